Background: an optimization exercise with open tools, aiming at small area. Do not read the settings as production practice.
RTL that was checked went through simulation tests only; none was proved equivalent to the original.
Runs are listed by start time; runs that overlapped did not see each other's results, and the first one shown may already differ from the original design.
The series may have gaps, and a smaller design here may also do less where the tests do not look.
The RTL of runs 1 to 4, 7, 8 and 10 to 14 was laid out without a check of its function.
No activity file was given, so power comes from the tool's default toggle rates.

==> flow/design.v <==
`timescale 1ns / 1ps
module comparator(
input[9:0] newdata, 
input[9:0] storeddata,
output CMP
    );
assign CMP = newdata > storeddata ? 1'b1 : 1'b0;
endmodule
`timescale 1ns / 1ps
module treg (
    input wire clk,             
    input wire rst,             
    input wire [9:0] data_in,   
    output reg [9:0] data_out   
);
    always @(posedge clk) begin
        if (rst) begin
            data_out <= 10'h000;
        end else begin
            data_out <= data_in;
        end
    end
endmodule
`timescale 1ns / 1ps
module SR_N(input[9:0] newdata, input[9:0] above, input ctrl, input clk, input reset, input [1:0] load,input abvctrl, output[9:0] down
    );
    reg [9:0] data;
    always@(posedge clk) begin
        if (reset==1) begin
            data <= 10'b0;
        end
   case (load) 
   2'b00: begin
         if (abvctrl==0&&ctrl==1) begin
            data<=newdata;
        end
        else if ((abvctrl==1&&ctrl==1))begin
            data<=above;
        end 
    end
    2'b10: begin
         if (abvctrl==0) begin
            data<=newdata;
        end
        else if (abvctrl==1)begin
            data<=above;
        end 
    end
        2'b11: begin     
            data<=above;    
    end
    2'b01: begin
        data<=10'b0;
        end
    endcase
    end
  assign down= data;
endmodule
`timescale 1ns / 1ps
module SR_full(input[9:0] newdata, input [9:0] above, input clk, input reset,input [1:0] load,input abvctrl, output cmp, output [9:0] down
    );
wire[9:0] curval;        
SR_N SR_N0(newdata,above,cmp,clk,reset,load,abvctrl,curval);     
comparator c0(newdata,curval,cmp);       
assign down=curval;      
endmodule
`timescale 1ns / 1ps
module SR_chain(input [9:0] in0, input clk, input reset, input [N:0] enable, output [9:0] out0);
    parameter N = 1000;   
    parameter R = N/10;  
    wire [N*10+19:0] downwire;   
    wire [R*10-1:0] regwire;     
    wire [N:0] ctrl;             
    genvar i, j;
    assign downwire[9:0] = 10'b1111111111;    
    assign ctrl[0] = 0;  
    generate
        for(i=0; i<R; i=i+1) begin : reg_gen
            treg tregx(clk, reset, in0, regwire[i*10+9:i*10]);
        end
    endgenerate
    SR_full sr0(regwire[9:0], downwire[9:0], clk, reset, enable[1:0], ctrl[0], ctrl[1], downwire[19:10]);
    generate
        for(i=0; i<R; i=i+1) begin : reg_group
            if(i == 0) begin
                for(j=1; j<N/R; j=j+1) begin : sr_chain_first
                    SR_full srx(regwire[i*10+9:i*10], 
                              downwire[(i*N/R+j)*10+9:(i*N/R+j)*10], 
                              clk, reset, enable[i*N/R+j+1:i*N/R+j], 
                              ctrl[i*N/R+j], 
                              ctrl[i*N/R+j+1], 
                              downwire[(i*N/R+j)*10+19:(i*N/R+j)*10+10]);
                end
            end
            else begin
                for(j=0; j<N/R; j=j+1) begin : sr_chain_others
                    SR_full srx(regwire[i*10+9:i*10], 
                              downwire[(i*N/R+j)*10+9:(i*N/R+j)*10], 
                              clk, reset, enable[i*N/R+j+1:i*N/R+j], 
                              ctrl[i*N/R+j], 
                              ctrl[i*N/R+j+1], 
                              downwire[(i*N/R+j)*10+19:(i*N/R+j)*10+10]);
                end
            end
        end
    endgenerate
    assign out0 = downwire[N*10+9:N*10];
endmodule
`timescale 1ns / 1ps
module SR_chain_control(
    input start,
    input clk,
    input reset,
    output reg [N:0] enable,     
    output reg MLP_en,           
    output reg frame_end             
);
    reg [9:0] count;
    reg[3:0] cordic_count;
    reg CHAIN_en;  
    parameter N = 1000;    
        always@(posedge clk) begin
        if (reset == 1) begin
            CHAIN_en<=0;
            cordic_count<=0;
        end
        else if ((cordic_count<14)&&(start==1)) begin
            cordic_count<=cordic_count+1;
            end
        else if (start==1) begin
            CHAIN_en<=1;
        end
        end            
    always @(posedge clk) begin
        if (reset == 1) begin
            count <= 1;
            enable <= {1'b1, {(N-1){1'b1}}, 1'b0};
        end
        else if (count == N && CHAIN_en == 1) begin
            count <= 1;
            enable <= {1'b1, {(N-1){1'b1}}, 1'b0};
        end
        else if (count < N && CHAIN_en == 1) begin
            count <= count + 1;
            enable[count] <= 1'b0;
        end
    end
    always@(posedge clk) begin
        if (reset == 1) begin
            MLP_en<=0;
        end
        else if ((count<30)&&(count>2)) begin
            MLP_en<=1;
            end
        else begin
            MLP_en<=0;
        end
        end        
   always@(posedge clk) begin
        if (reset == 1) begin
            frame_end<=0;
        end
        else if ((count==N)) begin
            frame_end<=1;
            end
        else begin
            frame_end<=0;
        end
        end     
endmodule
`timescale 1ns / 1ps
module SR_chain_and_control_improved(
    input[9:0] ini, inq,           
    input clk, 
    input reset,
    input start,
    output[9:0] out0, out1,          
    output MLP_en, frame_end        
);
parameter N=1000;     
   wire[N:0] enable;      
    SR_chain #(.N(N)) SRC0(ini, clk, reset, enable, out0);     
    SR_chain #(.N(N)) SRC1(inq, clk, reset, enable, out1);
    SR_chain_control #(.N(N)) SRCC0(start, clk, reset, enable,MLP_en,frame_end);     
endmodule
`timescale 1ns / 1ps
module cordic_rtop #(
    parameter IW = 14,          
    parameter OW = 10,          
    parameter NSTAGES = 12,     
    parameter WW = IW+1         
) (
    input  wire               i_clk,    
    input  wire               i_ce,     
    input  wire signed [IW-1:0] i_xval,   
    input  wire signed [IW-1:0] i_yval,   
    output reg [OW-1:0] o_mag,    
    output reg [OW-1:0] o_phase   
);
    reg signed [WW-1:0] xv [0:NSTAGES];
    reg signed [WW-1:0] yv [0:NSTAGES];
    reg signed [18:0]   ph [0:NSTAGES];   
    wire signed [WW-1:0] e_xval = { i_xval[IW-1], i_xval };
    wire signed [WW-1:0] e_yval = { i_yval[IW-1], i_yval };
    localparam signed [19:0] CORDIC_GAIN = 20'd39798;   
    wire [18:0] cordic_angle [0:NSTAGES-1];
    assign cordic_angle[0]  = 19'd27203;  
    assign cordic_angle[1]  = 19'd14373;  
    assign cordic_angle[2]  = 19'd7296;  
    assign cordic_angle[3]  = 19'd3662;  
    assign cordic_angle[4]  = 19'd1832;  
    assign cordic_angle[5]  = 19'd916;  
    assign cordic_angle[6]  = 19'd458;  
    assign cordic_angle[7]  = 19'd229;  
    assign cordic_angle[8]  = 19'd115;  
    assign cordic_angle[9]  = 19'd57;  
    assign cordic_angle[10] = 19'd29;  
    assign cordic_angle[11] = 19'd14;  
    always @(posedge i_clk)
    if (i_ce)
        case({i_xval[IW-1], i_yval[IW-1]})
        2'b01: begin  
            xv[0] <=  e_xval - e_yval;
            yv[0] <=  e_xval + e_yval;
            ph[0] <= 19'd322560;  
            end
        2'b10: begin  
            xv[0] <= -e_xval + e_yval;
            yv[0] <= -e_xval - e_yval;
            ph[0] <= 19'd138240;  
            end
        2'b11: begin  
            xv[0] <= -e_xval - e_yval;
            yv[0] <=  e_xval - e_yval;
            ph[0] <= 19'd230400;  
            end
        default: begin  
            xv[0] <=  e_xval + e_yval;
            yv[0] <= -e_xval + e_yval;
            ph[0] <= 19'd46080;  
            end
        endcase
    genvar i;
    generate for(i=0; i<NSTAGES; i=i+1) begin : TOPOLARloop
        always @(posedge i_clk)
        if (i_ce)
        begin
            if (yv[i][WW-1]) begin  
                xv[i+1] <= xv[i] - (yv[i]>>>(i+1));
                yv[i+1] <= yv[i] + (xv[i]>>>(i+1));
                ph[i+1] <= ph[i] - cordic_angle[i];
            end else begin
                xv[i+1] <= xv[i] + (yv[i]>>>(i+1));
                yv[i+1] <= yv[i] - (xv[i]>>>(i+1));
                ph[i+1] <= ph[i] + cordic_angle[i];
            end
        end
    end endgenerate
    reg signed [2*WW:0] mag_result;
    reg [OW-1:0] phase_result;
always @(posedge i_clk) begin
    if (i_ce) begin
        mag_result <= (xv[NSTAGES] * CORDIC_GAIN) >>> 13;
        phase_result <= ph[NSTAGES][18:19-OW];
    end
end
always @(posedge i_clk) begin
    if (i_ce) begin
        o_mag <= mag_result[WW-1:WW-OW];
        o_phase <= phase_result;
    end
end
endmodule
`timescale 1ns / 1ps
module DBSCAN_ARG(input[9:0] in0,input clk,input reset,input start,input frame_end,output [9:0] out0);
reg[9:0] newval,oldval,pointcount,clustercount;    
wire[9:0] diff;    
parameter e = 0;   
parameter m = 1;   
reg [9:0] outreg;    
assign diff=newval-oldval;
assign out0=outreg;     
always@(posedge clk) begin
oldval<=newval;      
newval<=in0;         
if (reset==1) begin
newval<=0;
oldval<=0;               
pointcount<=0;
clustercount <=0;
end
else if ((pointcount>=m)&&(frame_end==1)) begin
outreg<=clustercount+1;
clustercount <=0;
pointcount<=0;
end
else if ((pointcount<m)&&(frame_end==1)) begin
outreg<=clustercount;
clustercount <=0;
pointcount<=0;
end
else if ((diff<=e)&&(start==1)) begin
pointcount = pointcount +1;
end
else if ((pointcount>=m)&&(start==1))begin
clustercount =clustercount+1;
pointcount<=0;
end
end
endmodule
`timescale 1ns / 1ps
module DBSCAN_ABS(input[9:0] in0,input clk,input reset,input start,input frame_end,output [9:0] out0);
reg[9:0] newval,oldval,pointcount,clustercount;    
wire[9:0] diff;    
parameter e = 0;   
parameter m = 1;   
reg [9:0] outreg;    
assign diff=newval-oldval;
assign out0=outreg;     
always@(posedge clk) begin
oldval<=newval;      
newval<=in0;         
if (reset==1) begin
newval<=0;
oldval<=0;               
pointcount<=0;
clustercount <=0;
end
else if ((pointcount>=m)&&(frame_end==1)) begin
outreg<=clustercount+1;
clustercount <=0;
pointcount<=0;
end
else if ((pointcount<m)&&(frame_end==1)) begin
outreg<=clustercount;
clustercount <=0;
pointcount<=0;
end
else if ((diff<=e)&&(start==1)) begin
pointcount = pointcount +1;
end
else if ((pointcount>=m)&&(start==1))begin
clustercount =clustercount+1;
pointcount<=0;
end
end
endmodule
`timescale 1ns / 1ps
module mlp_24bit_scalable #(
    parameter NUM_HIDDEN = 3,
    parameter NUM_OUTPUTS = 15
)(
    input wire clk,
    input wire rst,
    input wire start,
    input wire [23:0] input_1,
    input wire [23:0] input_2,
    output wire [3:0] classification_result,
    output wire [23:0] regression_result,
    output wire done
);
    localparam IDLE = 3'd0;
    localparam COMPUTE_HIDDEN_MUL = 3'd1;
    localparam COMPUTE_HIDDEN_SUM = 3'd2;
    localparam COMPUTE_OUTPUT_MUL = 3'd3;
    localparam COMPUTE_OUTPUT_SUM = 3'd4;
    localparam ARGMAX = 3'd5;
    localparam DONE_STATE = 3'd6;
    reg [23:0] current_value;
    reg [2:0] state;
    localparam NUM_INPUTS = 2;
    reg [23:0] hidden_outputs [0:NUM_HIDDEN-1];
    reg [47:0] hidden_mul_results [0:NUM_HIDDEN-1][0:NUM_INPUTS-1];
    reg [23:0] hidden_sums [0:NUM_HIDDEN-1];
    reg [47:0] output_mul_results [0:NUM_OUTPUTS-1][0:NUM_HIDDEN-1];
    reg [23:0] output_values [0:NUM_OUTPUTS-1];
    reg [23:0] temp_sum;
    reg [4:0] counter;
    reg [23:0] max_value;
    reg [3:0] max_index;
    integer i, j;
function [15:0] hidden_weights;
    input integer a, b;
    begin
        case (a*4+b)
            0: hidden_weights = 16'h0032;   
            1: hidden_weights = 16'hFFEA;   
            4: hidden_weights = 16'hFFF6;   
            5: hidden_weights = 16'h005F;   
            8: hidden_weights = 16'hFFB8;   
            9: hidden_weights = 16'h0062;   
            default: hidden_weights = 16'h0000;
        endcase
    end
endfunction
function [15:0] hidden_biases;
    input integer a;
    begin
        case (a)
            0: hidden_biases = 16'hFBAA;   
            1: hidden_biases = 16'hFE84;   
            2: hidden_biases = 16'h07DA;   
            default: hidden_biases = 16'h0000;
        endcase
    end
endfunction
function [15:0] output_weights;
    input integer a, b;
    begin
        case (a*4+b)
            0: output_weights = 16'h0040;   
            1: output_weights = 16'hFFE3;   
            2: output_weights = 16'h00CE;   
            4: output_weights = 16'hF89B;   
            5: output_weights = 16'h0209;   
            6: output_weights = 16'hFEC1;   
            8: output_weights = 16'hFEB1;   
            9: output_weights = 16'h0082;   
            10: output_weights = 16'hFFB1;   
            12: output_weights = 16'hFF75;   
            13: output_weights = 16'h006C;   
            14: output_weights = 16'hFFAA;   
            16: output_weights = 16'hFFDC;   
            17: output_weights = 16'h0011;   
            18: output_weights = 16'hEAEE;   
            20: output_weights = 16'h0034;   
            21: output_weights = 16'h0000;   
            22: output_weights = 16'hF52C;   
            24: output_weights = 16'h005A;   
            25: output_weights = 16'h0014;   
            26: output_weights = 16'h0029;   
            28: output_weights = 16'hFF9E;   
            29: output_weights = 16'h0066;   
            30: output_weights = 16'hFFCD;   
            32: output_weights = 16'hFFD3;   
            33: output_weights = 16'hFF1D;   
            34: output_weights = 16'hFFD3;   
            36: output_weights = 16'hFFCE;   
            37: output_weights = 16'hFEB4;   
            38: output_weights = 16'hE351;   
            40: output_weights = 16'h001F;   
            41: output_weights = 16'hFF21;   
            42: output_weights = 16'hF64E;   
            44: output_weights = 16'hFFF2;   
            45: output_weights = 16'hFFA0;   
            46: output_weights = 16'hD835;   
            48: output_weights = 16'h003D;   
            49: output_weights = 16'hFFBD;   
            50: output_weights = 16'hF083;   
            52: output_weights = 16'h0070;   
            53: output_weights = 16'hFF91;   
            54: output_weights = 16'hFF6D;   
            56: output_weights = 16'h009C;   
            57: output_weights = 16'hFFDE;   
            58: output_weights = 16'hFE3A;   
            default: output_weights = 16'h0000;
        endcase
    end
endfunction
function [15:0] output_biases;
    input integer a;
    begin
        case (a)
            0: output_biases = 16'hFB48;   
            1: output_biases = 16'h1174;   
            2: output_biases = 16'h0802;   
            3: output_biases = 16'h03A5;   
            4: output_biases = 16'h053B;   
            5: output_biases = 16'hFAAF;   
            6: output_biases = 16'hEED2;   
            7: output_biases = 16'hFF66;   
            8: output_biases = 16'h0B76;   
            9: output_biases = 16'h0EA9;   
            10: output_biases = 16'h063F;   
            11: output_biases = 16'h08A5;   
            12: output_biases = 16'hFF7B;   
            13: output_biases = 16'hF731;   
            14: output_biases = 16'hE796;   
            default: output_biases = 16'h0000;
        endcase
    end
endfunction
    function [23:0] relu;
        input [23:0] value;
        begin
            relu = (value[23]) ? 24'h000000 : value;  
        end
    endfunction
    always @(posedge clk) begin
        if (rst) begin
            state <= IDLE;
            counter <= 5'd0;
            max_value <= 24'h800000;  
            max_index <= 4'd0;
            for (i = 0; i < NUM_OUTPUTS; i = i + 1) begin
                output_values[i] <= 24'h800000;
            end
            for (i = 0; i < NUM_HIDDEN; i = i + 1) begin
                hidden_outputs[i] <= 24'h000000;
            end
        end else begin
            case (state)
                IDLE: begin
                    if (start) begin
                        state <= COMPUTE_HIDDEN_MUL;
                    end
                end
                COMPUTE_HIDDEN_MUL: begin
                    for (i = 0; i < NUM_HIDDEN; i = i + 1) begin
                        hidden_mul_results[i][0] <= $signed(input_1) * $signed(hidden_weights(i,0));
                        hidden_mul_results[i][1] <= $signed(input_2) * $signed(hidden_weights(i,1));
                    end
                    state <= COMPUTE_HIDDEN_SUM;
                end
                COMPUTE_HIDDEN_SUM: begin
                    for (i = 0; i < NUM_HIDDEN; i = i + 1) begin
                        hidden_sums[i] = $signed(hidden_biases(i));
                        for (j = 0; j < NUM_INPUTS; j = j + 1) begin
                            hidden_sums[i] = hidden_sums[i] + $signed(hidden_mul_results[i][j][30:7]);
                        end
                        hidden_outputs[i] <= relu(hidden_sums[i]);
                    end
                    state <= COMPUTE_OUTPUT_MUL;
                end
                COMPUTE_OUTPUT_MUL: begin
                    for (i = 0; i < NUM_OUTPUTS; i = i + 1) begin
                        for (j = 0; j < NUM_HIDDEN; j = j + 1) begin
                            output_mul_results[i][j] <= $signed(hidden_outputs[j]) * $signed(output_weights(i,j));
                        end
                    end
                    state <= COMPUTE_OUTPUT_SUM;
                end
                COMPUTE_OUTPUT_SUM: begin
                    for (i = 0; i < NUM_OUTPUTS; i = i + 1) begin
                        temp_sum = $signed(output_biases(i));
                        for (j = 0; j < NUM_HIDDEN; j = j + 1) begin
                            temp_sum = temp_sum + $signed(output_mul_results[i][j][30:7]);
                        end
                        output_values[i] <= temp_sum;
                    end
                    counter <= 5'd0;
                    state <= ARGMAX;
                end
                ARGMAX: begin
                    if (counter < NUM_OUTPUTS) begin
                        if (counter == 0) begin
                            max_value <= output_values[0];
                            max_index <= 4'd0;
                            current_value <= output_values[counter+1];
                            counter <= counter + 1;
                        end else begin
                            if ($signed(current_value) > $signed(max_value)) begin
                                max_value <= current_value;
                                max_index <= counter[3:0];
                            end
                            if (counter < NUM_OUTPUTS - 1) begin
                                current_value <= output_values[counter+1];
                            end
                            counter <= counter + 1;
                            if (counter == (NUM_OUTPUTS - 1)) begin
                                state <= DONE_STATE;
                            end
                        end
                    end else begin
                        state <= DONE_STATE;
                    end
                end
                DONE_STATE: begin
                    if (start == 0) begin
                        state <= IDLE;
                    end
                end
                default: state <= IDLE;
            endcase
        end
    end
    assign classification_result = max_index;
    assign regression_result = output_values[0];
    assign done = (state == DONE_STATE);
endmodule
`timescale 1ns / 1ps
module SR_full_top(input [13:0] ini, 
                    input[13:0] inq, 
                    input clk, 
                    input reset, 
                    input start, 
                    output [9:0] out0, 
                    output [9:0] out1, 
                    output[3:0] classification_result, 
                    output [23:0] regression_result, 
                    output done,
                    output frame_end
    );
    parameter N=250;    
    wire [9:0] abs, arg,sortoutarg, sortoutabs;    
    wire MLP_en;   
    wire [23:0] mlpin0,mlpin1;   
cordic_rtop CORDIC0(clk,start,ini,inq,abs,arg);
SR_chain_and_control_improved #(.N(N)) SRCC0(abs,arg,clk,reset,start,sortoutabs,sortoutarg,MLP_en,frame_end);   
reg dbscan_final;
always@(posedge clk) begin
    if (reset == 1)
        dbscan_final <= 0;
    else
        dbscan_final <= frame_end;
end
DBSCAN_ARG DBSCANARG(sortoutarg, clk, reset, start, dbscan_final,out0);  
DBSCAN_ABS DBSCANABS(sortoutabs, clk, reset, start, dbscan_final,out1);
assign mlpin0 = {7'b0000000, out0, 7'b0000000};    
assign mlpin1 = {7'b0000000, out1, 7'b0000000};    
mlp_24bit_scalable MLP0(clk,reset,MLP_en,mlpin0,mlpin1,classification_result,regression_result,done);
endmodule
==> flow/run.sh <==
#!/bin/bash
# synth_recipe.tcl (not shown) runs the flow's synth.tcl, then flattens the netlist and writes it again
# the make line also repeats each setting of config.mk as NAME=value (left out here)
make -C /OpenROAD-flow-scripts/flow DESIGN_CONFIG=/design/flow/config.mk WORK_HOME=/design/flow/orfs CLKGATE_MAP_FILE= SYNTH_SCRIPT=/design/flow/synth_recipe.tcl finish
==> flow/config.mk <==
export PLATFORM = sky130hd
export DESIGN_NAME = SR_full_top
export DESIGN_NICKNAME = SR_full_top
export VERILOG_FILES = /design/flow/design.v
export SDC_FILE = /design/flow/constraint.sdc
export NUM_CORES = 8
export LEC_CHECK = 0
export CAP_MARGIN = 20
export CORE_MARGIN = 2
export CORE_UTILIZATION = 40
export PLACE_DENSITY = 0.5
export SLEW_MARGIN = 20
==> flow/constraint.sdc <==
create_clock -name core_clock -period 10.0 [get_ports {clk}]
set_input_delay 2.0000 -clock core_clock [delete_from_list [all_inputs] [get_ports {clk}]]
set_output_delay 2.0000 -clock core_clock [all_outputs]
set_load 0.01 [all_outputs]
==> results.txt, run 1 <==
* Endpoints failing setup at 0
* DP Worst Slack at 2140 ps
* Period minus WS final at 7970 ps
* Post-synth top area share at 20.9%
* Gate power share at 36.1%
* Share of cells above drive strength 1 at 5.12%
* Initial drt markers at 47000
* Post-route cell area at 619000 um2
* Vias at 461000
* Status: no timing/DRC/antenna violations
* Count of unique library cells instantiated by Yosys at 118
* Mapped Area at 559000 um2
* Rows at 434
* IO Port Bufs at 80
* Post-CTS resize count at 0
* Detailed-route wire length per cell at 26.0 um
* Worst skew pair latency at 1310 ps
* Unrepaired setup endpoints after global routing: false
* Worst-path cell chain: inv_1 -> ha_1 -> inv_1 -> fa_1 -> inv_1 -> fa_1 -> inv_1 -> fa_1 -> ha_1 -> ha_1 -> inv_1 -> o21ai_1 -> a21oi_1 -> o21ai_1 -> a211oi_1 -> o21ai_1 -> a41oi_1 -> a21oi_1 -> nor4bb_1 -> a211o_1
* Clk sinks at 7570
* Synthesis warning total at 16
* Routed WL at 2090000 um
* Delay-heaviest family, CP: adder cells
* Worst Tran Pin Value at 1330 ps
* Area contributors post-synth: dfxtp_1, ha_1, edfxtp_1, inv_1, fa_1
* Core Footprint at 1400000 um2
* Max H-tree Level at 6
* Power share of the sequential group at 32.5%
* Setup CP Type: reg2reg
* Clock power share at 31.4%
* Gr usage total at 28.7%
* Antenna viol nets, final at 0
* Post-synthesis sequential area ratio at 30.2%
* Leak pwr at 289 nW
* Die width at 1190 um
* Req. time, crit path at 11120 ps
* Max clock buf depth at 5
* Post-synth EDFFs at 1743
* Period Utilization, post-route at 79.7%
* Hold bufs inserted after CTS at 0
* Peak supply drop at 1.06 mV
* Most used flip-flop cell after synthesis: dfxtp_1
* HP Class: reg2reg
* Final Hold Vio Count at 0
* Leading area contributor after synthesis: dfxtp_1
* Largest stage delay on the critical path at 970 ps
* Setup Total Neg Slack at 0 ps
* Final worst slack at 2030 ps
* Clock buffer count from CTS at 922
* Io pins at 81
* Layout filler cell count at 137000
* Psw at 40.7 mW
* Setup crit end kind: register
* Internal power at 74.4 mW
* Yosys reg bits at 7570
* DRC violations left at 0
* Initial antenna violation count at 203
* Placer Congestion at 0.975
* Drt via density at 5.74
* Setup Buffers After CTS at 0
* Pwr/cell area at 186 nW/um2
* CP Buf/Inv Count at 5
* CTS root buf: clkbuf_16
* Die Span Y at 1190 um
* Slew Viols, Final at 0
* Placed cell count at 78300
* Synth-to-layout area growth at 10.6%
* RR Startpoint: MLP0.hidden_outputs[2][6]
* Upper clock frequency limit at 0.125 GHz
* Post-Syn Area per Cell at 9.21 um2
* Critical Path Start Type: register
* Max Clock Skew at 131 ps
* Detailed Place HPWL at 1600000 um
* Placed Area at 585000 um2
* Critical path's slowest cell: a41oi_1
* Slew headroom at 10.9%
* Hold WS at 355 ps
* TritonCTS clock tree: yes
* Vias in the first global route at 446000
* CP max FO at 12
* Die area at 1410000 um2
* Largest net degree at the start of global routing at 154
* NumNets Final at 71700
* FF/Latch Area at 169000 um2
* Crit. Startpoint: MLP0.hidden_outputs[2][6]
* Gate Count Post-Synth at 60700
* CP dominant cell by count: inv_1
* Non-Filler Instances at 80300
* First-pass GRT wire length at 3040000 um
* Ys async rst share at 0%
* GRT overflow at 0
* Area of the multi-input gates at 343000 um2
* Max-cap violations at 0
* Clk slew on worst S/H paths at 80 ps
* Critical path arrival at 9090 ps
* Worst hold start: CORDIC0.o_phase[6]
* Initial Util at 40.1%
* Sw Ratio at 35.4%
* Drt pass-1 iters at 12
## per-layer routing
layer  vias up  share of wire (%)  GRT usage [%]
met5         -              0.021              0
met4        70                4.4           11.4
met3      3251                6.7           4.52
met2     14400                 45           46.8
met1    224000                 43           38.1
li1     219000                  -              -
## per-stage QoR
step	power, mW	util (%)
finish	115	44.4
global placement	79.4	41.9
CTS	116	44.2
floorplan	68.7	-
global route	124	44.3
detailed placement	79.7	42.0
## layout make-up
cell class	instances	area share, %
clock buffers	1304	4.33
diodes	229	0.0926
flip-flops and latches	7570	27.3
clock inverters	413	0.854
inverters	11200	6.81
repair buffers	991	1.45
multi-input cells	40000	55.4
well taps	18500	3.75
## power groups by stage
stage	logic [mW]	registers (mW)	clock network, mW
global route	48.0	37.7	37.9
finish	41.5	37.4	36.2
CTS	42.0	37.5	36.8
global placement	41.3	38.1	0
detailed placement	41.7	38.1	0
floorplan	31.0	37.7	0
## registers in the layout, summed over array words and instances, names as in the netlist, 24 cells and up
name                                                         count
MLP0.output_values                                             360
MLP0.hidden_outputs                                             62
MLP0.hidden_mul_results                                         89
CORDIC0.xv                                                     195
MLP0.output_mul_results                                       1001
SRCC0.SRC0.reg_group.genblk1.sr_chain_others.srx.SR_N0.data   2400
SRCC0.SRC1.reg_group.genblk1.sr_chain_first.srx.SR_N0.data      90
SRCC0.SRCC0.enable                                             251
CORDIC0.yv                                                     167
SRCC0.SRC0.reg_group.genblk1.sr_chain_first.srx.SR_N0.data      90
MLP0.max_value                                                  24
CORDIC0.ph                                                     207
SRCC0.SRC1.reg_group.genblk1.sr_chain_others.srx.SR_N0.data   2400
MLP0.current_value                                              24
## Yosys cell counts (86+ instances only)
| cell | n |
|---|---|
| ha_1 | 8977 |
| or3_1 | 130 |
| a222oi_1 | 2075 |
| nand2b_1 | 278 |
| a21o_1 | 1325 |
| and4_1 | 176 |
| o32ai_1 | 138 |
| a211oi_1 | 349 |
| nor3_1 | 1605 |
| and3_1 | 366 |
| o21bai_1 | 315 |
| a2111oi_0 | 112 |
| and2_1 | 650 |
| nor3b_1 | 109 |
| fa_1 | 1966 |
| a22o_1 | 164 |
| a21oi_1 | 2793 |
| a221o_1 | 1643 |
| nand3_1 | 1778 |
| o21ai_0 | 1849 |
| nor2_1 | 2729 |
| o311ai_0 | 429 |
| edfxtp_1 | 1743 |
| xnor2_1 | 1294 |
| o22ai_1 | 181 |
| buf_1 | 229 |
| o221ai_1 | 174 |
| nor2b_1 | 836 |
| nand4_1 | 665 |
| or2_2 | 121 |
| o21a_1 | 1030 |
| clkbuf_1 | 1676 |
| a211o_1 | 86 |
| o211ai_1 | 131 |
| xor2_1 | 516 |
| a31oi_1 | 203 |
| o21ai_1 | 224 |
| a21boi_0 | 86 |
| inv_1 | 11200 |
| nor4_1 | 431 |
| dfxtp_1 | 5827 |
| o31ai_1 | 140 |
| nand2_1 | 2222 |
| a22oi_1 | 683 |
## cells in the final DEF, fill, tap and decap left out, drive strengths merged, types with 148 or more instances in the layout
cell,Yosys,routed
a211oi,355,355
a21boi,148,148
a21o,1325,1325
a21oi,2802,2802
a221o,1643,1643
a222oi,2075,2075
a22o,164,164
a22oi,683,683
a31oi,205,205
and2,660,660
and3,366,366
and4,176,176
buf,240,907
clkbuf,1679,1310
clkinv,8,275
dfxtp,5827,5827
diode,0,229
edfxtp,1743,1743
fa,1966,1966
ha,8977,8977
inv,11200,11200
nand2,2224,2224
nand2b,278,278
nand3,1779,1779
nand4,665,665
nor2,2729,2729
nor2b,838,838
nor3,1619,1619
nor4,505,505
o21a,1030,1030
o21ai,2073,2073
o21bai,315,315
o221ai,174,174
o22ai,184,184
o311ai,447,447
or2,156,156
xnor2,1294,1294
xor2,516,516
## worst reg2reg max path, stage by stage, from the launching register on
cell      delay (ps)
dfxtp_1          920
inv_1            650
ha_1             750
inv_1            260
fa_1             530
inv_1             50
fa_1             490
inv_1             50
fa_1             460
ha_1             290
ha_1             330
inv_1             80
o21ai_1           70
a21oi_1          330
o21ai_1          190
a211oi_1         390
o21ai_1          140
a41oi_1          970
a21oi_1          430
nor4bb_1         370
a211o_1          140
## cells by family (layout without fill, tap and decap cells)
kind of cell / Yosys count / count (layout) / share of synthesized area (%)
mux: 81 / 81 / 0.153
flops: 7570 / 7570 / 30.2
other cells: 0 / 229 / 0
buf+inv: 13100 / 13900 / 8.81
simple gates: 12400 / 12400 / 11.1
compound gates: 14800 / 14800 / 19.7
fa+ha+maj: 10900 / 10900 / 27.1
xor+xnor: 1810 / 1810 / 2.83
## path summary, 6_finish.rpt
path,depth (start not counted),slack [ps],to
max,20,2030,MLP0.output_mul_results[41][29]
min,1,360,SRCC0.SRC1.reg_gen[24].tregx.data_out[6]
max reg2reg,20,2030,MLP0.output_mul_results[41][29]
min reg2reg,1,360,SRCC0.SRC1.reg_gen[24].tregx.data_out[6]
==> run 2: changes to the inputs <==
==> flow/design.v (replaced) <==
`timescale 1ns / 1ps
module SR_chain #(parameter PH = 0) (
    input  wire       clk,
    input  wire       clr,
    input  wire [9:0] code,
    output wire       inc
);
    function automatic reachable(input integer v);
        begin
            if (PH == 0) reachable = 1'b1;
            else reachable = (v <= 721) || v == 725 || v == 739 || v == 1004 ||
                             v == 1018 || v == 1022 || v == 1023;
        end
    endfunction
    wire [31:0] row = 32'd1 << code[9:5];
    wire [31:0] col = 32'd1 << code[4:0];
    wire [1023:0] t;
    genvar r, c;
    generate for (r = 0; r < 32; r = r + 1) begin : rw
        for (c = 0; c < 32; c = c + 1) begin : cl
            if (reachable(r*32+c)) begin : e
                reg s1, s2;
                wire hit = row[r] & col[c];
                always @(posedge clk) begin
                    s1 <= hit | (s1 & ~clr);
                    s2 <= (s2 | (hit & s1)) & ~clr;
                end
                assign t[r*32+c] = hit & s1 & ~s2;
            end else begin : n
                assign t[r*32+c] = 1'b0;
            end
        end
    end endgenerate
    assign inc = |t;
endmodule
`timescale 1ns / 1ps
module SR_chain_control (
    input  wire       clk,
    input  wire       reset,
    input  wire       start,
    output reg  [7:0] q,
    output reg        run,
    output reg        frame_end,
    output reg        done
);
    wire last = (q == 8'd249);
    always @(posedge clk) begin
        if (reset) begin
            q <= 8'd235;
            run <= 1'b0;
            frame_end <= 1'b0;
            done <= 1'b0;
        end else begin
            if (run | start) begin
                q <= last ? 8'd0 : q + 8'd1;
                if (last) run <= 1'b1;
            end
            frame_end <= run & last;
            done <= run & (q >= 8'd22) & (q <= 8'd29);
        end
    end
endmodule
`timescale 1ns / 1ps
module cordic_rtop (
    input  wire        i_clk,
    input  wire [13:0] i_xval,
    input  wire [13:0] i_yval,
    output wire [9:0]  o_mag,
    output wire [9:0]  o_phase
);
    localparam NST = 12;
    wire signed [14:0] e_x = {i_xval[13], i_xval};
    wire signed [14:0] e_y = {i_yval[13], i_yval};
    reg signed [14:0] xv [0:NST];
    reg signed [14:0] yv [0:NST-1];
    reg [NST+1:0] dq [0:NST];
    always @(posedge i_clk) begin
        case ({i_xval[13], i_yval[13]})
        2'b01: begin xv[0] <=  e_x - e_y; yv[0] <=  e_x + e_y; end
        2'b10: begin xv[0] <= -e_x + e_y; yv[0] <= -e_x - e_y; end
        2'b11: begin xv[0] <= -e_x - e_y; yv[0] <=  e_x - e_y; end
        default: begin xv[0] <= e_x + e_y; yv[0] <= -e_x + e_y; end
        endcase
        dq[0] <= {i_xval[13], i_yval[13], {NST{1'b0}}};
    end
    genvar i;
    generate for (i = 0; i < NST; i = i + 1) begin : it
        wire neg = yv[i][14];
        always @(posedge i_clk) begin
            xv[i+1] <= neg ? xv[i] - (yv[i] >>> (i+1)) : xv[i] + (yv[i] >>> (i+1));
            dq[i+1] <= dq[i] | ({{(NST+1){1'b0}}, neg} << (NST-1-i));
        end
        if (i < NST-1) begin : yy
            always @(posedge i_clk)
                yv[i+1] <= neg ? yv[i] + (xv[i] >>> (i+1)) : yv[i] - (xv[i] >>> (i+1));
        end
    end endgenerate
    wire signed [31:0] prod = xv[NST] * 32'sd39798;
    assign o_mag = prod[27:18];
    wire [NST+1:0] f = dq[NST];
    reg [18:0] ph0;
    always @* begin
        case (f[NST+1:NST])
        2'b01: ph0 = 19'd322560;
        2'b10: ph0 = 19'd138240;
        2'b11: ph0 = 19'd230400;
        default: ph0 = 19'd46080;
        endcase
    end
    wire [18:0] a0  = f[11] ? -19'd27203 : 19'd27203;
    wire [18:0] a1  = f[10] ? -19'd14373 : 19'd14373;
    wire [18:0] a2  = f[9]  ? -19'd7296  : 19'd7296;
    wire [18:0] a3  = f[8]  ? -19'd3662  : 19'd3662;
    wire [18:0] a4  = f[7]  ? -19'd1832  : 19'd1832;
    wire [18:0] a5  = f[6]  ? -19'd916   : 19'd916;
    wire [18:0] a6  = f[5]  ? -19'd458   : 19'd458;
    wire [18:0] a7  = f[4]  ? -19'd229   : 19'd229;
    wire [18:0] a8  = f[3]  ? -19'd115   : 19'd115;
    wire [18:0] a9  = f[2]  ? -19'd57    : 19'd57;
    wire [18:0] a10 = f[1]  ? -19'd29    : 19'd29;
    wire [18:0] a11 = f[0]  ? -19'd14    : 19'd14;
    wire [18:0] ph = ph0 + a0 + a1 + a2 + a3 + a4 + a5 + a6 + a7 + a8 + a9 + a10 + a11;
    assign o_phase = ph[18:9];
endmodule
`timescale 1ns / 1ps
module DBSCAN_ARG (
    input  wire       clk,
    input  wire       clr,
    input  wire       inc,
    input  wire       load,
    output reg  [6:0] count,
    output wire [9:0] out
);
    reg [6:0] run_cnt, prev, out_r;
    always @(posedge clk) begin
        if (clr) begin
            run_cnt <= 7'd0;
            count <= run_cnt;
            prev <= count;
        end else begin
            run_cnt <= run_cnt + {6'd0, inc};
        end
        if (load) out_r <= prev;
    end
    assign out = {3'b000, out_r};
endmodule
`timescale 1ns / 1ps
module mlp_24bit_scalable (
    input  wire        clk,
    input  wire        go,          
    input  wire [6:0]  c0,
    input  wire [6:0]  c1,
    output wire [3:0]  classification_result,
    output wire [23:0] regression_result
);
    localparam W0 = 12, W1 = 11, W2 = 15;    
    reg        hid;         
    reg        act;         
    reg        fin;         
    reg  [3:0] b;           
    reg  [3:0] k;           
    wire       hid_last = hid & (b == 4'd6);
    wire       out_last = act & (b == 4'd13);
    reg signed [W0-1:0] A0; reg [6:0] L0;
    reg signed [W1-1:0] A1; reg [6:0] L1;
    reg signed [W2-1:0] A2; reg [6:0] L2;
    reg [13:0] h0, h1, h2;
    reg        xfer;        
    reg  [3:0] kp;          
    reg        have;        
    wire cb0 = c0[b[2:0]];
    wire cb1 = c1[b[2:0]];
    reg signed [W0-1:0] v0; reg signed [W1-1:0] v1; reg signed [W2-1:0] v2;
    always @* begin
        case (k)
        4'd0:  begin v0 = 64;    v1 = -29;  v2 = 206;    end
        4'd1:  begin v0 = -1893; v1 = 521;  v2 = -319;   end
        4'd2:  begin v0 = -335;  v1 = 130;  v2 = -79;    end
        4'd3:  begin v0 = -139;  v1 = 108;  v2 = -86;    end
        4'd4:  begin v0 = -36;   v1 = 17;   v2 = -5394;  end
        4'd5:  begin v0 = 52;    v1 = 0;    v2 = -2772;  end
        4'd6:  begin v0 = 90;    v1 = 20;   v2 = 41;     end
        4'd7:  begin v0 = -98;   v1 = 102;  v2 = -51;    end
        4'd8:  begin v0 = -45;   v1 = -227; v2 = -45;    end
        4'd9:  begin v0 = -50;   v1 = -332; v2 = -7343;  end
        4'd10: begin v0 = 31;    v1 = -223; v2 = -2482;  end
        4'd11: begin v0 = -14;   v1 = -96;  v2 = -10187; end
        4'd12: begin v0 = 61;    v1 = -67;  v2 = -3965;  end
        4'd13: begin v0 = 112;   v1 = -111; v2 = -147;   end
        default: begin v0 = 156; v1 = -34;  v2 = -454;   end
        endcase
    end
    reg signed [W0-1:0] d0; reg signed [W1-1:0] d1; reg signed [W2-1:0] d2;
    always @* begin
        if (hid) begin
            d0 = (cb0 ? 50 : 0)  + (cb1 ? -22 : 0);
            d1 = (cb0 ? -10 : 0) + (cb1 ? 95 : 0);
            d2 = (cb0 ? -72 : 0) + (cb1 ? 98 : 0);
        end else begin
            d0 = h0[b] ? v0 : 0;
            d1 = h1[b] ? v1 : 0;
            d2 = h2[b] ? v2 : 0;
        end
    end
    wire first = act & (b == 4'd0);
    wire signed [W0:0] s0 = (first ? 0 : A0) + d0;
    wire signed [W1:0] s1 = (first ? 0 : A1) + d1;
    wire signed [W2:0] s2 = (first ? 0 : A2) + d2;
    wire signed [W0+6:0] f0 = {A0, L0};
    wire signed [W1+6:0] f1 = {A1, L1};
    wire signed [W2+6:0] f2 = {A2, L2};
    reg signed [15:0] obk;
    always @* begin
        case (kp)
        4'd0: obk = -1208;  4'd1: obk = 4468;   4'd2: obk = 2050;  4'd3: obk = 933;
        4'd4: obk = 1339;   4'd5: obk = -1361;  4'd6: obk = -4398; 4'd7: obk = -154;
        4'd8: obk = 2934;   4'd9: obk = 3753;   4'd10: obk = 1599; 4'd11: obk = 2213;
        4'd12: obk = -133;  4'd13: obk = -2255; default: obk = -6250;
        endcase
    end
    wire signed [22:0] ok = obk + f0 + f1 + f2;
    reg signed [15:0] maxv;
    reg [3:0] maxi;
    reg signed [15:0] reg0;
    always @(posedge clk) begin
        if (go) begin
            hid <= 1'b1; act <= 1'b0; b <= 4'd0; k <= 4'd0; have <= 1'b0; xfer <= 1'b0;
            A0 <= -1110; A1 <= -380; A2 <= 2010;
        end else begin
            xfer <= hid_last;
            have <= out_last;
            if (out_last) kp <= k;
            if (hid) begin
                b <= b + 4'd1;
                if (hid_last) hid <= 1'b0;
            end
            if (xfer) begin
                h0 <= f0[W0+6] ? 14'd0 : f0[13:0];
                h1 <= f1[W1+6] ? 14'd0 : f1[13:0];
                h2 <= f2[W2+6] ? 14'd0 : f2[13:0];
                act <= 1'b1; b <= 4'd0; k <= 4'd0;
            end
            if (act) begin
                b <= out_last ? 4'd0 : b + 4'd1;
                if (out_last) begin
                    k <= k + 4'd1;
                    if (k == 4'd14) act <= 1'b0;
                end
            end
            if (hid | act) begin
                A0 <= s0 >>> 1; L0 <= {s0[0], L0[6:1]};
                A1 <= s1 >>> 1; L1 <= {s1[0], L1[6:1]};
                A2 <= s2 >>> 1; L2 <= {s2[0], L2[6:1]};
            end
            if (have) begin
                if (kp == 4'd0) begin
                    maxv <= ok[15:0]; maxi <= 4'd0; reg0 <= ok[15:0];
                end else if (ok > $signed({{7{maxv[15]}}, maxv})) begin
                    maxv <= ok[15:0]; maxi <= kp;
                end
            end
        end
    end
    assign classification_result = maxi;
    assign regression_result = {{8{reg0[15]}}, reg0};
endmodule
`timescale 1ns / 1ps
module SR_full_top(input [13:0] ini,
                   input [13:0] inq,
                   input clk,
                   input reset,
                   input start,
                   output [9:0] out0,
                   output [9:0] out1,
                   output [3:0] classification_result,
                   output [23:0] regression_result,
                   output done,
                   output frame_end
    );
    wire [7:0] q;
    wire run;
    SR_chain_control ctl(.clk(clk), .reset(reset), .start(start), .q(q), .run(run),
                         .frame_end(frame_end), .done(done));
    wire [9:0] mag, arg;
    cordic_rtop cordic(.i_clk(clk), .i_xval(ini), .i_yval(inq), .o_mag(mag), .o_phase(arg));
    wire clr = (q == 8'd247);
    wire inc_abs, inc_arg;
    SR_chain #(.PH(0)) hist_abs(.clk(clk), .clr(clr), .code(mag), .inc(inc_abs));
    SR_chain #(.PH(1)) hist_arg(.clk(clk), .clr(clr), .code(arg), .inc(inc_arg));
    wire [6:0] c_arg, c_abs;
    DBSCAN_ARG cnt_arg(.clk(clk), .clr(clr), .inc(inc_arg), .load(q == 8'd1), .count(c_arg), .out(out0));
    DBSCAN_ARG cnt_abs(.clk(clk), .clr(clr), .inc(inc_abs), .load(q == 8'd1), .count(c_abs), .out(out1));
    mlp_24bit_scalable mlp(.clk(clk), .go(run & (q == 8'd31)), .c0(c_arg), .c1(c_abs),
                           .classification_result(classification_result),
                           .regression_result(regression_result));
endmodule
==> run 2 against run 1 <==
Effect of this change:
- first-iteration DRC count fell by 76%
- global-route usage fell by 3.3 points
- sequential share of layout area increased by 15 points
==> results.txt, run 2 <==
* Layout filler cell count at 42000 (-69%)
* Vias at 140000 (-70%)
* NumNets Final at 20100 (-72%)
* TritonCTS clock tree: yes
* Area of the multi-input gates at 80400 um2 (-77%)
* Initial Util at 40.2% (+0.099 points)
* Period minus WS final at 9610 ps (+1630 ps)
* Gr usage total at 25.4% (-3.3 points)
* FF/Latch Area at 86400 um2 (-49%)
* R2R setup slack at 390 ps (-1630 ps)
* Final Hold Vio Count at 0 (unchanged)
* Largest stage delay on the critical path at 530 ps (-440 ps)
* Core Footprint at 442000 um2 (-68%)
* Synth-to-layout area growth at 16.0%
* Slew headroom at 20.5% (+9.6 points)
* Most used flip-flop cell after synthesis: dfxtp_1
* Clock buffer count from CTS at 458 (-50%)
* RR Startpoint: cordic.xv[12][2]
* Die area at 449000 um2 (-68%)
* Hold Path Stages at 0 (-1)
* Post-synth EDFFs at 145 (-92%)
* HP Class: reg2reg
* Critical Path Start Type: register
* Drt via density at 5.52 (-3.9%)
* Biggest regs: hist_abs.rw.cl.e.s1: 1024 flops, hist_abs.rw.cl.e.s2: 1024 flops
* Most frequent cell after synthesis: dfxtp_1
* Worst Tran Pin Value at 1180 ps (-145 ps)
* Met3 Use GR at 2.69% (-1.8 points)
* DP Worst Slack at -79.9 ps (-2220 ps)
* Mapped Area at 178000 um2 (-68%)
* Initial antenna violation count at 26 (-87%)
* IO Port Bufs at 74 (-7.5%)
* Largest net degree at the start of global routing at 182 (+18%)
* Synth top cells by count: dfxtp_1, inv_1, a21oi_1, a22o_1, nor2_1
* Setup crit end kind: register
* Crit. Startpoint: cordic.xv[12][2]
* Detailed-route wire length per cell at 23.3 um (-11%)
* Vias in the first global route at 132000 (-70%)
* Most used routing layer: met2
* GRT overflow at 0 (unchanged)
* Area contributors post-synth: dfxtp_1, a22o_1, ha_1, a21oi_1, inv_1
* Commonest cells after routing, fill and taps aside: dfxtp_1, inv_1, a21oi_1
* RR Endpoint: cnt_abs.run_cnt[6]
* Final worst slack at 395 ps (-1630 ps)
* Max clock buf depth at 4 (-1)
* Detailed Place HPWL at 405000 um (-75%)
* Critical path's slowest cell: fa_1
* Hold EP: cordic.dq[7][6]
* Clk sinks at 4241 (-44%)
* Hold WS at 295 ps (-60.3 ps)
* Max Clock Skew at 83.5 ps (-47.3 ps)
* Period Utilization, post-route at 96.1% (+16 points)
* Max-cap violations at 0 (unchanged)
* Synthesis warning total at 9 (-7)
* Post-synth top area share at 46.2% (+25 points)
* Critical path arrival at 10440 ps (+1350 ps)
* Met1 Track Usage GR at 36.5% (-1.6 points)
* CP max FO at 13 (+1)
* Endpoints failing setup at 0 (unchanged)
* Ys async rst share at 0% (unchanged)
* Routed WL at 592000 um (-72%)
* Share of cells above drive strength 1 at 9.87% (+4.7 points)
* FF-to-FF path depth at 37 (+85%)
* Most common cell after layout, fill and taps aside: dfxtp_1
* Gate Count Post-Synth at 19000 (-69%)
* Post-synthesis sequential area ratio at 48.6% (+18 points)
* Setup CP Type: reg2reg
* Die Span Y at 670 um (-44%)
* Rows at 244 (-44%)
* Antenna viol nets, final at 0 (unchanged)
* CTS root buf: clkbuf_16
* Count of unique library cells instantiated by Yosys at 104 (-12%)
* CP dominant cell by count: inv_1
* Die width at 670 um (-44%)
* Upper clock frequency limit at 0.104 GHz (-17%)
* Initial drt markers at 11300 (-76%)
* Clk slew on worst S/H paths at 60 ps (-20 ps)
* Worst hold start: cordic.dq[6][6]
* Worst skew pair latency at 1020 ps (-290 ps)
* Leading area contributor after synthesis: dfxtp_1
* Yosys reg bits at 4241 (-44%)
* Status: no timing/DRC/antenna violations
* Post-Syn Area per Cell at 9.33 um2 (+1.3%)
* DRC violations left at 0 (unchanged)
* Slew Viols, Final at 0 (unchanged)
* First-pass GRT wire length at 877000 um (-71%)
* Placer Congestion at 0.855 (-12%)
* Max H-tree Level at 5 (-1)
* Req. time, crit path at 10840 ps (-280 ps)
* Drt pass-1 iters at 6 (-6)
* Io pins at 81 (unchanged)
* M2 GR Usage at 40.6% (-6.2 points)
run 2: changes by cell type in the layout (fill, tap and decap cells not counted), sizes merged, moves of 1269 or more:
| cell | before | now |
|---|---|---|
| nor3 | 1619 | 125 |
| nand2 | 2224 | 708 |
| a222oi | 2075 | 13 |
| a21oi | 2802 | 1533 |
| fa | 1966 | 244 |
| o21ai | 2073 | 653 |
| dfxtp | 5827 | 4096 |
| inv | 11220 | 1812 |
| edfxtp | 1743 | 145 |
| ha | 8977 | 687 |
| a221o | 1643 | 2 |
| nor2 | 2729 | 1281 |
run 2: cell families (layout without fill, tap and decap cells):
| kind of cell | count (synthesis) | in the layout | share of synthesized area, % |
|---|---|---|---|
| AO/OA/AOI/OAI | 5537 | 5537 | 20.8 |
| XOR/XNOR | 544 | 544 | 2.69 |
| adder cells (fa/ha/maj) | 931 | 931 | 7.59 |
| buffers and inverters | 3148 | 3634 | 6.73 |
| flip-flops | 4241 | 4241 | 48.6 |
| multiplexers | 81 | 81 | 0.563 |
| other | 1 | 14 | 0.00211 |
| AND/OR/NAND/NOR | 4538 | 4539 | 13.0 |
run 2: per-layer routing:
metal  routed length, um  vias to the layer above  share of wire, %
li1                    -                    67500                 -
met1              279000                    68400                47
met2              265000                     3757                45
met3               32100                      765               5.4
met4               15500                        8               2.6
met5                  52                        -            0.0088
run 2: repair_timing:
action | 4_1_cts | 5_1_grt
endpoints found under the setup margin | 3 | 12
endpoints found under the hold margin | 0 | 0
gates cloned | 0 | 1
pin swaps | 1 | 13
hold buffers | 0 | 0
resized for setup | 6 | 70
buffers inserted | 0 | 23
run 2: cell type report:
class | instances | share of cell area [%]
inverters | 1794 | 3.28
repair buffers | 994 | 4.60
clock inverters | 181 | 1.06
flip-flops and latches | 4241 | 41.9
well taps | 5904 | 3.59
diodes | 8 | 0.00972
multi-input cells | 11600 | 39.1
clock buffers | 665 | 6.47
run 2: worst max-delay path by stage:
stage | end
floorplan | cnt_arg.run_cnt[6]
global placement | cnt_abs.run_cnt[6]
detailed placement | cnt_abs.run_cnt[6]
CTS | cnt_arg.run_cnt[6]
global route | cnt_abs.run_cnt[6]
finish | cnt_abs.run_cnt[6]
run 2: critical path, delay by kind of cell (launching register included):
kind                       cells  cell delay (ps)
AOI/OAI and AO/OA              4             1020
DFF                            1              390
buffers and inverters         10             1120
xor gates and xnor gates       1              150
adders and majority gates      9             3600
and+or+nand+nor               12             2840
muxes                          1              280
run 2: through the flow:
| step | TNS (ps) | instance area (um2) | util (%) | instances |
|---|---|---|---|---|
| after global placement | -584 | 190000 | 43.0 | 24500 |
| after global routing | -9.42 | 206000 | 46.6 | 25400 |
| after detailed placement | -101 | 190000 | 43.0 | 24500 |
| after CTS | 0 | 205000 | 46.5 | 25400 |
| final | 0 | 206000 | 46.6 | 25400 |
| after floorplan | 0 | 178000 | - | 19000 |
Power of run 2 is left out: the tool's default activity adds up to more than one toggle a clock period on the data nets, which glitch-free logic cannot reach.
==> run 3: changes to the inputs <==
==> flow/design.v (replaced) <==
`timescale 1ns / 1ps
module SR_chain #(parameter PH = 0) (
    input  wire       clk,
    input  wire       clr,
    input  wire [9:0] code,
    output wire       inc
);
    function automatic reachable(input integer v);
        begin
            if (PH == 0) reachable = 1'b1;
            else reachable = (v <= 721) || v == 725 || v == 739 || v == 1004 ||
                             v == 1018 || v == 1022 || v == 1023;
        end
    endfunction
    wire [31:0] row = 32'd1 << code[9:5];
    wire [31:0] col = 32'd1 << code[4:0];
    wire [1023:0] t;
    genvar r, c;
    generate for (r = 0; r < 32; r = r + 1) begin : rw
        for (c = 0; c < 32; c = c + 1) begin : cl
            if (reachable(r*32+c)) begin : e
                reg s1, s2;
                wire hit = row[r] & col[c];
                always @(posedge clk) begin
                    s1 <= hit | (s1 & ~clr);
                    s2 <= (s2 | (hit & s1)) & ~clr;
                end
                assign t[r*32+c] = hit & s1 & ~s2;
            end else begin : n
                assign t[r*32+c] = 1'b0;
            end
        end
    end endgenerate
    assign inc = |t;
endmodule
`timescale 1ns / 1ps
module SR_chain_control (
    input  wire       clk,
    input  wire       reset,
    input  wire       start,
    output reg  [7:0] q,
    output reg        run,
    output reg        frame_end,
    output reg        done
);
    wire last = (q == 8'd249);
    always @(posedge clk) begin
        if (reset) begin
            q <= 8'd235;
            run <= 1'b0;
            frame_end <= 1'b0;
            done <= 1'b0;
        end else begin
            if (run | start) begin
                q <= last ? 8'd0 : q + 8'd1;
                if (last) run <= 1'b1;
            end
            frame_end <= run & last;
            done <= run & (q >= 8'd22) & (q <= 8'd29);
        end
    end
endmodule
`timescale 1ns / 1ps
module cordic_rtop (
    input  wire        i_clk,
    input  wire [13:0] i_xval,
    input  wire [13:0] i_yval,
    output wire [9:0]  o_mag,
    output wire [9:0]  o_phase
);
    localparam NST = 12;
    wire sx = i_xval[13], sy = i_yval[13];
    wire [14:0] ex = {sx, i_xval};
    wire [14:0] ey = {sy, i_yval};
    wire [14:0] x0 = (ex ^ {15{sx}}) + (ey ^ {15{sy}}) + {13'd0, sx & sy, sx ^ sy};
    wire [14:0] y0 = (ex ^ {15{~sy}}) + (ey ^ {15{sx}}) + {13'd0, ~sy & sx, ~sy ^ sx};
    reg [14:0] xv [0:NST];
    reg [13:0] uv [0:NST-1];
    reg [NST+1:0] dq [0:NST];
    always @(posedge i_clk) begin
        xv[0] <= x0;
        uv[0] <= y0[13:0] ^ {14{y0[14]}};
        dq[0] <= {sx, sy, y0[14], {(NST-1){1'b0}}};
    end
    genvar i, j;
    generate for (i = 0; i < NST; i = i + 1) begin : it
        localparam S = i + 1;
        wire [14:0] x = xv[i];
        wire [13:0] u = uv[i];
        wire neg = dq[i][NST-1-i];
        wire [14:0] ua = {{(S+1){1'b0}}, u[13:S]};
        wire [15:0] cx;
        wire [14:0] xn;
        assign cx[0] = neg;
        for (j = 0; j < 15; j = j + 1) begin : ax
            assign xn[j] = x[j] ^ ua[j] ^ cx[j];
            assign cx[j+1] = (x[j] & ua[j]) | (cx[j] & (x[j] ^ ua[j]));
        end
        always @(posedge i_clk) xv[i+1] <= xn;
        if (i < NST-1) begin : yy
            wire [14:0] ua2 = {1'b0, u};
            wire [14:0] xs = ~({{S{x[14]}}, x[14:S]});
            wire [15:0] cy;
            wire [14:0] d;
            assign cy[0] = 1'b1;
            for (j = 0; j < 15; j = j + 1) begin : ay
                assign d[j] = ua2[j] ^ xs[j] ^ cy[j];
                assign cy[j+1] = (ua2[j] & xs[j]) | (cy[j] & (ua2[j] ^ xs[j]));
            end
            always @(posedge i_clk) begin
                uv[i+1] <= d[13:0] ^ {14{d[14]}};
                dq[i+1] <= dq[i] | ({{(NST+1){1'b0}}, neg ^ d[14]} << (NST-2-i));
            end
        end else begin : yl
            always @(posedge i_clk) dq[i+1] <= dq[i];
        end
    end endgenerate
    wire [27:0] xw = {{13{xv[NST][14]}}, xv[NST]};
    wire [27:0] prod = (xw << 15) + (xw << 13) - (xw << 10) - (xw << 7) - (xw << 3) - (xw << 1);
    assign o_mag = prod[27:18];
    wire [NST+1:0] f = dq[NST];
    reg [18:0] k0;
    always @* begin
        case (f[NST+1:NST])
        2'b01: k0 = 19'd322560 - 19'd56184;
        2'b10: k0 = 19'd138240 - 19'd56184;
        2'b11: k0 = 19'd230400 - 19'd56184;
        default: k0 = 19'd46080 - 19'd56184;
        endcase
    end
    wire [18:0] ph = k0
        + (f[11] ? 19'd0 : 19'd54406) + (f[10] ? 19'd0 : 19'd28746)
        + (f[9]  ? 19'd0 : 19'd14592) + (f[8]  ? 19'd0 : 19'd7324)
        + (f[7]  ? 19'd0 : 19'd3664)  + (f[6]  ? 19'd0 : 19'd1832)
        + (f[5]  ? 19'd0 : 19'd916)   + (f[4]  ? 19'd0 : 19'd458)
        + (f[3]  ? 19'd0 : 19'd230)   + (f[2]  ? 19'd0 : 19'd114)
        + (f[1]  ? 19'd0 : 19'd58)    + (f[0]  ? 19'd0 : 19'd28);
    assign o_phase = ph[18:9];
endmodule
`timescale 1ns / 1ps
module DBSCAN_ARG (
    input  wire       clk,
    input  wire       clr,
    input  wire       inc,
    input  wire       load,
    output reg  [6:0] count,
    output wire [9:0] out
);
    reg [6:0] run_cnt, prev, out_r;
    always @(posedge clk) begin
        if (clr) begin
            run_cnt <= 7'd0;
            count <= run_cnt;
            prev <= count;
        end else begin
            run_cnt <= run_cnt + {6'd0, inc};
        end
        if (load) out_r <= prev;
    end
    assign out = {3'b000, out_r};
endmodule
`timescale 1ns / 1ps
module mlp_24bit_scalable (
    input  wire        clk,
    input  wire [7:0]  q,
    input  wire [6:0]  c0,
    input  wire [6:0]  c1,
    output wire [3:0]  classification_result,
    output wire [23:0] regression_result
);
    localparam W0 = 12, W1 = 11, W2 = 15;    
    wire hid  = (q >= 8'd31) & (q <= 8'd37);
    wire hid0 = (q == 8'd31);
    wire xfer = (q == 8'd38);
    reg [3:0] b;       
    reg [3:0] k;       
    always @(posedge clk) begin
        b <= (xfer | b == 4'd13) ? 4'd0 : b + 4'd1;
        k <= xfer ? 4'd0 : (b == 4'd13) ? k + 4'd1 : k;
    end
    wire have = (b == 4'd0) & (q >= 8'd53);     
    wire [2:0] cs = q[2:0] + 3'd1;
    wire cb0 = c0[cs];
    wire cb1 = c1[cs];
    reg [13:0] h0, h1, h2;
    reg signed [W0-1:0] v0; reg signed [W1-1:0] v1; reg signed [W2-1:0] v2;
    always @* begin
        case (k)
        4'd0:  begin v0 = 64;    v1 = -29;  v2 = 206;    end
        4'd1:  begin v0 = -1893; v1 = 521;  v2 = -319;   end
        4'd2:  begin v0 = -335;  v1 = 130;  v2 = -79;    end
        4'd3:  begin v0 = -139;  v1 = 108;  v2 = -86;    end
        4'd4:  begin v0 = -36;   v1 = 17;   v2 = -5394;  end
        4'd5:  begin v0 = 52;    v1 = 0;    v2 = -2772;  end
        4'd6:  begin v0 = 90;    v1 = 20;   v2 = 41;     end
        4'd7:  begin v0 = -98;   v1 = 102;  v2 = -51;    end
        4'd8:  begin v0 = -45;   v1 = -227; v2 = -45;    end
        4'd9:  begin v0 = -50;   v1 = -332; v2 = -7343;  end
        4'd10: begin v0 = 31;    v1 = -223; v2 = -2482;  end
        4'd11: begin v0 = -14;   v1 = -96;  v2 = -10187; end
        4'd12: begin v0 = 61;    v1 = -67;  v2 = -3965;  end
        4'd13: begin v0 = 112;   v1 = -111; v2 = -147;   end
        default: begin v0 = 156; v1 = -34;  v2 = -454;   end
        endcase
    end
    reg signed [W0-1:0] d0; reg signed [W1-1:0] d1; reg signed [W2-1:0] d2;
    always @* begin
        if (hid) begin
            d0 = (cb0 ? 50 : 0)  + (cb1 ? -22 : 0);
            d1 = (cb0 ? -10 : 0) + (cb1 ? 95 : 0);
            d2 = (cb0 ? -72 : 0) + (cb1 ? 98 : 0);
        end else begin
            d0 = h0[0] ? v0 : 0;
            d1 = h1[0] ? v1 : 0;
            d2 = h2[0] ? v2 : 0;
        end
    end
    wire first = hid ? hid0 : (b == 4'd0);
    wire signed [W0-1:0] i0 = hid ? -1110 : 0;
    wire signed [W1-1:0] i1 = hid ? -380 : 0;
    wire signed [W2-1:0] i2 = hid ? 2010 : 0;
    reg signed [W0-1:0] A0; reg [6:0] L0;
    reg signed [W1-1:0] A1; reg [6:0] L1;
    reg signed [W2-1:0] A2; reg [6:0] L2;
    wire signed [W0:0] s0 = (first ? i0 : A0) + d0;
    wire signed [W1:0] s1 = (first ? i1 : A1) + d1;
    wire signed [W2:0] s2 = (first ? i2 : A2) + d2;
    always @(posedge clk) begin
        A0 <= s0 >>> 1; L0 <= {s0[0], L0[6:1]};
        A1 <= s1 >>> 1; L1 <= {s1[0], L1[6:1]};
        A2 <= s2 >>> 1; L2 <= {s2[0], L2[6:1]};
    end
    wire signed [W0+6:0] f0 = {A0, L0};
    wire signed [W1+6:0] f1 = {A1, L1};
    wire signed [W2+6:0] f2 = {A2, L2};
    always @(posedge clk) begin
        h0 <= xfer ? (f0[W0+6] ? 14'd0 : f0[13:0]) : {h0[0], h0[13:1]};
        h1 <= xfer ? (f1[W1+6] ? 14'd0 : f1[13:0]) : {h1[0], h1[13:1]};
        h2 <= xfer ? (f2[W2+6] ? 14'd0 : f2[13:0]) : {h2[0], h2[13:1]};
    end
    reg signed [15:0] obk;
    always @* begin
        case (k)
        4'd1: obk = -1208;  4'd2: obk = 4468;   4'd3: obk = 2050;  4'd4: obk = 933;
        4'd5: obk = 1339;   4'd6: obk = -1361;  4'd7: obk = -4398; 4'd8: obk = -154;
        4'd9: obk = 2934;   4'd10: obk = 3753;  4'd11: obk = 1599; 4'd12: obk = 2213;
        4'd13: obk = -133;  4'd14: obk = -2255; default: obk = -6250;
        endcase
    end
    wire signed [22:0] ok = obk + f0 + f1 + f2;
    reg signed [15:0] maxv;
    reg [3:0] maxi;
    reg signed [15:0] reg0;
    always @(posedge clk) begin
        if (have) begin
            if (k == 4'd1) begin
                maxv <= ok[15:0]; maxi <= 4'd0; reg0 <= ok[15:0];
            end else if (ok > $signed({{7{maxv[15]}}, maxv})) begin
                maxv <= ok[15:0]; maxi <= k - 4'd1;
            end
        end
    end
    assign classification_result = maxi;
    assign regression_result = {{8{reg0[15]}}, reg0};
endmodule
`timescale 1ns / 1ps
module SR_full_top(input [13:0] ini,
                   input [13:0] inq,
                   input clk,
                   input reset,
                   input start,
                   output [9:0] out0,
                   output [9:0] out1,
                   output [3:0] classification_result,
                   output [23:0] regression_result,
                   output done,
                   output frame_end
    );
    wire [7:0] q;
    wire run;
    SR_chain_control ctl(.clk(clk), .reset(reset), .start(start), .q(q), .run(run),
                         .frame_end(frame_end), .done(done));
    wire [9:0] mag, arg;
    cordic_rtop cordic(.i_clk(clk), .i_xval(ini), .i_yval(inq), .o_mag(mag), .o_phase(arg));
    wire clr = (q == 8'd247);
    wire inc_abs, inc_arg;
    SR_chain #(.PH(0)) hist_abs(.clk(clk), .clr(clr), .code(mag), .inc(inc_abs));
    SR_chain #(.PH(1)) hist_arg(.clk(clk), .clr(clr), .code(arg), .inc(inc_arg));
    wire [6:0] c_arg, c_abs;
    DBSCAN_ARG cnt_arg(.clk(clk), .clr(clr), .inc(inc_arg), .load(q == 8'd1), .count(c_arg), .out(out0));
    DBSCAN_ARG cnt_abs(.clk(clk), .clr(clr), .inc(inc_abs), .load(q == 8'd1), .count(c_abs), .out(out1));
    mlp_24bit_scalable mlp(.clk(clk), .q(q), .c0(c_arg), .c1(c_abs),
                           .classification_result(classification_result),
                           .regression_result(regression_result));
endmodule
==> run 3 against run 2 <==
Effect of this change:
- critical path depth shrank 7
- worst setup slack got worse by 110 ps
- maximum frequency decreased by 1.1%
- die area down 7.0%
- still clean on timing, DRC and antenna
- sequential share of layout area up 3.5 points
- non-clock buffer count is 397 lower
- flip-flop and latch count down 7
- largest cell class unchanged
- cell area down 8.5%
- highest routed layer unchanged
- hold slack improved by 18 ps
==> results.txt, run 3 <==
* Status: no timing/DRC/antenna violations
* Leading area contributor after synthesis: dfxtp_1
* Die area at 418000 um2 (-7.0%)
* Met3 Use GR at 2.92% (+0.23 points)
* Count of unique library cells instantiated by Yosys at 109 (+4.8%)
* Most used routing layer: met2
* Io pins at 81 (unchanged)
* Setup crit end kind: register
* Unrepaired setup endpoints after global routing: false
* Detailed-route wire length per cell at 24.4 um (+4.7%)
* Biggest regs: hist_abs.rw.cl.e.s1: 1024 flops, hist_abs.rw.cl.e.s2: 1024 flops
* Critical path's slowest cell: a2111oi_1
* Gate Count Post-Synth at 17200 (-9.6%)
* Max clock buf depth at 4 (unchanged)
* Yosys reg bits at 4234 (-0.17%)
* Routed WL at 555000 um (-6.2%)
* Drt pass-1 iters at 6 (unchanged)
* Share of cells above drive strength 1 at 8.67% (-1.2 points)
* NumNets Final at 17700 (-12%)
* Post-synth top area share at 50.4% (+4.2 points)
* Slew Viols, Final at 0 (unchanged)
* DRC violations left at 0 (unchanged)
* GRT overflow at 0 (unchanged)
* Gr usage total at 25.8% (+0.38 points)
* Worst Tran Pin Value at 1160 ps (-24.4 ps)
* Rows at 235 (-3.7%)
* Post-Syn Area per Cell at 9.60 um2 (+2.9%)
* Commonest cells after routing, fill and taps aside: dfxtp_1, inv_1, a22o_1
* Largest net degree at the start of global routing at 190 (+4.4%)
* Max H-tree Level at 5 (unchanged)
* Slew headroom at 22.8% (+2.3 points)
* Final Hold Vio Count at 0 (unchanged)
* CTS root buf: clkbuf_16
* Core Footprint at 410000 um2 (-7.1%)
* HP Class: reg2reg
* Initial drt markers at 12300 (+8.2%)
* M2 GR Usage at 39.8% (-0.74 points)
* Endpoints failing setup at 0 (unchanged)
* Mapped Area at 165000 um2 (-7.0%)
* Largest stage delay on the critical path at 630 ps (+100 ps)
* Setup CP Type: reg2reg
* Critical Path Start Type: register
* Most frequent cell after synthesis: dfxtp_1
* Die Span Y at 646 um (-3.5%)
* Max Clock Skew at 93.3 ps (+9.80 ps)
* Hold WS at 313 ps (+17.7 ps)
* CP max FO at 39 (+26)
* Period Utilization, post-route at 97.1% (+1.1 points)
* Vias at 128000 (-8.9%)
* Placer Congestion at 0.874 (+2.3%)
* Area contributors post-synth: dfxtp_1, a22o_1, fa_1, a21oi_1, inv_1
* Clk slew on worst S/H paths at 60 ps (about the same)
* Most used flip-flop cell after synthesis: dfxtp_1
* Drt via density at 5.61 (+1.6%)
* Die width at 646 um (-3.5%)
* Met1 Track Usage GR at 37.9% (+1.3 points)
* Antenna viol nets, final at 0 (unchanged)
* Initial Util at 40.2% (about the same)
* First-pass GRT wire length at 814000 um (-7.3%)
* Synth-to-layout area growth at 14.1%
* Initial antenna violation count at 41 (+58%)
* Clock buffer count from CTS at 456 (-0.44%)
* Worst skew pair latency at 1030 ps (about the same)
* Detailed Place HPWL at 362000 um (-11%)
* Synthesis warning total at 9 (unchanged)
* Period minus WS final at 9710 ps (+107 ps)
* Max-cap violations at 0 (unchanged)
* Req. time, crit path at 10820 ps (-20 ps)
* Vias in the first global route at 118000 (-10%)
* Fin util at 45.9% (-0.70 points)
* Hold bufs inserted after CTS at 0 (unchanged)
* Ys async rst share at 0% (unchanged)
* Critical path arrival at 10540 ps (+100 ps)
* Post-synthesis sequential area ratio at 51.8% (+3.2 points)
* CP dominant cell by count: buf_4
* Post-synth EDFFs at 78 (-46%)
* Upper clock frequency limit at 0.103 GHz (-1.1%)
* Most common cell after layout, fill and taps aside: dfxtp_1
* IO Port Bufs at 74 (unchanged)
* Clk sinks at 4234 (-0.17%)
* Synth top cells by count: dfxtp_1, inv_1, a22o_1, a21oi_1, nand3_1
* TritonCTS clock tree: yes
-- run 3: final cells by class --
class	count	area, um2
Inverter	1653	6220
Clock inverter	162	1860
Multi-Input combinational cell	9977	68900
Clock buffer	686	13600
Tap cell	5451	6820
Antenna cell	17	42.5
Fill cell	39000	222000
Timing Repair Buffer	597	5430
Sequential cell	4234	85500
-- run 3: metal layers --
| layer | wire length (um) | up-vias | share of wire, % |
|---|---|---|---|
| met1 | 261000 | 63000 | 47 |
| li1 | - | 59800 | - |
| met2 | 242000 | 4249 | 44 |
| met3 | 37000 | 777 | 6.7 |
| met4 | 15600 | 4 | 2.8 |
| met5 | 26 | - | 0.0047 |
-- run 3: path summary, 6_finish.rpt --
kind                startpoint                  to  slack [ps]  cells past startpoint
max          cordic.xv[12][14]  cnt_abs.run_cnt[6]         290                     30
min           cordic.dq[10][2]    cordic.dq[11][2]         310                      0
max reg2reg  cordic.xv[12][14]  cnt_abs.run_cnt[6]         290                     30
min reg2reg   cordic.dq[10][2]    cordic.dq[11][2]         310                      0
-- run 3: logic make-up (layout without fill, tap and decap cells) --
kind of cell | after synthesis | count (layout) | share of synthesized area, %
and+or+nand+nor | 3999 | 3999 | 12.3
xor gates and xnor gates | 376 | 376 | 1.99
buffers and inverters | 2988 | 3098 | 6.93
muxes | 19 | 19 | 0.134
DFF | 4234 | 4234 | 51.8
AOI/OAI and AO/OA | 4844 | 4844 | 19.7
adders and majority gates | 733 | 733 | 7.13
other | 1 | 23 | 0.00227
-- run 3: what timing repair did --
action,CTS,global route
pin swaps,1,0
setup buffers,3,0
resized for setup,0,9
setup endpoints to repair,2,9
-- run 3: per-stage QoR --
| step | area (um2) | setup TNS [ps] | worst slack, ps | instances |
|---|---|---|---|---|
| final | 188000 | 0 | 287 | 22800 |
| after global routing | 188000 | 0 | 12.5 | 22800 |
| after CTS | 188000 | 0 | 13.6 | 22800 |
| after detailed placement | 173000 | -182 | -108 | 21900 |
| after global placement | 173000 | -51.7 | -29.9 | 21900 |
| after floorplan | 165000 | 0 | 2600 | 17200 |
-- run 3: critical path, delay by kind of cell (launching register included) --
kind / cells / cell delay, ps
AOI/OAI and AO/OA: 7 / 2250
DFF: 1 / 370
xor gates and xnor gates: 1 / 160
and+or+nand+nor: 9 / 2450
adders and majority gates: 6 / 2650
buffers and inverters: 7 / 1620
Power of run 3 is left out for the same reason.
==> run 4: changes to the inputs <==
--- a/flow/design.v
+++ b/flow/design.v
@@ -174,88 +174,90 @@
     wire xfer = (q == 8'd38);
     reg [3:0] b;       
     reg [3:0] k;       
+    wire bl = (b == 4'd13);
     always @(posedge clk) begin
-        b <= (xfer | b == 4'd13) ? 4'd0 : b + 4'd1;
-        k <= xfer ? 4'd0 : (b == 4'd13) ? k + 4'd1 : k;
+        b <= (xfer | bl) ? 4'd0 : b + 4'd1;
+        k <= xfer ? 4'd0 : k + {3'd0, bl};
     end
     wire have = (b == 4'd0) & (q >= 8'd53);     
     wire [2:0] cs = q[2:0] + 3'd1;
     wire cb0 = c0[cs];
     wire cb1 = c1[cs];
     reg [13:0] h0, h1, h2;
-    reg signed [W0-1:0] v0; reg signed [W1-1:0] v1; reg signed [W2-1:0] v2;
-    always @* begin
-        case (k)
-        4'd0:  begin v0 = 64;    v1 = -29;  v2 = 206;    end
-        4'd1:  begin v0 = -1893; v1 = 521;  v2 = -319;   end
-        4'd2:  begin v0 = -335;  v1 = 130;  v2 = -79;    end
-        4'd3:  begin v0 = -139;  v1 = 108;  v2 = -86;    end
-        4'd4:  begin v0 = -36;   v1 = 17;   v2 = -5394;  end
-        4'd5:  begin v0 = 52;    v1 = 0;    v2 = -2772;  end
-        4'd6:  begin v0 = 90;    v1 = 20;   v2 = 41;     end
-        4'd7:  begin v0 = -98;   v1 = 102;  v2 = -51;    end
-        4'd8:  begin v0 = -45;   v1 = -227; v2 = -45;    end
-        4'd9:  begin v0 = -50;   v1 = -332; v2 = -7343;  end
-        4'd10: begin v0 = 31;    v1 = -223; v2 = -2482;  end
-        4'd11: begin v0 = -14;   v1 = -96;  v2 = -10187; end
-        4'd12: begin v0 = 61;    v1 = -67;  v2 = -3965;  end
-        4'd13: begin v0 = 112;   v1 = -111; v2 = -147;   end
-        default: begin v0 = 156; v1 = -34;  v2 = -454;   end
-        endcase
-    end
-    reg signed [W0-1:0] d0; reg signed [W1-1:0] d1; reg signed [W2-1:0] d2;
+    localparam [38*16-1:0] VROM = 608'b11111100011101011111011110000010011100111111000111010111110111100000100111001111111011011011111001000100000111000011100001000001111110111101000000111101101100000110101111101000001111111100101110110010011101110010000100000001111111000110101000111010110100111111001110111111111010011111000111011111110100111111111110011010000110011011111001111000000000010100100000010100000001011010111010100101100000000000000000001101001101010111011100000001000111111101110011111111010101000001101100111101110101111111110110001000100000101110101100011111110110000010100000100110001001101100000001100111011111100011000001000000;
+    wire [37:0] vk = VROM[k*38 +: 38];
+    wire [W0-1:0] v0 = vk[11:0];
+    wire [W1-1:0] v1 = vk[22:12];
+    wire [W2-1:0] v2 = vk[37:23];
+    reg [W0-1:0] d0; reg [W1-1:0] d1; reg [W2-1:0] d2;
     always @* begin
         if (hid) begin
-            d0 = (cb0 ? 50 : 0)  + (cb1 ? -22 : 0);
-            d1 = (cb0 ? -10 : 0) + (cb1 ? 95 : 0);
-            d2 = (cb0 ? -72 : 0) + (cb1 ? 98 : 0);
+            case ({cb1, cb0})
+            2'b00: begin d0 = 0;   d1 = 0;   d2 = 0;   end
+            2'b01: begin d0 = 50;  d1 = -10; d2 = -72; end
+            2'b10: begin d0 = -22; d1 = 95;  d2 = 98;  end
+            default: begin d0 = 28; d1 = 85; d2 = 26; end
+            endcase
         end else begin
-            d0 = h0[0] ? v0 : 0;
-            d1 = h1[0] ? v1 : 0;
-            d2 = h2[0] ? v2 : 0;
+            d0 = h0[0] ? v0 : {W0{1'b0}};
+            d1 = h1[0] ? v1 : {W1{1'b0}};
+            d2 = h2[0] ? v2 : {W2{1'b0}};
         end
     end
     wire first = hid ? hid0 : (b == 4'd0);
-    wire signed [W0-1:0] i0 = hid ? -1110 : 0;
-    wire signed [W1-1:0] i1 = hid ? -380 : 0;
-    wire signed [W2-1:0] i2 = hid ? 2010 : 0;
-    reg signed [W0-1:0] A0; reg [6:0] L0;
-    reg signed [W1-1:0] A1; reg [6:0] L1;
-    reg signed [W2-1:0] A2; reg [6:0] L2;
-    wire signed [W0:0] s0 = (first ? i0 : A0) + d0;
-    wire signed [W1:0] s1 = (first ? i1 : A1) + d1;
-    wire signed [W2:0] s2 = (first ? i2 : A2) + d2;
+    wire [W0-1:0] i0 = hid ? -12'sd1110 : 12'd0;
+    wire [W1-1:0] i1 = hid ? -11'sd380 : 11'd0;
+    wire [W2-1:0] i2 = hid ? 15'sd2010 : 15'd0;
+    reg [W0-1:0] A0; reg [6:0] L0;
+    reg [W1-1:0] A1; reg [6:0] L1;
+    reg [W2-1:0] A2; reg [6:0] L2;
+    wire [W0:0] s0; wire [W1:0] s1; wire [W2:0] s2;
+    mlp_radd #(W0) ad0(.a(first ? i0 : A0), .b(d0), .s(s0));
+    mlp_radd #(W1) ad1(.a(first ? i1 : A1), .b(d1), .s(s1));
+    mlp_radd #(W2) ad2(.a(first ? i2 : A2), .b(d2), .s(s2));
     always @(posedge clk) begin
-        A0 <= s0 >>> 1; L0 <= {s0[0], L0[6:1]};
-        A1 <= s1 >>> 1; L1 <= {s1[0], L1[6:1]};
-        A2 <= s2 >>> 1; L2 <= {s2[0], L2[6:1]};
-    end
-    wire signed [W0+6:0] f0 = {A0, L0};
-    wire signed [W1+6:0] f1 = {A1, L1};
-    wire signed [W2+6:0] f2 = {A2, L2};
+        A0 <= s0[W0:1]; L0 <= {s0[0], L0[6:1]};
+        A1 <= s1[W1:1]; L1 <= {s1[0], L1[6:1]};
+        A2 <= s2[W2:1]; L2 <= {s2[0], L2[6:1]};
+    end
+    wire [W0+6:0] f0 = {A0, L0};
+    wire [W1+6:0] f1 = {A1, L1};
+    wire [W2+6:0] f2 = {A2, L2};
     always @(posedge clk) begin
         h0 <= xfer ? (f0[W0+6] ? 14'd0 : f0[13:0]) : {h0[0], h0[13:1]};
         h1 <= xfer ? (f1[W1+6] ? 14'd0 : f1[13:0]) : {h1[0], h1[13:1]};
         h2 <= xfer ? (f2[W2+6] ? 14'd0 : f2[13:0]) : {h2[0], h2[13:1]};
     end
-    reg signed [15:0] obk;
-    always @* begin
-        case (k)
-        4'd1: obk = -1208;  4'd2: obk = 4468;   4'd3: obk = 2050;  4'd4: obk = 933;
-        4'd5: obk = 1339;   4'd6: obk = -1361;  4'd7: obk = -4398; 4'd8: obk = -154;
-        4'd9: obk = 2934;   4'd10: obk = 3753;  4'd11: obk = 1599; 4'd12: obk = 2213;
-        4'd13: obk = -133;  4'd14: obk = -2255; default: obk = -6250;
-        endcase
-    end
-    wire signed [22:0] ok = obk + f0 + f1 + f2;
-    reg signed [15:0] maxv;
+    localparam [16*16-1:0] OBROM = 256'b1110011110010110111101110011000111111111011110110000100010100101000001100011111100001110101010010000101101110110111111110110011011101110110100101111101010101111000001010011101100000011101001010000100000000010000100010111010011111011010010001110011110010110;
+    wire [15:0] obk = OBROM[k*16 +: 16];
+    wire [22:0] e0 = {{(23-W0-7){f0[W0+6]}}, f0};
+    wire [22:0] e1 = {{(23-W1-7){f1[W1+6]}}, f1};
+    wire [22:0] e2 = {{(23-W2-7){f2[W2+6]}}, f2};
+    wire [22:0] e3 = {{7{obk[15]}}, obk};
+    wire [22:0] p1 = e0 ^ e1 ^ e2;
+    wire [22:0] g1 = {(e0[21:0] & e1[21:0]) | (e2[21:0] & (e0[21:0] ^ e1[21:0])), 1'b0};
+    wire [22:0] p2 = p1 ^ g1 ^ e3;
+    wire [22:0] g2 = {(p1[21:0] & g1[21:0]) | (e3[21:0] & (p1[21:0] ^ g1[21:0])), 1'b0};
+    wire [23:0] ok;
+    mlp_radd #(23) ads(.a(p2), .b(g2), .s(ok));
+    reg [15:0] maxv;
     reg [3:0] maxi;
-    reg signed [15:0] reg0;
+    reg [15:0] reg0;
+    wire fits = (ok[22:15] == 8'h00) | (ok[22:15] == 8'hff);
+    wire [15:0] ma = {~maxv[15], maxv[14:0]};
+    wire [15:0] ob = {ok[15], ~ok[14:0]};
+    wire [16:0] cc;
+    assign cc[0] = 1'b1;
+    genvar j;
+    generate for (j = 0; j < 16; j = j + 1) begin : cmp
+        assign cc[j+1] = (ma[j] & ob[j]) | (cc[j] & (ma[j] | ob[j]));
+    end endgenerate
+    wire gt = fits & ~cc[16];
     always @(posedge clk) begin
         if (have) begin
             if (k == 4'd1) begin
                 maxv <= ok[15:0]; maxi <= 4'd0; reg0 <= ok[15:0];
-            end else if (ok > $signed({{7{maxv[15]}}, maxv})) begin
+            end else if (gt) begin
                 maxv <= ok[15:0]; maxi <= k - 4'd1;
             end
         end
@@ -263,6 +265,20 @@
     assign classification_result = maxi;
     assign regression_result = {{8{reg0[15]}}, reg0};
 endmodule
+module mlp_radd #(parameter W = 8) (
+    input  wire [W-1:0] a,
+    input  wire [W-1:0] b,
+    output wire [W:0]   s
+);
+    wire [W:0] c;
+    assign c[0] = 1'b0;
+    genvar j;
+    generate for (j = 0; j < W; j = j + 1) begin : fa
+        assign s[j] = a[j] ^ b[j] ^ c[j];
+        assign c[j+1] = (a[j] & b[j]) | (c[j] & (a[j] ^ b[j]));
+    end endgenerate
+    assign s[W] = a[W-1] ^ b[W-1] ^ c[W];
+endmodule
 `timescale 1ns / 1ps
 module SR_full_top(input [13:0] ini,
                    input [13:0] inq,
--- a/flow/config.mk
+++ b/flow/config.mk
@@ -8,5 +8,8 @@
 export CAP_MARGIN = 20
 export CORE_MARGIN = 2
 export CORE_UTILIZATION = 40
+export CTS_BUF_LIST = sky130_fd_sc_hd__clkbuf_8
+export CTS_CLUSTER_DIAMETER = 100
+export CTS_CLUSTER_SIZE = 12
 export PLACE_DENSITY = 0.5
 export SLEW_MARGIN = 20
==> run 4 against run 3 <==
Effect of this change:
- now fails the layout checks on setup timing
- clock-buffer cell count is 295 lower
- clock skew grew 40 ps
- maximum frequency down 5.2%
- die area down 0.90%
- worst setup slack got worse by 530 ps
- cell area is 5.3% lower
- non-clock buffer count increased by 131
- wire length increased by 3.0%
- global-route usage up 0.92 points
- critical endpoint is now mlp.maxv[4]
==> results.txt, run 4 <==
* Status: finished with violations
* Failed Checks: setup timing
* Period minus WS final at 10240 ps (+532 ps)
* Initial Util at 40.2% (about the same)
* Die Span Y at 644 um (-0.45%)
* Detailed Place HPWL at 374000 um (+3.3%)
* Ys async rst share at 0% (unchanged)
* Synth top cells by count: dfxtp_1, inv_1, nor2_1, a21oi_1, a22o_1
* Drt pass-1 iters at 8 (+2)
* Largest net degree at the start of global routing at 193 (+1.6%)
* Placer Congestion at 0.869 (-0.55%)
* NumNets Final at 17500 (-0.86%)
* Final worst slack at -245 ps (-532 ps)
* Antenna viol nets, final at 0 (unchanged)
* Clock buffer count from CTS at 388 (-15%)
* Max clock buf depth at 4 (unchanged)
* Unrepaired setup endpoints after global routing: true
* RR Endpoint: mlp.maxv[4]
* Detailed-route wire length per cell at 25.7 um (+5.3%)
* Hold EP: cordic.dq[7][9]
* TritonCTS clock tree: yes
* Worst skew pair latency at 1200 ps (+170 ps)
* RR Startpoint: mlp.k[0]
* Commonest cells after routing, fill and taps aside: dfxtp_1, inv_1, nor2_1
* Setup Buffers After CTS at 0 (-3)
* DRC violations left at 0 (unchanged)
* Endpoints failing setup at 20 (+20)
* Max Clock Skew at 133 ps (+39.7 ps)
* Gr usage total at 26.7% (+0.92 points)
* Vias at 127000 (-0.31%)
* Leading area contributor after synthesis: dfxtp_1
* Post-synth EDFFs at 78 (unchanged)
* First-pass GRT wire length at 833000 um (+2.4%)
* Clk slew on worst S/H paths at 100 ps (+40 ps)
* Die area at 414000 um2 (-0.90%)
* Hold Path Stages at 0 (unchanged)
* Critical path arrival at 11090 ps (+550 ps)
* Area contributors post-synth: dfxtp_1, a22o_1, fa_1, a31oi_1, a21oi_1
* Post-Syn Area per Cell at 9.61 um2 (about the same)
* CTS root buf: clkbuf_8
* Most frequent cell after synthesis: dfxtp_1
* Count of unique library cells instantiated by Yosys at 114 (+4.6%)
* Initial antenna violation count at 35 (-15%)
* Synth-to-layout area growth at 9.08%
* GRT overflow at 0 (unchanged)
* Worst Tran Pin Value at 1230 ps (+76.2 ps)
* Rows at 234 (-0.43%)
* FF-to-FF path depth at 36 (+20%)
* Hold bufs inserted after CTS at 0 (unchanged)
* Req. time, crit path at 10840 ps (+20 ps)
* Gate Count Post-Synth at 17000 (-0.94%)
* Period Utilization, post-route at 102% (+5.3 points)
* Synthesis warning total at 9 (unchanged)
* Max-cap violations at 0 (unchanged)
* Slew headroom at 17.7% (-5.1 points)
* Share of cells above drive strength 1 at 7.85% (-0.81 points)
* Setup CP Type: reg2reg
* Post-synthesis sequential area ratio at 51.7% (-0.15 points)
* Most used flip-flop cell after synthesis: dfxtp_1
* Largest stage delay on the critical path at 380 ps (-250 ps)
* Final Hold Vio Count at 0 (unchanged)
* Yosys reg bits at 4183 (-1.2%)
* Core Footprint at 407000 um2 (-0.92%)
* CP dominant cell by count: fa_2
* Most common cell after layout, fill and taps aside: dfxtp_1
* DP Worst Slack at -368 ps (-260 ps)
* Io pins at 81 (unchanged)
* Max H-tree Level at 5 (unchanged)
* Critical path's slowest cell: a31oi_1
* Routed WL at 572000 um (+3.0%)
* R2R setup slack at -240 ps (-530 ps)
* CP max FO at 20 (-49%)
* IO Port Bufs at 74 (unchanged)
* HP Class: reg2reg
* Die width at 644 um (-0.45%)
* Setup Total Neg Slack at -4800 ps (-4800 ps)
* Hold WS at 310 ps (-2.56 ps)
* Post-synth top area share at 50.2% (-0.16 points)
* Mapped Area at 164000 um2 (-0.91%)
* Upper clock frequency limit at 0.0976 GHz (-5.2%)
* Crit. Startpoint: mlp.k[0]
* Initial drt markers at 11800 (-3.5%)
* Vias in the first global route at 119000 (+0.77%)
* Biggest regs: hist_abs.rw.cl.e.s1: 1024 flops, hist_abs.rw.cl.e.s2: 1024 flops
* Worst hold start: cordic.dq[6][9]
* Drt via density at 5.72 (+1.9%)
* Setup crit end kind: register
* Slew Viols, Final at 0 (unchanged)
* Clk sinks at 4183 (-1.2%)
* Critical Path Start Type: register
## run 4: cell count changes after synthesis, moves of 72 or more
cell	delta
a21oi_1	-218
a22o_1	-243
a31oi_1	+204
clkbuf_1	+72
fa_1	+75
ha_1	-101
inv_1	-352
nand2_1	+172
nand3_1	-86
nand4b_1	+89
nor2_1	+135
o21ai_0	+253
o22ai_1	-75
## run 4: routing by layer
metal  wire length (um)  GRT usage, %  part of all wire (%)
met1             256000          37.1                    45
met3              35400          3.12                   6.2
met5                 92             0                 0.016
met4              20400          8.88                   3.6
met2             260000          43.0                    45
## run 4: kinds of logic after synthesis
| kind of cell | Yosys count | share of synthesized area, % |
|---|---|---|
| buf+inv | 2666 | 6.24 |
| flops | 4183 | 51.7 |
| compound gates | 4792 | 19.3 |
| other cells | 1 | 0.00229 |
| simple gates | 4366 | 13.7 |
| mux | 16 | 0.116 |
| xor+xnor | 294 | 1.59 |
| fa+ha+maj | 715 | 7.39 |
## run 4: timing repair
item / 4_1_cts / 5_1_grt
endpoints found under the setup margin: 20 / 22
gates resized for setup: 2 / 4
pin swaps: 0 / 1
## run 4: critical path: cells and delay by family, from the launching register on
kind	cells	cell delay, ps
AND/OR/NAND/NOR	3	650
adder cells (fa/ha/maj)	23	7270
buffers and inverters	3	300
flip-flops	1	350
XOR/XNOR	3	420
AO/OA/AOI/OAI	4	930
## run 4: how the worst max path moves through the flow
stage,slack [ps],to
detailed placement,-370,mlp.maxi[1]
CTS,-280,mlp.maxv[4]
floorplan,-120,mlp.maxi[0]
finish,-240,mlp.maxv[4]
global route,-590,mlp.maxv[4]
global placement,-310,mlp.maxi[2]
## run 4: layout make-up
| type | instances | area (um2) |
|---|---|---|
| antenna | 13 | 32.5 |
| timing repair buffer | 728 | 6660 |
| inverter | 1303 | 4900 |
| clock inverter | 38 | 333 |
| sequential | 4183 | 84500 |
| multi-input combinational | 10200 | 69800 |
| tap | 5428 | 6790 |
| fill | 39400 | 228000 |
| clock buffer | 391 | 5380 |
## run 4: metrics by stage
stage          util (%)  area, um2  cells
3_5_place_dp       42.5     173000  21800
5_1_grt            43.9     178000  22300
4_1_cts            43.9     178000  22300
2_1_floorplan         -     164000  17000
6_report           43.9     178000  22300
3_3_place_gp       42.5     173000  21800
Power of run 4 is left out for the same reason.
==> run 5: changes to the inputs <==
--- a/flow/design.v
+++ b/flow/design.v
@@ -240,12 +240,19 @@
     wire [22:0] g2 = {(p1[21:0] & g1[21:0]) | (e3[21:0] & (p1[21:0] ^ g1[21:0])), 1'b0};
     wire [23:0] ok;
     mlp_radd #(23) ads(.a(p2), .b(g2), .s(ok));
+    reg [15:0] okr;
+    reg        fits;
+    reg        cmpv;      
+    always @(posedge clk) begin
+        okr <= ok[15:0];
+        fits <= (ok[22:15] == 8'h00) | (ok[22:15] == 8'hff);
+        cmpv <= have;
+    end
     reg [15:0] maxv;
     reg [3:0] maxi;
     reg [15:0] reg0;
-    wire fits = (ok[22:15] == 8'h00) | (ok[22:15] == 8'hff);
     wire [15:0] ma = {~maxv[15], maxv[14:0]};
-    wire [15:0] ob = {ok[15], ~ok[14:0]};
+    wire [15:0] ob = {okr[15], ~okr[14:0]};
     wire [16:0] cc;
     assign cc[0] = 1'b1;
     genvar j;
@@ -254,11 +261,11 @@
     end endgenerate
     wire gt = fits & ~cc[16];
     always @(posedge clk) begin
-        if (have) begin
+        if (cmpv) begin
             if (k == 4'd1) begin
-                maxv <= ok[15:0]; maxi <= 4'd0; reg0 <= ok[15:0];
+                maxv <= okr; maxi <= 4'd0; reg0 <= okr;
             end else if (gt) begin
-                maxv <= ok[15:0]; maxi <= k - 4'd1;
+                maxv <= okr; maxi <= k - 4'd1;
             end
         end
     end
--- a/flow/config.mk
+++ b/flow/config.mk
@@ -7,9 +7,9 @@
 export LEC_CHECK = 0
 export CAP_MARGIN = 20
 export CORE_MARGIN = 2
-export CORE_UTILIZATION = 40
+export CORE_UTILIZATION = 50
 export CTS_BUF_LIST = sky130_fd_sc_hd__clkbuf_8
 export CTS_CLUSTER_DIAMETER = 100
 export CTS_CLUSTER_SIZE = 12
-export PLACE_DENSITY = 0.5
+export PLACE_DENSITY = 0.6
 export SLEW_MARGIN = 20
==> run 5 against run 4 <==
Effect of this change:
- the run now finishes clean
- non-clock buffer count grew 6
- wire length up 10%
- worst setup slack improved by 480 ps
- first-iteration DRC count up 51%
- clock skew increased by 0.77 ps
- synthesized area up 1.4%
- maximum frequency grew 5.0%
- synthesized cell count rose by 2.9%
- clock-buffer cell count up 5
- highest routed layer unchanged
==> results.txt, run 5 <==
* Status: no timing/DRC/antenna violations
* Period minus WS final at 9760 ps (-484 ps)
* Max Clock Skew at 134 ps (+0.773 ps)
* Gr usage total at 36.2% (+9.5 points)
* Most frequent cell after synthesis: dfxtp_1
* Critical path arrival at 10750 ps (-340 ps)
* Endpoints failing setup at 0 (-100%)
* Critical Path Start Type: register
* Worst Tran Pin Value at 1290 ps (+57.2 ps)
* Biggest regs: hist_abs.rw.cl.e.s1: 1024 flops, hist_abs.rw.cl.e.s2: 1024 flops
* Initial antenna violation count at 60 (+71%)
* Die width at 580 um (-9.9%)
* Placer Congestion at 1.02 (+17%)
* Most common cell after layout, fill and taps aside: dfxtp_1
* First-pass GRT wire length at 903000 um (+8.4%)
* Drt pass-1 iters at 9 (+1)
* Setup Buffers After CTS at 0 (unchanged)
* Initial drt markers at 17800 (+51%)
* Mapped Area at 166000 um2 (+1.4%)
* Leading area contributor after synthesis: dfxtp_1
* Layout filler cell count at 30000 (-24%)
* Detailed Place HPWL at 407000 um (+8.6%)
* Core Footprint at 330000 um2 (-19%)
* Routed WL at 629000 um (+10%)
* IO Port Bufs at 74 (unchanged)
* CTS root buf: clkbuf_8
* Upper clock frequency limit at 0.102 GHz (+5.0%)
* Max-cap violations at 0 (unchanged)
* Post-synth top area share at 49.8% (-0.47 points)
* Req. time, crit path at 10990 ps (+150 ps)
* Rows at 211 (-9.8%)
* Share of cells above drive strength 1 at 7.62% (-0.23 points)
* Io pins at 81 (unchanged)
* Max clock buf depth at 4 (unchanged)
* Clock buffer count from CTS at 390 (+0.52%)
* Die area at 336000 um2 (-19%)
* Max H-tree Level at 5 (unchanged)
* NumNets Final at 18000 (+2.6%)
* Initial Util at 50.2% (+10 points)
* HP Class: reg2reg
* Most used flip-flop cell after synthesis: dfxtp_1
* Unrepaired setup endpoints after global routing: false
* Synth-to-layout area growth at 8.47%
* Setup CP Type: reg2reg
* Slew Viols, Final at 0 (unchanged)
* Detailed-route wire length per cell at 29.0 um (+13%)
* Post-synthesis sequential area ratio at 51.2% (-0.49 points)
* Largest net degree at the start of global routing at 181 (-6.2%)
* Synthesis warning total at 9 (unchanged)
* Slew headroom at 13.1% (-4.6 points)
* Yosys reg bits at 4201 (+0.43%)
* Synth top cells by count: dfxtp_1, nor2_1, inv_1, nand2_1, a31oi_1
* Clk slew on worst S/H paths at 100 ps (about the same)
* GRT overflow at 0 (unchanged)
* Clk sinks at 4201 (+0.43%)
* Commonest cells after routing, fill and taps aside: dfxtp_1, nor2_1, inv_1
* Die Span Y at 580 um (-9.9%)
* Post-synth EDFFs at 78 (unchanged)
* Post-Syn Area per Cell at 9.46 um2 (-1.5%)
* Worst skew pair latency at 1220 ps (+20 ps)
* TritonCTS clock tree: yes
* Vias in the first global route at 128000 (+7.0%)
* CP max FO at 21 (+5.0%)
* Setup Total Neg Slack at 0 ps (+4800 ps)
* Setup crit end kind: register
* Vias at 138000 (+8.4%)
* DRC violations left at 0 (unchanged)
* Ys async rst share at 0% (unchanged)
* Gate Count Post-Synth at 17500 (+2.9%)
* Count of unique library cells instantiated by Yosys at 99 (-13%)
* Area contributors post-synth: dfxtp_1, fa_1, a31oi_1, a22o_1, o21ai_0
* Period Utilization, post-route at 97.6% (-4.8 points)
* Final Hold Vio Count at 0 (unchanged)
* Drt via density at 6.36 (+11%)
* Antenna viol nets, final at 0 (unchanged)
## run 5: logic make-up (layout without fill, tap and decap cells)
family	after synthesis	after routing	synth area share [%]
xor+xnor	299	299	1.58
buf+inv	2600	2366	6.05
fa+ha+maj	717	717	7.30
mux	29	29	0.198
compound gates	4781	4781	18.7
other cells	1	51	0.00226
simple gates	4903	4903	15.0
flops	4201	4201	51.2
## run 5: final cells by class
class / instances / area, um2 / area share [%]
Antenna cell: 45 / 113 / 0.0626
Clock buffer: 396 / 5450 / 3.03
Clock inverter: 41 / 327 / 0.181
Inverter: 1195 / 4490 / 2.50
Multi-Input combinational cell: 10700 / 72200 / 40.1
Sequential cell: 4201 / 84900 / 47.2
Tap cell: 4366 / 5460 / 3.04
Timing Repair Buffer: 734 / 7010 / 3.90
## run 5: final timing paths
check | startpoint | to | slack, ps | cells past startpoint
setup reg to reg | cordic.dq[12][4] | cnt_arg.run_cnt[6] | 240 | 27
setup / recovery | cordic.dq[12][4] | cnt_arg.run_cnt[6] | 240 | 27
hold / removal | cordic.dq[11][6] | cordic.dq[12][6] | 290 | 0
hold reg to reg | cordic.dq[11][6] | cordic.dq[12][6] | 290 | 0
## run 5: metal layers
metal  part of all wire (%)  GRT usage [%]  wire length, um
met5                  0.045              0              280
met4                    6.8           21.0            42700
met3                     11           8.93            71600
met2                     43           54.3           268000
met1                     39           47.3           246000
## run 5: metrics by stage
stage                     instances  util (%)  hold slack, ps  cell area, um2  setup WS [ps]
after floorplan               17500         -             310          166000           1390
after global placement        21200      52.7             310          174000            579
after detailed placement      21200      52.7             312          174000            601
after CTS                     21700      54.4             305          180000            576
after global routing          21700      54.4             320          180000           31.5
final                         21700      54.5             288          180000            239
## run 5: what timing repair did
action                     in CTS  in global routing
hold buffers                    0                  0
gates resized for setup         0                  1
setup endpoints to repair       0                  1
## run 5: critical path, stage by stage, from the launching register on
cell       delay [ps]
dfxtp_1           450
inv_1             190
fa_1              590
fa_1              460
fa_1              430
ha_1              290
ha_1              370
o21a_1            230
o2111ai_1         390
o22a_1            270
o21ai_1           260
o41a_1            590
nand2_2           600
buf_4             330
nor4_1            100
a221oi_1          650
nand4_1           150
nor4_1            760
nand2_1           370
nor4_1            520
buf_4             210
nand3_1           290
ha_1              360
ha_1              220
and3_1            210
nand3_1           100
xor2_1            150
nor2_1             50
Power of run 5 is left out for the same reason.
==> run 6: changes to the inputs <==
--- a/flow/config.mk
+++ b/flow/config.mk
@@ -7,9 +7,9 @@
 export LEC_CHECK = 0
 export CAP_MARGIN = 20
 export CORE_MARGIN = 2
-export CORE_UTILIZATION = 50
+export CORE_UTILIZATION = 40
 export CTS_BUF_LIST = sky130_fd_sc_hd__clkbuf_8
 export CTS_CLUSTER_DIAMETER = 100
 export CTS_CLUSTER_SIZE = 12
-export PLACE_DENSITY = 0.6
+export PLACE_DENSITY = 0.5
 export SLEW_MARGIN = 20
==> run 6 against run 5 <==
Effect of this change:
- sequential share of layout area is 0.50 points lower
- largest cell class unchanged
- register-to-register slack worse by 30 ps
- via count is 0.58% lower
- die area is 25% higher
- highest routed layer unchanged
- hold slack lost 40 ps
- global-route usage decreased by 5.0 points
- worst setup slack got worse by 27 ps
- cell area grew 1.1%
- core utilization decreased by 10 points
- clock skew up 8.4 ps
- critical path depth up 1
==> results.txt, run 6 <==
* Post-Syn Area per Cell at 9.46 um2 (unchanged)
* Commonest cells after routing, fill and taps aside: dfxtp_1, nor2_1, inv_1
* Worst Tran Pin Value at 1240 ps (-50.4 ps)
* Gate Count Post-Synth at 17500 (unchanged)
* Slew headroom at 17.1% (+4.0 points)
* Placer Congestion at 0.948 (-6.8%)
* Setup crit end kind: register
* Setup Buffers After CTS at 0 (unchanged)
* Leading area contributor after synthesis: dfxtp_1
* Synth top cells by count: dfxtp_1, nor2_1, inv_1, nand2_1, a31oi_1
* GRT overflow at 0 (unchanged)
* Critical path's slowest cell: nor4_1
* Detailed-route wire length per cell at 29.4 um (+1.6%)
* Final Hold Vio Count at 0 (unchanged)
* Max clock buf depth at 4 (unchanged)
* Die area at 420000 um2 (+25%)
* Main combinational cell family by area after synthesis: compound AO/OA/AOI/OAI gates
* Endpoints failing setup at 0 (unchanged)
* Antenna viol nets, final at 0 (unchanged)
* CP Buf/Inv Count at 5 (+2)
* Period Utilization, post-route at 97.9% (+0.27 points)
* TritonCTS clock tree: yes
* Yosys reg bits at 4201 (unchanged)
* Synthesis warning total at 9 (unchanged)
* Upper clock frequency limit at 0.102 GHz (-0.27%)
* Io pins at 81 (unchanged)
* Largest net degree at the start of global routing at 160 (-12%)
* Most used flip-flop cell after synthesis: dfxtp_1
* Multiplexer share of the synthesized area at 0.198% (unchanged)
* Die Span Y at 648 um (+12%)
* IO Port Bufs at 74 (unchanged)
* Max-cap violations at 0 (unchanged)
* First-pass GRT wire length at 952000 um (+5.4%)
* Vias at 137000 (-0.58%)
* Core Footprint at 413000 um2 (+25%)
* Die width at 648 um (+12%)
* Initial Util at 40.2% (-10 points)
* Req. time, crit path at 11000 ps (about the same)
* Drt pass-1 iters at 6 (-3)
* Mapped Area at 166000 um2 (unchanged)
* Gr usage total at 31.1% (-5.0 points)
* Post-Synth Simple-Gate Area at 15.0% (unchanged)
* Initial antenna violation count at 62 (+3.3%)
* Slew Viols, Final at 0 (unchanged)
* Xor and xnor fraction of the mapped netlist area at 1.58% (unchanged)
* Biggest regs: hist_abs.rw.cl.e.s1: 1024 flops, hist_abs.rw.cl.e.s2: 1024 flops
* Unrepaired setup endpoints after global routing: false
* Post-synthesis sequential area ratio at 51.2% (unchanged)
* HP Class: reg2reg
* Vias in the first global route at 126000 (-1.0%)
* CP dominant cell by count: nand3_1
* Complex-gate fraction of the synthesized area at 18.7% (unchanged)
* Routed WL at 674000 um (+7.2%)
* Period minus WS final at 9790 ps (+26.6 ps)
* Max Clock Skew at 142 ps (+8.36 ps)
* Clock buffer count from CTS at 392 (+0.51%)
* Setup Total Neg Slack at 0 ps (unchanged)
* Synth-to-layout area growth at 9.62%
* Critical path arrival at 10790 ps (+40 ps)
* Critical Path Start Type: register
* Post-synth EDFFs at 78 (unchanged)
* Delay-heaviest family, CP: simple AND/OR/NAND/NOR gates
* Status: no timing/DRC/antenna violations
* Drt via density at 6.00 (-5.8%)
* Ys async rst share at 0% (unchanged)
* Max H-tree Level at 5 (unchanged)
* Hold bufs inserted after CTS at 0 (unchanged)
* Rows at 236 (+12%)
* CTS root buf: clkbuf_8
* Area contributors post-synth: dfxtp_1, fa_1, a31oi_1, a22o_1, o21ai_0
* Layout filler cell count at 40200 (+34%)
* NumNets Final at 18100 (+0.56%)
* Worst skew pair latency at 1230 ps (about the same)
* Post-CTS resize count at 0 (unchanged)
* Post-synth top area share at 49.8% (unchanged)
* Share of cells above drive strength 1 at 8.21% (+0.59 points)
* Largest stage delay on the critical path at 710 ps (-50 ps)
* Clk sinks at 4201 (unchanged)
* Synth Area in Adders at 7.30% (unchanged)
* Most common cell after layout, fill and taps aside: dfxtp_1
* DRC violations left at 0 (unchanged)
* Setup CP Type: reg2reg
* CP max FO at 17 (-19%)
* Clk slew on worst S/H paths at 80 ps (-20 ps)
* Detailed Place HPWL at 447000 um (+10%)
* Initial drt markers at 17000 (-4.6%)
* Most frequent cell after synthesis: dfxtp_1
* Count of unique library cells instantiated by Yosys at 99 (unchanged)
## run 6: changes by cell type in the layout (fill, tap and decap cells not counted), moves of 3 or more
cell | before | now
inv_8 | 4 | 7
buf_4 | 553 | 672
diode_2 | 45 | 32
clkinv_2 | 3 | 0
nand3_1 | 779 | 776
nand3_2 | 12 | 15
buf_12 | 105 | 84
clkbuf_8 | 396 | 405
## run 6: path summary, 6_finish.rpt
| path | start | to | slack [ps] | cells after the start |
|---|---|---|---|---|
| worst max-delay path | cordic.xv[12][1] | cnt_abs.run_cnt[6] | 210 | 28 |
| worst min-delay path | cordic.dq[3][13] | cordic.dq[4][13] | 250 | 0 |
| worst max register to register | cordic.xv[12][1] | cnt_abs.run_cnt[6] | 210 | 28 |
| worst min register to register | cordic.dq[3][13] | cordic.dq[4][13] | 250 | 0 |
## run 6: cell type report
cell class	count	area, um2	area share, %
clock inverters	36	248	0.136
well taps	5474	6850	3.77
multi-input cells	10700	72200	39.7
flip-flops and latches	4201	84900	46.7
diodes	32	80.1	0.0440
inverters	1195	4490	2.47
clock buffers	404	5560	3.06
repair buffers	833	7510	4.13
## run 6: per-layer routing
layer / track usage [%] / vias to the layer above / wire, um
met3: 5.48 / 1441 / 60900
met1: 42.7 / 67900 / 284000
met5: 0 / - / 98
li1: - / 61200 / -
met2: 47.9 / 6780 / 293000
met4: 13.9 / 14 / 35400
## run 6: stage by stage
step | cell area, um2 | hold WS [ps] | util, % | setup WS (ps) | std cells
after global routing | 182000 | 330 | 44.0 | 30.1 | 22900
after floorplan | 166000 | 310 | - | 1390 | 17500
after global placement | 176000 | 310 | 42.6 | 297 | 22400
after detailed placement | 176000 | 312 | 42.6 | 317 | 22400
final | 182000 | 248 | 44.0 | 212 | 22900
after CTS | 182000 | 302 | 44.0 | 284 | 22900
## run 6: worst reg2reg max path, delay by kind of cell (launching register included)
kind,cells,cell delay [ps]
AND/OR/NAND/NOR,12,4660
adder cells (fa/ha/maj),6,2290
AO/OA/AOI/OAI,4,1070
buffers and inverters,5,910
flip-flops,1,510
XOR/XNOR,1,170
## run 6: cells by family after synthesis
family / Yosys count
compound gates: 4781
simple gates: 4903
xor+xnor: 299
mux: 29
fa+ha+maj: 717
buf+inv: 2600
other cells: 1
flops: 4201
Power of run 6 is left out for the same reason.
==> run 7: changes to the inputs <==
--- a/flow/design.v
+++ b/flow/design.v
@@ -12,22 +12,28 @@
                              v == 1018 || v == 1022 || v == 1023;
         end
     endfunction
-    wire [31:0] row = 32'd1 << code[9:5];
-    wire [31:0] col = 32'd1 << code[4:0];
+    wire [3:0]  qs  = 4'd1 << code[9:8];
+    wire [15:0] row = 16'd1 << code[7:4];
+    wire [15:0] col = 16'd1 << code[3:0];
     wire [1023:0] t;
-    genvar r, c;
-    generate for (r = 0; r < 32; r = r + 1) begin : rw
-        for (c = 0; c < 32; c = c + 1) begin : cl
-            if (reachable(r*32+c)) begin : e
-                reg s1, s2;
-                wire hit = row[r] & col[c];
-                always @(posedge clk) begin
-                    s1 <= hit | (s1 & ~clr);
-                    s2 <= (s2 | (hit & s1)) & ~clr;
+    genvar q, r, c;
+    generate for (q = 0; q < 4; q = q + 1) begin : qu
+        wire [15:0] rq = row & {16{qs[q]}};
+        wire [15:0] cq = col & {16{qs[q]}};
+        for (r = 0; r < 16; r = r + 1) begin : rw
+            for (c = 0; c < 16; c = c + 1) begin : cl
+                localparam integer V = q*256 + r*16 + c;
+                if (reachable(V)) begin : e
+                    reg s1, s2;
+                    wire hit = rq[r] & cq[c];
+                    always @(posedge clk) begin
+                        s1 <= hit | (s1 & ~clr);
+                        s2 <= (s2 | (hit & s1)) & ~clr;
+                    end
+                    assign t[V] = hit & s1 & ~s2;
+                end else begin : n
+                    assign t[V] = 1'b0;
                 end
-                assign t[r*32+c] = hit & s1 & ~s2;
-            end else begin : n
-                assign t[r*32+c] = 1'b0;
             end
         end
     end endgenerate
==> run 7 against run 6 <==
Effect of this change:
- still clean
- critical path depth increased by 1
- first-iteration DRC count increased by 0.42%
- flip-flop and latch count unchanged
- synthesized area decreased by 0.80%
==> results.txt, run 7 <==
* Status: no timing/DRC/antenna violations
* Mapped Area at 165000 um2 (-0.80%)
* Routed WL at 694000 um (+3.0%)
* Post-Syn Area per Cell at 9.57 um2 (+1.1%)
* IO Port Bufs at 74 (unchanged)
* Placed cell count at 22300 (-0.61%)
* Drt via density at 6.03 (+0.56%)
* Final Hold Vio Count at 0 (unchanged)
* Detailed Place HPWL at 485000 um (+8.5%)
* Setup Total Neg Slack at 0 ps (unchanged)
* Post-synth top area share at 50.2% (+0.40 points)
* CP Buf/Inv Count at 5 (unchanged)
* Req. time, crit path at 11090 ps (+90 ps)
* Leading area contributor after synthesis: dfxtp_1
* Rows at 235 (-0.42%)
* Antenna viol nets, final at 0 (unchanged)
* Worst hold start: cordic.dq[5][12]
* Gr usage total at 32.2% (+1.1 points)
* Post-synth EDFFs at 78 (unchanged)
* Initial drt markers at 17100 (+0.42%)
* Slew headroom at 10.8% (-6.4 points)
* DRC violations left at 0 (unchanged)
* Share of cells above drive strength 1 at 9.38% (+1.2 points)
* Vias at 137000 (-0.037%)
* Gate Count Post-Synth at 17200 (-1.9%)
* Endpoints failing setup at 0 (unchanged)
* Drt pass-1 iters at 6 (unchanged)
* Delay-heaviest family, CP: simple AND/OR/NAND/NOR gates
* Clk slew on worst S/H paths at 80 ps (about the same)
* NumNets Final at 18000 (-0.65%)
* Synth top cells by count: dfxtp_1, nor2_1, inv_1, a31oi_1, clkbuf_1
* First-pass GRT wire length at 974000 um (+2.3%)
* Hold EP: cordic.dq[6][12]
* Worst Tran Pin Value at 1320 ps (+83.6 ps)
* Biggest regs: hist_abs.qu.rw.cl.e.s1: 1024 flops, hist_abs.qu.rw.cl.e.s2: 1024 flops
* Most frequent cell after synthesis: dfxtp_1
* Fin util at 44.5% (+0.44 points)
* TritonCTS clock tree: yes
* Max-cap violations at 0 (unchanged)
* Largest stage delay on the critical path at 1040 ps (+330 ps)
* Upper clock frequency limit at 0.101 GHz (-1.0%)
* RR Startpoint: cordic.xv[12][1]
* HP Class: reg2reg
* Hold Path Stages at 0 (unchanged)
* Most common cell after layout, fill and taps aside: dfxtp_1
* Critical path's slowest cell: o21ai_2
* Initial antenna violation count at 56 (-9.7%)
* Max H-tree Level at 5 (unchanged)
* Critical path arrival at 10970 ps (+180 ps)
* Clock buffer count from CTS at 389 (-0.77%)
* FF-to-FF path depth at 29 (+3.6%)
* Count of unique library cells instantiated by Yosys at 104 (+5.1%)
* Detailed-route wire length per cell at 30.5 um (+3.6%)
* Ys async rst share at 0% (unchanged)
* Worst skew pair latency at 1270 ps (+40 ps)
* Initial Util at 40.2% (about the same)
* Placer Congestion at 0.990 (+4.4%)
* Yosys reg bits at 4201 (unchanged)
* CTS root buf: clkbuf_8
* Max Clock Skew at 148 ps (+5.57 ps)
* Vias in the first global route at 127000 (+0.31%)
* Max clock buf depth at 4 (unchanged)
* Hold bufs inserted after CTS at 0 (unchanged)
* RR Endpoint: cnt_abs.run_cnt[6]
* Synth-to-layout area growth at 10.7%
* Period minus WS final at 9890 ps (+102 ps)
* Setup CP Type: reg2reg
* GRT overflow at 0 (unchanged)
* Non-Filler Instances at 22800 (-0.59%)
* R2R setup slack at 110 ps (-100 ps)
* CP max FO at 8 (-9)
* Synthesis warning total at 9 (unchanged)
* Period Utilization, post-route at 98.9% (+1.0 points)
* Post-synthesis sequential area ratio at 51.6% (+0.41 points)
* Largest net degree at the start of global routing at 163 (+1.9%)
* Setup crit end kind: register
* Clk sinks at 4201 (unchanged)
* Io pins at 81 (unchanged)
* Commonest cells after routing, fill and taps aside: dfxtp_1, inv_1, nor2_1
* Die Span Y at 645 um (-0.40%)
* Die width at 645 um (-0.40%)
* Most used flip-flop cell after synthesis: dfxtp_1
* Hold WS at 269 ps (+21.1 ps)
* Slew Viols, Final at 0 (unchanged)
* Area contributors post-synth: dfxtp_1, a22o_1, fa_1, a31oi_1, nor2_1
* Core Footprint at 410000 um2 (-0.85%)
* Critical Path Start Type: register
* Die area at 417000 um2 (-0.79%)
run 7: cell count changes in the layout (fill, tap and decap cells not counted), moves of 90 or more:
cell	delta
nand2_1	-187
buf_4	+155
o21ai_0	-175
nor4b_1	+90
nor2b_1	-111
a22o_1	+212
run 7: cells by family after synthesis:
kind of cell,Yosys count,synth area share (%)
AO/OA/AOI/OAI,4745,18.9
XOR/XNOR,290,1.55
adder cells (fa/ha/maj),716,7.35
buffers and inverters,2586,5.98
flip-flops,4201,51.6
multiplexers,19,0.134
other,1,0.00228
AND/OR/NAND/NOR,4647,14.5
run 7: metrics by stage:
step	cell area [um2]	worst slack (ps)
floorplan	165000	1550
CTS	182000	65.9
global placement	176000	-408
finish	182000	111
detailed placement	176000	1.21
global route	182000	-0.140
run 7: metal layers:
metal  wire (um)  vias to the layer above  share of wire (%)  global-route usage [%]
li1            -                    60700                  -                       -
met1      285000                    67800                 41                    42.8
met2      299000                     7125                 43                    49.4
met3       65800                     1707                9.5                    6.60
met4       43900                       20                6.3                    17.0
met5         141                        -              0.020                       0
run 7: how the worst max path moves through the flow:
stage | slack (ps) | start | endpoint | depth (start not counted)
final | 110 | cordic.xv[12][1] | cnt_abs.run_cnt[6] | 29
after global routing | -0.1 | cordic.xv[12][8] | cnt_abs.run_cnt[6] | 29
after CTS | 70 | cordic.dq[12][4] | cnt_arg.run_cnt[6] | 32
after detailed placement | 1 | cordic.dq[12][4] | cnt_arg.run_cnt[6] | 31
after global placement | -410 | cordic.dq[12][4] | cnt_arg.run_cnt[6] | 32
after floorplan | 1550 | mlp.k[2] | mlp.fits | 35
run 7: repair_timing:
| item | 4_1_cts | 5_1_grt |
|---|---|---|
| pin swaps | 0 | 1 |
| buffers inserted | 0 | 0 |
| endpoints found under the setup margin | 1 | 6 |
| resized for setup | 1 | 8 |
run 7: final cells by class:
| type | instances | area, um2 |
|---|---|---|
| multi-input combinational | 10400 | 71500 |
| tap | 5451 | 6820 |
| antenna | 39 | 97.6 |
| sequential | 4201 | 84900 |
| fill | 39500 | 227000 |
| timing repair buffer | 974 | 8380 |
| clock buffer | 395 | 5440 |
| clock inverter | 41 | 324 |
| inverter | 1251 | 4700 |
Power of run 7 is left out for the same reason.
==> run 8: changes to the inputs <==
--- a/flow/design.v
+++ b/flow/design.v
@@ -121,27 +121,309 @@
             always @(posedge i_clk) dq[i+1] <= dq[i];
         end
     end endgenerate
-    wire [27:0] xw = {{13{xv[NST][14]}}, xv[NST]};
-    wire [27:0] prod = (xw << 15) + (xw << 13) - (xw << 10) - (xw << 7) - (xw << 3) - (xw << 1);
-    assign o_mag = prod[27:18];
-    wire [NST+1:0] f = dq[NST];
-    reg [18:0] k0;
-    always @* begin
-        case (f[NST+1:NST])
-        2'b01: k0 = 19'd322560 - 19'd56184;
-        2'b10: k0 = 19'd138240 - 19'd56184;
-        2'b11: k0 = 19'd230400 - 19'd56184;
-        default: k0 = 19'd46080 - 19'd56184;
-        endcase
-    end
-    wire [18:0] ph = k0
-        + (f[11] ? 19'd0 : 19'd54406) + (f[10] ? 19'd0 : 19'd28746)
-        + (f[9]  ? 19'd0 : 19'd14592) + (f[8]  ? 19'd0 : 19'd7324)
-        + (f[7]  ? 19'd0 : 19'd3664)  + (f[6]  ? 19'd0 : 19'd1832)
-        + (f[5]  ? 19'd0 : 19'd916)   + (f[4]  ? 19'd0 : 19'd458)
-        + (f[3]  ? 19'd0 : 19'd230)   + (f[2]  ? 19'd0 : 19'd114)
-        + (f[1]  ? 19'd0 : 19'd58)    + (f[0]  ? 19'd0 : 19'd28);
-    assign o_phase = ph[18:9];
+    cordic_mag mg(.x(xv[NST]), .o_mag(o_mag));
+    cordic_phase pg(.f(dq[NST]), .o_phase(o_phase));
+endmodule
+module cordic_mag (
+    input  wire [14:0] x,
+    output wire [9:0]  o_mag
+);
+    wire mg1 = x[0] ^ x[2];
+    wire mg2 = x[0] & x[2];
+    wire mg3 = x[1] ^ x[3];
+    wire mg4 = x[1] & x[3];
+    wire mg5 = ~x[0] ^ ~x[3];
+    wire mg6 = ~x[0] & ~x[3];
+    wire mg7 = ~x[1] ^ ~x[4];
+    wire mg8 = ~x[1] & ~x[4];
+    wire mg9 = ~x[2] ^ ~x[5];
+    wire mg10 = ~x[2] & ~x[5];
+    wire mg11 = x[0] ^ ~x[3] ^ ~x[6];
+    wire mg12 = (x[0] & ~x[3]) | (~x[6] & (x[0] ^ ~x[3]));
+    wire mg13 = x[1] ^ ~x[4] ^ ~x[7];
+    wire mg14 = (x[1] & ~x[4]) | (~x[7] & (x[1] ^ ~x[4]));
+    wire mg15 = ~x[5] ^ ~x[8] ^ ~x[12];
+    wire mg16 = (~x[5] & ~x[8]) | (~x[12] & (~x[5] ^ ~x[8]));
+    wire mg17 = x[14] ^ 1'b1;
+    wire mg18 = x[14] & 1'b1;
+    wire mg19 = ~x[6] ^ ~x[9] ^ ~x[13];
+    wire mg20 = (~x[6] & ~x[9]) | (~x[13] & (~x[6] ^ ~x[9]));
+    wire mg21 = 1'b1 ^ mg2 ^ mg3;
+    wire mg22 = (1'b1 & mg2) | (mg3 & (1'b1 ^ mg2));
+    wire mg23 = x[2] ^ x[4] ^ ~x[7];
+    wire mg24 = (x[2] & x[4]) | (~x[7] & (x[2] ^ x[4]));
+    wire mg25 = ~x[10] ^ x[14] ^ mg4;
+    wire mg26 = (~x[10] & x[14]) | (mg4 & (~x[10] ^ x[14]));
+    wire mg27 = x[3] ^ x[5] ^ ~x[8];
+    wire mg28 = (x[3] & x[5]) | (~x[8] & (x[3] ^ x[5]));
+    wire mg29 = ~x[11] ^ 1'b1;
+    wire mg30 = ~x[11] & 1'b1;
+    wire mg31 = x[4] ^ x[6] ^ ~x[9];
+    wire mg32 = (x[4] & x[6]) | (~x[9] & (x[4] ^ x[6]));
+    wire mg33 = ~x[12] ^ 1'b1;
+    wire mg34 = ~x[12] & 1'b1;
+    wire mg35 = x[5] ^ x[7] ^ ~x[10];
+    wire mg36 = (x[5] & x[7]) | (~x[10] & (x[5] ^ x[7]));
+    wire mg37 = ~x[13] ^ 1'b1;
+    wire mg38 = ~x[13] & 1'b1;
+    wire mg39 = x[6] ^ x[8] ^ ~x[11];
+    wire mg40 = (x[6] & x[8]) | (~x[11] & (x[6] ^ x[8]));
+    wire mg41 = x[7] ^ x[9];
+    wire mg42 = x[7] & x[9];
+    wire mg43 = x[8] ^ x[10];
+    wire mg44 = x[8] & x[10];
+    wire mg45 = ~x[0] ^ ~x[4];
+    wire mg46 = ~x[0] & ~x[4];
+    wire mg47 = ~x[1] ^ ~x[5];
+    wire mg48 = ~x[1] & ~x[5];
+    wire mg49 = ~x[2] ^ ~x[6];
+    wire mg50 = ~x[2] & ~x[6];
+    wire mg51 = ~x[7] ^ ~x[9] ^ 1'b1;
+    wire mg52 = (~x[7] & ~x[9]) | (1'b1 & (~x[7] ^ ~x[9]));
+    wire mg53 = ~x[8] ^ ~x[10] ^ mg6;
+    wire mg54 = (~x[8] & ~x[10]) | (mg6 & (~x[8] ^ ~x[10]));
+    wire mg55 = ~x[9] ^ ~x[11] ^ mg8;
+    wire mg56 = (~x[9] & ~x[11]) | (mg8 & (~x[9] ^ ~x[11]));
+    wire mg57 = ~x[10] ^ ~x[12] ^ mg10;
+    wire mg58 = (~x[10] & ~x[12]) | (mg10 & (~x[10] ^ ~x[12]));
+    wire mg59 = ~x[11] ^ ~x[13] ^ mg12;
+    wire mg60 = (~x[11] & ~x[13]) | (mg12 & (~x[11] ^ ~x[13]));
+    wire mg61 = mg1 ^ mg14 ^ mg15;
+    wire mg62 = (mg1 & mg14) | (mg15 & (mg1 ^ mg14));
+    wire mg63 = mg16 ^ mg18 ^ mg19;
+    wire mg64 = (mg16 & mg18) | (mg19 & (mg16 ^ mg18));
+    wire mg65 = mg20 ^ mg22 ^ mg23;
+    wire mg66 = (mg20 & mg22) | (mg23 & (mg20 ^ mg22));
+    wire mg67 = mg24 ^ mg26 ^ mg27;
+    wire mg68 = (mg24 & mg26) | (mg27 & (mg24 ^ mg26));
+    wire mg69 = mg28 ^ mg30 ^ mg31;
+    wire mg70 = (mg28 & mg30) | (mg31 & (mg28 ^ mg30));
+    wire mg71 = mg32 ^ mg34 ^ mg35;
+    wire mg72 = (mg32 & mg34) | (mg35 & (mg32 ^ mg34));
+    wire mg73 = x[14] ^ mg36 ^ mg38;
+    wire mg74 = (x[14] & mg36) | (mg38 & (x[14] ^ mg36));
+    wire mg75 = ~x[12] ^ 1'b1 ^ mg40;
+    wire mg76 = (~x[12] & 1'b1) | (mg40 & (~x[12] ^ 1'b1));
+    wire mg77 = ~x[13] ^ 1'b1 ^ mg42;
+    wire mg78 = (~x[13] & 1'b1) | (mg42 & (~x[13] ^ 1'b1));
+    wire mg79 = x[9] ^ x[11] ^ x[14];
+    wire mg80 = (x[9] & x[11]) | (x[14] & (x[9] ^ x[11]));
+    wire mg81 = x[10] ^ x[12];
+    wire mg82 = x[10] & x[12];
+    wire mg83 = x[11] ^ x[13];
+    wire mg84 = x[11] & x[13];
+    wire mg85 = ~x[0] ^ ~x[2];
+    wire mg86 = ~x[0] & ~x[2];
+    wire mg87 = ~x[1] ^ ~x[3];
+    wire mg88 = ~x[1] & ~x[3];
+    wire mg89 = ~x[2] ^ ~x[4];
+    wire mg90 = ~x[2] & ~x[4];
+    wire mg91 = ~x[3] ^ ~x[5];
+    wire mg92 = ~x[3] & ~x[5];
+    wire mg93 = ~x[6] ^ 1'b1 ^ mg45;
+    wire mg94 = (~x[6] & 1'b1) | (mg45 & (~x[6] ^ 1'b1));
+    wire mg95 = ~x[7] ^ mg46 ^ mg47;
+    wire mg96 = (~x[7] & mg46) | (mg47 & (~x[7] ^ mg46));
+    wire mg97 = ~x[8] ^ mg48 ^ mg49;
+    wire mg98 = (~x[8] & mg48) | (mg49 & (~x[8] ^ mg48));
+    wire mg99 = mg5 ^ mg50 ^ mg51;
+    wire mg100 = (mg5 & mg50) | (mg51 & (mg5 ^ mg50));
+    wire mg101 = mg7 ^ mg52 ^ mg53;
+    wire mg102 = (mg7 & mg52) | (mg53 & (mg7 ^ mg52));
+    wire mg103 = mg9 ^ mg54 ^ mg55;
+    wire mg104 = (mg9 & mg54) | (mg55 & (mg9 ^ mg54));
+    wire mg105 = mg11 ^ mg56 ^ mg57;
+    wire mg106 = (mg11 & mg56) | (mg57 & (mg11 ^ mg56));
+    wire mg107 = mg13 ^ mg58 ^ mg59;
+    wire mg108 = (mg13 & mg58) | (mg59 & (mg13 ^ mg58));
+    wire mg109 = mg17 ^ mg60 ^ mg61;
+    wire mg110 = (mg17 & mg60) | (mg61 & (mg17 ^ mg60));
+    wire mg111 = mg21 ^ mg62 ^ mg63;
+    wire mg112 = (mg21 & mg62) | (mg63 & (mg21 ^ mg62));
+    wire mg113 = mg25 ^ mg64 ^ mg65;
+    wire mg114 = (mg25 & mg64) | (mg65 & (mg25 ^ mg64));
+    wire mg115 = mg29 ^ mg66 ^ mg67;
+    wire mg116 = (mg29 & mg66) | (mg67 & (mg29 ^ mg66));
+    wire mg117 = mg33 ^ mg68 ^ mg69;
+    wire mg118 = (mg33 & mg68) | (mg69 & (mg33 ^ mg68));
+    wire mg119 = mg37 ^ mg70 ^ mg71;
+    wire mg120 = (mg37 & mg70) | (mg71 & (mg37 ^ mg70));
+    wire mg121 = mg39 ^ mg72 ^ mg73;
+    wire mg122 = (mg39 & mg72) | (mg73 & (mg39 ^ mg72));
+    wire mg123 = mg41 ^ mg74 ^ mg75;
+    wire mg124 = (mg41 & mg74) | (mg75 & (mg41 ^ mg74));
+    wire mg125 = mg43 ^ mg76 ^ mg77;
+    wire mg126 = (mg43 & mg76) | (mg77 & (mg43 ^ mg76));
+    wire mg127 = mg44 ^ mg78 ^ mg79;
+    wire mg128 = (mg44 & mg78) | (mg79 & (mg44 ^ mg78));
+    wire mg129 = 1'b1 ^ mg80 ^ mg81;
+    wire mg130 = (1'b1 & mg80) | (mg81 & (1'b1 ^ mg80));
+    wire mg131 = 1'b1 ^ mg82 ^ mg83;
+    wire mg132 = (1'b1 & mg82) | (mg83 & (1'b1 ^ mg82));
+    wire mg133 = x[12] ^ ~x[14] ^ mg84;
+    wire mg134 = (x[12] & ~x[14]) | (mg84 & (x[12] ^ ~x[14]));
+    wire mg135 = ~x[0] & 1'b1;
+    wire mg136 = ~x[1] & mg135;
+    wire mg137 = (1'b1 & mg85) | (mg136 & (1'b1 | mg85));
+    wire mg138 = (mg86 & mg87) | (mg137 & (mg86 | mg87));
+    wire mg139 = (mg88 & mg89) | (mg138 & (mg88 | mg89));
+    wire mg140 = (mg90 & mg91) | (mg139 & (mg90 | mg91));
+    wire mg141 = (mg92 & mg93) | (mg140 & (mg92 | mg93));
+    wire mg142 = (mg94 & mg95) | (mg141 & (mg94 | mg95));
+    wire mg143 = (mg96 & mg97) | (mg142 & (mg96 | mg97));
+    wire mg144 = (mg98 & mg99) | (mg143 & (mg98 | mg99));
+    wire mg145 = (mg100 & mg101) | (mg144 & (mg100 | mg101));
+    wire mg146 = (mg102 & mg103) | (mg145 & (mg102 | mg103));
+    wire mg147 = (mg104 & mg105) | (mg146 & (mg104 | mg105));
+    wire mg148 = (mg106 & mg107) | (mg147 & (mg106 | mg107));
+    wire mg149 = (mg108 & mg109) | (mg148 & (mg108 | mg109));
+    wire mg150 = (mg110 & mg111) | (mg149 & (mg110 | mg111));
+    wire mg151 = (mg112 & mg113) | (mg150 & (mg112 | mg113));
+    wire mg152 = mg114 ^ mg115 ^ mg151;
+    wire mg153 = (mg114 & mg115) | (mg151 & (mg114 ^ mg115));
+    wire mg154 = mg116 ^ mg117 ^ mg153;
+    wire mg155 = (mg116 & mg117) | (mg153 & (mg116 ^ mg117));
+    wire mg156 = mg118 ^ mg119 ^ mg155;
+    wire mg157 = (mg118 & mg119) | (mg155 & (mg118 ^ mg119));
+    wire mg158 = mg120 ^ mg121 ^ mg157;
+    wire mg159 = (mg120 & mg121) | (mg157 & (mg120 ^ mg121));
+    wire mg160 = mg122 ^ mg123 ^ mg159;
+    wire mg161 = (mg122 & mg123) | (mg159 & (mg122 ^ mg123));
+    wire mg162 = mg124 ^ mg125 ^ mg161;
+    wire mg163 = (mg124 & mg125) | (mg161 & (mg124 ^ mg125));
+    wire mg164 = mg126 ^ mg127 ^ mg163;
+    wire mg165 = (mg126 & mg127) | (mg163 & (mg126 ^ mg127));
+    wire mg166 = mg128 ^ mg129 ^ mg165;
+    wire mg167 = (mg128 & mg129) | (mg165 & (mg128 ^ mg129));
+    wire mg168 = mg130 ^ mg131 ^ mg167;
+    wire mg169 = (mg130 & mg131) | (mg167 & (mg130 ^ mg131));
+    wire mg170 = mg132 ^ mg133 ^ mg169;
+    wire mg171 = (mg132 & mg133) | (mg169 & (mg132 ^ mg133));
+    assign o_mag = {mg170, mg168, mg166, mg164, mg162, mg160, mg158, mg156, mg154, mg152};
+endmodule
+module cordic_phase (
+    input  wire [13:0] f,
+    output wire [9:0]  o_phase
+);
+    wire pg1 = ~f[10] ^ ~f[8];
+    wire pg2 = ~f[10] & ~f[8];
+    wire pg3 = ~f[8] ^ ~f[7];
+    wire pg4 = ~f[8] & ~f[7];
+    wire pg5 = ~f[11] ^ ~f[10] ^ ~f[4];
+    wire pg6 = (~f[11] & ~f[10]) | (~f[4] & (~f[11] ^ ~f[10]));
+    wire pg7 = ~f[11] ^ ~f[8] ^ ~f[5];
+    wire pg8 = (~f[11] & ~f[8]) | (~f[5] & (~f[11] ^ ~f[8]));
+    wire pg9 = ~f[6] ^ ~f[4] ^ ~f[1];
+    wire pg10 = (~f[6] & ~f[4]) | (~f[1] & (~f[6] ^ ~f[4]));
+    wire pg11 = ~f[0] ^ 1'b1;
+    wire pg12 = ~f[0] & 1'b1;
+    wire pg13 = ~f[5] ^ ~f[2] ^ ~f[1];
+    wire pg14 = (~f[5] & ~f[2]) | (~f[1] & (~f[5] ^ ~f[2]));
+    wire pg15 = ~f[0] ^ pg2 ^ pg3;
+    wire pg16 = (~f[0] & pg2) | (pg3 & (~f[0] ^ pg2));
+    wire pg17 = ~f[6] ^ ~f[3] ^ ~f[2];
+    wire pg18 = (~f[6] & ~f[3]) | (~f[2] & (~f[6] ^ ~f[3]));
+    wire pg19 = ~f[1] ^ pg4;
+    wire pg20 = ~f[1] & pg4;
+    wire pg21 = ~f[10] ^ ~f[7] ^ ~f[4];
+    wire pg22 = (~f[10] & ~f[7]) | (~f[4] & (~f[10] ^ ~f[7]));
+    wire pg23 = ~f[3] ^ ~f[2];
+    wire pg24 = ~f[3] & ~f[2];
+    wire pg25 = ~f[11] ^ ~f[8] ^ ~f[5];
+    wire pg26 = (~f[11] & ~f[8]) | (~f[5] & (~f[11] ^ ~f[8]));
+    wire pg27 = ~f[4] ^ ~f[3] ^ 1'b1;
+    wire pg28 = (~f[4] & ~f[3]) | (1'b1 & (~f[4] ^ ~f[3]));
+    wire pg29 = ~f[9] ^ ~f[6] ^ ~f[5];
+    wire pg30 = (~f[9] & ~f[6]) | (~f[5] & (~f[9] ^ ~f[6]));
+    wire pg31 = ~f[11] ^ ~f[10];
+    wire pg32 = ~f[11] & ~f[10];
+    wire pg33 = ~f[3] ^ ~f[2];
+    wire pg34 = ~f[3] & ~f[2];
+    wire pg35 = ~f[3] ^ ~f[0] ^ pg6;
+    wire pg36 = (~f[3] & ~f[0]) | (pg6 & (~f[3] ^ ~f[0]));
+    wire pg37 = pg1 ^ pg8 ^ pg9;
+    wire pg38 = (pg1 & pg8) | (pg9 & (pg1 ^ pg8));
+    wire pg39 = pg10 ^ pg12 ^ pg13;
+    wire pg40 = (pg10 & pg12) | (pg13 & (pg10 ^ pg12));
+    wire pg41 = pg14 ^ pg16 ^ pg17;
+    wire pg42 = (pg14 & pg16) | (pg17 & (pg14 ^ pg16));
+    wire pg43 = pg18 ^ pg20 ^ pg21;
+    wire pg44 = (pg18 & pg20) | (pg21 & (pg18 ^ pg20));
+    wire pg45 = pg22 ^ pg24 ^ pg25;
+    wire pg46 = (pg22 & pg24) | (pg25 & (pg22 ^ pg24));
+    wire pg47 = ~f[4] ^ pg26 ^ pg28;
+    wire pg48 = (~f[4] & pg26) | (pg28 & (~f[4] ^ pg26));
+    wire pg49 = ~f[7] ^ ~f[6] ^ ~f[5];
+    wire pg50 = (~f[7] & ~f[6]) | (~f[5] & (~f[7] ^ ~f[6]));
+    wire pg51 = ~f[11] ^ ~f[8] ^ ~f[7];
+    wire pg52 = (~f[11] & ~f[8]) | (~f[7] & (~f[11] ^ ~f[8]));
+    wire pg53 = ~f[9] ^ ~f[8] ^ ~f[7];
+    wire pg54 = (~f[9] & ~f[8]) | (~f[7] & (~f[9] ^ ~f[8]));
+    wire pg55 = ~f[9] ^ ~f[8] ^ ((~f[13] & ~f[12]) | (~f[13] & f[12]));
+    wire pg56 = (~f[9] & ~f[8]) | (((~f[13] & ~f[12]) | (~f[13] & f[12])) & (~f[9] ^ ~f[8]));
+    wire pg57 = ~f[10] ^ ~f[9] ^ ((f[13] & f[12]));
+    wire pg58 = (~f[10] & ~f[9]) | (((f[13] & f[12])) & (~f[10] ^ ~f[9]));
+    wire pg59 = ~f[11] ^ ~f[10];
+    wire pg60 = ~f[11] & ~f[10];
+    wire pg61 = ~f[1] ^ pg5;
+    wire pg62 = ~f[1] & pg5;
+    wire pg63 = pg7 ^ pg34 ^ pg35;
+    wire pg64 = (pg7 & pg34) | (pg35 & (pg7 ^ pg34));
+    wire pg65 = pg11 ^ pg36 ^ pg37;
+    wire pg66 = (pg11 & pg36) | (pg37 & (pg11 ^ pg36));
+    wire pg67 = pg15 ^ pg38 ^ pg39;
+    wire pg68 = (pg15 & pg38) | (pg39 & (pg15 ^ pg38));
+    wire pg69 = pg19 ^ pg40 ^ pg41;
+    wire pg70 = (pg19 & pg40) | (pg41 & (pg19 ^ pg40));
+    wire pg71 = pg23 ^ pg42 ^ pg43;
+    wire pg72 = (pg23 & pg42) | (pg43 & (pg23 ^ pg42));
+    wire pg73 = pg27 ^ pg44 ^ pg45;
+    wire pg74 = (pg27 & pg44) | (pg45 & (pg27 ^ pg44));
+    wire pg75 = pg29 ^ pg46 ^ pg47;
+    wire pg76 = (pg29 & pg46) | (pg47 & (pg29 ^ pg46));
+    wire pg77 = pg30 ^ pg48 ^ pg49;
+    wire pg78 = (pg30 & pg48) | (pg49 & (pg30 ^ pg48));
+    wire pg79 = ~f[6] ^ pg50 ^ pg51;
+    wire pg80 = (~f[6] & pg50) | (pg51 & (~f[6] ^ pg50));
+    wire pg81 = ((~f[13] & ~f[12]) | (f[13] & f[12])) ^ pg52 ^ pg53;
+    wire pg82 = (((~f[13] & ~f[12]) | (f[13] & f[12])) & pg52) | (pg53 & (((~f[13] & ~f[12]) | (f[13] & f[12])) ^ pg52));
+    wire pg83 = pg31 ^ pg54 ^ pg55;
+    wire pg84 = (pg31 & pg54) | (pg55 & (pg31 ^ pg54));
+    wire pg85 = pg32 ^ pg56 ^ pg57;
+    wire pg86 = (pg32 & pg56) | (pg57 & (pg32 ^ pg56));
+    wire pg87 = ((~f[13] & ~f[12]) | (f[13] & ~f[12])) ^ pg58 ^ pg59;
+    wire pg88 = (((~f[13] & ~f[12]) | (f[13] & ~f[12])) & pg58) | (pg59 & (((~f[13] & ~f[12]) | (f[13] & ~f[12])) ^ pg58));
+    wire pg89 = ~f[11] ^ ((~f[13] & ~f[12]) | (f[13] & f[12])) ^ pg60;
+    wire pg90 = (~f[11] & ((~f[13] & ~f[12]) | (f[13] & f[12]))) | (pg60 & (~f[11] ^ ((~f[13] & ~f[12]) | (f[13] & f[12]))));
+    wire pg91 = pg33 & pg61;
+    wire pg92 = (pg62 & pg63) | (pg91 & (pg62 | pg63));
+    wire pg93 = (pg64 & pg65) | (pg92 & (pg64 | pg65));
+    wire pg94 = (pg66 & pg67) | (pg93 & (pg66 | pg67));
+    wire pg95 = (pg68 & pg69) | (pg94 & (pg68 | pg69));
+    wire pg96 = (pg70 & pg71) | (pg95 & (pg70 | pg71));
+    wire pg97 = (pg72 & pg73) | (pg96 & (pg72 | pg73));
+    wire pg98 = (pg74 & pg75) | (pg97 & (pg74 | pg75));
+    wire pg99 = pg76 ^ pg77 ^ pg98;
+    wire pg100 = (pg76 & pg77) | (pg98 & (pg76 ^ pg77));
+    wire pg101 = pg78 ^ pg79 ^ pg100;
+    wire pg102 = (pg78 & pg79) | (pg100 & (pg78 ^ pg79));
+    wire pg103 = pg80 ^ pg81 ^ pg102;
+    wire pg104 = (pg80 & pg81) | (pg102 & (pg80 ^ pg81));
+    wire pg105 = pg82 ^ pg83 ^ pg104;
+    wire pg106 = (pg82 & pg83) | (pg104 & (pg82 ^ pg83));
+    wire pg107 = pg84 ^ pg85 ^ pg106;
+    wire pg108 = (pg84 & pg85) | (pg106 & (pg84 ^ pg85));
+    wire pg109 = pg86 ^ pg87 ^ pg108;
+    wire pg110 = (pg86 & pg87) | (pg108 & (pg86 ^ pg87));
+    wire pg111 = pg88 ^ pg89 ^ pg110;
+    wire pg112 = (pg88 & pg89) | (pg110 & (pg88 ^ pg89));
+    wire pg113 = ((~f[13] & ~f[12]) | (f[13] & ~f[12])) ^ pg90 ^ pg112;
+    wire pg114 = (((~f[13] & ~f[12]) | (f[13] & ~f[12])) & pg90) | (pg112 & (((~f[13] & ~f[12]) | (f[13] & ~f[12])) ^ pg90));
+    wire pg115 = ((~f[13] & ~f[12]) | (f[13] & f[12])) ^ pg114;
+    wire pg116 = ((~f[13] & ~f[12]) | (f[13] & f[12])) & pg114;
+    wire pg117 = ((~f[13] & ~f[12]) | (~f[13] & f[12])) ^ pg116;
+    wire pg118 = ((~f[13] & ~f[12]) | (~f[13] & f[12])) & pg116;
+    assign o_phase = {pg117, pg115, pg113, pg111, pg109, pg107, pg105, pg103, pg101, pg99};
 endmodule
 `timescale 1ns / 1ps
 module DBSCAN_ARG (
==> run 8 against run 7 <==
Effect of this change:
- now fails the layout checks on setup timing
- non-clock buffer count is 1020 higher
- maximum frequency decreased by 4.8%
- final cell count down 1.5%
- hold slack improved by 42 ps
- worst setup slack worse by 500 ps
- die area decreased by 4.3%
- sequential share of layout area is 1.2 points lower
- via count shrank 11%
- cell area increased by 2.7%
- first-iteration DRC count is 35% lower
- register-to-register slack worse by 500 ps
- largest cell class unchanged
- highest routed layer unchanged
==> results.txt, run 8 <==
* Status: finished with violations
* Failed Checks: setup timing
* Core Footprint at 392000 um2 (-4.2%)
* Slew Viols, Final at 0 (unchanged)
* Mapped Area at 158000 um2 (-4.3%)
* Count of unique library cells instantiated by Yosys at 81 (-22%)
* GRT overflow at 0 (unchanged)
* FF/Latch Area at 84900 um2 (about the same)
* Post-synthesis sequential area ratio at 53.9% (+2.3 points)
* Post-Syn Area per Cell at 9.87 um2 (+3.1%)
* Leading area contributor after synthesis: dfxtp_1
* Max Clock Skew at 94.5 ps (-53.2 ps)
* Ys async rst share at 0% (unchanged)
* Share of cells above drive strength 1 at 16.7% (+7.3 points)
* CP dominant cell by count: fa_2
* Die width at 632 um (-2.1%)
* Setup Total Neg Slack at -2090 ps (-2090 ps)
* Setup CP Type: reg2reg
* Detailed-route wire length per cell at 24.4 um (-20%)
* Period minus WS final at 10390 ps (+502 ps)
* CP max FO at 8 (unchanged)
* Area of the multi-input gates at 63400 um2 (-11%)
* Vias in the first global route at 115000 (-9.6%)
* Drt via density at 5.45 (-9.7%)
* CP Buf/Inv Count at 12 (+7)
* CTS root buf: clkbuf_8
* Synth top cells by count: dfxtp_1, inv_1, a22o_1, a21oi_1, nand3_1
* Final worst slack at -391 ps (-502 ps)
* Initial drt markers at 11000 (-35%)
* Post-synth EDFFs at 78 (unchanged)
* Gr usage total at 26.6% (-5.6 points)
* NumNets Final at 17800 (-0.73%)
* Placer Congestion at 0.907 (-8.4%)
* R2R setup slack at -390 ps (-500 ps)
* Biggest regs: hist_abs.qu.rw.cl.e.s1: 1024 flops, hist_abs.qu.rw.cl.e.s2: 1024 flops
* Critical Path Start Type: register
* Setup crit end kind: register
* Unrepaired setup endpoints after global routing: true
* First-pass GRT wire length at 793000 um (-19%)
* Req. time, crit path at 11000 ps (-90 ps)
* Clk slew on worst S/H paths at 90 ps (about the same)
* Synthesis warning total at 12 (+3)
* Post-route cell area at 187000 um2 (+2.7%)
* Initial antenna violation count at 13 (-77%)
* Gate Count Post-Synth at 16000 (-7.2%)
* Most common cell after layout, fill and taps aside: dfxtp_1
* Max-cap violations at 0 (unchanged)
* Worst Tran Pin Value at 1340 ps (+15.0 ps)
* Initial Util at 40.2% (about the same)
* Drt pass-1 iters at 7 (+1)
* Yosys reg bits at 4201 (unchanged)
* Most used flip-flop cell after synthesis: dfxtp_1
* Layout filler cell count at 36600 (-7.3%)
* Post-synth top area share at 52.4% (+2.2 points)
* Final Hold Vio Count at 0 (unchanged)
* Slew headroom at 10.7% (-0.065 points)
* Critical path's slowest cell: fa_1
* Io pins at 81 (unchanged)
* Vias at 122000 (-11%)
* TritonCTS clock tree: yes
* DRC violations left at 0 (unchanged)
* Most frequent cell after synthesis: dfxtp_1
* Rows at 230 (-2.1%)
* IO Port Bufs at 74 (unchanged)
* Clk sinks at 4201 (unchanged)
* Die Span Y at 632 um (-2.1%)
* Area contributors post-synth: dfxtp_1, a22o_1, fa_1, a21oi_1, nand3_1
* Detailed Place HPWL at 383000 um (-21%)
* Max clock buf depth at 4 (unchanged)
* Delay-heaviest family, CP: adder cells
* Synth-to-layout area growth at 18.7%
* Max H-tree Level at 5 (unchanged)
* Placed Area at 177000 um2 (+0.64%)
* Die area at 399000 um2 (-4.3%)
* Endpoints failing setup at 8 (+8)
* Period Utilization, post-route at 104% (+5.0 points)
* Largest stage delay on the critical path at 480 ps (-560 ps)
* Largest net degree at the start of global routing at 176 (+8.0%)
* Clock buffer count from CTS at 391 (+0.51%)
* Critical path arrival at 11390 ps (+420 ps)
* Antenna viol nets, final at 0 (unchanged)
* Worst skew pair latency at 1200 ps (-70 ps)
* Upper clock frequency limit at 0.0962 GHz (-4.8%)
* HP Class: reg2reg
* Routed WL at 548000 um (-21%)
* Commonest cells after routing, fill and taps aside: dfxtp_1, inv_1, a22o_1
==> run 8: cell types whose count changed after synthesis, moves of 133 or more <==
cell and change:
a31oi_1 -935, nor2_1 -862, nor3b_1 -207, nand4b_1 -233, nor4b_1 -133, nand3_1 +838, a22o_1 +767, a21oi_1 +810
inv_1 +803, o22ai_1 +497, nand2_1 -767, o21ai_0 -832
==> run 8: worst paths after layout <==
check,start,endpoint,depth (start not counted)
worst max-delay path,cordic.xv[12][6],cnt_abs.run_cnt[6],47
worst min-delay path,cordic.dq[11][9],cordic.dq[12][9],0
worst max register to register,cordic.xv[12][6],cnt_abs.run_cnt[6],47
worst min register to register,cordic.dq[11][9],cordic.dq[12][9],0
==> run 8: cells by family after synthesis <==
| group | synth area share [%] |
|---|---|
| AO/OA/AOI/OAI | 20.1 |
| other | 0.00238 |
| multiplexers | 0.0612 |
| buffers and inverters | 7.79 |
| flip-flops | 53.9 |
| XOR/XNOR | 1.61 |
| AND/OR/NAND/NOR | 9.38 |
| adder cells (fa/ha/maj) | 7.22 |
==> run 8: final cells by class <==
cell class / instances / area share, %
inverter: 2053 / 4.13
multi-input combinational: 8529 / 33.9
sequential: 4201 / 45.4
timing repair buffer: 1994 / 9.93
clock inverter: 43 / 0.212
clock buffer: 395 / 2.91
tap: 5220 / 3.49
antenna: 4 / 0.00535
==> run 8: through the flow <==
| step | worst slack [ps] | std cells | utilization, % | hold WS, ps |
|---|---|---|---|---|
| floorplan | 531 | 16000 | - | 310 |
| global placement | -1880 | 21900 | 45.2 | 310 |
| detailed placement | -1660 | 21900 | 45.2 | 312 |
| CTS | -473 | 22400 | 47.2 | 326 |
| global route | -686 | 22400 | 47.7 | 321 |
| finish | -391 | 22400 | 47.7 | 311 |
==> run 8: worst reg2reg max path, delay by kind of cell, from the launching register on <==
family | cells | cell delay, ps
buf+inv | 12 | 1470
simple gates | 10 | 2260
flops | 1 | 340
xor+xnor | 3 | 720
fa+ha+maj | 15 | 4420
compound gates | 7 | 1040
==> run 8: metal layers <==
layer / share of wire, % / wire length (um) / track usage [%] / vias up
met5: 0.0077 / 42 / 0 / -
met4: 3.6 / 19600 / 8.27 / 6
met3: 6.0 / 32900 / 2.88 / 869
met2: 44 / 243000 / 42.0 / 3903
met1: 46 / 252000 / 38.1 / 59700
li1: - / - / - / 57700
==> run 8: timing repair <==
item,4_1_cts,5_1_grt
buffers inserted,96,55
endpoints found under the hold margin,0,0
hold buffers,0,0
setup endpoints to repair,14,16
cloned,2,4
resized for setup,255,255
pin swaps,85,128
Power of run 8 is left out for the same reason.
==> run 9: changes to the inputs <==
--- a/flow/design.v
+++ b/flow/design.v
@@ -12,28 +12,22 @@
                              v == 1018 || v == 1022 || v == 1023;
         end
     endfunction
-    wire [3:0]  qs  = 4'd1 << code[9:8];
-    wire [15:0] row = 16'd1 << code[7:4];
-    wire [15:0] col = 16'd1 << code[3:0];
+    wire [31:0] row = 32'd1 << code[9:5];
+    wire [31:0] col = 32'd1 << code[4:0];
     wire [1023:0] t;
-    genvar q, r, c;
-    generate for (q = 0; q < 4; q = q + 1) begin : qu
-        wire [15:0] rq = row & {16{qs[q]}};
-        wire [15:0] cq = col & {16{qs[q]}};
-        for (r = 0; r < 16; r = r + 1) begin : rw
-            for (c = 0; c < 16; c = c + 1) begin : cl
-                localparam integer V = q*256 + r*16 + c;
-                if (reachable(V)) begin : e
-                    reg s1, s2;
-                    wire hit = rq[r] & cq[c];
-                    always @(posedge clk) begin
-                        s1 <= hit | (s1 & ~clr);
-                        s2 <= (s2 | (hit & s1)) & ~clr;
-                    end
-                    assign t[V] = hit & s1 & ~s2;
-                end else begin : n
-                    assign t[V] = 1'b0;
+    genvar r, c;
+    generate for (r = 0; r < 32; r = r + 1) begin : rw
+        for (c = 0; c < 32; c = c + 1) begin : cl
+            if (reachable(r*32+c)) begin : e
+                reg s1, s2;
+                wire hit = row[r] & col[c];
+                always @(posedge clk) begin
+                    s1 <= hit | (s1 & ~clr);
+                    s2 <= (s2 | (hit & s1)) & ~clr;
                 end
+                assign t[r*32+c] = hit & s1 & ~s2;
+            end else begin : n
+                assign t[r*32+c] = 1'b0;
             end
         end
     end endgenerate
@@ -591,9 +585,14 @@
     wire run;
     SR_chain_control ctl(.clk(clk), .reset(reset), .start(start), .q(q), .run(run),
                          .frame_end(frame_end), .done(done));
-    wire [9:0] mag, arg;
-    cordic_rtop cordic(.i_clk(clk), .i_xval(ini), .i_yval(inq), .o_mag(mag), .o_phase(arg));
-    wire clr = (q == 8'd247);
+    wire [9:0] mag_c, arg_c;
+    cordic_rtop cordic(.i_clk(clk), .i_xval(ini), .i_yval(inq), .o_mag(mag_c), .o_phase(arg_c));
+    reg [9:0] mag, arg;
+    always @(posedge clk) begin
+        mag <= mag_c;
+        arg <= arg_c;
+    end
+    wire clr = (q == 8'd248);
     wire inc_abs, inc_arg;
     SR_chain #(.PH(0)) hist_abs(.clk(clk), .clr(clr), .code(mag), .inc(inc_abs));
     SR_chain #(.PH(1)) hist_arg(.clk(clk), .clr(clr), .code(arg), .inc(inc_arg));
==> run 9 against run 8 <==
Effect of this change:
- the run now finishes clean
- hold slack lost 6.9 ps
- synthesized cell count is essentially flat
- core utilization shrank 4.5 points
- global-route usage shrank 4.7 points
- non-clock buffer count shrank 1652
- cell area shrank 9.6%
- maximum frequency grew 15%
- register-to-register slack gained 1400 ps
- synthesized area shrank 0.31%
- critical path type unchanged
==> results.txt, run 9 <==
* Period minus WS final at 9000 ps (-1390 ps)
* Post-synth EDFFs at 78 (unchanged)
* IO Port Bufs at 74 (unchanged)
* Worst skew pair latency at 1150 ps (-50 ps)
* Clk slew on worst S/H paths at 100 ps (about the same)
* Vias at 111000 (-9.5%)
* Biggest regs: hist_abs.rw.cl.e.s1: 1024 flops, hist_abs.rw.cl.e.s2: 1024 flops
* Non-Filler Instances at 20800 (-7.4%)
* Io pins at 81 (unchanged)
* Hold Path Stages at 0 (unchanged)
* Setup Buffers After CTS at 0 (-100%)
* Req. time, crit path at 11030 ps (+30 ps)
* Count of unique library cells instantiated by Yosys at 70 (-14%)
* Initial drt markers at 7568 (-31%)
* Area contributors post-synth: dfxtp_1, a22o_1, nand3_1, a21oi_1, fa_1
* Unrepaired setup endpoints after global routing: false
* CP dominant cell by count: fa_1
* RR Endpoint: mlp.fits
* Share of cells above drive strength 1 at 5.36% (-11 points)
* Core Footprint at 392000 um2 (-0.15%)
* Pwr/cell area at 295 nW/um2
* HP Class: reg2reg
* CTS root buf: clkbuf_8
* Setup CP Type: reg2reg
* FF-to-FF path depth at 33 (-30%)
* Die width at 631 um (-0.15%)
* Ys async rst share at 0% (unchanged)
* R2R setup slack at 1000 ps (+1390 ps)
* Total power at 49.9 mW
* Placer Congestion at 0.821 (-9.4%)
* Worst hold start: cordic.dq[4][10]
* Die area at 398000 um2 (-0.30%)
* Die Span Y at 631 um (-0.15%)
* Critical path's slowest cell: fa_1
* Largest net degree at the start of global routing at 182 (+3.4%)
* CP max FO at 9 (+1)
* Post-CTS resize count at 0 (-100%)
* Top sig layer: met5
* Max-cap violations at 0 (unchanged)
* Period Utilization, post-route at 90.0% (-14 points)
* Synth-to-layout area growth at 7.66%
* Synthesis warning total at 13 (+1)
* RR Startpoint: mlp.k[1]
* Gr usage total at 21.9% (-4.7 points)
* Most used flip-flop cell after synthesis: dfxtp_1
* Setup Total Neg Slack at 0 ps (+2090 ps)
* Hold EP: cordic.dq[5][10]
* Detailed-route wire length per cell at 21.5 um (-12%)
* Detailed Place HPWL at 268000 um (-30%)
* TritonCTS clock tree: yes
* DRC violations left at 0 (unchanged)
* Peak supply drop at 0.263 mV
* Post-synthesis sequential area ratio at 54.3% (+0.42 points)
* Antenna viol nets, final at 0 (unchanged)
* Worst Tran Pin Value at 1160 ps (-176 ps)
* Post-route cell area at 169000 um2 (-9.6%)
* Leak pwr at 74.6 nW
* Gate Count Post-Synth at 16000 (-0.025%)
* GRT overflow at 0 (unchanged)
* Drt pass-1 iters at 6 (-1)
* Met1 WL at 213000 um (-15%)
* Vias in the first global route at 105000 (-8.6%)
* First-pass GRT wire length at 672000 um (-15%)
* Initial Util at 40.1% (-0.064 points)
* Most frequent cell after synthesis: dfxtp_1
* Slew headroom at 21.8% (+11 points)
* Largest stage delay on the critical path at 470 ps (about the same)
* Slew Viols, Final at 0 (unchanged)
* Synth top cells by count: dfxtp_1, inv_1, nand3_1, a21oi_1, a22o_1
* Met3 wire length at 16300 um (-50%)
* Max H-tree Level at 5 (unchanged)
* Max Clock Skew at 99.0 ps (+4.48 ps)
* Yosys reg bits at 4221 (+0.48%)
* Hold bufs inserted after CTS at 0 (unchanged)
* Drt via density at 5.32 (-2.3%)
* Endpoints failing setup at 0 (-8)
* Critical path arrival at 10030 ps (-1360 ps)
* Critical Path Start Type: register
* Most common cell after layout, fill and taps aside: dfxtp_1
* Post-synth top area share at 52.8% (+0.42 points)
* Commonest cells after routing, fill and taps aside: dfxtp_1, inv_1, nand3_1
* Initial antenna violation count at 3 (-10)
* Setup crit end kind: register
* WL met2 at 208000 um (-15%)
* Clk sinks at 4221 (+0.48%)
* NumNets Final at 16200 (-9.2%)
* Post-Syn Area per Cell at 9.84 um2 (-0.28%)
* Placed Area at 163000 um2 (-7.9%)
* Placed cell count at 20400 (-6.8%)
* Rows at 230 (unchanged)
* Max clock buf depth at 4 (unchanged)
* Final Hold Vio Count at 0 (unchanged)
* Upper clock frequency limit at 0.111 GHz (+15%)
* Mapped Area at 157000 um2 (-0.31%)
* Routed WL at 446000 um (-18%)
* Status: no timing/DRC/antenna violations
* Clock buffer count from CTS at 390 (-0.26%)
* Leading area contributor after synthesis: dfxtp_1
==> run 9: cell count changes after synthesis, moves of 50 or more <==
| cell | before | now |
|---|---|---|
| a21oi_1 | 1670 | 1776 |
| o22ai_1 | 752 | 858 |
| a31oi_1 | 155 | 38 |
| nor2_1 | 437 | 487 |
| nor3_1 | 124 | 39 |
| nand3_1 | 1667 | 1798 |
| nand2_1 | 205 | 119 |
| inv_1 | 2052 | 2180 |
==> run 9: layout make-up <==
| type | instances | area [um2] |
|---|---|---|
| fillers | 37700 | 223000 |
| flip-flops and latches | 4221 | 85300 |
| multi-input cells | 8394 | 60000 |
| inverters | 2181 | 8190 |
| well taps | 5220 | 6530 |
| clock buffers | 397 | 5460 |
| repair buffers | 342 | 3320 |
| clock inverters | 31 | 245 |
| diodes | 2 | 5.00 |
==> run 9: how the worst max path moves through the flow <==
stage,from,endpoint,depth (start not counted)
floorplan,mlp.k[1],mlp.fits,35
global placement,mlp.k[1],mlp.fits,32
detailed placement,mlp.k[1],mlp.fits,33
CTS,mlp.k[1],mlp.fits,33
global route,mlp.k[1],mlp.fits,34
finish,mlp.k[1],mlp.fits,33
==> run 9: cell families after synthesis <==
| family | after synthesis | share of synthesized area, % |
|---|---|---|
| and+or+nand+nor | 2776 | 8.69 |
| buffers and inverters | 3354 | 8.07 |
| AOI/OAI and AO/OA | 4659 | 20.0 |
| other | 1 | 0.00239 |
| adders and majority gates | 661 | 7.29 |
| xor gates and xnor gates | 281 | 1.57 |
| muxes | 11 | 0.0868 |
| DFF | 4221 | 54.3 |
==> run 9: stage by stage <==
stage	worst slack (ps)	hold WS (ps)	util, %
detailed placement	1060	312	41.7
floorplan	1400	310	-
CTS	990	301	43.2
global route	629	308	43.2
global placement	1150	310	41.7
finish	1000	304	43.2
==> run 9: critical path: cells and delay by family (launching register included) <==
family                   cells  cell delay [ps]
XOR/XNOR                     3              410
flip-flops                   1              320
AND/OR/NAND/NOR              1              390
adder cells (fa/ha/maj)     23             6780
AO/OA/AOI/OAI                2              580
buffers and inverters        4              390
==> run 9: routing by layer <==
metal | GRT usage, % | vias up
met2 | 36.6 | 2004
met5 | 0 | -
met1 | 30.6 | 54000
met4 | 4.69 | 4
met3 | 2.05 | 553
li1 | - | 54000
==> run 9: power breakdown <==
group	internal [mW]	switching, mW
registers	22.2	2.77
logic	7.03	8.57
clock network	3.57	5.74
==> run 10: changes to the inputs <==
--- a/flow/design.v
+++ b/flow/design.v
@@ -72,23 +72,152 @@
     wire sx = i_xval[13], sy = i_yval[13];
     wire [14:0] ex = {sx, i_xval};
     wire [14:0] ey = {sy, i_yval};
-    wire [14:0] x0 = (ex ^ {15{sx}}) + (ey ^ {15{sy}}) + {13'd0, sx & sy, sx ^ sy};
-    wire [14:0] y0 = (ex ^ {15{~sy}}) + (ey ^ {15{sx}}) + {13'd0, ~sy & sx, ~sy ^ sx};
+    wire [14:0] x0, y0;
+    wire [14:0] pa = ex ^ {15{sx}};
+    wire [14:0] pb = ey ^ {15{sy}};
+    wire [14:0] pc = ex ^ {15{~sy}};
+    wire [14:0] pd = ey ^ {15{sx}};
+    wire px1 = pa[0] ^ pb[0];
+    wire px2 = pa[0] & pb[0];
+    wire px3 = sx ^ sy;
+    wire px4 = sx & sy;
+    wire px5 = pa[1] ^ pb[1] ^ px2;
+    wire px6 = (pa[1] & pb[1]) | (px2 & (pa[1] ^ pb[1]));
+    wire px7 = pa[2] ^ pb[2];
+    wire px8 = pa[2] & pb[2];
+    wire px9 = pa[3] ^ pb[3];
+    wire px10 = pa[3] & pb[3];
+    wire px11 = pa[4] ^ pb[4];
+    wire px12 = pa[4] & pb[4];
+    wire px13 = pa[5] ^ pb[5];
+    wire px14 = pa[5] & pb[5];
+    wire px15 = pa[6] ^ pb[6];
+    wire px16 = pa[6] & pb[6];
+    wire px17 = pa[7] ^ pb[7];
+    wire px18 = pa[7] & pb[7];
+    wire px19 = pa[8] ^ pb[8];
+    wire px20 = pa[8] & pb[8];
+    wire px21 = pa[9] ^ pb[9];
+    wire px22 = pa[9] & pb[9];
+    wire px23 = pa[10] ^ pb[10];
+    wire px24 = pa[10] & pb[10];
+    wire px25 = pa[11] ^ pb[11];
+    wire px26 = pa[11] & pb[11];
+    wire px27 = pa[12] ^ pb[12];
+    wire px28 = pa[12] & pb[12];
+    wire px29 = pa[13] ^ pb[13];
+    wire px30 = pa[13] & pb[13];
+    wire px31 = pa[14] ^ pb[14];
+    wire px32 = pa[14] & pb[14];
+    wire px33 = px1 ^ px3;
+    wire px34 = px1 & px3;
+    wire px35 = px4 ^ px5 ^ px34;
+    wire px36 = (px4 & px5) | (px34 & (px4 ^ px5));
+    wire px37 = px6 ^ px7 ^ px36;
+    wire px38 = (px6 & px7) | (px36 & (px6 ^ px7));
+    wire px39 = px8 ^ px9 ^ px38;
+    wire px40 = (px8 & px9) | (px38 & (px8 ^ px9));
+    wire px41 = px10 ^ px11 ^ px40;
+    wire px42 = (px10 & px11) | (px40 & (px10 ^ px11));
+    wire px43 = px12 ^ px13 ^ px42;
+    wire px44 = (px12 & px13) | (px42 & (px12 ^ px13));
+    wire px45 = px14 ^ px15 ^ px44;
+    wire px46 = (px14 & px15) | (px44 & (px14 ^ px15));
+    wire px47 = px16 ^ px17 ^ px46;
+    wire px48 = (px16 & px17) | (px46 & (px16 ^ px17));
+    wire px49 = px18 ^ px19 ^ px48;
+    wire px50 = (px18 & px19) | (px48 & (px18 ^ px19));
+    wire px51 = px20 ^ px21 ^ px50;
+    wire px52 = (px20 & px21) | (px50 & (px20 ^ px21));
+    wire px53 = px22 ^ px23 ^ px52;
+    wire px54 = (px22 & px23) | (px52 & (px22 ^ px23));
+    wire px55 = px24 ^ px25 ^ px54;
+    wire px56 = (px24 & px25) | (px54 & (px24 ^ px25));
+    wire px57 = px26 ^ px27 ^ px56;
+    wire px58 = (px26 & px27) | (px56 & (px26 ^ px27));
+    wire px59 = px28 ^ px29 ^ px58;
+    wire px60 = (px28 & px29) | (px58 & (px28 ^ px29));
+    wire px61 = px30 ^ px31 ^ px60;
+    wire px62 = (px30 & px31) | (px60 & (px30 ^ px31));
+    assign x0 = {px61, px59, px57, px55, px53, px51, px49, px47, px45, px43, px41, px39, px37, px35, px33};
+    wire py1 = pc[0] ^ pd[0];
+    wire py2 = pc[0] & pd[0];
+    wire py3 = ~sy ^ sx;
+    wire py4 = ~sy & sx;
+    wire py5 = pc[1] ^ pd[1] ^ py2;
+    wire py6 = (pc[1] & pd[1]) | (py2 & (pc[1] ^ pd[1]));
+    wire py7 = pc[2] ^ pd[2];
+    wire py8 = pc[2] & pd[2];
+    wire py9 = pc[3] ^ pd[3];
+    wire py10 = pc[3] & pd[3];
+    wire py11 = pc[4] ^ pd[4];
+    wire py12 = pc[4] & pd[4];
+    wire py13 = pc[5] ^ pd[5];
+    wire py14 = pc[5] & pd[5];
+    wire py15 = pc[6] ^ pd[6];
+    wire py16 = pc[6] & pd[6];
+    wire py17 = pc[7] ^ pd[7];
+    wire py18 = pc[7] & pd[7];
+    wire py19 = pc[8] ^ pd[8];
+    wire py20 = pc[8] & pd[8];
+    wire py21 = pc[9] ^ pd[9];
+    wire py22 = pc[9] & pd[9];
+    wire py23 = pc[10] ^ pd[10];
+    wire py24 = pc[10] & pd[10];
+    wire py25 = pc[11] ^ pd[11];
+    wire py26 = pc[11] & pd[11];
+    wire py27 = pc[12] ^ pd[12];
+    wire py28 = pc[12] & pd[12];
+    wire py29 = pc[13] ^ pd[13];
+    wire py30 = pc[13] & pd[13];
+    wire py31 = pc[14] ^ pd[14];
+    wire py32 = pc[14] & pd[14];
+    wire py33 = py1 ^ py3;
+    wire py34 = py1 & py3;
+    wire py35 = py4 ^ py5 ^ py34;
+    wire py36 = (py4 & py5) | (py34 & (py4 ^ py5));
+    wire py37 = py6 ^ py7 ^ py36;
+    wire py38 = (py6 & py7) | (py36 & (py6 ^ py7));
+    wire py39 = py8 ^ py9 ^ py38;
+    wire py40 = (py8 & py9) | (py38 & (py8 ^ py9));
+    wire py41 = py10 ^ py11 ^ py40;
+    wire py42 = (py10 & py11) | (py40 & (py10 ^ py11));
+    wire py43 = py12 ^ py13 ^ py42;
+    wire py44 = (py12 & py13) | (py42 & (py12 ^ py13));
+    wire py45 = py14 ^ py15 ^ py44;
+    wire py46 = (py14 & py15) | (py44 & (py14 ^ py15));
+    wire py47 = py16 ^ py17 ^ py46;
+    wire py48 = (py16 & py17) | (py46 & (py16 ^ py17));
+    wire py49 = py18 ^ py19 ^ py48;
+    wire py50 = (py18 & py19) | (py48 & (py18 ^ py19));
+    wire py51 = py20 ^ py21 ^ py50;
+    wire py52 = (py20 & py21) | (py50 & (py20 ^ py21));
+    wire py53 = py22 ^ py23 ^ py52;
+    wire py54 = (py22 & py23) | (py52 & (py22 ^ py23));
+    wire py55 = py24 ^ py25 ^ py54;
+    wire py56 = (py24 & py25) | (py54 & (py24 ^ py25));
+    wire py57 = py26 ^ py27 ^ py56;
+    wire py58 = (py26 & py27) | (py56 & (py26 ^ py27));
+    wire py59 = py28 ^ py29 ^ py58;
+    wire py60 = (py28 & py29) | (py58 & (py28 ^ py29));
+    wire py61 = py30 ^ py31 ^ py60;
+    wire py62 = (py30 & py31) | (py60 & (py30 ^ py31));
+    assign y0 = {py61, py59, py57, py55, py53, py51, py49, py47, py45, py43, py41, py39, py37, py35, py33};
     reg [14:0] xv [0:NST];
-    reg [13:0] uv [0:NST-1];
+    reg [13:0] nv [0:NST-1];
     reg [NST+1:0] dq [0:NST];
     always @(posedge i_clk) begin
         xv[0] <= x0;
-        uv[0] <= y0[13:0] ^ {14{y0[14]}};
+        nv[0] <= ~(y0[13:0] ^ {14{y0[14]}});
         dq[0] <= {sx, sy, y0[14], {(NST-1){1'b0}}};
     end
     genvar i, j;
     generate for (i = 0; i < NST; i = i + 1) begin : it
         localparam S = i + 1;
         wire [14:0] x = xv[i];
-        wire [13:0] u = uv[i];
+        wire [13:0] un = nv[i];
         wire neg = dq[i][NST-1-i];
-        wire [14:0] ua = {{(S+1){1'b0}}, u[13:S]};
+        wire [14:0] ua = {{(S+1){1'b0}}, ~un[13:S]};
         wire [15:0] cx;
         wire [14:0] xn;
         assign cx[0] = neg;
@@ -98,18 +227,18 @@
         end
         always @(posedge i_clk) xv[i+1] <= xn;
         if (i < NST-1) begin : yy
-            wire [14:0] ua2 = {1'b0, u};
-            wire [14:0] xs = ~({{S{x[14]}}, x[14:S]});
+            wire [14:0] ub = {1'b1, un};
+            wire [14:0] xs = {{S{x[14]}}, x[14:S]};
             wire [15:0] cy;
             wire [14:0] d;
-            assign cy[0] = 1'b1;
+            assign cy[0] = 1'b0;
             for (j = 0; j < 15; j = j + 1) begin : ay
-                assign d[j] = ua2[j] ^ xs[j] ^ cy[j];
-                assign cy[j+1] = (ua2[j] & xs[j]) | (cy[j] & (ua2[j] ^ xs[j]));
+                assign d[j] = ub[j] ^ xs[j] ^ cy[j];
+                assign cy[j+1] = (ub[j] & xs[j]) | (cy[j] & (ub[j] ^ xs[j]));
             end
             always @(posedge i_clk) begin
-                uv[i+1] <= d[13:0] ^ {14{d[14]}};
-                dq[i+1] <= dq[i] | ({{(NST+1){1'b0}}, neg ^ d[14]} << (NST-2-i));
+                nv[i+1] <= ~(d[13:0] ^ {14{d[14]}});
+                dq[i+1] <= dq[i] | ({{(NST+1){1'b0}}, neg ^ ~d[14]} << (NST-2-i));
             end
         end else begin : yl
             always @(posedge i_clk) dq[i+1] <= dq[i];
==> run 10 against run 9 <==
Effect of this change:
- critical endpoint unchanged
- still clean on timing, DRC and antenna
- core utilization rose by 0.27 points
- cell area rose by 0.11%
- critical path depth rose by 1
- first-iteration DRC count rose by 4.0%
- wire length rose by 1.4%
- flip-flop and latch count did not move
- die area barely moved
- register-to-register slack barely moved
- sequential power barely moved
==> results.txt, run 10 <==
* RR Endpoint: mlp.fits
* Die width at 630 um (about the same)
* Hold bufs inserted after CTS at 0 (unchanged)
* Io pins at 81 (unchanged)
* Internal power at 33.1 mW (+0.94%)
* Sw Ratio at 34.2% (-0.054 points)
* Total power at 50.3 mW (+0.86%)
* Fin util at 43.4% (+0.27 points)
* Max clock buf depth at 4 (unchanged)
* Post-synth EDFFs at 78 (unchanged)
* Placer Congestion at 0.828 (+0.78%)
* Setup Total Neg Slack at 0 ps (unchanged)
* Setup CP Type: reg2reg
* Max-cap violations at 0 (unchanged)
* Ys async rst share at 0% (unchanged)
* Die area at 397000 um2 (about the same)
* Hold WS at 321 ps (+16.5 ps)
* Initial drt markers at 7868 (+4.0%)
* CP dominant cell by count: fa_1
* Setup Buffers After CTS at 0 (unchanged)
* Most frequent cell after synthesis: dfxtp_1
* Status: no timing/DRC/antenna violations
* Clock power share at 18.5% (-0.2 points)
* Largest stage delay on the critical path at 450 ps (-20 ps)
* CP max FO at 9 (unchanged)
* Pwr/cell area at 297 nW/um2 (+0.75%)
* Clock buffer count from CTS at 390 (unchanged)
* Drt via density at 5.30 (-0.32%)
* Max Clock Skew at 99.2 ps (+0.270 ps)
* Most common cell after layout, fill and taps aside: dfxtp_1
* Count of unique library cells instantiated by Yosys at 72 (+2.9%)
* GRT overflow at 0 (unchanged)
* RR Startpoint: mlp.k[1]
* Gate Count Post-Synth at 15900 (-0.21%)
* Post-route cell area at 169000 um2 (+0.11%)
* Core Footprint at 390000 um2 (-0.51%)
* Delay-heaviest family, CP: adder cells
* HP Class: reg2reg
* Layout filler cell count at 37500 (-0.51%)
* Biggest regs: hist_abs.rw.cl.e.s1: 1024 flops, hist_abs.rw.cl.e.s2: 1024 flops
* Initial antenna violation count at 12 (+9)
* Gr usage total at 22.2% (+0.29 points)
* Critical path arrival at 9980 ps (-50 ps)
* Vias in the first global route at 105000 (-0.14%)
* Leak pwr at 75.2 nW (+0.75%)
* Clk slew on worst S/H paths at 80 ps (-20 ps)
* Period minus WS final at 8990 ps (-10.7 ps)
* Commonest cells after routing, fill and taps aside: dfxtp_1, inv_1, nand3_1
* Max H-tree Level at 5 (unchanged)
* Multiplexer share of the synthesized area at 0.115% (+0.028 points)
* Non-Filler Instances at 20800 (-0.024%)
* Detailed-route wire length per cell at 21.8 um (+1.4%)
* NumNets Final at 16200 (+0.068%)
* Placed Area at 163000 um2 (about the same)
* Placed cell count at 20300 (-0.084%)
* Rows at 229 (-0.43%)
* Setup crit end kind: register
* Most used flip-flop cell after synthesis: dfxtp_1
* Upper clock frequency limit at 0.111 GHz (+0.12%)
* Area of the multi-input gates at 59500 um2 (-0.88%)
* Detailed Place HPWL at 275000 um (+2.4%)
* Final Hold Vio Count at 0 (unchanged)
* Die Span Y at 630 um (about the same)
* Final worst slack at 1010 ps (+10.7 ps)
* Psw at 17.2 mW (+0.70%)
* Largest net degree at the start of global routing at 188 (+3.3%)
* CP Buf/Inv Count at 4 (unchanged)
* CTS root buf: clkbuf_8
* Post-Syn Area per Cell at 9.85 um2 (+0.12%)
* Critical Path Start Type: register
* Critical path's slowest cell: fa_1
* Worst skew pair latency at 1150 ps (about the same)
* Vias at 110000 (-0.34%)
* Share of cells above drive strength 1 at 5.53% (+0.17 points)
* Worst Tran Pin Value at 1160 ps (-3.42 ps)
* Post-synth top area share at 52.9% (about the same)
* Post-Synth Simple-Gate Area at 8.62% (-0.061 points)
* Synth Area in Adders at 7.41% (+0.13 points)
* Drt pass-1 iters at 5 (-1)
* Power share of the sequential group at 50.0% (about the same)
* Worst Setup EP: mlp.fits
* Yosys reg bits at 4221 (unchanged)
* Post-synthesis sequential area ratio at 54.4% (about the same)
* Initial Util at 40.3% (+0.17 points)
* Post-CTS resize count at 0 (unchanged)
* DRC violations left at 0 (unchanged)
* FF-to-FF path depth at 34 (+3.0%)
* Area contributors post-synth: dfxtp_1, a22o_1, nand3_1, fa_1, a21oi_1
* FF/Latch Area at 85300 um2 (unchanged)
* Req. time, crit path at 11000 ps (-30 ps)
* Main combinational cell family by area after synthesis: compound AO/OA/AOI/OAI gates
* Mapped Area at 157000 um2 (about the same)
* Clk sinks at 4221 (unchanged)
* Xor and xnor fraction of the mapped netlist area at 1.47% (-0.093 points)
* Routed WL at 453000 um (+1.4%)
* TritonCTS clock tree: yes
* Period Utilization, post-route at 89.9% (-0.11 points)
* Endpoints failing setup at 0 (unchanged)
* IO Port Bufs at 74 (unchanged)
* Synthesis warning total at 13 (unchanged)
* Synth-to-layout area growth at 7.88%
* Antenna viol nets, final at 0 (unchanged)
* R2R setup slack at 1010 ps (about the same)
* First-pass GRT wire length at 672000 um (about the same)
* Slew Viols, Final at 0 (unchanged)
* Critical path depth in cells at 34 (+3.0%)
* Unrepaired setup endpoints after global routing: false
* DP Worst Slack at 798 ps (-266 ps)
* Slew headroom at 22.5% (+0.64 points)
* Peak supply drop at 0.251 mV (-4.3%)
* Crit. Startpoint: mlp.k[1]
* Gate power share at 31.4% (about the same)
* Synth top cells by count: dfxtp_1, inv_1, nand3_1, a21oi_1, a22o_1
* Complex-gate fraction of the synthesized area at 19.7% (-0.27 points)
* Leading area contributor after synthesis: dfxtp_1
==> run 10: worst reg2reg max path, delay by kind of cell, from the launching register on <==
family          cells  cell delay [ps]
fa+ha+maj          23             6720
compound gates      3              640
xor+xnor            3              420
simple gates        1              420
buf+inv             4              410
flops               1              320
==> run 10: cell type report <==
type	count	area share (%)
tap	5197	3.84
inverter	2277	5.05
timing repair buffer	358	2.14
clock buffer	397	3.23
clock inverter	35	0.175
multi-input combinational	8288	35.2
sequential	4221	50.4
antenna	10	0.0148
==> run 10: cell families (layout without fill, tap and decap cells) <==
group | Yosys count | count (layout)
AND/OR/NAND/NOR | 2742 | 2742
buffers and inverters | 3426 | 3067
flip-flops | 4221 | 4221
AO/OA/AOI/OAI | 4598 | 4598
XOR/XNOR | 264 | 264
adder cells (fa/ha/maj) | 663 | 663
other | 1 | 16
multiplexers | 15 | 15
==> run 10: per-layer routing <==
layer	vias up	track usage (%)	share of wire, %
li1	53700	-	-
met1	53500	30.3	46
met2	2288	36.6	46
met3	647	2.77	4.6
met4	6	6.59	3.2
met5	-	0	0.0091
==> run 10: worst min-delay path by stage <==
| stage | slack, ps | startpoint | endpoint | cells past startpoint |
|---|---|---|---|---|
| 2_1_floorplan | 310 | cordic.dq[9][10] | cordic.dq[10][10] | 0 |
| 3_5_place_dp | 310 | cordic.dq[11][12] | cordic.dq[12][12] | 0 |
| 5_1_grt | 320 | cordic.dq[4][13] | cordic.dq[5][13] | 0 |
| 3_3_place_gp | 310 | cordic.dq[2][13] | cordic.dq[3][13] | 0 |
| 4_1_cts | 330 | cordic.dq[6][11] | cordic.dq[7][11] | 0 |
| 6_report | 320 | cordic.dq[6][11] | cordic.dq[7][11] | 0 |
==> run 10: power by group through the flow <==
| stage | sequential [mW] | clock, mW | combinational (mW) |
|---|---|---|---|
| 2_1_floorplan | 24.7 | 0 | 11.7 |
| 3_3_place_gp | 25.5 | 0 | 15.8 |
| 3_5_place_dp | 25.5 | 0 | 16.1 |
| 4_1_cts | 25.2 | 9.70 | 16.2 |
| 5_1_grt | 25.8 | 10.3 | 18.0 |
| 6_report | 25.2 | 9.32 | 15.8 |
==> run 11: changes to the inputs <==
--- a/flow/design.v
+++ b/flow/design.v
@@ -580,23 +580,25 @@
     output wire [23:0] regression_result
 );
     localparam W0 = 12, W1 = 11, W2 = 15;    
-    wire hid  = (q >= 8'd31) & (q <= 8'd37);
+    wire hid  = (q >= 8'd31) & (q <= 8'd44);    
+    wire hidc = (q >= 8'd31) & (q <= 8'd37);    
     wire hid0 = (q == 8'd31);
-    wire xfer = (q == 8'd38);
+    wire hidl = (q == 8'd44);
     reg [3:0] b;       
-    reg [3:0] k;       
+    reg [4:0] k;       
     wire bl = (b == 4'd13);
     always @(posedge clk) begin
-        b <= (xfer | bl) ? 4'd0 : b + 4'd1;
-        k <= xfer ? 4'd0 : k + {3'd0, bl};
+        b <= (hidl | bl) ? 4'd0 : b + 4'd1;
+        k <= hidl ? 5'd0 : k + {4'd0, bl};
     end
-    wire have = (b == 4'd0) & (q >= 8'd53);     
+    wire have = (b == 4'd0) & (k != 5'd0) & (k <= 5'd15);
     wire [2:0] cs = q[2:0] + 3'd1;
-    wire cb0 = c0[cs];
-    wire cb1 = c1[cs];
-    reg [13:0] h0, h1, h2;
+    wire cb0 = c0[cs] & hidc;
+    wire cb1 = c1[cs] & hidc;
+    reg [13:0] h0, h1, h2;      
+    reg        z0, z1, z2;      
     localparam [38*16-1:0] VROM = 608'b11111100011101011111011110000010011100111111000111010111110111100000100111001111111011011011111001000100000111000011100001000001111110111101000000111101101100000110101111101000001111111100101110110010011101110010000100000001111111000110101000111010110100111111001110111111111010011111000111011111110100111111111110011010000110011011111001111000000000010100100000010100000001011010111010100101100000000000000000001101001101010111011100000001000111111101110011111111010101000001101100111101110101111111110110001000100000101110101100011111110110000010100000100110001001101100000001100111011111100011000001000000;
-    wire [37:0] vk = VROM[k*38 +: 38];
+    wire [37:0] vk = VROM[k[3:0]*38 +: 38];
     wire [W0-1:0] v0 = vk[11:0];
     wire [W1-1:0] v1 = vk[22:12];
     wire [W2-1:0] v2 = vk[37:23];
@@ -610,9 +612,9 @@
             default: begin d0 = 28; d1 = 85; d2 = 26; end
             endcase
         end else begin
-            d0 = h0[0] ? v0 : {W0{1'b0}};
-            d1 = h1[0] ? v1 : {W1{1'b0}};
-            d2 = h2[0] ? v2 : {W2{1'b0}};
+            d0 = (h0[0] & ~z0) ? v0 : {W0{1'b0}};
+            d1 = (h1[0] & ~z1) ? v1 : {W1{1'b0}};
+            d2 = (h2[0] & ~z2) ? v2 : {W2{1'b0}};
         end
     end
     wire first = hid ? hid0 : (b == 4'd0);
@@ -630,17 +632,18 @@
         A0 <= s0[W0:1]; L0 <= {s0[0], L0[6:1]};
         A1 <= s1[W1:1]; L1 <= {s1[0], L1[6:1]};
         A2 <= s2[W2:1]; L2 <= {s2[0], L2[6:1]};
+        h0 <= hid ? {s0[0], h0[13:1]} : {h0[0], h0[13:1]};
+        h1 <= hid ? {s1[0], h1[13:1]} : {h1[0], h1[13:1]};
+        h2 <= hid ? {s2[0], h2[13:1]} : {h2[0], h2[13:1]};
+        if (hidl) begin
+            z0 <= s0[W0]; z1 <= s1[W1]; z2 <= s2[W2];
+        end
     end
     wire [W0+6:0] f0 = {A0, L0};
     wire [W1+6:0] f1 = {A1, L1};
     wire [W2+6:0] f2 = {A2, L2};
-    always @(posedge clk) begin
-        h0 <= xfer ? (f0[W0+6] ? 14'd0 : f0[13:0]) : {h0[0], h0[13:1]};
-        h1 <= xfer ? (f1[W1+6] ? 14'd0 : f1[13:0]) : {h1[0], h1[13:1]};
-        h2 <= xfer ? (f2[W2+6] ? 14'd0 : f2[13:0]) : {h2[0], h2[13:1]};
-    end
     localparam [16*16-1:0] OBROM = 256'b1110011110010110111101110011000111111111011110110000100010100101000001100011111100001110101010010000101101110110111111110110011011101110110100101111101010101111000001010011101100000011101001010000100000000010000100010111010011111011010010001110011110010110;
-    wire [15:0] obk = OBROM[k*16 +: 16];
+    wire [15:0] obk = OBROM[k[3:0]*16 +: 16];
     wire [22:0] e0 = {{(23-W0-7){f0[W0+6]}}, f0};
     wire [22:0] e1 = {{(23-W1-7){f1[W1+6]}}, f1};
     wire [22:0] e2 = {{(23-W2-7){f2[W2+6]}}, f2};
@@ -673,10 +676,10 @@
     wire gt = fits & ~cc[16];
     always @(posedge clk) begin
         if (cmpv) begin
-            if (k == 4'd1) begin
+            if (k == 5'd1) begin
                 maxv <= okr; maxi <= 4'd0; reg0 <= okr;
             end else if (gt) begin
-                maxv <= okr; maxi <= k - 4'd1;
+                maxv <= okr; maxi <= k[3:0] - 4'd1;
             end
         end
     end
--- a/flow/config.mk
+++ b/flow/config.mk
@@ -10,6 +10,6 @@
 export CORE_UTILIZATION = 40
 export CTS_BUF_LIST = sky130_fd_sc_hd__clkbuf_8
 export CTS_CLUSTER_DIAMETER = 100
-export CTS_CLUSTER_SIZE = 12
+export CTS_CLUSTER_SIZE = 15
 export PLACE_DENSITY = 0.5
 export SLEW_MARGIN = 20
==> run 11 against run 10 <==
Effect of this change:
- global-route usage shrank 0.35 points
- non-clock buffer count grew 12
- register-to-register slack gained 100 ps
- hold slack lost 27 ps
- sequential share of layout area grew 0.55 points
- synthesized area shrank 0.27%
- total power shrank 0.80%
- via count shrank 0.98%
- flip-flop and latch count grew 4
- highest routed layer unchanged
==> results.txt, run 11 <==
* Period Utilization, post-route at 88.8% (-1.0 points)
* Biggest regs: hist_abs.rw.cl.e.s1: 1024 flops, hist_abs.rw.cl.e.s2: 1024 flops
* Post-CTS resize count at 0 (unchanged)
* Most common cell after layout, fill and taps aside: dfxtp_1
* Count of unique library cells instantiated by Yosys at 67 (-6.9%)
* Max H-tree Level at 5 (unchanged)
* Setup crit end kind: register
* Antenna viol nets, final at 0 (unchanged)
* Max Clock Skew at 92.8 ps (-6.42 ps)
* Die Span Y at 629 um (-0.13%)
* Gr usage total at 21.8% (-0.35 points)
* CP dominant cell by count: fa_1
* Critical path's slowest cell: fa_1
* Leak pwr at 74.7 nW (-0.65%)
* Critical Path Start Type: register
* Pwr/cell area at 298 nW/um2 (+0.15%)
* Die width at 629 um (-0.13%)
* Die area at 396000 um2 (-0.27%)
* Upper clock frequency limit at 0.113 GHz (+1.2%)
* Initial antenna violation count at 11 (-1)
* GRT overflow at 0 (unchanged)
* Post-synth top area share at 53.0% (+0.16 points)
* Initial Util at 40.2% (-0.080 points)
* Most used flip-flop cell after synthesis: dfxtp_1
* Final Hold Vio Count at 0 (unchanged)
* Core Footprint at 389000 um2 (about the same)
* Initial drt markers at 7703 (-2.1%)
* Hold bufs inserted after CTS at 0 (unchanged)
* Mapped Area at 156000 um2 (-0.27%)
* Placed Area at 163000 um2 (-0.43%)
* Clk slew on worst S/H paths at 100 ps (+20 ps)
* Setup Buffers After CTS at 0 (unchanged)
* Post-synthesis sequential area ratio at 54.6% (+0.22 points)
* Slew Viols, Final at 0 (unchanged)
* Status: no timing/DRC/antenna violations
* CTS root buf: clkbuf_8
* Critical path arrival at 9870 ps (-110 ps)
* Clk sinks at 4225 (+0.095%)
* Vias at 109000 (-0.98%)
* NumNets Final at 16100 (-0.76%)
* Worst skew pair latency at 1120 ps (-30 ps)
* Max clock buf depth at 4 (unchanged)
* Drt pass-1 iters at 5 (unchanged)
* Rows at 229 (unchanged)
* Share of cells above drive strength 1 at 5.19% (-0.35 points)
* Largest stage delay on the critical path at 480 ps (+30 ps)
* Worst Tran Pin Value at 1090 ps (-72.1 ps)
* Ys async rst share at 0% (unchanged)
* Unrepaired setup endpoints after global routing: false
* Layout filler cell count at 37400 (-0.22%)
* CP max FO at 6 (-3)
* Post-synth EDFFs at 81 (+3.8%)
* Yosys reg bits at 4225 (+0.095%)
* Post-route cell area at 168000 um2 (-0.95%)
* Slew headroom at 26.8% (+4.3 points)
* Synth top cells by count: dfxtp_1, inv_1, nand3_1, a21oi_1, a22o_1
* Detailed Place HPWL at 270000 um (-1.6%)
* Req. time, crit path at 10990 ps (about the same)
* Synthesis warning total at 13 (unchanged)
* Synth-to-layout area growth at 7.15%
* Routed WL at 443000 um (-2.1%)
* Commonest cells after routing, fill and taps aside: dfxtp_1, inv_1, nand3_1
* Max-cap violations at 0 (unchanged)
* Detailed-route wire length per cell at 21.5 um (-1.5%)
* Setup CP Type: reg2reg
* DRC violations left at 0 (unchanged)
* Placer Congestion at 0.796 (-3.9%)
* Clock buffer count from CTS at 322 (-17%)
* HP Class: reg2reg
* Vias in the first global route at 105000 (-0.078%)
* Endpoints failing setup at 0 (unchanged)
* Peak supply drop at 0.238 mV (-5.3%)
* Area contributors post-synth: dfxtp_1, a22o_1, nand3_1, a21oi_1, fa_1
* Most frequent cell after synthesis: dfxtp_1
* Leading area contributor after synthesis: dfxtp_1
* Period minus WS final at 8880 ps (-104 ps)
* Gate Count Post-Synth at 15900 (-0.47%)
* Largest net degree at the start of global routing at 179 (-4.8%)
* First-pass GRT wire length at 669000 um (-0.46%)
* IO Port Bufs at 74 (unchanged)
* Setup Total Neg Slack at 0 ps (unchanged)
* TritonCTS clock tree: yes
* Drt via density at 5.28 (-0.40%)
* Io pins at 81 (unchanged)
* Post-Syn Area per Cell at 9.87 um2 (+0.20%)
## run 11: cell types whose count changed after synthesis, moves of 13 or more
cell / before / now
clkbuf_1: 864 / 792
buf_2: 22 / 60
nand2b_1: 59 / 21
nand2_1: 108 / 71
buf_1: 233 / 264
o21ai_0: 82 / 51
nor2_1: 475 / 497
a21oi_1: 1784 / 1798
nor2_2: 7 / 20
## run 11: kinds of logic after synthesis
kind of cell	Yosys count	share of synthesized area [%]
DFF	4225	54.6
AOI/OAI and AO/OA	4569	19.7
and+or+nand+nor	2704	8.49
muxes	8	0.0696
xor gates and xnor gates	266	1.49
adders and majority gates	656	7.38
other	1	0.00240
buffers and inverters	3426	8.32
## run 11: path summary, 6_finish.rpt
check             startpoint         to  slack, ps  cells past startpoint
setup / recovery    mlp.k[0]   mlp.fits       1120                     34
hold / removal    mlp.h2[10]  mlp.h2[9]        290                      0
setup reg to reg    mlp.k[0]   mlp.fits       1120                     34
hold reg to reg   mlp.h2[10]  mlp.h2[9]        290                      0
## run 11: cell type report
type                    instances  area (um2)  area share [%]
repair buffers                370        3310            1.98
inverters                    2289        8600            5.13
clock inverters                40         320           0.191
multi-input cells            8209       59000            35.2
clock buffers                 331        4560            2.72
well taps                    5197        6500            3.88
diodes                          2        5.00         0.00299
flip-flops and latches       4225       85400            50.9
## run 11: worst max-delay path: cells and delay by family, from the launching register on
family | cells | cell delay [ps]
adders and majority gates | 23 | 7020
AOI/OAI and AO/OA | 3 | 670
and+or+nand+nor | 4 | 510
DFF | 1 | 330
buffers and inverters | 4 | 300
## run 11: report_power, final
group | total, mW | internal [mW] | switching, mW
combinational | 16.1 | 7.21 | 8.86
sequential | 25.2 | 22.3 | 2.85
clock | 8.62 | 3.05 | 5.58
total | 49.9 | 32.6 | 17.3
## run 11: through the flow
| step | power, mW | hold slack [ps] | util [%] | worst slack (ps) | std cells |
|---|---|---|---|---|---|
| 2_1_floorplan | 36.5 | 310 | - | 439 | 15900 |
| 3_3_place_gp | 41.6 | 309 | 41.8 | 703 | 20300 |
| 3_5_place_dp | 41.9 | 312 | 41.8 | 701 | 20300 |
| 4_1_cts | 50.6 | 295 | 43.1 | 1050 | 20700 |
| 5_1_grt | 53.7 | 308 | 43.1 | 602 | 20700 |
| 6_report | 49.9 | 294 | 43.1 | 1120 | 20700 |
## run 11: layer usage
metal / wire length [um] / GRT usage [%] / vias up
met5: 27 / 0 / -
met4: 8380 / 4.31 / 4
met3: 17100 / 1.86 / 476
met2: 206000 / 36.5 / 1969
met1: 212000 / 30.8 / 53300
li1: - / - / 53400
==> run 12: changes to the inputs <==
--- a/flow/design.v
+++ b/flow/design.v
@@ -203,49 +203,47 @@
     wire py61 = py30 ^ py31 ^ py60;
     wire py62 = (py30 & py31) | (py60 & (py30 ^ py31));
     assign y0 = {py61, py59, py57, py55, py53, py51, py49, py47, py45, py43, py41, py39, py37, py35, py33};
-    reg [14:0] xv [0:NST];
-    reg [13:0] nv [0:NST-1];
-    reg [NST+1:0] dq [0:NST];
+    reg [14:0] xr [0:10];
+    reg [13:0] nr [0:10];
+    reg [NST+1:0] dr [0:10];
     always @(posedge i_clk) begin
-        xv[0] <= x0;
-        nv[0] <= ~(y0[13:0] ^ {14{y0[14]}});
-        dq[0] <= {sx, sy, y0[14], {(NST-1){1'b0}}};
+        xr[0] <= x0;
+        nr[0] <= ~(y0[13:0] ^ {14{y0[14]}});
+        dr[0] <= {sx, sy, y0[14], {(NST-1){1'b0}}};
     end
-    genvar i, j;
+    wire [14:0] xa [0:NST-1], xb [0:NST-1];
+    wire [13:0] na [0:NST-1], nb [0:NST-1];
+    wire        ga [0:NST-1], gb [0:NST-1];
+    genvar i;
     generate for (i = 0; i < NST; i = i + 1) begin : it
-        localparam S = i + 1;
-        wire [14:0] x = xv[i];
-        wire [13:0] un = nv[i];
-        wire neg = dq[i][NST-1-i];
-        wire [14:0] ua = {{(S+1){1'b0}}, ~un[13:S]};
-        wire [15:0] cx;
-        wire [14:0] xn;
-        assign cx[0] = neg;
-        for (j = 0; j < 15; j = j + 1) begin : ax
-            assign xn[j] = x[j] ^ ua[j] ^ cx[j];
-            assign cx[j+1] = (x[j] & ua[j]) | (cx[j] & (x[j] ^ ua[j]));
-        end
-        always @(posedge i_clk) xv[i+1] <= xn;
-        if (i < NST-1) begin : yy
-            wire [14:0] ub = {1'b1, un};
-            wire [14:0] xs = {{S{x[14]}}, x[14:S]};
-            wire [15:0] cy;
-            wire [14:0] d;
-            assign cy[0] = 1'b0;
-            for (j = 0; j < 15; j = j + 1) begin : ay
-                assign d[j] = ub[j] ^ xs[j] ^ cy[j];
-                assign cy[j+1] = (ub[j] & xs[j]) | (cy[j] & (ub[j] ^ xs[j]));
-            end
-            always @(posedge i_clk) begin
-                nv[i+1] <= ~(d[13:0] ^ {14{d[14]}});
-                dq[i+1] <= dq[i] | ({{(NST+1){1'b0}}, neg ^ ~d[14]} << (NST-2-i));
-            end
-        end else begin : yl
-            always @(posedge i_clk) dq[i+1] <= dq[i];
+        cordic_iter #(.S(i+1)) u_it(.x(xa[i]), .un(na[i]), .neg(ga[i]),
+                                    .xo(xb[i]), .uno(nb[i]), .nego(gb[i]));
+    end endgenerate
+    generate for (i = 0; i <= 7; i = i + 1) begin : s1
+        assign xa[i] = xr[i]; assign na[i] = nr[i]; assign ga[i] = dr[i][NST-1-i];
+        always @(posedge i_clk) begin
+            xr[i+1] <= xb[i];
+            nr[i+1] <= nb[i];
+            dr[i+1] <= dr[i] | ({{(NST+1){1'b0}}, gb[i]} << (NST-2-i));
         end
     end endgenerate
-    cordic_mag mg(.x(xv[NST]), .o_mag(o_mag));
-    cordic_phase pg(.f(dq[NST]), .o_phase(o_phase));
+    assign xa[8] = xr[8]; assign na[8] = nr[8]; assign ga[8] = dr[8][NST-1-8];
+    assign xa[9] = xb[8]; assign na[9] = nb[8]; assign ga[9] = gb[8];
+    always @(posedge i_clk) begin
+        xr[9] <= xb[9];
+        nr[9] <= nb[9];
+        dr[9] <= dr[8] | ({{(NST+1){1'b0}}, gb[8]} << (NST-1-9))
+                       | ({{(NST+1){1'b0}}, gb[9]} << (NST-1-10));
+    end
+    assign xa[10] = xr[9]; assign na[10] = nr[9]; assign ga[10] = dr[9][NST-1-10];
+    always @(posedge i_clk) begin
+        xr[10] <= xb[10];
+        nr[10] <= nb[10];
+        dr[10] <= dr[9] | ({{(NST+1){1'b0}}, gb[10]} << (NST-1-11));
+    end
+    assign xa[11] = xr[10]; assign na[11] = nr[10]; assign ga[11] = dr[10][0];
+    cordic_mag mg(.x(xb[NST-1]), .o_mag(o_mag));
+    cordic_phase pg(.f(dr[10]), .o_phase(o_phase));
 endmodule
 module cordic_mag (
     input  wire [14:0] x,
@@ -548,6 +546,34 @@
     wire pg118 = ((~f[13] & ~f[12]) | (~f[13] & f[12])) & pg116;
     assign o_phase = {pg117, pg115, pg113, pg111, pg109, pg107, pg105, pg103, pg101, pg99};
 endmodule
+module cordic_iter #(parameter S = 1) (
+    input  wire [14:0] x,
+    input  wire [13:0] un,
+    input  wire        neg,
+    output wire [14:0] xo,
+    output wire [13:0] uno,
+    output wire        nego
+);
+    genvar j;
+    wire [14:0] ua = {{(S+1){1'b0}}, ~un[13:S]};
+    wire [15:0] cx;
+    assign cx[0] = neg;
+    generate for (j = 0; j < 15; j = j + 1) begin : ax
+        assign xo[j] = x[j] ^ ua[j] ^ cx[j];
+        assign cx[j+1] = (x[j] & ua[j]) | (cx[j] & (x[j] ^ ua[j]));
+    end endgenerate
+    wire [14:0] ub = {1'b1, un};
+    wire [14:0] xs = {{S{x[14]}}, x[14:S]};
+    wire [15:0] cy;
+    wire [14:0] d;
+    assign cy[0] = 1'b0;
+    generate for (j = 0; j < 15; j = j + 1) begin : ay
+        assign d[j] = ub[j] ^ xs[j] ^ cy[j];
+        assign cy[j+1] = (ub[j] & xs[j]) | (cy[j] & (ub[j] ^ xs[j]));
+    end endgenerate
+    assign uno = ~(d[13:0] ^ {14{d[14]}});
+    assign nego = neg ^ ~d[14];
+endmodule
 `timescale 1ns / 1ps
 module DBSCAN_ARG (
     input  wire       clk,
@@ -724,7 +750,7 @@
         mag <= mag_c;
         arg <= arg_c;
     end
-    wire clr = (q == 8'd248);
+    wire clr = (q == 8'd246);
     wire inc_abs, inc_arg;
     SR_chain #(.PH(0)) hist_abs(.clk(clk), .clr(clr), .code(mag), .inc(inc_abs));
     SR_chain #(.PH(1)) hist_arg(.clk(clk), .clr(clr), .code(arg), .inc(inc_arg));
==> run 12 against run 11 <==
Effect of this change:
- the layout now fails its checks (setup timing)
- register-to-register slack got worse by 1400 ps
- first-iteration DRC count decreased by 0.66%
- clock-buffer cell count decreased by 12
- flip-flop and latch count decreased by 70
- non-clock buffer count increased by 20
- clock skew decreased by 9.2 ps
- final cell count decreased by 0.59%
- core utilization increased by 0.14 points
- worst setup slack got worse by 1400 ps
- sequential power decreased by 9.1%
- critical path depth increased by 4
- synthesized cell count decreased by 0.67%
- largest cell class unchanged
- largest power group unchanged
==> results.txt, run 12 <==
* Status: finished with violations
* Failed Checks: setup timing
* Met3 wire length at 17300 um (+1.7%)
* Clk sinks at 4155 (-1.7%)
* Placer Congestion at 0.790 (-0.70%)
* Detailed-route wire length per cell at 21.4 um (-0.23%)
* Initial drt markers at 7652 (-0.66%)
* Slew Viols, Final at 0 (unchanged)
* Vias at 109000 (-0.33%)
* Die area at 392000 um2 (-0.95%)
* Post-synth EDFFs at 81 (unchanged)
* Post-synthesis sequential area ratio at 54.2% (-0.38 points)
* Final worst slack at -235 ps (-1350 ps)
* Area contributors post-synth: dfxtp_1, a22o_1, nand3_1, fa_1, a21oi_1
* FF/Latch Area at 84000 um2 (-1.6%)
* Antenna viol nets, final at 0 (unchanged)
* Clk slew on worst S/H paths at 100 ps (about the same)
* Mapped Area at 155000 um2 (-0.96%)
* Drt via density at 5.29 (+0.26%)
* GRT overflow at 0 (unchanged)
* Layout filler cell count at 37200 (-0.55%)
* Endpoints failing setup at 15 (+15)
* Area of the multi-input gates at 59200 um2 (+0.39%)
* Setup Total Neg Slack at -3000 ps (-3000 ps)
* Leak pwr at 75.0 nW (+0.36%)
* CTS root buf: clkbuf_8
* Critical Path Start Type: register
* Drt pass-1 iters at 8 (+3)
* Period minus WS final at 10240 ps (+1350 ps)
* Largest stage delay on the critical path at 390 ps (-90 ps)
* Period Utilization, post-route at 102% (+14 points)
* Max clock buf depth at 4 (unchanged)
* Post-Syn Area per Cell at 9.84 um2 (-0.28%)
* Setup CP Type: reg2reg
* Most frequent cell after synthesis: dfxtp_1
* Io pins at 81 (unchanged)
* Biggest regs: hist_abs.rw.cl.e.s1: 1024 flops, hist_abs.rw.cl.e.s2: 1024 flops
* Detailed Place HPWL at 268000 um (-0.89%)
* Upper clock frequency limit at 0.0977 GHz (-13%)
* IO Port Bufs at 74 (unchanged)
* Non-Filler Instances at 20500 (-0.59%)
* HP Class: reg2reg
* WL met2 at 204000 um (-0.78%)
* Count of unique library cells instantiated by Yosys at 76 (+13%)
* Hold WS at 320 ps (+26.3 ps)
* Gr usage total at 21.9% (+0.071 points)
* NumNets Final at 16000 (-0.59%)
* Synth-to-layout area growth at 7.49%
* DRC violations left at 0 (unchanged)
* Gate Count Post-Synth at 15700 (-0.67%)
* CP dominant cell by count: fa_2
* Most used flip-flop cell after synthesis: dfxtp_1
* Die Span Y at 626 um (-0.48%)
* Die width at 626 um (-0.48%)
* Final Hold Vio Count at 0 (unchanged)
* Met1 WL at 209000 um (-1.4%)
* Synthesis warning total at 13 (unchanged)
* TritonCTS clock tree: yes
* Max H-tree Level at 5 (unchanged)
* Placed cell count at 20200 (-0.56%)
* First-pass GRT wire length at 661000 um (-1.1%)
* Routed WL at 440000 um (-0.82%)
* Largest net degree at the start of global routing at 203 (+13%)
* Post-synth top area share at 52.6% (-0.39 points)
* Most common cell after layout, fill and taps aside: dfxtp_1
* Req. time, crit path at 10950 ps (-40 ps)
* Share of cells above drive strength 1 at 5.65% (+0.46 points)
* Unrepaired setup endpoints after global routing: true
* Ys async rst share at 0% (unchanged)
* Max-cap violations at 0 (unchanged)
* Leading area contributor after synthesis: dfxtp_1
* Fin util at 43.2% (+0.14 points)
* Worst Tran Pin Value at 1160 ps (+68.2 ps)
* Slew headroom at 22.9% (-3.9 points)
* Hold Path Stages at 0 (unchanged)
* Critical path's slowest cell: fa_2
* FF-to-FF path depth at 38 (+12%)
* Critical path arrival at 11180 ps (+1310 ps)
* Top sig layer: met5
* Peak supply drop at 0.383 mV (+61%)
* Synth top cells by count: dfxtp_1, inv_1, nand3_1, a21oi_1, a22o_1
* Initial Util at 40.2% (about the same)
* Rows at 228 (-0.44%)
* CP max FO at 2 (-4)
* Setup crit end kind: register
* Pwr/cell area at 292 nW/um2 (-1.8%)
* Initial antenna violation count at 7 (-4)
* Max Clock Skew at 83.6 ps (-9.23 ps)
* Worst skew pair latency at 1100 ps (-20 ps)
* Commonest cells after routing, fill and taps aside: dfxtp_1, inv_1, nand3_1
* Clock buffer count from CTS at 316 (-1.9%)
* Yosys reg bits at 4155 (-1.7%)
* Core Footprint at 386000 um2 (-0.95%)
* Vias in the first global route at 104000 (-0.94%)
[run 12: layout make-up]
cell class | instances | area share [%]
timing repair buffer | 390 | 2.20
clock buffer | 319 | 2.64
multi-input combinational | 8201 | 35.5
inverter | 2260 | 5.10
clock inverter | 40 | 0.222
sequential | 4155 | 50.4
antenna | 2 | 0.00300
tap | 5175 | 3.89
[run 12: repair_timing]
| action | in CTS | in global routing |
|---|---|---|
| pin swaps | 15 | 9 |
| buffers inserted | 3 | 0 |
| resized for setup | 16 | 12 |
| endpoints found under the setup margin | 16 | 17 |
| cloned | 1 | 0 |
| hold buffers | 0 | 0 |
[run 12: cells by family (layout without fill, tap and decap cells)]
| family | count (synthesis) | count (layout) | share of synthesized area (%) |
|---|---|---|---|
| buf+inv | 3398 | 3009 | 8.33 |
| compound gates | 4569 | 4569 | 19.9 |
| flops | 4155 | 4155 | 54.2 |
| mux | 5 | 5 | 0.0492 |
| xor+xnor | 263 | 264 | 1.49 |
| other cells | 1 | 8 | 0.00242 |
| fa+ha+maj | 654 | 654 | 7.44 |
| simple gates | 2703 | 2703 | 8.60 |
[run 12: per-layer routing]
layer / vias up / global-route usage (%)
li1: 53100 / -
met1: 53100 / 30.7
met2: 1988 / 36.7
met3: 506 / 1.98
met4: 6 / 4.41
met5: - / 0
[run 12: critical path, delay by kind of cell (launching register included)]
family	cells	cell delay, ps
fa+ha+maj	28	8840
flops	1	340
buf+inv	8	670
xor+xnor	2	260
[run 12: where the power goes]
group          internal (mW)  switching, mW  total [mW]
logic                   7.96           9.39        17.3
registers               20.7           2.12        22.9
clock network           2.96           5.52        8.48
[run 12: worst paths after layout]
kind	slack [ps]	end	start
setup / recovery	-240	cordic.nr[9][13]	cordic.xr[8][9]
hold / removal	320	cordic.dr[9][13]	cordic.dr[8][13]
setup reg to reg	-240	cordic.nr[9][13]	cordic.xr[8][9]
hold reg to reg	320	cordic.dr[9][13]	cordic.dr[8][13]
[run 12: through the flow]
stage / power, mW / setup slack [ps] / instance area (um2)
6_report: 48.7 / -235 / 167000
5_1_grt: 52.6 / -604 / 167000
4_1_cts: 49.3 / -285 / 167000
3_5_place_dp: 40.5 / -723 / 162000
3_3_place_gp: 40.4 / -717 / 162000
2_1_floorplan: 35.3 / -500 / 155000
==> run 13: changes to the inputs <==
--- a/flow/design.v
+++ b/flow/design.v
@@ -203,47 +203,53 @@
     wire py61 = py30 ^ py31 ^ py60;
     wire py62 = (py30 & py31) | (py60 & (py30 ^ py31));
     assign y0 = {py61, py59, py57, py55, py53, py51, py49, py47, py45, py43, py41, py39, py37, py35, py33};
-    reg [14:0] xr [0:10];
-    reg [13:0] nr [0:10];
-    reg [NST+1:0] dr [0:10];
+    localparam [NST-2:0] REGB = 11'b11111111111;
+    reg [14:0] xr0;
+    reg [13:0] rr0;
+    reg [NST+1:0] dr0;    
     always @(posedge i_clk) begin
-        xr[0] <= x0;
-        nr[0] <= ~(y0[13:0] ^ {14{y0[14]}});
-        dr[0] <= {sx, sy, y0[14], {(NST-1){1'b0}}};
+        xr0 <= x0;
+        rr0 <= y0[13:0];      
+        dr0 <= {sx, sy, y0[14], {(NST-1){1'b0}}};
     end
     wire [14:0] xa [0:NST-1], xb [0:NST-1];
-    wire [13:0] na [0:NST-1], nb [0:NST-1];
-    wire        ga [0:NST-1], gb [0:NST-1];
+    wire [13:0] ra [0:NST-1], rb [0:NST-1];
+    wire        ma [0:NST-1];
+    wire [NST+1:0] da [0:NST-1], db [0:NST-1];
+    wire        gb [0:NST-1];
+    reg  [14:0] xq [0:NST-2];
+    reg  [13:0] rq [0:NST-2];
+    reg  [NST+1:0] dq [0:NST-2];
     genvar i;
     generate for (i = 0; i < NST; i = i + 1) begin : it
-        cordic_iter #(.S(i+1)) u_it(.x(xa[i]), .un(na[i]), .neg(ga[i]),
-                                    .xo(xb[i]), .uno(nb[i]), .nego(gb[i]));
-    end endgenerate
-    generate for (i = 0; i <= 7; i = i + 1) begin : s1
-        assign xa[i] = xr[i]; assign na[i] = nr[i]; assign ga[i] = dr[i][NST-1-i];
-        always @(posedge i_clk) begin
-            xr[i+1] <= xb[i];
-            nr[i+1] <= nb[i];
-            dr[i+1] <= dr[i] | ({{(NST+1){1'b0}}, gb[i]} << (NST-2-i));
+        if (i == 0) begin : s0
+            assign xa[0] = xr0; assign ra[0] = rr0; assign da[0] = dr0;
+            assign ma[0] = dr0[NST-1];
+        end else begin : sn
+            if (REGB[i-1]) begin : sr
+                assign xa[i] = xq[i-1]; assign ra[i] = rq[i-1]; assign da[i] = dq[i-1];
+            end else begin : sc
+                assign xa[i] = xb[i-1]; assign ra[i] = rb[i-1]; assign da[i] = db[i-1];
+            end
+            assign ma[i] = ~(da[i][NST-1-i] ^ da[i][NST-i]);
+        end
+        cordic_iter #(.S(i+1)) u_it(.x(xa[i]), .r(ra[i]), .m(ma[i]), .neg(da[i][NST-1-i]),
+                                    .xo(xb[i]), .ro(rb[i]), .nego(gb[i]));
+        if (i < NST-1) begin : dn
+            assign db[i] = da[i] | ({{(NST+1){1'b0}}, gb[i]} << (NST-2-i));
+            if (REGB[i]) begin : rg
+                always @(posedge i_clk) begin
+                    xq[i] <= xb[i];
+                    rq[i] <= rb[i];
+                    dq[i] <= db[i];
+                end
+            end
+        end else begin : dl
+            assign db[i] = da[i];
         end
     end endgenerate
-    assign xa[8] = xr[8]; assign na[8] = nr[8]; assign ga[8] = dr[8][NST-1-8];
-    assign xa[9] = xb[8]; assign na[9] = nb[8]; assign ga[9] = gb[8];
-    always @(posedge i_clk) begin
-        xr[9] <= xb[9];
-        nr[9] <= nb[9];
-        dr[9] <= dr[8] | ({{(NST+1){1'b0}}, gb[8]} << (NST-1-9))
-                       | ({{(NST+1){1'b0}}, gb[9]} << (NST-1-10));
-    end
-    assign xa[10] = xr[9]; assign na[10] = nr[9]; assign ga[10] = dr[9][NST-1-10];
-    always @(posedge i_clk) begin
-        xr[10] <= xb[10];
-        nr[10] <= nb[10];
-        dr[10] <= dr[9] | ({{(NST+1){1'b0}}, gb[10]} << (NST-1-11));
-    end
-    assign xa[11] = xr[10]; assign na[11] = nr[10]; assign ga[11] = dr[10][0];
     cordic_mag mg(.x(xb[NST-1]), .o_mag(o_mag));
-    cordic_phase pg(.f(dr[10]), .o_phase(o_phase));
+    cordic_phase pg(.f(da[NST-1]), .o_phase(o_phase));
 endmodule
 module cordic_mag (
     input  wire [14:0] x,
@@ -548,13 +554,15 @@
 endmodule
 module cordic_iter #(parameter S = 1) (
     input  wire [14:0] x,
-    input  wire [13:0] un,
+    input  wire [13:0] r,
+    input  wire        m,
     input  wire        neg,
     output wire [14:0] xo,
-    output wire [13:0] uno,
+    output wire [13:0] ro,
     output wire        nego
 );
     genvar j;
+    wire [13:0] un = ~(r ^ {14{m}});
     wire [14:0] ua = {{(S+1){1'b0}}, ~un[13:S]};
     wire [15:0] cx;
     assign cx[0] = neg;
@@ -571,7 +579,7 @@
         assign d[j] = ub[j] ^ xs[j] ^ cy[j];
         assign cy[j+1] = (ub[j] & xs[j]) | (cy[j] & (ub[j] ^ xs[j]));
     end endgenerate
-    assign uno = ~(d[13:0] ^ {14{d[14]}});
+    assign ro = d[13:0];
     assign nego = neg ^ ~d[14];
 endmodule
 `timescale 1ns / 1ps
@@ -750,7 +758,7 @@
         mag <= mag_c;
         arg <= arg_c;
     end
-    wire clr = (q == 8'd246);
+    wire clr = (q == 8'd247);
     wire inc_abs, inc_arg;
     SR_chain #(.PH(0)) hist_abs(.clk(clk), .clr(clr), .code(mag), .inc(inc_abs));
     SR_chain #(.PH(1)) hist_arg(.clk(clk), .clr(clr), .code(arg), .inc(inc_arg));
--- a/flow/config.mk
+++ b/flow/config.mk
@@ -10,6 +10,6 @@
 export CORE_UTILIZATION = 40
 export CTS_BUF_LIST = sky130_fd_sc_hd__clkbuf_8
 export CTS_CLUSTER_DIAMETER = 100
-export CTS_CLUSTER_SIZE = 15
+export CTS_CLUSTER_SIZE = 14
 export PLACE_DENSITY = 0.5
 export SLEW_MARGIN = 20
==> run 13 against run 12 <==
Effect of this change:
- total power is 4.5% higher
- wire length is 1.5% higher
- cell area is 0.61% higher
- first-iteration DRC count is 8.0% higher
- hold slack worse by 20 ps
- non-clock buffer count is 2 lower
- via count is 1.1% higher
- worst setup slack better by 670 ps
- critical path type unchanged
- sequential power is 2% higher
- now clean on timing, DRC and antenna
- synthesized area is 0.71% higher
- flip-flop and latch count is 41 higher
==> results.txt, run 13 <==
* Share of cells above drive strength 1 at 5.62% (-0.028 points)
* Max H-tree Level at 5 (unchanged)
* Req. time, crit path at 11010 ps (+60 ps)
* Initial drt markers at 8266 (+8.0%)
* Post-synthesis sequential area ratio at 54.3% (+0.14 points)
* Upper clock frequency limit at 0.105 GHz (+7.0%)
* TritonCTS clock tree: yes
* Critical Path Start Type: register
* Max Clock Skew at 102 ps (+18.2 ps)
* Status: no timing/DRC/antenna violations
* Worst Tran Pin Value at 1180 ps (+25.2 ps)
* Placed Area at 163000 um2 (+0.51%)
* Synth top cells by count: dfxtp_1, inv_1, nand3_1, a21oi_1, a22o_1
* Count of unique library cells instantiated by Yosys at 85 (+12%)
* Period minus WS final at 9570 ps (-666 ps)
* Hold WS at 300 ps (-20.1 ps)
* Clock buffer count from CTS at 339 (+7.3%)
* HP Class: reg2reg
* Hold Path Stages at 0 (unchanged)
* Yosys reg bits at 4196 (+0.99%)
* Most used flip-flop cell after synthesis: dfxtp_1
* Leading area contributor after synthesis: dfxtp_1
* Setup CP Type: reg2reg
* Final Hold Vio Count at 0 (unchanged)
* Vias at 110000 (+1.1%)
* Ys async rst share at 0% (unchanged)
* Slew Viols, Final at 0 (unchanged)
* Drt pass-1 iters at 22 (+14)
* IO Port Bufs at 74 (unchanged)
* Critical path arrival at 10580 ps (-600 ps)
* Drt via density at 5.32 (+0.57%)
* Peak supply drop at 0.531 mV (+39%)
* Post-synth EDFFs at 81 (unchanged)
* GRT overflow at 0 (unchanged)
* Rows at 229 (+0.44%)
* Initial antenna violation count at 14 (+7)
* Mapped Area at 156000 um2 (+0.71%)
* CP max FO at 3 (+1)
* Pwr/cell area at 304 nW/um2 (+3.9%)
* Synth-to-layout area growth at 7.38%
* Max clock buf depth at 4 (unchanged)
* Most common cell after layout, fill and taps aside: dfxtp_1
* Synthesis warning total at 13 (unchanged)
* Max-cap violations at 0 (unchanged)
* Commonest cells after routing, fill and taps aside: dfxtp_1, inv_1, nand3_1
* Layout filler cell count at 37800 (+1.5%)
* Detailed Place HPWL at 274000 um (+2.4%)
* Leak pwr at 75.3 nW (+0.43%)
* Critical path's slowest cell: fa_1
* Biggest regs: hist_abs.rw.cl.e.s1: 1024 flops, hist_abs.rw.cl.e.s2: 1024 flops
* FF-to-FF path depth at 40 (+5.3%)
* FF/Latch Area at 84800 um2 (+0.98%)
* Gate Count Post-Synth at 15800 (+0.39%)
* DRC violations left at 0 (unchanged)
* Gr usage total at 22.0% (+0.081 points)
* Period Utilization, post-route at 95.7% (-6.7 points)
* Total power at 50.9 mW (+4.5%)
* Antenna viol nets, final at 0 (unchanged)
* Worst skew pair latency at 1130 ps (+30 ps)
* Post-Syn Area per Cell at 9.87 um2 (+0.32%)
* Vias in the first global route at 105000 (+1.5%)
* Area contributors post-synth: dfxtp_1, a22o_1, nand3_1, a21oi_1, fa_1
* Post-route cell area at 168000 um2 (+0.61%)
* Slew headroom at 21.3% (-1.7 points)
* Setup crit end kind: register
* Post-synth top area share at 52.8% (+0.16 points)
* Die Span Y at 629 um (+0.35%)
* NumNets Final at 16100 (+0.36%)
* Most frequent cell after synthesis: dfxtp_1
* Die area at 395000 um2 (+0.70%)
* Endpoints failing setup at 0 (-15)
* Initial Util at 40.1% (-0.041 points)
* Io pins at 81 (unchanged)
* Largest stage delay on the critical path at 510 ps (+120 ps)
* CTS root buf: clkbuf_8
* Die width at 629 um (+0.35%)
* Clk sinks at 4196 (+0.99%)
* Clk slew on worst S/H paths at 90 ps (about the same)
* Area of the multi-input gates at 59200 um2 (about the same)
* Detailed-route wire length per cell at 21.6 um (+0.99%)
* First-pass GRT wire length at 671000 um (+1.5%)
* Largest net degree at the start of global routing at 203 (unchanged)
* Core Footprint at 389000 um2 (+0.81%)
* Placer Congestion at 0.812 (+2.8%)
* Routed WL at 446000 um (+1.5%)
run 13: repair_timing:
action,in CTS,in global routing
endpoints found under the setup margin,0,1
buffers inserted,0,0
hold buffers,0,0
gates resized for setup,0,4
run 13: cell type report:
class / count / area share, %
diodes: 4 / 0.00597
clock buffers: 347 / 2.85
clock inverters: 39 / 0.166
inverters: 2259 / 5.06
multi-input cells: 8212 / 35.3
flip-flops and latches: 4196 / 50.6
well taps: 5197 / 3.88
repair buffers: 388 / 2.12
run 13: kinds of logic after synthesis:
logic type      share of synthesized area (%)
compound gates                           19.8
flops                                    54.3
other cells                           0.00240
buf+inv                                  8.34
xor+xnor                                 1.61
simple gates                             8.63
mux                                    0.0681
fa+ha+maj                                7.23
run 13: power breakdown:
| part | internal (mW) | leakage (nW) | switching (mW) |
|---|---|---|---|
| Clock | 3.15 | 2.66 | 5.60 |
| Sequential | 21.1 | 34.2 | 2.15 |
| Combinational | 8.22 | 38.4 | 10.6 |
run 13: through the flow:
step	worst slack, ps	util [%]	instances	TNS (ps)
CTS	219	43.1	20600	0
global route	-10.6	43.1	20600	-10.6
detailed placement	152	41.8	20300	0
global placement	172	41.8	20300	0
floorplan	436	-	15800	0
finish	431	43.1	20600	0
run 13: routing by layer:
layer  track usage, %  vias to the layer above  wire [um]
li1                 -                    53400          -
met5                0                        -         27
met3             2.61                      509      18700
met2             36.9                     2048     208000
met4             4.39                        4       8980
met1             30.4                    53900     211000
run 13: worst max-delay path: cells and delay by family, from the launching register on:
family / cells / cell delay, ps
and+or+nand+nor: 2 / 110
xor gates and xnor gates: 5 / 780
buffers and inverters: 4 / 230
DFF: 1 / 340
AOI/OAI and AO/OA: 3 / 370
adders and majority gates: 26 / 7700
run 13: final timing paths:
path         slack (ps)               to              from
max                 430           mag[9]  cordic.dq[10][0]
min                 300  cordic.dq[9][8]   cordic.dq[8][8]
max reg2reg         430           mag[9]  cordic.dq[10][0]
min reg2reg         300  cordic.dq[9][8]   cordic.dq[8][8]
==> run 14: changes to the inputs <==
--- a/flow/config.mk
+++ b/flow/config.mk
@@ -7,9 +7,9 @@
 export LEC_CHECK = 0
 export CAP_MARGIN = 20
 export CORE_MARGIN = 2
-export CORE_UTILIZATION = 40
+export CORE_UTILIZATION = 55
 export CTS_BUF_LIST = sky130_fd_sc_hd__clkbuf_8
 export CTS_CLUSTER_DIAMETER = 100
 export CTS_CLUSTER_SIZE = 14
-export PLACE_DENSITY = 0.5
+export PLACE_DENSITY = 0.65
 export SLEW_MARGIN = 20
==> run 14 against run 13 <==
Effect of this change:
- flip-flop and latch count unchanged
- highest routed layer is now met4
- global-route usage rose by 6.0 points
- maximum frequency is 0.52% higher
- core utilization grew 16 points
- critical path type unchanged
- wire length fell by 7.9%
- cell area fell by 1.2%
- via count grew 1.5%
- hold slack better by 8.4 ps
- die area fell by 27%
==> results.txt, run 14 <==
* Mapped Area at 156000 um2 (unchanged)
* Setup crit end kind: register
* Clock buffer count from CTS at 338 (-0.29%)
* Slew Viols, Final at 0 (unchanged)
* Routed WL at 411000 um (-7.9%)
* Endpoints failing setup at 0 (unchanged)
* First-pass GRT wire length at 629000 um (-6.3%)
* Share of cells above drive strength 1 at 5.46% (-0.16 points)
* GRT overflow at 0 (unchanged)
* Yosys reg bits at 4196 (unchanged)
* Biggest regs: hist_abs.rw.cl.e.s1: 1024 flops, hist_abs.rw.cl.e.s2: 1024 flops
* Leading area contributor after synthesis: dfxtp_1
* IO Port Bufs at 74 (unchanged)
* Vias at 112000 (+1.5%)
* Die Span Y at 537 um (-15%)
* Vias in the first global route at 104000 (-1.1%)
* Area contributors post-synth: dfxtp_1, a22o_1, nand3_1, a21oi_1, fa_1
* Initial drt markers at 9723 (+18%)
* Status: no timing/DRC/antenna violations
* Worst skew pair latency at 1130 ps (about the same)
* Count of unique library cells instantiated by Yosys at 85 (unchanged)
* HP Class: reg2reg
* Gr usage total at 28.0% (+6.0 points)
* Synth-to-layout area growth at 6.08%
* Period Utilization, post-route at 95.2% (-0.50 points)
* Detailed-route wire length per cell at 21.4 um (-0.80%)
* CP dominant cell by count: ha_1
* Worst Tran Pin Value at 1160 ps (-18.9 ps)
* Upper clock frequency limit at 0.105 GHz (+0.52%)
* Initial antenna violation count at 5 (-9)
* Gate Count Post-Synth at 15800 (unchanged)
* Max-cap violations at 0 (unchanged)
* Die width at 537 um (-15%)
* Max clock buf depth at 4 (unchanged)
* Rows at 195 (-15%)
* Synthesis warning total at 13 (unchanged)
* Unrepaired setup endpoints after global routing: false
* Core Footprint at 282000 um2 (-27%)
* Synth top cells by count: dfxtp_1, inv_1, nand3_1, a21oi_1, a22o_1
* TritonCTS clock tree: yes
* Antenna viol nets, final at 0 (unchanged)
* CTS root buf: clkbuf_8
* Clk slew on worst S/H paths at 80 ps (about the same)
* Commonest cells after routing, fill and taps aside: dfxtp_1, inv_1, nand3_1
* DRC violations left at 0 (unchanged)
* Setup Total Neg Slack at 0 ps (unchanged)
* Slew headroom at 22.5% (+1.3 points)
* Max H-tree Level at 5 (unchanged)
* Post-synthesis sequential area ratio at 54.3% (unchanged)
* Largest stage delay on the critical path at 510 ps (about the same)
* Leak pwr at 75.1 nW (-0.22%)
* Max Clock Skew at 95.8 ps (-5.97 ps)
* Most used flip-flop cell after synthesis: dfxtp_1
* Post-synth top area share at 52.8% (unchanged)
* Io pins at 81 (unchanged)
* Detailed Place HPWL at 251000 um (-8.5%)
* Period minus WS final at 9520 ps (-49.9 ps)
* Post-Syn Area per Cell at 9.87 um2 (unchanged)
* Ys async rst share at 0% (unchanged)
* Critical Path Start Type: register
* Die area at 288000 um2 (-27%)
* Clk sinks at 4196 (unchanged)
* Post-synth EDFFs at 81 (unchanged)
* Critical path arrival at 10480 ps (-100 ps)
* Placer Congestion at 0.862 (+6.2%)
* Most frequent cell after synthesis: dfxtp_1
* CP max FO at 3 (unchanged)
* NumNets Final at 16000 (-0.17%)
* Drt via density at 5.82 (+9.4%)
* Non-Filler Instances at 19200 (-7.2%)
* Drt pass-1 iters at 6 (-73%)
* Final Hold Vio Count at 0 (unchanged)
* Largest net degree at the start of global routing at 225 (+11%)
* Peak supply drop at 0.488 mV (-8.1%)
* Setup CP Type: reg2reg
* Placed cell count at 18800 (-7.3%)
* Pwr/cell area at 305 nW/um2 (+0.35%)
* Req. time, crit path at 10960 ps (-50 ps)
* Layout filler cell count at 24400 (-35%)
* Most common cell after layout, fill and taps aside: dfxtp_1
* Initial Util at 55.3% (+15 points)
* Critical path's slowest cell: fa_1
run 14: cell families after synthesis:
family,synth area share [%]
buffers and inverters,8.34
AOI/OAI and AO/OA,19.8
DFF,54.3
muxes,0.0681
adders and majority gates,7.23
and+or+nand+nor,8.63
xor gates and xnor gates,1.61
other,0.00240
run 14: repair_timing:
item / CTS / global route
buffers inserted: 0 / 0
gates resized for setup: 0 / 6
hold buffers: 0 / 0
endpoints found under the setup margin: 0 / 2
run 14: area by class of cell:
type	count	area (um2)	area share [%]
clock inverters	39	319	0.193
clock buffers	343	4720	2.85
inverters	2259	8490	5.13
diodes	5	12.5	0.00756
flip-flops and latches	4196	84800	51.2
repair buffers	362	3370	2.04
multi-input cells	8212	59200	35.7
well taps	3743	4680	2.83
run 14: per-layer routing:
metal / track usage [%] / part of all wire [%] / vias up
li1: - / - / 53300
met4: 7.37 / 2.8 / 0
met3: 3.08 / 6.1 / 570
met2: 45.2 / 46 / 3139
met5: 0 / 0 / -
met1: 39.9 / 46 / 54500
run 14: through the flow:
step           power [mW]  instance area, um2  utilization (%)  setup slack [ps]  hold WS (ps)
6_report             50.4              166000             58.7               480           308
5_1_grt              54.6              166000             58.7              6.43           295
4_1_cts              51.0              166000             58.6               153           300
3_5_place_dp         42.5              160000             56.8               182           312
3_3_place_gp         42.0              160000             56.8               221           311
2_1_floorplan        36.6              156000                -               436           310
run 14: power breakdown:
group / switching, mW / internal, mW / leakage (nW)
logic: 10.4 / 8.17 / 38.3
clock network: 5.43 / 3.13 / 2.64
registers: 2.15 / 21.1 / 34.2
run 14: path summary, 6_finish.rpt:
check,from,endpoint,slack (ps),cells after the start
setup / recovery,cordic.dq[10][1],mag[9],480,40
setup reg to reg,cordic.dq[10][1],mag[9],480,40
hold / removal,cordic.dq[2][12],cordic.dq[3][12],310,0
hold reg to reg,cordic.dq[2][12],cordic.dq[3][12],310,0
run 14: critical path, delay by kind of cell (launching register included):
family | cells | cell delay (ps)
adder cells (fa/ha/maj) | 26 | 7580
AO/OA/AOI/OAI | 3 | 360
buffers and inverters | 4 | 270
flip-flops | 1 | 340
XOR/XNOR | 5 | 780
AND/OR/NAND/NOR | 2 | 110
==> run 15: changes to the inputs <==
--- a/flow/design.v
+++ b/flow/design.v
@@ -203,7 +203,7 @@
     wire py61 = py30 ^ py31 ^ py60;
     wire py62 = (py30 & py31) | (py60 & (py30 ^ py31));
     assign y0 = {py61, py59, py57, py55, py53, py51, py49, py47, py45, py43, py41, py39, py37, py35, py33};
-    localparam [NST-2:0] REGB = 11'b11111111111;
+    localparam [NST-2:0] REGB = 11'b10010101111;
     reg [14:0] xr0;
     reg [13:0] rr0;
     reg [NST+1:0] dr0;    
@@ -233,7 +233,7 @@
             end
             assign ma[i] = ~(da[i][NST-1-i] ^ da[i][NST-i]);
         end
-        cordic_iter #(.S(i+1)) u_it(.x(xa[i]), .r(ra[i]), .m(ma[i]), .neg(da[i][NST-1-i]),
+        cordic_iter #(.S(i+1), .FAST(i >= 4)) u_it(.x(xa[i]), .r(ra[i]), .m(ma[i]), .neg(da[i][NST-1-i]),
                                     .xo(xb[i]), .ro(rb[i]), .nego(gb[i]));
         if (i < NST-1) begin : dn
             assign db[i] = da[i] | ({{(NST+1){1'b0}}, gb[i]} << (NST-2-i));
@@ -552,7 +552,7 @@
     wire pg118 = ((~f[13] & ~f[12]) | (~f[13] & f[12])) & pg116;
     assign o_phase = {pg117, pg115, pg113, pg111, pg109, pg107, pg105, pg103, pg101, pg99};
 endmodule
-module cordic_iter #(parameter S = 1) (
+module cordic_iter #(parameter S = 1, parameter FAST = 0) (
     input  wire [14:0] x,
     input  wire [13:0] r,
     input  wire        m,
@@ -561,24 +561,46 @@
     output wire [13:0] ro,
     output wire        nego
 );
+    localparam LB = 14 - S;           
     genvar j;
     wire [13:0] un = ~(r ^ {14{m}});
-    wire [14:0] ua = {{(S+1){1'b0}}, ~un[13:S]};
+    wire [13:0] u = ~un;
     wire [15:0] cx;
     assign cx[0] = neg;
     generate for (j = 0; j < 15; j = j + 1) begin : ax
-        assign xo[j] = x[j] ^ ua[j] ^ cx[j];
-        assign cx[j+1] = (x[j] & ua[j]) | (cx[j] & (x[j] ^ ua[j]));
+        if (j < LB) begin : f
+            assign xo[j] = x[j] ^ u[j+S] ^ cx[j];
+            assign cx[j+1] = (x[j] & u[j+S]) | (cx[j] & (x[j] ^ u[j+S]));
+        end else begin : h
+            assign xo[j] = x[j] ^ cx[j];
+            assign cx[j+1] = x[j] & cx[j];
+        end
     end endgenerate
     wire [14:0] ub = {1'b1, un};
-    wire [14:0] xs = {{S{x[14]}}, x[14:S]};
+    wire k = x[14];
     wire [15:0] cy;
     wire [14:0] d;
     assign cy[0] = 1'b0;
-    generate for (j = 0; j < 15; j = j + 1) begin : ay
-        assign d[j] = ub[j] ^ xs[j] ^ cy[j];
-        assign cy[j+1] = (ub[j] & xs[j]) | (cy[j] & (ub[j] ^ xs[j]));
+    generate for (j = 0; j < LB; j = j + 1) begin : dl
+        assign d[j] = ub[j] ^ x[j+S] ^ cy[j];
+        assign cy[j+1] = (ub[j] & x[j+S]) | (cy[j] & (ub[j] ^ x[j+S]));
     end endgenerate
+    if (FAST) begin : fu
+        wire [15:0] po, pa;
+        assign po[LB] = 1'b0;
+        assign pa[LB] = 1'b1;
+        for (j = LB; j < 15; j = j + 1) begin : du
+            assign po[j+1] = po[j] | ub[j];
+            assign pa[j+1] = pa[j] & ub[j];
+            assign cy[j+1] = k ? (cy[LB] | po[j+1]) : (cy[LB] & pa[j+1]);
+            assign d[j] = ub[j] ^ k ^ cy[j];
+        end
+    end else begin : su
+        for (j = LB; j < 15; j = j + 1) begin : du
+            assign d[j] = ub[j] ^ k ^ cy[j];
+            assign cy[j+1] = (ub[j] & k) | (cy[j] & (ub[j] ^ k));
+        end
+    end
     assign ro = d[13:0];
     assign nego = neg ^ ~d[14];
 endmodule
@@ -758,7 +780,7 @@
         mag <= mag_c;
         arg <= arg_c;
     end
-    wire clr = (q == 8'd247);
+    wire clr = (q == 8'd243);
     wire inc_abs, inc_arg;
     SR_chain #(.PH(0)) hist_abs(.clk(clk), .clr(clr), .code(mag), .inc(inc_abs));
     SR_chain #(.PH(1)) hist_arg(.clk(clk), .clr(clr), .code(arg), .inc(inc_arg));
--- a/flow/config.mk
+++ b/flow/config.mk
@@ -7,9 +7,9 @@
 export LEC_CHECK = 0
 export CAP_MARGIN = 20
 export CORE_MARGIN = 2
-export CORE_UTILIZATION = 55
+export CORE_UTILIZATION = 40
 export CTS_BUF_LIST = sky130_fd_sc_hd__clkbuf_8
 export CTS_CLUSTER_DIAMETER = 100
 export CTS_CLUSTER_SIZE = 14
-export PLACE_DENSITY = 0.65
+export PLACE_DENSITY = 0.5
 export SLEW_MARGIN = 20
==> run 15 against run 14 <==
Effect of this change:
- sequential share of layout area down 1.8 points
- core utilization down 15 points
- maximum frequency down 1.3%
- clock power down 1%
- critical path type unchanged
==> results.txt, run 15 <==
* Status: no timing/DRC/antenna violations
* CP dominant cell by count: fa_2
* Upper clock frequency limit at 0.104 GHz (-1.3%)
* Biggest regs: hist_abs.rw.cl.e.s1: 1024 flops, hist_abs.rw.cl.e.s2: 1024 flops
* Post-Syn Area per Cell at 9.64 um2 (-2.3%)
* Peak supply drop at 0.508 mV (+4.1%)
* Detailed-route wire length per cell at 21.7 um (+1.1%)
* Setup crit end kind: register
* Initial drt markers at 7635 (-21%)
* Most used flip-flop cell after synthesis: dfxtp_1
* Delay-heaviest family, CP: adder cells
* Routed WL at 446000 um (+8.7%)
* First-pass GRT wire length at 675000 um (+7.4%)
* Max-cap violations at 0 (unchanged)
* Post-synth top area share at 51.6% (-1.1 points)
* IO Port Bufs at 74 (unchanged)
* Antenna viol nets, final at 0 (unchanged)
* Post-synth EDFFs at 81 (unchanged)
* CTS root buf: clkbuf_8
* Placed Area at 160000 um2 (-0.42%)
* Max Clock Skew at 86.0 ps (-9.87 ps)
* Mapped Area at 153000 um2 (-1.7%)
* Die Span Y at 623 um (+16%)
* GRT overflow at 0 (unchanged)
* Area contributors post-synth: dfxtp_1, a22o_1, a21oi_1, nand3_1, inv_1
* Critical Path Start Type: register
* Layout filler cell count at 37000 (+52%)
* Rows at 227 (+16%)
* Hold bufs inserted after CTS at 0 (unchanged)
* Critical path arrival at 10610 ps (+130 ps)
* Placer Congestion at 0.812 (-5.9%)
* NumNets Final at 16100 (+0.51%)
* Die area at 388000 um2 (+35%)
* Die width at 623 um (+16%)
* Critical path's slowest cell: fa_1
* Leading area contributor after synthesis: dfxtp_1
* Vias in the first global route at 106000 (+1.9%)
* Initial Util at 40.2% (-15 points)
* Period minus WS final at 9650 ps (+128 ps)
* Drt via density at 5.38 (-7.7%)
* Setup CP Type: reg2reg
* Most common cell after layout, fill and taps aside: dfxtp_1
* Count of unique library cells instantiated by Yosys at 99 (+16%)
* HP Class: reg2reg
* Vias at 111000 (-0.73%)
* Clock buffer count from CTS at 329 (-2.7%)
* Post-route cell area at 165000 um2 (-0.32%)
* Synth top cells by count: dfxtp_1, inv_1, a21oi_1, nand3_1, a22o_1
* Post-synthesis sequential area ratio at 53.2% (-1.1 points)
* Detailed Place HPWL at 276000 um (+10%)
* Io pins at 81 (unchanged)
* Worst skew pair latency at 1130 ps (about the same)
* Gate Count Post-Synth at 15900 (+0.64%)
* TritonCTS clock tree: yes
* Leak pwr at 73.9 nW (-1.6%)
* Req. time, crit path at 10960 ps (about the same)
* CP Buf/Inv Count at 4 (unchanged)
* Share of cells above drive strength 1 at 6.02% (+0.56 points)
* Commonest cells after routing, fill and taps aside: dfxtp_1, inv_1, a21oi_1
* Period Utilization, post-route at 96.5% (+1.3 points)
* Largest net degree at the start of global routing at 178 (-21%)
* Clk sinks at 4037 (-3.8%)
* Max H-tree Level at 5 (unchanged)
* Final Hold Vio Count at 0 (unchanged)
* Drt pass-1 iters at 5 (-1)
* Initial antenna violation count at 2 (-3)
* Slew headroom at 23.2% (+0.71 points)
* Max clock buf depth at 4 (unchanged)
* Largest stage delay on the critical path at 550 ps (+40 ps)
* Total power at 56.5 mW (+12%)
* Slew Viols, Final at 0 (unchanged)
* Synthesis warning total at 13 (unchanged)
* CP max FO at 2 (-1)
* Endpoints failing setup at 0 (unchanged)
* DRC violations left at 0 (unchanged)
* Clk slew on worst S/H paths at 100 ps (+20 ps)
* Ys async rst share at 0% (unchanged)
* Pwr/cell area at 342 nW/um2 (+12%)
* Synth-to-layout area growth at 7.60%
* Core Footprint at 382000 um2 (+35%)
* Yosys reg bits at 4037 (-3.8%)
* Most frequent cell after synthesis: dfxtp_1
* Fin util at 43.2% (-15 points)
* Gr usage total at 22.4% (-5.6 points)
* Worst Tran Pin Value at 1140 ps (-21.1 ps)
==> run 15: cell types whose count changed after synthesis, moves of 47 or more <==
cell / change
nand2_1: +63
buf_2: -123
dfxtp_1: -159
nor2_1: +56
clkbuf_1: +95
fa_1: -47
==> run 15: cells by family (layout without fill, tap and decap cells) <==
group | Yosys count | count (layout) | share of synthesized area [%]
other | 1 | 10 | 0.00244
AOI/OAI and AO/OA | 4699 | 4699 | 20.7
xor gates and xnor gates | 278 | 278 | 1.63
and+or+nand+nor | 2889 | 2889 | 9.28
DFF | 4037 | 4037 | 53.2
buffers and inverters | 3396 | 3036 | 8.38
adders and majority gates | 586 | 586 | 6.66
muxes | 24 | 24 | 0.176
==> run 15: cell type report <==
type	instances	area [um2]	share of cell area [%]
Sequential cell	4037	81600	49.5
Multi-Input combinational cell	8482	60100	36.4
Inverter	2240	8420	5.10
Tap cell	5038	6300	3.82
Clock buffer	333	4580	2.78
Timing Repair Buffer	417	3670	2.22
Clock inverter	46	355	0.215
Antenna cell	4	10.0	0.00606
==> run 15: repair_timing <==
| item | 4_1_cts | 5_1_grt |
|---|---|---|
| endpoints found under the setup margin | 1 | 6 |
| pin swaps | 2 | 26 |
| resized for setup | 2 | 55 |
| buffers inserted | 0 | 5 |
==> run 15: metal layers <==
metal / GRT usage, % / up-vias / wire (um)
met3: 1.89 / 467 / 16100
met1: 30.9 / 54300 / 210000
li1: - / 54000 / -
met4: 4.46 / 6 / 8480
met2: 38.3 / 1940 / 212000
met5: 0 / - / 46
==> run 15: report_power, final <==
part	leakage [nW]	total (mW)	switching [mW]	internal, mW
Sequential	33.0	23.5	2.47	21.0
Combinational	38.3	24.5	13.7	10.8
Clock	2.60	8.47	5.42	3.05
==> run 15: final timing paths <==
| check | start | to | slack [ps] | cells past startpoint |
|---|---|---|---|---|
| worst min-delay path | mlp.h2[2] | mlp.h2[1] | 310 | 0 |
| worst max-delay path | cordic.dq[10][0] | mag[9] | 350 | 39 |
| worst max register to register | cordic.dq[10][0] | mag[9] | 350 | 39 |
| worst min register to register | mlp.h2[2] | mlp.h2[1] | 310 | 0 |
==> run 15: metrics by stage <==
step	instances	hold WS, ps	TNS, ps	worst slack [ps]
2_1_floorplan	15900	310	0	184
3_3_place_gp	20200	310	-84.3	-84.3
3_5_place_dp	20200	312	-51.4	-51.4
4_1_cts	20600	317	0	35.2
5_1_grt	20600	322	-45.6	-26.4
6_report	20600	315	0	352
==> run 16: changes to the inputs <==
--- a/flow/config.mk
+++ b/flow/config.mk
@@ -7,9 +7,9 @@
 export LEC_CHECK = 0
 export CAP_MARGIN = 20
 export CORE_MARGIN = 2
-export CORE_UTILIZATION = 40
+export CORE_UTILIZATION = 55
 export CTS_BUF_LIST = sky130_fd_sc_hd__clkbuf_8
 export CTS_CLUSTER_DIAMETER = 100
 export CTS_CLUSTER_SIZE = 14
-export PLACE_DENSITY = 0.5
+export PLACE_DENSITY = 0.65
 export SLEW_MARGIN = 20
==> run 16 against run 15 <==
Effect of this change:
- register-to-register slack worse by 20 ps
- critical path type unchanged
- synthesized cell count stayed put
- first-iteration DRC count grew 21%
- still clean on timing, DRC and antenna
- non-clock buffer count down 20
- largest power group unchanged
==> results.txt, run 16 <==
* GRT overflow at 0 (unchanged)
* Vias at 112000 (+1.2%)
* Max H-tree Level at 5 (unchanged)
* Biggest regs: hist_abs.rw.cl.e.s1: 1024 flops, hist_abs.rw.cl.e.s2: 1024 flops
* Post-synthesis sequential area ratio at 53.2% (unchanged)
* Share of cells above drive strength 1 at 5.75% (-0.27 points)
* Clk slew on worst S/H paths at 100 ps (about the same)
* Leading area contributor after synthesis: dfxtp_1
* Drt via density at 5.83 (+8.4%)
* Delay-heaviest family, CP: adder cells
* Clk sinks at 4037 (unchanged)
* Largest stage delay on the critical path at 540 ps (about the same)
* CP Buf/Inv Count at 4 (unchanged)
* Setup Total Neg Slack at 0 ps (unchanged)
* Endpoints failing setup at 0 (unchanged)
* HP Class: reg2reg
* Initial antenna violation count at 4 (+2)
* Period minus WS final at 9660 ps (+16.6 ps)
* Max Clock Skew at 58.1 ps (-27.9 ps)
* Antenna viol nets, final at 0 (unchanged)
* Worst Tran Pin Value at 1320 ps (+182 ps)
* CP dominant cell by count: ha_1
* Most common cell after layout, fill and taps aside: dfxtp_1
* Commonest cells after routing, fill and taps aside: dfxtp_1, inv_1, a21oi_1
* Gr usage total at 28.0% (+5.6 points)
* Max clock buf depth at 4 (unchanged)
* First-pass GRT wire length at 624000 um (-7.6%)
* Final worst slack at 336 ps (-16.6 ps)
* Setup CP Type: reg2reg
* Multiplexer share of the synthesized area at 0.176% (unchanged)
* Slew Viols, Final at 0 (unchanged)
* TritonCTS clock tree: yes
* Rows at 193 (-15%)
* Initial Util at 55.4% (+15 points)
* Detailed Place HPWL at 251000 um (-9.1%)
* Most used flip-flop cell after synthesis: dfxtp_1
* Synthesis warning total at 13 (unchanged)
* Count of unique library cells instantiated by Yosys at 99 (unchanged)
* Io pins at 81 (unchanged)
* Main combinational cell family by area after synthesis: compound AO/OA/AOI/OAI gates
* Synth top cells by count: dfxtp_1, inv_1, a21oi_1, nand3_1, a22o_1
* Post-Synth Simple-Gate Area at 9.28% (unchanged)
* Final Hold Vio Count at 0 (unchanged)
* Ys async rst share at 0% (unchanged)
* Detailed-route wire length per cell at 21.3 um (-1.9%)
* Die width at 532 um (-15%)
* IO Port Bufs at 74 (unchanged)
* NumNets Final at 16100 (-0.14%)
* Upper clock frequency limit at 0.103 GHz (-0.17%)
* Clock buffer count from CTS at 326 (-0.91%)
* Setup crit end kind: register
* Total power at 55.9 mW (-0.99%)
* Post-synth EDFFs at 81 (unchanged)
* Placed cell count at 18800 (-6.7%)
* Area contributors post-synth: dfxtp_1, a22o_1, a21oi_1, nand3_1, inv_1
* Synth Area in Adders at 6.66% (unchanged)
* Worst skew pair latency at 1110 ps (-20 ps)
* Yosys reg bits at 4037 (unchanged)
* Drt pass-1 iters at 6 (+1)
* CTS root buf: clkbuf_8
* Req. time, crit path at 11000 ps (+40 ps)
* Hold WS at 300 ps (-14.8 ps)
* Xor and xnor fraction of the mapped netlist area at 1.63% (unchanged)
* Status: no timing/DRC/antenna violations
* Routed WL at 409000 um (-8.4%)
* Leak pwr at 73.8 nW (-0.20%)
* Die Span Y at 532 um (-15%)
* Mapped Area at 153000 um2 (unchanged)
* Initial drt markers at 9212 (+21%)
* Hold bufs inserted after CTS at 0 (unchanged)
* Largest net degree at the start of global routing at 227 (+28%)
* CP max FO at 2 (unchanged)
* Critical path arrival at 10660 ps (+50 ps)
* Period Utilization, post-route at 96.6% (+0.17 points)
* Max-cap violations at 0 (unchanged)
* Critical Path Start Type: register
* Placer Congestion at 0.845 (+4.1%)
* Post-Syn Area per Cell at 9.64 um2 (unchanged)
* Synth-to-layout area growth at 6.27%
* Post-synth top area share at 51.6% (unchanged)
* Die area at 283000 um2 (-27%)
* Vias in the first global route at 103000 (-2.4%)
* Core Footprint at 277000 um2 (-27%)
* Gate Count Post-Synth at 15900 (unchanged)
* Slew headroom at 11.8% (-11 points)
* Non-Filler Instances at 19200 (-6.6%)
* DP Worst Slack at -265 ps (-214 ps)
* Critical path's slowest cell: fa_1
* Pwr/cell area at 343 nW/um2 (+0.24%)
* Peak supply drop at 0.657 mV (+29%)
* Complex-gate fraction of the synthesized area at 20.7% (unchanged)
* Most frequent cell after synthesis: dfxtp_1
* DRC violations left at 0 (unchanged)
[run 16: path summary, 6_finish.rpt]
check             slack, ps              from  cells past startpoint         to
setup reg to reg        340  cordic.dq[10][0]                     39     mag[9]
setup / recovery        340  cordic.dq[10][0]                     39     mag[9]
hold reg to reg         300         mlp.h2[2]                      0  mlp.h2[1]
hold / removal          300         mlp.h2[2]                      0  mlp.h2[1]
[run 16: cell families after synthesis]
family / count (synthesis)
adders and majority gates: 586
xor gates and xnor gates: 278
and+or+nand+nor: 2889
other: 1
buffers and inverters: 3396
DFF: 4037
AOI/OAI and AO/OA: 4699
muxes: 24
[run 16: through the flow]
step           area, um2  utilization (%)
3_5_place_dp      158000             57.0
6_report          163000             58.8
4_1_cts           163000             58.8
2_1_floorplan     153000                -
3_3_place_gp      158000             57.0
5_1_grt           163000             58.8
[run 16: report_power, final]
group          internal [mW]  leakage [nW]  switching, mW
Clock                   3.00          2.55           5.27
Combinational           10.7          38.2           13.5
Sequential              21.0          33.0           2.46
Total                   34.7          73.8           21.2
[run 16: final cells by class]
cell class | count | area (um2)
clock inverters | 43 | 358
well taps | 3705 | 4640
inverters | 2240 | 8420
fillers | 24200 | 114000
flip-flops and latches | 4037 | 81600
repair buffers | 397 | 3510
multi-input cells | 8482 | 59900
diodes | 2 | 5.00
clock buffers | 327 | 4500
[run 16: metal layers]
layer | track usage (%) | vias to the layer above | wire [um]
met5 | 0 | - | 0
met2 | 46.9 | 3012 | 193000
met4 | 7.58 | 0 | 11100
met1 | 38.4 | 54500 | 181000
li1 | - | 54000 | -
met3 | 2.96 | 612 | 23000
[run 16: what timing repair did]
action | CTS | global route
endpoints found under the setup margin | 3 | 11
gates resized for setup | 6 | 32
setup buffers | 0 | 13
cloned | 0 | 1
pin swaps | 2 | 11
[run 16: worst register-to-register path: cells and delay by family, from the launching register on]
family	cells	cell delay [ps]
adder cells (fa/ha/maj)	26	7660
XOR/XNOR	5	780
flip-flops	1	350
AND/OR/NAND/NOR	1	310
AO/OA/AOI/OAI	3	300
buffers and inverters	4	220
==> run 17: changes to the inputs <==
--- a/flow/config.mk
+++ b/flow/config.mk
@@ -7,9 +7,9 @@
 export LEC_CHECK = 0
 export CAP_MARGIN = 20
 export CORE_MARGIN = 2
-export CORE_UTILIZATION = 55
+export CORE_UTILIZATION = 62
 export CTS_BUF_LIST = sky130_fd_sc_hd__clkbuf_8
 export CTS_CLUSTER_DIAMETER = 100
 export CTS_CLUSTER_SIZE = 14
-export PLACE_DENSITY = 0.65
+export PLACE_DENSITY = 0.72
 export SLEW_MARGIN = 20
==> run 17 against run 16 <==
Effect of this change:
- combinational power increased by 4%
- synthesized area unchanged
- register-to-register slack about the same
- via count increased by 4.7%
- worst setup slack got worse by 1.4 ps
- clock power about the same
- critical endpoint unchanged
- still clean
- sequential share of layout area increased by 0.11 points
- hold slack improved by 6.0 ps
- critical path type unchanged
- maximum frequency about the same
- wire length increased by 5.1%
==> results.txt, run 17 <==
* Status: no timing/DRC/antenna violations
* DP Worst Slack at -162 ps (+103 ps)
* Req. time, crit path at 10940 ps (-60 ps)
* Ys async rst share at 0% (unchanged)
* Worst Tran Pin Value at 1170 ps (-148 ps)
* Layout filler cell count at 19300 (-20%)
* Initial drt markers at 11300 (+23%)
* Antenna viol nets, final at 0 (unchanged)
* Post-synth EDFFs at 81 (unchanged)
* IO Port Bufs at 74 (unchanged)
* Pwr/cell area at 350 nW/um2 (+2.0%)
* Max H-tree Level at 5 (unchanged)
* Post-synth top area share at 51.6% (unchanged)
* Endpoints failing setup at 0 (unchanged)
* Biggest regs: hist_abs.rw.cl.e.s1: 1024 flops, hist_abs.rw.cl.e.s2: 1024 flops
* NumNets Final at 16100 (+0.24%)
* Worst hold start: cordic.dq[2][10]
* Vias at 117000 (+4.7%)
* GRT overflow at 0 (unchanged)
* Yosys reg bits at 4037 (unchanged)
* Peak supply drop at 0.457 mV (-30%)
* Slew Viols, Final at 0 (unchanged)
* Core Footprint at 246000 um2 (-11%)
* Largest stage delay on the critical path at 500 ps (-40 ps)
* Most common cell after layout, fill and taps aside: dfxtp_1
* Critical Path Start Type: register
* Upper clock frequency limit at 0.103 GHz (about the same)
* Critical path arrival at 10610 ps (-50 ps)
* Final Hold Vio Count at 0 (unchanged)
* Max clock buf depth at 4 (unchanged)
* RR Startpoint: cordic.dq[10][0]
* Commonest cells after routing, fill and taps aside: dfxtp_1, inv_1, a21oi_1
* CP dominant cell by count: ha_1
* Routed WL at 430000 um (+5.1%)
* Most frequent cell after synthesis: dfxtp_1
* Non-Filler Instances at 18800 (-2.4%)
* CTS root buf: clkbuf_8
* Crit. Startpoint: cordic.dq[10][0]
* Post-synthesis sequential area ratio at 53.2% (unchanged)
* Share of cells above drive strength 1 at 5.88% (+0.13 points)
* CP max FO at 2 (unchanged)
* Mapped Area at 153000 um2 (unchanged)
* Initial Util at 62.4% (+7.0 points)
* Leak pwr at 73.9 nW (+0.25%)
* Die area at 251000 um2 (-11%)
* Setup CP Type: reg2reg
* Period Utilization, post-route at 96.7% (about the same)
* Initial antenna violation count at 3 (-1)
* Drt pass-1 iters at 6 (unchanged)
* Detailed-route wire length per cell at 22.9 um (+7.6%)
* Final worst slack at 334 ps (-1.37 ps)
* Area contributors post-synth: dfxtp_1, a22o_1, a21oi_1, nand3_1, inv_1
* Area of the multi-input gates at 59900 um2 (about the same)
* Unrepaired setup endpoints after global routing: true
* DRC violations left at 0 (unchanged)
* Placer Congestion at 0.837 (-0.90%)
* Period minus WS final at 9670 ps (+1.37 ps)
* First-pass GRT wire length at 660000 um (+5.8%)
* Gate Count Post-Synth at 15900 (unchanged)
* Largest net degree at the start of global routing at 212 (-6.6%)
* Clk slew on worst S/H paths at 90 ps (about the same)
* Max-cap violations at 0 (unchanged)
* Placed cell count at 18400 (-2.4%)
* Setup Total Neg Slack at 0 ps (unchanged)
* Io pins at 81 (unchanged)
* Synthesis warning total at 13 (unchanged)
* Detailed Place HPWL at 266000 um (+6.2%)
* Count of unique library cells instantiated by Yosys at 99 (unchanged)
* Post-Syn Area per Cell at 9.64 um2 (unchanged)
* Slew headroom at 21.0% (+9.2 points)
* HP Class: reg2reg
* Post-route cell area at 163000 um2 (-0.22%)
* Placed Area at 158000 um2 (-0.23%)
* Die Span Y at 501 um (-5.8%)
* Synth-to-layout area growth at 6.03%
* Clk sinks at 4037 (unchanged)
* FF/Latch Area at 81600 um2 (unchanged)
* Critical path's slowest cell: fa_1
* Worst skew pair latency at 1110 ps (about the same)
* Clock buffer count from CTS at 339 (+4.0%)
* Rows at 182 (-5.7%)
* Most used flip-flop cell after synthesis: dfxtp_1
* Max Clock Skew at 118 ps (+59.6 ps)
* Die width at 501 um (-5.8%)
* Leading area contributor after synthesis: dfxtp_1
* Gr usage total at 33.4% (+5.4 points)
* TritonCTS clock tree: yes
* Synth top cells by count: dfxtp_1, inv_1, a21oi_1, nand3_1, a22o_1
* Vias in the first global route at 115000 (+12%)
* Setup crit end kind: register
* Drt via density at 6.25 (+7.2%)
## run 17: kinds of logic (layout without fill, tap and decap cells)
| family | after synthesis | after routing | share of synthesized area, % |
|---|---|---|---|
| mux | 24 | 24 | 0.176 |
| fa+ha+maj | 586 | 586 | 6.66 |
| compound gates | 4699 | 4699 | 20.7 |
| simple gates | 2889 | 2889 | 9.28 |
| xor+xnor | 278 | 278 | 1.63 |
| other cells | 1 | 9 | 0.00244 |
| flops | 4037 | 4037 | 53.2 |
| buf+inv | 3396 | 3034 | 8.38 |
## run 17: report_power, final
group / internal, mW / switching (mW)
clock: 3.14 / 5.15
sequential: 21.0 / 2.58
combinational: 10.9 / 14.1
## run 17: critical path, delay by kind of cell (launching register included)
family	cells	cell delay (ps)
adders and majority gates	26	7630
xor gates and xnor gates	5	800
buffers and inverters	4	230
AOI/OAI and AO/OA	3	310
DFF	1	350
and+or+nand+nor	1	300
## run 17: final cells by class
| cell class | count | area share, % |
|---|---|---|
| Antenna cell | 3 | 0.00462 |
| Clock buffer | 341 | 2.89 |
| Clock inverter | 31 | 0.151 |
| Inverter | 2240 | 5.18 |
| Multi-Input combinational cell | 8482 | 36.8 |
| Sequential cell | 4037 | 50.2 |
| Tap cell | 3220 | 2.48 |
| Timing Repair Buffer | 422 | 2.26 |
## run 17: routing by layer
layer	routed length [um]	track usage (%)	up-vias
met5	7	0	-
met4	19200	13.9	2
met3	33800	4.49	1022
met2	201000	55.5	4822
met1	175000	43.9	57500
li1	-	-	54100
## run 17: final timing paths
path                            slack [ps]  depth (start not counted)               end
worst min register to register         310                          0  cordic.dq[3][10]
worst max register to register         330                         39            mag[9]
worst max-delay path                   330                         39            mag[9]
worst min-delay path                   310                          0  cordic.dq[3][10]
## run 17: per-stage QoR
stage / power [mW] / hold WS, ps / utilization [%]
final: 57.0 / 306 / 66.1
after CTS: 57.0 / 295 / 66.1
after detailed placement: 48.8 / 312 / 64.0
after floorplan: 40.6 / 310 / -
after global placement: 47.8 / 311 / 64.0
after global routing: 61.4 / 296 / 66.1
## run 17: what timing repair did
item,4_1_cts,5_1_grt
gates cloned,0,1
buffers inserted,0,3
pin swaps,2,7
resized for setup,4,27
hold buffers,0,0
endpoints found under the setup margin,1,8
==> run 18: changes to the inputs <==
--- a/flow/design.v
+++ b/flow/design.v
@@ -647,13 +647,13 @@
         b <= (hidl | bl) ? 4'd0 : b + 4'd1;
         k <= hidl ? 5'd0 : k + {4'd0, bl};
     end
-    wire have = (b == 4'd0) & (k != 5'd0) & (k <= 5'd15);
+    wire have = (b == 4'd0) & (k != 5'd0) & (k <= 5'd11);
     wire [2:0] cs = q[2:0] + 3'd1;
     wire cb0 = c0[cs] & hidc;
     wire cb1 = c1[cs] & hidc;
     reg [13:0] h0, h1, h2;      
     reg        z0, z1, z2;      
-    localparam [38*16-1:0] VROM = 608'b11111100011101011111011110000010011100111111000111010111110111100000100111001111111011011011111001000100000111000011100001000001111110111101000000111101101100000110101111101000001111111100101110110010011101110010000100000001111111000110101000111010110100111111001110111111111010011111000111011111110100111111111110011010000110011011111001111000000000010100100000010100000001011010111010100101100000000000000000001101001101010111011100000001000111111101110011111111010101000001101100111101110101111111110110001000100000101110101100011111110110000010100000100110001001101100000001100111011111100011000001000000;
+    localparam [38*16-1:0] VROM = 608'b11100001000001111110111101000000111101111000010000011111101111010000001111011110000100000111111011110100000011110111100001000001111110111101000000111101111000010000011111101111010000001111011110000100000111111011110100000011110110110000011010111110100000111111110010111011001001110111001000010000000111111100011010100011101011010011111100111011111111101001111100011101111111010011111111111001101000011001101111100111101101010111011100000001000111111101110011111111010101000001101100111101110101111111110110001000100000101110101100011111110110000010100000100110001001101100000001100111011111100011000001000000;
     wire [37:0] vk = VROM[k[3:0]*38 +: 38];
     wire [W0-1:0] v0 = vk[11:0];
     wire [W1-1:0] v1 = vk[22:12];
@@ -698,8 +698,10 @@
     wire [W0+6:0] f0 = {A0, L0};
     wire [W1+6:0] f1 = {A1, L1};
     wire [W2+6:0] f2 = {A2, L2};
-    localparam [16*16-1:0] OBROM = 256'b1110011110010110111101110011000111111111011110110000100010100101000001100011111100001110101010010000101101110110111111110110011011101110110100101111101010101111000001010011101100000011101001010000100000000010000100010111010011111011010010001110011110010110;
-    wire [15:0] obk = OBROM[k[3:0]*16 +: 16];
+    localparam [20*16-1:0] OBROM = 320'b11111111011110111100111111110111101111001111111101111011110011111111011110111100111111110111101111000000100010100101101100000110001111111010000011101010100110010000101101110110100011111111011001100111000001010011101101000000001110100101001100001000000000100010000100010111010000011111101101001000000011111111011110111100;
+    wire [19:0] obn = OBROM[k[3:0]*20 +: 20];
+    wire [15:0] obk = obn[19:4];
+    wire [3:0] nk = obn[3:0];    
     wire [22:0] e0 = {{(23-W0-7){f0[W0+6]}}, f0};
     wire [22:0] e1 = {{(23-W1-7){f1[W1+6]}}, f1};
     wire [22:0] e2 = {{(23-W2-7){f2[W2+6]}}, f2};
@@ -735,7 +737,7 @@
             if (k == 5'd1) begin
                 maxv <= okr; maxi <= 4'd0; reg0 <= okr;
             end else if (gt) begin
-                maxv <= okr; maxi <= k[3:0] - 4'd1;
+                maxv <= okr; maxi <= nk;
             end
         end
     end
--- a/flow/config.mk
+++ b/flow/config.mk
@@ -7,9 +7,9 @@
 export LEC_CHECK = 0
 export CAP_MARGIN = 20
 export CORE_MARGIN = 2
-export CORE_UTILIZATION = 62
+export CORE_UTILIZATION = 55
 export CTS_BUF_LIST = sky130_fd_sc_hd__clkbuf_8
 export CTS_CLUSTER_DIAMETER = 100
 export CTS_CLUSTER_SIZE = 14
-export PLACE_DENSITY = 0.72
+export PLACE_DENSITY = 0.65
 export SLEW_MARGIN = 20
==> run 18 against run 17 <==
Effect of this change:
- maximum frequency down 1.4%
- die area up 12%
- hold slack better by 9.3 ps
- register-to-register slack worse by 140 ps
- largest power group is now sequential cells
- largest cell class unchanged
- flip-flop and latch count unchanged
- highest routed layer is now met4
- critical path type unchanged
==> results.txt, run 18 <==
* Status: no timing/DRC/antenna violations
* Die area at 283000 um2 (+12%)
* Post-synthesis sequential area ratio at 53.3% (+0.096 points)
* Synthesis warning total at 13 (unchanged)
* Slew headroom at 16.2% (-4.8 points)
* Initial Util at 55.3% (-7.0 points)
* FF-to-FF path depth at 40 (+2.6%)
* Placer Congestion at 0.835 (-0.23%)
* Drt via density at 5.84 (-6.6%)
* Critical Path Start Type: register
* Share of cells above drive strength 1 at 5.83% (-0.049 points)
* Vias at 112000 (-4.7%)
* Setup Total Neg Slack at 0 ps (unchanged)
* Fin util at 58.9% (-7.3 points)
* Post-synth top area share at 51.7% (+0.093 points)
* Post-route cell area at 163000 um2 (+0.17%)
* CTS root buf: clkbuf_8
* IO Port Bufs at 74 (unchanged)
* Setup CP Type: reg2reg
* Area contributors post-synth: dfxtp_1, a22o_1, a21oi_1, nand3_1, inv_1
* Upper clock frequency limit at 0.102 GHz (-1.4%)
* Most common cell after layout, fill and taps aside: dfxtp_1
* Max-cap violations at 0 (unchanged)
* Peak supply drop at 0.564 mV (+23%)
* NumNets Final at 16000 (-0.76%)
* Gr usage total at 27.8% (-5.6 points)
* Placed Area at 158000 um2 (+0.12%)
* WL met2 at 190000 um (-5.5%)
* Worst skew pair latency at 1100 ps (about the same)
* GRT overflow at 0 (unchanged)
* Period Utilization, post-route at 98.0% (+1.4 points)
* Pwr/cell area at 341 nW/um2 (-2.7%)
* Total power at 55.5 mW (-2.5%)
* Max clock buf depth at 4 (unchanged)
* Period minus WS final at 9800 ps (+137 ps)
* HP Class: reg2reg
* Gate Count Post-Synth at 15800 (-0.39%)
* Die Span Y at 532 um (+6.0%)
* Count of unique library cells instantiated by Yosys at 91 (-8.1%)
* Critical path arrival at 10790 ps (+180 ps)
* Detailed Place HPWL at 251000 um (-5.8%)
* Mapped Area at 153000 um2 (-0.18%)
* Synth top cells by count: dfxtp_1, inv_1, a21oi_1, nand3_1, a22o_1
* CP max FO at 3 (+1)
* Final Hold Vio Count at 0 (unchanged)
* Endpoints failing setup at 0 (unchanged)
* Core Footprint at 277000 um2 (+13%)
* Hold Path Stages at 0 (unchanged)
* Met1 WL at 183000 um (+4.2%)
* Most used flip-flop cell after synthesis: dfxtp_1
* Unrepaired setup endpoints after global routing: true
* Ys async rst share at 0% (unchanged)
* Max H-tree Level at 5 (unchanged)
* Yosys reg bits at 4037 (unchanged)
* Commonest cells after routing, fill and taps aside: dfxtp_1, inv_1, a21oi_1
* Largest stage delay on the critical path at 520 ps (+20 ps)
* TritonCTS clock tree: yes
* Post-Syn Area per Cell at 9.66 um2 (+0.21%)
* Setup crit end kind: register
* Top sig layer: met4
* Biggest regs: hist_abs.rw.cl.e.s1: 1024 flops, hist_abs.rw.cl.e.s2: 1024 flops
* Critical path's slowest cell: fa_1
* Leak pwr at 73.2 nW (-1.1%)
* Io pins at 81 (unchanged)
* Worst Tran Pin Value at 1260 ps (+82.3 ps)
* Largest net degree at the start of global routing at 224 (+5.7%)
* Vias in the first global route at 104000 (-9.8%)
* Initial drt markers at 8913 (-21%)
* Antenna viol nets, final at 0 (unchanged)
* Slew Viols, Final at 0 (unchanged)
* Clk sinks at 4037 (unchanged)
* Post-synth EDFFs at 81 (unchanged)
* Detailed-route wire length per cell at 21.2 um (-7.1%)
* Routed WL at 407000 um (-5.3%)
* Req. time, crit path at 10980 ps (+40 ps)
* Drt pass-1 iters at 5 (-1)
* Rows at 193 (+6.0%)
* Max Clock Skew at 83.4 ps (-34.3 ps)
* Leading area contributor after synthesis: dfxtp_1
* Die width at 532 um (+6.0%)
* First-pass GRT wire length at 623000 um (-5.7%)
* Clk slew on worst S/H paths at 100 ps (about the same)
* Initial antenna violation count at 3 (unchanged)
* Clock buffer count from CTS at 326 (-3.8%)
* Layout filler cell count at 24200 (+25%)
* Met3 wire length at 22000 um (-35%)
* Synth-to-layout area growth at 6.40%
* DRC violations left at 0 (unchanged)
* Most frequent cell after synthesis: dfxtp_1
-- run 18: cell count changes after synthesis, sizes merged, moves of 10 or more --
cell	previous run	this run
or4	4	19
nand2	133	104
nor3	69	54
a31oi	25	15
inv	2239	2209
clkbuf	878	888
-- run 18: logic make-up after synthesis --
logic type | after synthesis | share of synthesized area [%]
adder cells (fa/ha/maj) | 584 | 6.66
other | 1 | 0.00245
AO/OA/AOI/OAI | 4690 | 20.7
multiplexers | 24 | 0.187
flip-flops | 4037 | 53.3
XOR/XNOR | 279 | 1.62
AND/OR/NAND/NOR | 2860 | 9.24
buffers and inverters | 3373 | 8.31
-- run 18: final cells by class --
| class | count | area, um2 | area share (%) |
|---|---|---|---|
| tap | 3705 | 4640 | 2.85 |
| sequential | 4037 | 81600 | 50.1 |
| timing repair buffer | 384 | 3410 | 2.09 |
| multi-input combinational | 8443 | 60000 | 36.9 |
| antenna | 2 | 5.00 | 0.00307 |
| clock inverter | 38 | 307 | 0.188 |
| inverter | 2209 | 8300 | 5.09 |
| clock buffer | 333 | 4580 | 2.81 |
-- run 18: per-layer routing --
metal  GRT usage, %  up-vias
li1               -    53800
met2           46.3     2883
met3           2.77      617
met5              0        -
met4           7.93        0
met1           38.5    54600
-- run 18: repair_timing --
action | 4_1_cts | 5_1_grt
hold buffers | 0 | 0
buffers inserted | 0 | 6
gates resized for setup | 13 | 42
pin swaps | 6 | 31
endpoints found under the setup margin | 2 | 7
-- run 18: where the power goes --
group | switching, mW | internal [mW] | total, mW
Combinational | 13.0 | 10.5 | 23.5
Clock | 5.24 | 3.04 | 8.28
Sequential | 2.57 | 21.2 | 23.8
Total | 20.8 | 34.7 | 55.5
-- run 18: metrics by stage --
stage                     cells  worst slack [ps]  hold slack (ps)
after floorplan           15900             -3.81              310
after global placement    18800              -347              310
after detailed placement  18800              -425              312
after CTS                 19100              21.1              324
after global routing      19200              -134              328
final                     19200               197              315
-- run 18: worst max-delay path: cells and delay by family (launching register included) --
kind,cells,cell delay [ps]
buffers and inverters,3,150
AND/OR/NAND/NOR,1,100
AO/OA/AOI/OAI,3,410
flip-flops,1,340
XOR/XNOR,5,800
adder cells (fa/ha/maj),28,7910
-- run 18: path summary, 6_finish.rpt --
check | slack [ps] | to | from
worst max register to register | 200 | mag[9] | cordic.dq[10][1]
worst min-delay path | 320 | mlp.h0[0] | mlp.h0[1]
worst max-delay path | 200 | mag[9] | cordic.dq[10][1]
worst min register to register | 320 | mlp.h0[0] | mlp.h0[1]
==> run 19: changes to the inputs <==
==> flow/flow/run.sh (new file) <==
#!/bin/bash
# The standard layout (standard.sh, all steps), except that the
# input and output ports are buffered with the smallest buffer cell and
# gates off the critical paths are downsized after global routing.
export BUFFER_PORTS_ARGS="-buffer_cell sky130_fd_sc_hd__buf_1"
bash standard.sh finish RECOVER_POWER=100 > standard.log 2>&1
==> flow/standard.sh (new file) <==
#!/bin/bash
# synth_recipe.tcl (not shown) runs the flow's synth.tcl, then flattens the netlist and writes it again
# the make line also repeats each setting of config.mk as NAME=value (left out here)
make -C /OpenROAD-flow-scripts/flow DESIGN_CONFIG=/design/flow/config.mk WORK_HOME=/design/flow/orfs CLKGATE_MAP_FILE= SYNTH_SCRIPT=/design/flow/synth_recipe.tcl "${@:-finish}"
removed: flow/run.sh
==> run 19 against run 18 <==
Effect of this change:
- now fails the layout checks on capacitance limit, slew limit
- clock skew is 16 ps lower
- sequential share of layout area is 0.16 points higher
- via count is 0.15% higher
- die area stayed put
- worst setup slack better by 99 ps
- flip-flop and latch count stayed put
- clock-buffer cell count is 1 higher
- clock power hardly changed
- maximum frequency is 1.0% higher
- largest power group is now combinational logic
- highest routed layer is now met5
==> results.txt, run 19 <==
* Commonest cells after routing, fill and taps aside: dfxtp_1, inv_1, a21oi_1
* CTS root buf: clkbuf_8
* Initial antenna violation count at 6 (+3)
* Routed WL at 408000 um (+0.24%)
* Max H-tree Level at 5 (unchanged)
* Slew headroom at -222% (-240 points)
* Internal power at 35.0 mW (+0.73%)
* Gate Count Post-Synth at 15800 (unchanged)
* Synth top cells by count: dfxtp_1, inv_1, a21oi_1, nand3_1, a22o_1
* Yosys reg bits at 4037 (unchanged)
* NumNets Final at 16000 (+0.19%)
* Post-synth top area share at 51.7% (unchanged)
* Count of unique library cells instantiated by Yosys at 91 (unchanged)
* Drt via density at 5.84 (about the same)
* Rows at 193 (unchanged)
* Largest stage delay on the critical path at 490 ps (-30 ps)
* Die width at 532 um (unchanged)
* Clk sinks at 4037 (unchanged)
* Sw Ratio at 37.4% (about the same)
* Critical Path Start Type: register
* Max-cap violations at 26 (+26)
* Initial drt markers at 9089 (+2.0%)
* Worst Tran Pin Value at 4830 ps (+3570 ps)
* Max clock buf depth at 4 (unchanged)
* HP Class: reg2reg
* Status: finished with violations
* Hold WS at 317 ps (+2.20 ps)
* Core Footprint at 277000 um2 (unchanged)
* Most used flip-flop cell after synthesis: dfxtp_1
* Leading area contributor after synthesis: dfxtp_1
* Die Span Y at 532 um (unchanged)
* DRC violations left at 0 (unchanged)
* Clock buffer count from CTS at 328 (+0.61%)
* Synth-to-layout area growth at 6.05%
* Final Hold Vio Count at 0 (unchanged)
* GRT overflow at 0 (unchanged)
* TritonCTS clock tree: yes
* IO Port Bufs at 74 (unchanged)
* Power share of the sequential group at 42.5% (-0.3 points)
* Setup CP Type: reg2reg
* Slew Viols, Final at 2319 (+2319)
* Post-route cell area at 162000 um2 (-0.33%)
* Mapped Area at 153000 um2 (unchanged)
* Initial Util at 55.3% (unchanged)
* CP max FO at 3 (unchanged)
* Antenna viol nets, final at 0 (unchanged)
* Leak pwr at 72.9 nW (-0.32%)
* Failed Checks: capacitance limit, slew limit
* Gate power share at 42.7% (+0.4 points)
* Placer Congestion at 0.832 (-0.38%)
* Post-synthesis sequential area ratio at 53.3% (unchanged)
* Final worst slack at 296 ps (+99.0 ps)
* Peak supply drop at 0.517 mV (-8.3%)
* First-pass GRT wire length at 628000 um (+0.88%)
* Drt pass-1 iters at 7 (+2)
* Pwr/cell area at 344 nW/um2 (+1.1%)
* Post-Syn Area per Cell at 9.66 um2 (unchanged)
* Gr usage total at 28.1% (+0.29 points)
* Vias in the first global route at 105000 (+1.0%)
* Worst skew pair latency at 1110 ps (about the same)
* Clock power share at 14.8% (about the same)
* Period Utilization, post-route at 97.0% (-0.99 points)
* Req. time, crit path at 10960 ps (-20 ps)
* Detailed Place HPWL at 255000 um (+1.6%)
* Most common cell after layout, fill and taps aside: dfxtp_1
* Synthesis warning total at 13 (unchanged)
* Detailed-route wire length per cell at 21.3 um (about the same)
* Vias at 112000 (+0.15%)
* Period minus WS final at 9700 ps (-99.0 ps)
* Clk slew on worst S/H paths at 90 ps (about the same)
* Ys async rst share at 0% (unchanged)
* Die area at 283000 um2 (unchanged)
* Share of cells above drive strength 1 at 5.98% (+0.16 points)
* Largest net degree at the start of global routing at 203 (-9.4%)
* Placed Area at 157000 um2 (-0.25%)
* Psw at 20.9 mW (+0.75%)
* Post-synth EDFFs at 81 (unchanged)
* Biggest regs: hist_abs.rw.cl.e.s1: 1024 flops, hist_abs.rw.cl.e.s2: 1024 flops
* Io pins at 81 (unchanged)
* Critical path arrival at 10670 ps (-120 ps)
* DP Worst Slack at -433 ps (-7.86 ps)
* Critical path's slowest cell: fa_1
* Area contributors post-synth: dfxtp_1, a22o_1, a21oi_1, nand3_1, inv_1
* Setup Total Neg Slack at 0 ps (unchanged)
* Setup crit end kind: register
* Max Clock Skew at 67.9 ps (-15.5 ps)
* CP dominant cell by count: fa_2
* Layout filler cell count at 24200 (+0.045%)
* Fin util at 58.7% (-0.19 points)
* Endpoints failing setup at 0 (unchanged)
* Most frequent cell after synthesis: dfxtp_1
* Upper clock frequency limit at 0.103 GHz (+1.0%)
## run 19: cell count changes in the layout (fill, tap and decap cells not counted), sizes merged
cell,previous run,this run
clkdlybuf4s50,74,0
clkbuf,333,372
buf,310,373
inv,2239,2236
clkinvlp,4,8
clkinv,4,5
a21o,14,15
## run 19: worst max-delay path, delay by kind of cell (launching register included)
kind	cells	cell delay, ps
AO/OA/AOI/OAI	3	390
buffers and inverters	3	150
flip-flops	1	340
AND/OR/NAND/NOR	1	100
XOR/XNOR	5	730
adder cells (fa/ha/maj)	28	7850
## run 19: cell families after synthesis
kind of cell             after synthesis  synth area share [%]
AO/OA/AOI/OAI                       4690                  20.7
XOR/XNOR                             279                  1.62
adder cells (fa/ha/maj)              584                  6.66
buffers and inverters               3373                  8.31
flip-flops                          4037                  53.3
multiplexers                          24                 0.187
other                                  1               0.00245
AND/OR/NAND/NOR                     2860                  9.24
## run 19: final cells by class
type                            instances  area, um2  area share [%]
Timing Repair Buffer                  411       2880            1.77
Tap cell                             3705       4640            2.85
Inverter                             2209       8290            5.11
Sequential cell                      4037      81600            50.3
Clock inverter                         40        315           0.194
Antenna cell                            2       5.00         0.00308
Multi-Input combinational cell       8444      60000            37.0
Clock buffer                          334       4600            2.83
## run 19: what timing repair did
action	4_1_cts	5_1_grt
setup buffers	3	9
hold buffers	0	0
gates cloned	0	1
endpoints found under the hold margin	0	0
gates resized for setup	29	33
endpoints found under the setup margin	2	8
pin swaps	24	32
## run 19: final timing paths
path	from	endpoint	slack, ps	depth (start not counted)
setup / recovery	cordic.dq[10][1]	mag[9]	300	40
hold / removal	cordic.dq[1][11]	cordic.dq[2][11]	320	0
setup reg to reg	cordic.dq[10][1]	mag[9]	300	40
hold reg to reg	cordic.dq[1][11]	cordic.dq[2][11]	320	0
## run 19: power by group through the flow
stage	Sequential [mW]	Combinational [mW]	Clock, mW
2_1_floorplan	23.3	16.8	0
3_3_place_gp	23.9	22.7	0
3_5_place_dp	24.0	23.2	0
4_1_cts	23.7	23.8	8.51
5_1_grt	24.3	27.3	9.09
6_report	23.7	23.9	8.30
## run 19: metal layers
layer / vias to the layer above / share of wire (%) / global-route usage (%)
met2: 3057 / 47 / 46.8
met5: - / 0.013 / 0
met3: 641 / 5.7 / 2.96
met4: 6 / 2.8 / 7.96
li1: 53800 / - / -
met1: 54500 / 45 / 38.8
## run 19: through the flow
| step | instances | power (mW) |
|---|---|---|
| 2_1_floorplan | 15900 | 40.1 |
| 3_3_place_gp | 18800 | 46.7 |
| 3_5_place_dp | 18800 | 47.2 |
| 4_1_cts | 19200 | 56.0 |
| 5_1_grt | 19200 | 60.6 |
| 6_report | 19200 | 55.9 |
==> run 20: changes to the inputs <==
==> flow/run.sh (new file) <==
#!/bin/bash
# synth_recipe.tcl (not shown) runs the flow's synth.tcl, then flattens the netlist and writes it again
# the make line also repeats each setting of config.mk as NAME=value (left out here)
make -C /OpenROAD-flow-scripts/flow DESIGN_CONFIG=/design/flow/config.mk WORK_HOME=/design/flow/orfs CLKGATE_MAP_FILE= SYNTH_SCRIPT=/design/flow/synth_recipe.tcl finish
--- a/flow/config.mk
+++ b/flow/config.mk
@@ -5,11 +5,11 @@
 export SDC_FILE = /design/flow/constraint.sdc
 export NUM_CORES = 8
 export LEC_CHECK = 0
-export CAP_MARGIN = 20
+export CAP_MARGIN = 0
 export CORE_MARGIN = 2
 export CORE_UTILIZATION = 55
 export CTS_BUF_LIST = sky130_fd_sc_hd__clkbuf_8
 export CTS_CLUSTER_DIAMETER = 100
 export CTS_CLUSTER_SIZE = 14
 export PLACE_DENSITY = 0.65
-export SLEW_MARGIN = 20
+export SLEW_MARGIN = 0
removed: flow/flow/run.sh
removed: flow/standard.sh
==> run 20 against run 19 <==
Effect of this change:
- now clean on timing, DRC and antenna
- global-route usage decreased by 0.29 points
- hold slack worse by 2.2 ps
- register-to-register slack lost 99 ps
- worst setup slack worse by 99 ps
- non-clock buffer count down 27
- flip-flop and latch count stayed put
- clock skew increased by 16 ps
- first-iteration DRC count down 1.9%
==> results.txt, run 20 <==
* Upper clock frequency limit at 0.102 GHz (-1.0%)
* RR Startpoint: cordic.dq[10][1]
* Placed cell count at 18800 (-0.11%)
* Synth-to-layout area growth at 6.40%
* Initial drt markers at 8913 (-1.9%)
* Hold bufs inserted after CTS at 0 (unchanged)
* Die width at 532 um (unchanged)
* Placed Area at 158000 um2 (+0.25%)
* Largest net degree at the start of global routing at 224 (+10%)
* Vias in the first global route at 104000 (-1.0%)
* Non-Filler Instances at 19200 (-0.16%)
* FF-to-FF path depth at 40 (unchanged)
* Hold EP: mlp.h0[0]
* Clock buffer count from CTS at 326 (-0.61%)
* Max Clock Skew at 83.4 ps (+15.5 ps)
* Leading area contributor after synthesis: dfxtp_1
* Largest stage delay on the critical path at 520 ps (+30 ps)
* Peak supply drop at 0.564 mV (+9.1%)
* RR Endpoint: mag[9]
* Met3 Use GR at 2.77% (-0.19 points)
* Post-synth EDFFs at 81 (unchanged)
* DRC violations left at 0 (unchanged)
* Area contributors post-synth: dfxtp_1, a22o_1, a21oi_1, nand3_1, inv_1
* Setup CP Type: reg2reg
* Count of unique library cells instantiated by Yosys at 91 (unchanged)
* Period Utilization, post-route at 98.0% (+0.99 points)
* Most used routing layer: met2
* Yosys reg bits at 4037 (unchanged)
* Synth top cells by count: dfxtp_1, inv_1, a21oi_1, nand3_1, a22o_1
* Most frequent cell after synthesis: dfxtp_1
* Routed WL at 407000 um (-0.24%)
* Drt via density at 5.84 (about the same)
* Total power at 55.5 mW (-0.73%)
* Max H-tree Level at 5 (unchanged)
* IO Port Bufs at 74 (unchanged)
* Share of cells above drive strength 1 at 5.83% (-0.16 points)
* Slew headroom at 16.2% (+240 points)
* Final worst slack at 197 ps (-99.0 ps)
* Critical Path Start Type: register
* Antenna viol nets, final at 0 (unchanged)
* M2 GR Usage at 46.3% (-0.56 points)
* Req. time, crit path at 10980 ps (+20 ps)
* Pwr/cell area at 341 nW/um2 (-1.1%)
* Slew Viols, Final at 0 (-100%)
* Rows at 193 (unchanged)
* Max-cap violations at 0 (-100%)
* CTS root buf: clkbuf_8
* Detailed-route wire length per cell at 21.2 um (about the same)
* Placer Congestion at 0.835 (+0.38%)
* Gr usage total at 27.8% (-0.29 points)
* Hold Path Stages at 0 (unchanged)
* Fin util at 58.9% (+0.19 points)
* Die Span Y at 532 um (unchanged)
* Post-route cell area at 163000 um2 (+0.33%)
* Drt pass-1 iters at 5 (-2)
* Worst hold start: mlp.h0[1]
* Unrepaired setup endpoints after global routing: true
* Most used flip-flop cell after synthesis: dfxtp_1
* DP Worst Slack at -425 ps (+7.86 ps)
* Critical path arrival at 10790 ps (+120 ps)
* Detailed Place HPWL at 251000 um (-1.5%)
* Leak pwr at 73.2 nW (+0.32%)
* Ys async rst share at 0% (unchanged)
* Status: no timing/DRC/antenna violations
* Met1 Track Usage GR at 38.5% (-0.26 points)
* Worst skew pair latency at 1100 ps (about the same)
* Synthesis warning total at 13 (unchanged)
* TritonCTS clock tree: yes
* Core Footprint at 277000 um2 (unchanged)
* Post-synth top area share at 51.7% (unchanged)
* Most common cell after layout, fill and taps aside: dfxtp_1
* Post-Syn Area per Cell at 9.66 um2 (unchanged)
* Biggest regs: hist_abs.rw.cl.e.s1: 1024 flops, hist_abs.rw.cl.e.s2: 1024 flops
* Gate Count Post-Synth at 15800 (unchanged)
* Initial antenna violation count at 3 (-3)
* R2R setup slack at 200 ps (-100 ps)
* Initial Util at 55.3% (unchanged)
* Die area at 283000 um2 (unchanged)
* NumNets Final at 16000 (-0.19%)
* Worst Tran Pin Value at 1260 ps (-3570 ps)
* Hold WS at 315 ps (-2.20 ps)
* Vias at 112000 (-0.15%)
* Io pins at 81 (unchanged)
* Mapped Area at 153000 um2 (unchanged)
* HP Class: reg2reg
* Max clock buf depth at 4 (unchanged)
* Setup Total Neg Slack at 0 ps (unchanged)
* First-pass GRT wire length at 623000 um (-0.88%)
* Critical path's slowest cell: fa_1
* GRT overflow at 0 (unchanged)
* Setup crit end kind: register
* Endpoints failing setup at 0 (unchanged)
* Clk slew on worst S/H paths at 100 ps (about the same)
* Clk sinks at 4037 (unchanged)
* CP max FO at 3 (unchanged)
* Period minus WS final at 9800 ps (+99.0 ps)
* Final Hold Vio Count at 0 (unchanged)
* Post-synthesis sequential area ratio at 53.3% (unchanged)
* Commonest cells after routing, fill and taps aside: dfxtp_1, inv_1, a21oi_1
run 20: cell types whose count changed in the layout (fill, tap and decap cells not counted), moves of 12 or more:
cell             delta
buf_1              -71
buf_12             +16
clkbuf_1           -20
clkbuf_2           -12
clkdlybuf4s50_1    +74
ha_2               -12
run 20: worst max-delay path by stage:
| stage | depth (start not counted) | startpoint | endpoint | slack (ps) |
|---|---|---|---|---|
| 6_report | 40 | cordic.dq[10][1] | mag[9] | 200 |
| 5_1_grt | 40 | cordic.dq[10][1] | mag[9] | -130 |
| 4_1_cts | 40 | cordic.dq[10][0] | mag[9] | 20 |
| 3_5_place_dp | 40 | cordic.dq[10][1] | mag[9] | -420 |
| 3_3_place_gp | 40 | cordic.dq[10][0] | mag[9] | -350 |
| 2_1_floorplan | 45 | cordic.dq[7][4] | cordic.xq[10][14] | -4 |
run 20: kinds of logic (layout without fill, tap and decap cells):
| family | after synthesis | after routing | synth area share (%) |
|---|---|---|---|
| flops | 4037 | 4037 | 53.3 |
| fa+ha+maj | 584 | 584 | 6.66 |
| mux | 24 | 24 | 0.187 |
| simple gates | 2860 | 2860 | 9.24 |
| other cells | 1 | 8 | 0.00245 |
| compound gates | 4690 | 4690 | 20.7 |
| xor+xnor | 279 | 279 | 1.62 |
| buf+inv | 3373 | 2964 | 8.31 |
run 20: worst max-delay path: cells and delay by family, from the launching register on:
| family | cells | cell delay, ps |
|---|---|---|
| flops | 1 | 340 |
| fa+ha+maj | 28 | 7910 |
| compound gates | 3 | 410 |
| simple gates | 1 | 100 |
| xor+xnor | 5 | 800 |
| buf+inv | 3 | 150 |
run 20: what timing repair did:
item                                    CTS  global route
buffers inserted                          0             6
endpoints found under the setup margin    2             7
resized for setup                        13            42
pin swaps                                 6            31
hold endpoints to repair                  0             0
run 20: cell type report:
| class | instances | area [um2] |
|---|---|---|
| sequential | 4037 | 81600 |
| antenna | 2 | 5.00 |
| multi-input combinational | 8443 | 60000 |
| inverter | 2209 | 8300 |
| clock inverter | 38 | 307 |
| fill | 24200 | 114000 |
| clock buffer | 333 | 4580 |
| tap | 3705 | 4640 |
| timing repair buffer | 384 | 3410 |
run 20: power breakdown:
| group | internal [mW] | switching, mW | leakage, nW |
|---|---|---|---|
| Clock | 3.04 | 5.24 | 2.59 |
| Combinational | 10.5 | 13.0 | 37.6 |
| Sequential | 21.2 | 2.57 | 33.0 |
| Total | 34.7 | 20.8 | 73.2 |
run 20: per-layer routing:
| metal | vias up | routed length [um] |
|---|---|---|
| li1 | 53800 | - |
| met1 | 54600 | 183000 |
| met2 | 2883 | 190000 |
| met3 | 617 | 22000 |
| met4 | 0 | 12000 |
| met5 | - | 0 |
==> run 21: changes to the inputs <==
==> flow/flow/run.sh (new file) <==
#!/bin/bash
# The standard layout (standard.sh, all steps), except that the
# input and output ports are buffered with the smallest buffer cell.
export BUFFER_PORTS_ARGS="-buffer_cell sky130_fd_sc_hd__buf_1"
bash standard.sh > standard.log 2>&1
==> flow/standard.sh (new file) <==
#!/bin/bash
# synth_recipe.tcl (not shown) runs the flow's synth.tcl, then flattens the netlist and writes it again
# the make line also repeats each setting of config.mk as NAME=value (left out here)
make -C /OpenROAD-flow-scripts/flow DESIGN_CONFIG=/design/flow/config.mk WORK_HOME=/design/flow/orfs CLKGATE_MAP_FILE= SYNTH_SCRIPT=/design/flow/synth_recipe.tcl "${@:-finish}"
--- a/flow/config.mk
+++ b/flow/config.mk
@@ -5,11 +5,11 @@
 export SDC_FILE = /design/flow/constraint.sdc
 export NUM_CORES = 8
 export LEC_CHECK = 0
-export CAP_MARGIN = 0
+export CAP_MARGIN = 20
 export CORE_MARGIN = 2
 export CORE_UTILIZATION = 55
 export CTS_BUF_LIST = sky130_fd_sc_hd__clkbuf_8
 export CTS_CLUSTER_DIAMETER = 100
 export CTS_CLUSTER_SIZE = 14
 export PLACE_DENSITY = 0.65
-export SLEW_MARGIN = 0
+export SLEW_MARGIN = 20
removed: flow/run.sh
==> run 21 against run 20 <==
Effect of this change:
- still clean on timing, DRC and antenna
- global-route usage is 0.29 points higher
- sequential power hardly changed
- hold slack worse by 2.6 ps
- register-to-register slack better by 100 ps
- wire length is 0.26% higher
- clock skew is 22 ps lower
- critical path depth stayed put
- clock power hardly changed
- core utilization is 0.13 points lower
- critical path type unchanged
==> results.txt, run 21 <==
* Worst Tran Pin Value at 1270 ps (+9.53 ps)
* Yosys reg bits at 4037 (unchanged)
* Core Footprint at 277000 um2 (unchanged)
* Met3 wire length at 23800 um (+7.9%)
* CP max FO at 3 (unchanged)
* Ys async rst share at 0% (unchanged)
* Internal power at 35.0 mW (+0.76%)
* Req. time, crit path at 10960 ps (-20 ps)
* Clk sinks at 4037 (unchanged)
* GRT overflow at 0 (unchanged)
* Initial antenna violation count at 6 (+3)
* Mapped Area at 153000 um2 (unchanged)
* Drt pass-1 iters at 6 (+1)
* Biggest regs: hist_abs.rw.cl.e.s1: 1024 flops, hist_abs.rw.cl.e.s2: 1024 flops
* Initial drt markers at 9424 (+5.7%)
* Initial Util at 55.3% (unchanged)
* Period Utilization, post-route at 97.0% (-1.0 points)
* Vias in the first global route at 105000 (+1.0%)
* Share of cells above drive strength 1 at 6.14% (+0.31 points)
* IO Port Bufs at 74 (unchanged)
* Io pins at 81 (unchanged)
* Power share of the sequential group at 42.5% (-0.3 points)
* Max Clock Skew at 61.8 ps (-21.5 ps)
* CTS root buf: clkbuf_8
* Top sig layer: met5
* Leak pwr at 73.0 nW (-0.18%)
* Detailed Place HPWL at 255000 um (+1.6%)
* Critical path arrival at 10670 ps (-120 ps)
* Area contributors post-synth: dfxtp_1, a22o_1, a21oi_1, nand3_1, inv_1
* Critical Path Start Type: register
* Gate power share at 42.7% (+0.4 points)
* Most used flip-flop cell after synthesis: dfxtp_1
* Final Hold Vio Count at 0 (unchanged)
* NumNets Final at 16000 (+0.19%)
* Clock buffer count from CTS at 328 (+0.61%)
* Sw Ratio at 37.4% (about the same)
* Max clock buf depth at 4 (unchanged)
* Most frequent cell after synthesis: dfxtp_1
* Post-synth EDFFs at 81 (unchanged)
* R2R setup slack at 300 ps (+100 ps)
* Area of the multi-input gates at 60000 um2 (about the same)
* First-pass GRT wire length at 628000 um (+0.88%)
* Setup Total Neg Slack at 0 ps (unchanged)
* Synth-to-layout area growth at 6.17%
* Largest net degree at the start of global routing at 203 (-9.4%)
* Met1 WL at 181000 um (-0.87%)
* FF/Latch Area at 81600 um2 (unchanged)
* Pwr/cell area at 344 nW/um2 (+0.96%)
* Layout filler cell count at 24200 (-0.12%)
* Rows at 193 (unchanged)
* Worst skew pair latency at 1110 ps (about the same)
* HP Class: reg2reg
* Largest stage delay on the critical path at 490 ps (-30 ps)
* Most common cell after layout, fill and taps aside: dfxtp_1
* Endpoints failing setup at 0 (unchanged)
* Gr usage total at 28.1% (+0.29 points)
* Detailed-route wire length per cell at 21.3 um (+0.10%)
* Psw at 20.9 mW (+0.70%)
* Routed WL at 408000 um (+0.26%)
* Drt via density at 5.84 (about the same)
* Period minus WS final at 9700 ps (-99.8 ps)
* DRC violations left at 0 (unchanged)
* Setup crit end kind: register
* Count of unique library cells instantiated by Yosys at 91 (unchanged)
* Leading area contributor after synthesis: dfxtp_1
* Synth top cells by count: dfxtp_1, inv_1, a21oi_1, nand3_1, a22o_1
* Max-cap violations at 0 (unchanged)
* Die width at 532 um (unchanged)
* Critical path's slowest cell: fa_1
* Max H-tree Level at 5 (unchanged)
* CP dominant cell by count: fa_2
* Die Span Y at 532 um (unchanged)
* Post-Syn Area per Cell at 9.66 um2 (unchanged)
* Antenna viol nets, final at 0 (unchanged)
* Gate Count Post-Synth at 15800 (unchanged)
* Commonest cells after routing, fill and taps aside: dfxtp_1, inv_1, a21oi_1
* Clock power share at 14.9% (about the same)
* Upper clock frequency limit at 0.103 GHz (+1.0%)
* Peak supply drop at 0.518 mV (-8.2%)
* Slew Viols, Final at 0 (unchanged)
* Die area at 283000 um2 (unchanged)
* Post-synthesis sequential area ratio at 53.3% (unchanged)
* Placer Congestion at 0.832 (-0.38%)
* Fin util at 58.7% (-0.13 points)
* Status: no timing/DRC/antenna violations
* WL met2 at 192000 um (+0.75%)
* Hold bufs inserted after CTS at 0 (unchanged)
* Vias at 112000 (+0.15%)
* Synthesis warning total at 13 (unchanged)
* Total power at 55.9 mW (+0.74%)
* TritonCTS clock tree: yes
* Post-synth top area share at 51.7% (unchanged)
* Slew headroom at 15.5% (-0.64 points)
* Setup CP Type: reg2reg
* Clk slew on worst S/H paths at 90 ps (about the same)
## run 21: power groups by stage
stage | Clock [mW] | Combinational (mW) | Sequential (mW)
2_1_floorplan | 0 | 16.8 | 23.3
3_3_place_gp | 0 | 22.7 | 23.9
3_5_place_dp | 0 | 23.2 | 24.0
4_1_cts | 8.51 | 23.8 | 23.7
5_1_grt | 9.09 | 27.3 | 24.3
6_report | 8.31 | 23.9 | 23.7
## run 21: critical path: cells and delay by family (launching register included)
family | cells | cell delay (ps)
XOR/XNOR | 5 | 730
AO/OA/AOI/OAI | 3 | 390
adder cells (fa/ha/maj) | 28 | 7850
AND/OR/NAND/NOR | 1 | 100
flip-flops | 1 | 340
buffers and inverters | 3 | 150
## run 21: cell families after synthesis
family / synth area share (%)
DFF: 53.3
muxes: 0.187
and+or+nand+nor: 9.24
adders and majority gates: 6.66
other: 0.00245
AOI/OAI and AO/OA: 20.7
buffers and inverters: 8.31
xor gates and xnor gates: 1.62
## run 21: cell type report
cell class / count / area share [%]
antenna: 1 / 0.00154
clock buffer: 334 / 2.83
clock inverter: 40 / 0.194
inverter: 2209 / 5.11
multi-input combinational: 8444 / 36.9
sequential: 4037 / 50.2
tap: 3705 / 2.85
timing repair buffer: 411 / 1.87
## run 21: final timing paths
check | from | to | depth (start not counted)
worst max-delay path | cordic.dq[10][1] | mag[9] | 40
worst min-delay path | cordic.dq[1][11] | cordic.dq[2][11] | 0
worst max register to register | cordic.dq[10][1] | mag[9] | 40
worst min register to register | cordic.dq[1][11] | cordic.dq[2][11] | 0
## run 21: metrics by stage
step | cell area, um2 | std cells | hold slack [ps] | setup WS [ps]
6_report | 163000 | 19200 | 313 | 297
5_1_grt | 163000 | 19200 | 326 | -61.2
4_1_cts | 162000 | 19200 | 306 | 13.8
3_5_place_dp | 157000 | 18800 | 312 | -433
3_3_place_gp | 157000 | 18800 | 310 | -374
2_1_floorplan | 153000 | 15900 | 310 | -3.81
## run 21: timing repair
action                                  CTS  global route
gates resized for setup                  29            33
pin swaps                                24            32
cloned                                    0             1
endpoints found under the setup margin    2             8
buffers inserted                          3             9
## run 21: layer usage
layer	GRT usage, %	vias up
li1	-	53800
met1	38.8	54500
met2	46.8	3053
met3	2.96	636
met4	7.96	4
met5	0	-
==> run 22: changes to the inputs <==
--- a/flow/design.v
+++ b/flow/design.v
@@ -203,7 +203,7 @@
     wire py61 = py30 ^ py31 ^ py60;
     wire py62 = (py30 & py31) | (py60 & (py30 ^ py31));
     assign y0 = {py61, py59, py57, py55, py53, py51, py49, py47, py45, py43, py41, py39, py37, py35, py33};
-    localparam [NST-2:0] REGB = 11'b10010101111;
+    localparam [NST-2:0] REGB = 11'b10010101011;
     reg [14:0] xr0;
     reg [13:0] rr0;
     reg [NST+1:0] dr0;    
@@ -233,7 +233,7 @@
             end
             assign ma[i] = ~(da[i][NST-1-i] ^ da[i][NST-i]);
         end
-        cordic_iter #(.S(i+1), .FAST(i >= 4)) u_it(.x(xa[i]), .r(ra[i]), .m(ma[i]), .neg(da[i][NST-1-i]),
+        cordic_iter #(.S(i+1), .FAST(i >= 2), .CSEL(i == 2)) u_it(.x(xa[i]), .r(ra[i]), .m(ma[i]), .neg(da[i][NST-1-i]),
                                     .xo(xb[i]), .ro(rb[i]), .nego(gb[i]));
         if (i < NST-1) begin : dn
             assign db[i] = da[i] | ({{(NST+1){1'b0}}, gb[i]} << (NST-2-i));
@@ -552,7 +552,7 @@
     wire pg118 = ((~f[13] & ~f[12]) | (~f[13] & f[12])) & pg116;
     assign o_phase = {pg117, pg115, pg113, pg111, pg109, pg107, pg105, pg103, pg101, pg99};
 endmodule
-module cordic_iter #(parameter S = 1, parameter FAST = 0) (
+module cordic_iter #(parameter S = 1, parameter FAST = 0, parameter CSEL = 0) (
     input  wire [14:0] x,
     input  wire [13:0] r,
     input  wire        m,
@@ -581,10 +581,30 @@
     wire [15:0] cy;
     wire [14:0] d;
     assign cy[0] = 1'b0;
-    generate for (j = 0; j < LB; j = j + 1) begin : dl
-        assign d[j] = ub[j] ^ x[j+S] ^ cy[j];
-        assign cy[j+1] = (ub[j] & x[j+S]) | (cy[j] & (ub[j] ^ x[j+S]));
-    end endgenerate
+    if (CSEL) begin : cs
+        localparam LH = LB / 2;
+        wire [15:0] c0, c1;
+        wire [14:0] d0, d1;
+        for (j = 0; j < LH; j = j + 1) begin : dl
+            assign d[j] = ub[j] ^ x[j+S] ^ cy[j];
+            assign cy[j+1] = (ub[j] & x[j+S]) | (cy[j] & (ub[j] ^ x[j+S]));
+        end
+        assign c0[LH] = 1'b0;
+        assign c1[LH] = 1'b1;
+        for (j = LH; j < LB; j = j + 1) begin : dh
+            assign d0[j] = ub[j] ^ x[j+S] ^ c0[j];
+            assign c0[j+1] = (ub[j] & x[j+S]) | (c0[j] & (ub[j] ^ x[j+S]));
+            assign d1[j] = ub[j] ^ x[j+S] ^ c1[j];
+            assign c1[j+1] = (ub[j] & x[j+S]) | (c1[j] & (ub[j] ^ x[j+S]));
+            assign d[j] = cy[LH] ? d1[j] : d0[j];
+        end
+        assign cy[LB] = cy[LH] ? c1[LB] : c0[LB];
+    end else begin : rc
+        for (j = 0; j < LB; j = j + 1) begin : dl
+            assign d[j] = ub[j] ^ x[j+S] ^ cy[j];
+            assign cy[j+1] = (ub[j] & x[j+S]) | (cy[j] & (ub[j] ^ x[j+S]));
+        end
+    end
     if (FAST) begin : fu
         wire [15:0] po, pa;
         assign po[LB] = 1'b0;
@@ -782,7 +802,7 @@
         mag <= mag_c;
         arg <= arg_c;
     end
-    wire clr = (q == 8'd243);
+    wire clr = (q == 8'd242);
     wire inc_abs, inc_arg;
     SR_chain #(.PH(0)) hist_abs(.clk(clk), .clr(clr), .code(mag), .inc(inc_abs));
     SR_chain #(.PH(1)) hist_arg(.clk(clk), .clr(clr), .code(arg), .inc(inc_arg));
==> run 22 against run 21 <==
Effect of this change:
- core utilization is 0.19 points lower
- clock skew increased by 27 ps
- die area decreased by 0.54%
- non-clock buffer count is 13 lower
- global-route usage grew 0.24 points
- register-to-register slack better by 60 ps
- synthesized area shrank 0.55%
- critical endpoint unchanged
- total power increased by 0.90%
- worst setup slack better by 65 ps
- critical path depth stayed put
- wire length up 0.18%
- still clean on timing, DRC and antenna
==> results.txt, run 22 <==
* HP Class: reg2reg
* Initial drt markers at 9475 (+0.54%)
* Gate power share at 45.3% (+2.6 points)
* Die width at 530 um (-0.27%)
* Slew headroom at 21.4% (+5.8 points)
* DRC violations left at 0 (unchanged)
* DP Worst Slack at -89.7 ps (+343 ps)
* Initial antenna violation count at 7 (+1)
* Internal power at 34.7 mW (-0.88%)
* Area contributors post-synth: dfxtp_1, a22o_1, nand3_1, a21oi_1, inv_1
* RR Endpoint: mag[9]
* First-pass GRT wire length at 624000 um (-0.77%)
* Most common cell after layout, fill and taps aside: dfxtp_1
* Detailed-route wire length per cell at 21.3 um (+0.27%)
* Synth top cells by count: dfxtp_1, inv_1, nand3_1, a21oi_1, a22o_1
* Critical Path Start Type: register
* Max-cap violations at 0 (unchanged)
* Io pins at 81 (unchanged)
* Sw Ratio at 38.5% (+1.1 points)
* Critical path's slowest cell: fa_1
* Die Span Y at 530 um (-0.27%)
* Setup crit end kind: register
* GRT overflow at 0 (unchanged)
* Period Utilization, post-route at 96.4% (-0.65 points)
* Placer Congestion at 0.837 (+0.59%)
* Mapped Area at 152000 um2 (-0.55%)
* Peak supply drop at 0.547 mV (+5.6%)
* Largest net degree at the start of global routing at 205 (+0.99%)
* Antenna viol nets, final at 0 (unchanged)
* Gr usage total at 28.4% (+0.24 points)
* Post-synth top area share at 51.5% (-0.18 points)
* CTS root buf: clkbuf_8
* CP Buf/Inv Count at 4 (+1)
* Crit. Startpoint: cordic.dq[10][1]
* TritonCTS clock tree: yes
* Vias at 112000 (+0.0036%)
* Slew Viols, Final at 0 (unchanged)
* Max H-tree Level at 5 (unchanged)
* Hold Path Stages at 0 (unchanged)
* Leading area contributor after synthesis: dfxtp_1
* Routed WL at 409000 um (+0.18%)
* Commonest cells after routing, fill and taps aside: dfxtp_1, inv_1, nand3_1
* Detailed Place HPWL at 252000 um (-0.93%)
* Clock power share at 14.6% (-0.3 points)
* Delay-heaviest family, CP: adder cells
* Critical path arrival at 10550 ps (-120 ps)
* Drt via density at 5.84 (about the same)
* Post-Syn Area per Cell at 9.62 um2 (-0.45%)
* Total power at 56.4 mW (+0.90%)
* Gate Count Post-Synth at 15800 (-0.095%)
* Pwr/cell area at 349 nW/um2 (+1.5%)
* Count of unique library cells instantiated by Yosys at 86 (-5.5%)
* Final Hold Vio Count at 0 (unchanged)
* Max clock buf depth at 4 (unchanged)
* IO Port Bufs at 74 (unchanged)
* RR Startpoint: cordic.dq[10][1]
* Non-Filler Instances at 19200 (-0.094%)
* Hold WS at 301 ps (-11.7 ps)
* FF-to-FF path depth at 40 (unchanged)
* Drt pass-1 iters at 8 (+2)
* Biggest regs: hist_abs.rw.cl.e.s1: 1024 flops, hist_abs.rw.cl.e.s2: 1024 flops
* Placed Area at 157000 um2 (-0.50%)
* R2R setup slack at 360 ps (+60 ps)
* Synthesis warning total at 13 (unchanged)
* Share of cells above drive strength 1 at 5.84% (-0.30 points)
* Largest stage delay on the critical path at 510 ps (+20 ps)
* Most used flip-flop cell after synthesis: dfxtp_1
* CP max FO at 2 (-1)
* Initial Util at 55.2% (-0.16 points)
* Clk slew on worst S/H paths at 100 ps (about the same)
* Leak pwr at 73.1 nW (about the same)
* Yosys reg bits at 4002 (-0.87%)
* Most frequent cell after synthesis: dfxtp_1
* Layout filler cell count at 24200 (+0.29%)
* Vias in the first global route at 104000 (-1.4%)
* Req. time, crit path at 10910 ps (-50 ps)
* NumNets Final at 16000 (-0.16%)
* Final worst slack at 362 ps (+64.9 ps)
* Psw at 21.7 mW (+3.9%)
* Worst hold start: mlp.h0[3]
* Worst Tran Pin Value at 1180 ps (-87.4 ps)
* Max Clock Skew at 88.9 ps (+27.0 ps)
* Post-synth EDFFs at 81 (unchanged)
* Upper clock frequency limit at 0.104 GHz (+0.67%)
* Setup CP Type: reg2reg
* Power share of the sequential group at 40.1% (-2.4 points)
* Synth-to-layout area growth at 6.14% (about the same)
* Hold EP: mlp.h0[2]
* Placed cell count at 18800 (-0.016%)
* Hold bufs inserted after CTS at 0 (unchanged)
* Rows at 193 (unchanged)
* Clk sinks at 4002 (-0.87%)
* Period minus WS final at 9640 ps (-64.9 ps)
* Die area at 281000 um2 (-0.54%)
* Ys async rst share at 0% (unchanged)
* Clock buffer count from CTS at 324 (-1.2%)
* Post-synthesis sequential area ratio at 53.1% (-0.17 points)
* Post-route cell area at 162000 um2 (-0.58%)
* Worst skew pair latency at 1100 ps (about the same)
* Core Footprint at 276000 um2 (-0.26%)
* Endpoints failing setup at 0 (unchanged)
* Status: no timing/DRC/antenna violations
==> run 22: cell count changes after synthesis, moves of 12 or more <==
| cell | delta |
|---|---|
| buf_1 | -72 |
| clkbuf_1 | +54 |
| dfxtp_1 | -35 |
| nand2_1 | +28 |
| nor2_1 | +25 |
| or4_1 | -15 |
| nand3_1 | +12 |
| xnor2_1 | -12 |
==> run 22: how the worst max path moves through the flow <==
stage,endpoint,slack (ps),depth (start not counted)
2_1_floorplan,cordic.xq[3][14],-30,37
6_report,mag[9],360,40
3_5_place_dp,mag[9],-90,40
3_3_place_gp,mag[9],-60,40
5_1_grt,cordic.xq[10][14],-90,42
4_1_cts,mag[9],-70,40
==> run 22: power groups by stage <==
stage                     clock network (mW)  registers (mW)  logic, mW
after floorplan                            0            22.3       17.8
after global routing                    8.99            23.1       28.9
after detailed placement                   0            22.9       25.2
after CTS                               8.42            22.6       25.4
final                                   8.22            22.6       25.6
after global placement                     0            22.9       24.8
==> run 22: through the flow <==
stage / setup TNS [ps] / utilization (%)
3_3_place_gp: -57.3 / 56.7
5_1_grt: -100 / 58.6
6_report: 0 / 58.6
4_1_cts: -74.3 / 58.5
2_1_floorplan: -29.0 / -
3_5_place_dp: -107 / 56.7
==> run 22: cells by family (layout without fill, tap and decap cells) <==
group                    count (synthesis)  in the layout  share of synthesized area [%]
AO/OA/AOI/OAI                         4686           4686                           20.7
flip-flops                            4002           4002                           53.1
buffers and inverters                 3354           2973                           8.32
AND/OR/NAND/NOR                       2907           2907                           9.38
adder cells (fa/ha/maj)                580            580                           6.62
XOR/XNOR                               275            275                           1.60
multiplexers                            28             28                          0.214
other                                    1              7                        0.00246
==> run 22: layout make-up <==
type                       instances  area, um2  share of cell area, %
clock buffer                     331       4560                   2.82
clock inverter                    40        290                  0.180
sequential                      4002      80900                   50.1
multi-input combinational       8482      59900                   37.1
antenna                            1       2.50                0.00155
inverter                        2204       8280                   5.12
timing repair buffer             398       2990                   1.85
tap                             3705       4640                   2.87
==> run 22: per-layer routing <==
layer / GRT usage, % / part of all wire, % / up-vias
li1: - / - / 53800
met3: 2.85 / 5.8 / 578
met2: 46.1 / 46 / 3025
met1: 40.6 / 46 / 54600
met5: 0 / 0.0032 / -
met4: 7.02 / 2.5 / 2
==> run 22: what timing repair did <==
action	in CTS	in global routing
pin swaps	1	10
endpoints found under the setup margin	4	14
setup buffers	0	1
resized for setup	4	54
hold endpoints to repair	0	0
==> run 23: changes to the inputs <==
--- a/flow/config.mk
+++ b/flow/config.mk
@@ -10,6 +10,6 @@
 export CORE_UTILIZATION = 55
 export CTS_BUF_LIST = sky130_fd_sc_hd__clkbuf_8
 export CTS_CLUSTER_DIAMETER = 100
-export CTS_CLUSTER_SIZE = 14
+export CTS_CLUSTER_SIZE = 15
 export PLACE_DENSITY = 0.65
 export SLEW_MARGIN = 20
==> run 23 against run 22 <==
Effect of this change:
- global-route usage is essentially flat
- synthesized area is the same
- flip-flop and latch count is the same
- register-to-register slack is essentially flat
- still clean
- final cell count shrank 0.10%
- via count is essentially flat
- clock-buffer cell count shrank 21
- cell area shrank 0.15%
- sequential share of layout area grew 0.072 points
- core utilization shrank 0.086 points
==> results.txt, run 23 <==
* Initial Util at 55.2% (unchanged)
* Max H-tree Level at 5 (unchanged)
* HP Class: reg2reg
* Gate Count Post-Synth at 15800 (unchanged)
* NumNets Final at 16000 (-0.11%)
* First-pass GRT wire length at 623000 um (about the same)
* CP max FO at 3 (+1)
* Clock buffer count from CTS at 306 (-5.6%)
* Most frequent cell after synthesis: dfxtp_1
* Req. time, crit path at 10920 ps (about the same)
* Core Footprint at 276000 um2 (unchanged)
* Final Hold Vio Count at 0 (unchanged)
* Io pins at 81 (unchanged)
* Status: no timing/DRC/antenna violations
* Max Clock Skew at 82.0 ps (-6.92 ps)
* Fin util at 58.5% (-0.086 points)
* Critical Path Start Type: register
* Setup CP Type: reg2reg
* Ys async rst share at 0% (unchanged)
* Largest stage delay on the critical path at 520 ps (about the same)
* Initial antenna violation count at 6 (-1)
* Area contributors post-synth: dfxtp_1, a22o_1, nand3_1, a21oi_1, inv_1
* Detailed Place HPWL at 252000 um (unchanged)
* Post-synthesis sequential area ratio at 53.1% (unchanged)
* Gr usage total at 28.4% (about the same)
* Worst skew pair latency at 1110 ps (about the same)
* Most used flip-flop cell after synthesis: dfxtp_1
* Setup crit end kind: register
* Slew headroom at 22.0% (+0.57 points)
* Rows at 193 (unchanged)
* Detailed-route wire length per cell at 21.3 um (about the same)
* Leading area contributor after synthesis: dfxtp_1
* Critical path's slowest cell: or4b_4
* Leak pwr at 73.0 nW (-0.17%)
* Peak supply drop at 0.538 mV (-1.7%)
* Routed WL at 408000 um (about the same)
* Clk sinks at 4002 (unchanged)
* Critical path arrival at 10570 ps (+20 ps)
* Max-cap violations at 0 (unchanged)
* Share of cells above drive strength 1 at 5.70% (-0.13 points)
* Period Utilization, post-route at 96.5% (about the same)
* Max clock buf depth at 4 (unchanged)
* Largest net degree at the start of global routing at 205 (unchanged)
* Most common cell after layout, fill and taps aside: dfxtp_1
* Worst Tran Pin Value at 1170 ps (-8.62 ps)
* Die Span Y at 530 um (unchanged)
* Synthesis warning total at 13 (unchanged)
* DRC violations left at 0 (unchanged)
* Vias in the first global route at 103000 (-0.14%)
* Endpoints failing setup at 0 (unchanged)
* Vias at 112000 (-0.071%)
* Initial drt markers at 9496 (+0.22%)
* Placed Area at 157000 um2 (unchanged)
* Post-synth top area share at 51.5% (unchanged)
* Commonest cells after routing, fill and taps aside: dfxtp_1, inv_1, nand3_1
* IO Port Bufs at 74 (unchanged)
* Placer Congestion at 0.837 (unchanged)
* Count of unique library cells instantiated by Yosys at 86 (unchanged)
* Post-Syn Area per Cell at 9.62 um2 (unchanged)
* Post-synth EDFFs at 81 (unchanged)
* Die area at 281000 um2 (unchanged)
* CP dominant cell by count: ha_1
* Period minus WS final at 9650 ps (+7.77 ps)
* Drt pass-1 iters at 6 (-2)
* GRT overflow at 0 (unchanged)
* Clk slew on worst S/H paths at 110 ps (about the same)
* Upper clock frequency limit at 0.104 GHz (about the same)
* Synth-to-layout area growth at 5.98%
* Drt via density at 5.85 (about the same)
* Unrepaired setup endpoints after global routing: true
* Antenna viol nets, final at 0 (unchanged)
* Mapped Area at 152000 um2 (unchanged)
* CTS root buf: clkbuf_8
* Synth top cells by count: dfxtp_1, inv_1, nand3_1, a21oi_1, a22o_1
* Hold WS at 304 ps (+3.45 ps)
* TritonCTS clock tree: yes
* Die width at 530 um (unchanged)
* Setup Total Neg Slack at 0 ps (unchanged)
* Total power at 56.3 mW (-0.30%)
* Pwr/cell area at 349 nW/um2 (-0.15%)
* Yosys reg bits at 4002 (unchanged)
* Biggest regs: hist_abs.rw.cl.e.s1: 1024 flops, hist_abs.rw.cl.e.s2: 1024 flops
* Post-route cell area at 161000 um2 (-0.15%)
* Slew Viols, Final at 0 (unchanged)
[run 23: changes by cell type in the layout (fill, tap and decap cells not counted), sizes merged]
| cell | before | now |
|---|---|---|
| clkbuf | 333 | 312 |
| clkinvlp | 10 | 7 |
| clkinv | 4 | 8 |
[run 23: what timing repair did]
item                       CTS  global route
pin swaps                    3            10
hold buffers                 0             0
buffers inserted             1             0
gates resized for setup      8            44
setup endpoints to repair    3            12
[run 23: metal layers]
layer	track usage (%)	vias up	part of all wire [%]	wire length (um)
li1	-	53700	-	-
met1	40.6	54600	46	187000
met2	46.1	3005	46	187000
met3	2.73	549	5.8	23700
met4	6.98	2	2.5	10200
met5	0	-	0.0032	13
[run 23: stage by stage]
step | cells | setup slack, ps
2_1_floorplan | 15800 | -29.0
3_3_place_gp | 18800 | -57.3
6_report | 19100 | 354
3_5_place_dp | 18800 | -89.7
4_1_cts | 19100 | 0.802
5_1_grt | 19100 | -120
[run 23: final timing paths]
kind,from,to,slack (ps),cells after the start
hold reg to reg,mlp.h0[8],mlp.h0[7],300,0
setup reg to reg,cordic.dq[7][3],cordic.xq[10][14],350,42
setup / recovery,cordic.dq[7][3],cordic.xq[10][14],350,42
hold / removal,mlp.h0[8],mlp.h0[7],300,0
[run 23: power breakdown]
| part | switching (mW) | internal (mW) | leakage, nW | total (mW) |
|---|---|---|---|---|
| clock network | 5.20 | 2.86 | 2.43 | 8.05 |
| registers | 2.22 | 20.4 | 32.6 | 22.6 |
| logic | 14.3 | 11.3 | 38.0 | 25.6 |
[run 23: cells by family (layout without fill, tap and decap cells)]
group           count (synthesis)  in the layout  synth area share (%)
compound gates               4686           4686                  20.7
xor+xnor                      275            275                  1.60
fa+ha+maj                     580            580                  6.62
buf+inv                      3354           2953                  8.32
flops                        4002           4002                  53.1
mux                            28             28                 0.214
other cells                     1              7               0.00246
simple gates                 2907           2907                  9.38
[run 23: area by class of cell]
cell class	count	area [um2]
Sequential cell	4002	80900
Fill cell	24200	115000
Multi-Input combinational cell	8482	59900
Inverter	2204	8280
Timing Repair Buffer	398	2980
Clock inverter	41	365
Tap cell	3705	4640
Antenna cell	1	2.50
Clock buffer	310	4270
[run 23: critical path, delay by kind of cell (launching register included)]
family / cells / cell delay [ps]
XOR/XNOR: 4 / 530
AO/OA/AOI/OAI: 2 / 370
AND/OR/NAND/NOR: 3 / 810
flip-flops: 1 / 370
multiplexers: 1 / 200
adder cells (fa/ha/maj): 29 / 7020
buffers and inverters: 3 / 200
==> run 24: changes to the inputs <==
--- a/flow/design.v
+++ b/flow/design.v
@@ -203,7 +203,7 @@
     wire py61 = py30 ^ py31 ^ py60;
     wire py62 = (py30 & py31) | (py60 & (py30 ^ py31));
     assign y0 = {py61, py59, py57, py55, py53, py51, py49, py47, py45, py43, py41, py39, py37, py35, py33};
-    localparam [NST-2:0] REGB = 11'b10010101011;
+    localparam [NST-2:0] REGB = 11'b10010101010;
     reg [14:0] xr0;
     reg [13:0] rr0;
     reg [NST+1:0] dr0;    
@@ -233,7 +233,7 @@
             end
             assign ma[i] = ~(da[i][NST-1-i] ^ da[i][NST-i]);
         end
-        cordic_iter #(.S(i+1), .FAST(i >= 2), .CSEL(i == 2)) u_it(.x(xa[i]), .r(ra[i]), .m(ma[i]), .neg(da[i][NST-1-i]),
+        cordic_iter #(.S(i+1), .FAST(1), .CSEL(i <= 2)) u_it(.x(xa[i]), .r(ra[i]), .m(ma[i]), .neg(da[i][NST-1-i]),
                                     .xo(xb[i]), .ro(rb[i]), .nego(gb[i]));
         if (i < NST-1) begin : dn
             assign db[i] = da[i] | ({{(NST+1){1'b0}}, gb[i]} << (NST-2-i));
@@ -802,7 +802,7 @@
         mag <= mag_c;
         arg <= arg_c;
     end
-    wire clr = (q == 8'd242);
+    wire clr = (q == 8'd241);
     wire inc_abs, inc_arg;
     SR_chain #(.PH(0)) hist_abs(.clk(clk), .clr(clr), .code(mag), .inc(inc_abs));
     SR_chain #(.PH(1)) hist_arg(.clk(clk), .clr(clr), .code(arg), .inc(inc_arg));
==> run 24 against run 23 <==
Effect of this change:
- still clean on timing, DRC and antenna
- synthesized cell count barely moved
- total power rose by 4.9%
- clock-buffer cell count fell by 4
- global-route usage barely moved
- combinational power rose by 11%
- wire length fell by 0.74%
- critical path depth fell by 5
- worst setup slack got worse by 180 ps
- sequential share of layout area fell by 0.30 points
- synthesized area fell by 0.37%
- critical path type unchanged
- critical endpoint is now cordic.xq[1][14]
- largest power group unchanged
==> results.txt, run 24 <==
* DRC violations left at 0 (unchanged)
* Placed Area at 156000 um2 (-0.27%)
* Die Span Y at 529 um (-0.18%)
* Final Hold Vio Count at 0 (unchanged)
* Vias at 111000 (-0.46%)
* Die area at 280000 um2 (-0.37%)
* Status: no timing/DRC/antenna violations
* CP max FO at 3 (unchanged)
* Upper clock frequency limit at 0.102 GHz (-1.8%)
* Max-cap violations at 0 (unchanged)
* Max clock buf depth at 4 (unchanged)
* Leading area contributor after synthesis: dfxtp_1
* Gate power share at 48.0% (+2.6 points)
* Setup CP Type: reg2reg
* Met1 WL at 187000 um (-0.19%)
* Mapped Area at 152000 um2 (-0.37%)
* Vias in the first global route at 104000 (+0.48%)
* Drt pass-1 iters at 6 (unchanged)
* Post-synthesis sequential area ratio at 52.9% (-0.24 points)
* Top sig layer: met5
* Slew headroom at 19.3% (-2.7 points)
* Initial antenna violation count at 3 (-3)
* Post-route cell area at 161000 um2 (-0.22%)
* Routed WL at 405000 um (-0.74%)
* Drt via density at 5.83 (-0.36%)
* Synth top cells by count: dfxtp_1, inv_1, nand3_1, a21oi_1, a22o_1
* FF/Latch Area at 80300 um2 (-0.82%)
* Synthesis warning total at 13 (unchanged)
* Max H-tree Level at 5 (unchanged)
* Non-Filler Instances at 19100 (-0.10%)
* Period minus WS final at 9820 ps (+177 ps)
* Gr usage total at 28.3% (about the same)
* Area contributors post-synth: dfxtp_1, a22o_1, nand3_1, a21oi_1, inv_1
* Most frequent cell after synthesis: dfxtp_1
* Leak pwr at 72.9 nW (about the same)
* CP dominant cell by count: fa_2
* Largest net degree at the start of global routing at 217 (+5.9%)
* Biggest regs: hist_abs.rw.cl.e.s1: 1024 flops, hist_abs.rw.cl.e.s2: 1024 flops
* Io pins at 81 (unchanged)
* IO Port Bufs at 74 (unchanged)
* CP Buf/Inv Count at 4 (+1)
* First-pass GRT wire length at 623000 um (about the same)
* Internal power at 35.9 mW (+3.8%)
* Die width at 529 um (-0.18%)
* Sw Ratio at 39.2% (+0.59 points)
* Fin util at 58.7% (+0.28 points)
* TritonCTS clock tree: yes
* Unrepaired setup endpoints after global routing: true
* HP Class: reg2reg
* Clk sinks at 3969 (-0.82%)
* Clk slew on worst S/H paths at 100 ps (about the same)
* Layout filler cell count at 23800 (-1.7%)
* Power share of the sequential group at 38.5% (-1.7 points)
* Rows at 192 (-0.52%)
* Met3 wire length at 22400 um (-5.7%)
* Post-synth top area share at 51.3% (-0.24 points)
* Core Footprint at 274000 um2 (-0.69%)
* Detailed-route wire length per cell at 21.2 um (-0.64%)
* Critical path's slowest cell: fa_2
* CTS root buf: clkbuf_8
* Area of the multi-input gates at 60200 um2 (+0.51%)
* WL met2 at 185000 um (-1.1%)
* Setup crit end kind: register
* Req. time, crit path at 10920 ps (about the same)
* GRT overflow at 0 (unchanged)
* Clock power share at 13.5% (-0.8 points)
* Peak supply drop at 0.508 mV (-5.6%)
* Pwr/cell area at 366 nW/um2 (+5.1%)
* Initial drt markers at 8925 (-6.0%)
* Initial Util at 55.3% (+0.18 points)
* Max Clock Skew at 64.0 ps (-17.9 ps)
* Count of unique library cells instantiated by Yosys at 89 (+3.5%)
* Total power at 59.0 mW (+4.9%)
* Post-Syn Area per Cell at 9.58 um2 (-0.34%)
* NumNets Final at 16000 (-0.0063%)
* Yosys reg bits at 3969 (-0.82%)
* Critical path arrival at 10740 ps (+170 ps)
* Period Utilization, post-route at 98.2% (+1.8 points)
* Post-synth EDFFs at 81 (unchanged)
* Gate Count Post-Synth at 15800 (-0.032%)
* Antenna viol nets, final at 0 (unchanged)
* Synth-to-layout area growth at 6.15%
* Detailed Place HPWL at 252000 um (-0.25%)
* Most used flip-flop cell after synthesis: dfxtp_1
* Largest stage delay on the critical path at 380 ps (-140 ps)
* Slew Viols, Final at 0 (unchanged)
* Delay-heaviest family, CP: adder cells
* Psw at 23.1 mW (+6.5%)
* Worst skew pair latency at 1090 ps (-20 ps)
* Critical Path Start Type: register
* Commonest cells after routing, fill and taps aside: dfxtp_1, inv_1, nand3_1
* Placed cell count at 18800 (-0.096%)
* Ys async rst share at 0% (unchanged)
* Placer Congestion at 0.850 (+1.6%)
* Worst Tran Pin Value at 1210 ps (+40.4 ps)
* Endpoints failing setup at 0 (unchanged)
* Most common cell after layout, fill and taps aside: dfxtp_1
* Clock buffer count from CTS at 302 (-1.3%)
* Share of cells above drive strength 1 at 6.14% (+0.44 points)
==> run 24: cell count changes in the layout (fill, tap and decap cells not counted), sizes merged, moves of 9 or more <==
cell	change
dfxtp	-33
nor4	-9
xor2	+11
nor2	+20
xnor2	-12
or4	+13
==> run 24: final timing paths <==
kind / from / end / slack (ps) / cells past startpoint
worst max-delay path: cordic.dr0[11] / cordic.xq[1][14] / 180 / 37
worst min-delay path: mlp.h1[3] / mlp.h1[2] / 330 / 0
worst max register to register: cordic.dr0[11] / cordic.xq[1][14] / 180 / 37
worst min register to register: mlp.h1[3] / mlp.h1[2] / 330 / 0
==> run 24: cell families (layout without fill, tap and decap cells) <==
| family | Yosys count | after routing | synth area share, % |
|---|---|---|---|
| adders and majority gates | 582 | 582 | 6.63 |
| buffers and inverters | 3353 | 2954 | 8.35 |
| xor gates and xnor gates | 274 | 274 | 1.61 |
| muxes | 22 | 22 | 0.164 |
| and+or+nand+nor | 2932 | 2932 | 9.50 |
| other | 1 | 9 | 0.00247 |
| DFF | 3969 | 3969 | 52.9 |
| AOI/OAI and AO/OA | 4695 | 4695 | 20.8 |
==> run 24: power by group through the flow <==
stage               Clock, mW  Combinational, mW  Sequential, mW
floorplan                   0               19.2            22.3
global placement            0               26.9            22.9
global route             8.71               32.0            23.2
finish                   7.96               28.3            22.7
CTS                      8.15               27.8            22.6
detailed placement          0               27.5            22.9
==> run 24: area by class of cell <==
cell class,instances,area share [%]
sequential,3969,49.9
multi-input combinational,8511,37.4
inverter,2207,5.15
tap,3686,2.86
clock buffer,306,2.62
timing repair buffer,403,1.93
clock inverter,38,0.199
antenna,3,0.00466
==> run 24: repair_timing <==
action,CTS,global route
resized for setup,16,84
endpoints found under the setup margin,4,18
hold buffers,0,0
pin swaps,5,36
buffers inserted,1,4
==> run 24: routing by layer <==
layer  up-vias  GRT usage, %
met5         -             0
met3       608          2.75
met1     54100          40.5
li1      53800             -
met2      2927          45.9
met4         2          7.43
==> run 24: through the flow <==
stage	hold slack (ps)	setup TNS, ps	worst slack, ps
4_1_cts	328	-3.65	-3.65
2_1_floorplan	310	-75.9	-75.9
3_3_place_gp	310	-356	-277
3_5_place_dp	312	-479	-341
5_1_grt	328	-111	-45.2
6_report	326	0	177
==> run 25: changes to the inputs <==
--- a/flow/design.v
+++ b/flow/design.v
@@ -233,7 +233,7 @@
             end
             assign ma[i] = ~(da[i][NST-1-i] ^ da[i][NST-i]);
         end
-        cordic_iter #(.S(i+1), .FAST(1), .CSEL(i <= 2)) u_it(.x(xa[i]), .r(ra[i]), .m(ma[i]), .neg(da[i][NST-1-i]),
+        cordic_iter #(.S(i+1), .FAST(1), .CSEL(i <= 2), .CSX(i == 1)) u_it(.x(xa[i]), .r(ra[i]), .m(ma[i]), .neg(da[i][NST-1-i]),
                                     .xo(xb[i]), .ro(rb[i]), .nego(gb[i]));
         if (i < NST-1) begin : dn
             assign db[i] = da[i] | ({{(NST+1){1'b0}}, gb[i]} << (NST-2-i));
@@ -552,7 +552,7 @@
     wire pg118 = ((~f[13] & ~f[12]) | (~f[13] & f[12])) & pg116;
     assign o_phase = {pg117, pg115, pg113, pg111, pg109, pg107, pg105, pg103, pg101, pg99};
 endmodule
-module cordic_iter #(parameter S = 1, parameter FAST = 0, parameter CSEL = 0) (
+module cordic_iter #(parameter S = 1, parameter FAST = 0, parameter CSEL = 0, parameter CSX = 0) (
     input  wire [14:0] x,
     input  wire [13:0] r,
     input  wire        m,
@@ -567,15 +567,39 @@
     wire [13:0] u = ~un;
     wire [15:0] cx;
     assign cx[0] = neg;
-    generate for (j = 0; j < 15; j = j + 1) begin : ax
-        if (j < LB) begin : f
+    if (CSX) begin : xs
+        localparam LH = LB / 2;
+        wire [15:0] e0, e1;
+        wire [14:0] y0, y1;
+        for (j = 0; j < LH; j = j + 1) begin : f
             assign xo[j] = x[j] ^ u[j+S] ^ cx[j];
             assign cx[j+1] = (x[j] & u[j+S]) | (cx[j] & (x[j] ^ u[j+S]));
-        end else begin : h
+        end
+        assign e0[LH] = 1'b0;
+        assign e1[LH] = 1'b1;
+        for (j = LH; j < LB; j = j + 1) begin : g
+            assign y0[j] = x[j] ^ u[j+S] ^ e0[j];
+            assign e0[j+1] = (x[j] & u[j+S]) | (e0[j] & (x[j] ^ u[j+S]));
+            assign y1[j] = x[j] ^ u[j+S] ^ e1[j];
+            assign e1[j+1] = (x[j] & u[j+S]) | (e1[j] & (x[j] ^ u[j+S]));
+            assign xo[j] = cx[LH] ? y1[j] : y0[j];
+        end
+        assign cx[LB] = cx[LH] ? e1[LB] : e0[LB];
+        for (j = LB; j < 15; j = j + 1) begin : h
             assign xo[j] = x[j] ^ cx[j];
             assign cx[j+1] = x[j] & cx[j];
         end
-    end endgenerate
+    end else begin : xr
+        for (j = 0; j < 15; j = j + 1) begin : ax
+            if (j < LB) begin : f
+                assign xo[j] = x[j] ^ u[j+S] ^ cx[j];
+                assign cx[j+1] = (x[j] & u[j+S]) | (cx[j] & (x[j] ^ u[j+S]));
+            end else begin : h
+                assign xo[j] = x[j] ^ cx[j];
+                assign cx[j+1] = x[j] & cx[j];
+            end
+        end
+    end
     wire [14:0] ub = {1'b1, un};
     wire k = x[14];
     wire [15:0] cy;
==> run 25 against run 24 <==
Effect of this change:
- synthesized area hardly changed
- global-route usage is 0.17 points higher
- maximum frequency is 1.5% higher
- critical endpoint is now cordic.xq[10][14]
- largest power group unchanged
==> results.txt, run 25 <==
* Status: no timing/DRC/antenna violations
* Area contributors post-synth: dfxtp_1, a22o_1, a21oi_1, nand3_1, inv_1
* TritonCTS clock tree: yes
* Post-synth top area share at 51.3% (about the same)
* Largest net degree at the start of global routing at 221 (+1.8%)
* Req. time, crit path at 10960 ps (+40 ps)
* Clk sinks at 3969 (unchanged)
* DRC violations left at 0 (unchanged)
* Gate Count Post-Synth at 15800 (unchanged)
* Drt via density at 5.87 (+0.78%)
* Share of cells above drive strength 1 at 5.86% (-0.28 points)
* Xor and xnor fraction of the mapped netlist area at 1.59% (-0.012 points)
* Count of unique library cells instantiated by Yosys at 84 (-5.6%)
* Complex-gate fraction of the synthesized area at 20.9% (+0.081 points)
* NumNets Final at 16000 (unchanged)
* Max H-tree Level at 5 (unchanged)
* First-pass GRT wire length at 625000 um (+0.20%)
* HP Class: reg2reg
* Die Span Y at 529 um (about the same)
* Max clock buf depth at 4 (unchanged)
* Setup Total Neg Slack at 0 ps (unchanged)
* Slew Viols, Final at 0 (unchanged)
* Most common cell after layout, fill and taps aside: dfxtp_1
* CTS root buf: clkbuf_8
* Synth Area in Adders at 6.62% (-0.013 points)
* Synth top cells by count: dfxtp_1, inv_1, a21oi_1, nand3_1, a22o_1
* Commonest cells after routing, fill and taps aside: dfxtp_1, inv_1, a21oi_1
* Yosys reg bits at 3969 (unchanged)
* Drt pass-1 iters at 7 (+1)
* Core Footprint at 274000 um2 (about the same)
* Detailed Place HPWL at 252000 um (+0.28%)
* Post-synth EDFFs at 81 (unchanged)
* Upper clock frequency limit at 0.103 GHz (+1.5%)
* Max-cap violations at 0 (unchanged)
* Period Utilization, post-route at 96.8% (-1.4 points)
* Vias in the first global route at 103000 (-0.58%)
* Clk slew on worst S/H paths at 100 ps (about the same)
* Routed WL at 409000 um (+0.94%)
* Critical path arrival at 10640 ps (-100 ps)
* Period minus WS final at 9680 ps (-145 ps)
* Initial Util at 55.4% (about the same)
* Worst skew pair latency at 1080 ps (about the same)
* Multiplexer share of the synthesized area at 0.118% (-0.046 points)
* Post-Synth Simple-Gate Area at 9.45% (-0.049 points)
* Main combinational cell family by area after synthesis: compound AO/OA/AOI/OAI gates
* Vias at 112000 (+0.25%)
* Critical Path Start Type: register
* Setup CP Type: reg2reg
* GRT overflow at 0 (unchanged)
* Most used flip-flop cell after synthesis: dfxtp_1
* Gr usage total at 28.5% (+0.17 points)
* Setup crit end kind: register
* CP max FO at 3 (unchanged)
* Post-synthesis sequential area ratio at 52.9% (about the same)
* Leak pwr at 72.9 nW (about the same)
* Post-Syn Area per Cell at 9.58 um2 (about the same)
* Detailed-route wire length per cell at 21.5 um (+1.5%)
* Die area at 280000 um2 (about the same)
* Most frequent cell after synthesis: dfxtp_1
* Biggest regs: hist_abs.rw.cl.e.s1: 1024 flops, hist_abs.rw.cl.e.s2: 1024 flops
* Pwr/cell area at 363 nW/um2 (-0.93%)
* Final Hold Vio Count at 0 (unchanged)
* Peak supply drop at 0.611 mV (+20%)
* Leading area contributor after synthesis: dfxtp_1
* Critical path's slowest cell: or4_4
* Synth-to-layout area growth at 6.06% (about the same)
* Total power at 58.4 mW (-1.1%)
* Largest stage delay on the critical path at 540 ps (+160 ps)
* Max Clock Skew at 68.8 ps (+4.81 ps)
* Ys async rst share at 0% (unchanged)
* Antenna viol nets, final at 0 (unchanged)
* Rows at 192 (unchanged)
* Mapped Area at 152000 um2 (about the same)
* Initial antenna violation count at 5 (+2)
* Worst Tran Pin Value at 1200 ps (-10.7 ps)
* Placer Congestion at 0.857 (+0.84%)
* Slew headroom at 19.2% (-0.022 points)
* Synthesis warning total at 13 (unchanged)
* Die width at 529 um (about the same)
* Unrepaired setup endpoints after global routing: true
* CP dominant cell by count: ha_1
* Endpoints failing setup at 0 (unchanged)
* Hold bufs inserted after CTS at 0 (unchanged)
* Io pins at 81 (unchanged)
* IO Port Bufs at 74 (unchanged)
* Initial drt markers at 9139 (+2.4%)
* Clock buffer count from CTS at 303 (+0.33%)
* R2R setup slack at 320 ps (+140 ps)
run 25: kinds of logic (layout without fill, tap and decap cells):
family / Yosys count / count (layout)
other: 1 / 8
buffers and inverters: 3359 / 2958
adder cells (fa/ha/maj): 580 / 580
AO/OA/AOI/OAI: 4713 / 4713
AND/OR/NAND/NOR: 2920 / 2920
XOR/XNOR: 271 / 271
flip-flops: 3969 / 3969
multiplexers: 15 / 15
run 25: critical path: cells and delay by family (launching register included):
family | cells | cell delay [ps]
flops | 1 | 360
compound gates | 2 | 350
xor+xnor | 4 | 610
simple gates | 4 | 1110
fa+ha+maj | 29 | 6880
buf+inv | 4 | 230
run 25: area by class of cell:
cell class / instances / area [um2]
diodes: 2 / 5.00
inverters: 2211 / 8310
clock buffers: 310 / 4270
flip-flops and latches: 3969 / 80300
well taps: 3589 / 4490
repair buffers: 403 / 3240
multi-input cells: 8505 / 60000
fillers: 23900 / 113000
clock inverters: 34 / 233
run 25: what timing repair did:
| item | 4_1_cts | 5_1_grt |
|---|---|---|
| hold endpoints to repair | 0 | 0 |
| endpoints found under the setup margin | 4 | 19 |
| resized for setup | 11 | 80 |
| setup buffers | 4 | 15 |
| pin swaps | 5 | 26 |
run 25: worst paths after layout:
kind,start,to,depth (start not counted)
max,cordic.dq[7][3],cordic.xq[10][14],43
min,cordic.dq[7][9],cordic.dq[10][9],0
max reg2reg,cordic.dq[7][3],cordic.xq[10][14],43
min reg2reg,cordic.dq[7][9],cordic.dq[10][9],0
run 25: metrics by stage:
step	cell area [um2]	worst slack, ps	utilization (%)	hold WS (ps)	cells
2_1_floorplan	152000	-66.2	-	310	15800
3_3_place_gp	156000	18.0	56.9	310	18700
3_5_place_dp	156000	-131	56.9	312	18700
4_1_cts	160000	17.7	58.6	320	19000
5_1_grt	161000	-63.6	58.7	327	19000
6_report	161000	322	58.7	319	19000
run 25: routing by layer:
layer  share of wire [%]  vias up  GRT usage, %
met5              0.0032        -             0
met1                  46    54300          40.4
met3                 5.9      643          2.80
li1                    -    53700             -
met4                 3.0        2          8.01
met2                  46     3025          46.3
run 25: power by group:
| part | switching, mW | leakage (nW) | internal (mW) |
|---|---|---|---|
| clock | 5.10 | 2.38 | 2.83 |
| sequential | 2.24 | 32.3 | 20.4 |
| combinational | 15.6 | 38.2 | 12.2 |
| total | 22.9 | 72.9 | 35.5 |

==> what the ideal ports hide <==
How much do the figures lean on ideal ports? The routed layouts below were timed once more, with nothing changed but the port constraints. Step 1 sets driving cells, clkbuf_16 on the clock port and buf_2 on the other inputs (assumed; they add their load-dependent delay and slew). Step 2 also shifts input and output timing later by t, the mid clock arrival at the registers, as if the neighbouring blocks saw the same clock. a / b / c = ideal ports / drivers / drivers and shift; a / b = the first two.
run	shift t [ns]	setup WS [ns]	worst setup path after step 2	pins driven straight from the clock port
run 1	1.433	2.028 / 2.028 / 2.028	register to register	1
run 2	1.086	0.395 / 0.395 / 0.395	register to register	1
run 3	1.099	0.287 / 0.287 / 0.287	register to register	1
run 4	1.247	-0.245 / -0.245 / -0.245	register to register	1
run 5	1.265	0.239 / 0.239 / 0.239	register to register	1
run 6	1.288	0.212 / 0.212 / 0.212	register to register	1
run 7	1.300	0.111 / 0.111 / 0.111	register to register	1
run 8	1.244	-0.391 / -0.391 / -0.391	register to register	1
run 9	1.212	1.001 / 1.001 / 1.001	register to register	1
run 10	1.204	1.011 / 1.011 / 0.833	input to register	1
run 11	1.163	1.116 / 1.116 / 0.713	input to register	1
run 12	1.173	-0.235 / -0.235 / -0.235	register to register	1
run 13	1.184	0.431 / 0.431 / 0.431	register to register	1
run 14	1.169	0.480 / 0.480 / 0.480	register to register	1
run 15	1.190	0.352 / 0.352 / 0.352	register to register	1
run 16	1.177	0.336 / 0.336 / 0.336	register to register	1
run 17	1.166	0.334 / 0.334 / 0.334	register to register	1
run 18	1.151	0.197 / 0.197 / 0.197	register to register	1
run 19	1.170	0.296 / 0.296 / 0.296	register to register	1
run 20	1.151	0.197 / 0.197 / 0.197	register to register	1
run 21	1.167	0.297 / 0.297 / 0.297	register to register	1
run 22	1.151	0.362 / 0.362 / 0.362	register to register	1
run 23	1.161	0.354 / 0.354 / 0.354	register to register	1
run 24	1.151	0.177 / 0.177 / 0.177	register to register	1
run 25	1.144	0.322 / 0.322 / 0.322	register to register	1
The setup slack of run 11, which loses most, moves by 0.000 ns with the drivers and by -0.403 ns with both steps.
